Context: an optimization exercise on an open-source flow, tuned for small area and a short achievable clock period. The choices shown serve that exercise and are no tape-out recipe.
At most, simulation tests tie the RTL to the original design; equivalence was not proved.
Runs are listed by start time; runs that overlapped did not see each other's results, and the first one shown may already differ from the original design.
Not every run is shown, and edits may drop behaviour that the tests do not exercise.
For runs 2 to 22, 25, 28, 31, 32, 43, 46, 48, 52, 53, 55 to 57, 59, 63, 69, 70, 72, 75, 79 and 80, only the layout was checked, not whether the RTL still works.
Power figures rest on the tool's default switching activity, not on a simulated workload.

==> design.v <==
module square_cell #(
	parameter WIDTH = 4,
	parameter STEP = 0
)(
	input clk,     
	input rst_n,   
	input valid_din,
	input [2 * WIDTH - 1:0]radicand,
	input [WIDTH - 1:0]last_dout,
	input [2 * WIDTH - 1:0]remainder_din,
	output reg valid_dout,
	output reg [2 * WIDTH - 1:0]radicand_dout,
	output reg [WIDTH - 1:0]this_dout,
	output reg [2 * WIDTH - 1:0]remainder_dout
);
wire [2 * WIDTH - 1:0]target_data = {remainder_din[2 * WIDTH - 3:0],radicand[2 * STEP +:2]};
wire [2 * WIDTH - 1:0]try_data = {{(WIDTH - 2){1'b0}},last_dout,2'b01};
always @(posedge clk or negedge rst_n) begin
	if(~rst_n) begin
		{valid_dout,radicand_dout,this_dout,remainder_dout} <= 'b0;
	end else begin
		valid_dout <= valid_din;
		radicand_dout <= radicand;
		if(target_data >= try_data) begin
			this_dout <= {last_dout[WIDTH - 2:0],1'b1};
			remainder_dout <= target_data - try_data;
		end else begin
			this_dout <= {last_dout[WIDTH - 2:0],1'b0};
			remainder_dout <= target_data;
		end
	end
end
endmodule
module square_extractor #(
	parameter WIDTH = 32
)(
	input clk,     
	input rst_n,   
	input din_valid,
	input [2 * WIDTH - 1:0]radicand,
	output dout_valid,
	output [WIDTH - 1:0]dout,
	output [2 * WIDTH - 1:0]remainder
);
genvar i;
generate
	for (i = WIDTH - 1; i >= 0; i = i - 1) begin:square
		wire [2 * WIDTH - 1:0]remainder_dout,remainder_din;
		wire [WIDTH - 1:0]this_dout,last_dout;
		wire [2 * WIDTH - 1:0]radicand_dout,radicand_din;
		wire valid_dout,valid_din;
		if(i == WIDTH - 1) begin
			assign remainder_din = 'b0;
			assign last_dout = 'b0;
			assign radicand_din = radicand;
			assign valid_din = din_valid;
		end else begin
			assign remainder_din = square[i + 1].remainder_dout;
			assign last_dout = square[i + 1].this_dout;
			assign radicand_din = square[i + 1].radicand_dout;
			assign valid_din = square[i + 1].valid_dout;
		end
		square_cell #(
			.WIDTH(WIDTH),
			.STEP(i)
		) u_square_cell (
			.clk(clk),     
			.rst_n(rst_n),   
			.valid_din(valid_din),
			.radicand(radicand_din),
			.last_dout(last_dout),
			.remainder_din(remainder_din),
			.valid_dout(valid_dout),
			.radicand_dout(radicand_dout),
			.this_dout(this_dout),
			.remainder_dout(remainder_dout)
		);
	end
endgenerate
assign dout_valid = square[0].valid_dout;
assign dout = square[0].this_dout;
assign remainder = square[0].remainder_dout;
endmodule
==> run.sh <==
#!/bin/bash
# synth_recipe.tcl (not shown) runs the flow's synth.tcl, then flattens the netlist and writes it again
# the make line also repeats each setting of config.mk as NAME=value (left out here)
make -C /OpenROAD-flow-scripts/flow DESIGN_CONFIG=/design/flow/config.mk WORK_HOME=/design/flow/orfs CLKGATE_MAP_FILE= SYNTH_SCRIPT=/design/flow/synth_recipe.tcl finish
==> config.mk <==
export PLATFORM = sky130hd
export DESIGN_NAME = square_extractor
export DESIGN_NICKNAME = square_extractor
export VERILOG_FILES = /design/flow/design.v
export SDC_FILE = /design/flow/constraint.sdc
export NUM_CORES = 8
export LEC_CHECK = 0
export CAP_MARGIN = 20
export CORE_MARGIN = 2
export CORE_UTILIZATION = 40
export SLEW_MARGIN = 20
==> constraint.sdc <==
create_clock -name core_clock -period 5.5 [get_ports {clk}]
set_input_delay 1.1000 -clock core_clock [delete_from_list [all_inputs] [get_ports {clk}]]
set_output_delay 1.1000 -clock core_clock [all_outputs]
set_load 0.01 [all_outputs]
==> impl_metrics.yaml, run 1 <==
status:
  status: "no timing/DRC/antenna violations"
worst_setup_path:
  cp_max_fo: 47
  crit_required_ps: 6290
  critPathKind: "flop to flop"
  cp-end-kind: "flop"
  worstPathArrival_ps: 5680
  startpoint_type: "flop"
logic_synthesis:
  syn_inst: 13085
  synth-edff-count: 0
  syn_area_mm2: 0.147
  synth-async-reset-ratio_pct: 100
  yosysWarnings: 32
  ys.flop_type: "dfrtp_1"
  ys_types: 93
  ys_seq_elements: 3431
  synth-seq-area-share_pct: 58.6
  avgSynthCellArea_um2: 11.2
placed_design:
  port_buffers: 163
  gp_congestion: 0.924
  dpl_cell_area_mm2: 0.154
  dp_hpwl_mm: 248
clock_tree:
  post-cts-setup-buffers: 0
  clk_latency_ps: 940
  cts_root_buffer: "clkbuf_16"
  post_cts_resized: 0
  h-tree-depth: 5
  cts_sinks: 3431
  cts_tree: "done"
  cts_max_path_buffers: 4
  clk_pin_slew_worst_paths_ps: 60
  cts_hold_buf: 0
  numCtsBuffers: 372
global_routing:
  track_usage_pct: 17.7
  grt.overflow.total: 0
  antenna_found_initial: 7
  grt_start_max_net_pins: 194
  grt_pass1_vias: 96840
  grt_pass1_wl_mm: 531
cells_and_area:
  drive_gt1_share_pct: 6.94
  area_growth_pct: 14.1
  final_cell_area_mm2: 0.167
  nets: 14068
  final_common_cell: "dfrtp_1"
  layout_common_cells: "dfrtp_1, nor2_1, xor2_1, nand2_1, inv_1"
floorplan:
  fp.dieH_um: 609
  initial_core_util_pct: 40.1
  die_w_um: 609
  core.rowCount: 222
  core_mm2: 0.365
  die-area_mm2: 0.371
  io_pins: 164
drt:
  avgViaCountPerCell: 5.12
  drt-pass1-iter-count: 9
  ant_nets: 0
  drc_errors: 0
  finalWirelength_mm: 330
  routedWlPerCell_um: 17.7
  vias: 95005
  first_iter_violations: 6127
timing:
  fmax_mhz: 205
  setup_tns_ps: 0
  post-route-period-util_pct: 88.8
  setup_viol: 0
  fin_worst_skew_ps: 64.7
  slew_violations: 0
  period_needed_ps: 4880
  rsz0062_at_grt: "no"
  max-slew-margin-rel_pct: 30.0
  worst_pin_slew_ps: 1050
  finalHoldViolations: 0
power_and_ir_drop:
  vdd_drop_max_uv: 301
  powerDensity_mw_per_mm2: 416
  p_leak_nw: 74.1
hold_path:
  hold_class: "input pin to asynchronous set/reset pin"
flow_run:
  maxCapViolations: 0
==> state kept, by name, summed over array words and instances, names as in the netlist <==
name,cells
square.u_square_cell.remainder_dout,1879
square.u_square_cell.this_dout,528
square.u_square_cell.valid_dout,32
square.u_square_cell.radicand_dout,992
==> worst max-delay path, stage by stage, from the launching register on <==
cell,delay (ps)
dfrtp_1,450
or3_1,500
nor4_1,790
nand4_1,320
or4_1,690
a211o_1,310
a31o_2,520
o211ai_1,480
or3_1,430
nor4_1,110
xor2_1,160
==> synthesized netlist by cell type, drive strengths merged, types with 13 or more instances <==
cell type | n | area [µm²]
and2 | 49 | 307
or2 | 89 | 557
a31oi | 56 | 350
xor2 | 940 | 8230
nor3b | 42 | 315
nand2b | 166 | 1040
a2111oi | 20 | 181
nand4 | 156 | 982
a21o | 237 | 1780
a211o | 18 | 158
o41ai | 24 | 210
xnor2 | 724 | 6340
nor4b | 35 | 307
nor3 | 537 | 2690
and3 | 54 | 338
a211oi | 53 | 398
o21ai | 513 | 2570
a21boi | 21 | 158
o21a | 92 | 691
nor4 | 311 | 1950
dfrtp | 3431 | 85900
o31ai | 68 | 510
o2111ai | 17 | 149
nand4b | 31 | 272
and4 | 13 | 114
nand3b | 50 | 375
nor2b | 93 | 582
mux2 | 72 | 811
inv | 747 | 2800
nand3 | 241 | 1210
or3 | 258 | 1620
or4b | 13 | 130
ha | 564 | 7060
nor2 | 966 | 3630
o21bai | 62 | 465
or4 | 213 | 1620
o211ai | 29 | 218
a21oi | 721 | 3610
clkbuf | 265 | 995
nand2 | 896 | 3360
buf | 32 | 173
==> logic make-up after synthesis <==
| family | Yosys count | synth area share, % |
|---|---|---|
| fa+ha+maj | 564 | 4.81 |
| compound gates | 2063 | 8.63 |
| buf+inv | 1048 | 2.72 |
| mux | 79 | 0.601 |
| flops | 3431 | 58.6 |
| simple gates | 4235 | 14.7 |
| xor+xnor | 1664 | 9.94 |
| other cells | 1 | 0.00256 |
==> final timing paths <==
check	slack [ps]	depth (start not counted)	to	start
max	620	10	square[9].u_square_cell.remainder_dout[60]$_DFF_PN0_	square[10].u_square_cell.remainder_dout[22]$_DFF_PN0_
min	180	1	square[2].u_square_cell.remainder_dout[0]$_DFF_PN0_	rst_n
max reg2reg	620	10	square[9].u_square_cell.remainder_dout[60]$_DFF_PN0_	square[10].u_square_cell.remainder_dout[22]$_DFF_PN0_
min reg2reg	320	0	square[27].u_square_cell.radicand_dout[44]$_DFF_PN0_	square[28].u_square_cell.radicand_dout[44]$_DFF_PN0_
max in group asynchronous	3760	3	square[31].u_square_cell.radicand_dout[29]$_DFF_PN0_	rst_n
min in group core_clock	320	0	square[27].u_square_cell.radicand_dout[44]$_DFF_PN0_	square[28].u_square_cell.radicand_dout[44]$_DFF_PN0_
==> routing by layer <==
layer	up-vias	wire length, µm	share of wire (%)	global-route usage, %
li1	45789	-	-	-
met1	46602	139000	42	22.2
met2	1923	161000	49	30.5
met3	691	13700	4.2	2.61
met4	0	15600	4.7	7.72
met5	-	0	0	0
==> through the flow <==
stage,setup WS (ps),utilization (%),hold slack (ps),power [mW],cells
6_report,617,45.8,183,69.6,18571
2_1_floorplan,1540,-,331,40.0,13085
3_3_place_gp,816,42.3,331,44.5,17878
3_5_place_dp,635,42.3,335,44.6,17879
4_1_cts,639,45.8,122,70.6,18555
5_1_grt,328,45.8,144,73.4,18564
==> cell type report <==
class	count	area [µm²]
timing repair buffer	275	2860
antenna	16	40.0
sequential	3431	85900
clock inverter	161	2140
multi-input combinational	8606	56900
inverter	751	2820
tap	4816	6030
clock buffer	515	10700
fill	33440	198000
==> power by group <==
group / total, mW / switching, mW / internal [mW]
Clock: 25.5 / 10.2 / 15.3
Sequential: 33.8 / 4.27 / 29.6
Combinational: 10.3 / 5.74 / 4.52
==> run 2: too many edits to list; what changed since run 1 <==
design.v: 83 -> 508 lines; modules unchanged: 0
  square_cell: edited, 33 -> 15 lines
  square_extractor: edited, 50 -> 493 lines, shown in part
==> module square_cell as of run 2 <==
module square_cell #(
	parameter J = 1
)(
	input  [J:0]   r,      
	input  [J-1:0] q,      
	input  [1:0]   b,      
	output [J+1:0] nr,
	output [J:0]   nq
);
	wire [J+1:0] s = {1'b0, r} + {1'b0, 1'b1, ~q} + {{(J+1){1'b0}}, |b};
	wire ge = s[J+1];
	assign nq = {q, ge};
	assign nr[1:0]   = ge ? {~(b[1] ^ b[0]), ~b[0]} : b;
	assign nr[J+1:2] = ge ? s[J-1:0] : r[J-1:0];
endmodule
==> module square_extractor, changes in run 2, first 15 of 522 lines <==
@@ -11,40 +11,483 @@
 );
-genvar i;
-generate
-	for (i = WIDTH - 1; i >= 0; i = i - 1) begin:square
-		wire [2 * WIDTH - 1:0]remainder_dout,remainder_din;
-		wire [WIDTH - 1:0]this_dout,last_dout;
-		wire [2 * WIDTH - 1:0]radicand_dout,radicand_din;
-		wire valid_dout,valid_din;
-		if(i == WIDTH - 1) begin
-			assign remainder_din = 'b0;
-			assign last_dout = 'b0;
-			assign radicand_din = radicand;
-			assign valid_din = din_valid;
-		end else begin
==> impl_metrics.yaml, run 2 <==
status:
  status: "no timing/DRC/antenna violations"
global_routing:
  track_usage_pct: 12.5
  use_met3_pct: 2.56
  busiest_layer: "met2"
  use_met2_pct: 20.7
  grtUsageMet1_pct: 15.5
  grt.overflow.total: 0
  grt_start_max_net_pins: 56
cells_and_area:
  nFillCells: 16214
  area_growth_pct: 15.8
  final_common_cell: "dfxtp_1"
  drive_gt1_share_pct: 9.85
  antennaDiodeCount: 0
  nets: 7418
  fin_util_pct: 46.7
  regArea_mm2: 0.0424
  multi_input_area_mm2: 0.0273
  largest_reg_flops: 62
  final_cell_area_mm2: 0.0844
placed_design:
  dp_hpwl_mm: 84.0
  port_buffers: 132
  place_inst: 8956
  gp_congestion: 0.873
  place_ws_ps: 1110
logic_synthesis:
  ys_seq_elements: 2112
  synth-seq-area-share_pct: 58.2
  synth-xor-area-share_pct: 4.49
  yosysWarnings: 1
  synth_mux_area_share_pct: 4.73
  synth_top_family_by_area: "compound AO/OA/AOI/OAI gates"
  synth-edff-count: 0
  avgSynthCellArea_um2: 11.2
  ys_types: 84
  synth-compound-area-share_pct: 10.8
  synth-async-reset-ratio_pct: 1.52
  synth_commonest_cells: "dfxtp_1, inv_1, ha_1"
  synth.most_common_cell: "dfxtp_1"
clock_tree:
  clk_latency_ps: 850
  h-tree-depth: 4
  post_cts_resized: 0
  numCtsBuffers: 208
  cts_hold_buf: 0
  post-cts-setup-buffers: 0
drt:
  wl_met3_mm: 4.40
  drc_errors: 0
  met2WireLength_mm: 52.4
  drt-pass1-iter-count: 5
  vias: 43006
flow_run:
  maxCapViolations: 0
floorplan:
  io_pins: 164
  die-area_mm2: 0.186
  core_mm2: 0.181
worst_setup_path:
  cpMostUsedCell: "inv_1"
  ff2ff_path_depth: 15
  worstPathCellList: "inv_1, ha_1, inv_1, fa_1, inv_1, fa_1, nor2b_1, o31a_1, o41ai_2, a31oi_1, a221oi_1, o31a_1, o21a_1, buf_4, mux2_2"
  crit_family: "compound AO/OA/AOI/OAI gates"
  path_buf_inv: 4
  critPathKind: "flop to flop"
  max_stage_delay_ps: 500
  cp_slowest_cell: "a221oi_1"
  crit_required_ps: 6230
  startpoint_type: "flop"
timing:
  max-slew-margin-rel_pct: 29.2
  period_needed_ps: 4400
  finalHoldViolations: 0
  hold_ws_ps: 280
  fin_ws_ps: 1100
  setup_viol: 0
  fin_worst_skew_ps: 56.4
hold_path:
  hold_class: "flop to flop"
  min_from: "x_s7[18]$_DFF_P_"
==> run 2: cell count changes in the layout (fill, tap and decap cells not counted), sizes merged, moves of 176 or more <==
cell | before | now
dfrtp | 3431 | 32
dfxtp | 0 | 2080
xor2 | 940 | 138
nor2 | 966 | 323
nand2 | 896 | 299
xnor2 | 724 | 236
nor3 | 537 | 100
a21oi | 721 | 360
nor4 | 311 | 8
or3 | 258 | 24
clkbuf | 515 | 288
or4 | 213 | 12
mux2 | 72 | 257
o21ai | 513 | 337
==> run 2: worst max path at each step <==
| stage | start | end | slack (ps) | cells after the start |
|---|---|---|---|---|
| after floorplan | x_s24[12]$_DFF_P_ | r_s25[19]$_DFF_P_ | 1690 | 15 |
| after global placement | x_s30[0]$_DFF_P_ | r_s31[2]$_DFF_P_ | 1150 | 15 |
| after detailed placement | x_s24[12]$_DFF_P_ | r_s25[6]$_DFF_P_ | 1110 | 15 |
| after CTS | x_s24[12]$_DFF_P_ | r_s25[21]$_DFF_P_ | 1070 | 15 |
| after global routing | x_s24[12]$_DFF_P_ | r_s25[21]$_DFF_P_ | 750 | 15 |
| final | x_s30[0]$_DFF_P_ | r_s31[2]$_DFF_P_ | 1100 | 15 |
==> run 2: final cells by class <==
class	count	area share, %
clock buffer	288	7.03
clock inverter	98	1.86
inverter	723	3.21
multi-input combinational	3596	32.3
sequential	2112	50.3
tap	2370	3.51
timing repair buffer	155	1.77
Power of run 2 is not shown: the default activity estimate is doubtful for this run.
==> inputs of run 3 (changes only) <==
--- a/config.mk
+++ b/config.mk
@@ -7,2 +7,3 @@
 export LEC_CHECK = 0
+export ABC_CLOCK_PERIOD_IN_PS = 1500
 export CAP_MARGIN = 20
==> impl_metrics.yaml, run 3 <==
clock_tree:
  cts_root_buffer: "clkbuf_16"
  post-cts-setup-buffers: 0
  h-tree-depth: 4
  clk_latency_ps: 850
  clk_pin_slew_worst_paths_ps: 60
  cts_sinks: 2112
  numCtsBuffers: 208
logic_synthesis:
  ys.flop_type: "dfxtp_1"
  synth_top_area_share_pct: 57.1
  synth.most_common_cell: "dfxtp_1"
  avgSynthCellArea_um2: 11.2
  synth-seq-area-share_pct: 58.2
  synth_top_cell_by_area: "dfxtp_1"
  synth-async-reset-ratio_pct: 1.52
  synth_commonest_cells: "dfxtp_1, inv_1, ha_1"
  synth-edff-count: 0
  ys_types: 84
floorplan:
  core.rowCount: 156
  io_pins: 164
  core_mm2: 0.181
  die_w_um: 431
worst_setup_path:
  ff2ff_path_depth: 15
  path_buf_inv: 4
  ff2ff_setup_slack_ps: 1100
  cp_slowest_cell: "a221oi_1"
  critPathKind: "flop to flop"
  max_stage_delay_ps: 500
  crit_required_ps: 6230
  crit_family: "compound AO/OA/AOI/OAI gates"
  reg2reg_from: "x_s30[0]$_DFF_P_"
  startpoint_type: "flop"
  cpMostUsedCell: "inv_1"
cells_and_area:
  area_growth_pct: 15.8
  largest-register: "x_s0"
  final_common_cell: "dfxtp_1"
  multi_input_area_mm2: 0.0273
  largest_reg_flops: 62
  regArea_mm2: 0.0424
  nets: 7418
  nFillCells: 16214
  final_cell_area_mm2: 0.0844
  instances_no_fill: 9342
  reg_top3: "x_s0 (62), x_s1 (60), x_s2 (58)"
  antennaDiodeCount: 0
drt:
  wirelength_met1_mm: 55.3
  avgViaCountPerCell: 4.60
  finalWirelength_mm: 116
  drt-pass1-iter-count: 5
  wl_met3_mm: 4.40
  vias: 43006
  routedWlPerCell_um: 12.4
placed_design:
  dp_hpwl_mm: 84.0
  place_ws_ps: 1110
  place_inst: 8956
timing:
  fin_ws_ps: 1100
  worst_pin_slew_ps: 1030
  slew_violations: 0
  setup_tns_ps: 0
  setup_viol: 0
  fin_worst_skew_ps: 56.4
  finalHoldViolations: 0
hold_path:
  hold_class: "flop to flop"
  min_from: "x_s7[18]$_DFF_P_"
  min_path_cells: 0
flow_run:
  maxCapViolations: 0
global_routing:
  grt_start_max_net_pins: 56
  grt_pass1_wl_mm: 197
  track_usage_pct: 12.5
  use_met2_pct: 20.7
  grtUsageMet1_pct: 15.5
status:
  status: "no timing/DRC/antenna violations"
-- run 3: layout make-up --
| type | instances | share of cell area, % |
|---|---|---|
| clock buffer | 288 | 7.03 |
| clock inverter | 98 | 1.86 |
| inverter | 723 | 3.21 |
| multi-input combinational | 3596 | 32.3 |
| sequential | 2112 | 50.3 |
| tap | 2370 | 3.51 |
| timing repair buffer | 155 | 1.77 |
-- run 3: worst max-delay path by stage --
stage                            startpoint           endpoint
final                      x_s30[0]$_DFF_P_   r_s31[2]$_DFF_P_
after global routing      x_s24[12]$_DFF_P_  r_s25[21]$_DFF_P_
after CTS                 x_s24[12]$_DFF_P_  r_s25[21]$_DFF_P_
after detailed placement  x_s24[12]$_DFF_P_   r_s25[6]$_DFF_P_
after global placement     x_s30[0]$_DFF_P_   r_s31[2]$_DFF_P_
after floorplan           x_s24[12]$_DFF_P_  r_s25[19]$_DFF_P_
-- run 3: cell families (layout without fill, tap and decap cells) --
logic type / count (synthesis) / count (layout) / share of synthesized area (%)
AOI/OAI and AO/OA: 1246 / 1246 / 10.8
xor gates and xnor gates: 374 / 374 / 4.49
and+or+nand+nor: 1087 / 1087 / 6.99
other: 1 / 31 / 0.00515
DFF: 2112 / 2112 / 58.2
adders and majority gates: 555 / 555 / 10.1
muxes: 303 / 303 / 4.73
buffers and inverters: 834 / 1264 / 4.55
Power of run 3 is not shown: the default activity estimate is doubtful for this run.
==> inputs of run 4 (changes only) <==
--- a/config.mk
+++ b/config.mk
@@ -11,2 +11,3 @@
 export CORE_UTILIZATION = 40
+export SETUP_SLACK_MARGIN = 3.0
 export SLEW_MARGIN = 20
==> impl_metrics.yaml, run 4 <==
status:
  status: "no timing/DRC/antenna violations"
clock_tree:
  clk_pin_slew_worst_paths_ps: 60
  clk_latency_ps: 850
  cts_hold_buf: 0
  cts_tree: "done"
  post_cts_resized: 966
  post-cts-setup-buffers: 232
  cts_max_path_buffers: 3
placed_design:
  gp_congestion: 0.892
  dpl_cell_area_mm2: 0.0784
  port_buffers: 132
timing:
  fmax_mhz: 266
  max-slew-margin-rel_pct: 48.2
  setup_viol: 0
  setup_tns_ps: 0
  hold_ws_ps: 298
  finalHoldViolations: 0
  fin_ws_ps: 1740
worst_setup_path:
  cp_slowest_cell: "o41a_1"
  path_buf_inv: 4
  cp-end-kind: "flop"
  max_stage_delay_ps: 400
  worstPathArrival_ps: 4460
  cpMostUsedCell: "inv_2"
  startpoint_type: "flop"
  crit_required_ps: 6200
  worstPathCellList: "inv_2, ha_4, inv_2, fa_2, inv_2, fa_2, nor2b_1, o31a_1, o41a_1, o221a_4, a21oi_4, o21ai_1, o41a_1, a211o_1, buf_12, mux2_4"
  cp_max_fo: 30
  critPathKind: "flop to flop"
global_routing:
  grt.overflow.total: 0
  grt_pass1_wl_mm: 224
  antenna_found_initial: 2
  track_usage_pct: 14.6
drt:
  first_iter_violations: 1646
  drc_errors: 0
  vias: 45849
  finalWirelength_mm: 139
  drt-pass1-iter-count: 5
  avgViaCountPerCell: 4.70
floorplan:
  die-area_mm2: 0.186
  core.rowCount: 156
  core_mm2: 0.181
  fp.dieH_um: 431
  io_pins: 164
  die_w_um: 431
  initial_core_util_pct: 40.3
logic_synthesis:
  synth-async-reset-ratio_pct: 1.52
  ys.flop_type: "dfxtp_1"
  ys_types: 84
  syn_inst: 6512
  avgSynthCellArea_um2: 11.2
  syn_area_mm2: 0.0729
  synth.most_common_cell: "dfxtp_1"
  synth_top_area_share_pct: 57.1
  synth-edff-count: 0
  synth_commonest_cells: "dfxtp_1, inv_1, ha_1"
  synthTopCellsByArea: "dfxtp_1, ha_1, inv_1, mux2_2, xnor2_1"
  ys_seq_elements: 2112
cells_and_area:
  top_area_cell_class: "sequential cells"
  drive_gt1_share_pct: 25.9
  multi_input_area_share_pct: 34.0
  buf_share_pct: 6.43
  signal_buffers: 537
  nFillCells: 15296
  final_common_cell: "dfxtp_1"
  largest_reg_flops: 62
  nonClockInverterCount: 726
  area_growth_pct: 29.3
  regArea_mm2: 0.0425
  final_cell_area_mm2: 0.0943
  largest-register: "x_s0"
[run 4: cell counts after synthesis]
Identical to the previous run, type by type.
[run 4: worst paths after layout]
check	from	end	depth (start not counted)
max in group asynchronous	rst_n	v_s22$_DFF_PN0_	2
min in group asynchronous	rst_n	v_s0$_DFF_PN0_	2
setup reg to reg	x_s26[9]$_DFF_P_	r_s27[19]$_DFF_P_	16
hold / removal	x_s26[7]$_DFF_P_	x_s27[7]$_DFF_P_	0
hold reg to reg	x_s26[7]$_DFF_P_	x_s27[7]$_DFF_P_	0
setup / recovery	x_s26[9]$_DFF_P_	r_s27[19]$_DFF_P_	16
[run 4: per-layer routing]
layer	wire length, µm	up-vias	track usage, %
met5	0	-	0
met1	52400	21463	14.5
li1	-	23267	-
met2	74600	724	28.0
met4	7600	0	8.51
met3	4630	395	2.70
[run 4: per-stage QoR]
step,utilization (%),cells
final,52.1,9756
after global routing,52.1,9755
after CTS,50.8,9646
after detailed placement,43.3,8958
after global placement,43.3,8958
after floorplan,-,6542
[run 4: kinds of logic after synthesis]
kind of cell,synth area share (%)
flip-flops,58.2
AO/OA/AOI/OAI,10.8
AND/OR/NAND/NOR,6.99
buffers and inverters,4.55
adder cells (fa/ha/maj),10.1
XOR/XNOR,4.49
multiplexers,4.73
other,0.00515
Power of run 4 is not shown: default switching activity piles up to over one toggle a cycle in this logic, so the estimate is an artifact.
==> inputs of run 5 (changes only) <==
--- a/config.mk
+++ b/config.mk
@@ -7,3 +7,3 @@
 export LEC_CHECK = 0
-export ABC_CLOCK_PERIOD_IN_PS = 1500
+export ABC_AREA = 1
 export CAP_MARGIN = 20
@@ -11,3 +11,2 @@
 export CORE_UTILIZATION = 40
-export SETUP_SLACK_MARGIN = 3.0
 export SLEW_MARGIN = 20
==> impl_metrics.yaml, run 5 <==
drt:
  vias: 59838
  routedWlPerCell_um: 15.5
  drt-pass1-iter-count: 6
  ant_nets: 0
  finalWirelength_mm: 201
  avgViaCountPerCell: 4.62
worst_setup_path:
  path_buf_inv: 5
  worstPathArrival_ps: 4150
  crit_path_start: "x_s26[8]$_DFF_P_"
  ff2ff_path_depth: 16
  critPathKind: "flop to flop"
  cp_slowest_cell: "nand2_2"
  reg2reg_from: "x_s26[8]$_DFF_P_"
  worstPathCellList: "inv_1, ha_1, inv_1, fa_1, inv_1, fa_1, inv_1, nand3_1, nand3_1, nand3_1, nand3_1, nand3b_1, nand2_2, inv_2, nand2_1, nand2_1"
  cp-end-kind: "flop"
  ff2ff_setup_slack_ps: 2040
  startpoint_type: "flop"
  max_stage_delay_ps: 580
  crit_family: "simple AND/OR/NAND/NOR gates"
floorplan:
  core.rowCount: 166
  io_pins: 164
  core_mm2: 0.204
  die_w_um: 456
  initial_core_util_pct: 40.1
  die-area_mm2: 0.208
global_routing:
  grt_pass1_wl_mm: 319
  grt_pass1_vias: 58536
  grt_start_max_net_pins: 46
  track_usage_pct: 19.2
status:
  status: "no timing/DRC/antenna violations"
logic_synthesis:
  syn_inst: 9854
  syn_area_mm2: 0.0818
  synth_top_area_share_pct: 50.9
  synth-async-reset-ratio_pct: 1.52
  ys.flop_type: "dfxtp_1"
  ys_types: 51
  yosysWarnings: 1
  synth.most_common_cell: "nand2_1"
  synth-seq-area-share_pct: 51.9
  synth-edff-count: 0
cells_and_area:
  largest-register: "x_s0"
  area_growth_pct: 13.8
  instances_no_fill: 12962
  final_cell_area_mm2: 0.0931
  layout_common_cells: "nand2_1, dfxtp_1, inv_1, nand3_1, nor2_1"
  largest_reg_flops: 62
  reg_top3: "x_s0 (62), x_s1 (60), x_s2 (58)"
  fin_util_pct: 45.7
clock_tree:
  clk_latency_ps: 870
  cts_max_path_buffers: 3
  h-tree-depth: 4
  post_cts_resized: 0
  cts_sinks: 2112
  post-cts-setup-buffers: 0
  cts_tree: "done"
timing:
  fin_ws_ps: 2040
  fin_worst_skew_ps: 45.7
  setup_tns_ps: 0
  fmax_mhz: 289
  hold_ws_ps: 303
  rsz0062_at_grt: "no"
  setup_viol: 0
  finalHoldViolations: 0
  slew_violations: 0
hold_path:
  min_to: "x_s18[18]$_DFF_P_"
  hold_class: "flop to flop"
placed_design:
  dp_hpwl_mm: 159
  dpl_cell_area_mm2: 0.0857
  gp_congestion: 0.893
  place_inst: 12580
  place_ws_ps: 2080
## run 5: worst max path at each step
stage,endpoint,cells past startpoint
6_report,r_s27[22]$_DFF_P_,16
3_5_place_dp,r_s27[19]$_DFF_P_,16
2_1_floorplan,r_s15[13]$_DFF_P_,15
5_1_grt,r_s27[21]$_DFF_P_,16
3_3_place_gp,r_s24[25]$_DFF_P_,12
4_1_cts,r_s27[22]$_DFF_P_,16
## run 5: kinds of logic (layout without fill, tap and decap cells)
group | count (synthesis) | count (layout) | share of synthesized area [%]
AO/OA/AOI/OAI | 816 | 816 | 5.50
XOR/XNOR | 259 | 259 | 2.77
flip-flops | 2112 | 2112 | 51.9
AND/OR/NAND/NOR | 4378 | 4378 | 22.3
buffers and inverters | 1733 | 2122 | 8.52
other | 1 | 32 | 0.00458
adder cells (fa/ha/maj) | 555 | 555 | 9.04
## run 5: final cells by class
type,instances,area [µm²]
antenna,1,2.50
clock buffer,297,6010
clock inverter,83,1390
fill,19995,111000
inverter,1605,6030
multi-input combinational,6039,32500
sequential,2112,42400
tap,2688,3360
timing repair buffer,137,1370
## run 5: metal layers
layer / wire, µm / up-vias / GRT usage [%]
met5: 0 / - / 0
met4: 4850 / 0 / 5.49
met3: 8590 / 276 / 2.69
met2: 94800 / 1145 / 32.7
met1: 93000 / 27281 / 25.2
li1: - / 31136 / -
Power of run 5 is not shown: the default activity estimate is doubtful for this run.
==> run 6: too many edits to list; what changed since run 5 <==
design.v: 508 -> 4801 lines; modules unchanged: 0
  square_row1: new, 20 lines, not shown
  square_row2: new, 24 lines, not shown
  square_row3: new, 30 lines, not shown
  square_row4: new, 36 lines, not shown
  square_row5: new, 42 lines, not shown
  square_row6: new, 48 lines, not shown
  square_row7: new, 56 lines, not shown
  square_row8: new, 64 lines, not shown
  square_row9: new, 72 lines, not shown
  square_row10: new, 80 lines, not shown
  square_row11: new, 88 lines, not shown
  square_row12: new, 96 lines, not shown
  square_row13: new, 104 lines, not shown
  square_row14: new, 112 lines, not shown
  square_row15: new, 122 lines, not shown
  square_row16: new, 132 lines, not shown
  square_row17: new, 142 lines, not shown
  square_row18: new, 152 lines, not shown
  square_row19: new, 162 lines, not shown
  square_row20: new, 172 lines, not shown
  and 12 more new or edited modules, 0 of them shown
  removed: square_cell
==> impl_metrics.yaml, run 6 <==
timing:
  max-slew-margin-rel_pct: 35.3
  post-route-period-util_pct: 62.4
  worst_pin_slew_ps: 970
  fin_ws_ps: 2070
  fmax_mhz: 292
  rsz0062_at_grt: "no"
  setup_viol: 0
  slew_violations: 0
  setup_tns_ps: 0
  period_needed_ps: 3430
cells_and_area:
  reg_top3: "x_s0 (62), x_s1 (60), x_s2 (58)"
  area_growth_pct: 13.7
  final_common_cell: "inv_1"
  nFillCells: 21989
  final_cell_area_mm2: 0.103
  largest_reg_flops: 62
  instances_no_fill: 14491
  nets: 12418
  layout_common_cells: "inv_1, nand2_1, dfxtp_1, ha_1, nor2_1"
worst_setup_path:
  cp_max_fo: 42
  crit_family: "simple AND/OR/NAND/NOR gates"
  cp-end-kind: "flop"
  startpoint_type: "flop"
  cp_slowest_cell: "nand3_2"
  endpoint: "r_s25[4]$_DFF_P_"
  reg2reg_from: "q_s24[9]$_DFF_P_"
  max_stage_delay_ps: 910
  critPathKind: "flop to flop"
  path_depth: 9
  ff2ff_path_depth: 9
  path_buf_inv: 2
clock_tree:
  cts_root_buffer: "clkbuf_16"
  numCtsBuffers: 218
  cts_tree: "done"
  clk_latency_ps: 880
  cts_hold_buf: 0
  post-cts-setup-buffers: 0
  h-tree-depth: 4
logic_synthesis:
  synth-async-reset-ratio_pct: 1.52
  yosysWarnings: 1
  synth-seq-area-share_pct: 46.7
  synth-edff-count: 0
  synth_mux_area_share_pct: 0
  synth_adder_area_share_pct: 14.7
  synthTopCellsByArea: "dfxtp_1, ha_1, inv_1, nand2_1, nor2_1"
  synth-xor-area-share_pct: 2.91
  synth_top_family_by_area: "simple AND/OR/NAND/NOR gates"
  synth-simple-area-share_pct: 18.2
  synth.most_common_cell: "inv_1"
  ys_types: 51
  ys.flop_type: "dfxtp_1"
  synth_top_cell_by_area: "dfxtp_1"
  ys_seq_elements: 2112
  synth_top_area_share_pct: 45.8
  syn_area_mm2: 0.0909
drt:
  routedWlPerCell_um: 15.1
  finalWirelength_mm: 218
  drc_errors: 0
  ant_nets: 0
  drt-pass1-iter-count: 8
global_routing:
  grt_pass1_wl_mm: 345
  track_usage_pct: 18.7
  grt.overflow.total: 0
  antenna_found_initial: 1
status:
  status: "no timing/DRC/antenna violations"
placed_design:
  port_buffers: 132
  dpl_cell_area_mm2: 0.0953
  gp_congestion: 0.945
floorplan:
  initial_core_util_pct: 40.3
  io_pins: 164
  core_mm2: 0.225
run 6: logic make-up after synthesis:
logic type,count (synthesis)
fa+ha+maj,1051
simple gates,3937
other cells,1
compound gates,1192
buf+inv,2443
flops,2112
xor+xnor,302
run 6: routing by layer:
layer / track usage, % / wire length (µm) / vias to the layer above
li1: - / - / 34325
met1: 24.3 / 100000 / 30454
met2: 32.0 / 102000 / 1386
met3: 2.70 / 10300 / 295
met4: 5.30 / 5500 / 0
met5: 0 / 0 / -
run 6: through the flow:
stage	util (%)	hold WS (ps)
6_report	45.9	305
5_1_grt	45.9	305
4_1_cts	45.8	285
3_5_place_dp	42.3	312
3_3_place_gp	42.3	310
2_1_floorplan	-	310
run 6: cell type report:
type / instances / area (µm²) / area share, %
sequential: 2112 / 42400 / 41.1
multi-input combinational: 6513 / 39100 / 37.8
inverter: 2314 / 8690 / 8.41
clock buffer: 286 / 6040 / 5.85
tap: 2992 / 3740 / 3.62
clock inverter: 127 / 1960 / 1.90
timing repair buffer: 141 / 1390 / 1.34
antenna: 6 / 15.0 / 0.0145
run 6: worst register-to-register path, stage by stage, from the launching register on:
cell,delay [ps]
dfxtp_1,370
inv_1,60
ha_1,210
inv_1,60
o21ai_0,180
a21oi_1,170
nand3_1,270
nand3_1,590
nand3_2,910
o21ai_0,500
Power of run 6 is not shown: the default activity estimate is doubtful for this run.
==> inputs of run 7 (changes only) <==
==> design.v: back to that of run 2 <==
--- a/config.mk
+++ b/config.mk
@@ -11,2 +11,3 @@
 export CORE_UTILIZATION = 40
+export SETUP_SLACK_MARGIN = 3.0
 export SLEW_MARGIN = 20
==> impl_metrics.yaml, run 7 <==
clock_tree:
  cts_max_path_buffers: 3
  h-tree-depth: 4
  numCtsBuffers: 209
  post_cts_resized: 475
  cts_root_buffer: "clkbuf_16"
  cts_tree: "done"
  post-cts-setup-buffers: 72
  clk_pin_slew_worst_paths_ps: 70
global_routing:
  grtUsageMet1_pct: 26.2
  busiest_layer: "met2"
  use_met3_pct: 2.67
  antenna_found_initial: 3
  track_usage_pct: 19.8
  use_met2_pct: 33.7
  grt_start_max_net_pins: 46
worst_setup_path:
  cp_slowest_cell: "fa_2"
  worstPathArrival_ps: 3280
  worstPathCellList: "inv_2, ha_4, inv_2, fa_2, fa_2, nand2_2, nand3_4, nand2_4, o21ai_4, nand2_2, nand3_4, buf_12, clkinv_8, nand2_1, o21ai_1"
  cp-end-kind: "flop"
  critPathKind: "flop to flop"
  max_stage_delay_ps: 410
  cp_max_fo: 6
  reg2reg_from: "x_s22[17]$_DFF_P_"
  crit_path_start: "x_s22[17]$_DFF_P_"
timing:
  fin_ws_ps: 3000
  post-route-period-util_pct: 45.4
  slew_violations: 0
  setup_viol: 0
  hold_ws_ps: 299
  fin_worst_skew_ps: 48.9
  finalHoldViolations: 0
  max-slew-margin-rel_pct: 43.7
  setup_tns_ps: 0
logic_synthesis:
  syn_area_mm2: 0.0818
  synth_top_cell_by_area: "dfxtp_1"
  synth-simple-area-share_pct: 22.3
  synth-xor-area-share_pct: 2.77
  synth.most_common_cell: "nand2_1"
  synth_top_area_share_pct: 50.9
  synth-seq-area-share_pct: 51.9
  syn_inst: 9854
  synth_mux_area_share_pct: 0
  synth-compound-area-share_pct: 5.50
  ys_types: 51
  synth_commonest_cells: "nand2_1, dfxtp_1, inv_1"
  yosysWarnings: 1
  ys.flop_type: "dfxtp_1"
  synth-edff-count: 0
  synth_top_family_by_area: "simple AND/OR/NAND/NOR gates"
  synth-async-reset-ratio_pct: 1.52
  ys_seq_elements: 2112
  synthTopCellsByArea: "dfxtp_1, nand2_1, ha_1, inv_1, nand3_1"
cells_and_area:
  layout_common_cells: "nand2_1, dfxtp_1, inv_1, nor2_1, nand3_1"
  nets: 10918
  drive_gt1_share_pct: 9.89
  final_common_cell: "nand2_1"
  largest_reg_flops: 62
  fin_util_pct: 47.4
  area_growth_pct: 18.1
floorplan:
  core_mm2: 0.204
  die-area_mm2: 0.208
  core.rowCount: 166
  io_pins: 164
  die_w_um: 456
placed_design:
  place_ws_ps: 2080
  place_inst: 12580
  dpl_cell_area_mm2: 0.0857
status:
  status: "no timing/DRC/antenna violations"
drt:
  first_iter_violations: 3963
flow_run:
  maxCapViolations: 0
hold_path:
  min_from: "x_s17[18]$_DFF_P_"
run 7: cell types whose count changed after synthesis, sizes merged, moves of 26 or more:
| cell | delta |
|---|---|
| nor2 | -218 |
| xnor2 | +52 |
| o21bai | -26 |
| nand3 | +43 |
| inv | -709 |
| ha | -526 |
| a21oi | +28 |
| nand2 | +657 |
| fa | +30 |
| xor2 | -95 |
| o21ai | -362 |
run 7: cell families (layout without fill, tap and decap cells):
kind of cell	after synthesis	count (layout)
flip-flops	2112	2112
AND/OR/NAND/NOR	4378	4411
other	1	32
XOR/XNOR	259	259
AO/OA/AOI/OAI	816	816
buffers and inverters	1733	2281
adder cells (fa/ha/maj)	555	555
run 7: metal layers:
layer	vias up	wire, µm	part of all wire (%)
met5	-	0	0
met4	0	5110	2.4
met3	296	9460	4.4
met2	1310	100000	47
met1	28206	98200	46
li1	31614	-	-
run 7: critical path, delay by kind of cell, from the launching register on:
family	cells	cell delay [ps]
compound gates	2	150
buf+inv	4	390
simple gates	6	610
fa+ha+maj	3	940
flops	1	330
run 7: area by class of cell:
class | count | area (µm²)
multi-input cells | 6072 | 34400
repair inverters | 15 | 189
repair buffers | 281 | 2570
fillers | 19749 | 107000
flip-flops and latches | 2112 | 42500
inverters | 1605 | 6180
diodes | 1 | 2.50
clock inverters | 83 | 1390
clock buffers | 297 | 6010
well taps | 2688 | 3360
Power of run 7 is not shown: the default activity estimate is doubtful for this run.
==> inputs of run 8 (changes only) <==
--- a/config.mk
+++ b/config.mk
@@ -11,3 +11,3 @@
 export CORE_UTILIZATION = 40
-export SETUP_SLACK_MARGIN = 3.0
+export SETUP_SLACK_MARGIN = 2.0
 export SLEW_MARGIN = 20
==> impl_metrics.yaml, run 8 <==
logic_synthesis:
  ys.flop_type: "dfxtp_1"
  synth_top_family_by_area: "simple AND/OR/NAND/NOR gates"
  syn_inst: 9854
  yosysWarnings: 1
  avgSynthCellArea_um2: 8.30
  synth-compound-area-share_pct: 5.50
  synth-simple-area-share_pct: 22.3
  synth_top_area_share_pct: 50.9
  synth-async-reset-ratio_pct: 1.52
  synth-xor-area-share_pct: 2.77
  synth_mux_area_share_pct: 0
  synth.most_common_cell: "nand2_1"
  ys_seq_elements: 2112
  ys_types: 51
  synth-seq-area-share_pct: 51.9
  syn_area_mm2: 0.0818
  synth_adder_area_share_pct: 9.04
hold_path:
  hold_class: "flop to flop"
drt:
  ant_nets: 0
  finalWirelength_mm: 201
  vias: 59862
  routedWlPerCell_um: 15.5
  drt-pass1-iter-count: 6
  drc_errors: 0
  avgViaCountPerCell: 4.62
timing:
  fin_worst_skew_ps: 49.8
  fmax_mhz: 315
  fin_ws_ps: 2330
  slew_violations: 0
  max-slew-margin-rel_pct: 32.3
  setup_viol: 0
  worst_pin_slew_ps: 1010
  period_needed_ps: 3170
  post-route-period-util_pct: 57.7
  finalHoldViolations: 0
  hold_ws_ps: 301
floorplan:
  initial_core_util_pct: 40.1
  fp.dieH_um: 456
  core.rowCount: 166
  die_w_um: 456
clock_tree:
  cts_tree: "done"
  numCtsBuffers: 209
  post-cts-setup-buffers: 0
  h-tree-depth: 4
  clk_pin_slew_worst_paths_ps: 70
  cts_max_path_buffers: 3
placed_design:
  dpl_cell_area_mm2: 0.0857
  place_inst: 12580
  dp_hpwl_mm: 159
  port_buffers: 132
  gp_congestion: 0.893
global_routing:
  track_usage_pct: 19.2
  antenna_found_initial: 3
  grt_pass1_wl_mm: 319
  grt_pass1_vias: 58536
worst_setup_path:
  crit_family: "adder cells"
  cpMostUsedCell: "nand2_1"
  worstPathCellList: "inv_1, ha_1, inv_1, fa_1, fa_1, nand2_1, nand3_1, nand2_1, o21ai_2, nand2_1, nand3_2, inv_4, o21ai_0"
  crit_required_ps: 6200
  cp_max_fo: 35
  critPathKind: "flop to flop"
  cp-end-kind: "flop"
  startpoint_type: "flop"
  worstPathArrival_ps: 3870
cells_and_area:
  drive_gt1_share_pct: 4.34
  largest_reg_flops: 62
  area_growth_pct: 13.9
  instances_no_fill: 12962
  layout_common_cells: "nand2_1, dfxtp_1, inv_1, nand3_1, nor2_1"
flow_run:
  maxCapViolations: 0
status:
  status: "no timing/DRC/antenna violations"
-- run 8: cell counts after synthesis --
Identical to the previous run, type by type.
-- run 8: per-layer routing --
metal	part of all wire (%)	vias to the layer above	wire length [µm]	GRT usage (%)
met5	0	-	0	0
met4	2.4	0	4860	5.49
met3	4.4	279	8780	2.69
met2	47	1187	94600	32.7
met1	46	27250	92900	25.2
li1	-	31146	-	-
-- run 8: final cells by class --
type	instances	area share, %
Clock buffer	297	6.45
Antenna cell	1	0.00269
Multi-Input combinational cell	6039	34.9
Tap cell	2688	3.61
Clock inverter	83	1.49
Sequential cell	2112	45.6
Inverter	1605	6.48
Timing Repair Buffer	137	1.47
-- run 8: repair_timing --
item,4_1_cts,5_1_grt
gates resized for setup,0,11
setup endpoints to repair,0,180
endpoints found under the hold margin,0,0
-- run 8: worst paths after layout --
path                                   start           endpoint  slack [ps]  cells past startpoint
min in group asynchronous              rst_n     v_s0$_DFF_PN0_         640                      2
hold / removal             x_s17[18]$_DFF_P_  x_s18[18]$_DFF_P_         300                      0
hold reg to reg            x_s17[18]$_DFF_P_  x_s18[18]$_DFF_P_         300                      0
setup / recovery           x_s22[16]$_DFF_P_  r_s23[12]$_DFF_P_        2330                     13
setup reg to reg           x_s22[16]$_DFF_P_  r_s23[12]$_DFF_P_        2330                     13
max in group asynchronous              rst_n     v_s9$_DFF_PN0_        4560                      2
Power of run 8 is not shown: the default activity estimate is doubtful for this run.
==> run 9: too many edits to list; what changed since run 8 <==
design.v: 508 -> 508 lines; modules unchanged: 0
  square_cell: edited, 15 -> 15 lines, not shown
  square_extractor: edited, 493 -> 493 lines, not shown
--- a/config.mk
+++ b/config.mk
@@ -11,3 +11,3 @@
 export CORE_UTILIZATION = 40
-export SETUP_SLACK_MARGIN = 2.0
+export SETUP_SLACK_MARGIN = 4.0
 export SLEW_MARGIN = 20
==> impl_metrics.yaml, run 9 <==
cells_and_area:
  nets: 10720
  largest-register: "x_s0"
  reg_top3: "x_s0 (62), x_s1 (60), x_s2 (58)"
  final_common_cell: "nand2_1"
  nFillCells: 17812
  instances_no_fill: 12926
  largest_reg_flops: 62
timing:
  post-route-period-util_pct: 44.2
  fmax_mhz: 411
  setup_tns_ps: 0
  max-slew-margin-rel_pct: 55.8
  hold_ws_ps: 286
  setup_viol: 0
logic_synthesis:
  ys_seq_elements: 2112
  synth-seq-area-share_pct: 53.5
  ys.flop_type: "dfxtp_1"
  synth_top_cell_by_area: "dfxtp_1"
  synthTopCellsByArea: "dfxtp_1, nand2_1, ha_1, inv_1, nand3_1"
  synth_top_area_share_pct: 52.5
  synth.most_common_cell: "nand2_1"
  synth-edff-count: 0
  syn_inst: 9359
  synth-async-reset-ratio_pct: 1.52
  avgSynthCellArea_um2: 8.47
  synth-simple-area-share_pct: 23.0
  synth_commonest_cells: "nand2_1, dfxtp_1, inv_1"
worst_setup_path:
  max_stage_delay_ps: 380
  critPathKind: "flop to flop"
  crit_path_start: "x_s20[20]$_DFF_P_"
  cp_slowest_cell: "fa_2"
  reg2reg_to: "r_s21[21]$_DFF_P_"
  path_buf_inv: 3
  ff2ff_path_depth: 13
  ff2ff_setup_slack_ps: 3070
  crit_required_ps: 6200
  startpoint_type: "flop"
clock_tree:
  clk_latency_ps: 860
  cts_root_buffer: "clkbuf_16"
  post-cts-setup-buffers: 270
  cts_max_path_buffers: 3
  cts_sinks: 2112
placed_design:
  dpl_cell_area_mm2: 0.0848
  dp_hpwl_mm: 149
  gp_congestion: 0.916
  place_inst: 12047
floorplan:
  initial_core_util_pct: 40.2
  die_w_um: 449
  io_pins: 164
  die-area_mm2: 0.202
global_routing:
  use_met2_pct: 35.2
  grt_pass1_vias: 60927
  grt.overflow.total: 0
  grt_pass1_wl_mm: 332
  use_met3_pct: 2.93
  antenna_found_initial: 5
  grt_start_max_net_pins: 33
  grtUsageMet1_pct: 26.5
  busiest_layer: "met2"
drt:
  top_layer_used: "met4"
  routedWlPerCell_um: 16.6
  finalWirelength_mm: 215
  ant_nets: 0
  vias: 61708
  drt-pass1-iter-count: 6
  first_iter_violations: 3800
  wirelength_met1_mm: 94.5
  avgViaCountPerCell: 4.77
status:
  status: "no timing/DRC/antenna violations"
hold_path:
  min_from: "x_s14[2]$_DFF_P_"
  min_path_cells: 0
  hold_class: "flop to flop"
[run 9: cell count changes after synthesis, moves of 11 or more]
| cell | change |
|---|---|
| o21ai_0 | +33 |
| nand3_1 | -23 |
| buf_6 | -12 |
| nor2_1 | -57 |
| xnor2_1 | +30 |
| xor2_1 | -24 |
| nand3b_1 | -20 |
| inv_1 | -498 |
| buf_2 | +11 |
| nand2_1 | +234 |
| nand4_1 | -45 |
| a21oi_1 | -91 |
[run 9: cell type report]
cell class / count / area, µm² / area share [%]
Tap cell: 2640 / 3300 / 3.13
Inverter: 1119 / 4630 / 4.39
Clock inverter: 120 / 1740 / 1.65
Timing Repair Buffer: 515 / 5570 / 5.28
Antenna cell: 1 / 2.50 / 0.00237
Sequential cell: 2112 / 42600 / 40.4
Timing Repair inverter: 83 / 1320 / 1.25
Multi-Input combinational cell: 6057 / 40500 / 38.3
Clock buffer: 279 / 5920 / 5.61
[run 9: worst max path at each step]
stage / cells after the start / endpoint
after global routing: 13 / r_s21[14]$_DFF_P_
after CTS: 2 / dout[24]
after global placement: 16 / r_s29[12]$_DFF_P_
after detailed placement: 16 / r_s29[27]$_DFF_P_
final: 13 / r_s21[21]$_DFF_P_
after floorplan: 13 / r_s21[13]$_DFF_P_
Power of run 9 is left out: the tool's default activity adds up to more than one toggle a clock period on the data nets, which glitch-free logic cannot reach.
==> inputs of run 10 (changes only) <==
--- a/config.mk
+++ b/config.mk
@@ -11,3 +11,3 @@
 export CORE_UTILIZATION = 40
-export SETUP_SLACK_MARGIN = 4.0
+export SETUP_SLACK_MARGIN = 5.0
 export SLEW_MARGIN = 20
==> impl_metrics.yaml, run 10 <==
cells_and_area:
  largest_reg_flops: 62
  reg_top3: "x_s0 (62), x_s1 (60), x_s2 (58)"
  instances_no_fill: 12934
  fin_util_pct: 53.5
  largest-register: "x_s0"
  layout_common_cells: "nand2_1, dfxtp_1, inv_1, nor2_1, nand2_2"
  final_cell_area_mm2: 0.106
  nets: 10731
  multi_input_area_mm2: 0.0403
logic_synthesis:
  synth-edff-count: 0
  avgSynthCellArea_um2: 8.47
  synthTopCellsByArea: "dfxtp_1, nand2_1, ha_1, inv_1, nand3_1"
  synth-compound-area-share_pct: 4.96
  synth_top_family_by_area: "simple AND/OR/NAND/NOR gates"
  synth-xor-area-share_pct: 2.93
  syn_inst: 9359
  synth_top_area_share_pct: 52.5
  yosysWarnings: 1
  synth_top_cell_by_area: "dfxtp_1"
  synth-seq-area-share_pct: 53.5
  ys_types: 51
  ys_seq_elements: 2112
  synth-async-reset-ratio_pct: 1.52
drt:
  first_iter_violations: 3524
  ant_nets: 0
  finalWirelength_mm: 216
  vias: 61746
  drc_errors: 0
  drt-pass1-iter-count: 6
global_routing:
  antenna_found_initial: 10
  grt_start_max_net_pins: 18
  grt_pass1_vias: 60652
timing:
  hold_ws_ps: 252
  setup_tns_ps: 0
  rsz0062_at_grt: "yes"
  worst_pin_slew_ps: 699
  fin_worst_skew_ps: 58.5
  max-slew-margin-rel_pct: 53.2
  fmax_mhz: 412
  period_needed_ps: 2430
  finalHoldViolations: 0
  fin_ws_ps: 3070
  post-route-period-util_pct: 44.1
floorplan:
  io_pins: 164
  die_w_um: 449
  core.rowCount: 163
  die-area_mm2: 0.202
  initial_core_util_pct: 40.2
  fp.dieH_um: 449
  core_mm2: 0.197
clock_tree:
  clk_pin_slew_worst_paths_ps: 70
  cts_max_path_buffers: 3
  cts_sinks: 2112
  cts_root_buffer: "clkbuf_16"
worst_setup_path:
  worstPathCellList: "buf_6"
  cp_slowest_cell: "dfxtp_2"
  cp-end-kind: "output pin"
  worstPathArrival_ps: 1330
  crit_required_ps: 4400
  max_stage_delay_ps: 360
  path_depth: 1
  path_buf_inv: 1
  cp_max_fo: 1
  reg2reg_from: "x_s22[17]$_DFF_P_"
placed_design:
  place_ws_ps: 2400
  port_buffers: 132
  dpl_cell_area_mm2: 0.0848
  dp_hpwl_mm: 150
status:
  status: "no timing/DRC/antenna violations"
hold_path:
  hold_class: "input pin to asynchronous set/reset pin"
flow_run:
  maxCapViolations: 0
## run 10: worst paths after layout
check	end	slack (ps)
worst max register to register	r_s23[3]$_DFF_P_	3080
max in group asynchronous	v_s26$_DFF_PN0_	5130
worst max-delay path	remainder[21]	3070
min in group core_clock	x_s29[2]$_DFF_P_	280
worst min-delay path	v_s16$_DFF_PN0_	250
worst min register to register	x_s29[2]$_DFF_P_	280
## run 10: metal layers
layer | track usage (%) | up-vias | wire length (µm)
li1 | - | 31060 | -
met1 | 26.6 | 28917 | 94300
met2 | 35.7 | 1408 | 105000
met3 | 3.17 | 359 | 10600
met4 | 6.67 | 2 | 6490
met5 | 0 | - | 9
## run 10: kinds of logic (layout without fill, tap and decap cells)
kind of cell               after synthesis  in the layout
muxes                                    1              1
xor gates and xnor gates               265            265
AOI/OAI and AO/OA                      735            735
and+or+nand+nor                       4453           4478
DFF                                   2112           2112
other                                    1             37
buffers and inverters                 1237           2111
adders and majority gates              555            555
## run 10: layout make-up
| class | count | area share (%) |
|---|---|---|
| Timing Repair Buffer | 518 | 5.36 |
| Antenna cell | 6 | 0.0142 |
| Sequential cell | 2112 | 40.6 |
| Multi-Input combinational cell | 6065 | 38.2 |
| Inverter | 1119 | 4.38 |
| Clock inverter | 109 | 1.43 |
| Timing Repair inverter | 84 | 1.26 |
| Tap cell | 2640 | 3.13 |
| Clock buffer | 281 | 5.65 |
Power of run 10 is left out for the same reason.
==> inputs of run 11 (changes only) <==
--- a/design.v
+++ b/design.v
@@ -9,7 +9,6 @@
 );
-	wire [J+1:0] s = {1'b0, r} + {1'b0, 1'b1, qn} + {{(J+1){1'b0}}, |b};
-	wire ge = s[J+1];
+	wire [J+2:0] d = {r, b} + {1'b1, qn, 2'b11};
+	wire ge = ~d[J+2];
 	assign nqn = {qn, ~ge};
-	assign nr[1:0]   = ge ? {~(b[1] ^ b[0]), ~b[0]} : b;
-	assign nr[J+1:2] = ge ? s[J-1:0] : r[J-1:0];
+	assign nr = ge ? d[J+1:0] : {r[J-1:0], b};
 endmodule
--- a/config.mk
+++ b/config.mk
@@ -11,3 +11,3 @@
 export CORE_UTILIZATION = 40
-export SETUP_SLACK_MARGIN = 5.0
+export SETUP_SLACK_MARGIN = 3
 export SLEW_MARGIN = 20
==> impl_metrics.yaml, run 11 <==
logic_synthesis:
  yosysWarnings: 1
  synth-seq-area-share_pct: 51.1
  ys_seq_elements: 2112
  syn_inst: 10201
  avgSynthCellArea_um2: 8.15
  synth_commonest_cells: "nand2_1, dfxtp_1, inv_1"
  synth_top_cell_by_area: "dfxtp_1"
  synth_top_area_share_pct: 50.1
  synth-async-reset-ratio_pct: 1.52
  synth-edff-count: 0
  ys_types: 49
  synth.most_common_cell: "nand2_1"
worst_setup_path:
  startpoint_type: "flop"
  endpoint: "dout_valid"
  ff2ff_path_depth: 10
  path_depth: 1
  path_buf_inv: 1
  crit_family: "flip-flops"
  reg2reg_from: "r_s29[17]$_DFF_P_"
  reg2reg_to: "r_s30[14]$_DFF_P_"
  max_stage_delay_ps: 380
  worstPathCellList: "buf_2"
  critPathKind: "flop to output pin"
  cp_slowest_cell: "dfrtp_1"
  crit_path_start: "v_s31$_DFF_PN0_"
  worstPathArrival_ps: 1360
floorplan:
  fp.dieH_um: 460
  core_mm2: 0.207
  io_pins: 164
  die_w_um: 460
  core.rowCount: 167
  die-area_mm2: 0.211
drt:
  top_layer_used: "met4"
  vias: 65228
  met2WireLength_mm: 111
  wl_met3_mm: 11.3
  drt-pass1-iter-count: 6
placed_design:
  gp_congestion: 0.961
  dp_hpwl_mm: 185
  port_buffers: 132
  place_inst: 12930
cells_and_area:
  layout_common_cells: "nand2_1, dfxtp_1, inv_1, nand3_1, nor2_1"
  area_growth_pct: 15.1
  instances_no_fill: 13361
  final_common_cell: "nand2_1"
  largest_reg_flops: 62
  nets: 11074
  drive_gt1_share_pct: 6.95
clock_tree:
  cts_sinks: 2112
  cts_hold_buf: 0
  clk_latency_ps: 830
  clk_pin_slew_worst_paths_ps: 60
  cts_tree: "done"
global_routing:
  use_met2_pct: 37.0
  track_usage_pct: 21.8
  busiest_layer: "met2"
  grt_pass1_vias: 63382
  antenna_found_initial: 4
  grt_pass1_wl_mm: 361
  grtUsageMet1_pct: 28.2
  use_met3_pct: 2.91
timing:
  finalHoldViolations: 0
  post-route-period-util_pct: 44.8
  rsz0062_at_grt: "yes"
  slew_violations: 0
  worst_pin_slew_ps: 763
  max-slew-margin-rel_pct: 49.1
  setup_viol: 0
  setup_tns_ps: 0
hold_path:
  min_path_cells: 0
status:
  status: "no timing/DRC/antenna violations"
## run 11: stage by stage
| stage | utilization, % | hold slack, ps | setup WS, ps | area (µm²) |
|---|---|---|---|---|
| floorplan | - | 310 | 3570 | 83200 |
| global placement | 42.0 | 310 | 2450 | 87000 |
| detailed placement | 42.0 | 312 | 2540 | 87000 |
| CTS | 45.8 | 280 | 2940 | 94700 |
| global route | 46.2 | 289 | 2960 | 95600 |
| finish | 46.2 | 280 | 3040 | 95600 |
## run 11: kinds of logic (layout without fill, tap and decap cells)
kind of cell / Yosys count / after routing / share of synthesized area, %
fa+ha+maj: 527 / 527 / 7.93
xor+xnor: 328 / 328 / 3.47
compound gates: 1038 / 1038 / 6.74
simple gates: 4966 / 4981 / 24.7
buf+inv: 1229 / 1640 / 6.11
flops: 2112 / 2112 / 51.1
other cells: 1 / 31 / 0.00451
## run 11: cell type report
cell class                      instances  area [µm²]  share of cell area [%]
Clock inverter                        104        1370                    1.43
Timing Repair Buffer                  161        1350                    1.41
Tap cell                             2704        3380                    3.54
Inverter                             1089        4090                    4.27
Sequential cell                      2112       42500                    44.4
Clock buffer                          286        6020                    6.29
Multi-Input combinational cell       6905       36900                    38.6
## run 11: repair_timing
| action | CTS | global route |
|---|---|---|
| gates resized for setup | 367 | 161 |
| cloned | 6 | 9 |
| buffers inserted | 9 | 17 |
| setup endpoints to repair | 469 | 445 |
| pin swaps | 8 | 19 |
Power of run 11 is left out for the same reason.
==> inputs of run 12 (changes only) <==
--- a/config.mk
+++ b/config.mk
@@ -11,3 +11,3 @@
 export CORE_UTILIZATION = 40
-export SETUP_SLACK_MARGIN = 3
+export SETUP_SLACK_MARGIN = 2.5
 export SLEW_MARGIN = 20
==> impl_metrics.yaml, run 12 <==
timing:
  setup_viol: 0
  fmax_mhz: 352
  post-route-period-util_pct: 51.6
  slew_violations: 0
  max-slew-margin-rel_pct: 38.5
  period_needed_ps: 2840
  fin_worst_skew_ps: 63.2
  worst_pin_slew_ps: 922
worst_setup_path:
  ff2ff_path_depth: 10
  worstPathArrival_ps: 1740
  startpoint_type: "flop"
  reg2reg_to: "r_s26[24]$_DFF_P_"
  cp-end-kind: "output pin"
  critPathKind: "flop to output pin"
  reg2reg_from: "qn_s25[11]$_DFF_P_"
  ff2ff_setup_slack_ps: 2660
cells_and_area:
  reg_top3: "x_s0 (62), x_s1 (60), x_s2 (58)"
  drive_gt1_share_pct: 4.60
  instances_no_fill: 13321
  final_common_cell: "nand2_1"
  fin_util_pct: 45.6
  nets: 11033
  largest-register: "x_s0"
  largest_reg_flops: 62
logic_synthesis:
  syn_area_mm2: 0.0831
  synth_top_family_by_area: "simple AND/OR/NAND/NOR gates"
  synth_top_area_share_pct: 50.1
  synth-edff-count: 0
  syn_inst: 10201
  synth-async-reset-ratio_pct: 1.52
  synth-simple-area-share_pct: 24.7
  synth_adder_area_share_pct: 7.93
  synth_mux_area_share_pct: 0
  ys.flop_type: "dfxtp_1"
  ys_types: 49
  synth_commonest_cells: "nand2_1, dfxtp_1, inv_1"
  synth-xor-area-share_pct: 3.47
  yosysWarnings: 1
  synth-compound-area-share_pct: 6.74
drt:
  first_iter_violations: 4581
  drc_errors: 0
  drt-pass1-iter-count: 6
  finalWirelength_mm: 232
  vias: 64672
  wirelength_met1_mm: 103
  top_layer_used: "met4"
  avgViaCountPerCell: 4.85
global_routing:
  grt_start_max_net_pins: 35
  track_usage_pct: 21.6
  use_met3_pct: 2.92
  use_met2_pct: 36.6
  grt_pass1_vias: 62907
  grt_pass1_wl_mm: 357
  grt.overflow.total: 0
clock_tree:
  clk_latency_ps: 830
  post-cts-setup-buffers: 0
  cts_sinks: 2112
  cts_tree: "done"
  h-tree-depth: 4
  cts_root_buffer: "clkbuf_16"
  cts_max_path_buffers: 3
hold_path:
  min_path_cells: 0
  hold_class: "flop to flop"
  min_to: "x_s5[26]$_DFF_P_"
floorplan:
  initial_core_util_pct: 40.2
  core.rowCount: 167
  core_mm2: 0.207
placed_design:
  place_inst: 12930
  port_buffers: 132
  dp_hpwl_mm: 185
status:
  status: "no timing/DRC/antenna violations"
==> run 12: cell counts after synthesis <==
Identical to the previous run, type by type.
==> run 12: layout make-up <==
class	count	area, µm²
fill	20393	112000
sequential	2112	42400
multi-input combinational	6890	35800
clock buffer	286	6020
inverter	1089	4090
tap	2704	3380
clock inverter	104	1370
timing repair buffer	135	1350
antenna	1	2.50
==> run 12: how the worst max path moves through the flow <==
stage,startpoint,endpoint,slack [ps],cells after the start
floorplan,qn_s24[12]$_DFF_P_,r_s25[13]$_DFF_P_,3570,12
global placement,r_s26[20]$_DFF_P_,r_s27[23]$_DFF_P_,2450,10
detailed placement,qn_s23[22]$_DFF_P_,r_s24[4]$_DFF_P_,2540,10
CTS,qn_s30[24]$_DFF_P_,r_s31[6]$_DFF_P_,2520,11
global route,qn_s29[0]$_DFF_P_,r_s30[25]$_DFF_P_,2510,13
finish,qn_s31[5]$_DFF_P_,dout[5],2660,2
==> run 12: what timing repair did <==
item | CTS | global route
gates resized for setup | 1 | 14
hold buffers | 0 | 0
cloned | 0 | 0
setup endpoints to repair | 1 | 83
==> run 12: through the flow <==
stage                     hold WS (ps)  worst slack (ps)
after floorplan                    310              3570
after CTS                          280              2520
final                              282              2660
after global routing               289              2510
after detailed placement           312              2540
after global placement             310              2450
==> run 12: critical path, cell delays in order, from the launching register on <==
cell and delay (ps):
dfxtp_1 330, inv_1 60, clkdlybuf4s50_1 520
Power of run 12 is left out for the same reason.
==> run 13: too many edits to list; what changed since run 12 <==
design.v: 507 -> 443 lines; modules unchanged: 1
  square_extractor: edited, 493 -> 429 lines, not shown
--- a/config.mk
+++ b/config.mk
@@ -11,3 +11,3 @@
 export CORE_UTILIZATION = 40
-export SETUP_SLACK_MARGIN = 2.5
+export SETUP_SLACK_MARGIN = 3
 export SLEW_MARGIN = 20
==> impl_metrics.yaml, run 13 <==
logic_synthesis:
  synth_top_cell_by_area: "dfxtp_1"
  ys_seq_elements: 1584
  syn_inst: 7374
  synth-async-reset-ratio_pct: 1.52
  yosysWarnings: 1
  synth_top_area_share_pct: 48.6
  synth-seq-area-share_pct: 49.5
  synth-edff-count: 0
  syn_area_mm2: 0.0643
  synth_commonest_cells: "nand2_1, dfxtp_1, o21ai_0"
  ys.flop_type: "dfxtp_1"
cells_and_area:
  signal_buffers: 475
  layout_common_cells: "nand2_1, dfxtp_1, inv_1, a21oi_1, o21ai_0"
  area_growth_pct: 30.2
  largest-register: "x_s0"
  nets: 8572
  reg_top3: "x_s0 (60), x_s1 (56), x_s2 (52)"
  buf_share_pct: 4.76
  nFillCells: 14456
  design.seq.count: 1584
  nClkBuffers: 225
  seq_share_pct: 38.4
  multi_input_area_mm2: 0.0361
  drive_gt1_share_pct: 22.7
  clock_area_share_pct: 7.20
  largest_reg_flops: 60
  antennaDiodeCount: 0
drt:
  drc_errors: 0
  ant_nets: 0
  vias: 51442
  routedWlPerCell_um: 17.5
  first_iter_violations: 3325
worst_setup_path:
  endpoint: "r_s6[8]$_DFF_P_"
  path_buf_inv: 13
  reg2reg_from: "qn_s5[0]$_DFF_P_"
  worstPathArrival_ps: 4210
  max_stage_delay_ps: 340
  cp_max_fo: 7
  reg2reg_to: "r_s6[8]$_DFF_P_"
  ff2ff_setup_slack_ps: 1990
  critPathKind: "flop to flop"
  path_depth: 25
  startpoint_type: "flop"
clock_tree:
  cts_hold_buf: 0
  post-cts-setup-buffers: 239
  clk_latency_ps: 810
  cts_tree: "done"
  cts_root_buffer: "clkbuf_16"
  cts_sinks: 1584
  post_cts_resized: 1208
global_routing:
  grt.overflow.total: 0
  grt_start_max_net_pins: 61
  track_usage_pct: 20.9
  grt_pass1_wl_mm: 272
  antenna_found_initial: 2
  grt_pass1_vias: 50156
floorplan:
  core.rowCount: 147
  initial_core_util_pct: 40.2
  core_mm2: 0.160
placed_design:
  dpl_cell_area_mm2: 0.0685
  gp_congestion: 0.917
  dp_hpwl_mm: 128
timing:
  fin_worst_skew_ps: 25.4
  period_needed_ps: 3510
  worst_pin_slew_ps: 752
  setup_tns_ps: 0
  fmax_mhz: 285
  max-slew-margin-rel_pct: 49.5
  setup_viol: 0
status:
  status: "no timing/DRC/antenna violations"
hold_path:
  hold_class: "input pin to asynchronous set/reset pin"
## run 13: changes by cell type after synthesis, sizes merged, moves of 18 or more
cell	before	now
nor2	579	355
a31oi	10	61
nand3	682	264
xnor2	78	224
dfxtp	2080	1560
nand4	155	51
nand2	3416	1738
inv	1089	599
o21ai	356	683
clkbuf	3	39
buf	137	82
nor4	5	29
and2	24	6
## run 13: per-stage QoR
step | instances | hold slack, ps | utilization, % | worst slack [ps]
floorplan | 7404 | 310 | - | 2310
global placement | 9506 | 310 | 42.8 | 1390
detailed placement | 9506 | 312 | 42.8 | 1360
CTS | 10094 | 307 | 49.8 | 2120
global route | 10200 | 266 | 52.3 | 1850
finish | 10200 | 266 | 52.3 | 1990
## run 13: cells by family after synthesis
group,after synthesis,synth area share [%]
xor+xnor,465,6.37
fa+ha+maj,529,10.3
flops,1584,49.5
simple gates,2556,16.2
compound gates,1519,13.0
other cells,1,0.00584
buf+inv,720,4.53
## run 13: layer usage
layer / vias to the layer above / track usage [%] / part of all wire, % / wire, µm
met5: - / 0 / 0 / 0
met4: 0 / 7.14 / 3.0 / 5320
met3: 313 / 3.22 / 4.6 / 8180
met2: 1196 / 34.7 / 46 / 83100
met1: 24031 / 27.7 / 46 / 82200
li1: 25902 / - / - / -
Power of run 13 is left out for the same reason.
--- run 14: outline of the changes from run 13 ---
design.v: 443 -> 475 lines; modules unchanged: 1
  square_extractor: edited, 429 -> 461 lines, not shown
==> impl_metrics.yaml, run 14 <==
status:
  status: "no timing/DRC/antenna violations"
placed_design:
  place_ws_ps: 2200
  gp_congestion: 0.921
  place_inst: 10526
  port_buffers: 132
cells_and_area:
  drive_gt1_share_pct: 11.2
  regArea_mm2: 0.0372
  buf_share_pct: 2.24
  nets: 9082
  instances_no_fill: 11004
  clock_area_share_pct: 7.91
  nonClockInverterCount: 593
  nClkBuffers: 250
  signal_buffers: 224
  multi_input_area_share_pct: 39.8
  multi_input_gates: 5629
  reg_top3: "x_s0 (60), x_s1 (56), x_s2 (52)"
  final_cell_area_mm2: 0.0851
  multi_input_area_mm2: 0.0339
  largest-register: "x_s0"
  fin_util_pct: 47.8
  design.seq.count: 1848
  largest_reg_flops: 60
drt:
  wl_met3_mm: 9.47
  vias: 54888
  finalWirelength_mm: 188
  first_iter_violations: 3526
  drc_errors: 0
  top_layer_used: "met4"
  ant_nets: 0
  routedWlPerCell_um: 17.1
  wirelength_met1_mm: 86.0
hold_path:
  hold_class: "flop to flop"
  min_path_cells: 0
  min_to: "x_s19[11]$_DFF_P_"
clock_tree:
  cts_root_buffer: "clkbuf_16"
  cts_max_path_buffers: 3
  cts_tree: "done"
  numCtsBuffers: 191
  clk_latency_ps: 840
floorplan:
  die_w_um: 427
  core_mm2: 0.178
  io_pins: 164
  die-area_mm2: 0.182
worst_setup_path:
  path_buf_inv: 0
  cp-end-kind: "flop"
  worstPathCellList: "ha_4, nand2_2, nand2_2, a21oi_4, nand2_2, nand2_4, nand2_8, o21ai_4, ha_4, a21oi_4, o21bai_1, a21oi_2, nand3_2, nand2_4, nand2_1, nand2_1"
  crit_family: "simple AND/OR/NAND/NOR gates"
  ff2ff_setup_slack_ps: 2660
  cpMostUsedCell: "nand2_2"
timing:
  rsz0062_at_grt: "yes"
  slew_violations: 0
  finalHoldViolations: 0
  setup_viol: 0
  post-route-period-util_pct: 51.6
  fin_ws_ps: 2660
  fmax_mhz: 352
global_routing:
  track_usage_pct: 19.7
  use_met3_pct: 2.99
logic_synthesis:
  synthTopCellsByArea: "dfxtp_1, nand2_1, ha_1, o21ai_0, a21oi_1"
  synth_adder_area_share_pct: 9.23
  synth_top_cell_by_area: "dfxtp_1"
  avgSynthCellArea_um2: 8.81
  syn_inst: 8129
  synth_top_area_share_pct: 50.9
  syn_area_mm2: 0.0716
  synth-xor-area-share_pct: 5.49
  yosysWarnings: 1
  synth-seq-area-share_pct: 51.9
  ys_seq_elements: 1848
flow_run:
  maxCapViolations: 0
-- run 14: cell types whose count changed in the layout (fill, tap and decap cells not counted), moves of 67 or more --
cell / delta
nand2_1: +419
dfxtp_1: +331
buf_4: -221
o21ai_0: +174
ha_1: +135
a21oi_1: +125
ha_4: -125
nand3_1: +103
nand2_2: -102
nor2_1: +96
o21ai_2: -67
-- run 14: how the worst max path moves through the flow --
| stage | slack [ps] | cells past startpoint | to | startpoint |
|---|---|---|---|---|
| 6_report | 2660 | 16 | r_s3[8]$_DFF_P_ | r_s2[3]$_DFF_P_ |
| 5_1_grt | 2540 | 17 | r_s3[8]$_DFF_P_ | r_s2[3]$_DFF_P_ |
| 4_1_cts | 2760 | 17 | r_s3[8]$_DFF_P_ | r_s2[4]$_DFF_P_ |
| 3_5_place_dp | 2200 | 12 | r_s26[3]$_DFF_P_ | x_s25[2]$_DFF_P_ |
| 3_3_place_gp | 2330 | 12 | r_s26[22]$_DFF_P_ | x_s25[2]$_DFF_P_ |
| 2_1_floorplan | 2890 | 21 | r_s2[5]$_DFF_P_ | qn_s1[2]$_DFF_P_ |
-- run 14: repair_timing --
item | 4_1_cts | 5_1_grt
setup buffers | 33 | 54
setup endpoints to repair | 523 | 484
gates resized for setup | 518 | 370
pin swaps | 41 | 83
cloned | 15 | 21
Power of run 14 is left out for the same reason.
==> inputs of run 15 (changes only) <==
==> design.v: back to that of run 11 <==
--- a/config.mk
+++ b/config.mk
@@ -11,2 +11,3 @@
 export CORE_UTILIZATION = 40
+export CTS_BUF_LIST = sky130_fd_sc_hd__clkbuf_8
 export SETUP_SLACK_MARGIN = 3
==> impl_metrics.yaml, run 15 <==
worst_setup_path:
  startpoint_type: "flop"
  reg2reg_to: "r_s29[17]$_DFF_P_"
  path_buf_inv: 1
  crit_required_ps: 4400
  endpoint: "dout_valid"
  worstPathArrival_ps: 1540
  cp-end-kind: "output pin"
  reg2reg_from: "qn_s28[24]$_DFF_P_"
  path_depth: 1
  crit_family: "flip-flops"
  cp_slowest_cell: "dfrtp_1"
logic_synthesis:
  ys_types: 49
  yosysWarnings: 1
  avgSynthCellArea_um2: 8.15
  synth-seq-area-share_pct: 51.1
  synth.most_common_cell: "nand2_1"
  synth_top_family_by_area: "simple AND/OR/NAND/NOR gates"
  synth-xor-area-share_pct: 3.47
  ys_seq_elements: 2112
  synth_top_cell_by_area: "dfxtp_1"
  synth-edff-count: 0
  synthTopCellsByArea: "dfxtp_1, nand2_1, ha_1, inv_1, nand3_1"
  ys.flop_type: "dfxtp_1"
global_routing:
  grt_start_max_net_pins: 35
  grt.overflow.total: 0
  track_usage_pct: 22.0
  grt_pass1_vias: 64566
hold_path:
  hold_class: "flop to flop"
  min_from: "x_s2[29]$_DFF_P_"
cells_and_area:
  layout_common_cells: "nand2_1, dfxtp_1, inv_1, nand3_1, nor2_1"
  nFillCells: 20447
  reg_top3: "x_s0 (62), x_s1 (60), x_s2 (58)"
  multi_input_area_mm2: 0.0369
  drive_gt1_share_pct: 8.45
  regArea_mm2: 0.0425
  largest-register: "x_s0"
  fin_util_pct: 46.3
  largest_reg_flops: 62
  area_growth_pct: 15.2
timing:
  finalHoldViolations: 0
  post-route-period-util_pct: 48.1
  period_needed_ps: 2640
  fin_ws_ps: 2860
  hold_ws_ps: 274
  slew_violations: 0
  setup_tns_ps: 0
floorplan:
  core.rowCount: 167
  io_pins: 164
  die_w_um: 460
  die-area_mm2: 0.211
  fp.dieH_um: 460
clock_tree:
  clk_pin_slew_worst_paths_ps: 60
  h-tree-depth: 5
  clk_latency_ps: 1030
  post_cts_resized: 408
  cts_max_path_buffers: 4
  numCtsBuffers: 355
  cts_tree: "done"
drt:
  first_iter_violations: 4491
  drt-pass1-iter-count: 5
  drc_errors: 0
  finalWirelength_mm: 239
  ant_nets: 0
  vias: 66117
placed_design:
  place_inst: 12930
  dp_hpwl_mm: 185
  place_ws_ps: 2540
  gp_congestion: 0.961
  dpl_cell_area_mm2: 0.0870
  port_buffers: 132
status:
  status: "no timing/DRC/antenna violations"
## run 15: cell count changes in the layout (fill, tap and decap cells not counted), moves of 54 or more
cell       delta
clkbuf_16   -196
nor2_1      +140
inv_1       +608
nand2_1    +1384
nand3_1     +345
clkbuf_8    +426
o21ai_0     -187
o21ai_1     -119
xnor2_1     -141
ha_1         +54
buf_4        -59
dfxtp_1     +270
nand4_1      +56
## run 15: logic make-up after synthesis
| kind of cell | Yosys count |
|---|---|
| XOR/XNOR | 328 |
| other | 1 |
| AO/OA/AOI/OAI | 1038 |
| flip-flops | 2112 |
| buffers and inverters | 1229 |
| AND/OR/NAND/NOR | 4966 |
| adder cells (fa/ha/maj) | 527 |
## run 15: layer usage
layer | vias up | wire (µm) | global-route usage, %
li1 | 33470 | - | -
met1 | 30288 | 105000 | 28.0
met2 | 1841 | 112000 | 37.0
met3 | 518 | 11900 | 3.13
met4 | 0 | 10100 | 9.52
met5 | - | 0 | 0
## run 15: cell type report
cell class,instances,share of cell area (%)
Timing Repair Buffer,153,1.59
Sequential cell,2112,44.4
Antenna cell,4,0.0105
Clock inverter,154,1.11
Inverter,1089,4.27
Multi-Input combinational cell,6905,38.6
Tap cell,2704,3.53
Clock buffer,455,6.54
Power of run 15 is left out for the same reason.
==> inputs of run 16 (changes only) <==
--- a/config.mk
+++ b/config.mk
@@ -11,3 +11,4 @@
 export CORE_UTILIZATION = 40
-export CTS_BUF_LIST = sky130_fd_sc_hd__clkbuf_8
+export CTS_CLUSTER_DIAMETER = 60
+export CTS_CLUSTER_SIZE = 30
 export SETUP_SLACK_MARGIN = 3
==> impl_metrics.yaml, run 16 <==
status:
  status: "no timing/DRC/antenna violations"
logic_synthesis:
  synth_top_cell_by_area: "dfxtp_1"
  synth-compound-area-share_pct: 6.74
  ys_seq_elements: 2112
  yosysWarnings: 1
  syn_area_mm2: 0.0831
  avgSynthCellArea_um2: 8.15
  synth_commonest_cells: "nand2_1, dfxtp_1, inv_1"
  synth-xor-area-share_pct: 3.47
  syn_inst: 10201
  ys.flop_type: "dfxtp_1"
  synth-seq-area-share_pct: 51.1
  synth_adder_area_share_pct: 7.93
  ys_types: 49
  synth-edff-count: 0
  synth-simple-area-share_pct: 24.7
  synth_top_area_share_pct: 50.1
  synthTopCellsByArea: "dfxtp_1, nand2_1, ha_1, inv_1, nand3_1"
  synth_mux_area_share_pct: 0
worst_setup_path:
  crit_required_ps: 6200
  cp-end-kind: "flop"
  cp_slowest_cell: "dfxtp_1"
  cp_max_fo: 6
  worstPathCellList: "ha_1, nand2_1, o21ai_0, nand2_1, nand2_1, a21oi_4, buf_4, nand3_4, buf_12, nand3_1, nand2_1"
  startpoint_type: "flop"
  critPathKind: "flop to flop"
clock_tree:
  cts_max_path_buffers: 3
  clk_pin_slew_worst_paths_ps: 100
  post_cts_resized: 368
  numCtsBuffers: 146
  cts_hold_buf: 0
  cts_root_buffer: "clkbuf_16"
  h-tree-depth: 4
cells_and_area:
  instances_no_fill: 13232
  largest_reg_flops: 62
  final_cell_area_mm2: 0.0937
  nFillCells: 20478
  largest-register: "x_s0"
  area_growth_pct: 12.8
  reg_top3: "x_s0 (62), x_s1 (60), x_s2 (58)"
  regArea_mm2: 0.0425
  final_common_cell: "nand2_1"
hold_path:
  min_path_cells: 0
  hold_class: "flop to flop"
timing:
  rsz0062_at_grt: "yes"
  fin_worst_skew_ps: 34.4
  worst_pin_slew_ps: 694
  setup_tns_ps: 0
  fin_ws_ps: 3010
  slew_violations: 0
drt:
  met2WireLength_mm: 110
  avgViaCountPerCell: 4.89
  drc_errors: 0
  vias: 64731
  top_layer_used: "met4"
  ant_nets: 0
placed_design:
  place_ws_ps: 2540
  place_inst: 12930
  dp_hpwl_mm: 185
  gp_congestion: 0.961
  port_buffers: 132
  dpl_cell_area_mm2: 0.0870
global_routing:
  grtUsageMet1_pct: 28.0
  busiest_layer: "met2"
  antenna_found_initial: 6
  use_met3_pct: 2.62
  track_usage_pct: 21.6
  grt_pass1_wl_mm: 357
floorplan:
  core.rowCount: 167
  io_pins: 164
  fp.dieH_um: 460
run 16: cell counts after synthesis:
No cell type changed its count.
run 16: cell families after synthesis:
family          count (synthesis)
compound gates               1038
xor+xnor                      328
simple gates                 4966
flops                        2112
buf+inv                      1229
other cells                     1
fa+ha+maj                     527
run 16: worst max-delay path by stage:
stage                             from                end  cells after the start
finish               r_s24[19]$_DFF_P_  r_s25[18]$_DFF_P_                     11
global route        qn_s15[11]$_DFF_P_  r_s16[10]$_DFF_P_                     10
CTS                 qn_s22[20]$_DFF_P_  r_s23[15]$_DFF_P_                     10
detailed placement  qn_s23[22]$_DFF_P_   r_s24[4]$_DFF_P_                     10
global placement     r_s26[20]$_DFF_P_  r_s27[23]$_DFF_P_                     10
floorplan           qn_s24[12]$_DFF_P_  r_s25[13]$_DFF_P_                     12
run 16: cell type report:
cell class | instances | share of cell area [%]
Sequential cell | 2112 | 45.3
Multi-Input combinational cell | 6905 | 39.4
Inverter | 1089 | 4.36
Clock buffer | 156 | 4.05
Tap cell | 2704 | 3.61
Clock inverter | 105 | 1.76
Timing Repair Buffer | 159 | 1.44
Antenna cell | 2 | 0.00534
run 16: critical path: cells and delay by family, from the launching register on:
kind	cells	cell delay [ps]
AND/OR/NAND/NOR	6	750
AO/OA/AOI/OAI	2	380
flip-flops	1	480
adder cells (fa/ha/maj)	1	370
buffers and inverters	2	390
Power of run 16 is left out for the same reason.
==> inputs of run 17 (changes only) <==
--- a/config.mk
+++ b/config.mk
@@ -10,3 +10,3 @@
 export CORE_MARGIN = 2
-export CORE_UTILIZATION = 40
+export CORE_UTILIZATION = 55
 export CTS_CLUSTER_DIAMETER = 60
==> impl_metrics.yaml, run 17 <==
drt:
  first_iter_violations: 6083
  wl_met3_mm: 17.2
  top_layer_used: "met4"
  finalWirelength_mm: 235
  vias: 66363
  met2WireLength_mm: 100
  wirelength_met1_mm: 109
global_routing:
  track_usage_pct: 29.3
  grt_pass1_vias: 61772
  antenna_found_initial: 5
  grtUsageMet1_pct: 42.2
  grt_start_max_net_pins: 34
  grt_pass1_wl_mm: 350
  grt.overflow.total: 0
  busiest_layer: "met2"
worst_setup_path:
  reg2reg_to: "r_s28[23]$_DFF_P_"
  max_stage_delay_ps: 480
  startpoint_type: "flop"
  crit_family: "simple AND/OR/NAND/NOR gates"
  path_buf_inv: 1
  cp-end-kind: "flop"
  critPathKind: "flop to flop"
  worstPathCellList: "ha_1, nand2_1, nor2_1, inv_1, o21ai_0, nand3_1, nand4_1, nand2_1, nand2_1, nand2_1"
  ff2ff_setup_slack_ps: 3010
  reg2reg_from: "qn_s27[12]$_DFF_P_"
  path_depth: 10
timing:
  setup_viol: 0
  rsz0062_at_grt: "yes"
  max-slew-margin-rel_pct: 37.6
  fmax_mhz: 401
  worst_pin_slew_ps: 935
  setup_tns_ps: 0
  post-route-period-util_pct: 45.3
logic_synthesis:
  synth_mux_area_share_pct: 0
  yosysWarnings: 1
  synth_adder_area_share_pct: 7.93
  synth-xor-area-share_pct: 3.47
  synth-edff-count: 0
  synth-simple-area-share_pct: 24.7
  ys_seq_elements: 2112
  synth-compound-area-share_pct: 6.74
  syn_area_mm2: 0.0831
  ys.flop_type: "dfxtp_1"
  synth-seq-area-share_pct: 51.1
  synth-async-reset-ratio_pct: 1.52
  ys_types: 49
  synth_top_area_share_pct: 50.1
cells_and_area:
  nets: 11007
  instances_no_fill: 12538
  area_growth_pct: 11.5
  largest-register: "x_s0"
  antennaDiodeCount: 0
  largest_reg_flops: 62
  layout_common_cells: "nand2_1, dfxtp_1, inv_1, nand3_1, nor2_1"
placed_design:
  dp_hpwl_mm: 182
  port_buffers: 132
floorplan:
  die_w_um: 393
  io_pins: 164
  initial_core_util_pct: 55.4
  core.rowCount: 142
  die-area_mm2: 0.154
hold_path:
  min_to: "x_s14[7]$_DFF_P_"
  min_from: "x_s13[7]$_DFF_P_"
  hold_class: "flop to flop"
clock_tree:
  clk_latency_ps: 780
  h-tree-depth: 4
  clk_pin_slew_worst_paths_ps: 100
  cts_hold_buf: 0
  cts_sinks: 2112
  cts_max_path_buffers: 3
status:
  status: "no timing/DRC/antenna violations"
[run 17: cell counts after synthesis]
No cell type changed its count.
[run 17: per-stage QoR]
step | util, % | hold slack (ps) | setup slack, ps | instance area, µm²
final | 61.8 | 310 | 3010 | 92700
after global routing | 61.8 | 310 | 2920 | 92700
after CTS | 61.1 | 315 | 3000 | 91600
after floorplan | - | 310 | 3570 | 83200
after global placement | 57.4 | 310 | 2520 | 86100
after detailed placement | 57.4 | 312 | 2520 | 86100
[run 17: worst reg2reg max path, stage by stage, from the launching register on]
cell	delay, ps
dfxtp_1	370
ha_1	390
nand2_1	130
nor2_1	320
inv_1	70
o21ai_0	480
nand3_1	260
nand4_1	140
nand2_1	80
nand2_1	70
nand2_1	70
[run 17: repair_timing]
| action | CTS | global route |
|---|---|---|
| resized for setup | 247 | 185 |
| endpoints found under the setup margin | 436 | 476 |
| gates cloned | 4 | 13 |
| endpoints found under the hold margin | 0 | 0 |
| pin swaps | 3 | 15 |
| setup buffers | 11 | 15 |
[run 17: layout make-up]
cell class / instances / area [µm²]
clock buffers: 158 / 3720
multi-input cells: 6906 / 36800
well taps: 2016 / 2520
flip-flops and latches: 2112 / 42500
clock inverters: 94 / 1460
fillers: 13381 / 57300
inverters: 1089 / 4090
repair buffers: 163 / 1560
Power of run 17 is left out for the same reason.
==> inputs of run 18 (changes only) <==
--- a/config.mk
+++ b/config.mk
@@ -10,3 +10,3 @@
 export CORE_MARGIN = 2
-export CORE_UTILIZATION = 55
+export CORE_UTILIZATION = 65
 export CTS_CLUSTER_DIAMETER = 60
==> impl_metrics.yaml, run 18 <==
cells_and_area:
  multi_input_area_mm2: 0.0370
  reg_top3: "x_s0 (62), x_s1 (60), x_s2 (58)"
  buf_share_pct: 1.50
  signal_buffers: 159
  largest-register: "x_s0"
  largest_reg_flops: 62
  layout_common_cells: "nand2_1, dfxtp_1, inv_1, nand3_1, nor2_1"
  area_growth_pct: 10.8
  instances_no_fill: 12176
  design.seq.count: 2112
  final_common_cell: "nand2_1"
  seq_share_pct: 46.2
  nonClockInverterCount: 1090
  nFillCells: 9437
  nets: 10999
  top_area_cell_class: "sequential cells"
  antennaDiodeCount: 6
  drive_gt1_share_pct: 6.06
logic_synthesis:
  synth_top_area_share_pct: 50.1
  synth_adder_area_share_pct: 7.93
  avgSynthCellArea_um2: 8.15
  ys_types: 49
  synth-async-reset-ratio_pct: 1.52
  ys.flop_type: "dfxtp_1"
  synth-edff-count: 0
  synth.most_common_cell: "nand2_1"
  synth_commonest_cells: "nand2_1, dfxtp_1, inv_1"
  synth-compound-area-share_pct: 6.74
  yosysWarnings: 1
  synth-seq-area-share_pct: 51.1
worst_setup_path:
  worstPathCellList: "ha_1, a21o_1, a31oi_1, nand3_2, xor2_4, buf_12, o21ai_0"
  cp-end-kind: "flop"
  ff2ff_path_depth: 7
  reg2reg_to: "r_s10[9]$_DFF_P_"
  startpoint_type: "flop"
  path_buf_inv: 1
  cp_slowest_cell: "ha_1"
  critPathKind: "flop to flop"
  crit_family: "compound AO/OA/AOI/OAI gates"
  ff2ff_setup_slack_ps: 2950
  crit_path_start: "qn_s9[7]$_DFF_P_"
global_routing:
  antenna_found_initial: 12
  grt_pass1_vias: 66334
  grt_pass1_wl_mm: 376
clock_tree:
  clk_latency_ps: 830
  cts_hold_buf: 0
  cts_max_path_buffers: 3
  numCtsBuffers: 133
  cts_root_buffer: "clkbuf_16"
  cts_sinks: 2112
  cts_tree: "done"
drt:
  avgViaCountPerCell: 5.77
  vias: 70308
  drt-pass1-iter-count: 8
  first_iter_violations: 8356
  routedWlPerCell_um: 20.9
floorplan:
  die-area_mm2: 0.131
  initial_core_util_pct: 65.3
  fp.dieH_um: 362
  io_pins: 164
timing:
  slew_violations: 0
  finalHoldViolations: 0
  setup_tns_ps: 0
  setup_viol: 0
  post-route-period-util_pct: 46.4
hold_path:
  min_to: "x_s2[30]$_DFF_P_"
  min_from: "x_s1[30]$_DFF_P_"
  hold_class: "flop to flop"
placed_design:
  port_buffers: 132
  dp_hpwl_mm: 185
status:
  status: "no timing/DRC/antenna violations"
==> run 18: stage by stage <==
step / util (%) / area [µm²] / hold slack [ps] / setup WS, ps
floorplan: - / 83200 / 310 / 3570
global placement: 67.3 / 85700 / 310 / 2440
detailed placement: 67.3 / 85700 / 312 / 2490
CTS: 71.4 / 90800 / 303 / 2980
global route: 72.4 / 92000 / 302 / 2920
finish: 72.4 / 92100 / 305 / 2950
==> run 18: worst register-to-register path, cell delays in order (launching register included) <==
cell     delay, ps
dfxtp_2        400
ha_1           410
a21o_1         230
a31oi_1        310
nand3_2        300
xor2_4         270
buf_12         170
o21ai_0        350
==> run 18: how the worst max path moves through the flow <==
stage | slack, ps | end
global placement | 2440 | r_s28[27]$_DFF_P_
detailed placement | 2490 | r_s24[20]$_DFF_P_
global route | 2920 | r_s29[9]$_DFF_P_
CTS | 2980 | r_s24[10]$_DFF_P_
floorplan | 3570 | r_s25[13]$_DFF_P_
finish | 2950 | r_s10[9]$_DFF_P_
==> run 18: timing repair <==
action | in CTS | in global routing
pin swaps | 3 | 22
cloned | 5 | 16
endpoints found under the setup margin | 446 | 486
setup buffers | 6 | 18
gates resized for setup | 328 | 221
==> run 18: layer usage <==
layer,vias up,part of all wire [%],track usage (%)
li1,32943,-,-
met1,32334,41,49.7
met2,4105,43,56.9
met3,920,10,7.37
met4,6,5.2,17.6
met5,-,0.015,0
Power of run 18 is left out for the same reason.
==> run 19: too many edits to list; what changed since run 18 <==
design.v: 507 -> 499 lines; modules unchanged: 1
  square_extractor: edited, 493 -> 485 lines, not shown
--- a/config.mk
+++ b/config.mk
@@ -10,3 +10,3 @@
 export CORE_MARGIN = 2
-export CORE_UTILIZATION = 65
+export CORE_UTILIZATION = 40
 export CTS_CLUSTER_DIAMETER = 60
==> impl_metrics.yaml, run 19 <==
clock_tree:
  cts_root_buffer: "clkbuf_16"
  h-tree-depth: 4
  numCtsBuffers: 152
  clk_latency_ps: 830
  cts_hold_buf: 0
  cts_tree: "done"
drt:
  met2WireLength_mm: 112
  drt-pass1-iter-count: 6
  finalWirelength_mm: 231
  routedWlPerCell_um: 17.6
  avgViaCountPerCell: 4.91
  wirelength_met1_mm: 102
  ant_nets: 0
  drc_errors: 0
  first_iter_violations: 4775
  top_layer_used: "met4"
global_routing:
  use_met3_pct: 2.60
  track_usage_pct: 21.4
  grtUsageMet1_pct: 27.2
  antenna_found_initial: 5
  busiest_layer: "met2"
worst_setup_path:
  path_depth: 2
  max_stage_delay_ps: 380
  reg2reg_to: "r_s30[24]$_DFF_P_"
  path_buf_inv: 2
  reg2reg_from: "r_s29[24]$_DFF_P_"
  crit_required_ps: 4400
  critPathKind: "flop to output pin"
  crit_path_start: "qn_s30[10]$_DFF_P_"
  cp_max_fo: 1
  crit_family: "flip-flops"
  cp_slowest_cell: "dfxtp_2"
  worstPathArrival_ps: 1360
  endpoint: "dout[10]"
  startpoint_type: "flop"
placed_design:
  gp_congestion: 0.917
  place_inst: 12831
  port_buffers: 132
  place_ws_ps: 2410
cells_and_area:
  nets: 10951
  final_cell_area_mm2: 0.0928
  largest-register: "x_s0"
  final_common_cell: "nand2_1"
  largest_reg_flops: 60
logic_synthesis:
  ys.flop_type: "dfxtp_1"
  synth_top_area_share_pct: 49.5
  ys_seq_elements: 2046
  synth_top_cell_by_area: "dfxtp_1"
  synthTopCellsByArea: "dfxtp_1, nand2_1, ha_1, inv_1, nand3_1"
  syn_inst: 10133
  synth_commonest_cells: "nand2_1, dfxtp_1, inv_1"
  yosysWarnings: 1
  synth-seq-area-share_pct: 50.4
  ys_types: 49
status:
  status: "no timing/DRC/antenna violations"
flow_run:
  maxCapViolations: 0
floorplan:
  fp.dieH_um: 455
  initial_core_util_pct: 40.3
  die-area_mm2: 0.207
  core_mm2: 0.202
  core.rowCount: 165
timing:
  post-route-period-util_pct: 44.7
  slew_violations: 0
  finalHoldViolations: 0
  period_needed_ps: 2460
  max-slew-margin-rel_pct: 42.4
  setup_tns_ps: 0
  rsz0062_at_grt: "yes"
  worst_pin_slew_ps: 863
  fin_worst_skew_ps: 49.2
hold_path:
  hold_class: "flop to flop"
-- run 19: cell families after synthesis --
logic type,synth area share (%)
xor gates and xnor gates,3.55
buffers and inverters,6.11
other,0.00460
DFF,50.4
adders and majority gates,8.09
and+or+nand+nor,25.1
AOI/OAI and AO/OA,6.68
-- run 19: cell type report --
type	instances	area [µm²]
Multi-Input combinational cell	6922	37100
Clock buffer	164	3940
Tap cell	2672	3340
Timing Repair Buffer	160	1420
Fill cell	20046	110000
Clock inverter	110	1740
Antenna cell	1	2.50
Sequential cell	2046	41200
Inverter	1075	4040
-- run 19: worst min-delay path by stage --
stage	from	end	slack, ps	cells past startpoint
floorplan	x_s9[0]$_DFF_P_	x_s10[0]$_DFF_P_	310	0
global placement	x_s1[17]$_DFF_P_	x_s2[17]$_DFF_P_	310	0
detailed placement	x_s3[42]$_DFF_P_	x_s4[42]$_DFF_P_	310	0
CTS	x_s13[21]$_DFF_P_	x_s14[21]$_DFF_P_	300	0
global route	x_s13[21]$_DFF_P_	x_s14[21]$_DFF_P_	300	0
finish	x_s13[21]$_DFF_P_	x_s14[21]$_DFF_P_	300	0
-- run 19: timing repair --
action                                  CTS  global route
endpoints found under the setup margin  492           458
buffers inserted                         10            14
pin swaps                                 5            27
gates cloned                              5            15
gates resized for setup                 383           214
Power of run 19 is left out for the same reason.
## Run 20: large edit since run 19, in outline
design.v: 499 -> 653 lines; modules unchanged: 1
  square_cell4: new, 19 lines, not shown
  square_extractor: edited, 485 -> 620 lines, not shown
==> impl_metrics.yaml, run 20 <==
timing:
  rsz0062_at_grt: "yes"
  setup_viol: 0
  fin_worst_skew_ps: 62.0
  hold_ws_ps: 311
  fmax_mhz: 404
  post-route-period-util_pct: 45.0
  slew_violations: 0
  max-slew-margin-rel_pct: 38.4
  fin_ws_ps: 3020
  worst_pin_slew_ps: 923
  finalHoldViolations: 0
global_routing:
  grt_pass1_vias: 61770
  antenna_found_initial: 6
  grt_start_max_net_pins: 34
  use_met3_pct: 3.50
  grt.overflow.total: 0
  grt_pass1_wl_mm: 367
  grtUsageMet1_pct: 32.7
  track_usage_pct: 23.2
hold_path:
  min_to: "x_s1[0]$_DFF_P_"
  min_from: "x_s0[0]$_DFF_P_"
  min_path_cells: 0
cells_and_area:
  final_cell_area_mm2: 0.0912
  reg_top3: "x_s0 (56), x_s1 (54), x_s2 (52)"
  final_common_cell: "nand2_1"
  fin_util_pct: 46.2
  largest_reg_flops: 56
  layout_common_cells: "nand2_1, dfxtp_1, inv_1, nand3_1, nor2_1"
logic_synthesis:
  synth_commonest_cells: "nand2_1, dfxtp_1, inv_1"
  ys.flop_type: "dfxtp_1"
  synth-compound-area-share_pct: 7.33
  synth_top_area_share_pct: 47.4
  synth-edff-count: 0
  synth_mux_area_share_pct: 0
  syn_area_mm2: 0.0796
  synth.most_common_cell: "nand2_1"
  ys_types: 53
  avgSynthCellArea_um2: 7.86
worst_setup_path:
  max_stage_delay_ps: 490
  crit_required_ps: 6240
  ff2ff_setup_slack_ps: 3020
  worstPathCellList: "ha_1, nand2_1, inv_1, nand2_1, nand2_1, nand2_1, nand2_1, a21oi_4, nand3_2, nand2_8, nand2_1, nand2_1"
  reg2reg_to: "r_s27[18]$_DFF_P_"
  critPathKind: "flop to flop"
  cp-end-kind: "flop"
  cp_max_fo: 16
  cp_slowest_cell: "dfxtp_1"
  ff2ff_path_depth: 12
  worstPathArrival_ps: 3210
  reg2reg_from: "qn_s26[17]$_DFF_P_"
floorplan:
  core_mm2: 0.198
  io_pins: 164
  core.rowCount: 163
  fp.dieH_um: 450
drt:
  first_iter_violations: 5396
  avgViaCountPerCell: 4.98
  drt-pass1-iter-count: 8
  wirelength_met1_mm: 116
  top_layer_used: "met4"
  finalWirelength_mm: 246
  met2WireLength_mm: 108
  wl_met3_mm: 15.4
placed_design:
  place_ws_ps: 1800
  gp_congestion: 0.946
  place_inst: 12790
clock_tree:
  cts_max_path_buffers: 3
  cts_sinks: 1914
  clk_latency_ps: 830
  clk_pin_slew_worst_paths_ps: 90
  cts_root_buffer: "clkbuf_16"
status:
  status: "no timing/DRC/antenna violations"
[run 20: cell types whose count changed after synthesis, sizes merged, moves of 9 or more]
cell / previous run / this run
o211ai: 1 / 10
dfxtp: 2015 / 1885
xor2: 253 / 241
o21bai: 60 / 69
inv: 1075 / 1103
nand2: 3433 / 3479
a21oi: 527 / 541
[run 20: worst max-delay path: cells and delay by family, from the launching register on]
family | cells | cell delay, ps
flops | 1 | 490
simple gates | 9 | 1240
compound gates | 1 | 230
buf+inv | 1 | 50
fa+ha+maj | 1 | 370
[run 20: logic make-up after synthesis]
kind of cell               after synthesis
and+or+nand+nor                       5051
DFF                                   1914
buffers and inverters                 1253
xor gates and xnor gates               318
adders and majority gates              524
other                                    1
AOI/OAI and AO/OA                     1068
[run 20: timing repair]
| item | CTS | global route |
|---|---|---|
| buffers inserted | 11 | 48 |
| hold buffers | 0 | 0 |
| gates cloned | 5 | 17 |
| gates resized for setup | 393 | 249 |
| endpoints found under the setup margin | 494 | 460 |
| pin swaps | 6 | 37 |
[run 20: layout make-up]
cell class | count | area, µm²
Sequential cell | 1914 | 38500
Tap cell | 2640 | 3300
Timing Repair Buffer | 197 | 1750
Clock inverter | 110 | 1810
Inverter | 1106 | 4160
Multi-Input combinational cell | 7014 | 37800
Antenna cell | 2 | 5.00
Clock buffer | 160 | 3880
Fill cell | 19567 | 106000
Power of run 20 is left out for the same reason.
==> inputs of run 21 (changes only) <==
==> design.v: back to that of run 19 <==
==> flow/run.sh (new file) <==
#!/bin/bash
# Own flow: the standard layout (standard.sh), except that synthesis maps
# the combinational logic with flow/abc.script (see flow/synth.tcl).  Each
# step's full output goes to a log file of its own in this folder.
set -euo pipefail
W=$(pwd)
export OWN_WORK=$W
export OWN_ABC_SCRIPT=$W/flow/abc.script
for step in synth floorplan place cts route finish; do
  bash standard.sh SYNTH_SCRIPT=$W/flow/synth.tcl $step > $W/$step.log 2>&1
done
==> flow/abc.script (new file) <==
strash
dch
map -a
topo
stime -c
buffer -c
upsize -c
dnsize -c
==> flow/synth.tcl (new file) <==
# The standard flow's synthesis script (synth_recipe.tcl in the work folder), with Yosys's
# abc pass run on flow/abc.script instead of ORFS's script.  Only the mapping
# of the combinational logic changes; the flip-flops and their names are the
# standard synthesis's.
proc abc {args} {
  set i [lsearch $args -script]
  lset args [expr {$i + 1}] $::env(OWN_ABC_SCRIPT)
  puts "own flow: abc $args"
  yosys abc {*}$args
}
source $::env(OWN_WORK)/synth_recipe.tcl
==> standard.sh (new file) <==
#!/bin/bash
# synth_recipe.tcl (not shown) runs the flow's synth.tcl, then flattens the netlist and writes it again
# the make line also repeats each setting of config.mk as NAME=value (left out here)
make -C /OpenROAD-flow-scripts/flow DESIGN_CONFIG=/design/flow/config.mk WORK_HOME=/design/flow/orfs CLKGATE_MAP_FILE= SYNTH_SCRIPT=/design/flow/synth_recipe.tcl "${@:-finish}"
removed: run.sh
==> impl_metrics.yaml, run 21 <==
placed_design:
  place_inst: 9743
  port_buffers: 132
  dpl_cell_area_mm2: 0.0759
  gp_congestion: 0.893
  dp_hpwl_mm: 123
cells_and_area:
  nClkBuffers: 161
  antennaDiodeCount: 1
  nonClockInverterCount: 685
  design.seq.count: 2046
  nets: 8453
  final_cell_area_mm2: 0.0908
  signal_buffers: 465
  buf_share_pct: 6.17
  largest_reg_flops: 60
  layout_common_cells: "dfxtp_1, nand2_1, inv_1, a21oi_1, o21ai_0"
  seq_share_pct: 45.5
  area_growth_pct: 25.9
  instances_no_fill: 10335
  drive_gt1_share_pct: 21.2
  nFillCells: 16023
flow_run:
  maxCapViolations: 0
timing:
  fin_ws_ps: 2910
  setup_viol: 0
  post-route-period-util_pct: 47.1
  rsz0062_at_grt: "yes"
  period_needed_ps: 2590
  worst_pin_slew_ps: 835
  fin_worst_skew_ps: 44.8
logic_synthesis:
  yosysWarnings: 1
  synth_mux_area_share_pct: 0
  ys.flop_type: "dfxtp_1"
  syn_inst: 7341
  synth_top_cell_by_area: "dfxtp_1"
  synth_top_family_by_area: "compound AO/OA/AOI/OAI gates"
  synth-simple-area-share_pct: 9.38
  synth_adder_area_share_pct: 9.14
  synthTopCellsByArea: "dfxtp_1, ha_1, o21ai_0, xor2_1, nand2_1"
  avgSynthCellArea_um2: 9.82
  synth-edff-count: 0
  synth-compound-area-share_pct: 13.0
worst_setup_path:
  worstPathCellList: "buf_6"
  path_buf_inv: 1
  cp_slowest_cell: "dfrtp_2"
  cp_max_fo: 1
  critPathKind: "flop to output pin"
  crit_family: "flip-flops"
  max_stage_delay_ps: 510
  cp-end-kind: "output pin"
floorplan:
  initial_core_util_pct: 40.3
  fp.dieH_um: 429
  io_pins: 164
  die_w_um: 429
  core.rowCount: 155
  nWellTaps: 2355
clock_tree:
  cts_root_buffer: "clkbuf_16"
  cts_hold_buf: 0
  h-tree-depth: 4
  cts_sinks: 2046
  post-cts-setup-buffers: 140
  cts_max_path_buffers: 3
  clk_latency_ps: 810
  clk_pin_slew_worst_paths_ps: 90
global_routing:
  grt_start_max_net_pins: 43
  track_usage_pct: 18.2
  grt.overflow.total: 0
hold_path:
  hold_class: "flop to flop"
drt:
  finalWirelength_mm: 179
  first_iter_violations: 2871
  drt-pass1-iter-count: 7
  drc_errors: 0
status:
  status: "no timing/DRC/antenna violations"
[run 21: cell count changes in the layout (fill, tap and decap cells not counted), moves of 84 or more]
cell	change
nand2_1	-2627
nand3_1	-554
inv_1	-452
nor2_1	-198
xor2_1	+180
o21ai_0	+173
o21ai_1	+167
nand4_1	-137
o21ai_2	+125
buf_4	+118
nand2_2	+91
ha_4	+84
[run 21: routing by layer]
metal | global-route usage (%) | up-vias | share of wire, %
met3 | 2.53 | 358 | 3.5
met1 | 23.4 | 23800 | 45
met5 | 0 | - | 0
met2 | 31.2 | 942 | 48
met4 | 6.11 | 0 | 3.4
li1 | - | 25516 | -
[run 21: final timing paths]
| check | startpoint | to | slack [ps] | depth (start not counted) |
|---|---|---|---|---|
| max in group asynchronous | rst_n | v_s30$_DFF_PN0_ | 4680 | 1 |
| min reg2reg | x_s0[21]$_DFF_P_ | x_s1[21]$_DFF_P_ | 310 | 0 |
| min | x_s0[21]$_DFF_P_ | x_s1[21]$_DFF_P_ | 310 | 0 |
| min in group asynchronous | rst_n | v_s21$_DFF_PN0_ | 320 | 1 |
| max reg2reg | r_s28[21]$_DFF_P_ | r_s29[29]$_DFF_P_ | 2930 | 12 |
| max | v_s30$_DFF_PN0_ | dout_valid | 2910 | 1 |
Power of run 21 is left out for the same reason.
==> run 22: too many edits to list; what changed since run 21 <==
design.v: 499 -> 437 lines; modules unchanged: 1
  square_cell4: new, 19 lines, not shown
  square_extractor: edited, 485 -> 404 lines, not shown
removed: flow/run.sh
removed: flow/abc.script
removed: flow/synth.tcl
removed: standard.sh
==> run.sh (new file) <==
#!/bin/bash
# synth_recipe.tcl (not shown) runs the flow's synth.tcl, then flattens the netlist and writes it again
# the make line also repeats each setting of config.mk as NAME=value (left out here)
make -C /OpenROAD-flow-scripts/flow DESIGN_CONFIG=/design/flow/config.mk WORK_HOME=/design/flow/orfs CLKGATE_MAP_FILE= SYNTH_SCRIPT=/design/flow/synth_recipe.tcl finish
==> impl_metrics.yaml, run 22 <==
clock_tree:
  cts_max_path_buffers: 3
  cts_tree: "done"
  h-tree-depth: 4
  cts_hold_buf: 0
  clk_latency_ps: 820
  cts_root_buffer: "clkbuf_16"
  cts_sinks: 1782
  numCtsBuffers: 145
logic_synthesis:
  synth-async-reset-ratio_pct: 1.52
  synthTopCellsByArea: "dfxtp_1, nand2_1, ha_1, inv_1, nand3_1"
  syn_inst: 10083
  synth_top_cell_by_area: "dfxtp_1"
  synth-edff-count: 0
  synth_top_area_share_pct: 45.2
  syn_area_mm2: 0.0777
  synth_commonest_cells: "nand2_1, dfxtp_1, inv_1"
  yosysWarnings: 1
  ys_types: 52
  synth-seq-area-share_pct: 46.1
  avgSynthCellArea_um2: 7.71
cells_and_area:
  final_common_cell: "nand2_1"
  fin_util_pct: 46.1
  nFillCells: 18966
  drive_gt1_share_pct: 6.72
  area_growth_pct: 14.2
  layout_common_cells: "nand2_1, dfxtp_1, inv_1, nand3_1, nor2_1"
  largest-register: "x_s0"
floorplan:
  initial_core_util_pct: 40.3
  fp.dieH_um: 445
  die_w_um: 445
  die-area_mm2: 0.198
  core.rowCount: 161
  io_pins: 164
  core_mm2: 0.193
worst_setup_path:
  endpoint: "r_s20[20]$_DFF_P_"
  critPathKind: "flop to flop"
  cp_max_fo: 5
  crit_required_ps: 6140
  cp-end-kind: "flop"
  reg2reg_from: "qn_s19[13]$_DFF_P_"
  ff2ff_setup_slack_ps: 2950
  reg2reg_to: "r_s20[20]$_DFF_P_"
  crit_path_start: "qn_s19[13]$_DFF_P_"
  startpoint_type: "flop"
  ff2ff_path_depth: 10
global_routing:
  antenna_found_initial: 11
  grt_pass1_wl_mm: 349
  track_usage_pct: 22.3
  grt.overflow.total: 0
  grt_start_max_net_pins: 35
placed_design:
  dp_hpwl_mm: 179
  place_ws_ps: 2460
  gp_congestion: 0.960
  dpl_cell_area_mm2: 0.0815
  port_buffers: 132
timing:
  rsz0062_at_grt: "yes"
  setup_viol: 0
  fin_ws_ps: 2950
  post-route-period-util_pct: 46.3
  hold_ws_ps: 247
  fin_worst_skew_ps: 37.9
  setup_tns_ps: 0
  finalHoldViolations: 0
  slew_violations: 0
drt:
  drc_errors: 0
  finalWirelength_mm: 230
  first_iter_violations: 4640
  ant_nets: 0
  routedWlPerCell_um: 17.8
flow_run:
  maxCapViolations: 0
status:
  status: "no timing/DRC/antenna violations"
## run 22: worst max-delay path, stage by stage (launching register included)
cell	delay (ps)
dfxtp_1	370
ha_1	420
nand2_1	130
nor2_1	190
inv_1	80
nor3_1	400
nand3_1	300
nand4_1	180
nand2_1	100
nand2_1	80
nand2_1	140
## run 22: what timing repair did
| item | CTS | global route |
|---|---|---|
| pin swaps | 11 | 32 |
| resized for setup | 399 | 230 |
| setup endpoints to repair | 453 | 466 |
| endpoints found under the hold margin | 0 | 0 |
| setup buffers | 7 | 33 |
| cloned | 4 | 17 |
## run 22: cell type report
type                       instances  area (µm²)  area share [%]
antenna                            2        5.00         0.00564
clock buffer                     163        3940            4.43
clock inverter                   105        1560            1.76
inverter                        1131        4250            4.79
multi-input combinational       7081       38500            43.3
sequential                      1782       35900            40.4
tap                             2526        3160            3.56
timing repair buffer             179        1500            1.69
## run 22: routing by layer
| layer | global-route usage (%) | routed length, µm |
|---|---|---|
| met1 | 30.5 | 108000 |
| met2 | 36.6 | 104000 |
| met3 | 2.69 | 10700 |
| met4 | 7.34 | 7640 |
| met5 | 0 | 0 |
## run 22: kinds of logic after synthesis
logic type	synth area share [%]
AND/OR/NAND/NOR	26.8
buffers and inverters	6.66
other	0.00482
AO/OA/AOI/OAI	7.36
flip-flops	46.1
adder cells (fa/ha/maj)	9.56
XOR/XNOR	3.53
Power of run 22 is left out for the same reason.
==> inputs of run 23 (changes only) <==
==> design.v (replaced) <==
module square_cell #(
	parameter J = 1
)(
	input  [J:0]   r,      
	input  [J-1:0] qn,     
	input  [1:0]   b,      
	output [J+1:0] nr,
	output [J:0]   nqn
);
	wire [J+2:0] d = {r, b} + {1'b1, qn, 2'b11};
	wire ge = ~d[J+2];
	assign nqn = {qn, ~ge};
	assign nr = ge ? d[J+1:0] : {r[J-1:0], b};
endmodule
module square_cell4 #(
	parameter J = 1
)(
	input  [J:0]   r,      
	input  [J-1:0] qn,     
	input  [3:0]   b,      
	output [J+2:0] nr,
	output [J+1:0] nqn
);
	wire [J+5:0] t = {1'b0, r, b};
	wire [J+5:0] d1 = t + {3'b111, qn, 3'b111};             
	wire [J+5:0] d2 = t + {2'b11, qn, 4'b1100};             
	wire [J+5:0] d3 = t + {3'b111, qn, 3'b000} + {2'b11, qn, 4'b1111};  
	wire ge1 = ~d1[J+5];
	wire ge2 = ~d2[J+5];
	wire ge3 = ~d3[J+5];
	assign nqn = {qn, ~ge2, ~((ge1 & ~ge2) | ge3)};
	assign nr = ge3 ? d3[J+2:0] : ge2 ? d2[J+2:0] : ge1 ? d1[J+2:0] : t[J+2:0];
endmodule
module square_extractor #(
	parameter WIDTH = 32
)(
	input clk,     
	input rst_n,   
	input din_valid,
	input [2 * WIDTH - 1:0]radicand,
	output dout_valid,
	output [WIDTH - 1:0]dout,
	output [2 * WIDTH - 1:0]remainder
);
	reg [2:0] qn3;
	reg [3:0] r3;
	always @(*)
		case (radicand[63:58])
			6'd0: begin qn3 = 3'd7; r3 = 4'd0; end
			6'd1: begin qn3 = 3'd6; r3 = 4'd0; end
			6'd2: begin qn3 = 3'd6; r3 = 4'd1; end
			6'd3: begin qn3 = 3'd6; r3 = 4'd2; end
			6'd4: begin qn3 = 3'd5; r3 = 4'd0; end
			6'd5: begin qn3 = 3'd5; r3 = 4'd1; end
			6'd6: begin qn3 = 3'd5; r3 = 4'd2; end
			6'd7: begin qn3 = 3'd5; r3 = 4'd3; end
			6'd8: begin qn3 = 3'd5; r3 = 4'd4; end
			6'd9: begin qn3 = 3'd4; r3 = 4'd0; end
			6'd10: begin qn3 = 3'd4; r3 = 4'd1; end
			6'd11: begin qn3 = 3'd4; r3 = 4'd2; end
			6'd12: begin qn3 = 3'd4; r3 = 4'd3; end
			6'd13: begin qn3 = 3'd4; r3 = 4'd4; end
			6'd14: begin qn3 = 3'd4; r3 = 4'd5; end
			6'd15: begin qn3 = 3'd4; r3 = 4'd6; end
			6'd16: begin qn3 = 3'd3; r3 = 4'd0; end
			6'd17: begin qn3 = 3'd3; r3 = 4'd1; end
			6'd18: begin qn3 = 3'd3; r3 = 4'd2; end
			6'd19: begin qn3 = 3'd3; r3 = 4'd3; end
			6'd20: begin qn3 = 3'd3; r3 = 4'd4; end
			6'd21: begin qn3 = 3'd3; r3 = 4'd5; end
			6'd22: begin qn3 = 3'd3; r3 = 4'd6; end
			6'd23: begin qn3 = 3'd3; r3 = 4'd7; end
			6'd24: begin qn3 = 3'd3; r3 = 4'd8; end
			6'd25: begin qn3 = 3'd2; r3 = 4'd0; end
			6'd26: begin qn3 = 3'd2; r3 = 4'd1; end
			6'd27: begin qn3 = 3'd2; r3 = 4'd2; end
			6'd28: begin qn3 = 3'd2; r3 = 4'd3; end
			6'd29: begin qn3 = 3'd2; r3 = 4'd4; end
			6'd30: begin qn3 = 3'd2; r3 = 4'd5; end
			6'd31: begin qn3 = 3'd2; r3 = 4'd6; end
			6'd32: begin qn3 = 3'd2; r3 = 4'd7; end
			6'd33: begin qn3 = 3'd2; r3 = 4'd8; end
			6'd34: begin qn3 = 3'd2; r3 = 4'd9; end
			6'd35: begin qn3 = 3'd2; r3 = 4'd10; end
			6'd36: begin qn3 = 3'd1; r3 = 4'd0; end
			6'd37: begin qn3 = 3'd1; r3 = 4'd1; end
			6'd38: begin qn3 = 3'd1; r3 = 4'd2; end
			6'd39: begin qn3 = 3'd1; r3 = 4'd3; end
			6'd40: begin qn3 = 3'd1; r3 = 4'd4; end
			6'd41: begin qn3 = 3'd1; r3 = 4'd5; end
			6'd42: begin qn3 = 3'd1; r3 = 4'd6; end
			6'd43: begin qn3 = 3'd1; r3 = 4'd7; end
			6'd44: begin qn3 = 3'd1; r3 = 4'd8; end
			6'd45: begin qn3 = 3'd1; r3 = 4'd9; end
			6'd46: begin qn3 = 3'd1; r3 = 4'd10; end
			6'd47: begin qn3 = 3'd1; r3 = 4'd11; end
			6'd48: begin qn3 = 3'd1; r3 = 4'd12; end
			6'd49: begin qn3 = 3'd0; r3 = 4'd0; end
			6'd50: begin qn3 = 3'd0; r3 = 4'd1; end
			6'd51: begin qn3 = 3'd0; r3 = 4'd2; end
			6'd52: begin qn3 = 3'd0; r3 = 4'd3; end
			6'd53: begin qn3 = 3'd0; r3 = 4'd4; end
			6'd54: begin qn3 = 3'd0; r3 = 4'd5; end
			6'd55: begin qn3 = 3'd0; r3 = 4'd6; end
			6'd56: begin qn3 = 3'd0; r3 = 4'd7; end
			6'd57: begin qn3 = 3'd0; r3 = 4'd8; end
			6'd58: begin qn3 = 3'd0; r3 = 4'd9; end
			6'd59: begin qn3 = 3'd0; r3 = 4'd10; end
			6'd60: begin qn3 = 3'd0; r3 = 4'd11; end
			6'd61: begin qn3 = 3'd0; r3 = 4'd12; end
			6'd62: begin qn3 = 3'd0; r3 = 4'd13; end
			6'd63: begin qn3 = 3'd0; r3 = 4'd14; end
			default: begin qn3 = 3'd0; r3 = 4'd0; end
		endcase
	wire [57:0] x3 = radicand[57:0];
	reg v_s0;
	reg [2:0] qn_s0;
	reg [3:0] r_s0;
	reg [57:0] x_s0;
	always @(posedge clk or negedge rst_n)
		if (!rst_n) v_s0 <= 1'b0;
		else v_s0 <= din_valid;
	always @(posedge clk) begin qn_s0 <= qn3; r_s0 <= r3; x_s0 <= x3; end
	wire [4:0] qn5;
	wire [5:0] r5;
	square_cell4 #(.J(3)) u_step3 (.r(r_s0), .qn(qn_s0), .b(x_s0[57:54]), .nr(r5), .nqn(qn5));
	wire [53:0] x5 = x_s0[53:0];
	reg v_s1;
	reg [4:0] qn_s1;
	reg [5:0] r_s1;
	reg [53:0] x_s1;
	always @(posedge clk or negedge rst_n)
		if (!rst_n) v_s1 <= 1'b0;
		else v_s1 <= v_s0;
	always @(posedge clk) begin qn_s1 <= qn5; r_s1 <= r5; x_s1 <= x5; end
	wire [6:0] qn7;
	wire [7:0] r7;
	square_cell4 #(.J(5)) u_step5 (.r(r_s1), .qn(qn_s1), .b(x_s1[53:50]), .nr(r7), .nqn(qn7));
	wire [49:0] x7 = x_s1[49:0];
	reg v_s2;
	reg [6:0] qn_s2;
	reg [7:0] r_s2;
	reg [49:0] x_s2;
	always @(posedge clk or negedge rst_n)
		if (!rst_n) v_s2 <= 1'b0;
		else v_s2 <= v_s1;
	always @(posedge clk) begin qn_s2 <= qn7; r_s2 <= r7; x_s2 <= x7; end
	wire [8:0] qn9;
	wire [9:0] r9;
	square_cell4 #(.J(7)) u_step7 (.r(r_s2), .qn(qn_s2), .b(x_s2[49:46]), .nr(r9), .nqn(qn9));
	wire [45:0] x9 = x_s2[45:0];
	reg v_s3;
	reg [8:0] qn_s3;
	reg [9:0] r_s3;
	reg [45:0] x_s3;
	always @(posedge clk or negedge rst_n)
		if (!rst_n) v_s3 <= 1'b0;
		else v_s3 <= v_s2;
	always @(posedge clk) begin qn_s3 <= qn9; r_s3 <= r9; x_s3 <= x9; end
	wire [10:0] qn11;
	wire [11:0] r11;
	square_cell4 #(.J(9)) u_step9 (.r(r_s3), .qn(qn_s3), .b(x_s3[45:42]), .nr(r11), .nqn(qn11));
	wire [41:0] x11 = x_s3[41:0];
	reg v_s4;
	reg [10:0] qn_s4;
	reg [11:0] r_s4;
	reg [41:0] x_s4;
	always @(posedge clk or negedge rst_n)
		if (!rst_n) v_s4 <= 1'b0;
		else v_s4 <= v_s3;
	always @(posedge clk) begin qn_s4 <= qn11; r_s4 <= r11; x_s4 <= x11; end
	wire [12:0] qn13;
	wire [13:0] r13;
	square_cell4 #(.J(11)) u_step11 (.r(r_s4), .qn(qn_s4), .b(x_s4[41:38]), .nr(r13), .nqn(qn13));
	wire [37:0] x13 = x_s4[37:0];
	reg v_s5;
	reg [12:0] qn_s5;
	reg [13:0] r_s5;
	reg [37:0] x_s5;
	always @(posedge clk or negedge rst_n)
		if (!rst_n) v_s5 <= 1'b0;
		else v_s5 <= v_s4;
	always @(posedge clk) begin qn_s5 <= qn13; r_s5 <= r13; x_s5 <= x13; end
	wire [13:0] qn14;
	wire [14:0] r14;
	square_cell #(.J(13)) u_step13 (.r(r_s5), .qn(qn_s5), .b(x_s5[37:36]), .nr(r14), .nqn(qn14));
	wire [35:0] x14 = x_s5[35:0];
	reg v_s6;
	reg [13:0] qn_s6;
	reg [14:0] r_s6;
	reg [35:0] x_s6;
	always @(posedge clk or negedge rst_n)
		if (!rst_n) v_s6 <= 1'b0;
		else v_s6 <= v_s5;
	always @(posedge clk) begin qn_s6 <= qn14; r_s6 <= r14; x_s6 <= x14; end
	wire [14:0] qn15;
	wire [15:0] r15;
	square_cell #(.J(14)) u_step14 (.r(r_s6), .qn(qn_s6), .b(x_s6[35:34]), .nr(r15), .nqn(qn15));
	wire [33:0] x15 = x_s6[33:0];
	reg v_s7;
	reg [14:0] qn_s7;
	reg [15:0] r_s7;
	reg [33:0] x_s7;
	always @(posedge clk or negedge rst_n)
		if (!rst_n) v_s7 <= 1'b0;
		else v_s7 <= v_s6;
	always @(posedge clk) begin qn_s7 <= qn15; r_s7 <= r15; x_s7 <= x15; end
	wire [15:0] qn16;
	wire [16:0] r16;
	square_cell #(.J(15)) u_step15 (.r(r_s7), .qn(qn_s7), .b(x_s7[33:32]), .nr(r16), .nqn(qn16));
	wire [31:0] x16 = x_s7[31:0];
	reg v_s8;
	reg [15:0] qn_s8;
	reg [16:0] r_s8;
	reg [31:0] x_s8;
	always @(posedge clk or negedge rst_n)
		if (!rst_n) v_s8 <= 1'b0;
		else v_s8 <= v_s7;
	always @(posedge clk) begin qn_s8 <= qn16; r_s8 <= r16; x_s8 <= x16; end
	wire [16:0] qn17;
	wire [17:0] r17;
	square_cell #(.J(16)) u_step16 (.r(r_s8), .qn(qn_s8), .b(x_s8[31:30]), .nr(r17), .nqn(qn17));
	wire [29:0] x17 = x_s8[29:0];
	reg v_s9;
	reg [16:0] qn_s9;
	reg [17:0] r_s9;
	reg [29:0] x_s9;
	always @(posedge clk or negedge rst_n)
		if (!rst_n) v_s9 <= 1'b0;
		else v_s9 <= v_s8;
	always @(posedge clk) begin qn_s9 <= qn17; r_s9 <= r17; x_s9 <= x17; end
	wire [17:0] qn18;
	wire [18:0] r18;
	square_cell #(.J(17)) u_step17 (.r(r_s9), .qn(qn_s9), .b(x_s9[29:28]), .nr(r18), .nqn(qn18));
	wire [27:0] x18 = x_s9[27:0];
	reg v_s10;
	reg [17:0] qn_s10;
	reg [18:0] r_s10;
	reg [27:0] x_s10;
	always @(posedge clk or negedge rst_n)
		if (!rst_n) v_s10 <= 1'b0;
		else v_s10 <= v_s9;
	always @(posedge clk) begin qn_s10 <= qn18; r_s10 <= r18; x_s10 <= x18; end
	wire [18:0] qn19;
	wire [19:0] r19;
	square_cell #(.J(18)) u_step18 (.r(r_s10), .qn(qn_s10), .b(x_s10[27:26]), .nr(r19), .nqn(qn19));
	wire [25:0] x19 = x_s10[25:0];
	reg v_s11;
	reg [18:0] qn_s11;
	reg [19:0] r_s11;
	reg [25:0] x_s11;
	always @(posedge clk or negedge rst_n)
		if (!rst_n) v_s11 <= 1'b0;
		else v_s11 <= v_s10;
	always @(posedge clk) begin qn_s11 <= qn19; r_s11 <= r19; x_s11 <= x19; end
	wire [19:0] qn20;
	wire [20:0] r20;
	square_cell #(.J(19)) u_step19 (.r(r_s11), .qn(qn_s11), .b(x_s11[25:24]), .nr(r20), .nqn(qn20));
	wire [23:0] x20 = x_s11[23:0];
	reg v_s12;
	reg [19:0] qn_s12;
	reg [20:0] r_s12;
	reg [23:0] x_s12;
	always @(posedge clk or negedge rst_n)
		if (!rst_n) v_s12 <= 1'b0;
		else v_s12 <= v_s11;
	always @(posedge clk) begin qn_s12 <= qn20; r_s12 <= r20; x_s12 <= x20; end
	wire [20:0] qn21;
	wire [21:0] r21;
	square_cell #(.J(20)) u_step20 (.r(r_s12), .qn(qn_s12), .b(x_s12[23:22]), .nr(r21), .nqn(qn21));
	wire [21:0] x21 = x_s12[21:0];
	reg v_s13;
	reg [20:0] qn_s13;
	reg [21:0] r_s13;
	reg [21:0] x_s13;
	always @(posedge clk or negedge rst_n)
		if (!rst_n) v_s13 <= 1'b0;
		else v_s13 <= v_s12;
	always @(posedge clk) begin qn_s13 <= qn21; r_s13 <= r21; x_s13 <= x21; end
	wire [21:0] qn22;
	wire [22:0] r22;
	square_cell #(.J(21)) u_step21 (.r(r_s13), .qn(qn_s13), .b(x_s13[21:20]), .nr(r22), .nqn(qn22));
	wire [19:0] x22 = x_s13[19:0];
	reg v_s14;
	reg [21:0] qn_s14;
	reg [22:0] r_s14;
	reg [19:0] x_s14;
	always @(posedge clk or negedge rst_n)
		if (!rst_n) v_s14 <= 1'b0;
		else v_s14 <= v_s13;
	always @(posedge clk) begin qn_s14 <= qn22; r_s14 <= r22; x_s14 <= x22; end
	wire [22:0] qn23;
	wire [23:0] r23;
	square_cell #(.J(22)) u_step22 (.r(r_s14), .qn(qn_s14), .b(x_s14[19:18]), .nr(r23), .nqn(qn23));
	wire [17:0] x23 = x_s14[17:0];
	reg v_s15;
	reg [22:0] qn_s15;
	reg [23:0] r_s15;
	reg [17:0] x_s15;
	always @(posedge clk or negedge rst_n)
		if (!rst_n) v_s15 <= 1'b0;
		else v_s15 <= v_s14;
	always @(posedge clk) begin qn_s15 <= qn23; r_s15 <= r23; x_s15 <= x23; end
	wire [23:0] qn24;
	wire [24:0] r24;
	square_cell #(.J(23)) u_step23 (.r(r_s15), .qn(qn_s15), .b(x_s15[17:16]), .nr(r24), .nqn(qn24));
	wire [15:0] x24 = x_s15[15:0];
	reg v_s16;
	reg [23:0] qn_s16;
	reg [24:0] r_s16;
	reg [15:0] x_s16;
	always @(posedge clk or negedge rst_n)
		if (!rst_n) v_s16 <= 1'b0;
		else v_s16 <= v_s15;
	always @(posedge clk) begin qn_s16 <= qn24; r_s16 <= r24; x_s16 <= x24; end
	wire [24:0] qn25;
	wire [25:0] r25;
	square_cell #(.J(24)) u_step24 (.r(r_s16), .qn(qn_s16), .b(x_s16[15:14]), .nr(r25), .nqn(qn25));
	wire [13:0] x25 = x_s16[13:0];
	reg v_s17;
	reg [24:0] qn_s17;
	reg [25:0] r_s17;
	reg [13:0] x_s17;
	always @(posedge clk or negedge rst_n)
		if (!rst_n) v_s17 <= 1'b0;
		else v_s17 <= v_s16;
	always @(posedge clk) begin qn_s17 <= qn25; r_s17 <= r25; x_s17 <= x25; end
	wire [25:0] qn26;
	wire [26:0] r26;
	square_cell #(.J(25)) u_step25 (.r(r_s17), .qn(qn_s17), .b(x_s17[13:12]), .nr(r26), .nqn(qn26));
	wire [11:0] x26 = x_s17[11:0];
	reg v_s18;
	reg [25:0] qn_s18;
	reg [26:0] r_s18;
	reg [11:0] x_s18;
	always @(posedge clk or negedge rst_n)
		if (!rst_n) v_s18 <= 1'b0;
		else v_s18 <= v_s17;
	always @(posedge clk) begin qn_s18 <= qn26; r_s18 <= r26; x_s18 <= x26; end
	wire [26:0] qn27;
	wire [27:0] r27;
	square_cell #(.J(26)) u_step26 (.r(r_s18), .qn(qn_s18), .b(x_s18[11:10]), .nr(r27), .nqn(qn27));
	wire [9:0] x27 = x_s18[9:0];
	reg v_s19;
	reg [26:0] qn_s19;
	reg [27:0] r_s19;
	reg [9:0] x_s19;
	always @(posedge clk or negedge rst_n)
		if (!rst_n) v_s19 <= 1'b0;
		else v_s19 <= v_s18;
	always @(posedge clk) begin qn_s19 <= qn27; r_s19 <= r27; x_s19 <= x27; end
	wire [27:0] qn28;
	wire [28:0] r28;
	square_cell #(.J(27)) u_step27 (.r(r_s19), .qn(qn_s19), .b(x_s19[9:8]), .nr(r28), .nqn(qn28));
	wire [7:0] x28 = x_s19[7:0];
	reg v_s20;
	reg [27:0] qn_s20;
	reg [28:0] r_s20;
	reg [7:0] x_s20;
	always @(posedge clk or negedge rst_n)
		if (!rst_n) v_s20 <= 1'b0;
		else v_s20 <= v_s19;
	always @(posedge clk) begin qn_s20 <= qn28; r_s20 <= r28; x_s20 <= x28; end
	wire [28:0] qn29;
	wire [29:0] r29;
	square_cell #(.J(28)) u_step28 (.r(r_s20), .qn(qn_s20), .b(x_s20[7:6]), .nr(r29), .nqn(qn29));
	wire [5:0] x29 = x_s20[5:0];
	reg v_s21;
	reg [28:0] qn_s21;
	reg [29:0] r_s21;
	reg [5:0] x_s21;
	always @(posedge clk or negedge rst_n)
		if (!rst_n) v_s21 <= 1'b0;
		else v_s21 <= v_s20;
	always @(posedge clk) begin qn_s21 <= qn29; r_s21 <= r29; x_s21 <= x29; end
	wire [29:0] qn30;
	wire [30:0] r30;
	square_cell #(.J(29)) u_step29 (.r(r_s21), .qn(qn_s21), .b(x_s21[5:4]), .nr(r30), .nqn(qn30));
	wire [3:0] x30 = x_s21[3:0];
	reg v_s22;
	reg [29:0] qn_s22;
	reg [30:0] r_s22;
	reg [3:0] x_s22;
	always @(posedge clk or negedge rst_n)
		if (!rst_n) v_s22 <= 1'b0;
		else v_s22 <= v_s21;
	always @(posedge clk) begin qn_s22 <= qn30; r_s22 <= r30; x_s22 <= x30; end
	wire [30:0] qn31;
	wire [31:0] r31;
	square_cell #(.J(30)) u_step30 (.r(r_s22), .qn(qn_s22), .b(x_s22[3:2]), .nr(r31), .nqn(qn31));
	wire [1:0] x31 = x_s22[1:0];
	reg v_s23;
	reg [30:0] qn_s23;
	reg [31:0] r_s23;
	reg [1:0] x_s23;
	always @(posedge clk or negedge rst_n)
		if (!rst_n) v_s23 <= 1'b0;
		else v_s23 <= v_s22;
	always @(posedge clk) begin qn_s23 <= qn31; r_s23 <= r31; x_s23 <= x31; end
	wire [31:0] qn32;
	wire [32:0] r32;
	square_cell #(.J(31)) u_step31 (.r(r_s23), .qn(qn_s23), .b(x_s23[1:0]), .nr(r32), .nqn(qn32));
	reg v_s24;
	reg [31:0] qn_s24;
	reg [32:0] r_s24;
	always @(posedge clk or negedge rst_n)
		if (!rst_n) v_s24 <= 1'b0;
		else v_s24 <= v_s23;
	always @(posedge clk) begin qn_s24 <= qn32; r_s24 <= r32; end
	assign dout_valid = v_s24;
	assign dout = ~qn_s24;
	assign remainder = {31'b0, r_s24};
endmodule
==> impl_metrics.yaml, run 23 <==
status:
  status: "no timing/DRC/antenna violations"
global_routing:
  use_met3_pct: 3.31
  track_usage_pct: 22.2
  grt_pass1_vias: 61393
  grt_pass1_wl_mm: 346
  grt_start_max_net_pins: 35
  grtUsageMet1_pct: 30.9
logic_synthesis:
  ys_types: 55
  synthTopCellsByArea: "dfxtp_1, nand2_1, ha_1, inv_1, nand3_1"
  synth-seq-area-share_pct: 42.9
  synth-async-reset-ratio_pct: 1.52
  avgSynthCellArea_um2: 7.51
  synth_top_cell_by_area: "dfxtp_1"
  ys_seq_elements: 1650
  synth_commonest_cells: "nand2_1, dfxtp_1, inv_1"
  ys.flop_type: "dfxtp_1"
  syn_area_mm2: 0.0773
  synth-edff-count: 0
  synth_top_area_share_pct: 42.1
drt:
  drt-pass1-iter-count: 8
  routedWlPerCell_um: 17.3
  ant_nets: 0
  drc_errors: 0
  finalWirelength_mm: 228
  avgViaCountPerCell: 4.97
timing:
  worst_pin_slew_ps: 793
  finalHoldViolations: 0
  fin_ws_ps: 2990
  setup_tns_ps: 0
  slew_violations: 0
  fin_worst_skew_ps: 56.5
  hold_ws_ps: 310
  max-slew-margin-rel_pct: 47.1
worst_setup_path:
  cpMostUsedCell: "nand2_1"
  reg2reg_to: "r_s23[6]$_DFF_P_"
  max_stage_delay_ps: 400
  startpoint_type: "flop"
  crit_path_start: "qn_s22[0]$_DFF_P_"
  endpoint: "r_s23[6]$_DFF_P_"
  reg2reg_from: "qn_s22[0]$_DFF_P_"
  path_depth: 12
  path_buf_inv: 0
  ff2ff_path_depth: 12
  cp_slowest_cell: "ha_2"
  crit_required_ps: 6150
  ff2ff_setup_slack_ps: 2990
  critPathKind: "flop to flop"
  cp_max_fo: 16
clock_tree:
  numCtsBuffers: 132
  clk_pin_slew_worst_paths_ps: 100
  cts_tree: "done"
  clk_latency_ps: 820
  cts_root_buffer: "clkbuf_16"
  cts_hold_buf: 0
hold_path:
  hold_class: "flop to flop"
  min_from: "x_s6[18]$_DFF_P_"
floorplan:
  die-area_mm2: 0.197
  io_pins: 164
  core_mm2: 0.192
  fp.dieH_um: 444
  core.rowCount: 161
  initial_core_util_pct: 40.2
cells_and_area:
  layout_common_cells: "nand2_1, dfxtp_1, inv_1, nand3_1, nor2_1"
  largest-register: "x_s0"
  reg_top3: "x_s0 (58), x_s1 (54), x_s2 (50)"
  drive_gt1_share_pct: 6.84
flow_run:
  maxCapViolations: 0
placed_design:
  dpl_cell_area_mm2: 0.0810
  place_ws_ps: 2440
  gp_congestion: 0.956
  place_inst: 12850
-- run 23: cell types whose count changed in the layout (fill, tap and decap cells not counted), moves of 9 or more --
cell,before,now
ha_1,540,580
dfxtp_2,61,86
clkbuf_16,153,135
dfxtp_1,1686,1528
inv_1,1127,1210
xnor2_1,72,62
o21ai_0,291,273
nor2_1,592,621
nand3_1,685,731
fa_1,18,39
nand4_1,164,173
inv_2,3,13
nand2_1,3357,3455
o21ai_1,31,20
-- run 23: kinds of logic after synthesis --
logic type / share of synthesized area, %
compound gates: 7.35
other cells: 0.00485
flops: 42.9
simple gates: 28.3
xor+xnor: 3.55
buf+inv: 7.21
fa+ha+maj: 10.7
-- run 23: routing by layer --
metal | wire, µm | share of wire [%]
met4 | 5710 | 2.5
met3 | 13600 | 6.0
met5 | 8 | 0.0035
met2 | 101000 | 44
met1 | 107000 | 47
-- run 23: repair_timing --
| action | 4_1_cts | 5_1_grt |
|---|---|---|
| setup endpoints to repair | 517 | 476 |
| resized for setup | 413 | 251 |
| setup buffers | 9 | 27 |
| gates cloned | 1 | 12 |
| pin swaps | 5 | 40 |
-- run 23: final cells by class --
type | instances | area [µm²]
fillers | 19268 | 105000
multi-input cells | 7320 | 40200
flip-flops and latches | 1650 | 33300
inverters | 1228 | 4620
clock buffers | 145 | 3470
well taps | 2526 | 3160
repair buffers | 175 | 1470
clock inverters | 97 | 1470
diodes | 3 | 7.51
Power of run 23 is left out for the same reason.
==> run 24: too many edits to list; what changed since run 23 <==
design.v: 413 -> 473 lines; modules unchanged: 2
  square_extractor: edited, 380 -> 440 lines, not shown
==> impl_metrics.yaml, run 24 <==
logic_synthesis:
  synth.most_common_cell: "nand2_1"
  synth_top_area_share_pct: 48.4
  ys_types: 52
  synth-simple-area-share_pct: 25.6
  ys.flop_type: "dfxtp_1"
  synth-async-reset-ratio_pct: 1.52
  yosysWarnings: 1
  synth-edff-count: 0
  avgSynthCellArea_um2: 7.98
  synth_commonest_cells: "nand2_1, dfxtp_1, inv_1"
  synth_top_cell_by_area: "dfxtp_1"
  syn_area_mm2: 0.0806
  synth_adder_area_share_pct: 8.21
  synth-xor-area-share_pct: 3.49
floorplan:
  fp.dieH_um: 453
  io_pins: 164
  core_mm2: 0.200
  core.rowCount: 164
drt:
  met2WireLength_mm: 110
  drt-pass1-iter-count: 7
  avgViaCountPerCell: 4.95
  top_layer_used: "met4"
  drc_errors: 0
  finalWirelength_mm: 234
  routedWlPerCell_um: 17.8
cells_and_area:
  area_growth_pct: 13.7
  nFillCells: 19847
  multi_input_area_mm2: 0.0373
  drive_gt1_share_pct: 6.58
  largest-register: "x_s0"
  instances_no_fill: 13089
  nets: 10911
clock_tree:
  cts_sinks: 1980
  clk_pin_slew_worst_paths_ps: 100
  post-cts-setup-buffers: 0
  cts_tree: "done"
  post_cts_resized: 395
  cts_max_path_buffers: 3
  h-tree-depth: 4
  cts_root_buffer: "clkbuf_16"
worst_setup_path:
  worstPathArrival_ps: 1360
  worstPathCellList: "inv_2, buf_6"
  cp_slowest_cell: "dfxtp_2"
  critPathKind: "flop to output pin"
  startpoint_type: "flop"
  cp-end-kind: "output pin"
  path_buf_inv: 2
  cp_max_fo: 1
timing:
  worst_pin_slew_ps: 769
  fmax_mhz: 406
  period_needed_ps: 2460
  slew_violations: 0
  post-route-period-util_pct: 44.8
  max-slew-margin-rel_pct: 48.7
  finalHoldViolations: 0
  fin_ws_ps: 3040
global_routing:
  grt_pass1_vias: 62236
  busiest_layer: "met2"
  use_met2_pct: 37.2
  grt.overflow.total: 0
  grt_pass1_wl_mm: 353
  antenna_found_initial: 6
  use_met3_pct: 2.85
  grt_start_max_net_pins: 35
placed_design:
  dpl_cell_area_mm2: 0.0844
  place_inst: 12779
  place_ws_ps: 2560
  port_buffers: 132
flow_run:
  maxCapViolations: 0
status:
  status: "no timing/DRC/antenna violations"
hold_path:
  hold_class: "flop to flop"
==> run 24: final cells by class <==
cell class / count / area share, %
Inverter: 1095 / 4.48
Sequential cell: 1980 / 43.5
Timing Repair Buffer: 161 / 1.55
Antenna cell: 2 / 0.00546
Clock inverter: 113 / 2.13
Clock buffer: 149 / 4.00
Multi-Input combinational cell: 6933 / 40.7
Tap cell: 2656 / 3.63
==> run 24: path summary, 6_finish.rpt <==
| path | from | to | slack, ps | cells past startpoint |
|---|---|---|---|---|
| max in group asynchronous | rst_n | v_s26$_DFF_PN0_ | 4540 | 2 |
| hold reg to reg | x_s16[16]$_DFF_P_ | x_s17[16]$_DFF_P_ | 310 | 0 |
| hold / removal | x_s16[16]$_DFF_P_ | x_s17[16]$_DFF_P_ | 310 | 0 |
| setup / recovery | qn_s29[5]$_DFF_P_ | dout[5] | 3040 | 2 |
| min in group asynchronous | rst_n | v_s0$_DFF_PN0_ | 630 | 2 |
| setup reg to reg | qn_s19[16]$_DFF_P_ | r_s20[19]$_DFF_P_ | 3050 | 11 |
==> run 24: cell families (layout without fill, tap and decap cells) <==
group / Yosys count / count (layout)
AO/OA/AOI/OAI: 1041 / 1041
XOR/XNOR: 320 / 320
adder cells (fa/ha/maj): 529 / 529
buffers and inverters: 1238 / 1518
flip-flops: 1980 / 1980
other: 1 / 33
AND/OR/NAND/NOR: 4993 / 5012
Power of run 24 is left out for the same reason.
==> inputs of run 25 (changes only) <==
==> design.v (replaced) <==
module square_cell #(
	parameter J = 1
)(
	input  [J:0]   r,      
	input  [J-1:0] qn,     
	input  [1:0]   b,      
	output [J+1:0] nr,
	output [J:0]   nqn
);
	wire [J+2:0] d = {r, b} + {1'b1, qn, 2'b11};
	wire ge = ~d[J+2];
	assign nqn = {qn, ~ge};
	assign nr = ge ? d[J+1:0] : {r[J-1:0], b};
endmodule
module square_cell4 #(
	parameter J = 1
)(
	input  [J:0]   r,      
	input  [J-1:0] qn,     
	input  [3:0]   b,      
	output [J+2:0] nr,
	output [J+1:0] nqn
);
	wire [J+5:0] t = {1'b0, r, b};
	wire [J+5:0] d1 = t + {3'b111, qn, 3'b111};             
	wire [J+5:0] d2 = t + {2'b11, qn, 4'b1100};             
	wire [J+5:0] d3 = t + {3'b111, qn, 3'b000} + {2'b11, qn, 4'b1111};  
	wire ge1 = ~d1[J+5];
	wire ge2 = ~d2[J+5];
	wire ge3 = ~d3[J+5];
	assign nqn = {qn, ~ge2, ~((ge1 & ~ge2) | ge3)};
	assign nr = ge3 ? d3[J+2:0] : ge2 ? d2[J+2:0] : ge1 ? d1[J+2:0] : t[J+2:0];
endmodule
module square_extractor #(
	parameter WIDTH = 32
)(
	input clk,     
	input rst_n,   
	input din_valid,
	input [2 * WIDTH - 1:0]radicand,
	output dout_valid,
	output [WIDTH - 1:0]dout,
	output [2 * WIDTH - 1:0]remainder
);
	reg [2:0] qn3;
	reg [3:0] r3;
	always @(*)
		case (radicand[63:58])
			6'd0: begin qn3 = 3'd7; r3 = 4'd0; end
			6'd1: begin qn3 = 3'd6; r3 = 4'd0; end
			6'd2: begin qn3 = 3'd6; r3 = 4'd1; end
			6'd3: begin qn3 = 3'd6; r3 = 4'd2; end
			6'd4: begin qn3 = 3'd5; r3 = 4'd0; end
			6'd5: begin qn3 = 3'd5; r3 = 4'd1; end
			6'd6: begin qn3 = 3'd5; r3 = 4'd2; end
			6'd7: begin qn3 = 3'd5; r3 = 4'd3; end
			6'd8: begin qn3 = 3'd5; r3 = 4'd4; end
			6'd9: begin qn3 = 3'd4; r3 = 4'd0; end
			6'd10: begin qn3 = 3'd4; r3 = 4'd1; end
			6'd11: begin qn3 = 3'd4; r3 = 4'd2; end
			6'd12: begin qn3 = 3'd4; r3 = 4'd3; end
			6'd13: begin qn3 = 3'd4; r3 = 4'd4; end
			6'd14: begin qn3 = 3'd4; r3 = 4'd5; end
			6'd15: begin qn3 = 3'd4; r3 = 4'd6; end
			6'd16: begin qn3 = 3'd3; r3 = 4'd0; end
			6'd17: begin qn3 = 3'd3; r3 = 4'd1; end
			6'd18: begin qn3 = 3'd3; r3 = 4'd2; end
			6'd19: begin qn3 = 3'd3; r3 = 4'd3; end
			6'd20: begin qn3 = 3'd3; r3 = 4'd4; end
			6'd21: begin qn3 = 3'd3; r3 = 4'd5; end
			6'd22: begin qn3 = 3'd3; r3 = 4'd6; end
			6'd23: begin qn3 = 3'd3; r3 = 4'd7; end
			6'd24: begin qn3 = 3'd3; r3 = 4'd8; end
			6'd25: begin qn3 = 3'd2; r3 = 4'd0; end
			6'd26: begin qn3 = 3'd2; r3 = 4'd1; end
			6'd27: begin qn3 = 3'd2; r3 = 4'd2; end
			6'd28: begin qn3 = 3'd2; r3 = 4'd3; end
			6'd29: begin qn3 = 3'd2; r3 = 4'd4; end
			6'd30: begin qn3 = 3'd2; r3 = 4'd5; end
			6'd31: begin qn3 = 3'd2; r3 = 4'd6; end
			6'd32: begin qn3 = 3'd2; r3 = 4'd7; end
			6'd33: begin qn3 = 3'd2; r3 = 4'd8; end
			6'd34: begin qn3 = 3'd2; r3 = 4'd9; end
			6'd35: begin qn3 = 3'd2; r3 = 4'd10; end
			6'd36: begin qn3 = 3'd1; r3 = 4'd0; end
			6'd37: begin qn3 = 3'd1; r3 = 4'd1; end
			6'd38: begin qn3 = 3'd1; r3 = 4'd2; end
			6'd39: begin qn3 = 3'd1; r3 = 4'd3; end
			6'd40: begin qn3 = 3'd1; r3 = 4'd4; end
			6'd41: begin qn3 = 3'd1; r3 = 4'd5; end
			6'd42: begin qn3 = 3'd1; r3 = 4'd6; end
			6'd43: begin qn3 = 3'd1; r3 = 4'd7; end
			6'd44: begin qn3 = 3'd1; r3 = 4'd8; end
			6'd45: begin qn3 = 3'd1; r3 = 4'd9; end
			6'd46: begin qn3 = 3'd1; r3 = 4'd10; end
			6'd47: begin qn3 = 3'd1; r3 = 4'd11; end
			6'd48: begin qn3 = 3'd1; r3 = 4'd12; end
			6'd49: begin qn3 = 3'd0; r3 = 4'd0; end
			6'd50: begin qn3 = 3'd0; r3 = 4'd1; end
			6'd51: begin qn3 = 3'd0; r3 = 4'd2; end
			6'd52: begin qn3 = 3'd0; r3 = 4'd3; end
			6'd53: begin qn3 = 3'd0; r3 = 4'd4; end
			6'd54: begin qn3 = 3'd0; r3 = 4'd5; end
			6'd55: begin qn3 = 3'd0; r3 = 4'd6; end
			6'd56: begin qn3 = 3'd0; r3 = 4'd7; end
			6'd57: begin qn3 = 3'd0; r3 = 4'd8; end
			6'd58: begin qn3 = 3'd0; r3 = 4'd9; end
			6'd59: begin qn3 = 3'd0; r3 = 4'd10; end
			6'd60: begin qn3 = 3'd0; r3 = 4'd11; end
			6'd61: begin qn3 = 3'd0; r3 = 4'd12; end
			6'd62: begin qn3 = 3'd0; r3 = 4'd13; end
			6'd63: begin qn3 = 3'd0; r3 = 4'd14; end
			default: begin qn3 = 3'd0; r3 = 4'd0; end
		endcase
	wire [57:0] x3 = radicand[57:0];
	reg v_s0;
	reg [2:0] qn_s0;
	reg [3:0] r_s0;
	reg [57:0] x_s0;
	always @(posedge clk or negedge rst_n)
		if (!rst_n) v_s0 <= 1'b0;
		else v_s0 <= din_valid;
	always @(posedge clk) begin qn_s0 <= qn3; r_s0 <= r3; x_s0 <= x3; end
	wire [4:0] qn5;
	wire [5:0] r5;
	square_cell4 #(.J(3)) u_step3 (.r(r_s0), .qn(qn_s0), .b(x_s0[57:54]), .nr(r5), .nqn(qn5));
	wire [53:0] x5 = x_s0[53:0];
	reg v_s1;
	reg [4:0] qn_s1;
	reg [5:0] r_s1;
	reg [53:0] x_s1;
	always @(posedge clk or negedge rst_n)
		if (!rst_n) v_s1 <= 1'b0;
		else v_s1 <= v_s0;
	always @(posedge clk) begin qn_s1 <= qn5; r_s1 <= r5; x_s1 <= x5; end
	wire [6:0] qn7;
	wire [7:0] r7;
	square_cell4 #(.J(5)) u_step5 (.r(r_s1), .qn(qn_s1), .b(x_s1[53:50]), .nr(r7), .nqn(qn7));
	wire [49:0] x7 = x_s1[49:0];
	reg v_s2;
	reg [6:0] qn_s2;
	reg [7:0] r_s2;
	reg [49:0] x_s2;
	always @(posedge clk or negedge rst_n)
		if (!rst_n) v_s2 <= 1'b0;
		else v_s2 <= v_s1;
	always @(posedge clk) begin qn_s2 <= qn7; r_s2 <= r7; x_s2 <= x7; end
	wire [8:0] qn9;
	wire [9:0] r9;
	square_cell4 #(.J(7)) u_step7 (.r(r_s2), .qn(qn_s2), .b(x_s2[49:46]), .nr(r9), .nqn(qn9));
	wire [45:0] x9 = x_s2[45:0];
	reg v_s3;
	reg [8:0] qn_s3;
	reg [9:0] r_s3;
	reg [45:0] x_s3;
	always @(posedge clk or negedge rst_n)
		if (!rst_n) v_s3 <= 1'b0;
		else v_s3 <= v_s2;
	always @(posedge clk) begin qn_s3 <= qn9; r_s3 <= r9; x_s3 <= x9; end
	wire [10:0] qn11;
	wire [11:0] r11;
	square_cell4 #(.J(9)) u_step9 (.r(r_s3), .qn(qn_s3), .b(x_s3[45:42]), .nr(r11), .nqn(qn11));
	wire [41:0] x11 = x_s3[41:0];
	reg v_s4;
	reg [10:0] qn_s4;
	reg [11:0] r_s4;
	reg [41:0] x_s4;
	always @(posedge clk or negedge rst_n)
		if (!rst_n) v_s4 <= 1'b0;
		else v_s4 <= v_s3;
	always @(posedge clk) begin qn_s4 <= qn11; r_s4 <= r11; x_s4 <= x11; end
	wire [12:0] qn13;
	wire [13:0] r13;
	square_cell4 #(.J(11)) u_step11 (.r(r_s4), .qn(qn_s4), .b(x_s4[41:38]), .nr(r13), .nqn(qn13));
	wire [37:0] x13 = x_s4[37:0];
	reg v_s5;
	reg [12:0] qn_s5;
	reg [13:0] r_s5;
	reg [37:0] x_s5;
	always @(posedge clk or negedge rst_n)
		if (!rst_n) v_s5 <= 1'b0;
		else v_s5 <= v_s4;
	always @(posedge clk) begin qn_s5 <= qn13; r_s5 <= r13; x_s5 <= x13; end
	wire [14:0] qn15;
	wire [15:0] r15;
	square_cell4 #(.J(13)) u_step13 (.r(r_s5), .qn(qn_s5), .b(x_s5[37:34]), .nr(r15), .nqn(qn15));
	wire [33:0] x15 = x_s5[33:0];
	reg v_s6;
	reg [14:0] qn_s6;
	reg [15:0] r_s6;
	reg [33:0] x_s6;
	always @(posedge clk or negedge rst_n)
		if (!rst_n) v_s6 <= 1'b0;
		else v_s6 <= v_s5;
	always @(posedge clk) begin qn_s6 <= qn15; r_s6 <= r15; x_s6 <= x15; end
	wire [16:0] qn17;
	wire [17:0] r17;
	square_cell4 #(.J(15)) u_step15 (.r(r_s6), .qn(qn_s6), .b(x_s6[33:30]), .nr(r17), .nqn(qn17));
	wire [29:0] x17 = x_s6[29:0];
	reg v_s7;
	reg [16:0] qn_s7;
	reg [17:0] r_s7;
	reg [29:0] x_s7;
	always @(posedge clk or negedge rst_n)
		if (!rst_n) v_s7 <= 1'b0;
		else v_s7 <= v_s6;
	always @(posedge clk) begin qn_s7 <= qn17; r_s7 <= r17; x_s7 <= x17; end
	wire [18:0] qn19;
	wire [19:0] r19;
	square_cell4 #(.J(17)) u_step17 (.r(r_s7), .qn(qn_s7), .b(x_s7[29:26]), .nr(r19), .nqn(qn19));
	wire [25:0] x19 = x_s7[25:0];
	reg v_s8;
	reg [18:0] qn_s8;
	reg [19:0] r_s8;
	reg [25:0] x_s8;
	always @(posedge clk or negedge rst_n)
		if (!rst_n) v_s8 <= 1'b0;
		else v_s8 <= v_s7;
	always @(posedge clk) begin qn_s8 <= qn19; r_s8 <= r19; x_s8 <= x19; end
	wire [19:0] qn20;
	wire [20:0] r20;
	square_cell #(.J(19)) u_step19 (.r(r_s8), .qn(qn_s8), .b(x_s8[25:24]), .nr(r20), .nqn(qn20));
	wire [23:0] x20 = x_s8[23:0];
	reg v_s9;
	reg [19:0] qn_s9;
	reg [20:0] r_s9;
	reg [23:0] x_s9;
	always @(posedge clk or negedge rst_n)
		if (!rst_n) v_s9 <= 1'b0;
		else v_s9 <= v_s8;
	always @(posedge clk) begin qn_s9 <= qn20; r_s9 <= r20; x_s9 <= x20; end
	wire [20:0] qn21;
	wire [21:0] r21;
	square_cell #(.J(20)) u_step20 (.r(r_s9), .qn(qn_s9), .b(x_s9[23:22]), .nr(r21), .nqn(qn21));
	wire [21:0] x21 = x_s9[21:0];
	reg v_s10;
	reg [20:0] qn_s10;
	reg [21:0] r_s10;
	reg [21:0] x_s10;
	always @(posedge clk or negedge rst_n)
		if (!rst_n) v_s10 <= 1'b0;
		else v_s10 <= v_s9;
	always @(posedge clk) begin qn_s10 <= qn21; r_s10 <= r21; x_s10 <= x21; end
	wire [21:0] qn22;
	wire [22:0] r22;
	square_cell #(.J(21)) u_step21 (.r(r_s10), .qn(qn_s10), .b(x_s10[21:20]), .nr(r22), .nqn(qn22));
	wire [19:0] x22 = x_s10[19:0];
	reg v_s11;
	reg [21:0] qn_s11;
	reg [22:0] r_s11;
	reg [19:0] x_s11;
	always @(posedge clk or negedge rst_n)
		if (!rst_n) v_s11 <= 1'b0;
		else v_s11 <= v_s10;
	always @(posedge clk) begin qn_s11 <= qn22; r_s11 <= r22; x_s11 <= x22; end
	wire [22:0] qn23;
	wire [23:0] r23;
	square_cell #(.J(22)) u_step22 (.r(r_s11), .qn(qn_s11), .b(x_s11[19:18]), .nr(r23), .nqn(qn23));
	wire [17:0] x23 = x_s11[17:0];
	reg v_s12;
	reg [22:0] qn_s12;
	reg [23:0] r_s12;
	reg [17:0] x_s12;
	always @(posedge clk or negedge rst_n)
		if (!rst_n) v_s12 <= 1'b0;
		else v_s12 <= v_s11;
	always @(posedge clk) begin qn_s12 <= qn23; r_s12 <= r23; x_s12 <= x23; end
	wire [23:0] qn24;
	wire [24:0] r24;
	square_cell #(.J(23)) u_step23 (.r(r_s12), .qn(qn_s12), .b(x_s12[17:16]), .nr(r24), .nqn(qn24));
	wire [15:0] x24 = x_s12[15:0];
	reg v_s13;
	reg [23:0] qn_s13;
	reg [24:0] r_s13;
	reg [15:0] x_s13;
	always @(posedge clk or negedge rst_n)
		if (!rst_n) v_s13 <= 1'b0;
		else v_s13 <= v_s12;
	always @(posedge clk) begin qn_s13 <= qn24; r_s13 <= r24; x_s13 <= x24; end
	wire [24:0] qn25;
	wire [25:0] r25;
	square_cell #(.J(24)) u_step24 (.r(r_s13), .qn(qn_s13), .b(x_s13[15:14]), .nr(r25), .nqn(qn25));
	wire [13:0] x25 = x_s13[13:0];
	reg v_s14;
	reg [24:0] qn_s14;
	reg [25:0] r_s14;
	reg [13:0] x_s14;
	always @(posedge clk or negedge rst_n)
		if (!rst_n) v_s14 <= 1'b0;
		else v_s14 <= v_s13;
	always @(posedge clk) begin qn_s14 <= qn25; r_s14 <= r25; x_s14 <= x25; end
	wire [25:0] qn26;
	wire [26:0] r26;
	square_cell #(.J(25)) u_step25 (.r(r_s14), .qn(qn_s14), .b(x_s14[13:12]), .nr(r26), .nqn(qn26));
	wire [11:0] x26 = x_s14[11:0];
	reg v_s15;
	reg [25:0] qn_s15;
	reg [26:0] r_s15;
	reg [11:0] x_s15;
	always @(posedge clk or negedge rst_n)
		if (!rst_n) v_s15 <= 1'b0;
		else v_s15 <= v_s14;
	always @(posedge clk) begin qn_s15 <= qn26; r_s15 <= r26; x_s15 <= x26; end
	wire [26:0] qn27;
	wire [27:0] r27;
	square_cell #(.J(26)) u_step26 (.r(r_s15), .qn(qn_s15), .b(x_s15[11:10]), .nr(r27), .nqn(qn27));
	wire [9:0] x27 = x_s15[9:0];
	reg v_s16;
	reg [26:0] qn_s16;
	reg [27:0] r_s16;
	reg [9:0] x_s16;
	always @(posedge clk or negedge rst_n)
		if (!rst_n) v_s16 <= 1'b0;
		else v_s16 <= v_s15;
	always @(posedge clk) begin qn_s16 <= qn27; r_s16 <= r27; x_s16 <= x27; end
	wire [27:0] qn28;
	wire [28:0] r28;
	square_cell #(.J(27)) u_step27 (.r(r_s16), .qn(qn_s16), .b(x_s16[9:8]), .nr(r28), .nqn(qn28));
	wire [7:0] x28 = x_s16[7:0];
	reg v_s17;
	reg [27:0] qn_s17;
	reg [28:0] r_s17;
	reg [7:0] x_s17;
	always @(posedge clk or negedge rst_n)
		if (!rst_n) v_s17 <= 1'b0;
		else v_s17 <= v_s16;
	always @(posedge clk) begin qn_s17 <= qn28; r_s17 <= r28; x_s17 <= x28; end
	wire [28:0] qn29;
	wire [29:0] r29;
	square_cell #(.J(28)) u_step28 (.r(r_s17), .qn(qn_s17), .b(x_s17[7:6]), .nr(r29), .nqn(qn29));
	wire [5:0] x29 = x_s17[5:0];
	reg v_s18;
	reg [28:0] qn_s18;
	reg [29:0] r_s18;
	reg [5:0] x_s18;
	always @(posedge clk or negedge rst_n)
		if (!rst_n) v_s18 <= 1'b0;
		else v_s18 <= v_s17;
	always @(posedge clk) begin qn_s18 <= qn29; r_s18 <= r29; x_s18 <= x29; end
	wire [29:0] qn30;
	wire [30:0] r30;
	square_cell #(.J(29)) u_step29 (.r(r_s18), .qn(qn_s18), .b(x_s18[5:4]), .nr(r30), .nqn(qn30));
	wire [3:0] x30 = x_s18[3:0];
	reg v_s19;
	reg [29:0] qn_s19;
	reg [30:0] r_s19;
	reg [3:0] x_s19;
	always @(posedge clk or negedge rst_n)
		if (!rst_n) v_s19 <= 1'b0;
		else v_s19 <= v_s18;
	always @(posedge clk) begin qn_s19 <= qn30; r_s19 <= r30; x_s19 <= x30; end
	wire [30:0] qn31;
	wire [31:0] r31;
	square_cell #(.J(30)) u_step30 (.r(r_s19), .qn(qn_s19), .b(x_s19[3:2]), .nr(r31), .nqn(qn31));
	wire [1:0] x31 = x_s19[1:0];
	reg v_s20;
	reg [30:0] qn_s20;
	reg [31:0] r_s20;
	reg [1:0] x_s20;
	always @(posedge clk or negedge rst_n)
		if (!rst_n) v_s20 <= 1'b0;
		else v_s20 <= v_s19;
	always @(posedge clk) begin qn_s20 <= qn31; r_s20 <= r31; x_s20 <= x31; end
	wire [31:0] qn32;
	wire [32:0] r32;
	square_cell #(.J(31)) u_step31 (.r(r_s20), .qn(qn_s20), .b(x_s20[1:0]), .nr(r32), .nqn(qn32));
	reg v_s21;
	reg [31:0] qn_s21;
	reg [32:0] r_s21;
	always @(posedge clk or negedge rst_n)
		if (!rst_n) v_s21 <= 1'b0;
		else v_s21 <= v_s20;
	always @(posedge clk) begin qn_s21 <= qn32; r_s21 <= r32; end
	assign dout_valid = v_s21;
	assign dout = ~qn_s21;
	assign remainder = {31'b0, r_s21};
endmodule
==> impl_metrics.yaml, run 25 <==
logic_synthesis:
  avgSynthCellArea_um2: 7.57
  ys.flop_type: "dfxtp_1"
  synth_top_cell_by_area: "dfxtp_1"
  synth_commonest_cells: "nand2_1, dfxtp_1, inv_1"
  synth-seq-area-share_pct: 39.0
  syn_inst: 9876
  synthTopCellsByArea: "dfxtp_1, nand2_1, ha_1, inv_1, a21oi_1"
  synth-async-reset-ratio_pct: 1.52
  yosysWarnings: 1
  ys_types: 66
  synth-edff-count: 0
  synth_top_area_share_pct: 38.3
  ys_seq_elements: 1452
drt:
  vias: 65420
  avgViaCountPerCell: 5.10
  drt-pass1-iter-count: 7
  routedWlPerCell_um: 17.8
  top_layer_used: "met4"
  wl_met3_mm: 14.2
  wirelength_met1_mm: 102
  finalWirelength_mm: 229
  met2WireLength_mm: 106
cells_and_area:
  nets: 11044
  antennaDiodeCount: 0
  largest-register: "x_s0"
  drive_gt1_share_pct: 11.7
  reg_top3: "x_s0 (58), x_s1 (54), x_s2 (50)"
  final_common_cell: "nand2_1"
  largest_reg_flops: 58
  fin_util_pct: 47.3
clock_tree:
  cts_sinks: 1452
  h-tree-depth: 4
  cts_max_path_buffers: 3
  cts_hold_buf: 0
  cts_root_buffer: "clkbuf_16"
  cts_tree: "done"
worst_setup_path:
  crit_path_start: "qn_s7[13]$_DFF_P_"
  worstPathArrival_ps: 3320
  reg2reg_to: "r_s8[10]$_DFF_P_"
  worstPathCellList: "inv_2, fa_1, inv_2, ha_4, inv_4, nor3_4, nand2_2, nor2_2, nand2_2, nand3_4, clkinvlp_4, buf_12, buf_16, nand3_2, nand2_1"
  ff2ff_setup_slack_ps: 2890
  cp-end-kind: "flop"
  cp_max_fo: 6
  critPathKind: "flop to flop"
  cp_slowest_cell: "fa_1"
  ff2ff_path_depth: 15
  reg2reg_from: "qn_s7[13]$_DFF_P_"
  path_buf_inv: 6
placed_design:
  place_inst: 12392
  gp_congestion: 0.995
  dp_hpwl_mm: 176
  port_buffers: 132
global_routing:
  grt_start_max_net_pins: 38
  use_met2_pct: 37.6
  grtUsageMet1_pct: 30.2
  grt_pass1_vias: 61832
  grt.overflow.total: 0
  busiest_layer: "met2"
  antenna_found_initial: 8
floorplan:
  initial_core_util_pct: 40.3
  fp.dieH_um: 436
  core.rowCount: 158
status:
  status: "no timing/DRC/antenna violations"
timing:
  post-route-period-util_pct: 47.5
  setup_viol: 0
  fmax_mhz: 383
  period_needed_ps: 2610
  max-slew-margin-rel_pct: 38.1
  slew_violations: 0
  hold_ws_ps: 311
hold_path:
  hold_class: "flop to flop"
[run 25: metrics by stage]
stage | area (µm²) | worst slack (ps)
6_report | 87800 | 2890
3_3_place_gp | 78200 | 2200
4_1_cts | 84700 | 2870
3_5_place_dp | 78200 | 2130
5_1_grt | 87800 | 2780
2_1_floorplan | 74900 | 3060
[run 25: timing repair]
action / in CTS / in global routing
resized for setup: 590 / 515
pin swaps: 47 / 127
gates cloned: 12 / 26
setup buffers: 53 / 85
endpoints found under the setup margin: 390 / 461
[run 25: final cells by class]
| cell class | count | area (µm²) |
|---|---|---|
| flip-flops and latches | 1452 | 29600 |
| inverters | 974 | 3710 |
| multi-input cells | 7384 | 43900 |
| clock buffers | 142 | 3410 |
| clock inverters | 108 | 1710 |
| repair inverters | 1 | 7.51 |
| repair buffers | 277 | 2410 |
| well taps | 2480 | 3100 |
| fillers | 18414 | 97800 |
[run 25: kinds of logic (layout without fill, tap and decap cells)]
family                     after synthesis  count (layout)  share of synthesized area, %
AOI/OAI and AO/OA                     1292            1292                          9.46
DFF                                   1452            1452                          39.0
other                                    1              31                       0.00502
adders and majority gates              753             753                          13.5
xor gates and xnor gates               361             361                          4.23
buffers and inverters                 1103            1502                          6.33
and+or+nand+nor                       4914            4947                          27.5
Power of run 25 is left out for the same reason.
==> inputs of run 26 (changes only) <==
==> design.v: back to that of run 23 <==
--- a/config.mk
+++ b/config.mk
@@ -13,3 +13,3 @@
 export CTS_CLUSTER_SIZE = 30
-export SETUP_SLACK_MARGIN = 3
+export SETUP_SLACK_MARGIN = 3.2
 export SLEW_MARGIN = 20
==> impl_metrics.yaml, run 26 <==
status:
  status: "no timing/DRC/antenna violations"
worst_setup_path:
  startpoint_type: "flop"
  crit_family: "flip-flops"
  reg2reg_to: "r_s5[11]$_DFF_P_"
  cp-end-kind: "output pin"
  max_stage_delay_ps: 370
  crit_required_ps: 4400
  cp_max_fo: 1
  reg2reg_from: "qn_s4[4]$_DFF_P_"
  cp_slowest_cell: "dfxtp_2"
  endpoint: "dout[5]"
  ff2ff_path_depth: 11
drt:
  first_iter_violations: 5305
  vias: 67618
  ant_nets: 0
  routedWlPerCell_um: 18.2
  drc_errors: 0
  drt-pass1-iter-count: 8
  avgViaCountPerCell: 5.07
  finalWirelength_mm: 243
logic_synthesis:
  synth_adder_area_share_pct: 10.7
  synth-async-reset-ratio_pct: 1.52
  avgSynthCellArea_um2: 7.51
  synth.most_common_cell: "nand2_1"
  synth-simple-area-share_pct: 28.3
  synth-xor-area-share_pct: 3.55
  synthTopCellsByArea: "dfxtp_1, nand2_1, ha_1, inv_1, nand3_1"
  syn_area_mm2: 0.0773
  syn_inst: 10295
  ys_seq_elements: 1650
  ys.flop_type: "dfxtp_1"
  ys_types: 55
  synth_top_area_share_pct: 42.1
  synth-compound-area-share_pct: 7.35
  synth-edff-count: 0
  synth_mux_area_share_pct: 0
clock_tree:
  numCtsBuffers: 135
  clk_latency_ps: 820
  post-cts-setup-buffers: 86
  cts_sinks: 1650
  cts_root_buffer: "clkbuf_16"
  clk_pin_slew_worst_paths_ps: 100
  h-tree-depth: 4
hold_path:
  hold_class: "input pin to asynchronous set/reset pin"
cells_and_area:
  area_growth_pct: 21.2
  final_cell_area_mm2: 0.0937
  drive_gt1_share_pct: 14.5
  largest-register: "x_s0"
  layout_common_cells: "nand2_1, dfxtp_1, inv_1, nand3_1, nor2_1"
  nets: 11396
  reg_top3: "x_s0 (58), x_s1 (54), x_s2 (50)"
placed_design:
  dpl_cell_area_mm2: 0.0810
  port_buffers: 132
timing:
  slew_violations: 0
  setup_tns_ps: 0
  fmax_mhz: 410
  rsz0062_at_grt: "yes"
  max-slew-margin-rel_pct: 48.1
  period_needed_ps: 2440
  finalHoldViolations: 0
  post-route-period-util_pct: 44.3
  fin_worst_skew_ps: 38.3
global_routing:
  grt.overflow.total: 0
  grt_pass1_wl_mm: 358
  grt_start_max_net_pins: 31
  antenna_found_initial: 9
flow_run:
  maxCapViolations: 0
floorplan:
  die-area_mm2: 0.197
  fp.dieH_um: 444
  core.rowCount: 161
  die_w_um: 444
## run 26: cell count changes after synthesis, moves of 55 or more
| cell | previous run | this run |
|---|---|---|
| a21oi_1 | 668 | 562 |
| dfxtp_1 | 1430 | 1625 |
| ha_1 | 665 | 599 |
| inv_1 | 962 | 1222 |
| nand2_1 | 3138 | 3502 |
| nand3_1 | 618 | 751 |
| nor2_1 | 679 | 624 |
| o21ai_0 | 368 | 282 |
## run 26: cells by family after synthesis
group / Yosys count
other cells: 1
fa+ha+maj: 639
xor+xnor: 312
compound gates: 1043
buf+inv: 1367
flops: 1650
simple gates: 5283
## run 26: cell type report
type                            instances  area (µm²)
Timing Repair Buffer                  309        3060
Antenna cell                            3        7.51
Sequential cell                      1650       33500
Multi-Input combinational cell       7366       44200
Fill cell                           18653       98700
Clock buffer                          152        3600
Tap cell                             2526        3160
Clock inverter                         95        1470
Inverter                             1228        4630
## run 26: per-layer routing
metal	GRT usage (%)	vias up	part of all wire, %
met1	32.3	31273	46
met5	0	-	0.089
li1	-	33807	-
met2	36.8	2137	44
met3	2.96	399	6.0
met4	7.11	2	3.0
## run 26: stage by stage
stage	utilization, %	setup WS, ps
after floorplan	-	3220
after global placement	42.1	2520
after detailed placement	42.1	2450
after CTS	46.4	2960
after global routing	48.7	3000
final	48.7	3060
Power of run 26 is left out for the same reason.
==> inputs of run 27 (changes only) <==
--- a/config.mk
+++ b/config.mk
@@ -7,3 +7,3 @@
 export LEC_CHECK = 0
-export ABC_AREA = 1
+export ABC_AREA = 0
 export CAP_MARGIN = 20
@@ -13,3 +13,3 @@
 export CTS_CLUSTER_SIZE = 30
-export SETUP_SLACK_MARGIN = 3.2
+export SETUP_SLACK_MARGIN = 3
 export SLEW_MARGIN = 20
==> impl_metrics.yaml, run 27 <==
worst_setup_path:
  crit_required_ps: 6130
  cp_slowest_cell: "dfxtp_2"
  ff2ff_path_depth: 13
  endpoint: "r_s18[3]$_DFF_P_"
  crit_path_start: "qn_s17[0]$_DFF_P_"
  cp-end-kind: "flop"
  worstPathCellList: "ha_4, o21a_1, o21a_1, o2111ai_2, nand4_1, a41oi_4, nor4b_4, o32a_1, a211oi_4, xnor2_4, buf_12, buf_16, mux2_2"
status:
  status: "no timing/DRC/antenna violations"
cells_and_area:
  design.seq.count: 1650
  nClkBuffers: 143
  clock_area_share_pct: 5.82
  largest_reg_flops: 58
  signal_buffers: 625
  layout_common_cells: "dfxtp_1, ha_1, mux2_4, a21oi_1, xnor2_1"
  multi_input_gates: 4132
  nonClockInverterCount: 328
  reg_top3: "x_s0 (58), x_s1 (54), x_s2 (50)"
  area_growth_pct: 30.3
  nets: 7577
  multi_input_area_mm2: 0.0378
  largest-register: "x_s0"
  instances_no_fill: 9186
  top_area_cell_class: "multi-input gates"
  buf_share_pct: 7.86
floorplan:
  die_w_um: 413
  io_pins: 164
  die-area_mm2: 0.171
  core_mm2: 0.167
  nWellTaps: 2204
  fp.dieH_um: 413
  initial_core_util_pct: 40.2
drt:
  drt-pass1-iter-count: 5
  ant_nets: 0
  drc_errors: 0
  first_iter_violations: 1902
  vias: 46078
logic_synthesis:
  synth_mux_area_share_pct: 7.22
  ys_seq_elements: 1650
  synth_top_cell_by_area: "dfxtp_1"
  yosysWarnings: 1
  syn_area_mm2: 0.0670
  synth_commonest_cells: "dfxtp_1, ha_1, a21oi_1"
  synth_top_area_share_pct: 48.6
  ys.flop_type: "dfxtp_1"
  synth.most_common_cell: "dfxtp_1"
  synth-xor-area-share_pct: 6.08
  synthTopCellsByArea: "dfxtp_1, ha_1, mux2_2, xnor2_1, a21oi_1"
  synth-async-reset-ratio_pct: 1.52
  avgSynthCellArea_um2: 10.8
  ys_types: 101
  synth-simple-area-share_pct: 8.51
  syn_inst: 6185
  synth-edff-count: 0
  synth-seq-area-share_pct: 49.5
placed_design:
  dp_hpwl_mm: 103
  gp_congestion: 0.868
timing:
  fin_worst_skew_ps: 47.2
  period_needed_ps: 3320
  rsz0062_at_grt: "yes"
  finalHoldViolations: 0
  worst_pin_slew_ps: 683
  fmax_mhz: 301
  fin_ws_ps: 2180
global_routing:
  antenna_found_initial: 1
  grt_pass1_wl_mm: 240
  track_usage_pct: 17.3
  grt_start_max_net_pins: 31
clock_tree:
  cts_sinks: 1650
  cts_hold_buf: 0
  numCtsBuffers: 134
  clk_pin_slew_worst_paths_ps: 100
run 27: kinds of logic (layout without fill, tap and decap cells):
kind of cell / Yosys count / count (layout)
xor gates and xnor gates: 459 / 460
buffers and inverters: 438 / 1200
DFF: 1650 / 1650
AOI/OAI and AO/OA: 1389 / 1390
muxes: 432 / 432
adders and majority gates: 640 / 640
other: 1 / 31
and+or+nand+nor: 1176 / 1179
run 27: what timing repair did:
action | in CTS | in global routing
setup endpoints to repair | 597 | 540
hold endpoints to repair | 0 | 0
setup buffers | 290 | 140
resized for setup | 1062 | 362
pin swaps | 272 | 207
gates cloned | 45 | 3
run 27: worst max-delay path, delay by kind of cell (launching register included):
family                     cells  cell delay (ps)
AOI/OAI and AO/OA              6             1450
xor gates and xnor gates       1              210
adders and majority gates      1              240
buffers and inverters          2              270
DFF                            1              340
muxes                          1              330
and+or+nand+nor                2              310
run 27: stage by stage:
step	hold WS, ps	util [%]	area [µm²]
floorplan	310	-	69400
global placement	310	43.7	72800
detailed placement	312	43.7	72800
CTS	300	50.7	84500
global route	263	52.4	87300
finish	286	52.4	87300
run 27: layer usage:
layer	GRT usage, %	wire length [µm]
met5	0	0
met1	18.7	60700
met3	2.64	4650
met4	8.23	7610
met2	32.8	79600
Power of run 27 is left out for the same reason.
## Run 28: large edit since run 27, in outline
design.v: 413 -> 593 lines; modules unchanged: 2
  square_extractor: edited, 380 -> 560 lines, shown in part
==> module square_extractor as of run 28, first 26 of 560 lines <==
module square_extractor #(
	parameter WIDTH = 32
)(
	input clk,     
	input rst_n,   
	input din_valid,
	input [2 * WIDTH - 1:0]radicand,
	output dout_valid,
	output [WIDTH - 1:0]dout,
	output [2 * WIDTH - 1:0]remainder
);
	reg [3:0] qn4;
	reg [4:0] r4;
	always @(*)
		case (radicand[63:56])
			8'd0: begin qn4 = 4'd15; r4 = 5'd0; end
			8'd1: begin qn4 = 4'd14; r4 = 5'd0; end
			8'd2: begin qn4 = 4'd14; r4 = 5'd1; end
			8'd3: begin qn4 = 4'd14; r4 = 5'd2; end
			8'd4: begin qn4 = 4'd13; r4 = 5'd0; end
			8'd5: begin qn4 = 4'd13; r4 = 5'd1; end
			8'd6: begin qn4 = 4'd13; r4 = 5'd2; end
			8'd7: begin qn4 = 4'd13; r4 = 5'd3; end
			8'd8: begin qn4 = 4'd13; r4 = 5'd4; end
			8'd9: begin qn4 = 4'd12; r4 = 5'd0; end
			8'd10: begin qn4 = 4'd12; r4 = 5'd1; end
--- a/config.mk
+++ b/config.mk
@@ -7,3 +7,3 @@
 export LEC_CHECK = 0
-export ABC_AREA = 0
+export ABC_AREA = 1
 export CAP_MARGIN = 20
==> impl_metrics.yaml, run 28 <==
status:
  status: "no timing/DRC/antenna violations"
worst_setup_path:
  ff2ff_path_depth: 9
  path_buf_inv: 1
  cp-end-kind: "flop"
  crit_required_ps: 6160
  path_depth: 9
  critPathKind: "flop to flop"
  crit_family: "compound AO/OA/AOI/OAI gates"
  cp_max_fo: 8
  worstPathArrival_ps: 3140
  worstPathCellList: "inv_2, fa_1, nand2_1, o21ai_0, nand3_1, nand3_1, nand2_1, a21oi_2, a21oi_1"
  startpoint_type: "flop"
clock_tree:
  cts_max_path_buffers: 3
  cts_hold_buf: 0
  cts_root_buffer: "clkbuf_16"
  cts_tree: "done"
  h-tree-depth: 4
  cts_sinks: 1584
  clk_pin_slew_worst_paths_ps: 90
timing:
  finalHoldViolations: 0
  max-slew-margin-rel_pct: 44.6
  post-route-period-util_pct: 45.0
  setup_viol: 0
  fin_ws_ps: 3030
  setup_tns_ps: 0
  slew_violations: 0
  period_needed_ps: 2470
  fmax_mhz: 404
global_routing:
  track_usage_pct: 22.3
  grt_start_max_net_pins: 35
  use_met2_pct: 36.3
  busiest_layer: "met2"
  grt.overflow.total: 0
  use_met3_pct: 2.87
  grtUsageMet1_pct: 30.9
  antenna_found_initial: 1
cells_and_area:
  area_growth_pct: 14.0
  fin_util_pct: 46.0
  final_common_cell: "nand2_1"
  final_cell_area_mm2: 0.0877
  reg_top3: "x_s0 (56), x_s1 (52), x_s2 (48)"
  instances_no_fill: 13269
floorplan:
  core_mm2: 0.191
  fp.dieH_um: 443
  core.rowCount: 160
  die_w_um: 443
  io_pins: 164
placed_design:
  place_inst: 12948
  dpl_cell_area_mm2: 0.0806
  gp_congestion: 0.959
drt:
  wl_met3_mm: 12.5
  routedWlPerCell_um: 17.2
  top_layer_used: "met4"
  finalWirelength_mm: 229
  wirelength_met1_mm: 108
  ant_nets: 0
  drc_errors: 0
logic_synthesis:
  synth_commonest_cells: "nand2_1, dfxtp_1, inv_1"
  synth-seq-area-share_pct: 41.4
  syn_area_mm2: 0.0769
  syn_inst: 10416
  ys.flop_type: "dfxtp_1"
  synth-edff-count: 0
  synth.most_common_cell: "nand2_1"
  avgSynthCellArea_um2: 7.39
  synthTopCellsByArea: "dfxtp_1, nand2_1, ha_1, inv_1, nand3_1"
  yosysWarnings: 1
  ys_seq_elements: 1584
  synth_top_area_share_pct: 40.6
hold_path:
  hold_class: "input pin to asynchronous set/reset pin"
flow_run:
  maxCapViolations: 0
run 28: layout make-up:
class                      count  area, µm²
multi-input combinational   7474      41200
clock buffer                 146       3520
sequential                  1584      32000
antenna                       15       37.5
fill                       19214     103000
inverter                    1261       4750
timing repair buffer         177       1560
tap                         2511       3140
clock inverter               100       1480
timing repair inverter         1       7.51
run 28: repair_timing:
action | 4_1_cts | 5_1_grt
cloned | 5 | 14
setup buffers | 17 | 24
resized for setup | 384 | 270
setup endpoints to repair | 514 | 479
pin swaps | 11 | 33
run 28: cell families after synthesis:
logic type               Yosys count  share of synthesized area (%)
XOR/XNOR                         306                           3.48
AO/OA/AOI/OAI                   1120                           7.97
flip-flops                      1584                           41.4
AND/OR/NAND/NOR                 5357                           28.9
adder cells (fa/ha/maj)          643                           10.9
buffers and inverters           1405                           7.43
other                              1                        0.00487
run 28: path summary, 6_finish.rpt:
check                      slack (ps)             start               end
min in group core_clock           320  x_s0[19]$_DFF_P_  x_s1[19]$_DFF_P_
hold / removal                    250             rst_n   v_s18$_DFF_PN0_
setup reg to reg                 3030  x_s4[38]$_DFF_P_  r_s5[12]$_DFF_P_
hold reg to reg                   320  x_s0[19]$_DFF_P_  x_s1[19]$_DFF_P_
setup / recovery                 3030  x_s4[38]$_DFF_P_  r_s5[12]$_DFF_P_
max in group asynchronous        4900             rst_n    v_s4$_DFF_PN0_
Power of run 28 is left out for the same reason.
==> inputs of run 29 (changes only) <==
==> design.v: back to that of run 23 <==
--- a/config.mk
+++ b/config.mk
@@ -13,3 +13,3 @@
 export CTS_CLUSTER_SIZE = 30
-export SETUP_SLACK_MARGIN = 3
+export SETUP_SLACK_MARGIN = 3.1
 export SLEW_MARGIN = 20
==> impl_metrics.yaml, run 29 <==
timing:
  worst_pin_slew_ps: 923
  setup_viol: 0
  setup_tns_ps: 0
  rsz0062_at_grt: "yes"
  hold_ws_ps: 310
  fin_ws_ps: 3070
  period_needed_ps: 2430
  slew_violations: 0
  max-slew-margin-rel_pct: 38.4
  finalHoldViolations: 0
cells_and_area:
  signal_buffers: 213
  final_cell_area_mm2: 0.0898
  design.seq.count: 1650
  multi_input_area_share_pct: 46.3
  top_area_cell_class: "multi-input gates"
  nets: 11269
  seq_share_pct: 37.2
  regArea_mm2: 0.0334
  fin_util_pct: 46.7
  buf_share_pct: 2.31
  antennaDiodeCount: 3
  instances_no_fill: 13200
  nFillCells: 19087
  area_growth_pct: 16.1
logic_synthesis:
  synth_commonest_cells: "nand2_1, dfxtp_1, inv_1"
  synth_mux_area_share_pct: 0
  synth-async-reset-ratio_pct: 1.52
  yosysWarnings: 1
  synth_top_area_share_pct: 42.1
  synth-simple-area-share_pct: 28.3
  synth-seq-area-share_pct: 42.9
  syn_area_mm2: 0.0773
  synthTopCellsByArea: "dfxtp_1, nand2_1, ha_1, inv_1, nand3_1"
  synth-xor-area-share_pct: 3.55
  ys_seq_elements: 1650
  synth_top_family_by_area: "simple AND/OR/NAND/NOR gates"
  synth-compound-area-share_pct: 7.35
  ys.flop_type: "dfxtp_1"
worst_setup_path:
  endpoint: "r_s5[0]$_DFF_P_"
  reg2reg_from: "r_s4[9]$_DFF_P_"
  cp_slowest_cell: "fa_1"
  cp_max_fo: 5
  crit_required_ps: 6180
  ff2ff_path_depth: 10
  critPathKind: "flop to flop"
  crit_path_start: "r_s4[9]$_DFF_P_"
  worstPathCellList: "fa_1, ha_4, nand2_1, a21oi_1, nor3b_2, nand2_1, a21oi_4, buf_8, o21ai_2, xor2_1"
  cpMostUsedCell: "nand2_1"
floorplan:
  io_pins: 164
  core.rowCount: 161
  die-area_mm2: 0.197
  core_mm2: 0.192
  nWellTaps: 2526
global_routing:
  grt_pass1_vias: 61835
placed_design:
  gp_congestion: 0.956
  port_buffers: 132
  dpl_cell_area_mm2: 0.0810
status:
  status: "no timing/DRC/antenna violations"
drt:
  first_iter_violations: 5198
  drc_errors: 0
  drt-pass1-iter-count: 6
  avgViaCountPerCell: 5.00
  ant_nets: 0
flow_run:
  maxCapViolations: 0
clock_tree:
  h-tree-depth: 4
  clk_latency_ps: 820
  post-cts-setup-buffers: 28
  cts_sinks: 1650
  cts_hold_buf: 0
  post_cts_resized: 578
hold_path:
  hold_class: "flop to flop"
==> run 29: cell types whose count changed after synthesis, moves of 15 or more <==
cell / before / now
dfxtp_1: 1560 / 1625
a21oi_1: 597 / 562
inv_1: 1248 / 1222
nand2_1: 3547 / 3502
xor2_1: 233 / 248
==> run 29: worst min path at each step <==
stage | start | end | depth (start not counted)
floorplan | x_s9[0]$_DFF_P_ | x_s10[0]$_DFF_P_ | 0
global placement | x_s12[14]$_DFF_P_ | x_s13[14]$_DFF_P_ | 0
detailed placement | x_s9[11]$_DFF_P_ | x_s10[11]$_DFF_P_ | 0
CTS | x_s6[18]$_DFF_P_ | x_s7[18]$_DFF_P_ | 0
global route | x_s3[1]$_DFF_P_ | x_s4[1]$_DFF_P_ | 0
finish | x_s6[18]$_DFF_P_ | x_s7[18]$_DFF_P_ | 0
==> run 29: metal layers <==
layer  GRT usage [%]  part of all wire, %  vias up
met4            6.10                  2.6        2
met1            31.3                   47    30383
met2            36.0                   44     1799
li1                -                    -    33476
met5               0               0.0035        -
met3            3.39                  6.0      319
==> run 29: worst max-delay path: cells and delay by family, from the launching register on <==
kind,cells,cell delay [ps]
compound gates,3,340
simple gates,3,430
fa+ha+maj,2,830
xor+xnor,1,180
buf+inv,1,180
flops,1,350
Power of run 29 is left out for the same reason.
==> inputs of run 30 (changes only) <==
--- a/config.mk
+++ b/config.mk
@@ -11,5 +11,5 @@
 export CORE_UTILIZATION = 40
-export CTS_CLUSTER_DIAMETER = 60
-export CTS_CLUSTER_SIZE = 30
-export SETUP_SLACK_MARGIN = 3.1
+export CTS_CLUSTER_DIAMETER = 40
+export CTS_CLUSTER_SIZE = 20
+export SETUP_SLACK_MARGIN = 3.05
 export SLEW_MARGIN = 20
==> impl_metrics.yaml, run 30 <==
timing:
  setup_viol: 0
  worst_pin_slew_ps: 792
  fmax_mhz: 406
  finalHoldViolations: 0
  period_needed_ps: 2470
  hold_ws_ps: 304
  post-route-period-util_pct: 44.8
  fin_worst_skew_ps: 53.3
logic_synthesis:
  synth-compound-area-share_pct: 7.35
  synth.most_common_cell: "nand2_1"
  synth-seq-area-share_pct: 42.9
  syn_area_mm2: 0.0773
  yosysWarnings: 1
  syn_inst: 10295
  ys_types: 55
  synth_mux_area_share_pct: 0
  synth-simple-area-share_pct: 28.3
  synth-edff-count: 0
  ys_seq_elements: 1650
  synth-async-reset-ratio_pct: 1.52
cells_and_area:
  antennaDiodeCount: 2
  nets: 11336
  final_common_cell: "nand2_1"
  multi_input_area_mm2: 0.0408
  multi_input_area_share_pct: 44.3
  largest-register: "x_s0"
  seq_share_pct: 36.2
  design.seq.count: 1650
  final_cell_area_mm2: 0.0922
  regArea_mm2: 0.0334
  layout_common_cells: "nand2_1, dfxtp_1, inv_1, nand3_1, nor2_1"
  buf_share_pct: 2.12
  drive_gt1_share_pct: 9.85
  top_area_cell_class: "multi-input gates"
  reg_top3: "x_s0 (58), x_s1 (54), x_s2 (50)"
  nClkBuffers: 246
  nonClockInverterCount: 1228
  largest_reg_flops: 58
drt:
  routedWlPerCell_um: 17.3
  drt-pass1-iter-count: 10
  avgViaCountPerCell: 4.97
  vias: 66419
  finalWirelength_mm: 231
global_routing:
  grt.overflow.total: 0
  grt_pass1_vias: 62644
  antenna_found_initial: 7
floorplan:
  die-area_mm2: 0.197
  fp.dieH_um: 444
  initial_core_util_pct: 40.2
  nWellTaps: 2526
  core.rowCount: 161
clock_tree:
  clk_pin_slew_worst_paths_ps: 70
  h-tree-depth: 4
  cts_root_buffer: "clkbuf_16"
  cts_tree: "done"
  cts_sinks: 1650
  cts_hold_buf: 0
placed_design:
  dpl_cell_area_mm2: 0.0810
  dp_hpwl_mm: 180
  port_buffers: 132
worst_setup_path:
  ff2ff_path_depth: 11
  reg2reg_to: "r_s5[8]$_DFF_P_"
  cp_slowest_cell: "dfrtp_1"
  worstPathArrival_ps: 1370
  path_depth: 1
  crit_required_ps: 4400
  max_stage_delay_ps: 380
  crit_path_start: "v_s24$_DFF_PN0_"
hold_path:
  hold_class: "flop to flop"
  min_from: "x_s8[17]$_DFF_P_"
status:
  status: "no timing/DRC/antenna violations"
run 30: how the worst min path moves through the flow:
stage | endpoint | slack, ps | cells past startpoint
after floorplan | x_s10[0]$_DFF_P_ | 310 | 0
after global placement | x_s13[14]$_DFF_P_ | 310 | 0
after detailed placement | x_s10[11]$_DFF_P_ | 310 | 0
after CTS | x_s6[23]$_DFF_P_ | 300 | 0
after global routing | x_s13[8]$_DFF_P_ | 310 | 0
final | x_s9[17]$_DFF_P_ | 300 | 0
run 30: what timing repair did:
action | in CTS | in global routing
endpoints found under the hold margin | 0 | 0
gates cloned | 6 | 15
endpoints found under the setup margin | 538 | 537
pin swaps | 16 | 57
setup buffers | 15 | 42
gates resized for setup | 510 | 369
run 30: layer usage:
metal  routed length (µm)  share of wire (%)  vias up  track usage, %
li1                     -                  -    33734               -
met1               108000                 47    30390            31.2
met2               103000                 45     1938            36.1
met3                14400                6.2      357            3.68
met4                 5830                2.5        0            6.26
met5                    0                  0        -               0
run 30: per-stage QoR:
step	std cells	util [%]	worst slack [ps]
6_report	13361	47.9	3030
5_1_grt	13359	47.9	2950
4_1_cts	13302	46.8	2940
3_5_place_dp	12850	42.1	2440
3_3_place_gp	12847	42.1	2510
2_1_floorplan	10325	-	3130
Power of run 30 is left out for the same reason.
==> run 31: too many edits to list; what changed since run 30 <==
design.v: 413 -> 4186 lines; modules unchanged: 1
  square_row13: new, 109 lines, not shown
  square_row14: new, 119 lines, not shown
  square_row15: new, 129 lines, not shown
  square_row16: new, 139 lines, not shown
  square_row17: new, 149 lines, not shown
  square_row18: new, 159 lines, not shown
  square_row19: new, 169 lines, not shown
  square_row20: new, 179 lines, not shown
  square_row21: new, 189 lines, not shown
  square_row22: new, 199 lines, not shown
  square_row23: new, 209 lines, not shown
  square_row24: new, 219 lines, not shown
  square_row25: new, 229 lines, not shown
  square_row26: new, 239 lines, not shown
  square_row27: new, 249 lines, not shown
  and 5 more new or edited modules, 0 of them shown
  removed: square_cell
--- a/config.mk
+++ b/config.mk
@@ -11,5 +11,5 @@
 export CORE_UTILIZATION = 40
-export CTS_CLUSTER_DIAMETER = 40
-export CTS_CLUSTER_SIZE = 20
-export SETUP_SLACK_MARGIN = 3.05
+export CTS_CLUSTER_DIAMETER = 60
+export CTS_CLUSTER_SIZE = 30
+export SETUP_SLACK_MARGIN = 3.1
 export SLEW_MARGIN = 20
==> impl_metrics.yaml, run 31 <==
global_routing:
  track_usage_pct: 21.9
  grt.overflow.total: 0
  grt_start_max_net_pins: 35
logic_synthesis:
  synthTopCellsByArea: "dfxtp_1, nand2_1, ha_1, inv_1, nand3_1"
  avgSynthCellArea_um2: 7.53
  synth.most_common_cell: "nand2_1"
  synth-simple-area-share_pct: 28.3
  ys_seq_elements: 1650
  ys.flop_type: "dfxtp_1"
  synth-seq-area-share_pct: 42.7
  synth_top_family_by_area: "simple AND/OR/NAND/NOR gates"
  synth_mux_area_share_pct: 0
  synth-async-reset-ratio_pct: 1.52
  synth_top_cell_by_area: "dfxtp_1"
  yosysWarnings: 1
  synth_commonest_cells: "nand2_1, dfxtp_1, inv_1"
  synth_top_area_share_pct: 41.9
  synth-xor-area-share_pct: 3.49
timing:
  fin_worst_skew_ps: 72.1
  finalHoldViolations: 0
  worst_pin_slew_ps: 939
  slew_violations: 0
  hold_ws_ps: 267
  post-route-period-util_pct: 44.6
  period_needed_ps: 2450
  setup_tns_ps: 0
  rsz0062_at_grt: "yes"
  fin_ws_ps: 3050
floorplan:
  fp.dieH_um: 445
  initial_core_util_pct: 40.3
  io_pins: 164
  die_w_um: 445
  core_mm2: 0.193
cells_and_area:
  drive_gt1_share_pct: 9.78
  area_growth_pct: 15.6
  fin_util_pct: 46.6
  layout_common_cells: "nand2_1, dfxtp_1, inv_1, nand3_1, nor2_1"
  nets: 11261
worst_setup_path:
  path_buf_inv: 3
  cp_slowest_cell: "fa_2"
  endpoint: "r_s3[0]$_DFF_P_"
  reg2reg_from: "qn_s2[1]$_DFF_P_"
  crit_path_start: "qn_s2[1]$_DFF_P_"
  startpoint_type: "flop"
  ff2ff_setup_slack_ps: 3050
  cp-end-kind: "flop"
  worstPathArrival_ps: 3150
  critPathKind: "flop to flop"
  crit_required_ps: 6200
clock_tree:
  numCtsBuffers: 120
  h-tree-depth: 3
  cts_max_path_buffers: 3
  clk_latency_ps: 810
  cts_tree: "done"
  clk_pin_slew_worst_paths_ps: 100
  cts_root_buffer: "clkbuf_16"
  cts_sinks: 1650
placed_design:
  place_ws_ps: 2510
  gp_congestion: 0.979
  place_inst: 12857
  dpl_cell_area_mm2: 0.0812
  port_buffers: 132
drt:
  drc_errors: 0
  avgViaCountPerCell: 5.01
  wirelength_met1_mm: 105
  top_layer_used: "met4"
  wl_met3_mm: 14.5
  routedWlPerCell_um: 17.2
  drt-pass1-iter-count: 6
  ant_nets: 0
status:
  status: "no timing/DRC/antenna violations"
-- run 31: changes by cell type after synthesis, moves of 5 or more --
cell      before   now
nand2_2       41    73
nor2_1       624   610
o21bai_1      61    66
inv_1       1222  1234
nand3_1      751   758
xor2_1       248   241
a21oi_2        6    15
nand2_1     3502  3463
o21ai_0      282   269
-- run 31: timing repair --
| action | 4_1_cts | 5_1_grt |
|---|---|---|
| gates resized for setup | 527 | 497 |
| setup buffers | 22 | 52 |
| cloned | 6 | 22 |
| pin swaps | 15 | 66 |
| endpoints found under the setup margin | 526 | 551 |
| hold endpoints to repair | 0 | 0 |
-- run 31: final cells by class --
cell class | instances | area (µm²)
clock inverters | 95 | 1600
well taps | 2526 | 3160
fillers | 18973 | 103000
repair buffers | 210 | 2120
multi-input cells | 7333 | 41600
inverters | 1240 | 4670
flip-flops and latches | 1650 | 33400
diodes | 3 | 7.51
clock buffers | 131 | 3150
-- run 31: logic make-up after synthesis --
logic type | after synthesis
flip-flops | 1650
buffers and inverters | 1380
AO/OA/AOI/OAI | 1053
AND/OR/NAND/NOR | 5275
other | 1
adder cells (fa/ha/maj) | 639
XOR/XNOR | 308
-- run 31: routing by layer --
| layer | global-route usage (%) | vias up |
|---|---|---|
| met1 | 30.3 | 30370 |
| met4 | 5.59 | 0 |
| li1 | - | 33457 |
| met5 | 0 | - |
| met2 | 35.6 | 1954 |
| met3 | 3.21 | 351 |
Power of run 31 is left out for the same reason.
==> inputs of run 32 (changes only) <==
==> design.v (replaced) <==
module square_cell #(
	parameter J = 1
)(
	input  [J:0]   r,      
	input  [J-1:0] qn,     
	input  [1:0]   b,      
	output [J+1:0] nr,
	output [J:0]   nqn
);
	wire [J+2:0] d = {r, b} + {1'b1, qn, 2'b11};
	wire ge = ~d[J+2];
	assign nqn = {qn, ~ge};
	assign nr = ge ? d[J+1:0] : {r[J-1:0], b};
endmodule
module square_cell4 #(
	parameter J = 1
)(
	input  [J:0]   r,      
	input  [J-1:0] qn,     
	input  [3:0]   b,      
	output [J+2:0] nr,
	output [J+1:0] nqn
);
	wire [J+5:0] t = {1'b0, r, b};
	wire [J+5:0] d1 = t + {3'b111, qn, 3'b111};             
	wire [J+5:0] d2 = t + {2'b11, qn, 4'b1100};             
	wire [J+5:0] d3 = t + {3'b111, qn, 3'b000} + {2'b11, qn, 4'b1111};  
	wire ge1 = ~d1[J+5];
	wire ge2 = ~d2[J+5];
	wire ge3 = ~d3[J+5];
	assign nqn = {qn, ~ge2, ~((ge1 & ~ge2) | ge3)};
	assign nr = ge3 ? d3[J+2:0] : ge2 ? d2[J+2:0] : ge1 ? d1[J+2:0] : t[J+2:0];
endmodule
module square_extractor #(
	parameter WIDTH = 32
)(
	input clk,     
	input rst_n,   
	input din_valid,
	input [2 * WIDTH - 1:0]radicand,
	output dout_valid,
	output [WIDTH - 1:0]dout,
	output [2 * WIDTH - 1:0]remainder
);
	wire [4:0] qn5;
	wire [5:0] r5;
	wire [4:0] q5_t;
	wire [9:0] sq5_t;
	assign q5_t = (radicand[63:54] >= 10'd961) ? 5'd31 : (radicand[63:54] >= 10'd900) ? 5'd30 : (radicand[63:54] >= 10'd841) ? 5'd29 : (radicand[63:54] >= 10'd784) ? 5'd28 : (radicand[63:54] >= 10'd729) ? 5'd27 : (radicand[63:54] >= 10'd676) ? 5'd26 : (radicand[63:54] >= 10'd625) ? 5'd25 : (radicand[63:54] >= 10'd576) ? 5'd24 : (radicand[63:54] >= 10'd529) ? 5'd23 : (radicand[63:54] >= 10'd484) ? 5'd22 : (radicand[63:54] >= 10'd441) ? 5'd21 : (radicand[63:54] >= 10'd400) ? 5'd20 : (radicand[63:54] >= 10'd361) ? 5'd19 : (radicand[63:54] >= 10'd324) ? 5'd18 : (radicand[63:54] >= 10'd289) ? 5'd17 : (radicand[63:54] >= 10'd256) ? 5'd16 : (radicand[63:54] >= 10'd225) ? 5'd15 : (radicand[63:54] >= 10'd196) ? 5'd14 : (radicand[63:54] >= 10'd169) ? 5'd13 : (radicand[63:54] >= 10'd144) ? 5'd12 : (radicand[63:54] >= 10'd121) ? 5'd11 : (radicand[63:54] >= 10'd100) ? 5'd10 : (radicand[63:54] >= 10'd81) ? 5'd9 : (radicand[63:54] >= 10'd64) ? 5'd8 : (radicand[63:54] >= 10'd49) ? 5'd7 : (radicand[63:54] >= 10'd36) ? 5'd6 : (radicand[63:54] >= 10'd25) ? 5'd5 : (radicand[63:54] >= 10'd16) ? 5'd4 : (radicand[63:54] >= 10'd9) ? 5'd3 : (radicand[63:54] >= 10'd4) ? 5'd2 : (radicand[63:54] >= 10'd1) ? 5'd1 : 5'd0;
	assign sq5_t = (radicand[63:54] >= 10'd961) ? 10'd961 : (radicand[63:54] >= 10'd900) ? 10'd900 : (radicand[63:54] >= 10'd841) ? 10'd841 : (radicand[63:54] >= 10'd784) ? 10'd784 : (radicand[63:54] >= 10'd729) ? 10'd729 : (radicand[63:54] >= 10'd676) ? 10'd676 : (radicand[63:54] >= 10'd625) ? 10'd625 : (radicand[63:54] >= 10'd576) ? 10'd576 : (radicand[63:54] >= 10'd529) ? 10'd529 : (radicand[63:54] >= 10'd484) ? 10'd484 : (radicand[63:54] >= 10'd441) ? 10'd441 : (radicand[63:54] >= 10'd400) ? 10'd400 : (radicand[63:54] >= 10'd361) ? 10'd361 : (radicand[63:54] >= 10'd324) ? 10'd324 : (radicand[63:54] >= 10'd289) ? 10'd289 : (radicand[63:54] >= 10'd256) ? 10'd256 : (radicand[63:54] >= 10'd225) ? 10'd225 : (radicand[63:54] >= 10'd196) ? 10'd196 : (radicand[63:54] >= 10'd169) ? 10'd169 : (radicand[63:54] >= 10'd144) ? 10'd144 : (radicand[63:54] >= 10'd121) ? 10'd121 : (radicand[63:54] >= 10'd100) ? 10'd100 : (radicand[63:54] >= 10'd81) ? 10'd81 : (radicand[63:54] >= 10'd64) ? 10'd64 : (radicand[63:54] >= 10'd49) ? 10'd49 : (radicand[63:54] >= 10'd36) ? 10'd36 : (radicand[63:54] >= 10'd25) ? 10'd25 : (radicand[63:54] >= 10'd16) ? 10'd16 : (radicand[63:54] >= 10'd9) ? 10'd9 : (radicand[63:54] >= 10'd4) ? 10'd4 : (radicand[63:54] >= 10'd1) ? 10'd1 : 10'd0;
	assign qn5 = ~q5_t;
	wire [9:0] r5_t = radicand[63:54] - sq5_t;
	assign r5 = r5_t[5:0];
	wire [53:0] x5 = radicand[53:0];
	reg v_s0;
	reg [4:0] qn_s0;
	reg [5:0] r_s0;
	reg [53:0] x_s0;
	always @(posedge clk or negedge rst_n)
		if (!rst_n) v_s0 <= 1'b0;
		else v_s0 <= din_valid;
	always @(posedge clk) begin qn_s0 <= qn5; r_s0 <= r5; x_s0 <= x5; end
	wire [6:0] qn7;
	wire [7:0] r7;
	square_cell4 #(.J(5)) u_step5 (.r(r_s0), .qn(qn_s0), .b(x_s0[53:50]), .nr(r7), .nqn(qn7));
	wire [49:0] x7 = x_s0[49:0];
	reg v_s1;
	reg [6:0] qn_s1;
	reg [7:0] r_s1;
	reg [49:0] x_s1;
	always @(posedge clk or negedge rst_n)
		if (!rst_n) v_s1 <= 1'b0;
		else v_s1 <= v_s0;
	always @(posedge clk) begin qn_s1 <= qn7; r_s1 <= r7; x_s1 <= x7; end
	wire [8:0] qn9;
	wire [9:0] r9;
	square_cell4 #(.J(7)) u_step7 (.r(r_s1), .qn(qn_s1), .b(x_s1[49:46]), .nr(r9), .nqn(qn9));
	wire [45:0] x9 = x_s1[45:0];
	reg v_s2;
	reg [8:0] qn_s2;
	reg [9:0] r_s2;
	reg [45:0] x_s2;
	always @(posedge clk or negedge rst_n)
		if (!rst_n) v_s2 <= 1'b0;
		else v_s2 <= v_s1;
	always @(posedge clk) begin qn_s2 <= qn9; r_s2 <= r9; x_s2 <= x9; end
	wire [10:0] qn11;
	wire [11:0] r11;
	square_cell4 #(.J(9)) u_step9 (.r(r_s2), .qn(qn_s2), .b(x_s2[45:42]), .nr(r11), .nqn(qn11));
	wire [41:0] x11 = x_s2[41:0];
	reg v_s3;
	reg [10:0] qn_s3;
	reg [11:0] r_s3;
	reg [41:0] x_s3;
	always @(posedge clk or negedge rst_n)
		if (!rst_n) v_s3 <= 1'b0;
		else v_s3 <= v_s2;
	always @(posedge clk) begin qn_s3 <= qn11; r_s3 <= r11; x_s3 <= x11; end
	wire [12:0] qn13;
	wire [13:0] r13;
	square_cell4 #(.J(11)) u_step11 (.r(r_s3), .qn(qn_s3), .b(x_s3[41:38]), .nr(r13), .nqn(qn13));
	wire [37:0] x13 = x_s3[37:0];
	reg v_s4;
	reg [12:0] qn_s4;
	reg [13:0] r_s4;
	reg [37:0] x_s4;
	always @(posedge clk or negedge rst_n)
		if (!rst_n) v_s4 <= 1'b0;
		else v_s4 <= v_s3;
	always @(posedge clk) begin qn_s4 <= qn13; r_s4 <= r13; x_s4 <= x13; end
	wire [13:0] qn14;
	wire [14:0] r14;
	square_cell #(.J(13)) u_step13 (.r(r_s4), .qn(qn_s4), .b(x_s4[37:36]), .nr(r14), .nqn(qn14));
	wire [35:0] x14 = x_s4[35:0];
	reg v_s5;
	reg [13:0] qn_s5;
	reg [14:0] r_s5;
	reg [35:0] x_s5;
	always @(posedge clk or negedge rst_n)
		if (!rst_n) v_s5 <= 1'b0;
		else v_s5 <= v_s4;
	always @(posedge clk) begin qn_s5 <= qn14; r_s5 <= r14; x_s5 <= x14; end
	wire [14:0] qn15;
	wire [15:0] r15;
	square_cell #(.J(14)) u_step14 (.r(r_s5), .qn(qn_s5), .b(x_s5[35:34]), .nr(r15), .nqn(qn15));
	wire [33:0] x15 = x_s5[33:0];
	reg v_s6;
	reg [14:0] qn_s6;
	reg [15:0] r_s6;
	reg [33:0] x_s6;
	always @(posedge clk or negedge rst_n)
		if (!rst_n) v_s6 <= 1'b0;
		else v_s6 <= v_s5;
	always @(posedge clk) begin qn_s6 <= qn15; r_s6 <= r15; x_s6 <= x15; end
	wire [15:0] qn16;
	wire [16:0] r16;
	square_cell #(.J(15)) u_step15 (.r(r_s6), .qn(qn_s6), .b(x_s6[33:32]), .nr(r16), .nqn(qn16));
	wire [31:0] x16 = x_s6[31:0];
	reg v_s7;
	reg [15:0] qn_s7;
	reg [16:0] r_s7;
	reg [31:0] x_s7;
	always @(posedge clk or negedge rst_n)
		if (!rst_n) v_s7 <= 1'b0;
		else v_s7 <= v_s6;
	always @(posedge clk) begin qn_s7 <= qn16; r_s7 <= r16; x_s7 <= x16; end
	wire [16:0] qn17;
	wire [17:0] r17;
	square_cell #(.J(16)) u_step16 (.r(r_s7), .qn(qn_s7), .b(x_s7[31:30]), .nr(r17), .nqn(qn17));
	wire [29:0] x17 = x_s7[29:0];
	reg v_s8;
	reg [16:0] qn_s8;
	reg [17:0] r_s8;
	reg [29:0] x_s8;
	always @(posedge clk or negedge rst_n)
		if (!rst_n) v_s8 <= 1'b0;
		else v_s8 <= v_s7;
	always @(posedge clk) begin qn_s8 <= qn17; r_s8 <= r17; x_s8 <= x17; end
	wire [17:0] qn18;
	wire [18:0] r18;
	square_cell #(.J(17)) u_step17 (.r(r_s8), .qn(qn_s8), .b(x_s8[29:28]), .nr(r18), .nqn(qn18));
	wire [27:0] x18 = x_s8[27:0];
	reg v_s9;
	reg [17:0] qn_s9;
	reg [18:0] r_s9;
	reg [27:0] x_s9;
	always @(posedge clk or negedge rst_n)
		if (!rst_n) v_s9 <= 1'b0;
		else v_s9 <= v_s8;
	always @(posedge clk) begin qn_s9 <= qn18; r_s9 <= r18; x_s9 <= x18; end
	wire [18:0] qn19;
	wire [19:0] r19;
	square_cell #(.J(18)) u_step18 (.r(r_s9), .qn(qn_s9), .b(x_s9[27:26]), .nr(r19), .nqn(qn19));
	wire [25:0] x19 = x_s9[25:0];
	reg v_s10;
	reg [18:0] qn_s10;
	reg [19:0] r_s10;
	reg [25:0] x_s10;
	always @(posedge clk or negedge rst_n)
		if (!rst_n) v_s10 <= 1'b0;
		else v_s10 <= v_s9;
	always @(posedge clk) begin qn_s10 <= qn19; r_s10 <= r19; x_s10 <= x19; end
	wire [19:0] qn20;
	wire [20:0] r20;
	square_cell #(.J(19)) u_step19 (.r(r_s10), .qn(qn_s10), .b(x_s10[25:24]), .nr(r20), .nqn(qn20));
	wire [23:0] x20 = x_s10[23:0];
	reg v_s11;
	reg [19:0] qn_s11;
	reg [20:0] r_s11;
	reg [23:0] x_s11;
	always @(posedge clk or negedge rst_n)
		if (!rst_n) v_s11 <= 1'b0;
		else v_s11 <= v_s10;
	always @(posedge clk) begin qn_s11 <= qn20; r_s11 <= r20; x_s11 <= x20; end
	wire [20:0] qn21;
	wire [21:0] r21;
	square_cell #(.J(20)) u_step20 (.r(r_s11), .qn(qn_s11), .b(x_s11[23:22]), .nr(r21), .nqn(qn21));
	wire [21:0] x21 = x_s11[21:0];
	reg v_s12;
	reg [20:0] qn_s12;
	reg [21:0] r_s12;
	reg [21:0] x_s12;
	always @(posedge clk or negedge rst_n)
		if (!rst_n) v_s12 <= 1'b0;
		else v_s12 <= v_s11;
	always @(posedge clk) begin qn_s12 <= qn21; r_s12 <= r21; x_s12 <= x21; end
	wire [21:0] qn22;
	wire [22:0] r22;
	square_cell #(.J(21)) u_step21 (.r(r_s12), .qn(qn_s12), .b(x_s12[21:20]), .nr(r22), .nqn(qn22));
	wire [19:0] x22 = x_s12[19:0];
	reg v_s13;
	reg [21:0] qn_s13;
	reg [22:0] r_s13;
	reg [19:0] x_s13;
	always @(posedge clk or negedge rst_n)
		if (!rst_n) v_s13 <= 1'b0;
		else v_s13 <= v_s12;
	always @(posedge clk) begin qn_s13 <= qn22; r_s13 <= r22; x_s13 <= x22; end
	wire [22:0] qn23;
	wire [23:0] r23;
	square_cell #(.J(22)) u_step22 (.r(r_s13), .qn(qn_s13), .b(x_s13[19:18]), .nr(r23), .nqn(qn23));
	wire [17:0] x23 = x_s13[17:0];
	reg v_s14;
	reg [22:0] qn_s14;
	reg [23:0] r_s14;
	reg [17:0] x_s14;
	always @(posedge clk or negedge rst_n)
		if (!rst_n) v_s14 <= 1'b0;
		else v_s14 <= v_s13;
	always @(posedge clk) begin qn_s14 <= qn23; r_s14 <= r23; x_s14 <= x23; end
	wire [23:0] qn24;
	wire [24:0] r24;
	square_cell #(.J(23)) u_step23 (.r(r_s14), .qn(qn_s14), .b(x_s14[17:16]), .nr(r24), .nqn(qn24));
	wire [15:0] x24 = x_s14[15:0];
	reg v_s15;
	reg [23:0] qn_s15;
	reg [24:0] r_s15;
	reg [15:0] x_s15;
	always @(posedge clk or negedge rst_n)
		if (!rst_n) v_s15 <= 1'b0;
		else v_s15 <= v_s14;
	always @(posedge clk) begin qn_s15 <= qn24; r_s15 <= r24; x_s15 <= x24; end
	wire [24:0] qn25;
	wire [25:0] r25;
	square_cell #(.J(24)) u_step24 (.r(r_s15), .qn(qn_s15), .b(x_s15[15:14]), .nr(r25), .nqn(qn25));
	wire [13:0] x25 = x_s15[13:0];
	reg v_s16;
	reg [24:0] qn_s16;
	reg [25:0] r_s16;
	reg [13:0] x_s16;
	always @(posedge clk or negedge rst_n)
		if (!rst_n) v_s16 <= 1'b0;
		else v_s16 <= v_s15;
	always @(posedge clk) begin qn_s16 <= qn25; r_s16 <= r25; x_s16 <= x25; end
	wire [25:0] qn26;
	wire [26:0] r26;
	square_cell #(.J(25)) u_step25 (.r(r_s16), .qn(qn_s16), .b(x_s16[13:12]), .nr(r26), .nqn(qn26));
	wire [11:0] x26 = x_s16[11:0];
	reg v_s17;
	reg [25:0] qn_s17;
	reg [26:0] r_s17;
	reg [11:0] x_s17;
	always @(posedge clk or negedge rst_n)
		if (!rst_n) v_s17 <= 1'b0;
		else v_s17 <= v_s16;
	always @(posedge clk) begin qn_s17 <= qn26; r_s17 <= r26; x_s17 <= x26; end
	wire [26:0] qn27;
	wire [27:0] r27;
	square_cell #(.J(26)) u_step26 (.r(r_s17), .qn(qn_s17), .b(x_s17[11:10]), .nr(r27), .nqn(qn27));
	wire [9:0] x27 = x_s17[9:0];
	reg v_s18;
	reg [26:0] qn_s18;
	reg [27:0] r_s18;
	reg [9:0] x_s18;
	always @(posedge clk or negedge rst_n)
		if (!rst_n) v_s18 <= 1'b0;
		else v_s18 <= v_s17;
	always @(posedge clk) begin qn_s18 <= qn27; r_s18 <= r27; x_s18 <= x27; end
	wire [27:0] qn28;
	wire [28:0] r28;
	square_cell #(.J(27)) u_step27 (.r(r_s18), .qn(qn_s18), .b(x_s18[9:8]), .nr(r28), .nqn(qn28));
	wire [7:0] x28 = x_s18[7:0];
	reg v_s19;
	reg [27:0] qn_s19;
	reg [28:0] r_s19;
	reg [7:0] x_s19;
	always @(posedge clk or negedge rst_n)
		if (!rst_n) v_s19 <= 1'b0;
		else v_s19 <= v_s18;
	always @(posedge clk) begin qn_s19 <= qn28; r_s19 <= r28; x_s19 <= x28; end
	wire [28:0] qn29;
	wire [29:0] r29;
	square_cell #(.J(28)) u_step28 (.r(r_s19), .qn(qn_s19), .b(x_s19[7:6]), .nr(r29), .nqn(qn29));
	wire [5:0] x29 = x_s19[5:0];
	reg v_s20;
	reg [28:0] qn_s20;
	reg [29:0] r_s20;
	reg [5:0] x_s20;
	always @(posedge clk or negedge rst_n)
		if (!rst_n) v_s20 <= 1'b0;
		else v_s20 <= v_s19;
	always @(posedge clk) begin qn_s20 <= qn29; r_s20 <= r29; x_s20 <= x29; end
	wire [29:0] qn30;
	wire [30:0] r30;
	square_cell #(.J(29)) u_step29 (.r(r_s20), .qn(qn_s20), .b(x_s20[5:4]), .nr(r30), .nqn(qn30));
	wire [3:0] x30 = x_s20[3:0];
	reg v_s21;
	reg [29:0] qn_s21;
	reg [30:0] r_s21;
	reg [3:0] x_s21;
	always @(posedge clk or negedge rst_n)
		if (!rst_n) v_s21 <= 1'b0;
		else v_s21 <= v_s20;
	always @(posedge clk) begin qn_s21 <= qn30; r_s21 <= r30; x_s21 <= x30; end
	wire [30:0] qn31;
	wire [31:0] r31;
	square_cell #(.J(30)) u_step30 (.r(r_s21), .qn(qn_s21), .b(x_s21[3:2]), .nr(r31), .nqn(qn31));
	wire [1:0] x31 = x_s21[1:0];
	reg v_s22;
	reg [30:0] qn_s22;
	reg [31:0] r_s22;
	reg [1:0] x_s22;
	always @(posedge clk or negedge rst_n)
		if (!rst_n) v_s22 <= 1'b0;
		else v_s22 <= v_s21;
	always @(posedge clk) begin qn_s22 <= qn31; r_s22 <= r31; x_s22 <= x31; end
	wire [31:0] qn32;
	wire [32:0] r32;
	square_cell #(.J(31)) u_step31 (.r(r_s22), .qn(qn_s22), .b(x_s22[1:0]), .nr(r32), .nqn(qn32));
	reg v_s23;
	reg [31:0] qn_s23;
	reg [32:0] r_s23;
	always @(posedge clk or negedge rst_n)
		if (!rst_n) v_s23 <= 1'b0;
		else v_s23 <= v_s22;
	always @(posedge clk) begin qn_s23 <= qn32; r_s23 <= r32; end
	assign dout_valid = v_s23;
	assign dout = ~qn_s23;
	assign remainder = {31'b0, r_s23};
endmodule
==> impl_metrics.yaml, run 32 <==
status:
  status: "no timing/DRC/antenna violations"
global_routing:
  grt_start_max_net_pins: 47
  grt_pass1_vias: 49554
  track_usage_pct: 19.6
placed_design:
  gp_congestion: 0.887
  place_inst: 9129
  dp_hpwl_mm: 108
  port_buffers: 132
  place_ws_ps: 697
timing:
  hold_ws_ps: 292
  fmax_mhz: 312
  max-slew-margin-rel_pct: 54.2
  slew_violations: 0
  finalHoldViolations: 0
  setup_viol: 0
  rsz0062_at_grt: "yes"
  worst_pin_slew_ps: 685
floorplan:
  nWellTaps: 2160
  die-area_mm2: 0.165
drt:
  met2WireLength_mm: 86.7
  routedWlPerCell_um: 17.3
  avgViaCountPerCell: 5.01
  finalWirelength_mm: 173
  top_layer_used: "met5"
  wirelength_met1_mm: 71.4
  drc_errors: 0
  wl_met3_mm: 6.51
worst_setup_path:
  startpoint_type: "input pin"
  cp-end-kind: "flop"
  ff2ff_path_depth: 16
  crit_family: "simple AND/OR/NAND/NOR gates"
  reg2reg_from: "qn_s3[1]$_DFF_P_"
  critPathKind: "input pin to flop"
  crit_required_ps: 6140
  worstPathCellList: "buf_8, nor2_4, nand2_2, nand2_4, nand3_4, nor2_1, nor2_1, nor3_1, o21ai_1, nand2_1, nand3_1, nand2_1, a21boi_1, o21ai_1, nand2_1, nand2_1, nand2_2, ha_4, a21o_1, a21oi_2, nor2_1, nor2_1, xor2_1, xnor2_1"
cells_and_area:
  regArea_mm2: 0.0323
  largest-register: "x_s0"
  design.seq.count: 1584
  layout_common_cells: "dfxtp_1, nand2_1, inv_1, a21oi_1, buf_4"
  clock_area_share_pct: 5.39
  nonClockInverterCount: 617
  signal_buffers: 676
  multi_input_gates: 4695
  multi_input_area_mm2: 0.0382
  top_area_cell_class: "multi-input gates"
  reg_top3: "x_s0 (54), x_s1 (50), x_s2 (46)"
  area_growth_pct: 36.2
  nFillCells: 13499
  buf_share_pct: 7.59
  largest_reg_flops: 54
  instances_no_fill: 9976
clock_tree:
  cts_max_path_buffers: 3
  clk_pin_slew_worst_paths_ps: 80
  post-cts-setup-buffers: 323
  cts_sinks: 1584
  h-tree-depth: 4
  clk_latency_ps: 790
  cts_root_buffer: "clkbuf_16"
logic_synthesis:
  syn_inst: 6922
  synth_adder_area_share_pct: 12.3
  synth_top_cell_by_area: "dfxtp_1"
  synth-simple-area-share_pct: 11.7
  synth_top_area_share_pct: 48.4
  synth_mux_area_share_pct: 0
  synth-seq-area-share_pct: 49.3
  syn_area_mm2: 0.0646
  ys_seq_elements: 1584
  yosysWarnings: 1
  synth_commonest_cells: "dfxtp_1, nand2_1, a21oi_1"
  synth-async-reset-ratio_pct: 1.52
  synth-xor-area-share_pct: 7.10
==> run 32: cell count changes in the layout (fill, tap and decap cells not counted), moves of 169 or more <==
cell and change:
nor2_1 -370, nand2_4 +169, buf_4 +317, nand3_1 -641
nand2_1 -2543, dfxtp_1 -172, o21ai_2 +281, inv_1 -727
==> run 32: worst min path at each step <==
stage | startpoint | endpoint | slack (ps) | depth (start not counted)
floorplan | x_s1[44]$_DFF_P_ | x_s2[44]$_DFF_P_ | 310 | 0
global placement | x_s14[4]$_DFF_P_ | x_s15[4]$_DFF_P_ | 310 | 0
detailed placement | x_s12[8]$_DFF_P_ | x_s13[8]$_DFF_P_ | 310 | 0
CTS | x_s13[5]$_DFF_P_ | x_s14[5]$_DFF_P_ | 300 | 0
global route | x_s10[5]$_DFF_P_ | x_s11[5]$_DFF_P_ | 300 | 0
finish | x_s13[5]$_DFF_P_ | x_s14[5]$_DFF_P_ | 290 | 0
==> run 32: metal layers <==
| layer | vias to the layer above | global-route usage [%] |
|---|---|---|
| met5 | - | 0 |
| li1 | 24858 | - |
| met1 | 23573 | 23.2 |
| met3 | 461 | 2.87 |
| met4 | 2 | 8.41 |
| met2 | 1073 | 35.0 |
Power of run 32 is left out for the same reason.
==> inputs of run 33 (changes only) <==
==> design.v: back to that of run 23 <==
--- a/config.mk
+++ b/config.mk
@@ -12,4 +12,4 @@
 export CTS_CLUSTER_DIAMETER = 60
-export CTS_CLUSTER_SIZE = 30
-export SETUP_SLACK_MARGIN = 3.1
+export CTS_CLUSTER_SIZE = 40
+export SETUP_SLACK_MARGIN = 3.05
 export SLEW_MARGIN = 20
==> impl_metrics.yaml, run 33 <==
logic_synthesis:
  syn_inst: 10295
  synth-xor-area-share_pct: 3.55
  syn_area_mm2: 0.0773
  synth_mux_area_share_pct: 0
  synth-compound-area-share_pct: 7.35
  synth-seq-area-share_pct: 42.9
  synth_adder_area_share_pct: 10.7
  ys.flop_type: "dfxtp_1"
  yosysWarnings: 1
  ys_seq_elements: 1650
  ys_types: 55
  synth_top_area_share_pct: 42.1
  synth_top_cell_by_area: "dfxtp_1"
cells_and_area:
  multi_input_area_share_pct: 46.1
  buf_share_pct: 1.92
  nFillCells: 19192
  seq_share_pct: 37.6
  fin_util_pct: 46.1
  regArea_mm2: 0.0334
  largest_reg_flops: 58
  multi_input_gates: 7329
  nonClockInverterCount: 1228
  nClkBuffers: 143
  final_common_cell: "nand2_1"
drt:
  finalWirelength_mm: 229
  vias: 65725
  routedWlPerCell_um: 17.4
  drt-pass1-iter-count: 9
  met2WireLength_mm: 102
global_routing:
  grt_pass1_vias: 61547
  grtUsageMet1_pct: 31.3
  use_met3_pct: 3.59
  antenna_found_initial: 7
  grt_start_max_net_pins: 38
  grt.overflow.total: 0
  track_usage_pct: 22.4
  grt_pass1_wl_mm: 348
  use_met2_pct: 35.9
timing:
  hold_ws_ps: 306
  finalHoldViolations: 0
  slew_violations: 0
  setup_tns_ps: 0
  fin_worst_skew_ps: 44.5
  setup_viol: 0
  max-slew-margin-rel_pct: 24.9
worst_setup_path:
  cp-end-kind: "output pin"
  cp_max_fo: 1
  crit_family: "flip-flops"
  ff2ff_setup_slack_ps: 3060
  ff2ff_path_depth: 13
  path_buf_inv: 2
  cp_slowest_cell: "dfxtp_2"
  startpoint_type: "flop"
status:
  status: "no timing/DRC/antenna violations"
floorplan:
  core.rowCount: 161
  die_w_um: 444
  core_mm2: 0.192
  nWellTaps: 2526
  initial_core_util_pct: 40.2
placed_design:
  port_buffers: 132
  gp_congestion: 0.956
  dpl_cell_area_mm2: 0.0810
  dp_hpwl_mm: 180
clock_tree:
  post-cts-setup-buffers: 13
  cts_max_path_buffers: 3
  cts_hold_buf: 0
  h-tree-depth: 4
  clk_latency_ps: 820
  clk_pin_slew_worst_paths_ps: 110
  cts_tree: "done"
hold_path:
  hold_class: "flop to flop"
## run 33: cell count changes in the layout (fill, tap and decap cells not counted), sizes merged, moves of 21 or more
cell,delta
buf,-484
o21ai,-452
nand3,+650
dfxtp,+65
xor2,-37
a31oi,-27
inv,+626
nor3,+39
nor2,+383
nand4,+130
ha,+21
a21oi,-51
nand2,+2245
xnor2,-171
## run 33: worst max-delay path by stage
| stage | startpoint | endpoint | slack, ps | depth (start not counted) |
|---|---|---|---|---|
| after floorplan | qn_s2[0]$_DFF_P_ | r_s3[4]$_DFF_P_ | 3130 | 14 |
| after detailed placement | qn_s4[2]$_DFF_P_ | r_s5[1]$_DFF_P_ | 2440 | 10 |
| after CTS | qn_s24[5]$_DFF_P_ | dout[5] | 2960 | 2 |
| after global routing | r_s4[8]$_DFF_P_ | r_s5[12]$_DFF_P_ | 2920 | 13 |
| final | qn_s24[3]$_DFF_P_ | dout[3] | 3050 | 2 |
| after global placement | qn_s4[2]$_DFF_P_ | r_s5[1]$_DFF_P_ | 2510 | 10 |
## run 33: per-stage QoR
stage / setup WS [ps] / instances
5_1_grt: 2920 / 13168
4_1_cts: 2960 / 13112
2_1_floorplan: 3130 / 10325
6_report: 3050 / 13171
3_3_place_gp: 2510 / 12847
3_5_place_dp: 2440 / 12850
Power of run 33 is left out for the same reason.
==> inputs of run 34 (changes only) <==
--- a/config.mk
+++ b/config.mk
@@ -11,4 +11,4 @@
 export CORE_UTILIZATION = 40
-export CTS_CLUSTER_DIAMETER = 60
-export CTS_CLUSTER_SIZE = 40
+export CTS_CLUSTER_DIAMETER = 100
+export CTS_CLUSTER_SIZE = 30
 export SETUP_SLACK_MARGIN = 3.05
==> impl_metrics.yaml, run 34 <==
timing:
  max-slew-margin-rel_pct: 39.6
  rsz0062_at_grt: "yes"
  slew_violations: 0
  finalHoldViolations: 0
  fin_ws_ps: 3040
  period_needed_ps: 2460
  worst_pin_slew_ps: 904
  hold_ws_ps: 297
  post-route-period-util_pct: 44.7
logic_synthesis:
  syn_area_mm2: 0.0773
  synth_commonest_cells: "nand2_1, dfxtp_1, inv_1"
  synth.most_common_cell: "nand2_1"
  ys.flop_type: "dfxtp_1"
  synthTopCellsByArea: "dfxtp_1, nand2_1, ha_1, inv_1, nand3_1"
  synth-edff-count: 0
  synth_top_family_by_area: "simple AND/OR/NAND/NOR gates"
  synth_top_area_share_pct: 42.1
  syn_inst: 10295
  synth_mux_area_share_pct: 0
  synth_adder_area_share_pct: 10.7
  synth-compound-area-share_pct: 7.35
  synth-async-reset-ratio_pct: 1.52
  yosysWarnings: 1
drt:
  top_layer_used: "met4"
  ant_nets: 0
  drt-pass1-iter-count: 8
  finalWirelength_mm: 229
  met2WireLength_mm: 103
  avgViaCountPerCell: 5.01
placed_design:
  dpl_cell_area_mm2: 0.0810
  place_inst: 12850
  dp_hpwl_mm: 180
  port_buffers: 132
  place_ws_ps: 2440
worst_setup_path:
  crit_family: "adder cells"
  ff2ff_setup_slack_ps: 3040
  path_buf_inv: 4
  cp-end-kind: "flop"
  max_stage_delay_ps: 530
  critPathKind: "flop to flop"
  cp_slowest_cell: "fa_1"
  worstPathCellList: "fa_1, ha_4, inv_4, o21bai_1, nand3_1, nand3_4, a21oi_2, buf_6, buf_6, nand2_2, inv_2, nand2_1, nand2_1"
  crit_required_ps: 6160
global_routing:
  track_usage_pct: 22.2
  grt_pass1_wl_mm: 346
  use_met3_pct: 2.76
  use_met2_pct: 36.0
  busiest_layer: "met2"
  grt.overflow.total: 0
  grt_pass1_vias: 60935
  grtUsageMet1_pct: 31.2
  grt_start_max_net_pins: 35
clock_tree:
  cts_hold_buf: 0
  clk_pin_slew_worst_paths_ps: 120
  cts_sinks: 1650
  clk_latency_ps: 760
floorplan:
  core_mm2: 0.192
  initial_core_util_pct: 40.2
  fp.dieH_um: 444
  core.rowCount: 161
  die_w_um: 444
cells_and_area:
  final_cell_area_mm2: 0.0863
  instances_no_fill: 13056
  area_growth_pct: 11.6
  fin_util_pct: 44.8
  layout_common_cells: "nand2_1, dfxtp_1, inv_1, nand3_1, nor2_1"
  drive_gt1_share_pct: 7.36
  largest_reg_flops: 58
  largest-register: "x_s0"
status:
  status: "no timing/DRC/antenna violations"
flow_run:
  maxCapViolations: 0
==> run 34: layout make-up <==
class	instances	area, µm²
clock inverter	36	542
timing repair buffer	202	1680
multi-input combinational	7331	41000
antenna	1	2.50
clock buffer	82	1890
tap	2526	3160
inverter	1228	4620
fill	19439	106000
sequential	1650	33400
==> run 34: logic make-up after synthesis <==
| kind of cell | after synthesis |
|---|---|
| AOI/OAI and AO/OA | 1043 |
| xor gates and xnor gates | 312 |
| adders and majority gates | 639 |
| buffers and inverters | 1367 |
| DFF | 1650 |
| other | 1 |
| and+or+nand+nor | 5283 |
==> run 34: what timing repair did <==
item,4_1_cts,5_1_grt
gates resized for setup,469,387
cloned,5,18
pin swaps,11,73
endpoints found under the setup margin,542,502
buffers inserted,17,47
==> run 34: worst paths after layout <==
kind / from / depth (start not counted) / end
worst max-delay path: qn_s4[2]$_DFF_P_ / 13 / r_s5[11]$_DFF_P_
worst min-delay path: x_s9[18]$_DFF_P_ / 0 / x_s10[18]$_DFF_P_
worst max register to register: qn_s4[2]$_DFF_P_ / 13 / r_s5[11]$_DFF_P_
worst min register to register: x_s9[18]$_DFF_P_ / 0 / x_s10[18]$_DFF_P_
max in group asynchronous: rst_n / 2 / v_s1$_DFF_PN0_
min in group asynchronous: rst_n / 2 / v_s22$_DFF_PN0_
Power of run 34 is left out for the same reason.
==> inputs of run 35 (changes only) <==
--- a/config.mk
+++ b/config.mk
@@ -12,3 +12,3 @@
 export CTS_CLUSTER_DIAMETER = 100
-export CTS_CLUSTER_SIZE = 30
+export CTS_CLUSTER_SIZE = 25
 export SETUP_SLACK_MARGIN = 3.05
==> impl_metrics.yaml, run 35 <==
status:
  status: "no timing/DRC/antenna violations"
logic_synthesis:
  synth-seq-area-share_pct: 42.9
  syn_inst: 10295
  synth-edff-count: 0
  synth_top_area_share_pct: 42.1
  synth.most_common_cell: "nand2_1"
  synth_commonest_cells: "nand2_1, dfxtp_1, inv_1"
  yosysWarnings: 1
floorplan:
  core.rowCount: 161
  fp.dieH_um: 444
  die-area_mm2: 0.197
  io_pins: 164
  die_w_um: 444
  core_mm2: 0.192
  initial_core_util_pct: 40.2
clock_tree:
  cts_root_buffer: "clkbuf_16"
  cts_hold_buf: 0
  post-cts-setup-buffers: 15
  cts_sinks: 1650
placed_design:
  dpl_cell_area_mm2: 0.0810
  place_ws_ps: 2440
  place_inst: 12850
  dp_hpwl_mm: 180
  gp_congestion: 0.956
  port_buffers: 132
timing:
  max-slew-margin-rel_pct: 47.9
  hold_ws_ps: 300
  rsz0062_at_grt: "yes"
  period_needed_ps: 2460
  finalHoldViolations: 0
  post-route-period-util_pct: 44.7
  worst_pin_slew_ps: 780
  setup_viol: 0
  fin_worst_skew_ps: 35.1
  fmax_mhz: 406
worst_setup_path:
  critPathKind: "flop to flop"
  cp_slowest_cell: "fa_1"
  reg2reg_from: "qn_s4[7]$_DFF_P_"
  path_depth: 13
  path_buf_inv: 6
  startpoint_type: "flop"
  endpoint: "r_s5[11]$_DFF_P_"
  worstPathCellList: "inv_2, fa_1, inv_2, ha_4, inv_4, nor4_4, a21oi_2, buf_6, buf_6, nand2_2, inv_2, nand2_1, nand2_1"
  max_stage_delay_ps: 550
  cp_max_fo: 7
  ff2ff_path_depth: 13
  cp-end-kind: "flop"
  cpMostUsedCell: "inv_2"
  crit_family: "adder cells"
  reg2reg_to: "r_s5[11]$_DFF_P_"
  crit_required_ps: 6140
cells_and_area:
  fin_util_pct: 44.6
  final_common_cell: "nand2_1"
  regArea_mm2: 0.0334
  largest-register: "x_s0"
  multi_input_area_mm2: 0.0406
  final_cell_area_mm2: 0.0859
  nets: 11182
  reg_top3: "x_s0 (58), x_s1 (54), x_s2 (50)"
  area_growth_pct: 11.1
drt:
  avgViaCountPerCell: 4.99
  vias: 65154
  drc_errors: 0
  first_iter_violations: 5167
  drt-pass1-iter-count: 6
  ant_nets: 0
hold_path:
  min_from: "x_s3[29]$_DFF_P_"
global_routing:
  grt_pass1_vias: 61054
  antenna_found_initial: 6
  grt.overflow.total: 0
flow_run:
  maxCapViolations: 0
## run 35: worst min path at each step
stage / to / slack [ps] / depth (start not counted)
2_1_floorplan: x_s10[0]$_DFF_P_ / 310 / 0
3_3_place_gp: x_s13[14]$_DFF_P_ / 310 / 0
3_5_place_dp: x_s10[11]$_DFF_P_ / 310 / 0
4_1_cts: x_s4[28]$_DFF_P_ / 300 / 0
5_1_grt: x_s2[26]$_DFF_P_ / 310 / 0
6_report: x_s4[29]$_DFF_P_ / 300 / 0
## run 35: cell families (layout without fill, tap and decap cells)
logic type      Yosys count  count (layout)  share of synthesized area [%]
compound gates         1043            1043                           7.35
simple gates           5283            5302                           28.3
fa+ha+maj               639             639                           10.7
xor+xnor                312             312                           3.55
flops                  1650            1650                           42.9
buf+inv                1367            1540                           7.21
other cells               1              34                        0.00485
## run 35: layer usage
layer	track usage, %	wire, µm
met5	0	0
met4	5.61	5150
met3	2.77	12500
met2	36.0	103000
met1	31.2	108000
## run 35: area by class of cell
| type | count | area share, % |
|---|---|---|
| sequential | 1650 | 38.9 |
| clock buffer | 100 | 2.61 |
| clock inverter | 27 | 0.372 |
| antenna | 3 | 0.00874 |
| timing repair buffer | 185 | 1.76 |
| inverter | 1228 | 5.38 |
| tap | 2526 | 3.68 |
| multi-input combinational | 7327 | 47.3 |
Power of run 35 is left out for the same reason.
==> inputs of run 36 (changes only) <==
--- a/config.mk
+++ b/config.mk
@@ -11,4 +11,4 @@
 export CORE_UTILIZATION = 40
-export CTS_CLUSTER_DIAMETER = 100
-export CTS_CLUSTER_SIZE = 25
+export CTS_CLUSTER_DIAMETER = 150
+export CTS_CLUSTER_SIZE = 30
 export SETUP_SLACK_MARGIN = 3.05
==> impl_metrics.yaml, run 36 <==
logic_synthesis:
  avgSynthCellArea_um2: 7.51
  synth-async-reset-ratio_pct: 1.52
  syn_inst: 10295
  yosysWarnings: 1
  synth_top_area_share_pct: 42.1
  ys_types: 55
  synth_commonest_cells: "nand2_1, dfxtp_1, inv_1"
  synthTopCellsByArea: "dfxtp_1, nand2_1, ha_1, inv_1, nand3_1"
  synth-edff-count: 0
  ys.flop_type: "dfxtp_1"
timing:
  slew_violations: 0
  fin_ws_ps: 3080
  hold_ws_ps: 315
  max-slew-margin-rel_pct: 50.5
  period_needed_ps: 2420
  finalHoldViolations: 0
  setup_tns_ps: 0
  post-route-period-util_pct: 44.0
placed_design:
  place_ws_ps: 2440
  dpl_cell_area_mm2: 0.0810
  dp_hpwl_mm: 180
  place_inst: 12850
  port_buffers: 132
floorplan:
  initial_core_util_pct: 40.2
  fp.dieH_um: 444
  core.rowCount: 161
  die-area_mm2: 0.197
global_routing:
  grt_pass1_vias: 60803
  busiest_layer: "met2"
  grt_start_max_net_pins: 35
  grt.overflow.total: 0
  grtUsageMet1_pct: 31.0
  antenna_found_initial: 7
  track_usage_pct: 22.0
drt:
  ant_nets: 0
  wirelength_met1_mm: 109
  drt-pass1-iter-count: 6
  drc_errors: 0
  routedWlPerCell_um: 17.6
  vias: 65034
  first_iter_violations: 5145
  wl_met3_mm: 12.7
  finalWirelength_mm: 228
  avgViaCountPerCell: 5.00
flow_run:
  maxCapViolations: 0
hold_path:
  hold_class: "flop to flop"
  min_from: "x_s5[22]$_DFF_P_"
  min_path_cells: 0
worst_setup_path:
  endpoint: "r_s5[11]$_DFF_P_"
  startpoint_type: "flop"
  critPathKind: "flop to flop"
  worstPathArrival_ps: 3100
  cp-end-kind: "flop"
  reg2reg_to: "r_s5[11]$_DFF_P_"
clock_tree:
  cts_sinks: 1650
  post_cts_resized: 489
  clk_latency_ps: 780
  cts_hold_buf: 0
  numCtsBuffers: 61
  cts_max_path_buffers: 3
  post-cts-setup-buffers: 18
  cts_root_buffer: "clkbuf_16"
cells_and_area:
  fin_util_pct: 44.4
  final_cell_area_mm2: 0.0854
  nets: 11177
  reg_top3: "x_s0 (58), x_s1 (54), x_s2 (50)"
  nFillCells: 19544
  instances_no_fill: 13010
  multi_input_area_mm2: 0.0408
  area_growth_pct: 10.4
status:
  status: "no timing/DRC/antenna violations"
==> run 36: cell types whose count changed in the layout (fill, tap and decap cells not counted), sizes merged <==
| cell | delta |
|---|---|
| inv | -17 |
| buf | +16 |
| clkbuf | -31 |
| nand2 | +1 |
| diode | -2 |
| nand3 | +1 |
| clkinv | -4 |
==> run 36: worst max-delay path, cell delays in order (launching register included) <==
cell and delay, ps:
dfxtp_4 400, fa_1 550, ha_4 320, inv_2 50
o21bai_1 170, nand3_1 150, nand3_4 160, a21oi_2 80
buf_6 160, buf_6 120, nand2_2 60, inv_2 30
nand2_1 50, nand2_1 50
==> run 36: cells by family after synthesis <==
| logic type | count (synthesis) | share of synthesized area [%] |
|---|---|---|
| simple gates | 5283 | 28.3 |
| flops | 1650 | 42.9 |
| buf+inv | 1367 | 7.21 |
| compound gates | 1043 | 7.35 |
| fa+ha+maj | 639 | 10.7 |
| xor+xnor | 312 | 3.55 |
| other cells | 1 | 0.00485 |
==> run 36: cell type report <==
type                            instances  share of cell area [%]
Antenna cell                            1                 0.00293
Inverter                             1228                    5.41
Tap cell                             2526                    3.70
Timing Repair Buffer                  201                    2.08
Sequential cell                      1650                    39.1
Clock buffer                           69                    1.82
Clock inverter                          6                  0.0689
Multi-Input combinational cell       7329                    47.8
Power of run 36 is left out for the same reason.
==> inputs of run 37 (changes only) <==
--- a/config.mk
+++ b/config.mk
@@ -11,4 +11,4 @@
 export CORE_UTILIZATION = 40
-export CTS_CLUSTER_DIAMETER = 150
-export CTS_CLUSTER_SIZE = 30
+export CTS_CLUSTER_DIAMETER = 100
+export CTS_CLUSTER_SIZE = 20
 export SETUP_SLACK_MARGIN = 3.05
==> impl_metrics.yaml, run 37 <==
timing:
  post-route-period-util_pct: 44.8
  hold_ws_ps: 309
  slew_violations: 0
  setup_tns_ps: 0
  setup_viol: 0
  fmax_mhz: 406
  fin_worst_skew_ps: 45.2
  finalHoldViolations: 0
worst_setup_path:
  startpoint_type: "flop"
  path_buf_inv: 5
  crit_family: "adder cells"
  cpMostUsedCell: "inv_2"
  cp_max_fo: 6
  cp-end-kind: "flop"
  crit_required_ps: 6160
  max_stage_delay_ps: 540
  crit_path_start: "qn_s4[9]$_DFF_P_"
  cp_slowest_cell: "fa_1"
  worstPathCellList: "inv_2, fa_1, inv_2, ha_4, nand4_1, nor4_4, a21oi_2, buf_6, buf_6, nand2_2, inv_2, nand2_1, nand2_1"
  critPathKind: "flop to flop"
cells_and_area:
  reg_top3: "x_s0 (58), x_s1 (54), x_s2 (50)"
  nets: 11205
  largest-register: "x_s0"
  instances_no_fill: 13058
  final_common_cell: "nand2_1"
  largest_reg_flops: 58
floorplan:
  core.rowCount: 161
  die_w_um: 444
  core_mm2: 0.192
  fp.dieH_um: 444
  die-area_mm2: 0.197
  io_pins: 164
  initial_core_util_pct: 40.2
logic_synthesis:
  synth.most_common_cell: "nand2_1"
  synth_commonest_cells: "nand2_1, dfxtp_1, inv_1"
  yosysWarnings: 1
  syn_inst: 10295
  synth_top_cell_by_area: "dfxtp_1"
  ys.flop_type: "dfxtp_1"
  syn_area_mm2: 0.0773
  synth-seq-area-share_pct: 42.9
  avgSynthCellArea_um2: 7.51
  synth-async-reset-ratio_pct: 1.52
  ys_seq_elements: 1650
  synth_top_area_share_pct: 42.1
drt:
  drt-pass1-iter-count: 7
  finalWirelength_mm: 228
  ant_nets: 0
  drc_errors: 0
  avgViaCountPerCell: 5.00
  routedWlPerCell_um: 17.5
  vias: 65301
  first_iter_violations: 5126
clock_tree:
  post-cts-setup-buffers: 19
  numCtsBuffers: 95
  post_cts_resized: 488
  cts_hold_buf: 0
  cts_max_path_buffers: 3
  h-tree-depth: 3
  clk_pin_slew_worst_paths_ps: 90
placed_design:
  place_ws_ps: 2440
  port_buffers: 132
  dpl_cell_area_mm2: 0.0810
  dp_hpwl_mm: 180
  place_inst: 12850
  gp_congestion: 0.956
hold_path:
  hold_class: "flop to flop"
global_routing:
  grt_start_max_net_pins: 35
  grt_pass1_wl_mm: 347
  grt.overflow.total: 0
status:
  status: "no timing/DRC/antenna violations"
run 37: per-layer routing:
metal	up-vias	routed length (µm)	global-route usage [%]
li1	33207	-	-
met2	1768	102000	36.0
met5	-	0	0
met3	276	13500	2.97
met4	0	5530	5.74
met1	30050	107000	31.2
run 37: kinds of logic after synthesis:
logic type      synth area share (%)
simple gates                    28.3
fa+ha+maj                       10.7
compound gates                  7.35
buf+inv                         7.21
flops                           42.9
xor+xnor                        3.55
other cells                  0.00485
run 37: area by class of cell:
type / instances / area, µm²
fill: 19440 / 106000
inverter: 1228 / 4620
antenna: 4 / 10.0
tap: 2526 / 3160
clock buffer: 106 / 2420
multi-input combinational: 7325 / 40600
timing repair buffer: 199 / 1720
clock inverter: 20 / 280
sequential: 1650 / 33400
run 37: path summary, 6_finish.rpt:
kind / end / slack, ps / cells after the start
min in group asynchronous: v_s22$_DFF_PN0_ / 690 / 2
max in group asynchronous: v_s23$_DFF_PN0_ / 4550 / 2
worst min register to register: x_s2[48]$_DFF_P_ / 310 / 0
worst max-delay path: r_s5[11]$_DFF_P_ / 3040 / 13
worst max register to register: r_s5[11]$_DFF_P_ / 3040 / 13
worst min-delay path: x_s2[48]$_DFF_P_ / 310 / 0
Power of run 37 is left out for the same reason.
==> inputs of run 38 (changes only) <==
--- a/config.mk
+++ b/config.mk
@@ -11,3 +11,3 @@
 export CORE_UTILIZATION = 40
-export CTS_CLUSTER_DIAMETER = 100
+export CTS_CLUSTER_DIAMETER = 200
 export CTS_CLUSTER_SIZE = 20
==> impl_metrics.yaml, run 38 <==
status:
  status: "no timing/DRC/antenna violations"
timing:
  rsz0062_at_grt: "yes"
  fmax_mhz: 411
  finalHoldViolations: 0
  max-slew-margin-rel_pct: 48.6
  worst_pin_slew_ps: 770
  slew_violations: 0
  fin_worst_skew_ps: 49.1
worst_setup_path:
  crit_family: "adder cells"
  endpoint: "r_s5[11]$_DFF_P_"
  cp_slowest_cell: "fa_1"
  startpoint_type: "flop"
  path_buf_inv: 4
  crit_required_ps: 6150
  cp_max_fo: 5
  worstPathArrival_ps: 3090
  reg2reg_to: "r_s5[11]$_DFF_P_"
  cp-end-kind: "flop"
  ff2ff_path_depth: 13
  crit_path_start: "qn_s4[2]$_DFF_P_"
placed_design:
  gp_congestion: 0.956
  dpl_cell_area_mm2: 0.0810
  place_ws_ps: 2440
  dp_hpwl_mm: 180
  port_buffers: 132
clock_tree:
  cts_sinks: 1650
  h-tree-depth: 3
  cts_tree: "done"
  post-cts-setup-buffers: 18
  clk_pin_slew_worst_paths_ps: 100
  numCtsBuffers: 92
  cts_hold_buf: 0
cells_and_area:
  regArea_mm2: 0.0334
  nFillCells: 19438
  largest_reg_flops: 58
  area_growth_pct: 11.4
  largest-register: "x_s0"
  final_cell_area_mm2: 0.0862
  drive_gt1_share_pct: 6.89
  layout_common_cells: "nand2_1, dfxtp_1, inv_1, nand3_1, nor2_1"
  nets: 11211
  multi_input_area_mm2: 0.0409
global_routing:
  grtUsageMet1_pct: 31.2
  grt_start_max_net_pins: 35
  track_usage_pct: 22.3
  use_met3_pct: 2.96
logic_synthesis:
  yosysWarnings: 1
  synth_top_family_by_area: "simple AND/OR/NAND/NOR gates"
  synthTopCellsByArea: "dfxtp_1, nand2_1, ha_1, inv_1, nand3_1"
  synth_commonest_cells: "nand2_1, dfxtp_1, inv_1"
  synth-compound-area-share_pct: 7.35
  synth-simple-area-share_pct: 28.3
  avgSynthCellArea_um2: 7.51
  synth_top_area_share_pct: 42.1
  synth-xor-area-share_pct: 3.55
  ys_seq_elements: 1650
  syn_inst: 10295
  synth-seq-area-share_pct: 42.9
  synth-async-reset-ratio_pct: 1.52
floorplan:
  core.rowCount: 161
  die-area_mm2: 0.197
  io_pins: 164
  die_w_um: 444
drt:
  finalWirelength_mm: 229
  wl_met3_mm: 13.4
  drc_errors: 0
  ant_nets: 0
  avgViaCountPerCell: 5.00
  vias: 65255
  met2WireLength_mm: 102
hold_path:
  min_path_cells: 0
## run 38: cell counts after synthesis
No cell type changed its count.
## run 38: worst min path at each step
stage | from | to
2_1_floorplan | x_s9[0]$_DFF_P_ | x_s10[0]$_DFF_P_
6_report | x_s7[18]$_DFF_P_ | x_s8[18]$_DFF_P_
3_3_place_gp | x_s12[14]$_DFF_P_ | x_s13[14]$_DFF_P_
3_5_place_dp | x_s9[11]$_DFF_P_ | x_s10[11]$_DFF_P_
4_1_cts | x_s3[28]$_DFF_P_ | x_s4[28]$_DFF_P_
5_1_grt | x_s11[0]$_DFF_P_ | x_s12[0]$_DFF_P_
## run 38: cells by family (layout without fill, tap and decap cells)
family | count (synthesis) | in the layout
compound gates | 1043 | 1043
fa+ha+maj | 639 | 639
other cells | 1 | 35
xor+xnor | 312 | 312
simple gates | 5283 | 5304
flops | 1650 | 1650
buf+inv | 1367 | 1536
## run 38: final cells by class
| class | instances | share of cell area [%] |
|---|---|---|
| Multi-Input combinational cell | 7329 | 47.4 |
| Sequential cell | 1650 | 38.7 |
| Inverter | 1228 | 5.36 |
| Tap cell | 2526 | 3.67 |
| Clock buffer | 102 | 2.79 |
| Timing Repair Buffer | 204 | 1.99 |
| Clock inverter | 2 | 0.0232 |
| Antenna cell | 4 | 0.0116 |
Power of run 38 is left out for the same reason.
==> inputs of run 39 (changes only) <==
--- a/config.mk
+++ b/config.mk
@@ -11,4 +11,4 @@
 export CORE_UTILIZATION = 40
-export CTS_CLUSTER_DIAMETER = 200
-export CTS_CLUSTER_SIZE = 20
+export CTS_CLUSTER_DIAMETER = 250
+export CTS_CLUSTER_SIZE = 25
 export SETUP_SLACK_MARGIN = 3.05
==> impl_metrics.yaml, run 39 <==
cells_and_area:
  area_growth_pct: 10.9
  largest-register: "x_s0"
  final_common_cell: "nand2_1"
  final_cell_area_mm2: 0.0858
  fin_util_pct: 44.6
  drive_gt1_share_pct: 6.87
  reg_top3: "x_s0 (58), x_s1 (54), x_s2 (50)"
  largest_reg_flops: 58
  layout_common_cells: "nand2_1, dfxtp_1, inv_1, nand3_1, nor2_1"
worst_setup_path:
  crit_path_start: "r_s2[5]$_DFF_P_"
  reg2reg_from: "r_s2[5]$_DFF_P_"
  cp_max_fo: 5
  cp-end-kind: "flop"
  worstPathArrival_ps: 3080
  path_buf_inv: 1
  cp_slowest_cell: "fa_1"
  crit_required_ps: 6160
  max_stage_delay_ps: 590
  startpoint_type: "flop"
logic_synthesis:
  synth.most_common_cell: "nand2_1"
  synth_top_cell_by_area: "dfxtp_1"
  synth-async-reset-ratio_pct: 1.52
  syn_area_mm2: 0.0773
  ys.flop_type: "dfxtp_1"
  synth-simple-area-share_pct: 28.3
  synthTopCellsByArea: "dfxtp_1, nand2_1, ha_1, inv_1, nand3_1"
  ys_seq_elements: 1650
  syn_inst: 10295
  yosysWarnings: 1
  synth-compound-area-share_pct: 7.35
  synth-xor-area-share_pct: 3.55
  avgSynthCellArea_um2: 7.51
  synth-edff-count: 0
drt:
  routedWlPerCell_um: 17.5
  wirelength_met1_mm: 108
  wl_met3_mm: 12.4
  drt-pass1-iter-count: 6
  avgViaCountPerCell: 5.00
  vias: 65183
placed_design:
  gp_congestion: 0.956
  place_inst: 12850
  dpl_cell_area_mm2: 0.0810
  dp_hpwl_mm: 180
  place_ws_ps: 2440
clock_tree:
  cts_sinks: 1650
  clk_latency_ps: 750
  clk_pin_slew_worst_paths_ps: 110
  h-tree-depth: 3
  cts_tree: "done"
floorplan:
  fp.dieH_um: 444
  core.rowCount: 161
  core_mm2: 0.192
  die-area_mm2: 0.197
timing:
  period_needed_ps: 2420
  max-slew-margin-rel_pct: 52.3
  setup_tns_ps: 0
  hold_ws_ps: 315
  fin_worst_skew_ps: 39.3
  finalHoldViolations: 0
  setup_viol: 0
  slew_violations: 0
  fin_ws_ps: 3080
global_routing:
  grt_start_max_net_pins: 35
  grtUsageMet1_pct: 31.2
  grt_pass1_wl_mm: 346
  antenna_found_initial: 7
  busiest_layer: "met2"
  grt.overflow.total: 0
flow_run:
  maxCapViolations: 0
hold_path:
  hold_class: "flop to flop"
status:
  status: "no timing/DRC/antenna violations"
run 39: kinds of logic (layout without fill, tap and decap cells):
logic type / Yosys count / in the layout
AO/OA/AOI/OAI: 1043 / 1043
XOR/XNOR: 312 / 312
adder cells (fa/ha/maj): 639 / 639
buffers and inverters: 1367 / 1525
flip-flops: 1650 / 1650
other: 1 / 33
AND/OR/NAND/NOR: 5283 / 5301
run 39: layout make-up:
type	count	area [µm²]	share of cell area, %
Antenna cell	2	5.00	0.00584
Clock buffer	84	1930	2.25
Clock inverter	6	111	0.130
Inverter	1228	4620	5.38
Multi-Input combinational cell	7326	40800	47.6
Sequential cell	1650	33400	38.9
Tap cell	2526	3160	3.69
Timing Repair Buffer	207	1720	2.00
run 39: what timing repair did:
item	CTS	global route
cloned	5	13
hold buffers	0	0
buffers inserted	20	49
pin swaps	15	64
endpoints found under the setup margin	541	492
resized for setup	479	346
run 39: final timing paths:
| kind | slack [ps] | depth (start not counted) | endpoint |
|---|---|---|---|
| hold reg to reg | 310 | 0 | x_s4[41]$_DFF_P_ |
| setup / recovery | 3080 | 9 | r_s3[0]$_DFF_P_ |
| setup reg to reg | 3080 | 9 | r_s3[0]$_DFF_P_ |
| hold / removal | 310 | 0 | x_s4[41]$_DFF_P_ |
| min in group asynchronous | 720 | 2 | v_s24$_DFF_PN0_ |
| max in group asynchronous | 4530 | 2 | v_s2$_DFF_PN0_ |
Power of run 39 is left out for the same reason.
==> inputs of run 40 (changes only) <==
--- a/config.mk
+++ b/config.mk
@@ -11,4 +11,4 @@
 export CORE_UTILIZATION = 40
-export CTS_CLUSTER_DIAMETER = 250
-export CTS_CLUSTER_SIZE = 25
+export CTS_CLUSTER_DIAMETER = 300
+export CTS_CLUSTER_SIZE = 16
 export SETUP_SLACK_MARGIN = 3.05
==> impl_metrics.yaml, run 40 <==
worst_setup_path:
  endpoint: "r_s5[11]$_DFF_P_"
  worstPathArrival_ps: 3160
  startpoint_type: "flop"
  ff2ff_setup_slack_ps: 3040
  crit_required_ps: 6200
  crit_path_start: "r_s4[6]$_DFF_P_"
  reg2reg_to: "r_s5[11]$_DFF_P_"
global_routing:
  grt_pass1_wl_mm: 348
  antenna_found_initial: 7
  grt_start_max_net_pins: 35
  grt_pass1_vias: 61378
  track_usage_pct: 22.3
cells_and_area:
  nets: 11209
  fin_util_pct: 44.9
  largest-register: "x_s0"
  reg_top3: "x_s0 (58), x_s1 (54), x_s2 (50)"
  instances_no_fill: 13047
  final_cell_area_mm2: 0.0864
  drive_gt1_share_pct: 6.74
  largest_reg_flops: 58
  final_common_cell: "nand2_1"
clock_tree:
  numCtsBuffers: 113
  clk_latency_ps: 810
  cts_sinks: 1650
  cts_tree: "done"
  clk_pin_slew_worst_paths_ps: 80
  cts_max_path_buffers: 3
  cts_root_buffer: "clkbuf_16"
  h-tree-depth: 3
timing:
  worst_pin_slew_ps: 753
  fmax_mhz: 407
  max-slew-margin-rel_pct: 49.3
  fin_ws_ps: 3040
  finalHoldViolations: 0
  post-route-period-util_pct: 44.7
  hold_ws_ps: 282
  setup_viol: 0
  fin_worst_skew_ps: 64.2
  rsz0062_at_grt: "yes"
  setup_tns_ps: 0
  period_needed_ps: 2460
logic_synthesis:
  synth-edff-count: 0
  yosysWarnings: 1
  synthTopCellsByArea: "dfxtp_1, nand2_1, ha_1, inv_1, nand3_1"
  synth_top_area_share_pct: 42.1
  synth-async-reset-ratio_pct: 1.52
  ys_types: 55
  ys.flop_type: "dfxtp_1"
  synth.most_common_cell: "nand2_1"
  synth-seq-area-share_pct: 42.9
  synth_top_cell_by_area: "dfxtp_1"
  synth_commonest_cells: "nand2_1, dfxtp_1, inv_1"
  syn_inst: 10295
  syn_area_mm2: 0.0773
hold_path:
  min_path_cells: 0
  hold_class: "flop to flop"
floorplan:
  die_w_um: 444
  core.rowCount: 161
  initial_core_util_pct: 40.2
  die-area_mm2: 0.197
  core_mm2: 0.192
drt:
  vias: 65381
  drc_errors: 0
  drt-pass1-iter-count: 10
  avgViaCountPerCell: 5.01
  first_iter_violations: 5076
placed_design:
  place_ws_ps: 2440
  gp_congestion: 0.956
  place_inst: 12850
flow_run:
  maxCapViolations: 0
status:
  status: "no timing/DRC/antenna violations"
-- run 40: cell counts after synthesis --
Identical to the previous run, type by type.
-- run 40: cell type report --
type                    instances  area, µm²
fillers                     19416     106000
multi-input cells            7327      40700
flip-flops and latches       1650      33300
inverters                    1228       4620
well taps                    2526       3160
clock buffers                 123       2870
repair buffers                183       1540
clock inverters                 8        203
diodes                          2       5.00
-- run 40: worst max-delay path, cell delays in order (launching register included) --
cell	delay [ps]
dfxtp_2	370
fa_1	490
ha_2	410
inv_1	110
nor4_4	390
a21oi_2	120
buf_6	160
buf_6	120
nand2_2	60
inv_2	30
nand2_1	50
nand2_1	50
-- run 40: cells by family after synthesis --
kind of cell / after synthesis / synth area share, %
DFF: 1650 / 42.9
buffers and inverters: 1367 / 7.21
and+or+nand+nor: 5283 / 28.3
xor gates and xnor gates: 312 / 3.55
AOI/OAI and AO/OA: 1043 / 7.35
adders and majority gates: 639 / 10.7
other: 1 / 0.00485
-- run 40: what timing repair did --
action	in CTS	in global routing
pin swaps	15	56
setup buffers	13	32
endpoints found under the setup margin	525	497
gates resized for setup	474	320
hold buffers	0	0
cloned	6	13
-- run 40: metal layers --
layer  vias up  track usage [%]  wire [µm]
met4         2             5.83       5950
li1      33206                -          -
met1     30123             31.2     108000
met3       312             3.12      13300
met2      1738             36.0     102000
met5         -                0          7
Power of run 40 is left out for the same reason.
==> inputs of run 41 (changes only) <==
--- a/config.mk
+++ b/config.mk
@@ -11,5 +11,5 @@
 export CORE_UTILIZATION = 40
-export CTS_CLUSTER_DIAMETER = 300
-export CTS_CLUSTER_SIZE = 16
-export SETUP_SLACK_MARGIN = 3.05
+export CTS_CLUSTER_DIAMETER = 250
+export CTS_CLUSTER_SIZE = 25
+export SETUP_SLACK_MARGIN = 3.1
 export SLEW_MARGIN = 20
==> impl_metrics.yaml, run 41 <==
worst_setup_path:
  worstPathCellList: "fa_1, ha_1, inv_1, nor3_1, nand2_1, nand3_4, a21oi_2, buf_6, buf_6, nand2_2, inv_2, nand2_1, nand2_1"
  path_depth: 13
  cp_slowest_cell: "dfxtp_1"
  ff2ff_setup_slack_ps: 3050
  ff2ff_path_depth: 13
  endpoint: "r_s5[11]$_DFF_P_"
  cp-end-kind: "flop"
  worstPathArrival_ps: 3100
  cpMostUsedCell: "nand2_1"
  critPathKind: "flop to flop"
  reg2reg_from: "r_s4[0]$_DFF_P_"
  max_stage_delay_ps: 460
  crit_path_start: "r_s4[0]$_DFF_P_"
  crit_required_ps: 6150
  reg2reg_to: "r_s5[11]$_DFF_P_"
placed_design:
  port_buffers: 132
  place_inst: 12850
  dpl_cell_area_mm2: 0.0810
  gp_congestion: 0.956
  dp_hpwl_mm: 180
  place_ws_ps: 2440
timing:
  worst_pin_slew_ps: 856
  max-slew-margin-rel_pct: 42.9
  post-route-period-util_pct: 44.5
  period_needed_ps: 2450
  finalHoldViolations: 0
  rsz0062_at_grt: "yes"
  slew_violations: 0
status:
  status: "no timing/DRC/antenna violations"
logic_synthesis:
  synth_top_cell_by_area: "dfxtp_1"
  syn_area_mm2: 0.0773
  synth-async-reset-ratio_pct: 1.52
  ys.flop_type: "dfxtp_1"
  syn_inst: 10295
  yosysWarnings: 1
  synth-seq-area-share_pct: 42.9
  synth_top_area_share_pct: 42.1
  ys_types: 55
  ys_seq_elements: 1650
hold_path:
  min_path_cells: 0
  min_to: "x_s2[48]$_DFF_P_"
  hold_class: "flop to flop"
  min_from: "x_s1[48]$_DFF_P_"
cells_and_area:
  final_common_cell: "nand2_1"
  fin_util_pct: 45.3
  drive_gt1_share_pct: 8.96
  layout_common_cells: "nand2_1, dfxtp_1, inv_1, nand3_1, nor2_1"
  reg_top3: "x_s0 (58), x_s1 (54), x_s2 (50)"
drt:
  avgViaCountPerCell: 5.02
  routedWlPerCell_um: 17.7
  drc_errors: 0
  drt-pass1-iter-count: 9
  vias: 65618
floorplan:
  io_pins: 164
  core_mm2: 0.192
  fp.dieH_um: 444
  die-area_mm2: 0.197
  die_w_um: 444
clock_tree:
  h-tree-depth: 3
  cts_tree: "done"
  clk_pin_slew_worst_paths_ps: 110
  cts_hold_buf: 0
  cts_max_path_buffers: 3
  cts_sinks: 1650
  numCtsBuffers: 75
  cts_root_buffer: "clkbuf_16"
global_routing:
  grt_pass1_vias: 61235
  antenna_found_initial: 8
  grt_start_max_net_pins: 35
  track_usage_pct: 22.3
  grt.overflow.total: 0
## run 41: cell counts after synthesis
Identical to the previous run, type by type.
## run 41: kinds of logic (layout without fill, tap and decap cells)
group,count (synthesis),after routing,share of synthesized area [%]
and+or+nand+nor,5283,5313,28.3
xor gates and xnor gates,312,312,3.55
AOI/OAI and AO/OA,1043,1043,7.35
adders and majority gates,639,639,10.7
other,1,36,0.00485
buffers and inverters,1367,1558,7.21
DFF,1650,1650,42.9
## run 41: layout make-up
| class | count | area, µm² |
|---|---|---|
| Antenna cell | 5 | 12.5 |
| Clock buffer | 84 | 1930 |
| Clock inverter | 6 | 111 |
| Fill cell | 19371 | 105000 |
| Inverter | 1228 | 4620 |
| Multi-Input combinational cell | 7338 | 41700 |
| Sequential cell | 1650 | 33400 |
| Tap cell | 2526 | 3160 |
| Timing Repair Buffer | 240 | 2210 |
## run 41: repair_timing
action                                  CTS  global route
pin swaps                                31           115
endpoints found under the hold margin     0             0
gates resized for setup                 567           494
endpoints found under the setup margin  554           522
cloned                                   10            20
setup buffers                            32            70
## run 41: routing by layer
layer / GRT usage [%] / wire length, µm / share of wire (%) / vias to the layer above
met4: 5.46 / 5470 / 2.4 / 0
met2: 36.3 / 104000 / 45 / 1792
met1: 31.5 / 108000 / 47 / 30305
met5: 0 / 0 / 0 / -
li1: - / - / - / 33250
met3: 2.69 / 13300 / 5.8 / 271
Power of run 41 is left out for the same reason.
==> inputs of run 42 (changes only) <==
--- a/config.mk
+++ b/config.mk
@@ -13,3 +13,3 @@
 export CTS_CLUSTER_SIZE = 25
-export SETUP_SLACK_MARGIN = 3.1
+export SETUP_SLACK_MARGIN = 3.15
 export SLEW_MARGIN = 20
==> impl_metrics.yaml, run 42 <==
global_routing:
  track_usage_pct: 22.7
  grt.overflow.total: 0
  grt_pass1_wl_mm: 353
  antenna_found_initial: 5
  grt_pass1_vias: 62363
logic_synthesis:
  ys.flop_type: "dfxtp_1"
  syn_area_mm2: 0.0773
  ys_types: 55
  synth_top_area_share_pct: 42.1
  synthTopCellsByArea: "dfxtp_1, nand2_1, ha_1, inv_1, nand3_1"
  ys_seq_elements: 1650
  synth_commonest_cells: "nand2_1, dfxtp_1, inv_1"
  syn_inst: 10295
  synth-edff-count: 0
  synth-async-reset-ratio_pct: 1.52
clock_tree:
  cts_max_path_buffers: 3
  clk_pin_slew_worst_paths_ps: 100
  cts_root_buffer: "clkbuf_16"
  cts_tree: "done"
  cts_sinks: 1650
timing:
  setup_tns_ps: 0
  post-route-period-util_pct: 43.6
  finalHoldViolations: 0
  max-slew-margin-rel_pct: 42.3
  fin_worst_skew_ps: 47.6
  worst_pin_slew_ps: 865
  rsz0062_at_grt: "yes"
  period_needed_ps: 2400
  setup_viol: 0
worst_setup_path:
  reg2reg_to: "r_s5[10]$_DFF_P_"
  ff2ff_setup_slack_ps: 3100
  worstPathCellList: "inv_2, fa_1, inv_2, ha_4, nand4_1, nor4_4, buf_4, a21oi_4, buf_6, a21oi_2, a21oi_1"
  reg2reg_from: "r_s4[8]$_DFF_P_"
  path_depth: 11
  max_stage_delay_ps: 540
  startpoint_type: "flop"
  cp_slowest_cell: "fa_1"
  critPathKind: "flop to flop"
  crit_family: "adder cells"
  path_buf_inv: 4
  cp_max_fo: 7
  crit_required_ps: 6140
floorplan:
  die_w_um: 444
  core_mm2: 0.192
  fp.dieH_um: 444
  io_pins: 164
cells_and_area:
  nets: 11298
  largest-register: "x_s0"
  reg_top3: "x_s0 (58), x_s1 (54), x_s2 (50)"
  instances_no_fill: 13131
  layout_common_cells: "nand2_1, dfxtp_1, inv_1, nand3_1, nor2_1"
  area_growth_pct: 15.1
  largest_reg_flops: 58
  drive_gt1_share_pct: 11.2
  final_common_cell: "nand2_1"
drt:
  finalWirelength_mm: 238
  drt-pass1-iter-count: 8
  ant_nets: 0
  routedWlPerCell_um: 18.1
  drc_errors: 0
  top_layer_used: "met4"
  met2WireLength_mm: 108
  wl_met3_mm: 12.5
  wirelength_met1_mm: 111
placed_design:
  port_buffers: 132
  gp_congestion: 0.965
  dp_hpwl_mm: 182
status:
  status: "no timing/DRC/antenna violations"
hold_path:
  hold_class: "flop to flop"
  min_to: "x_s10[19]$_DFF_P_"
flow_run:
  maxCapViolations: 0
run 42: final cells by class:
type                       instances  area [µm²]
fill                           19116      103000
multi-input combinational       7355       42900
sequential                      1650       33500
inverter                        1228        4630
tap                             2526        3160
timing repair buffer             282        2760
clock buffer                      85        1980
clock inverter                     4        53.8
antenna                            1        2.50
run 42: metrics by stage:
step | hold slack (ps) | util [%] | setup slack [ps] | cell area (µm²)
after floorplan | 310 | - | 3190 | 77400
after CTS | 320 | 44.3 | 3060 | 85100
final | 314 | 46.3 | 3100 | 89000
after global placement | 310 | 42.1 | 2300 | 81000
after detailed placement | 312 | 42.1 | 2310 | 81000
after global routing | 324 | 46.3 | 3030 | 89000
run 42: logic make-up (layout without fill, tap and decap cells):
family,after synthesis,after routing,synth area share (%)
compound gates,1043,1043,7.35
xor+xnor,312,312,3.55
fa+ha+maj,639,639,10.7
buf+inv,1367,1599,7.21
flops,1650,1650,42.9
other cells,1,32,0.00485
simple gates,5283,5330,28.3
run 42: what timing repair did:
action | in CTS | in global routing
endpoints found under the hold margin | 0 | 0
setup buffers | 58 | 87
setup endpoints to repair | 573 | 558
resized for setup | 691 | 668
pin swaps | 50 | 125
hold buffers | 0 | 0
cloned | 17 | 33
run 42: metal layers:
metal  up-vias  global-route usage, %
met5         -                      0
met4         0                   6.39
met3       306                   2.28
met2      1855                   37.4
met1     30608                   31.4
li1      33431                      -
Power of run 42 is left out for the same reason.
==> inputs of run 43 (changes only) <==
==> design.v: back to that of run 28 <==
--- a/config.mk
+++ b/config.mk
@@ -13,3 +13,3 @@
 export CTS_CLUSTER_SIZE = 25
-export SETUP_SLACK_MARGIN = 3.15
+export SETUP_SLACK_MARGIN = 3.05
 export SLEW_MARGIN = 20
==> impl_metrics.yaml, run 43 <==
logic_synthesis:
  synth_top_area_share_pct: 40.6
  synth-compound-area-share_pct: 7.97
  synth-xor-area-share_pct: 3.48
  ys.flop_type: "dfxtp_1"
  synth-seq-area-share_pct: 41.4
  synthTopCellsByArea: "dfxtp_1, nand2_1, ha_1, inv_1, nand3_1"
  synth_top_cell_by_area: "dfxtp_1"
  synth_mux_area_share_pct: 0
  syn_inst: 10416
  syn_area_mm2: 0.0769
  synth.most_common_cell: "nand2_1"
  synth-edff-count: 0
cells_and_area:
  seq_share_pct: 37.5
  final_common_cell: "nand2_1"
  largest-register: "x_s0"
  layout_common_cells: "nand2_1, dfxtp_1, inv_1, nand3_1, nor2_1"
  final_cell_area_mm2: 0.0854
  reg_top3: "x_s0 (56), x_s1 (52), x_s2 (48)"
  multi_input_area_share_pct: 48.9
  antennaDiodeCount: 12
  design.seq.count: 1584
  nClkBuffers: 83
  top_area_cell_class: "multi-input gates"
  nets: 11315
  multi_input_area_mm2: 0.0418
  nFillCells: 19396
  signal_buffers: 198
  multi_input_gates: 7485
drt:
  ant_nets: 0
  wirelength_met1_mm: 108
  finalWirelength_mm: 230
  first_iter_violations: 5448
  routedWlPerCell_um: 17.5
  wl_met3_mm: 12.6
  met2WireLength_mm: 103
  drc_errors: 0
  drt-pass1-iter-count: 7
timing:
  fin_worst_skew_ps: 52.5
  fmax_mhz: 410
  rsz0062_at_grt: "yes"
  period_needed_ps: 2440
  max-slew-margin-rel_pct: 34.7
  setup_tns_ps: 0
floorplan:
  core_mm2: 0.191
  die_w_um: 443
  die-area_mm2: 0.196
  nWellTaps: 2511
  fp.dieH_um: 443
  initial_core_util_pct: 40.4
clock_tree:
  cts_tree: "done"
  clk_latency_ps: 750
  cts_root_buffer: "clkbuf_16"
worst_setup_path:
  crit_required_ps: 6140
  crit_family: "compound AO/OA/AOI/OAI gates"
  path_buf_inv: 1
  worstPathCellList: "clkinvlp_4, fa_2, nand2_1, o21ai_0, nand3_1, nand3_1, nand2_1, a21oi_2, a21oi_1"
  cp_max_fo: 7
  worstPathArrival_ps: 3080
  startpoint_type: "flop"
  cp_slowest_cell: "fa_2"
global_routing:
  busiest_layer: "met2"
  grt_pass1_wl_mm: 350
  grt_pass1_vias: 62371
  grtUsageMet1_pct: 31.0
  grt_start_max_net_pins: 35
  antenna_found_initial: 1
  use_met3_pct: 2.30
  grt.overflow.total: 0
flow_run:
  maxCapViolations: 0
status:
  status: "no timing/DRC/antenna violations"
placed_design:
  dpl_cell_area_mm2: 0.0806
[run 43: cell types whose count changed after synthesis, moves of 6 or more]
cell,delta
dfxtp_1,-65
nand2_1,+45
a21oi_1,+35
inv_1,+26
xor2_1,-15
nor2_1,+13
o21ai_0,+13
nand2_2,+12
xnor2_1,+11
o21bai_1,+9
a31oi_1,+8
clkbuf_1,+8
a21o_1,+6
inv_2,+6
[run 43: path summary, 6_finish.rpt]
check / start / end / slack [ps] / cells after the start
min in group asynchronous: rst_n / v_s16$_DFF_PN0_ / 340 / 1
max: x_s4[38]$_DFF_P_ / r_s5[12]$_DFF_P_ / 3060 / 9
min reg2reg: x_s0[19]$_DFF_P_ / x_s1[19]$_DFF_P_ / 310 / 0
max in group asynchronous: rst_n / v_s0$_DFF_PN0_ / 4820 / 1
max reg2reg: x_s4[38]$_DFF_P_ / r_s5[12]$_DFF_P_ / 3060 / 9
min: x_s0[19]$_DFF_P_ / x_s1[19]$_DFF_P_ / 310 / 0
[run 43: repair_timing]
item	4_1_cts	5_1_grt
endpoints found under the setup margin	538	489
setup buffers	18	44
gates cloned	12	19
hold buffers	0	0
pin swaps	20	65
gates resized for setup	493	337
Power of run 43 is left out for the same reason.
==> inputs of run 44 (changes only) <==
==> design.v: back to that of run 23 <==
==> flow/run.sh (new file) <==
#!/bin/bash
# Own flow: the standard layout (standard.sh), except that synthesis maps
# the combinational logic with flow/abc.script (see flow/synth.tcl).  Each
# step's full output goes to a log file of its own in this folder.
set -euo pipefail
W=$(pwd)
export OWN_WORK=$W
export OWN_ABC_SCRIPT=$W/flow/abc.script
for step in synth floorplan place cts route finish; do
  bash standard.sh SYNTH_SCRIPT=$W/flow/synth.tcl $step > $W/$step.log 2>&1
done
==> flow/abc.script (new file) <==
strash
dch
map -D 900
topo
stime -c
buffer -c
upsize -c
dnsize -c
==> flow/synth.tcl (new file) <==
# The standard flow's synthesis script (synth_recipe.tcl in the work folder), with Yosys's
# abc pass run on flow/abc.script instead of ORFS's script.  Only the mapping
# of the combinational logic changes; the flip-flops and their names are the
# standard synthesis's.
proc abc {args} {
  set i [lsearch $args -script]
  lset args [expr {$i + 1}] $::env(OWN_ABC_SCRIPT)
  puts "own flow: abc $args"
  yosys abc {*}$args
}
source $::env(OWN_WORK)/synth_recipe.tcl
==> standard.sh (new file) <==
#!/bin/bash
# synth_recipe.tcl (not shown) runs the flow's synth.tcl, then flattens the netlist and writes it again
# the make line also repeats each setting of config.mk as NAME=value (left out here)
make -C /OpenROAD-flow-scripts/flow DESIGN_CONFIG=/design/flow/config.mk WORK_HOME=/design/flow/orfs CLKGATE_MAP_FILE= SYNTH_SCRIPT=/design/flow/synth_recipe.tcl "${@:-finish}"
removed: run.sh
==> impl_metrics.yaml, run 44 <==
worst_setup_path:
  reg2reg_to: "r_s15[0]$_DFF_P_"
  path_depth: 9
  startpoint_type: "flop"
  crit_required_ps: 6100
  worstPathCellList: "ha_1, nand2_1, nor2_4, inv_1, nor3_4, nand3b_4, o211ai_4, buf_4, xnor3_1"
  cp-end-kind: "flop"
  worstPathArrival_ps: 3060
  reg2reg_from: "r_s14[13]$_DFF_P_"
  critPathKind: "flop to flop"
  max_stage_delay_ps: 400
  cp_slowest_cell: "ha_1"
  ff2ff_path_depth: 9
  crit_path_start: "r_s14[13]$_DFF_P_"
placed_design:
  gp_congestion: 0.977
  place_ws_ps: 2250
  dp_hpwl_mm: 181
  place_inst: 11233
floorplan:
  core_mm2: 0.186
  initial_core_util_pct: 40.3
  die_w_um: 437
  io_pins: 164
drt:
  drc_errors: 0
  ant_nets: 0
  finalWirelength_mm: 238
  first_iter_violations: 5261
  drt-pass1-iter-count: 6
  avgViaCountPerCell: 5.50
  vias: 63474
timing:
  fin_worst_skew_ps: 34.6
  slew_violations: 0
  rsz0062_at_grt: "yes"
  finalHoldViolations: 0
  period_needed_ps: 2460
  max-slew-margin-rel_pct: 46.9
  fin_ws_ps: 3040
  hold_ws_ps: 303
  worst_pin_slew_ps: 786
  setup_viol: 0
global_routing:
  antenna_found_initial: 3
  track_usage_pct: 23.6
  grt.overflow.total: 0
logic_synthesis:
  ys_types: 94
  synth_commonest_cells: "dfxtp_1, nand2_1, inv_1"
  ys_seq_elements: 1650
  avgSynthCellArea_um2: 8.53
  synth-edff-count: 0
  synth_top_area_share_pct: 43.5
  syn_area_mm2: 0.0748
  ys.flop_type: "dfxtp_1"
  synth-xor-area-share_pct: 3.33
cells_and_area:
  layout_common_cells: "dfxtp_1, nand2_1, inv_1, nand3_1, a21oi_1"
  largest_reg_flops: 58
  reg_top3: "x_s0 (58), x_s1 (54), x_s2 (50)"
  largest-register: "x_s0"
  drive_gt1_share_pct: 13.3
  fin_util_pct: 46.2
  area_growth_pct: 14.6
  instances_no_fill: 11538
hold_path:
  min_path_cells: 0
  min_to: "x_s10[23]$_DFF_P_"
  hold_class: "flop to flop"
  min_from: "x_s9[23]$_DFF_P_"
clock_tree:
  h-tree-depth: 3
  clk_latency_ps: 760
  cts_root_buffer: "clkbuf_16"
  numCtsBuffers: 75
  clk_pin_slew_worst_paths_ps: 110
  cts_max_path_buffers: 3
  cts_tree: "done"
status:
  status: "no timing/DRC/antenna violations"
flow_run:
  maxCapViolations: 0
[run 44: changes by cell type after synthesis, moves of 65 or more]
cell / before / now
nor2_1: 637 / 495
o21ai_2: 3 / 76
nand2_1: 3547 / 1459
dfxtp_1: 1560 / 1625
o211ai_1: 13 / 78
inv_1: 1248 / 749
nand4_1: 178 / 262
o21ai_1: 19 / 115
a21oi_1: 597 / 712
o21ai_0: 295 / 589
nand3b_1: 15 / 88
nand3_1: 750 / 672
[run 44: routing by layer]
layer / wire length (µm) / vias to the layer above / GRT usage [%]
li1: - / 30834 / -
met1: 107000 / 30098 / 32.1
met2: 109000 / 2095 / 38.9
met3: 13000 / 447 / 2.73
met4: 8970 / 0 / 8.02
met5: 0 / - / 0
[run 44: timing repair]
action | in CTS | in global routing
resized for setup | 714 | 505
cloned | 27 | 16
buffers inserted | 79 | 96
pin swaps | 65 | 104
setup endpoints to repair | 549 | 508
hold endpoints to repair | 0 | 0
[run 44: final cells by class]
cell class / instances / area, µm²
Fill cell: 17995 / 99900
Multi-Input combinational cell: 6234 / 41400
Sequential cell: 1650 / 33400
Tap cell: 2480 / 3100
Timing Repair Buffer: 326 / 2900
Inverter: 760 / 2880
Clock buffer: 80 / 1920
Clock inverter: 6 / 115
Timing Repair inverter: 1 / 5.00
Antenna cell: 1 / 2.50
Power of run 44 is left out for the same reason.
==> inputs of run 45 (changes only) <==
==> flow/abc.script (replaced) <==
strash
dch
map -B 0.9
topo
stime -c
buffer -c
upsize -c
dnsize -c
==> flow/synth.tcl (replaced) <==
# The standard flow's synthesis script (synth_recipe.tcl in the work folder), without
# Yosys's extract_fa step (ORFS's mapping of full and half adders onto the
# library's fa/ha cells) and with Yosys's abc pass run on flow/abc.script.
# Only the mapping of the combinational logic changes; the flip-flops and
# their names are the standard synthesis's.
proc extract_fa {args} { puts "own flow: extract_fa skipped" }
proc abc {args} {
  set i [lsearch $args -script]
  lset args [expr {$i + 1}] $::env(OWN_ABC_SCRIPT)
  puts "own flow: abc $args"
  yosys abc {*}$args
}
source $::env(OWN_WORK)/synth_recipe.tcl
==> impl_metrics.yaml, run 45 <==
logic_synthesis:
  synth-edff-count: 0
  yosysWarnings: 1
  ys_types: 51
  ys.flop_type: "dfxtp_1"
  synthTopCellsByArea: "dfxtp_1, nand2_1, nor2_1, inv_1, nand3_1"
  synth-seq-area-share_pct: 43.0
  syn_area_mm2: 0.0771
  synth_top_cell_by_area: "dfxtp_1"
  avgSynthCellArea_um2: 6.58
  synth_top_area_share_pct: 42.2
  synth.most_common_cell: "nand2_1"
  syn_inst: 11713
  synth_commonest_cells: "nand2_1, dfxtp_1, nor2_1"
timing:
  fmax_mhz: 417
  max-slew-margin-rel_pct: 54.7
  fin_worst_skew_ps: 38.4
  setup_viol: 0
  post-route-period-util_pct: 43.6
  rsz0062_at_grt: "yes"
  worst_pin_slew_ps: 672
  slew_violations: 0
  finalHoldViolations: 0
drt:
  avgViaCountPerCell: 4.93
  drc_errors: 0
  finalWirelength_mm: 234
  met2WireLength_mm: 107
  routedWlPerCell_um: 16.2
  vias: 71043
  top_layer_used: "met4"
  drt-pass1-iter-count: 6
status:
  status: "no timing/DRC/antenna violations"
floorplan:
  fp.dieH_um: 443
  die-area_mm2: 0.196
  core.rowCount: 161
  die_w_um: 443
  io_pins: 164
  initial_core_util_pct: 40.2
worst_setup_path:
  worstPathArrival_ps: 1300
  crit_family: "flip-flops"
  worstPathCellList: "inv_2, buf_6"
  cp_slowest_cell: "dfxtp_2"
  reg2reg_from: "r_s21[21]$_DFF_P_"
  startpoint_type: "flop"
  cp_max_fo: 1
  crit_path_start: "qn_s24[11]$_DFF_P_"
  path_buf_inv: 2
  crit_required_ps: 4400
cells_and_area:
  layout_common_cells: "nand2_1, dfxtp_1, inv_1, nor2_1, nand3_1"
  drive_gt1_share_pct: 5.04
  final_common_cell: "nand2_1"
  largest-register: "x_s0"
  area_growth_pct: 9.21
  largest_reg_flops: 58
clock_tree:
  clk_latency_ps: 760
  cts_max_path_buffers: 3
  cts_hold_buf: 0
  post-cts-setup-buffers: 4
  clk_pin_slew_worst_paths_ps: 110
  cts_tree: "done"
  cts_root_buffer: "clkbuf_16"
  h-tree-depth: 3
placed_design:
  gp_congestion: 0.971
  dp_hpwl_mm: 183
  place_ws_ps: 2630
  port_buffers: 132
global_routing:
  grt_pass1_wl_mm: 354
  grt_start_max_net_pins: 46
  grt.overflow.total: 0
  antenna_found_initial: 3
  track_usage_pct: 22.5
flow_run:
  maxCapViolations: 0
==> run 45: worst paths after layout <==
check / to / slack, ps / depth (start not counted)
min in group core_clock: x_s11[1]$_DFF_P_ / 310 / 0
worst max register to register: r_s22[27]$_DFF_P_ / 3150 / 12
worst max-delay path: dout[11] / 3100 / 2
worst min register to register: x_s11[1]$_DFF_P_ / 310 / 0
max in group asynchronous: v_s2$_DFF_PN0_ / 4860 / 1
worst min-delay path: v_s17$_DFF_PN0_ / 290 / 1
==> run 45: metrics by stage <==
stage               instances  cell area [µm²]  util, %  hold WS (ps)
floorplan               11743            77200        -           310
global placement        14259            80600     42.0           310
detailed placement      14259            80600     42.0           312
CTS                     14353            82700     43.1           313
global route            14399            84200     43.9           313
finish                  14401            84200     43.9           294
==> run 45: layout make-up <==
class	instances	area, µm²
timing repair buffer	153	1240
clock inverter	5	55.1
clock buffer	81	1940
antenna	4	10.0
fill	20080	108000
multi-input combinational	8502	39000
tap	2526	3160
inverter	1480	5560
sequential	1650	33300
==> run 45: cells by family after synthesis <==
family / Yosys count / synth area share (%)
other cells: 1 / 0.00486
xor+xnor: 342 / 3.88
simple gates: 6921 / 36.1
buf+inv: 1624 / 8.60
compound gates: 1175 / 8.37
flops: 1650 / 43.0
==> run 45: per-layer routing <==
layer  track usage [%]  vias up
met5                 0        -
met4              7.18        0
met3              2.16      329
met2              38.1     1859
met1              30.1    32254
li1                  -    36601
Power of run 45 is not shown: the default activity estimate is doubtful for this run.
==> inputs of run 46 (changes only) <==
==> design.v (replaced) <==
module square_cell #(
	parameter J = 1
)(
	input  [J:0]   r,      
	input  [J-1:0] qn,     
	input  [1:0]   b,      
	output [J+1:0] nr,
	output [J:0]   nqn
);
	wire [J+2:0] d = {r, b} + {1'b1, qn, 2'b11};
	wire ge = ~d[J+2];
	assign nqn = {qn, ~ge};
	assign nr = ge ? d[J+1:0] : {r[J-1:0], b};
endmodule
module square_cell4 #(
	parameter J = 1
)(
	input  [J:0]   r,      
	input  [J-1:0] qn,     
	input  [3:0]   b,      
	output [J+2:0] nr,
	output [J+1:0] nqn
);
	wire [J+5:0] t = {1'b0, r, b};
	wire [J+5:0] d1 = t + {3'b111, qn, 3'b111};             
	wire [J+5:0] d2 = t + {2'b11, qn, 4'b1100};             
	wire [J+5:0] d3 = t + {3'b111, qn, 3'b000} + {2'b11, qn, 4'b1111};  
	wire ge1 = ~d1[J+5];
	wire ge2 = ~d2[J+5];
	wire ge3 = ~d3[J+5];
	assign nqn = {qn, ~ge2, ~((ge1 & ~ge2) | ge3)};
	assign nr = ge3 ? d3[J+2:0] : ge2 ? d2[J+2:0] : ge1 ? d1[J+2:0] : t[J+2:0];
endmodule
module square_extractor #(
	parameter WIDTH = 32
)(
	input clk,     
	input rst_n,   
	input din_valid,
	input [2 * WIDTH - 1:0]radicand,
	output dout_valid,
	output [WIDTH - 1:0]dout,
	output [2 * WIDTH - 1:0]remainder
);
	wire [2:0] qn3;
	wire [3:0] r3;
	wire [2:0] q3_t;
	wire [5:0] sq3_t;
	assign q3_t = (radicand[63:58] >= 6'd49) ? 3'd7 : (radicand[63:58] >= 6'd36) ? 3'd6 : (radicand[63:58] >= 6'd25) ? 3'd5 : (radicand[63:58] >= 6'd16) ? 3'd4 : (radicand[63:58] >= 6'd9) ? 3'd3 : (radicand[63:58] >= 6'd4) ? 3'd2 : (radicand[63:58] >= 6'd1) ? 3'd1 : 3'd0;
	assign sq3_t = (radicand[63:58] >= 6'd49) ? 6'd49 : (radicand[63:58] >= 6'd36) ? 6'd36 : (radicand[63:58] >= 6'd25) ? 6'd25 : (radicand[63:58] >= 6'd16) ? 6'd16 : (radicand[63:58] >= 6'd9) ? 6'd9 : (radicand[63:58] >= 6'd4) ? 6'd4 : (radicand[63:58] >= 6'd1) ? 6'd1 : 6'd0;
	assign qn3 = ~q3_t;
	wire [5:0] r3_t = radicand[63:58] - sq3_t;
	assign r3 = r3_t[3:0];
	wire [57:0] x3 = radicand[57:0];
	reg v_s0;
	reg [2:0] qn_s0;
	reg [3:0] r_s0;
	reg [57:0] x_s0;
	always @(posedge clk or negedge rst_n)
		if (!rst_n) v_s0 <= 1'b0;
		else v_s0 <= din_valid;
	always @(posedge clk) begin qn_s0 <= qn3; r_s0 <= r3; x_s0 <= x3; end
	wire [4:0] qn5;
	wire [5:0] r5;
	square_cell4 #(.J(3)) u_step3 (.r(r_s0), .qn(qn_s0), .b(x_s0[57:54]), .nr(r5), .nqn(qn5));
	wire [53:0] x5 = x_s0[53:0];
	reg v_s1;
	reg [4:0] qn_s1;
	reg [5:0] r_s1;
	reg [53:0] x_s1;
	always @(posedge clk or negedge rst_n)
		if (!rst_n) v_s1 <= 1'b0;
		else v_s1 <= v_s0;
	always @(posedge clk) begin qn_s1 <= qn5; r_s1 <= r5; x_s1 <= x5; end
	wire [6:0] qn7;
	wire [7:0] r7;
	square_cell4 #(.J(5)) u_step5 (.r(r_s1), .qn(qn_s1), .b(x_s1[53:50]), .nr(r7), .nqn(qn7));
	wire [49:0] x7 = x_s1[49:0];
	reg v_s2;
	reg [6:0] qn_s2;
	reg [7:0] r_s2;
	reg [49:0] x_s2;
	always @(posedge clk or negedge rst_n)
		if (!rst_n) v_s2 <= 1'b0;
		else v_s2 <= v_s1;
	always @(posedge clk) begin qn_s2 <= qn7; r_s2 <= r7; x_s2 <= x7; end
	wire [8:0] qn9;
	wire [9:0] r9;
	square_cell4 #(.J(7)) u_step7 (.r(r_s2), .qn(qn_s2), .b(x_s2[49:46]), .nr(r9), .nqn(qn9));
	wire [45:0] x9 = x_s2[45:0];
	reg v_s3;
	reg [8:0] qn_s3;
	reg [9:0] r_s3;
	reg [45:0] x_s3;
	always @(posedge clk or negedge rst_n)
		if (!rst_n) v_s3 <= 1'b0;
		else v_s3 <= v_s2;
	always @(posedge clk) begin qn_s3 <= qn9; r_s3 <= r9; x_s3 <= x9; end
	wire [10:0] qn11;
	wire [11:0] r11;
	square_cell4 #(.J(9)) u_step9 (.r(r_s3), .qn(qn_s3), .b(x_s3[45:42]), .nr(r11), .nqn(qn11));
	wire [41:0] x11 = x_s3[41:0];
	reg v_s4;
	reg [10:0] qn_s4;
	reg [11:0] r_s4;
	reg [41:0] x_s4;
	always @(posedge clk or negedge rst_n)
		if (!rst_n) v_s4 <= 1'b0;
		else v_s4 <= v_s3;
	always @(posedge clk) begin qn_s4 <= qn11; r_s4 <= r11; x_s4 <= x11; end
	wire [12:0] qn13;
	wire [13:0] r13;
	square_cell4 #(.J(11)) u_step11 (.r(r_s4), .qn(qn_s4), .b(x_s4[41:38]), .nr(r13), .nqn(qn13));
	wire [37:0] x13 = x_s4[37:0];
	reg v_s5;
	reg [12:0] qn_s5;
	reg [13:0] r_s5;
	reg [37:0] x_s5;
	always @(posedge clk or negedge rst_n)
		if (!rst_n) v_s5 <= 1'b0;
		else v_s5 <= v_s4;
	always @(posedge clk) begin qn_s5 <= qn13; r_s5 <= r13; x_s5 <= x13; end
	wire [14:0] qn15;
	wire [15:0] r15;
	square_cell4 #(.J(13)) u_step13 (.r(r_s5), .qn(qn_s5), .b(x_s5[37:34]), .nr(r15), .nqn(qn15));
	wire [33:0] x15 = x_s5[33:0];
	reg v_s6;
	reg [14:0] qn_s6;
	reg [15:0] r_s6;
	reg [33:0] x_s6;
	always @(posedge clk or negedge rst_n)
		if (!rst_n) v_s6 <= 1'b0;
		else v_s6 <= v_s5;
	always @(posedge clk) begin qn_s6 <= qn15; r_s6 <= r15; x_s6 <= x15; end
	wire [15:0] qn16;
	wire [16:0] r16;
	square_cell #(.J(15)) u_step15 (.r(r_s6), .qn(qn_s6), .b(x_s6[33:32]), .nr(r16), .nqn(qn16));
	wire [31:0] x16 = x_s6[31:0];
	reg v_s7;
	reg [15:0] qn_s7;
	reg [16:0] r_s7;
	reg [31:0] x_s7;
	always @(posedge clk or negedge rst_n)
		if (!rst_n) v_s7 <= 1'b0;
		else v_s7 <= v_s6;
	always @(posedge clk) begin qn_s7 <= qn16; r_s7 <= r16; x_s7 <= x16; end
	wire [16:0] qn17;
	wire [17:0] r17;
	square_cell #(.J(16)) u_step16 (.r(r_s7), .qn(qn_s7), .b(x_s7[31:30]), .nr(r17), .nqn(qn17));
	wire [29:0] x17 = x_s7[29:0];
	reg v_s8;
	reg [16:0] qn_s8;
	reg [17:0] r_s8;
	reg [29:0] x_s8;
	always @(posedge clk or negedge rst_n)
		if (!rst_n) v_s8 <= 1'b0;
		else v_s8 <= v_s7;
	always @(posedge clk) begin qn_s8 <= qn17; r_s8 <= r17; x_s8 <= x17; end
	wire [17:0] qn18;
	wire [18:0] r18;
	square_cell #(.J(17)) u_step17 (.r(r_s8), .qn(qn_s8), .b(x_s8[29:28]), .nr(r18), .nqn(qn18));
	wire [27:0] x18 = x_s8[27:0];
	reg v_s9;
	reg [17:0] qn_s9;
	reg [18:0] r_s9;
	reg [27:0] x_s9;
	always @(posedge clk or negedge rst_n)
		if (!rst_n) v_s9 <= 1'b0;
		else v_s9 <= v_s8;
	always @(posedge clk) begin qn_s9 <= qn18; r_s9 <= r18; x_s9 <= x18; end
	wire [18:0] qn19;
	wire [19:0] r19;
	square_cell #(.J(18)) u_step18 (.r(r_s9), .qn(qn_s9), .b(x_s9[27:26]), .nr(r19), .nqn(qn19));
	wire [25:0] x19 = x_s9[25:0];
	reg v_s10;
	reg [18:0] qn_s10;
	reg [19:0] r_s10;
	reg [25:0] x_s10;
	always @(posedge clk or negedge rst_n)
		if (!rst_n) v_s10 <= 1'b0;
		else v_s10 <= v_s9;
	always @(posedge clk) begin qn_s10 <= qn19; r_s10 <= r19; x_s10 <= x19; end
	wire [19:0] qn20;
	wire [20:0] r20;
	square_cell #(.J(19)) u_step19 (.r(r_s10), .qn(qn_s10), .b(x_s10[25:24]), .nr(r20), .nqn(qn20));
	wire [23:0] x20 = x_s10[23:0];
	reg v_s11;
	reg [19:0] qn_s11;
	reg [20:0] r_s11;
	reg [23:0] x_s11;
	always @(posedge clk or negedge rst_n)
		if (!rst_n) v_s11 <= 1'b0;
		else v_s11 <= v_s10;
	always @(posedge clk) begin qn_s11 <= qn20; r_s11 <= r20; x_s11 <= x20; end
	wire [20:0] qn21;
	wire [21:0] r21;
	square_cell #(.J(20)) u_step20 (.r(r_s11), .qn(qn_s11), .b(x_s11[23:22]), .nr(r21), .nqn(qn21));
	wire [21:0] x21 = x_s11[21:0];
	reg v_s12;
	reg [20:0] qn_s12;
	reg [21:0] r_s12;
	reg [21:0] x_s12;
	always @(posedge clk or negedge rst_n)
		if (!rst_n) v_s12 <= 1'b0;
		else v_s12 <= v_s11;
	always @(posedge clk) begin qn_s12 <= qn21; r_s12 <= r21; x_s12 <= x21; end
	wire [21:0] qn22;
	wire [22:0] r22;
	square_cell #(.J(21)) u_step21 (.r(r_s12), .qn(qn_s12), .b(x_s12[21:20]), .nr(r22), .nqn(qn22));
	wire [19:0] x22 = x_s12[19:0];
	reg v_s13;
	reg [21:0] qn_s13;
	reg [22:0] r_s13;
	reg [19:0] x_s13;
	always @(posedge clk or negedge rst_n)
		if (!rst_n) v_s13 <= 1'b0;
		else v_s13 <= v_s12;
	always @(posedge clk) begin qn_s13 <= qn22; r_s13 <= r22; x_s13 <= x22; end
	wire [22:0] qn23;
	wire [23:0] r23;
	square_cell #(.J(22)) u_step22 (.r(r_s13), .qn(qn_s13), .b(x_s13[19:18]), .nr(r23), .nqn(qn23));
	wire [17:0] x23 = x_s13[17:0];
	reg v_s14;
	reg [22:0] qn_s14;
	reg [23:0] r_s14;
	reg [17:0] x_s14;
	always @(posedge clk or negedge rst_n)
		if (!rst_n) v_s14 <= 1'b0;
		else v_s14 <= v_s13;
	always @(posedge clk) begin qn_s14 <= qn23; r_s14 <= r23; x_s14 <= x23; end
	wire [23:0] qn24;
	wire [24:0] r24;
	square_cell #(.J(23)) u_step23 (.r(r_s14), .qn(qn_s14), .b(x_s14[17:16]), .nr(r24), .nqn(qn24));
	wire [15:0] x24 = x_s14[15:0];
	reg v_s15;
	reg [23:0] qn_s15;
	reg [24:0] r_s15;
	reg [15:0] x_s15;
	always @(posedge clk or negedge rst_n)
		if (!rst_n) v_s15 <= 1'b0;
		else v_s15 <= v_s14;
	always @(posedge clk) begin qn_s15 <= qn24; r_s15 <= r24; x_s15 <= x24; end
	wire [24:0] qn25;
	wire [25:0] r25;
	square_cell #(.J(24)) u_step24 (.r(r_s15), .qn(qn_s15), .b(x_s15[15:14]), .nr(r25), .nqn(qn25));
	wire [13:0] x25 = x_s15[13:0];
	reg v_s16;
	reg [24:0] qn_s16;
	reg [25:0] r_s16;
	reg [13:0] x_s16;
	always @(posedge clk or negedge rst_n)
		if (!rst_n) v_s16 <= 1'b0;
		else v_s16 <= v_s15;
	always @(posedge clk) begin qn_s16 <= qn25; r_s16 <= r25; x_s16 <= x25; end
	wire [25:0] qn26;
	wire [26:0] r26;
	square_cell #(.J(25)) u_step25 (.r(r_s16), .qn(qn_s16), .b(x_s16[13:12]), .nr(r26), .nqn(qn26));
	wire [11:0] x26 = x_s16[11:0];
	reg v_s17;
	reg [25:0] qn_s17;
	reg [26:0] r_s17;
	reg [11:0] x_s17;
	always @(posedge clk or negedge rst_n)
		if (!rst_n) v_s17 <= 1'b0;
		else v_s17 <= v_s16;
	always @(posedge clk) begin qn_s17 <= qn26; r_s17 <= r26; x_s17 <= x26; end
	wire [26:0] qn27;
	wire [27:0] r27;
	square_cell #(.J(26)) u_step26 (.r(r_s17), .qn(qn_s17), .b(x_s17[11:10]), .nr(r27), .nqn(qn27));
	wire [9:0] x27 = x_s17[9:0];
	reg v_s18;
	reg [26:0] qn_s18;
	reg [27:0] r_s18;
	reg [9:0] x_s18;
	always @(posedge clk or negedge rst_n)
		if (!rst_n) v_s18 <= 1'b0;
		else v_s18 <= v_s17;
	always @(posedge clk) begin qn_s18 <= qn27; r_s18 <= r27; x_s18 <= x27; end
	wire [27:0] qn28;
	wire [28:0] r28;
	square_cell #(.J(27)) u_step27 (.r(r_s18), .qn(qn_s18), .b(x_s18[9:8]), .nr(r28), .nqn(qn28));
	wire [7:0] x28 = x_s18[7:0];
	reg v_s19;
	reg [27:0] qn_s19;
	reg [28:0] r_s19;
	reg [7:0] x_s19;
	always @(posedge clk or negedge rst_n)
		if (!rst_n) v_s19 <= 1'b0;
		else v_s19 <= v_s18;
	always @(posedge clk) begin qn_s19 <= qn28; r_s19 <= r28; x_s19 <= x28; end
	wire [28:0] qn29;
	wire [29:0] r29;
	square_cell #(.J(28)) u_step28 (.r(r_s19), .qn(qn_s19), .b(x_s19[7:6]), .nr(r29), .nqn(qn29));
	wire [5:0] x29 = x_s19[5:0];
	reg v_s20;
	reg [28:0] qn_s20;
	reg [29:0] r_s20;
	reg [5:0] x_s20;
	always @(posedge clk or negedge rst_n)
		if (!rst_n) v_s20 <= 1'b0;
		else v_s20 <= v_s19;
	always @(posedge clk) begin qn_s20 <= qn29; r_s20 <= r29; x_s20 <= x29; end
	wire [29:0] qn30;
	wire [30:0] r30;
	square_cell #(.J(29)) u_step29 (.r(r_s20), .qn(qn_s20), .b(x_s20[5:4]), .nr(r30), .nqn(qn30));
	wire [3:0] x30 = x_s20[3:0];
	reg v_s21;
	reg [29:0] qn_s21;
	reg [30:0] r_s21;
	reg [3:0] x_s21;
	always @(posedge clk or negedge rst_n)
		if (!rst_n) v_s21 <= 1'b0;
		else v_s21 <= v_s20;
	always @(posedge clk) begin qn_s21 <= qn30; r_s21 <= r30; x_s21 <= x30; end
	wire [30:0] qn31;
	wire [31:0] r31;
	square_cell #(.J(30)) u_step30 (.r(r_s21), .qn(qn_s21), .b(x_s21[3:2]), .nr(r31), .nqn(qn31));
	wire [1:0] x31 = x_s21[1:0];
	reg v_s22;
	reg [30:0] qn_s22;
	reg [31:0] r_s22;
	reg [1:0] x_s22;
	always @(posedge clk or negedge rst_n)
		if (!rst_n) v_s22 <= 1'b0;
		else v_s22 <= v_s21;
	always @(posedge clk) begin qn_s22 <= qn31; r_s22 <= r31; x_s22 <= x31; end
	wire [31:0] qn32;
	wire [32:0] r32;
	square_cell #(.J(31)) u_step31 (.r(r_s22), .qn(qn_s22), .b(x_s22[1:0]), .nr(r32), .nqn(qn32));
	reg v_s23;
	reg [31:0] qn_s23;
	reg [32:0] r_s23;
	always @(posedge clk or negedge rst_n)
		if (!rst_n) v_s23 <= 1'b0;
		else v_s23 <= v_s22;
	always @(posedge clk) begin qn_s23 <= qn32; r_s23 <= r32; end
	assign dout_valid = v_s23;
	assign dout = ~qn_s23;
	assign remainder = {31'b0, r_s23};
endmodule
==> impl_metrics.yaml, run 46 <==
worst_setup_path:
  worstPathCellList: "nor2_1, inv_1, nand2_1, nor2_2, inv_2, nor2_2, inv_2, nor3_2, nand3_1, nand3b_1, buf_4, nand2_4, o21ai_1"
  startpoint_type: "flop"
  ff2ff_setup_slack_ps: 3090
  reg2reg_from: "qn_s17[11]$_DFF_P_"
  cp_max_fo: 11
  reg2reg_to: "r_s18[13]$_DFF_P_"
  endpoint: "r_s18[13]$_DFF_P_"
  path_buf_inv: 4
  crit_family: "simple AND/OR/NAND/NOR gates"
  ff2ff_path_depth: 13
  crit_path_start: "qn_s17[11]$_DFF_P_"
cells_and_area:
  reg_top3: "x_s0 (58), x_s1 (54), x_s2 (50)"
  antennaDiodeCount: 2
  buf_share_pct: 1.61
  top_area_cell_class: "multi-input gates"
  final_common_cell: "nand2_1"
  largest_reg_flops: 58
  fin_util_pct: 44.1
  nFillCells: 19859
  drive_gt1_share_pct: 6.54
  clock_area_share_pct: 2.38
  nets: 11676
  regArea_mm2: 0.0319
  seq_share_pct: 38.4
drt:
  avgViaCountPerCell: 4.95
  routedWlPerCell_um: 16.3
  drc_errors: 0
  ant_nets: 0
  vias: 69928
logic_synthesis:
  synth-xor-area-share_pct: 4.57
  avgSynthCellArea_um2: 6.62
  synth.most_common_cell: "nand2_1"
  synth-async-reset-ratio_pct: 1.52
  yosysWarnings: 1
  synth_mux_area_share_pct: 0
  synth-simple-area-share_pct: 35.9
  ys.flop_type: "dfxtp_1"
  synth_top_family_by_area: "simple AND/OR/NAND/NOR gates"
  synth_top_area_share_pct: 41.2
  synth_adder_area_share_pct: 0.0132
  syn_inst: 11458
  ys_types: 61
  synth-compound-area-share_pct: 8.95
  synth-edff-count: 0
  syn_area_mm2: 0.0759
global_routing:
  use_met2_pct: 37.4
  busiest_layer: "met2"
  grt_pass1_wl_mm: 349
  use_met3_pct: 2.17
  grt.overflow.total: 0
timing:
  worst_pin_slew_ps: 735
  finalHoldViolations: 0
  setup_tns_ps: 0
  fin_worst_skew_ps: 55.5
  rsz0062_at_grt: "yes"
  fmax_mhz: 415
floorplan:
  die_w_um: 440
  core_mm2: 0.188
  fp.dieH_um: 440
  die-area_mm2: 0.193
  io_pins: 164
  core.rowCount: 159
clock_tree:
  cts_root_buffer: "clkbuf_16"
  cts_tree: "done"
  numCtsBuffers: 73
  post-cts-setup-buffers: 7
  cts_max_path_buffers: 3
  clk_latency_ps: 760
  clk_pin_slew_worst_paths_ps: 120
placed_design:
  gp_congestion: 0.944
status:
  status: "no timing/DRC/antenna violations"
==> run 46: worst min-delay path by stage <==
| stage | startpoint | depth (start not counted) | to | slack, ps |
|---|---|---|---|---|
| floorplan | x_s9[0]$_DFF_P_ | 0 | x_s10[0]$_DFF_P_ | 310 |
| global placement | x_s10[6]$_DFF_P_ | 0 | x_s11[6]$_DFF_P_ | 310 |
| detailed placement | x_s9[12]$_DFF_P_ | 0 | x_s10[12]$_DFF_P_ | 310 |
| CTS | x_s6[31]$_DFF_P_ | 0 | x_s7[31]$_DFF_P_ | 310 |
| global route | rst_n | 1 | v_s4$_DFF_PN0_ | 320 |
| finish | x_s6[31]$_DFF_P_ | 0 | x_s7[31]$_DFF_P_ | 300 |
==> run 46: cell families (layout without fill, tap and decap cells) <==
kind of cell | Yosys count | after routing
DFF | 1584 | 1584
buffers and inverters | 1557 | 1651
AOI/OAI and AO/OA | 1231 | 1232
and+or+nand+nor | 6690 | 6725
xor gates and xnor gates | 394 | 394
other | 1 | 33
adders and majority gates | 1 | 1
==> run 46: metal layers <==
| layer | routed length, µm | vias to the layer above |
|---|---|---|
| met5 | 0 | - |
| met3 | 12000 | 281 |
| met2 | 104000 | 1869 |
| met4 | 6500 | 0 |
| li1 | - | 35883 |
| met1 | 108000 | 31895 |
Power of run 46 is not shown: the default activity estimate is doubtful for this run.
==> inputs of run 47 (changes only) <==
==> design.v: back to that of run 23 <==
--- a/config.mk
+++ b/config.mk
@@ -11,4 +11,4 @@
 export CORE_UTILIZATION = 40
-export CTS_CLUSTER_DIAMETER = 250
-export CTS_CLUSTER_SIZE = 25
+export CTS_CLUSTER_DIAMETER = 200
+export CTS_CLUSTER_SIZE = 20
 export SETUP_SLACK_MARGIN = 3.05
==> impl_metrics.yaml, run 47 <==
timing:
  post-route-period-util_pct: 43.7
  fin_worst_skew_ps: 42.4
  finalHoldViolations: 0
  setup_tns_ps: 0
  setup_viol: 0
  worst_pin_slew_ps: 636
  period_needed_ps: 2400
  slew_violations: 0
  max-slew-margin-rel_pct: 57.2
flow_run:
  maxCapViolations: 0
drt:
  routedWlPerCell_um: 16.2
  finalWirelength_mm: 233
  drt-pass1-iter-count: 6
  ant_nets: 0
  first_iter_violations: 5651
  drc_errors: 0
clock_tree:
  clk_latency_ps: 780
  cts_sinks: 1650
  cts_root_buffer: "clkbuf_16"
  numCtsBuffers: 92
  cts_tree: "done"
  clk_pin_slew_worst_paths_ps: 90
  cts_max_path_buffers: 3
worst_setup_path:
  startpoint_type: "flop"
  ff2ff_path_depth: 13
  reg2reg_to: "r_s16[18]$_DFF_P_"
  critPathKind: "flop to output pin"
  worstPathArrival_ps: 1300
  cp_max_fo: 1
  endpoint: "dout[11]"
  cp-end-kind: "output pin"
  ff2ff_setup_slack_ps: 3150
logic_synthesis:
  synth_top_cell_by_area: "dfxtp_1"
  synth_top_family_by_area: "simple AND/OR/NAND/NOR gates"
  synth_commonest_cells: "nand2_1, dfxtp_1, nor2_1"
  synth-edff-count: 0
  synth-seq-area-share_pct: 43.0
  synth-async-reset-ratio_pct: 1.52
  synth-xor-area-share_pct: 3.88
  synthTopCellsByArea: "dfxtp_1, nand2_1, nor2_1, inv_1, nand3_1"
  yosysWarnings: 1
  syn_area_mm2: 0.0771
  synth_top_area_share_pct: 42.2
  synth-compound-area-share_pct: 8.37
  avgSynthCellArea_um2: 6.58
  synth-simple-area-share_pct: 36.1
  syn_inst: 11713
  ys_seq_elements: 1650
  synth_mux_area_share_pct: 0
  ys.flop_type: "dfxtp_1"
global_routing:
  grt.overflow.total: 0
  grt_start_max_net_pins: 46
  grt_pass1_vias: 65497
  antenna_found_initial: 3
floorplan:
  die_w_um: 443
  core_mm2: 0.192
  io_pins: 164
  fp.dieH_um: 443
  die-area_mm2: 0.196
cells_and_area:
  nets: 11936
  drive_gt1_share_pct: 5.12
  multi_input_area_mm2: 0.0389
  regArea_mm2: 0.0333
  area_growth_pct: 9.62
  largest_reg_flops: 58
  layout_common_cells: "nand2_1, dfxtp_1, inv_1, nor2_1, nand3_1"
  reg_top3: "x_s0 (58), x_s1 (54), x_s2 (50)"
hold_path:
  hold_class: "input pin to asynchronous set/reset pin"
status:
  status: "no timing/DRC/antenna violations"
placed_design:
  port_buffers: 132
  gp_congestion: 0.971
==> run 47: area by class of cell <==
class,count,share of cell area (%)
multi-input cells,8497,46.0
flip-flops and latches,1650,39.3
inverters,1480,6.58
well taps,2526,3.74
clock buffers,99,2.83
repair buffers,148,1.40
clock inverters,5,0.0681
diodes,3,0.00888
==> run 47: timing repair <==
item	4_1_cts	5_1_grt
setup buffers	4	10
setup endpoints to repair	426	466
gates cloned	4	24
gates resized for setup	346	282
pin swaps	4	31
==> run 47: per-layer routing <==
metal / global-route usage (%) / vias up / part of all wire (%)
met3: 2.32 / 347 / 5.2
met2: 38.3 / 1838 / 46
met1: 30.1 / 32296 / 46
li1: - / 36581 / -
met5: 0 / - / 0
met4: 7.01 / 0 / 3.2
==> run 47: stage by stage <==
stage | hold slack [ps] | instance area, µm² | setup slack [ps] | instances | util [%]
5_1_grt | 297 | 84500 | 3000 | 14407 | 44.0
2_1_floorplan | 310 | 77200 | 3580 | 11743 | -
3_3_place_gp | 310 | 80600 | 2640 | 14259 | 42.0
6_report | 295 | 84500 | 3100 | 14408 | 44.0
4_1_cts | 302 | 83200 | 2820 | 14371 | 43.3
3_5_place_dp | 312 | 80600 | 2630 | 14259 | 42.0
==> run 47: worst max-delay path, stage by stage (launching register included) <==
cell and delay [ps]:
dfxtp_2 370, inv_2 50, buf_6 110
Power of run 47 is not shown: the default activity estimate is doubtful for this run.
==> inputs of run 48 (changes only) <==
==> design.v: back to that of run 46 <==
==> impl_metrics.yaml, run 48 <==
placed_design:
  place_ws_ps: 2400
  dp_hpwl_mm: 179
  dpl_cell_area_mm2: 0.0792
  gp_congestion: 0.944
  port_buffers: 132
worst_setup_path:
  crit_family: "simple AND/OR/NAND/NOR gates"
  ff2ff_path_depth: 13
  max_stage_delay_ps: 370
  path_buf_inv: 3
  reg2reg_from: "qn_s13[2]$_DFF_P_"
  cp_max_fo: 6
  path_depth: 13
  crit_path_start: "qn_s13[2]$_DFF_P_"
  cp-end-kind: "flop"
  startpoint_type: "flop"
  cp_slowest_cell: "dfxtp_2"
  worstPathCellList: "nand2_1, inv_1, nor2_2, nand2_1, inv_1, nand2_1, o21bai_4, nand3_2, nand4_1, buf_4, nand2_4, nand2_1, nand2_1"
  cpMostUsedCell: "nand2_1"
  crit_required_ps: 6130
  ff2ff_setup_slack_ps: 3100
logic_synthesis:
  synth-xor-area-share_pct: 4.57
  syn_inst: 11458
  synth_top_cell_by_area: "dfxtp_1"
  synth-simple-area-share_pct: 35.9
  synth_adder_area_share_pct: 0.0132
  synth-edff-count: 0
  synth-seq-area-share_pct: 42.0
  synth_top_area_share_pct: 41.2
  ys.flop_type: "dfxtp_1"
  synth_mux_area_share_pct: 0
  synth_top_family_by_area: "simple AND/OR/NAND/NOR gates"
  synth_commonest_cells: "nand2_1, dfxtp_1, nor2_1"
  ys_seq_elements: 1584
  synthTopCellsByArea: "dfxtp_1, nand2_1, nor2_1, inv_1, nand3_1"
  synth-compound-area-share_pct: 8.95
  avgSynthCellArea_um2: 6.62
drt:
  ant_nets: 0
  top_layer_used: "met4"
  avgViaCountPerCell: 4.96
  routedWlPerCell_um: 16.3
  drt-pass1-iter-count: 6
  finalWirelength_mm: 231
  first_iter_violations: 5735
cells_and_area:
  drive_gt1_share_pct: 6.80
  reg_top3: "x_s0 (58), x_s1 (54), x_s2 (50)"
  layout_common_cells: "nand2_1, dfxtp_1, nor2_1, inv_1, nand3_1"
  nets: 11696
  fin_util_pct: 44.4
  largest-register: "x_s0"
timing:
  post-route-period-util_pct: 43.6
  fin_worst_skew_ps: 45.4
  max-slew-margin-rel_pct: 50.0
  fin_ws_ps: 3100
  fmax_mhz: 417
clock_tree:
  numCtsBuffers: 89
  cts_hold_buf: 0
  cts_sinks: 1584
  h-tree-depth: 3
  clk_pin_slew_worst_paths_ps: 90
  cts_max_path_buffers: 3
global_routing:
  grt.overflow.total: 0
  antenna_found_initial: 4
  grt_pass1_wl_mm: 350
  track_usage_pct: 22.6
  grt_pass1_vias: 63937
floorplan:
  core_mm2: 0.188
  core.rowCount: 159
  io_pins: 164
status:
  status: "no timing/DRC/antenna violations"
hold_path:
  hold_class: "input pin to asynchronous set/reset pin"
flow_run:
  maxCapViolations: 0
[run 48: changes by cell type after synthesis, sizes merged, moves of 6 or more]
cell / change
nand2: -235
inv: -74
nor2: +68
dfxtp: -65
o21ai: +55
xor2: +55
nand4: -49
a31oi: +29
a21oi: -16
nor3: -14
o21a: -10
nand3b: -6
[run 48: area by class of cell]
type | instances | area (µm²) | share of cell area [%]
Clock buffer | 95 | 2270 | 2.72
Antenna cell | 2 | 5.00 | 0.00600
Multi-Input combinational cell | 8380 | 39400 | 47.2
Clock inverter | 7 | 141 | 0.169
Sequential cell | 1584 | 31900 | 38.2
Tap cell | 2495 | 3120 | 3.74
Inverter | 1408 | 5310 | 6.36
Timing Repair Buffer | 166 | 1330 | 1.59
[run 48: repair_timing]
action / CTS / global route
endpoints found under the setup margin: 374 / 451
resized for setup: 330 / 342
pin swaps: 7 / 41
setup buffers: 6 / 28
gates cloned: 7 / 26
[run 48: metal layers]
| layer | up-vias | GRT usage (%) |
|---|---|---|
| met2 | 1908 | 37.4 |
| li1 | 35935 | - |
| met4 | 0 | 7.03 |
| met5 | - | 0 |
| met1 | 31995 | 30.9 |
| met3 | 299 | 2.36 |
Power of run 48 is not shown: the default activity estimate is doubtful for this run.
==> inputs of run 49 (changes only) <==
==> design.v (replaced) <==
module square_cell #(
	parameter J = 1
)(
	input  [J:0]   r,      
	input  [J-1:0] qn,     
	input  [1:0]   b,      
	output [J+1:0] nr,
	output [J:0]   nqn
);
	wire [J+2:0] d = {r, b} + {1'b1, qn, 2'b11};
	wire ge = ~d[J+2];
	assign nqn = {qn, ~ge};
	assign nr = ge ? d[J+1:0] : {r[J-1:0], b};
endmodule
module square_cell4 #(
	parameter J = 1
)(
	input  [J:0]   r,      
	input  [J-1:0] qn,     
	input  [3:0]   b,      
	output [J+2:0] nr,
	output [J+1:0] nqn
);
	wire [J+5:0] t = {1'b0, r, b};
	wire [J+5:0] d1 = t + {3'b111, qn, 3'b111};             
	wire [J+5:0] d2 = t + {2'b11, qn, 4'b1100};             
	wire [J+5:0] d3 = t + {3'b111, qn, 3'b000} + {2'b11, qn, 4'b1111};  
	wire ge1 = ~d1[J+5];
	wire ge2 = ~d2[J+5];
	wire ge3 = ~d3[J+5];
	assign nqn = {qn, ~ge2, ~((ge1 & ~ge2) | ge3)};
	assign nr = ge3 ? d3[J+2:0] : ge2 ? d2[J+2:0] : ge1 ? d1[J+2:0] : t[J+2:0];
endmodule
module square_extractor #(
	parameter WIDTH = 32
)(
	input clk,     
	input rst_n,   
	input din_valid,
	input [2 * WIDTH - 1:0]radicand,
	output dout_valid,
	output [WIDTH - 1:0]dout,
	output [2 * WIDTH - 1:0]remainder
);
	wire [2:0] qn3;
	wire [3:0] r3;
	wire [2:0] q3_t;
	wire [5:0] sq3_t;
	assign q3_t = (radicand[63:58] >= 6'd49) ? 3'd7 : (radicand[63:58] >= 6'd36) ? 3'd6 : (radicand[63:58] >= 6'd25) ? 3'd5 : (radicand[63:58] >= 6'd16) ? 3'd4 : (radicand[63:58] >= 6'd9) ? 3'd3 : (radicand[63:58] >= 6'd4) ? 3'd2 : (radicand[63:58] >= 6'd1) ? 3'd1 : 3'd0;
	assign sq3_t = (radicand[63:58] >= 6'd49) ? 6'd49 : (radicand[63:58] >= 6'd36) ? 6'd36 : (radicand[63:58] >= 6'd25) ? 6'd25 : (radicand[63:58] >= 6'd16) ? 6'd16 : (radicand[63:58] >= 6'd9) ? 6'd9 : (radicand[63:58] >= 6'd4) ? 6'd4 : (radicand[63:58] >= 6'd1) ? 6'd1 : 6'd0;
	assign qn3 = ~q3_t;
	wire [5:0] r3_t = radicand[63:58] - sq3_t;
	assign r3 = r3_t[3:0];
	wire [57:0] x3 = radicand[57:0];
	reg v_s0;
	reg [2:0] qn_s0;
	reg [3:0] r_s0;
	reg [57:0] x_s0;
	always @(posedge clk or negedge rst_n)
		if (!rst_n) v_s0 <= 1'b0;
		else v_s0 <= din_valid;
	always @(posedge clk) begin qn_s0 <= qn3; r_s0 <= r3; x_s0 <= x3; end
	wire [4:0] qn5;
	wire [5:0] r5;
	square_cell4 #(.J(3)) u_step3 (.r(r_s0), .qn(qn_s0), .b(x_s0[57:54]), .nr(r5), .nqn(qn5));
	wire [53:0] x5 = x_s0[53:0];
	reg v_s1;
	reg [4:0] qn_s1;
	reg [5:0] r_s1;
	reg [53:0] x_s1;
	always @(posedge clk or negedge rst_n)
		if (!rst_n) v_s1 <= 1'b0;
		else v_s1 <= v_s0;
	always @(posedge clk) begin qn_s1 <= qn5; r_s1 <= r5; x_s1 <= x5; end
	wire [6:0] qn7;
	wire [7:0] r7;
	square_cell4 #(.J(5)) u_step5 (.r(r_s1), .qn(qn_s1), .b(x_s1[53:50]), .nr(r7), .nqn(qn7));
	wire [49:0] x7 = x_s1[49:0];
	reg v_s2;
	reg [6:0] qn_s2;
	reg [7:0] r_s2;
	reg [49:0] x_s2;
	always @(posedge clk or negedge rst_n)
		if (!rst_n) v_s2 <= 1'b0;
		else v_s2 <= v_s1;
	always @(posedge clk) begin qn_s2 <= qn7; r_s2 <= r7; x_s2 <= x7; end
	wire [8:0] qn9;
	wire [9:0] r9;
	square_cell4 #(.J(7)) u_step7 (.r(r_s2), .qn(qn_s2), .b(x_s2[49:46]), .nr(r9), .nqn(qn9));
	wire [45:0] x9 = x_s2[45:0];
	reg v_s3;
	reg [8:0] qn_s3;
	reg [9:0] r_s3;
	reg [45:0] x_s3;
	always @(posedge clk or negedge rst_n)
		if (!rst_n) v_s3 <= 1'b0;
		else v_s3 <= v_s2;
	always @(posedge clk) begin qn_s3 <= qn9; r_s3 <= r9; x_s3 <= x9; end
	wire [10:0] qn11;
	wire [11:0] r11;
	square_cell4 #(.J(9)) u_step9 (.r(r_s3), .qn(qn_s3), .b(x_s3[45:42]), .nr(r11), .nqn(qn11));
	wire [41:0] x11 = x_s3[41:0];
	reg v_s4;
	reg [10:0] qn_s4;
	reg [11:0] r_s4;
	reg [41:0] x_s4;
	always @(posedge clk or negedge rst_n)
		if (!rst_n) v_s4 <= 1'b0;
		else v_s4 <= v_s3;
	always @(posedge clk) begin qn_s4 <= qn11; r_s4 <= r11; x_s4 <= x11; end
	wire [12:0] qn13;
	wire [13:0] r13;
	square_cell4 #(.J(11)) u_step11 (.r(r_s4), .qn(qn_s4), .b(x_s4[41:38]), .nr(r13), .nqn(qn13));
	wire [37:0] x13 = x_s4[37:0];
	reg v_s5;
	reg [12:0] qn_s5;
	reg [13:0] r_s5;
	reg [37:0] x_s5;
	always @(posedge clk or negedge rst_n)
		if (!rst_n) v_s5 <= 1'b0;
		else v_s5 <= v_s4;
	always @(posedge clk) begin qn_s5 <= qn13; r_s5 <= r13; x_s5 <= x13; end
	wire [14:0] qn15;
	wire [15:0] r15;
	square_cell4 #(.J(13)) u_step13 (.r(r_s5), .qn(qn_s5), .b(x_s5[37:34]), .nr(r15), .nqn(qn15));
	wire [33:0] x15 = x_s5[33:0];
	reg v_s6;
	reg [14:0] qn_s6;
	reg [15:0] r_s6;
	reg [33:0] x_s6;
	always @(posedge clk or negedge rst_n)
		if (!rst_n) v_s6 <= 1'b0;
		else v_s6 <= v_s5;
	always @(posedge clk) begin qn_s6 <= qn15; r_s6 <= r15; x_s6 <= x15; end
	wire [16:0] qn17;
	wire [17:0] r17;
	square_cell4 #(.J(15)) u_step15 (.r(r_s6), .qn(qn_s6), .b(x_s6[33:30]), .nr(r17), .nqn(qn17));
	wire [29:0] x17 = x_s6[29:0];
	reg v_s7;
	reg [16:0] qn_s7;
	reg [17:0] r_s7;
	reg [29:0] x_s7;
	always @(posedge clk or negedge rst_n)
		if (!rst_n) v_s7 <= 1'b0;
		else v_s7 <= v_s6;
	always @(posedge clk) begin qn_s7 <= qn17; r_s7 <= r17; x_s7 <= x17; end
	wire [18:0] qn19;
	wire [19:0] r19;
	square_cell4 #(.J(17)) u_step17 (.r(r_s7), .qn(qn_s7), .b(x_s7[29:26]), .nr(r19), .nqn(qn19));
	wire [25:0] x19 = x_s7[25:0];
	reg v_s8;
	reg [18:0] qn_s8;
	reg [19:0] r_s8;
	reg [25:0] x_s8;
	always @(posedge clk or negedge rst_n)
		if (!rst_n) v_s8 <= 1'b0;
		else v_s8 <= v_s7;
	always @(posedge clk) begin qn_s8 <= qn19; r_s8 <= r19; x_s8 <= x19; end
	wire [19:0] qn20;
	wire [20:0] r20;
	square_cell #(.J(19)) u_step19 (.r(r_s8), .qn(qn_s8), .b(x_s8[25:24]), .nr(r20), .nqn(qn20));
	wire [23:0] x20 = x_s8[23:0];
	reg v_s9;
	reg [19:0] qn_s9;
	reg [20:0] r_s9;
	reg [23:0] x_s9;
	always @(posedge clk or negedge rst_n)
		if (!rst_n) v_s9 <= 1'b0;
		else v_s9 <= v_s8;
	always @(posedge clk) begin qn_s9 <= qn20; r_s9 <= r20; x_s9 <= x20; end
	wire [20:0] qn21;
	wire [21:0] r21;
	square_cell #(.J(20)) u_step20 (.r(r_s9), .qn(qn_s9), .b(x_s9[23:22]), .nr(r21), .nqn(qn21));
	wire [21:0] x21 = x_s9[21:0];
	reg v_s10;
	reg [20:0] qn_s10;
	reg [21:0] r_s10;
	reg [21:0] x_s10;
	always @(posedge clk or negedge rst_n)
		if (!rst_n) v_s10 <= 1'b0;
		else v_s10 <= v_s9;
	always @(posedge clk) begin qn_s10 <= qn21; r_s10 <= r21; x_s10 <= x21; end
	wire [21:0] qn22;
	wire [22:0] r22;
	square_cell #(.J(21)) u_step21 (.r(r_s10), .qn(qn_s10), .b(x_s10[21:20]), .nr(r22), .nqn(qn22));
	wire [19:0] x22 = x_s10[19:0];
	reg v_s11;
	reg [21:0] qn_s11;
	reg [22:0] r_s11;
	reg [19:0] x_s11;
	always @(posedge clk or negedge rst_n)
		if (!rst_n) v_s11 <= 1'b0;
		else v_s11 <= v_s10;
	always @(posedge clk) begin qn_s11 <= qn22; r_s11 <= r22; x_s11 <= x22; end
	wire [22:0] qn23;
	wire [23:0] r23;
	square_cell #(.J(22)) u_step22 (.r(r_s11), .qn(qn_s11), .b(x_s11[19:18]), .nr(r23), .nqn(qn23));
	wire [17:0] x23 = x_s11[17:0];
	reg v_s12;
	reg [22:0] qn_s12;
	reg [23:0] r_s12;
	reg [17:0] x_s12;
	always @(posedge clk or negedge rst_n)
		if (!rst_n) v_s12 <= 1'b0;
		else v_s12 <= v_s11;
	always @(posedge clk) begin qn_s12 <= qn23; r_s12 <= r23; x_s12 <= x23; end
	wire [23:0] qn24;
	wire [24:0] r24;
	square_cell #(.J(23)) u_step23 (.r(r_s12), .qn(qn_s12), .b(x_s12[17:16]), .nr(r24), .nqn(qn24));
	wire [15:0] x24 = x_s12[15:0];
	reg v_s13;
	reg [23:0] qn_s13;
	reg [24:0] r_s13;
	reg [15:0] x_s13;
	always @(posedge clk or negedge rst_n)
		if (!rst_n) v_s13 <= 1'b0;
		else v_s13 <= v_s12;
	always @(posedge clk) begin qn_s13 <= qn24; r_s13 <= r24; x_s13 <= x24; end
	wire [24:0] qn25;
	wire [25:0] r25;
	square_cell #(.J(24)) u_step24 (.r(r_s13), .qn(qn_s13), .b(x_s13[15:14]), .nr(r25), .nqn(qn25));
	wire [13:0] x25 = x_s13[13:0];
	reg v_s14;
	reg [24:0] qn_s14;
	reg [25:0] r_s14;
	reg [13:0] x_s14;
	always @(posedge clk or negedge rst_n)
		if (!rst_n) v_s14 <= 1'b0;
		else v_s14 <= v_s13;
	always @(posedge clk) begin qn_s14 <= qn25; r_s14 <= r25; x_s14 <= x25; end
	wire [25:0] qn26;
	wire [26:0] r26;
	square_cell #(.J(25)) u_step25 (.r(r_s14), .qn(qn_s14), .b(x_s14[13:12]), .nr(r26), .nqn(qn26));
	wire [11:0] x26 = x_s14[11:0];
	reg v_s15;
	reg [25:0] qn_s15;
	reg [26:0] r_s15;
	reg [11:0] x_s15;
	always @(posedge clk or negedge rst_n)
		if (!rst_n) v_s15 <= 1'b0;
		else v_s15 <= v_s14;
	always @(posedge clk) begin qn_s15 <= qn26; r_s15 <= r26; x_s15 <= x26; end
	wire [26:0] qn27;
	wire [27:0] r27;
	square_cell #(.J(26)) u_step26 (.r(r_s15), .qn(qn_s15), .b(x_s15[11:10]), .nr(r27), .nqn(qn27));
	wire [9:0] x27 = x_s15[9:0];
	reg v_s16;
	reg [26:0] qn_s16;
	reg [27:0] r_s16;
	reg [9:0] x_s16;
	always @(posedge clk or negedge rst_n)
		if (!rst_n) v_s16 <= 1'b0;
		else v_s16 <= v_s15;
	always @(posedge clk) begin qn_s16 <= qn27; r_s16 <= r27; x_s16 <= x27; end
	wire [27:0] qn28;
	wire [28:0] r28;
	square_cell #(.J(27)) u_step27 (.r(r_s16), .qn(qn_s16), .b(x_s16[9:8]), .nr(r28), .nqn(qn28));
	wire [7:0] x28 = x_s16[7:0];
	reg v_s17;
	reg [27:0] qn_s17;
	reg [28:0] r_s17;
	reg [7:0] x_s17;
	always @(posedge clk or negedge rst_n)
		if (!rst_n) v_s17 <= 1'b0;
		else v_s17 <= v_s16;
	always @(posedge clk) begin qn_s17 <= qn28; r_s17 <= r28; x_s17 <= x28; end
	wire [28:0] qn29;
	wire [29:0] r29;
	square_cell #(.J(28)) u_step28 (.r(r_s17), .qn(qn_s17), .b(x_s17[7:6]), .nr(r29), .nqn(qn29));
	wire [5:0] x29 = x_s17[5:0];
	reg v_s18;
	reg [28:0] qn_s18;
	reg [29:0] r_s18;
	reg [5:0] x_s18;
	always @(posedge clk or negedge rst_n)
		if (!rst_n) v_s18 <= 1'b0;
		else v_s18 <= v_s17;
	always @(posedge clk) begin qn_s18 <= qn29; r_s18 <= r29; x_s18 <= x29; end
	wire [29:0] qn30;
	wire [30:0] r30;
	square_cell #(.J(29)) u_step29 (.r(r_s18), .qn(qn_s18), .b(x_s18[5:4]), .nr(r30), .nqn(qn30));
	wire [3:0] x30 = x_s18[3:0];
	reg v_s19;
	reg [29:0] qn_s19;
	reg [30:0] r_s19;
	reg [3:0] x_s19;
	always @(posedge clk or negedge rst_n)
		if (!rst_n) v_s19 <= 1'b0;
		else v_s19 <= v_s18;
	always @(posedge clk) begin qn_s19 <= qn30; r_s19 <= r30; x_s19 <= x30; end
	wire [30:0] qn31;
	wire [31:0] r31;
	square_cell #(.J(30)) u_step30 (.r(r_s19), .qn(qn_s19), .b(x_s19[3:2]), .nr(r31), .nqn(qn31));
	wire [1:0] x31 = x_s19[1:0];
	reg v_s20;
	reg [30:0] qn_s20;
	reg [31:0] r_s20;
	reg [1:0] x_s20;
	always @(posedge clk or negedge rst_n)
		if (!rst_n) v_s20 <= 1'b0;
		else v_s20 <= v_s19;
	always @(posedge clk) begin qn_s20 <= qn31; r_s20 <= r31; x_s20 <= x31; end
	wire [31:0] qn32;
	wire [32:0] r32;
	square_cell #(.J(31)) u_step31 (.r(r_s20), .qn(qn_s20), .b(x_s20[1:0]), .nr(r32), .nqn(qn32));
	reg v_s21;
	reg [31:0] qn_s21;
	reg [32:0] r_s21;
	always @(posedge clk or negedge rst_n)
		if (!rst_n) v_s21 <= 1'b0;
		else v_s21 <= v_s20;
	always @(posedge clk) begin qn_s21 <= qn32; r_s21 <= r32; end
	assign dout_valid = v_s21;
	assign dout = ~qn_s21;
	assign remainder = {31'b0, r_s21};
endmodule
==> impl_metrics.yaml, run 49 <==
status:
  status: "no timing/DRC/antenna violations"
cells_and_area:
  nets: 11780
  drive_gt1_share_pct: 9.00
  reg_top3: "x_s0 (58), x_s1 (54), x_s2 (50)"
  largest-register: "x_s0"
  area_growth_pct: 12.2
  fin_util_pct: 45.1
  layout_common_cells: "nand2_1, nor2_1, inv_1, dfxtp_1, nand3_1"
  final_common_cell: "nand2_1"
  instances_no_fill: 14203
drt:
  vias: 71490
  drt-pass1-iter-count: 6
  avgViaCountPerCell: 5.03
  drc_errors: 0
  routedWlPerCell_um: 16.5
  first_iter_violations: 5793
worst_setup_path:
  critPathKind: "flop to output pin"
  worstPathCellList: "clkdlybuf4s15_1"
  cp_slowest_cell: "dfxtp_1"
  crit_required_ps: 4400
  path_buf_inv: 1
  worstPathArrival_ps: 1280
  max_stage_delay_ps: 320
  startpoint_type: "flop"
clock_tree:
  clk_latency_ps: 750
  h-tree-depth: 3
  numCtsBuffers: 82
  cts_max_path_buffers: 3
  clk_pin_slew_worst_paths_ps: 80
  cts_root_buffer: "clkbuf_16"
  cts_tree: "done"
logic_synthesis:
  syn_inst: 11518
  avgSynthCellArea_um2: 6.46
  synthTopCellsByArea: "dfxtp_1, nand2_1, nor2_1, inv_1, nand3_1"
  ys_types: 67
  ys_seq_elements: 1452
  synth.most_common_cell: "nand2_1"
  synth-xor-area-share_pct: 5.06
  synth_top_area_share_pct: 38.5
  synth-edff-count: 0
  yosysWarnings: 1
  synth-compound-area-share_pct: 10.8
  syn_area_mm2: 0.0744
  synth_adder_area_share_pct: 0
  synth-async-reset-ratio_pct: 1.52
  ys.flop_type: "dfxtp_1"
  synth-simple-area-share_pct: 36.2
  synth_top_cell_by_area: "dfxtp_1"
  synth_mux_area_share_pct: 0
  synth-seq-area-share_pct: 39.2
timing:
  slew_violations: 0
  fin_worst_skew_ps: 38.7
  fin_ws_ps: 3120
  max-slew-margin-rel_pct: 39.4
  period_needed_ps: 2380
floorplan:
  die_w_um: 435
  fp.dieH_um: 435
  initial_core_util_pct: 40.2
  core.rowCount: 158
  io_pins: 164
placed_design:
  place_ws_ps: 2370
  port_buffers: 132
  place_inst: 13993
  dp_hpwl_mm: 180
  dpl_cell_area_mm2: 0.0778
  gp_congestion: 0.952
hold_path:
  hold_class: "flop to flop"
global_routing:
  grt.overflow.total: 0
  antenna_found_initial: 5
  grt_pass1_vias: 65740
flow_run:
  maxCapViolations: 0
[run 49: final cells by class]
type                            count  area (µm²)
Antenna cell                        1        2.50
Clock buffer                       87        2090
Clock inverter                      6        82.6
Fill cell                       19427      102000
Inverter                         1401        5320
Multi-Input combinational cell   8566       41600
Sequential cell                  1452       29400
Tap cell                         2480        3100
Timing Repair Buffer              209        1880
Timing Repair inverter              1        8.76
[run 49: layer usage]
metal | GRT usage, % | up-vias | routed length (µm)
li1 | - | 36514 | -
met1 | 30.7 | 32749 | 105000
met2 | 40.0 | 1900 | 109000
met3 | 2.21 | 327 | 12400
met4 | 6.85 | 0 | 6560
met5 | 0 | - | 0
[run 49: worst paths after layout]
kind,from,to,slack (ps),cells past startpoint
worst max-delay path,r_s21[16]$_DFF_P_,remainder[16],3120,1
worst min-delay path,x_s10[4]$_DFF_P_,x_s11[4]$_DFF_P_,310,0
worst max register to register,qn_s8[13]$_DFF_P_,r_s9[18]$_DFF_P_,3130,12
worst min register to register,x_s10[4]$_DFF_P_,x_s11[4]$_DFF_P_,310,0
max in group asynchronous,rst_n,v_s20$_DFF_PN0_,4060,1
min in group asynchronous,rst_n,v_s0$_DFF_PN0_,870,1
[run 49: what timing repair did]
action,in CTS,in global routing
pin swaps,19,68
gates cloned,13,29
buffers inserted,17,57
setup endpoints to repair,508,466
resized for setup,442,611
Power of run 49 is not shown: default switching activity piles up to over one toggle a cycle in this logic, so the estimate is an artifact.
==> inputs of run 50 (changes only) <==
--- a/flow/run.sh
+++ b/flow/run.sh
@@ -9,3 +9,3 @@
 for step in synth floorplan place cts route finish; do
-  bash standard.sh SYNTH_SCRIPT=$W/flow/synth.tcl $step > $W/$step.log 2>&1
+  bash standard.sh SYNTH_SCRIPT=$W/flow/synth.tcl RECOVER_POWER=100 $step > $W/$step.log 2>&1
 done
==> impl_metrics.yaml, run 50 <==
status:
  status: "no timing/DRC/antenna violations"
worst_setup_path:
  cpMostUsedCell: "nand2_1"
  cp-end-kind: "flop"
  crit_required_ps: 6170
  max_stage_delay_ps: 680
  critPathKind: "flop to flop"
  path_buf_inv: 2
  startpoint_type: "flop"
  crit_family: "simple AND/OR/NAND/NOR gates"
  worstPathCellList: "inv_1, nand2_1, nand3_1, nand2_1, nand3_1, nand2_1, o21ai_0, nand2_1, nand2_1, a21oi_1, nand2_2, nor2_4, clkbuf_1, nand2_1, nand2_1"
  cp_max_fo: 16
drt:
  vias: 71596
  routedWlPerCell_um: 16.5
  drc_errors: 0
  ant_nets: 0
  drt-pass1-iter-count: 6
  met2WireLength_mm: 109
  wirelength_met1_mm: 105
  top_layer_used: "met4"
  avgViaCountPerCell: 5.04
  first_iter_violations: 5770
floorplan:
  fp.dieH_um: 435
  die_w_um: 435
  initial_core_util_pct: 40.2
  core.rowCount: 158
placed_design:
  port_buffers: 132
  place_ws_ps: 2370
  dpl_cell_area_mm2: 0.0778
  gp_congestion: 0.952
flow_run:
  maxCapViolations: 0
cells_and_area:
  nets: 11780
  drive_gt1_share_pct: 6.34
  final_cell_area_mm2: 0.0821
  largest-register: "x_s0"
  largest_reg_flops: 58
  layout_common_cells: "nand2_1, nor2_1, dfxtp_1, inv_1, nand3_1"
  reg_top3: "x_s0 (58), x_s1 (54), x_s2 (50)"
  area_growth_pct: 10.3
  final_common_cell: "nand2_1"
timing:
  fin_worst_skew_ps: 42.2
  period_needed_ps: 3660
  setup_viol: 0
  max-slew-margin-rel_pct: 36.9
  slew_violations: 0
  setup_tns_ps: 0
  fin_ws_ps: 1840
global_routing:
  grt.overflow.total: 0
  use_met3_pct: 2.21
  grtUsageMet1_pct: 30.7
  use_met2_pct: 40.0
  busiest_layer: "met2"
  grt_start_max_net_pins: 40
  antenna_found_initial: 6
logic_synthesis:
  ys_seq_elements: 1452
  synth_adder_area_share_pct: 0
  synth-edff-count: 0
  ys.flop_type: "dfxtp_1"
  syn_inst: 11518
  yosysWarnings: 1
  synth-seq-area-share_pct: 39.2
  synth_top_cell_by_area: "dfxtp_1"
  ys_types: 67
  synth-xor-area-share_pct: 5.06
  synth_commonest_cells: "nand2_1, nor2_1, dfxtp_1"
  syn_area_mm2: 0.0744
  synthTopCellsByArea: "dfxtp_1, nand2_1, nor2_1, inv_1, nand3_1"
clock_tree:
  cts_root_buffer: "clkbuf_16"
  clk_pin_slew_worst_paths_ps: 90
  numCtsBuffers: 82
  cts_hold_buf: 0
  cts_tree: "done"
-- run 50: area by class of cell --
| type | count | area share, % |
|---|---|---|
| timing repair inverter | 1 | 0.00610 |
| timing repair buffer | 209 | 2.05 |
| multi-input combinational | 8566 | 49.4 |
| clock buffer | 87 | 2.55 |
| sequential | 1452 | 35.6 |
| clock inverter | 6 | 0.101 |
| antenna | 1 | 0.00305 |
| inverter | 1401 | 6.45 |
| tap | 2480 | 3.78 |
-- run 50: final timing paths --
check | from | to | slack, ps | cells after the start
max in group asynchronous | rst_n | v_s20$_DFF_PN0_ | 3980 | 1
min reg2reg | x_s10[4]$_DFF_P_ | x_s11[4]$_DFF_P_ | 310 | 0
min in group asynchronous | rst_n | v_s0$_DFF_PN0_ | 940 | 1
min | x_s10[4]$_DFF_P_ | x_s11[4]$_DFF_P_ | 310 | 0
max | qn_s5[6]$_DFF_P_ | r_s6[6]$_DFF_P_ | 1840 | 15
max reg2reg | qn_s5[6]$_DFF_P_ | r_s6[6]$_DFF_P_ | 1840 | 15
-- run 50: kinds of logic after synthesis --
kind of cell	count (synthesis)
flops	1452
other cells	1
buf+inv	1571
xor+xnor	430
compound gates	1432
simple gates	6632
-- run 50: repair_timing --
item | 4_1_cts | 5_1_grt
setup buffers | 17 | 57
pin swaps | 19 | 68
setup endpoints to repair | 508 | 466
cloned | 13 | 29
gates resized for setup | 442 | 611
Power of run 50 is left out for the same reason.
==> inputs of run 51 (changes only) <==
--- a/flow/run.sh
+++ b/flow/run.sh
@@ -9,3 +9,3 @@
 for step in synth floorplan place cts route finish; do
-  bash standard.sh SYNTH_SCRIPT=$W/flow/synth.tcl RECOVER_POWER=100 $step > $W/$step.log 2>&1
+  bash standard.sh SYNTH_SCRIPT=$W/flow/synth.tcl $step > $W/$step.log 2>&1
 done
==> flow/abc.script (replaced) <==
strash
dch
map -B 0.5
topo
stime -c
buffer -c
upsize -c
dnsize -c
==> impl_metrics.yaml, run 51 <==
placed_design:
  gp_congestion: 0.953
  dp_hpwl_mm: 178
  port_buffers: 132
global_routing:
  grt_pass1_wl_mm: 353
  grt_pass1_vias: 64362
  grt.overflow.total: 0
worst_setup_path:
  max_stage_delay_ps: 420
  worstPathCellList: "nand2_1, inv_1, nor2_2, a21oi_1, o21ai_0, a21o_1, a21oi_1, nand2_2, nand2_8, nand2_8, nand2_8, nand3_1, nand2_1"
  worstPathArrival_ps: 3130
  endpoint: "r_s21[19]$_DFF_P_"
  cp_max_fo: 17
  cp-end-kind: "flop"
  ff2ff_setup_slack_ps: 3060
  ff2ff_path_depth: 13
  reg2reg_from: "r_s20[14]$_DFF_P_"
  crit_required_ps: 6190
  critPathKind: "flop to flop"
  crit_path_start: "r_s20[14]$_DFF_P_"
  cpMostUsedCell: "nand2_8"
logic_synthesis:
  synth-edff-count: 0
  ys.flop_type: "dfxtp_1"
  synth.most_common_cell: "nand2_1"
  synth_top_cell_by_area: "dfxtp_1"
  synth-xor-area-share_pct: 5.40
  synthTopCellsByArea: "dfxtp_1, nand2_1, nor2_1, inv_1, a21oi_1"
  ys_types: 72
  synth-compound-area-share_pct: 13.5
  synth-simple-area-share_pct: 32.9
  avgSynthCellArea_um2: 6.70
  synth_commonest_cells: "nand2_1, nor2_1, dfxtp_1"
  synth_mux_area_share_pct: 0
  syn_inst: 10835
  synth-seq-area-share_pct: 40.2
  synth-async-reset-ratio_pct: 1.52
  synth_adder_area_share_pct: 0
  ys_seq_elements: 1452
  synth_top_family_by_area: "simple AND/OR/NAND/NOR gates"
floorplan:
  fp.dieH_um: 430
  core.rowCount: 156
  io_pins: 164
  initial_core_util_pct: 40.2
drt:
  avgViaCountPerCell: 5.21
  routedWlPerCell_um: 17.4
  first_iter_violations: 5524
  drc_errors: 0
  vias: 70325
  ant_nets: 0
flow_run:
  maxCapViolations: 0
hold_path:
  hold_class: "flop to flop"
  min_path_cells: 0
  min_to: "x_s4[36]$_DFF_P_"
  min_from: "x_s3[36]$_DFF_P_"
timing:
  worst_pin_slew_ps: 913
  rsz0062_at_grt: "yes"
  slew_violations: 0
  period_needed_ps: 2440
  setup_tns_ps: 0
  finalHoldViolations: 0
clock_tree:
  clk_pin_slew_worst_paths_ps: 100
  cts_root_buffer: "clkbuf_16"
  cts_tree: "done"
  numCtsBuffers: 82
  clk_latency_ps: 770
  cts_hold_buf: 0
  h-tree-depth: 3
cells_and_area:
  nets: 11176
  drive_gt1_share_pct: 10.6
  largest_reg_flops: 58
  reg_top3: "x_s0 (58), x_s1 (54), x_s2 (50)"
  largest-register: "x_s0"
status:
  status: "no timing/DRC/antenna violations"
## run 51: metal layers
metal / global-route usage, % / up-vias / wire length (µm)
met5: 0 / - / 0
met1: 31.4 / 32564 / 105000
met4: 7.91 / 0 / 7650
met3: 2.46 / 382 / 12700
met2: 40.6 / 2017 / 109000
li1: - / 35362 / -
## run 51: what timing repair did
item                                    4_1_cts  5_1_grt
endpoints found under the setup margin      514      464
setup buffers                                43       91
pin swaps                                    28      103
resized for setup                           623      705
gates cloned                                 20       32
## run 51: area by class of cell
type / instances / area, µm²
multi-input combinational: 8042 / 40900
fill: 18461 / 97700
antenna: 1 / 2.50
clock inverter: 7 / 175
timing repair buffer: 275 / 2430
inverter: 1256 / 4770
clock buffer: 87 / 2090
sequential: 1452 / 29600
tap: 2370 / 2970
## run 51: cells by family after synthesis
family	after synthesis
flops	1452
buf+inv	1420
simple gates	5762
xor+xnor	446
compound gates	1754
other cells	1
## run 51: per-stage QoR
step	hold slack, ps	cell area (µm²)	setup slack [ps]	cells
3_3_place_gp	310	75900	2120	13209
2_1_floorplan	310	72700	3120	10865
5_1_grt	325	82900	2930	13489
3_5_place_dp	312	75900	2150	13209
6_report	310	82900	3060	13490
4_1_cts	310	79500	2960	13366
## run 51: critical path: cells and delay by family (launching register included)
family | cells | cell delay (ps)
flops | 1 | 420
compound gates | 4 | 750
simple gates | 8 | 1060
buf+inv | 1 | 110
Power of run 51 is left out for the same reason.
--- run 52: outline of the changes from run 51 ---
design.v: 316 -> 2191 lines; modules unchanged: 1
  square_row19: new, 111 lines, not shown
  square_row20: new, 113 lines, not shown
  square_row21: new, 123 lines, not shown
  square_row22: new, 125 lines, not shown
  square_row23: new, 135 lines, not shown
  square_row24: new, 137 lines, not shown
  square_row25: new, 147 lines, not shown
  square_row26: new, 149 lines, not shown
  square_row27: new, 159 lines, not shown
  square_row28: new, 161 lines, not shown
  square_row29: new, 171 lines, not shown
  square_row30: new, 173 lines, not shown
  square_row31: new, 185 lines, not shown
  square_extractor: edited, 283 -> 283 lines, not shown
  removed: square_cell
==> flow/abc.script (replaced) <==
strash
dch
map -B 0.9
topo
stime -c
buffer -c
upsize -c
dnsize -c
==> impl_metrics.yaml, run 52 <==
clock_tree:
  cts_sinks: 1452
  clk_pin_slew_worst_paths_ps: 100
  cts_max_path_buffers: 3
  h-tree-depth: 3
  post_cts_resized: 494
  cts_root_buffer: "clkbuf_16"
  cts_hold_buf: 0
  cts_tree: "done"
  post-cts-setup-buffers: 27
  clk_latency_ps: 790
timing:
  fmax_mhz: 418
  period_needed_ps: 2390
  fin_worst_skew_ps: 57.3
  fin_ws_ps: 3110
  finalHoldViolations: 0
  hold_ws_ps: 273
  setup_tns_ps: 0
drt:
  avgViaCountPerCell: 4.89
  ant_nets: 0
  drt-pass1-iter-count: 6
  wirelength_met1_mm: 91.4
  wl_met3_mm: 9.65
  vias: 64616
  finalWirelength_mm: 204
  met2WireLength_mm: 97.2
  top_layer_used: "met5"
  routedWlPerCell_um: 15.5
cells_and_area:
  multi_input_area_mm2: 0.0371
  fin_util_pct: 45.2
  nets: 10948
  area_growth_pct: 12.1
  final_common_cell: "nand2_1"
  drive_gt1_share_pct: 8.59
  largest_reg_flops: 58
  reg_top3: "x_s0 (58), x_s1 (54), x_s2 (50)"
  nFillCells: 17922
logic_synthesis:
  ys_seq_elements: 1452
  synth-seq-area-share_pct: 41.5
  synth-simple-area-share_pct: 36.2
  avgSynthCellArea_um2: 6.59
  synth-xor-area-share_pct: 5.47
  ys.flop_type: "dfxtp_1"
  syn_area_mm2: 0.0703
  synth-async-reset-ratio_pct: 1.52
  synth_mux_area_share_pct: 0
  synth_commonest_cells: "nand2_1, dfxtp_1, inv_1"
  ys_types: 55
  synth_top_family_by_area: "simple AND/OR/NAND/NOR gates"
  synth-edff-count: 0
  synthTopCellsByArea: "dfxtp_1, nand2_1, inv_1, nor2_1, nand3_1"
  synth-compound-area-share_pct: 8.05
global_routing:
  antenna_found_initial: 4
  use_met3_pct: 2.24
  grtUsageMet1_pct: 27.7
  grt_start_max_net_pins: 45
worst_setup_path:
  worstPathArrival_ps: 1290
  crit_family: "flip-flops"
  cp-end-kind: "output pin"
  max_stage_delay_ps: 360
  cp_slowest_cell: "dfxtp_2"
  worstPathCellList: "inv_1, buf_2"
  critPathKind: "flop to output pin"
placed_design:
  port_buffers: 132
  dp_hpwl_mm: 155
  gp_congestion: 0.906
  place_ws_ps: 2280
flow_run:
  maxCapViolations: 0
floorplan:
  initial_core_util_pct: 40.3
  die_w_um: 423
  fp.dieH_um: 423
status:
  status: "no timing/DRC/antenna violations"
-- run 52: worst paths after layout --
check,from,end,slack (ps),cells past startpoint
max,qn_s21[18]$_DFF_P_,dout[18],3110,2
min,x_s6[28]$_DFF_P_,x_s7[28]$_DFF_P_,270,0
max reg2reg,x_s14[12]$_DFF_P_,r_s15[24]$_DFF_P_,3130,15
min reg2reg,x_s6[28]$_DFF_P_,x_s7[28]$_DFF_P_,270,0
max in group asynchronous,rst_n,v_s7$_DFF_PN0_,4870,1
min in group asynchronous,rst_n,v_s18$_DFF_PN0_,290,1
-- run 52: kinds of logic after synthesis --
| logic type | Yosys count |
|---|---|
| other | 1 |
| AO/OA/AOI/OAI | 1009 |
| XOR/XNOR | 439 |
| buffers and inverters | 1469 |
| flip-flops | 1452 |
| AND/OR/NAND/NOR | 6286 |
-- run 52: cell type report --
cell class,count,area share [%]
inverters,1306,6.45
repair buffers,232,2.42
multi-input cells,7800,47.1
flip-flops and latches,1452,37.5
clock inverters,8,0.208
repair inverters,7,0.0683
well taps,2325,3.69
clock buffers,87,2.63
diodes,1,0.00318
-- run 52: through the flow --
step | std cells | instance area, µm²
6_report | 13218 | 78700
5_1_grt | 13217 | 78700
4_1_cts | 13123 | 76400
3_5_place_dp | 12985 | 73500
3_3_place_gp | 12984 | 73400
2_1_floorplan | 10686 | 70400
Power of run 52 is left out for the same reason.
## Run 53: large edit since run 52, in outline
design.v: 2191 -> 1685 lines; modules unchanged: 2
  square_row19: edited, 111 -> 83 lines, not shown
  square_row20: edited, 113 -> 85 lines, not shown
  square_row21: edited, 123 -> 93 lines, not shown
  square_row22: edited, 125 -> 95 lines, not shown
  square_row23: edited, 135 -> 99 lines, not shown
  square_row24: edited, 137 -> 101 lines, not shown
  square_row25: edited, 147 -> 107 lines, not shown
  square_row26: edited, 149 -> 109 lines, not shown
  square_row27: edited, 159 -> 113 lines, not shown
  square_row28: edited, 161 -> 115 lines, not shown
  square_row29: edited, 171 -> 125 lines, not shown
  square_row30: edited, 173 -> 127 lines, not shown
  square_row31: edited, 185 -> 131 lines, not shown
==> impl_metrics.yaml, run 53 <==
cells_and_area:
  area_growth_pct: 17.6
  multi_input_area_share_pct: 46.3
  largest_reg_flops: 58
  drive_gt1_share_pct: 15.2
  nClkBuffers: 86
  antennaDiodeCount: 1
  final_common_cell: "nand2_1"
  fin_util_pct: 47.2
  design.seq.count: 1452
  layout_common_cells: "nand2_1, dfxtp_1, inv_1, nor2_1, xor2_1"
  regArea_mm2: 0.0296
  signal_buffers: 335
  multi_input_gates: 6693
  nets: 9663
  nonClockInverterCount: 1032
  instances_no_fill: 11795
  multi_input_area_mm2: 0.0359
worst_setup_path:
  cpMostUsedCell: "nand2_4"
  critPathKind: "flop to flop"
  cp_slowest_cell: "dfxtp_2"
  reg2reg_from: "qn_s18[11]$_DFF_P_"
  cp_max_fo: 8
  path_buf_inv: 2
  cp-end-kind: "flop"
  crit_required_ps: 6130
  worstPathCellList: "nor2_1, nor2_4, nand2_2, nor2_4, a21oi_2, nand2_2, nand2_2, nand2_4, nand2_4, nand2_4, nand2_4, nand2_4, nand2_8, buf_12, buf_12, nand3_4, nand3_4, nand2_2"
  ff2ff_path_depth: 18
  endpoint: "r_s19[11]$_DFF_P_"
global_routing:
  grt_start_max_net_pins: 50
  use_met3_pct: 1.98
  grt_pass1_vias: 51729
  busiest_layer: "met2"
  use_met2_pct: 31.6
  antenna_found_initial: 2
drt:
  drt-pass1-iter-count: 6
  ant_nets: 0
  finalWirelength_mm: 173
logic_synthesis:
  synth-xor-area-share_pct: 7.69
  ys_seq_elements: 1452
  synth-async-reset-ratio_pct: 1.52
  synth_top_cell_by_area: "dfxtp_1"
  synth_adder_area_share_pct: 0
  syn_inst: 9253
  synth.most_common_cell: "nand2_1"
  synth_commonest_cells: "nand2_1, dfxtp_1, nor2_1"
  yosysWarnings: 1
  ys_types: 69
  synthTopCellsByArea: "dfxtp_1, nand2_1, nor2_1, inv_1, xor2_1"
  synth_mux_area_share_pct: 0
  syn_area_mm2: 0.0660
  synth-compound-area-share_pct: 9.42
  ys.flop_type: "dfxtp_1"
timing:
  fin_ws_ps: 3020
  setup_tns_ps: 0
  worst_pin_slew_ps: 1090
  setup_viol: 0
  period_needed_ps: 2480
  max-slew-margin-rel_pct: 27.0
placed_design:
  dpl_cell_area_mm2: 0.0689
  dp_hpwl_mm: 117
  port_buffers: 132
clock_tree:
  cts_tree: "done"
  cts_sinks: 1452
  h-tree-depth: 3
  cts_max_path_buffers: 3
  numCtsBuffers: 82
floorplan:
  core_mm2: 0.164
  nWellTaps: 2189
  core.rowCount: 149
  io_pins: 164
status:
  status: "no timing/DRC/antenna violations"
## run 53: cell count changes after synthesis, moves of 39 or more
| cell | previous run | this run |
|---|---|---|
| nand3_1 | 609 | 464 |
| nor2_1 | 1245 | 1050 |
| inv_1 | 1280 | 993 |
| nand4_1 | 84 | 36 |
| nand2_2 | 48 | 120 |
| xor2_1 | 285 | 383 |
| o21ai_0 | 345 | 391 |
| o21bai_1 | 72 | 11 |
| xnor2_1 | 154 | 193 |
| nand2_1 | 4032 | 2949 |
## run 53: worst min path at each step
stage                       from                 to  cells after the start
6_report       x_s12[12]$_DFF_P_  x_s13[12]$_DFF_P_                      0
5_1_grt         x_s3[13]$_DFF_P_   x_s4[13]$_DFF_P_                      0
4_1_cts        x_s11[16]$_DFF_P_  x_s12[16]$_DFF_P_                      0
3_5_place_dp   x_s10[10]$_DFF_P_  x_s11[10]$_DFF_P_                      0
3_3_place_gp    x_s1[41]$_DFF_P_   x_s2[41]$_DFF_P_                      0
2_1_floorplan    x_s9[0]$_DFF_P_   x_s10[0]$_DFF_P_                      0
## run 53: timing repair
action | CTS | global route
endpoints found under the setup margin | 468 | 473
resized for setup | 505 | 878
cloned | 25 | 52
buffers inserted | 46 | 149
pin swaps | 29 | 186
## run 53: routing by layer
metal	up-vias	routed length (µm)
met3	360	7340
met5	-	0
met4	0	6940
met1	25954	73700
met2	1256	84600
li1	29616	-
Power of run 53 is left out for the same reason.
--- run 54: outline of the changes from run 53 ---
design.v: 1685 -> 3781 lines; modules unchanged: 1
  square_cell: new, 14 lines, not shown
  square_row19: edited, 83 -> 101 lines, not shown
  square_row20: edited, 85 -> 111 lines, not shown
  square_row21: edited, 93 -> 113 lines, not shown
  square_row22: edited, 95 -> 123 lines, not shown
  square_row23: edited, 99 -> 125 lines, not shown
  square_row24: edited, 101 -> 135 lines, not shown
  square_row25: edited, 107 -> 137 lines, not shown
  square_row26: edited, 109 -> 147 lines, not shown
  square_row27: edited, 113 -> 149 lines, not shown
  square_row28: edited, 115 -> 159 lines, not shown
  square_row29: edited, 125 -> 161 lines, not shown
  square_row30: edited, 127 -> 171 lines, not shown
  square_row31: edited, 131 -> 173 lines, not shown
  square_row4_3: new, 98 lines, not shown
  square_row4_5: new, 128 lines, not shown
  square_row4_7: new, 158 lines, not shown
  square_row4_9: new, 188 lines, not shown
  square_row4_11: new, 218 lines, not shown
  square_row4_13: new, 254 lines, not shown
  and 3 more new or edited modules, 0 of them shown
==> impl_metrics.yaml, run 54 <==
worst_setup_path:
  path_buf_inv: 2
  reg2reg_to: "r_s8[11]$_DFF_P_"
  critPathKind: "flop to flop"
  ff2ff_setup_slack_ps: 3080
  cp_slowest_cell: "dfxtp_1"
  cpMostUsedCell: "nand2_1"
  reg2reg_from: "r_s7[7]$_DFF_P_"
  cp_max_fo: 24
  path_depth: 14
  worstPathArrival_ps: 3060
  endpoint: "r_s8[11]$_DFF_P_"
  worstPathCellList: "inv_1, nand2_1, nand2_1, nor3_2, nand3_1, nor2_1, nand2_1, nand2_2, a21oi_2, buf_12, o211ai_1, o21ai_0, nand2_1, nand2_1"
  cp-end-kind: "flop"
placed_design:
  place_inst: 11619
  gp_congestion: 0.909
  port_buffers: 132
  place_ws_ps: 2260
  dp_hpwl_mm: 128
drt:
  avgViaCountPerCell: 4.86
  vias: 57607
  drc_errors: 0
  finalWirelength_mm: 173
  drt-pass1-iter-count: 6
  first_iter_violations: 4084
  ant_nets: 0
logic_synthesis:
  synth_top_cell_by_area: "dfxtp_1"
  synth_top_area_share_pct: 43.7
  synth-edff-count: 0
  synth-seq-area-share_pct: 44.6
  synth-async-reset-ratio_pct: 1.52
  ys.flop_type: "dfxtp_1"
  syn_area_mm2: 0.0655
  yosysWarnings: 1
  synth_commonest_cells: "nand2_1, dfxtp_1, nor2_1"
  synthTopCellsByArea: "dfxtp_1, nand2_1, nor2_1, inv_1, nand3_1"
timing:
  rsz0062_at_grt: "yes"
  worst_pin_slew_ps: 657
  fin_ws_ps: 3080
  fin_worst_skew_ps: 40.8
  slew_violations: 0
  setup_viol: 0
  fmax_mhz: 414
  setup_tns_ps: 0
  hold_ws_ps: 311
cells_and_area:
  largest_reg_flops: 58
  final_common_cell: "nand2_1"
  drive_gt1_share_pct: 10.5
  nets: 9734
  largest-register: "x_s0"
  multi_input_area_mm2: 0.0341
  antennaDiodeCount: 0
  layout_common_cells: "nand2_1, dfxtp_1, inv_1, nor2_1, nand3_1"
  instances_no_fill: 11851
  area_growth_pct: 14.2
clock_tree:
  cts_root_buffer: "clkbuf_16"
  clk_latency_ps: 740
  h-tree-depth: 3
  cts_max_path_buffers: 3
  cts_hold_buf: 0
  numCtsBuffers: 82
  post-cts-setup-buffers: 21
floorplan:
  io_pins: 164
  core_mm2: 0.163
  die_w_um: 409
global_routing:
  grt.overflow.total: 0
  grt_start_max_net_pins: 44
  track_usage_pct: 19.3
hold_path:
  min_from: "x_s4[14]$_DFF_P_"
  min_to: "x_s5[14]$_DFF_P_"
  min_path_cells: 0
status:
  status: "no timing/DRC/antenna violations"
==> run 54: cell count changes after synthesis, sizes merged, moves of 23 or more <==
| cell | previous run | this run |
|---|---|---|
| a21boi | 51 | 19 |
| a31oi | 35 | 12 |
| nand2 | 3085 | 3420 |
| nand3 | 482 | 564 |
| nand3b | 16 | 51 |
| o21bai | 11 | 38 |
| xor2 | 383 | 267 |
==> run 54: worst register-to-register path, cell delays in order, from the launching register on <==
cell	delay (ps)
dfxtp_1	420
inv_1	100
nand2_1	130
nand2_1	130
nor3_2	240
nand3_1	220
nor2_1	130
nand2_1	80
nand2_2	170
a21oi_2	110
buf_12	190
o211ai_1	130
o21ai_0	170
nand2_1	90
nand2_1	40
==> run 54: cells by family after synthesis <==
group	share of synthesized area [%]
AOI/OAI and AO/OA	8.48
xor gates and xnor gates	6.15
buffers and inverters	7.31
DFF	44.6
other	0.00573
and+or+nand+nor	33.5
==> run 54: layer usage <==
metal	vias to the layer above	wire, µm	track usage, %
met4	0	4580	5.41
li1	29802	-	-
met3	265	7400	1.95
met1	26329	76200	24.2
met2	1211	85000	34.8
met5	-	0	0
==> run 54: area by class of cell <==
cell class / instances / area share (%)
multi-input combinational: 6878 / 45.6
sequential: 1452 / 39.4
inverter: 1011 / 5.25
tap: 2175 / 3.64
timing repair buffer: 239 / 3.08
clock buffer: 85 / 2.76
clock inverter: 8 / 0.236
timing repair inverter: 3 / 0.0285
Power of run 54 is left out for the same reason.
==> run 55: too many edits to list; what changed since run 54 <==
design.v: 3781 -> 2051 lines; modules unchanged: 2
  square_row19: edited, 101 -> 95 lines, not shown
  square_row20: edited, 111 -> 101 lines, not shown
  square_row21: edited, 113 -> 107 lines, not shown
  square_row22: edited, 123 -> 115 lines, not shown
  square_row23: edited, 125 -> 119 lines, not shown
  square_row24: edited, 135 -> 125 lines, not shown
  square_row25: edited, 137 -> 131 lines, not shown
  square_row26: edited, 147 -> 139 lines, not shown
  square_row27: edited, 149 -> 145 lines, not shown
  square_row28: edited, 159 -> 153 lines, not shown
  square_row29: edited, 161 -> 161 lines, not shown
  square_row30: edited, 171 -> 171 lines, not shown
  square_row31: edited, 173 -> 173 lines, not shown
  square_extractor: edited, 283 -> 283 lines, not shown
  removed: square_row4_3, square_row4_5, square_row4_7, square_row4_9, square_row4_11, square_row4_13, square_row4_15, square_row4_17
==> impl_metrics.yaml, run 55 <==
timing:
  setup_viol: 0
  slew_violations: 0
  fmax_mhz: 407
  hold_ws_ps: 308
  worst_pin_slew_ps: 1120
  rsz0062_at_grt: "yes"
  setup_tns_ps: 0
  post-route-period-util_pct: 44.6
  fin_worst_skew_ps: 44.1
  period_needed_ps: 2450
logic_synthesis:
  synth-async-reset-ratio_pct: 1.52
  avgSynthCellArea_um2: 6.68
  synth.most_common_cell: "nand2_1"
  synth-edff-count: 0
  synth_commonest_cells: "nand2_1, dfxtp_1, nor2_1"
  syn_area_mm2: 0.0706
  syn_inst: 10579
  ys.flop_type: "dfxtp_1"
  ys_types: 65
  synth-seq-area-share_pct: 41.3
  synth_top_cell_by_area: "dfxtp_1"
  yosysWarnings: 1
  ys_seq_elements: 1452
cells_and_area:
  drive_gt1_share_pct: 10.9
  final_cell_area_mm2: 0.0803
  layout_common_cells: "nand2_1, dfxtp_1, inv_1, nor2_1, nand3_1"
  instances_no_fill: 13197
  area_growth_pct: 13.7
  final_common_cell: "nand2_1"
worst_setup_path:
  ff2ff_setup_slack_ps: 3050
  reg2reg_to: "r_s21[2]$_DFF_P_"
  critPathKind: "flop to flop"
  crit_required_ps: 6110
  startpoint_type: "flop"
  endpoint: "r_s21[2]$_DFF_P_"
  reg2reg_from: "r_s20[13]$_DFF_P_"
  crit_path_start: "r_s20[13]$_DFF_P_"
  worstPathCellList: "nand2_2, inv_1, or2_1, nor2_2, nand2_2, nor2_4, nand2_8, nand2_8, nand2_4, nand2_4, nand2_8, buf_12, nand2_8, nand2_8, nand3_2, nand2_1"
  worstPathArrival_ps: 3060
  cp_slowest_cell: "dfxtp_2"
placed_design:
  gp_congestion: 0.904
  place_inst: 12896
  dpl_cell_area_mm2: 0.0736
  place_ws_ps: 2220
  dp_hpwl_mm: 134
  port_buffers: 132
hold_path:
  min_to: "x_s7[27]$_DFF_P_"
  min_from: "x_s6[27]$_DFF_P_"
  min_path_cells: 0
drt:
  drt-pass1-iter-count: 8
  avgViaCountPerCell: 4.89
  finalWirelength_mm: 192
  drc_errors: 0
  routedWlPerCell_um: 14.5
flow_run:
  maxCapViolations: 0
clock_tree:
  h-tree-depth: 3
  cts_max_path_buffers: 3
  cts_sinks: 1452
  clk_pin_slew_worst_paths_ps: 100
  cts_tree: "done"
  clk_latency_ps: 750
  cts_root_buffer: "clkbuf_16"
floorplan:
  fp.dieH_um: 424
  core_mm2: 0.176
  core.rowCount: 154
  initial_core_util_pct: 40.2
  die_w_um: 424
global_routing:
  grt_pass1_vias: 58763
  grt_pass1_wl_mm: 283
  grt.overflow.total: 0
status:
  status: "no timing/DRC/antenna violations"
-- run 55: cell type report --
type | count | area (µm²)
Multi-Input combinational cell | 7820 | 38700
Timing Repair Buffer | 273 | 2370
Timing Repair inverter | 2 | 15.0
Clock buffer | 88 | 2120
Tap cell | 2340 | 2930
Sequential cell | 1452 | 29500
Clock inverter | 6 | 125
Fill cell | 17780 | 95400
Inverter | 1216 | 4600
-- run 55: routing by layer --
layer / share of wire, % / GRT usage (%) / vias up
li1: - / - / 33557
met2: 51 / 34.7 / 1351
met1: 41 / 22.4 / 29297
met3: 4.0 / 2.09 / 367
met4: 3.6 / 6.13 / 0
met5: 0 / 0 / -
-- run 55: cell families (layout without fill, tap and decap cells) --
family | count (synthesis) | count (layout) | share of synthesized area [%]
other | 1 | 31 | 0.00531
AOI/OAI and AO/OA | 1004 | 1005 | 8.12
buffers and inverters | 1404 | 1585 | 8.48
DFF | 1452 | 1452 | 41.3
adders and majority gates | 1 | 1 | 0.0142
and+or+nand+nor | 6318 | 6384 | 37.1
xor gates and xnor gates | 399 | 399 | 4.95
-- run 55: what timing repair did --
action	in CTS	in global routing
hold buffers	0	0
pin swaps	15	106
buffers inserted	23	113
cloned	12	59
gates resized for setup	402	554
endpoints found under the setup margin	491	468
-- run 55: critical path, delay by kind of cell, from the launching register on --
family                 cells  cell delay (ps)
and+or+nand+nor           14             1760
buffers and inverters      2              190
DFF                        1              350
Power of run 55 is not shown: the default activity estimate is doubtful for this run.
## Run 56: large edit since run 55, in outline
design.v: 2051 -> 1983 lines; modules unchanged: 3
  square_row19: edited, 95 -> 79 lines, not shown
  square_row20: edited, 101 -> 83 lines, not shown
  square_row21: edited, 107 -> 85 lines, not shown
  square_row22: edited, 115 -> 93 lines, not shown
  square_row23: edited, 119 -> 95 lines, not shown
  square_row24: edited, 125 -> 135 lines, not shown
  square_row25: edited, 131 -> 137 lines, not shown
  square_row26: edited, 139 -> 147 lines, not shown
  square_row27: edited, 145 -> 149 lines, not shown
  square_row28: edited, 153 -> 159 lines, not shown
  square_row29: edited, 161 -> 161 lines, not shown
  square_row30: edited, 171 -> 171 lines, not shown
  square_row31: edited, 173 -> 173 lines, not shown
==> impl_metrics.yaml, run 56 <==
placed_design:
  port_buffers: 132
global_routing:
  grt.overflow.total: 0
  grtUsageMet1_pct: 26.1
  grt_pass1_wl_mm: 293
  grt_start_max_net_pins: 44
  use_met3_pct: 2.17
  track_usage_pct: 20.7
  use_met2_pct: 36.8
  grt_pass1_vias: 56094
timing:
  fmax_mhz: 417
  max-slew-margin-rel_pct: 36.5
  post-route-period-util_pct: 43.6
  setup_tns_ps: 0
  finalHoldViolations: 0
  worst_pin_slew_ps: 951
  setup_viol: 0
drt:
  avgViaCountPerCell: 4.92
  finalWirelength_mm: 193
  drc_errors: 0
  top_layer_used: "met4"
  ant_nets: 0
  met2WireLength_mm: 93.1
worst_setup_path:
  crit_path_start: "x_s5[37]$_DFF_P_"
  critPathKind: "flop to flop"
  ff2ff_path_depth: 14
  worstPathCellList: "nor2_1, inv_2, nand2_1, inv_1, nand4_1, nor3_4, nand3_4, nand3_4, buf_4, nand2_1, o211ai_1, nand2_1, nand2_1, nand2_1"
  ff2ff_setup_slack_ps: 3100
  cp-end-kind: "flop"
  crit_required_ps: 6120
  cp_slowest_cell: "dfxtp_1"
  worstPathArrival_ps: 3020
  max_stage_delay_ps: 430
  crit_family: "simple AND/OR/NAND/NOR gates"
  cpMostUsedCell: "nand2_1"
  startpoint_type: "flop"
  reg2reg_to: "r_s6[3]$_DFF_P_"
  path_buf_inv: 3
clock_tree:
  clk_pin_slew_worst_paths_ps: 90
  post_cts_resized: 500
  cts_tree: "done"
  post-cts-setup-buffers: 45
  cts_sinks: 1452
  h-tree-depth: 3
  cts_root_buffer: "clkbuf_16"
  numCtsBuffers: 82
  cts_hold_buf: 0
flow_run:
  maxCapViolations: 0
logic_synthesis:
  synth-edff-count: 0
  ys_seq_elements: 1452
  synth.most_common_cell: "nand2_1"
  syn_area_mm2: 0.0684
  avgSynthCellArea_um2: 6.86
  ys.flop_type: "dfxtp_1"
  synth_commonest_cells: "nand2_1, dfxtp_1, nor2_1"
  synth-async-reset-ratio_pct: 1.52
floorplan:
  io_pins: 164
  fp.dieH_um: 418
  core_mm2: 0.170
  core.rowCount: 151
  die_w_um: 418
cells_and_area:
  largest_reg_flops: 58
  area_growth_pct: 14.3
  final_common_cell: "nand2_1"
  nets: 10322
  reg_top3: "x_s0 (58), x_s1 (54), x_s2 (50)"
  antennaDiodeCount: 0
  layout_common_cells: "nand2_1, dfxtp_1, inv_1, nor2_1, nand3_1"
  drive_gt1_share_pct: 11.2
hold_path:
  min_path_cells: 0
  min_from: "x_s14[5]$_DFF_P_"
status:
  status: "no timing/DRC/antenna violations"
## run 56: changes by cell type in the layout (fill, tap and decap cells not counted), moves of 29 or more
cell | before | now
o21bai_1 | 26 | 55
nand3_1 | 690 | 520
nand4_1 | 92 | 61
xnor2_1 | 134 | 252
inv_1 | 1148 | 1097
o21ai_0 | 217 | 333
nand2_1 | 3824 | 3283
## run 56: stage by stage
step,setup slack (ps),cell area (µm²),hold WS [ps],std cells,util [%]
2_1_floorplan,3070,68500,310,10003,-
6_report,3100,78200,295,12482,46.1
3_5_place_dp,2380,71300,312,12181,42.1
4_1_cts,3020,75300,286,12349,44.4
5_1_grt,2950,78200,308,12482,46.1
3_3_place_gp,2270,71300,310,12181,42.1
## run 56: cell type report
cell class | count | area, µm²
tap | 2218 | 2780
timing repair inverter | 3 | 25.0
timing repair buffer | 279 | 2580
sequential | 1452 | 29500
clock buffer | 86 | 2090
fill | 17140 | 91500
clock inverter | 7 | 175
inverter | 1145 | 4370
multi-input combinational | 7292 | 36700
## run 56: cell families after synthesis
kind of cell,after synthesis,share of synthesized area [%]
flip-flops,1452,42.7
buffers and inverters,1322,8.19
XOR/XNOR,502,6.48
other,1,0.00548
AND/OR/NAND/NOR,5534,33.0
AO/OA/AOI/OAI,1162,9.66
Power of run 56 is not shown: default switching activity piles up to over one toggle a cycle in this logic, so the estimate is an artifact.
--- run 57: outline of the changes from run 56 ---
design.v: 1983 -> 4069 lines; modules unchanged: 10
  square_row23: edited, 95 -> 125 lines, not shown
  square_row4_3: new, 98 lines, not shown
  square_row4_5: new, 128 lines, not shown
  square_row4_7: new, 158 lines, not shown
  square_row4_9: new, 188 lines, not shown
  square_row4_11: new, 218 lines, not shown
  square_row4_13: new, 254 lines, not shown
  square_row4_15: new, 290 lines, not shown
  square_row4_17: new, 326 lines, not shown
  square_row4_19: new, 362 lines, not shown
  square_row4_21: new, 398 lines, not shown
  square_extractor: edited, 283 -> 259 lines, not shown
  removed: square_row19, square_row20, square_row21, square_row22
==> impl_metrics.yaml, run 57 <==
global_routing:
  grt_pass1_vias: 56227
  grt_start_max_net_pins: 51
  antenna_found_initial: 2
  use_met2_pct: 36.7
  use_met3_pct: 2.20
cells_and_area:
  drive_gt1_share_pct: 14.5
  instances_no_fill: 12622
  largest-register: "x_s0"
  seq_share_pct: 34.7
  nets: 10489
  buf_share_pct: 4.50
  nonClockInverterCount: 1161
  nFillCells: 16620
  layout_common_cells: "nand2_1, dfxtp_1, inv_1, nor2_1, nand3_1"
  reg_top3: "x_s0 (58), x_s1 (54), x_s2 (50)"
  regArea_mm2: 0.0270
  clock_area_share_pct: 2.65
  multi_input_area_share_pct: 48.7
  nClkBuffers: 79
  multi_input_gates: 7492
  multi_input_area_mm2: 0.0378
  top_area_cell_class: "multi-input gates"
  largest_reg_flops: 58
drt:
  wl_met3_mm: 10.3
  ant_nets: 0
  wirelength_met1_mm: 88.2
  drc_errors: 0
  top_layer_used: "met4"
  vias: 63042
  met2WireLength_mm: 91.7
  finalWirelength_mm: 196
  drt-pass1-iter-count: 7
clock_tree:
  cts_tree: "done"
  cts_sinks: 1320
  post-cts-setup-buffers: 74
  cts_root_buffer: "clkbuf_16"
  numCtsBuffers: 75
  clk_pin_slew_worst_paths_ps: 100
  h-tree-depth: 3
  cts_max_path_buffers: 3
  cts_hold_buf: 0
logic_synthesis:
  syn_area_mm2: 0.0662
  synth-compound-area-share_pct: 9.78
  synth-xor-area-share_pct: 5.86
  synth_mux_area_share_pct: 0
  syn_inst: 10047
  yosysWarnings: 1
  synth_top_area_share_pct: 39.3
  synth_top_cell_by_area: "dfxtp_1"
  synth-simple-area-share_pct: 36.0
  ys.flop_type: "dfxtp_1"
  synth.most_common_cell: "nand2_1"
  ys_types: 64
  synth_commonest_cells: "nand2_1, dfxtp_1, inv_1"
worst_setup_path:
  crit_required_ps: 6140
  reg2reg_to: "r_s10[7]$_DFF_P_"
  ff2ff_path_depth: 15
  cp_max_fo: 7
  critPathKind: "flop to flop"
  startpoint_type: "flop"
  ff2ff_setup_slack_ps: 3060
timing:
  setup_viol: 0
  worst_pin_slew_ps: 876
  finalHoldViolations: 0
  slew_violations: 0
  period_needed_ps: 2440
flow_run:
  maxCapViolations: 0
floorplan:
  core.rowCount: 149
  die_w_um: 411
status:
  status: "no timing/DRC/antenna violations"
placed_design:
  dp_hpwl_mm: 143
## run 57: worst min-delay path by stage
stage	startpoint	endpoint	slack [ps]	depth (start not counted)
finish	x_s5[22]$_DFF_P_	x_s6[22]$_DFF_P_	310	0
CTS	x_s5[22]$_DFF_P_	x_s6[22]$_DFF_P_	300	0
floorplan	x_s9[0]$_DFF_P_	x_s10[0]$_DFF_P_	310	0
global route	x_s2[8]$_DFF_P_	x_s3[8]$_DFF_P_	310	0
detailed placement	x_s11[3]$_DFF_P_	x_s12[3]$_DFF_P_	310	0
global placement	x_s6[27]$_DFF_P_	x_s7[27]$_DFF_P_	310	0
## run 57: through the flow
stage | utilization (%) | worst slack [ps] | area (µm²) | hold slack, ps
3_5_place_dp | 42.1 | 1770 | 69300 | 312
5_1_grt | 47.1 | 2950 | 77600 | 313
3_3_place_gp | 42.1 | 1730 | 69300 | 310
2_1_floorplan | - | 3160 | 66300 | 310
4_1_cts | 44.7 | 3000 | 73500 | 302
6_report | 47.1 | 3060 | 77600 | 308
## run 57: critical path, stage by stage, from the launching register on
cell and delay, ps:
dfxtp_4 440, clkinvlp_4 170, a21oi_4 210, nand3_4 130
a21oi_4 200, nand2_1 80, nand2_2 100, nor3_2 60
nand2_2 110, nand3_2 80, nand2_2 100, buf_12 140
clkinvlp_4 160, clkbuf_16 220, nand2_2 60, nand2_1 50
Power of run 57 is left out for the same reason.
==> inputs of run 58 (changes only) <==
==> design.v: back to that of run 54 <==
--- a/config.mk
+++ b/config.mk
@@ -13,3 +13,3 @@
 export CTS_CLUSTER_SIZE = 20
-export SETUP_SLACK_MARGIN = 3.05
+export SETUP_SLACK_MARGIN = 3.1
 export SLEW_MARGIN = 20
==> impl_metrics.yaml, run 58 <==
logic_synthesis:
  synth-xor-area-share_pct: 6.15
  synth_adder_area_share_pct: 0
  syn_inst: 9416
  synth_top_family_by_area: "simple AND/OR/NAND/NOR gates"
  synth_mux_area_share_pct: 0
  syn_area_mm2: 0.0655
  synth-seq-area-share_pct: 44.6
  synth_commonest_cells: "nand2_1, dfxtp_1, nor2_1"
  synth.most_common_cell: "nand2_1"
  synthTopCellsByArea: "dfxtp_1, nand2_1, nor2_1, inv_1, nand3_1"
  synth_top_cell_by_area: "dfxtp_1"
  ys.flop_type: "dfxtp_1"
  synth-async-reset-ratio_pct: 1.52
  ys_seq_elements: 1452
  synth-edff-count: 0
floorplan:
  io_pins: 164
  nWellTaps: 2175
  core.rowCount: 148
  core_mm2: 0.163
  die_w_um: 409
  die-area_mm2: 0.167
  initial_core_util_pct: 40.3
worst_setup_path:
  worstPathCellList: "inv_2, buf_6"
  startpoint_type: "flop"
  critPathKind: "flop to output pin"
  crit_required_ps: 4400
  max_stage_delay_ps: 340
  cp_max_fo: 1
timing:
  finalHoldViolations: 0
  max-slew-margin-rel_pct: 55.6
  slew_violations: 0
  rsz0062_at_grt: "yes"
  post-route-period-util_pct: 42.5
cells_and_area:
  largest_reg_flops: 58
  multi_input_area_share_pct: 45.9
  drive_gt1_share_pct: 13.0
  design.seq.count: 1452
  final_common_cell: "nand2_1"
  signal_buffers: 291
  reg_top3: "x_s0 (58), x_s1 (54), x_s2 (50)"
  layout_common_cells: "nand2_1, dfxtp_1, inv_1, nor2_1, nand3_1"
  multi_input_gates: 6885
  seq_share_pct: 38.9
  nFillCells: 16344
  nets: 9796
  largest-register: "x_s0"
  fin_util_pct: 46.7
  nonClockInverterCount: 1017
  nClkBuffers: 85
  top_area_cell_class: "multi-input gates"
  final_cell_area_mm2: 0.0760
  clock_area_share_pct: 2.95
global_routing:
  grt.overflow.total: 0
  track_usage_pct: 19.5
  grt_start_max_net_pins: 44
  grt_pass1_wl_mm: 266
  grt_pass1_vias: 52458
clock_tree:
  h-tree-depth: 3
  cts_tree: "done"
  clk_latency_ps: 740
  numCtsBuffers: 82
  cts_sinks: 1452
flow_run:
  maxCapViolations: 0
status:
  status: "no timing/DRC/antenna violations"
drt:
  first_iter_violations: 3846
  avgViaCountPerCell: 4.88
  routedWlPerCell_um: 14.8
  drt-pass1-iter-count: 8
placed_design:
  port_buffers: 132
  dp_hpwl_mm: 128
hold_path:
  hold_class: "flop to flop"
-- run 58: worst paths after layout --
kind	to	from	slack (ps)	cells after the start
hold reg to reg	x_s5[14]$_DFF_P_	x_s4[14]$_DFF_P_	310	0
setup reg to reg	r_s18[14]$_DFF_P_	qn_s17[12]$_DFF_P_	3170	13
setup / recovery	dout[13]	qn_s21[13]$_DFF_P_	3160	2
hold / removal	x_s5[14]$_DFF_P_	x_s4[14]$_DFF_P_	310	0
min in group asynchronous	v_s13$_DFF_PN0_	rst_n	330	1
max in group asynchronous	v_s0$_DFF_PN0_	rst_n	4840	1
-- run 58: per-stage QoR --
| step | setup slack (ps) | instances |
|---|---|---|
| after floorplan | 3190 | 9446 |
| after global placement | 2300 | 11619 |
| after global routing | 3050 | 11913 |
| after CTS | 3080 | 11766 |
| after detailed placement | 2260 | 11619 |
| final | 3160 | 11913 |
-- run 58: layer usage --
layer	track usage (%)	wire length, µm
met1	24.5	77100
met2	35.1	87100
met3	1.97	7600
met4	5.44	4520
met5	0	0
-- run 58: what timing repair did --
item	CTS	global route
pin swaps	31	102
buffers inserted	36	109
endpoints found under the setup margin	510	461
resized for setup	551	759
gates cloned	18	37
-- run 58: critical path, delay by kind of cell, from the launching register on --
family,cells,cell delay (ps)
flops,1,340
buf+inv,2,160
Power of run 58 is left out for the same reason.
==> run 59: too many edits to list; what changed since run 58 <==
design.v: 3781 -> 3919 lines; modules unchanged: 21
  square_row4_19: new, 362 lines, not shown
  square_extractor: edited, 283 -> 271 lines, not shown
  removed: square_row19, square_row20
--- a/config.mk
+++ b/config.mk
@@ -13,3 +13,3 @@
 export CTS_CLUSTER_SIZE = 20
-export SETUP_SLACK_MARGIN = 3.1
+export SETUP_SLACK_MARGIN = 3.05
 export SLEW_MARGIN = 20
==> impl_metrics.yaml, run 59 <==
status:
  status: "no timing/DRC/antenna violations"
timing:
  fin_worst_skew_ps: 26.8
  rsz0062_at_grt: "yes"
  slew_violations: 0
  setup_viol: 0
  max-slew-margin-rel_pct: 40.6
  period_needed_ps: 2390
  fin_ws_ps: 3110
worst_setup_path:
  crit_family: "flip-flops"
  endpoint: "remainder[4]"
  path_depth: 1
  worstPathCellList: "dlygate4sd2_1"
  worstPathArrival_ps: 1290
  crit_path_start: "r_s20[4]$_DFF_P_"
  path_buf_inv: 1
  ff2ff_path_depth: 17
  max_stage_delay_ps: 300
  crit_required_ps: 4400
  reg2reg_from: "qn_s6[1]$_DFF_P_"
  cp_max_fo: 1
  startpoint_type: "flop"
clock_tree:
  cts_tree: "done"
  clk_latency_ps: 730
  cts_max_path_buffers: 3
  clk_pin_slew_worst_paths_ps: 90
  h-tree-depth: 3
  cts_sinks: 1386
logic_synthesis:
  synth_top_area_share_pct: 41.8
  syn_area_mm2: 0.0654
  synth.most_common_cell: "nand2_1"
  synth-seq-area-share_pct: 42.6
  syn_inst: 9598
  synth-edff-count: 0
  synth_top_cell_by_area: "dfxtp_1"
  synth-async-reset-ratio_pct: 1.52
  ys.flop_type: "dfxtp_1"
  synth_commonest_cells: "nand2_1, dfxtp_1, nor2_1"
placed_design:
  gp_congestion: 0.950
  dpl_cell_area_mm2: 0.0685
  place_ws_ps: 1890
  port_buffers: 132
cells_and_area:
  largest_reg_flops: 58
  regArea_mm2: 0.0282
  drive_gt1_share_pct: 13.3
  area_growth_pct: 16.3
  fin_util_pct: 46.8
  nFillCells: 16526
  buf_share_pct: 3.83
  multi_input_gates: 7097
  reg_top3: "x_s0 (58), x_s1 (54), x_s2 (50)"
  final_cell_area_mm2: 0.0761
  design.seq.count: 1386
  signal_buffers: 310
  multi_input_area_mm2: 0.0359
  final_common_cell: "nand2_1"
  nonClockInverterCount: 1041
  seq_share_pct: 37.1
  nClkBuffers: 81
floorplan:
  core_mm2: 0.163
  io_pins: 164
  nWellTaps: 2175
  initial_core_util_pct: 40.2
drt:
  routedWlPerCell_um: 15.0
  avgViaCountPerCell: 4.90
  drc_errors: 0
hold_path:
  hold_class: "flop to flop"
  min_from: "x_s7[13]$_DFF_P_"
global_routing:
  grt_pass1_vias: 54031
  track_usage_pct: 20.4
  antenna_found_initial: 4
  grt_pass1_wl_mm: 279
run 59: cell types whose count changed in the layout (fill, tap and decap cells not counted), moves of 31 or more:
cell	delta
dfxtp_1	-79
o21ai_1	+66
buf_2	-49
o21ai_0	+42
nand3_1	+40
nand2_2	+34
nand2_1	-31
run 59: logic make-up (layout without fill, tap and decap cells):
kind of cell	Yosys count	after routing	synth area share [%]
AND/OR/NAND/NOR	5438	5479	34.2
flip-flops	1386	1386	42.6
buffers and inverters	1186	1440	7.68
AO/OA/AOI/OAI	1157	1157	9.72
XOR/XNOR	430	430	5.77
other	1	36	0.00573
run 59: per-stage QoR:
| step | cells | hold slack [ps] |
|---|---|---|
| global placement | 11796 | 310 |
| detailed placement | 11796 | 312 |
| finish | 12103 | 314 |
| floorplan | 9628 | 310 |
| CTS | 11955 | 319 |
| global route | 12101 | 322 |
run 59: repair_timing:
item / CTS / global route
endpoints found under the setup margin: 495 / 450
endpoints found under the hold margin: 0 / 0
buffers inserted: 48 / 116
gates cloned: 22 / 27
gates resized for setup: 467 / 777
pin swaps: 34 / 111
run 59: routing by layer:
| metal | part of all wire [%] | track usage, % |
|---|---|---|
| met2 | 47 | 35.3 |
| met4 | 3.3 | 6.78 |
| met1 | 44 | 26.1 |
| met5 | 0.0060 | 0 |
| met3 | 5.2 | 2.81 |
Power of run 59 is left out for the same reason.
==> inputs of run 60 (changes only) <==
==> design.v: back to that of run 54 <==
==> flow/run.sh (replaced) <==
#!/bin/bash
# Own flow: the standard layout (standard.sh, all steps unchanged), except
# that synthesis skips Yosys's extract_fa step and maps the combinational
# logic with flow/abc.script (ORFS's abc_area.script); see flow/synth.tcl.
# Each step's full output goes to a log file of its own in this folder.
set -euo pipefail
W=$(pwd)
export OWN_WORK=$W
export OWN_ABC_SCRIPT=$W/flow/abc.script
for step in synth floorplan place cts route finish; do
  bash standard.sh SYNTH_SCRIPT=$W/flow/synth.tcl $step > $W/$step.log 2>&1
done
--- a/config.mk
+++ b/config.mk
@@ -13,3 +13,3 @@
 export CTS_CLUSTER_SIZE = 20
-export SETUP_SLACK_MARGIN = 3.05
+export SETUP_SLACK_MARGIN = 3.1
 export SLEW_MARGIN = 20
==> impl_metrics.yaml, run 60 <==
status:
  status: "no timing/DRC/antenna violations"
placed_design:
  port_buffers: 132
  place_ws_ps: 2260
  dp_hpwl_mm: 128
  dpl_cell_area_mm2: 0.0687
drt:
  wirelength_met1_mm: 77.1
  wl_met3_mm: 7.60
  met2WireLength_mm: 87.1
  finalWirelength_mm: 176
  ant_nets: 0
  routedWlPerCell_um: 14.8
cells_and_area:
  largest-register: "x_s0"
  antennaDiodeCount: 0
  final_common_cell: "nand2_1"
  layout_common_cells: "nand2_1, dfxtp_1, inv_1, nor2_1, nand3_1"
  drive_gt1_share_pct: 13.0
  fin_util_pct: 46.7
  instances_no_fill: 11913
  area_growth_pct: 16.0
  regArea_mm2: 0.0295
  reg_top3: "x_s0 (58), x_s1 (54), x_s2 (50)"
  nets: 9796
timing:
  fin_worst_skew_ps: 41.8
  fin_ws_ps: 3160
  finalHoldViolations: 0
  setup_viol: 0
  rsz0062_at_grt: "yes"
  post-route-period-util_pct: 42.5
  worst_pin_slew_ps: 663
  max-slew-margin-rel_pct: 55.6
  hold_ws_ps: 311
  slew_violations: 0
  fmax_mhz: 428
worst_setup_path:
  worstPathArrival_ps: 1240
  cp-end-kind: "output pin"
  critPathKind: "flop to output pin"
  cp_slowest_cell: "dfxtp_2"
  max_stage_delay_ps: 340
  worstPathCellList: "inv_2, buf_6"
  crit_family: "flip-flops"
logic_synthesis:
  synth-seq-area-share_pct: 44.6
  synth-async-reset-ratio_pct: 1.52
  synth.most_common_cell: "nand2_1"
  ys_types: 69
  synth-compound-area-share_pct: 8.48
  ys_seq_elements: 1452
  ys.flop_type: "dfxtp_1"
  synth_commonest_cells: "nand2_1, dfxtp_1, nor2_1"
  synth-xor-area-share_pct: 6.15
  synthTopCellsByArea: "dfxtp_1, nand2_1, nor2_1, inv_1, nand3_1"
  syn_area_mm2: 0.0655
clock_tree:
  cts_tree: "done"
  clk_pin_slew_worst_paths_ps: 90
  h-tree-depth: 3
  post-cts-setup-buffers: 36
  clk_latency_ps: 740
  cts_root_buffer: "clkbuf_16"
global_routing:
  busiest_layer: "met2"
  grt_pass1_wl_mm: 266
  use_met2_pct: 35.1
  grt_pass1_vias: 52458
  antenna_found_initial: 2
floorplan:
  core_mm2: 0.163
  fp.dieH_um: 409
  initial_core_util_pct: 40.3
  die_w_um: 409
  core.rowCount: 148
  io_pins: 164
hold_path:
  min_path_cells: 0
  min_from: "x_s4[14]$_DFF_P_"
  hold_class: "flop to flop"
run 60: how the worst max path moves through the flow:
stage | end | slack (ps) | start | cells past startpoint
2_1_floorplan | r_s0[3]$_DFF_P_ | 3190 | radicand[61] | 14
5_1_grt | r_s16[1]$_DFF_P_ | 3050 | r_s15[8]$_DFF_P_ | 15
6_report | dout[13] | 3160 | qn_s21[13]$_DFF_P_ | 2
3_5_place_dp | r_s6[12]$_DFF_P_ | 2260 | qn_s5[3]$_DFF_P_ | 12
4_1_cts | r_s21[7]$_DFF_P_ | 3080 | qn_s20[11]$_DFF_P_ | 15
3_3_place_gp | r_s6[12]$_DFF_P_ | 2300 | qn_s5[0]$_DFF_P_ | 12
run 60: cell families (layout without fill, tap and decap cells):
logic type | count (synthesis) | in the layout
AND/OR/NAND/NOR | 5351 | 5394
flip-flops | 1452 | 1452
buffers and inverters | 1152 | 1401
AO/OA/AOI/OAI | 1003 | 1003
XOR/XNOR | 457 | 457
other | 1 | 31
run 60: final cells by class:
class / count / area share (%)
timing repair inverter: 6 / 0.0774
clock inverter: 8 / 0.232
sequential: 1452 / 38.9
multi-input combinational: 6885 / 45.9
inverter: 1011 / 5.20
tap: 2175 / 3.58
clock buffer: 85 / 2.72
timing repair buffer: 291 / 3.42
Power of run 60 is left out for the same reason.
==> inputs of run 61 (changes only) <==
--- a/config.mk
+++ b/config.mk
@@ -13,3 +13,3 @@
 export CTS_CLUSTER_SIZE = 20
-export SETUP_SLACK_MARGIN = 3.1
+export SETUP_SLACK_MARGIN = 3.15
 export SLEW_MARGIN = 20
==> impl_metrics.yaml, run 61 <==
logic_synthesis:
  yosysWarnings: 1
  ys.flop_type: "dfxtp_1"
  synth.most_common_cell: "nand2_1"
  synth-xor-area-share_pct: 6.15
  synth-simple-area-share_pct: 33.5
  syn_area_mm2: 0.0655
  synth_top_family_by_area: "simple AND/OR/NAND/NOR gates"
  synth_adder_area_share_pct: 0
  synth-async-reset-ratio_pct: 1.52
  ys_types: 69
  synth-compound-area-share_pct: 8.48
  synth_commonest_cells: "nand2_1, dfxtp_1, nor2_1"
  synth_mux_area_share_pct: 0
  synth-edff-count: 0
  ys_seq_elements: 1452
worst_setup_path:
  reg2reg_to: "r_s7[4]$_DFF_P_"
  crit_required_ps: 4400
  cp_slowest_cell: "dfxtp_2"
  worstPathArrival_ps: 1240
  path_depth: 2
  crit_family: "flip-flops"
  ff2ff_path_depth: 19
  reg2reg_from: "qn_s6[5]$_DFF_P_"
  path_buf_inv: 2
  crit_path_start: "qn_s21[13]$_DFF_P_"
  startpoint_type: "flop"
  endpoint: "dout[13]"
  ff2ff_setup_slack_ps: 3180
  critPathKind: "flop to output pin"
  max_stage_delay_ps: 340
placed_design:
  port_buffers: 132
  dp_hpwl_mm: 128
drt:
  ant_nets: 0
  first_iter_violations: 4023
  drt-pass1-iter-count: 6
  finalWirelength_mm: 179
  vias: 58546
  avgViaCountPerCell: 4.89
  drc_errors: 0
floorplan:
  core_mm2: 0.163
  die-area_mm2: 0.167
  io_pins: 164
  initial_core_util_pct: 40.3
  fp.dieH_um: 409
  core.rowCount: 148
global_routing:
  grt_pass1_vias: 52779
  track_usage_pct: 19.7
  grt_start_max_net_pins: 44
status:
  status: "no timing/DRC/antenna violations"
cells_and_area:
  drive_gt1_share_pct: 16.2
  largest_reg_flops: 58
  reg_top3: "x_s0 (58), x_s1 (54), x_s2 (50)"
  nets: 9848
  nFillCells: 16222
clock_tree:
  cts_hold_buf: 0
  clk_latency_ps: 740
  h-tree-depth: 3
  clk_pin_slew_worst_paths_ps: 100
  numCtsBuffers: 82
  cts_sinks: 1452
timing:
  setup_tns_ps: 0
  max-slew-margin-rel_pct: 53.7
  hold_ws_ps: 311
  fmax_mhz: 428
  period_needed_ps: 2340
  slew_violations: 0
  fin_worst_skew_ps: 40.2
  rsz0062_at_grt: "yes"
  post-route-period-util_pct: 42.5
hold_path:
  min_path_cells: 0
  hold_class: "flop to flop"
[run 61: cell types whose count changed in the layout (fill, tap and decap cells not counted), sizes merged]
| cell | change |
|---|---|
| buf | +42 |
| clkinv | +3 |
| clkinvlp | +1 |
| nand2 | +5 |
| nand3 | +1 |
[run 61: routing by layer]
layer | track usage (%) | vias up | wire, µm
li1 | - | 30062 | -
met1 | 24.7 | 27072 | 78200
met2 | 35.6 | 1169 | 89200
met3 | 1.98 | 243 | 7750
met4 | 5.45 | 0 | 4260
met5 | 0 | - | 0
[run 61: timing repair]
action	4_1_cts	5_1_grt
gates cloned	25	40
endpoints found under the setup margin	522	497
pin swaps	45	170
hold endpoints to repair	0	0
setup buffers	53	134
gates resized for setup	655	1047
[run 61: area by class of cell]
cell class,instances,share of cell area (%)
timing repair inverter,10,0.135
clock inverter,8,0.227
clock buffer,85,2.66
tap,2175,3.51
sequential,1452,38.2
timing repair buffer,333,4.03
inverter,1011,5.12
multi-input combinational,6891,46.2
[run 61: per-stage QoR]
| step | utilization [%] | std cells | area (µm²) | worst slack, ps |
|---|---|---|---|---|
| floorplan | - | 9446 | 65600 | 3190 |
| global placement | 42.2 | 11619 | 68700 | 2300 |
| detailed placement | 42.2 | 11619 | 68700 | 2260 |
| CTS | 44.7 | 11790 | 72700 | 3100 |
| global route | 47.7 | 11965 | 77600 | 3070 |
| finish | 47.7 | 11965 | 77600 | 3160 |
Power of run 61 is left out for the same reason.
==> inputs of run 62 (changes only) <==
--- a/config.mk
+++ b/config.mk
@@ -13,3 +13,3 @@
 export CTS_CLUSTER_SIZE = 20
-export SETUP_SLACK_MARGIN = 3.15
+export SETUP_SLACK_MARGIN = 3.2
 export SLEW_MARGIN = 20
==> impl_metrics.yaml, run 62 <==
worst_setup_path:
  max_stage_delay_ps: 370
  path_buf_inv: 2
  startpoint_type: "flop"
  crit_required_ps: 6210
  worstPathCellList: "nand2_1, nand2_4, nor2_4, nand3_4, nor2_4, nand4_1, nand3_4, clkinvlp_4, buf_12, o211ai_1, nand3_1, nand2_1"
  reg2reg_from: "r_s7[11]$_DFF_P_"
  path_depth: 12
  endpoint: "r_s8[7]$_DFF_P_"
  cp_slowest_cell: "dfxtp_4"
  ff2ff_setup_slack_ps: 3160
  crit_path_start: "r_s7[11]$_DFF_P_"
floorplan:
  core_mm2: 0.163
  initial_core_util_pct: 40.3
  core.rowCount: 148
  io_pins: 164
timing:
  setup_viol: 0
  setup_tns_ps: 0
  post-route-period-util_pct: 42.6
  max-slew-margin-rel_pct: 34.5
  slew_violations: 0
  fin_ws_ps: 3160
  rsz0062_at_grt: "yes"
  period_needed_ps: 2340
  hold_ws_ps: 312
cells_and_area:
  largest-register: "x_s0"
  final_common_cell: "nand2_1"
  largest_reg_flops: 58
  fin_util_pct: 49.2
  layout_common_cells: "nand2_1, dfxtp_1, inv_1, nor2_1, nand3_1"
  final_cell_area_mm2: 0.0800
  area_growth_pct: 22.2
placed_design:
  port_buffers: 132
  dp_hpwl_mm: 129
  place_ws_ps: 2090
logic_synthesis:
  yosysWarnings: 1
  ys.flop_type: "dfxtp_1"
  synth_top_family_by_area: "simple AND/OR/NAND/NOR gates"
  synth-simple-area-share_pct: 33.5
  synth-async-reset-ratio_pct: 1.52
  ys_types: 69
  ys_seq_elements: 1452
  synthTopCellsByArea: "dfxtp_1, nand2_1, nor2_1, inv_1, nand3_1"
  synth.most_common_cell: "nand2_1"
  synth-seq-area-share_pct: 44.6
  synth-xor-area-share_pct: 6.15
flow_run:
  maxCapViolations: 0
clock_tree:
  post_cts_resized: 818
  cts_tree: "done"
  post-cts-setup-buffers: 86
  cts_sinks: 1452
  numCtsBuffers: 82
  cts_root_buffer: "clkbuf_16"
  clk_latency_ps: 760
global_routing:
  grt_pass1_wl_mm: 277
  grt.overflow.total: 0
  grtUsageMet1_pct: 25.3
  grt_pass1_vias: 53713
  busiest_layer: "met2"
  grt_start_max_net_pins: 41
drt:
  wirelength_met1_mm: 80.0
  avgViaCountPerCell: 4.91
  routedWlPerCell_um: 15.3
  met2WireLength_mm: 92.1
  finalWirelength_mm: 185
  wl_met3_mm: 7.94
  drc_errors: 0
  drt-pass1-iter-count: 6
  top_layer_used: "met4"
  ant_nets: 0
hold_path:
  hold_class: "flop to flop"
status:
  status: "no timing/DRC/antenna violations"
-- run 62: cell type report --
cell class                      instances  area, µm²
Fill cell                           15985      82600
Multi-Input combinational cell       6892      37000
Sequential cell                      1452      29800
Timing Repair Buffer                  420       4060
Inverter                             1011       3990
Tap cell                             2175       2720
Clock buffer                           87       2110
Timing Repair inverter                 18        196
Clock inverter                          6        125
Antenna cell                            2       5.00
-- run 62: logic make-up (layout without fill, tap and decap cells) --
kind of cell | after synthesis | after routing
buf+inv | 1152 | 1542
simple gates | 5351 | 5400
flops | 1452 | 1452
other cells | 1 | 33
xor+xnor | 457 | 457
compound gates | 1003 | 1004
-- run 62: how the worst min path moves through the flow --
| stage | cells past startpoint | end | slack (ps) | start |
|---|---|---|---|---|
| finish | 0 | x_s3[36]$_DFF_P_ | 310 | x_s2[36]$_DFF_P_ |
| global route | 0 | x_s13[10]$_DFF_P_ | 320 | x_s12[10]$_DFF_P_ |
| CTS | 0 | x_s13[10]$_DFF_P_ | 310 | x_s12[10]$_DFF_P_ |
| detailed placement | 0 | x_s10[5]$_DFF_P_ | 310 | x_s9[5]$_DFF_P_ |
| global placement | 0 | x_s2[46]$_DFF_P_ | 310 | x_s1[46]$_DFF_P_ |
| floorplan | 0 | x_s10[0]$_DFF_P_ | 310 | x_s9[0]$_DFF_P_ |
Power of run 62 is left out for the same reason.
==> run 63: too many edits to list; what changed since run 62 <==
design.v: 3781 -> 3773 lines; modules unchanged: 23
  square_extractor: edited, 283 -> 275 lines, not shown
--- a/config.mk
+++ b/config.mk
@@ -13,3 +13,3 @@
 export CTS_CLUSTER_SIZE = 20
-export SETUP_SLACK_MARGIN = 3.2
+export SETUP_SLACK_MARGIN = 3.1
 export SLEW_MARGIN = 20
==> impl_metrics.yaml, run 63 <==
timing:
  slew_violations: 0
  fin_worst_skew_ps: 64.6
  finalHoldViolations: 0
  setup_tns_ps: 0
  fmax_mhz: 424
  setup_viol: 0
  period_needed_ps: 2360
  rsz0062_at_grt: "yes"
  post-route-period-util_pct: 42.9
  worst_pin_slew_ps: 893
status:
  status: "no timing/DRC/antenna violations"
placed_design:
  place_ws_ps: 1940
  port_buffers: 132
  dp_hpwl_mm: 134
  gp_congestion: 0.918
cells_and_area:
  multi_input_area_share_pct: 46.7
  signal_buffers: 323
  drive_gt1_share_pct: 15.5
  nClkBuffers: 83
  multi_input_area_mm2: 0.0352
  nonClockInverterCount: 1048
  regArea_mm2: 0.0283
  seq_share_pct: 37.5
  top_area_cell_class: "multi-input gates"
  buf_share_pct: 3.73
  largest-register: "x_s0"
  design.seq.count: 1386
  nFillCells: 16143
  multi_input_gates: 6837
global_routing:
  track_usage_pct: 20.6
  grt.overflow.total: 0
  grt_pass1_wl_mm: 275
clock_tree:
  post-cts-setup-buffers: 47
  cts_hold_buf: 0
  numCtsBuffers: 79
  post_cts_resized: 557
  clk_latency_ps: 740
  h-tree-depth: 3
  cts_tree: "done"
  clk_pin_slew_worst_paths_ps: 90
  cts_root_buffer: "clkbuf_16"
  cts_sinks: 1386
worst_setup_path:
  ff2ff_setup_slack_ps: 3150
  crit_family: "flip-flops"
  worstPathCellList: "inv_2, buf_6"
  cp_max_fo: 1
  max_stage_delay_ps: 370
  worstPathArrival_ps: 1260
logic_synthesis:
  synth-xor-area-share_pct: 6.09
  synth_commonest_cells: "nand2_1, dfxtp_1, nor2_1"
  yosysWarnings: 1
  ys_seq_elements: 1386
  ys.flop_type: "dfxtp_1"
  synth.most_common_cell: "nand2_1"
  avgSynthCellArea_um2: 6.93
  synth_top_area_share_pct: 42.2
  synth_top_cell_by_area: "dfxtp_1"
  synth-compound-area-share_pct: 10.1
  synth-async-reset-ratio_pct: 1.52
drt:
  vias: 57915
  finalWirelength_mm: 182
  drc_errors: 0
  first_iter_violations: 3646
  ant_nets: 0
  drt-pass1-iter-count: 8
floorplan:
  fp.dieH_um: 406
  nWellTaps: 2160
  die-area_mm2: 0.165
  core.rowCount: 147
flow_run:
  maxCapViolations: 0
hold_path:
  hold_class: "flop to flop"
run 63: cell types whose count changed after synthesis, sizes merged, moves of 9 or more:
cell / previous run / this run
nand2: 3420 / 3141
o21ai: 477 / 594
a21oi: 362 / 431
dfxtp: 1430 / 1365
nor2: 1095 / 1152
inv: 1011 / 1035
o211ai: 54 / 31
a31oi: 12 / 30
or2: 82 / 96
a21o: 10 / 22
nand3b: 51 / 40
xnor2: 190 / 180
nor3: 55 / 46
run 63: worst paths after layout:
kind,start,to,cells past startpoint
setup / recovery,qn_s20[25]$_DFF_P_,dout[25],2
hold / removal,x_s5[14]$_DFF_P_,x_s6[14]$_DFF_P_,0
setup reg to reg,qn_s5[9]$_DFF_P_,r_s6[4]$_DFF_P_,12
hold reg to reg,x_s5[14]$_DFF_P_,x_s6[14]$_DFF_P_,0
max in group asynchronous,rst_n,v_s16$_DFF_PN0_,1
min in group asynchronous,rst_n,v_s2$_DFF_PN0_,1
run 63: layer usage:
metal	up-vias	track usage, %	wire length [µm]
met2	1183	35.9	86600
met1	26563	26.9	82700
met3	269	1.97	7800
met4	0	6.34	5320
li1	29900	-	-
met5	-	0	0
run 63: stage by stage:
stage	instance area, µm²	utilization, %
finish	75300	46.9
global route	75300	46.9
CTS	71200	44.4
detailed placement	67900	42.3
global placement	67900	42.3
floorplan	64900	-
Power of run 63 is left out for the same reason.
==> inputs of run 64 (changes only) <==
==> design.v: back to that of run 54 <==
--- a/config.mk
+++ b/config.mk
@@ -13,2 +13,3 @@
 export CTS_CLUSTER_SIZE = 20
+export PLACE_DENSITY = 0.75
 export SETUP_SLACK_MARGIN = 3.1
==> impl_metrics.yaml, run 64 <==
status:
  status: "no timing/DRC/antenna violations"
cells_and_area:
  final_cell_area_mm2: 0.0756
  antennaDiodeCount: 1
  area_growth_pct: 15.4
  multi_input_gates: 6883
  nets: 9785
  drive_gt1_share_pct: 13.0
  seq_share_pct: 39.0
  regArea_mm2: 0.0295
  nonClockInverterCount: 1014
  nFillCells: 15913
  clock_area_share_pct: 2.98
  largest_reg_flops: 58
  layout_common_cells: "nand2_1, dfxtp_1, inv_1, nor2_1, nand3_1"
  signal_buffers: 285
worst_setup_path:
  cp-end-kind: "flop"
  worstPathCellList: "nand2_1, inv_1, nor2_1, nand2_1, o21ai_0, a21oi_1, nand2_4, nand2_4, nand3_4, nor2_2, nor2_4, xor2_1"
  endpoint: "r_s8[0]$_DFF_P_"
  reg2reg_from: "qn_s7[12]$_DFF_P_"
  worstPathArrival_ps: 2950
  crit_required_ps: 6100
  ff2ff_setup_slack_ps: 3150
  crit_family: "simple AND/OR/NAND/NOR gates"
  reg2reg_to: "r_s8[0]$_DFF_P_"
  path_depth: 12
  critPathKind: "flop to flop"
logic_synthesis:
  synth_top_family_by_area: "simple AND/OR/NAND/NOR gates"
  yosysWarnings: 1
  synth-xor-area-share_pct: 6.15
  synth_top_cell_by_area: "dfxtp_1"
  syn_inst: 9416
  synth_commonest_cells: "nand2_1, dfxtp_1, nor2_1"
  syn_area_mm2: 0.0655
  synth-edff-count: 0
  synth_adder_area_share_pct: 0
  synth-simple-area-share_pct: 33.5
  synth-seq-area-share_pct: 44.6
  synth_mux_area_share_pct: 0
  avgSynthCellArea_um2: 6.95
drt:
  avgViaCountPerCell: 4.94
  ant_nets: 0
  routedWlPerCell_um: 14.2
  met2WireLength_mm: 84.0
  wirelength_met1_mm: 68.1
  wl_met3_mm: 8.48
global_routing:
  grt_pass1_vias: 53962
  antenna_found_initial: 2
  grt_start_max_net_pins: 49
placed_design:
  dpl_cell_area_mm2: 0.0687
  gp_congestion: 0.952
  dp_hpwl_mm: 121
hold_path:
  min_from: "x_s2[44]$_DFF_P_"
  min_to: "x_s3[44]$_DFF_P_"
  hold_class: "flop to flop"
clock_tree:
  cts_max_path_buffers: 3
  cts_root_buffer: "clkbuf_16"
  clk_pin_slew_worst_paths_ps: 90
  cts_sinks: 1452
  cts_hold_buf: 0
  cts_tree: "done"
  numCtsBuffers: 82
floorplan:
  die_w_um: 409
  nWellTaps: 2175
  core_mm2: 0.163
  die-area_mm2: 0.167
timing:
  rsz0062_at_grt: "yes"
  finalHoldViolations: 0
  setup_viol: 0
  hold_ws_ps: 291
  post-route-period-util_pct: 42.8
  worst_pin_slew_ps: 984
[run 64: changes by cell type after synthesis, sizes merged, moves of 10 or more]
cell    before   now
a21o        22    10
nand2     3141  3420
inv       1035  1011
a21oi      431   362
o21ai      594   477
a31oi       30    12
dfxtp     1365  1430
nand3b      40    51
o211ai      31    54
nor2      1152  1095
xnor2      180   190
or2         96    82
[run 64: per-stage QoR]
stage	worst slack [ps]	utilization [%]
after floorplan	3190	-
after global placement	2150	42.2
after detailed placement	2330	42.2
after CTS	2990	44.3
after global routing	3020	46.5
final	3150	46.5
[run 64: metal layers]
| layer | global-route usage [%] | up-vias |
|---|---|---|
| li1 | - | 29938 |
| met1 | 21.4 | 26597 |
| met2 | 34.0 | 1730 |
| met3 | 2.26 | 475 |
| met4 | 8.84 | 0 |
| met5 | 0 | - |
[run 64: kinds of logic (layout without fill, tap and decap cells)]
logic type | after synthesis | after routing
AND/OR/NAND/NOR | 5351 | 5391
AO/OA/AOI/OAI | 1003 | 1004
buffers and inverters | 1152 | 1391
other | 1 | 32
XOR/XNOR | 457 | 457
flip-flops | 1452 | 1452
[run 64: repair_timing]
item                                    CTS  global route
pin swaps                                26           113
resized for setup                       531           733
hold endpoints to repair                  0             0
setup buffers                            42           107
endpoints found under the setup margin  521           453
cloned                                   17            28
Power of run 64 is left out for the same reason.
==> inputs of run 65 (changes only) <==
--- a/config.mk
+++ b/config.mk
@@ -13,3 +13,3 @@
 export CTS_CLUSTER_SIZE = 20
-export PLACE_DENSITY = 0.75
+export PLACE_DENSITY = 0.45
 export SETUP_SLACK_MARGIN = 3.1
==> impl_metrics.yaml, run 65 <==
placed_design:
  place_ws_ps: 2350
  place_inst: 11624
  dp_hpwl_mm: 138
  port_buffers: 132
clock_tree:
  h-tree-depth: 3
  cts_tree: "done"
  cts_sinks: 1452
  cts_hold_buf: 0
  numCtsBuffers: 82
  cts_max_path_buffers: 3
cells_and_area:
  nets: 9809
  clock_area_share_pct: 2.92
  buf_share_pct: 3.54
  antennaDiodeCount: 2
  area_growth_pct: 16.1
  top_area_cell_class: "multi-input gates"
  reg_top3: "x_s0 (58), x_s1 (54), x_s2 (50)"
  seq_share_pct: 38.9
  nClkBuffers: 86
  largest-register: "x_s0"
  regArea_mm2: 0.0296
  nonClockInverterCount: 1018
  final_common_cell: "nand2_1"
  design.seq.count: 1452
  instances_no_fill: 11927
  layout_common_cells: "nand2_1, dfxtp_1, inv_1, nor2_1, nand3_1"
  multi_input_area_mm2: 0.0348
  nFillCells: 16636
floorplan:
  initial_core_util_pct: 40.3
  die_w_um: 409
  die-area_mm2: 0.167
  io_pins: 164
  fp.dieH_um: 409
  nWellTaps: 2175
timing:
  setup_tns_ps: 0
  worst_pin_slew_ps: 1020
  slew_violations: 0
  hold_ws_ps: 288
  fin_ws_ps: 3160
  finalHoldViolations: 0
  fin_worst_skew_ps: 46.1
  rsz0062_at_grt: "yes"
drt:
  first_iter_violations: 3315
  drt-pass1-iter-count: 6
  avgViaCountPerCell: 4.80
  routedWlPerCell_um: 15.7
  finalWirelength_mm: 187
  ant_nets: 0
  drc_errors: 0
logic_synthesis:
  synth-async-reset-ratio_pct: 1.52
  synth-seq-area-share_pct: 44.6
  ys.flop_type: "dfxtp_1"
  yosysWarnings: 1
  synthTopCellsByArea: "dfxtp_1, nand2_1, nor2_1, inv_1, nand3_1"
  synth_commonest_cells: "nand2_1, dfxtp_1, nor2_1"
  ys_seq_elements: 1452
  avgSynthCellArea_um2: 6.95
  synth_top_area_share_pct: 43.7
global_routing:
  antenna_found_initial: 2
  grt_start_max_net_pins: 44
  track_usage_pct: 21.2
  grt_pass1_vias: 53134
  grt_pass1_wl_mm: 284
hold_path:
  min_path_cells: 0
worst_setup_path:
  cp-end-kind: "output pin"
  crit_required_ps: 4400
  worstPathArrival_ps: 1240
  startpoint_type: "flop"
  ff2ff_setup_slack_ps: 3180
flow_run:
  maxCapViolations: 0
status:
  status: "no timing/DRC/antenna violations"
==> run 65: worst max-delay path by stage <==
stage	end	cells past startpoint
final	dout[15]	2
after global routing	r_s11[17]$_DFF_P_	13
after CTS	r_s19[30]$_DFF_P_	17
after detailed placement	r_s6[12]$_DFF_P_	11
after global placement	r_s6[12]$_DFF_P_	11
after floorplan	r_s0[3]$_DFF_P_	14
==> run 65: cell families (layout without fill, tap and decap cells) <==
group                     Yosys count  after routing  synth area share [%]
AOI/OAI and AO/OA                1003           1003                  8.48
xor gates and xnor gates          457            457                  6.15
buffers and inverters            1152           1421                  7.31
DFF                              1452           1452                  44.6
other                               1             33               0.00573
and+or+nand+nor                  5351           5386                  33.5
==> run 65: timing repair <==
item,CTS,global route
endpoints found under the setup margin,517,454
buffers inserted,52,109
cloned,23,25
pin swaps,36,90
gates resized for setup,606,797
==> run 65: through the flow <==
stage / cell area [µm²] / util (%)
floorplan: 65600 / -
detailed placement: 68700 / 42.3
global route: 76000 / 46.8
global placement: 68700 / 42.3
CTS: 72400 / 44.6
finish: 76000 / 46.8
==> run 65: layer usage <==
metal	part of all wire (%)	vias to the layer above	global-route usage (%)
met1	44	26255	25.8
met4	2.5	0	5.84
met5	0	-	0
li1	-	29939	-
met2	50	877	39.3
met3	3.2	225	2.16
==> run 65: critical path, stage by stage, from the launching register on <==
cell,delay [ps]
dfxtp_2,340
inv_1,30
buf_2,130
Power of run 65 is left out for the same reason.
==> inputs of run 66 (changes only) <==
--- a/config.mk
+++ b/config.mk
@@ -13,4 +13,4 @@
 export CTS_CLUSTER_SIZE = 20
-export PLACE_DENSITY = 0.45
 export SETUP_SLACK_MARGIN = 3.1
 export SLEW_MARGIN = 20
+export TNS_END_PERCENT = 30.0
==> impl_metrics.yaml, run 66 <==
status:
  status: "no timing/DRC/antenna violations"
cells_and_area:
  design.seq.count: 1452
  multi_input_gates: 6874
  reg_top3: "x_s0 (58), x_s1 (54), x_s2 (50)"
  nets: 9712
  area_growth_pct: 13.0
  top_area_cell_class: "multi-input gates"
  multi_input_area_mm2: 0.0336
  layout_common_cells: "nand2_1, dfxtp_1, nor2_1, inv_1, nand3_1"
  drive_gt1_share_pct: 8.74
  final_common_cell: "nand2_1"
global_routing:
  use_met3_pct: 1.95
  grtUsageMet1_pct: 24.0
  grt_pass1_vias: 52090
  grt_start_max_net_pins: 44
  busiest_layer: "met2"
  track_usage_pct: 19.1
  antenna_found_initial: 1
  grt_pass1_wl_mm: 262
  grt.overflow.total: 0
logic_synthesis:
  synth_adder_area_share_pct: 0
  synth-simple-area-share_pct: 33.5
  synth_top_cell_by_area: "dfxtp_1"
  ys_types: 69
  synth.most_common_cell: "nand2_1"
  syn_area_mm2: 0.0655
  synthTopCellsByArea: "dfxtp_1, nand2_1, nor2_1, inv_1, nand3_1"
  synth-xor-area-share_pct: 6.15
  syn_inst: 9416
  synth_mux_area_share_pct: 0
  synth_commonest_cells: "nand2_1, dfxtp_1, nor2_1"
  synth_top_area_share_pct: 43.7
  yosysWarnings: 1
  avgSynthCellArea_um2: 6.95
clock_tree:
  cts_max_path_buffers: 3
  clk_pin_slew_worst_paths_ps: 100
  cts_tree: "done"
  post-cts-setup-buffers: 26
  h-tree-depth: 3
  numCtsBuffers: 82
  post_cts_resized: 229
drt:
  routedWlPerCell_um: 14.5
  finalWirelength_mm: 171
  avgViaCountPerCell: 4.85
  drt-pass1-iter-count: 8
  wirelength_met1_mm: 75.5
  wl_met3_mm: 7.57
  drc_errors: 0
  top_layer_used: "met4"
  first_iter_violations: 4006
timing:
  period_needed_ps: 2700
  max-slew-margin-rel_pct: 52.1
  worst_pin_slew_ps: 716
  rsz0062_at_grt: "yes"
  fin_worst_skew_ps: 39.5
  slew_violations: 0
  post-route-period-util_pct: 49.0
  setup_viol: 0
  fmax_mhz: 371
worst_setup_path:
  cp_max_fo: 1
  crit_family: "buffers and inverters"
  startpoint_type: "flop"
  path_buf_inv: 1
  crit_path_start: "r_s21[22]$_DFF_P_"
  worstPathCellList: "clkdlybuf4s50_1"
floorplan:
  core.rowCount: 148
  core_mm2: 0.163
  die_w_um: 409
placed_design:
  port_buffers: 132
flow_run:
  maxCapViolations: 0
hold_path:
  min_from: "x_s7[11]$_DFF_P_"
## run 66: cell count changes in the layout (fill, tap and decap cells not counted), sizes merged, moves of 2 or more
cell           change
clkinvlp           -3
dlymetal6s2s       +9
inv                +3
nand2              -4
dlygate4sd2       +15
buf              -149
clkbuf             +7
clkdlybuf4s50     +28
diode              -2
clkinv             -3
## run 66: worst paths after layout
kind,endpoint,slack [ps],cells after the start
min reg2reg,x_s8[11]$_DFF_P_,310,0
min,x_s8[11]$_DFF_P_,310,0
max reg2reg,r_s16[22]$_DFF_P_,3050,14
min in group asynchronous,v_s13$_DFF_PN0_,330,1
max in group asynchronous,v_s0$_DFF_PN0_,4840,1
max,remainder[22],2800,1
## run 66: per-stage QoR
step | util [%] | hold slack [ps] | std cells
floorplan | - | 310 | 9446
global placement | 42.2 | 310 | 11619
detailed placement | 42.2 | 312 | 11619
CTS | 44.2 | 298 | 11746
global route | 45.5 | 306 | 11829
finish | 45.5 | 311 | 11829
## run 66: worst reg2reg max path, stage by stage (launching register included)
cell     delay (ps)
dfxtp_1         360
nand2_1          80
inv_1            70
nor2_1           70
and2_1          210
a21oi_1         240
nor2_1           70
nor2_1          140
nor2_1           60
nor2_1          110
nand2_2          90
xor2_4          170
inv_4           330
nand2_1         110
o21ai_1         230
Power of run 66 is left out for the same reason.
==> inputs of run 67 (changes only) <==
--- a/config.mk
+++ b/config.mk
@@ -15,2 +15,2 @@
 export SLEW_MARGIN = 20
-export TNS_END_PERCENT = 30.0
+export TNS_END_PERCENT = 60.0
==> impl_metrics.yaml, run 67 <==
logic_synthesis:
  ys_types: 69
  synth-seq-area-share_pct: 44.6
  synth.most_common_cell: "nand2_1"
  ys_seq_elements: 1452
  syn_area_mm2: 0.0655
  synth_commonest_cells: "nand2_1, dfxtp_1, nor2_1"
  synth-async-reset-ratio_pct: 1.52
  avgSynthCellArea_um2: 6.95
  synth_top_area_share_pct: 43.7
  ys.flop_type: "dfxtp_1"
  yosysWarnings: 1
  synthTopCellsByArea: "dfxtp_1, nand2_1, nor2_1, inv_1, nand3_1"
cells_and_area:
  design.seq.count: 1452
  nFillCells: 16340
  final_cell_area_mm2: 0.0759
  drive_gt1_share_pct: 12.6
  reg_top3: "x_s0 (58), x_s1 (54), x_s2 (50)"
  multi_input_gates: 6884
  largest_reg_flops: 58
  clock_area_share_pct: 2.95
  nets: 9786
  signal_buffers: 283
  layout_common_cells: "nand2_1, dfxtp_1, inv_1, nor2_1, nand3_1"
  multi_input_area_share_pct: 45.9
  buf_share_pct: 3.42
floorplan:
  fp.dieH_um: 409
  die-area_mm2: 0.167
  core.rowCount: 148
  nWellTaps: 2175
  initial_core_util_pct: 40.3
  core_mm2: 0.163
timing:
  fin_worst_skew_ps: 39.3
  slew_violations: 0
  setup_viol: 0
  setup_tns_ps: 0
  worst_pin_slew_ps: 642
  period_needed_ps: 2430
  max-slew-margin-rel_pct: 56.9
  fmax_mhz: 412
  finalHoldViolations: 0
drt:
  ant_nets: 0
  first_iter_violations: 3918
  routedWlPerCell_um: 14.7
  drc_errors: 0
  avgViaCountPerCell: 4.87
  vias: 57942
  met2WireLength_mm: 86.6
  drt-pass1-iter-count: 7
clock_tree:
  clk_latency_ps: 740
  clk_pin_slew_worst_paths_ps: 100
  numCtsBuffers: 82
  cts_root_buffer: "clkbuf_16"
  cts_sinks: 1452
  cts_tree: "done"
  cts_max_path_buffers: 3
  post-cts-setup-buffers: 33
worst_setup_path:
  cp-end-kind: "flop"
  ff2ff_setup_slack_ps: 3070
  crit_family: "simple AND/OR/NAND/NOR gates"
  cp_max_fo: 4
  startpoint_type: "flop"
  cp_slowest_cell: "dfxtp_1"
  worstPathArrival_ps: 3030
placed_design:
  dpl_cell_area_mm2: 0.0687
  port_buffers: 132
global_routing:
  grt.overflow.total: 0
  antenna_found_initial: 1
  track_usage_pct: 19.4
hold_path:
  min_from: "x_s7[11]$_DFF_P_"
  min_path_cells: 0
status:
  status: "no timing/DRC/antenna violations"
## run 67: how the worst max path moves through the flow
stage                              to  slack, ps  depth (start not counted)
floorplan             r_s0[3]$_DFF_P_       3190                         14
global placement     r_s6[12]$_DFF_P_       2300                         12
detailed placement   r_s6[12]$_DFF_P_       2260                         12
CTS                     remainder[10]       2750                          1
global route        r_s20[31]$_DFF_P_       2960                         15
finish              r_s16[25]$_DFF_P_       3070                         13
## run 67: stage by stage
| stage | setup slack, ps | util (%) | hold slack (ps) | cells |
|---|---|---|---|---|
| after floorplan | 3190 | - | 310 | 9446 |
| after global placement | 2300 | 42.2 | 310 | 11619 |
| after detailed placement | 2260 | 42.2 | 312 | 11619 |
| after CTS | 2750 | 44.3 | 298 | 11762 |
| after global routing | 2960 | 46.7 | 306 | 11903 |
| final | 3070 | 46.7 | 311 | 11903 |
## run 67: per-layer routing
| metal | vias up | track usage (%) |
|---|---|---|
| met2 | 1175 | 35.0 |
| met1 | 26594 | 24.5 |
| met3 | 239 | 2.02 |
| li1 | 29934 | - |
| met5 | - | 0 |
| met4 | 0 | 5.39 |
## run 67: cell families (layout without fill, tap and decap cells)
logic type	after synthesis	count (layout)	synth area share, %
simple gates	5351	5393	33.5
xor+xnor	457	457	6.15
compound gates	1003	1003	8.48
flops	1452	1452	44.6
buf+inv	1152	1392	7.31
other cells	1	31	0.00573
Power of run 67 is left out for the same reason.
==> inputs of run 68 (changes only) <==
--- a/config.mk
+++ b/config.mk
@@ -10,7 +10,7 @@
 export CORE_MARGIN = 2
-export CORE_UTILIZATION = 40
+export CORE_UTILIZATION = 55
 export CTS_CLUSTER_DIAMETER = 200
 export CTS_CLUSTER_SIZE = 20
+export PLACE_DENSITY = 0.75
 export SETUP_SLACK_MARGIN = 3.1
 export SLEW_MARGIN = 20
-export TNS_END_PERCENT = 60.0
==> impl_metrics.yaml, run 68 <==
timing:
  fin_ws_ps: 3150
  fin_worst_skew_ps: 50.2
  hold_ws_ps: 287
  setup_tns_ps: 0
  setup_viol: 0
  max-slew-margin-rel_pct: 28.5
  finalHoldViolations: 0
  period_needed_ps: 2350
  slew_violations: 0
  rsz0062_at_grt: "yes"
hold_path:
  hold_class: "flop to flop"
  min_from: "x_s11[15]$_DFF_P_"
global_routing:
  grt.overflow.total: 0
  track_usage_pct: 26.4
  grt_start_max_net_pins: 49
  antenna_found_initial: 2
  grt_pass1_wl_mm: 263
logic_synthesis:
  ys.flop_type: "dfxtp_1"
  synth-seq-area-share_pct: 44.6
  synthTopCellsByArea: "dfxtp_1, nand2_1, nor2_1, inv_1, nand3_1"
  synth_commonest_cells: "nand2_1, dfxtp_1, nor2_1"
  synth-edff-count: 0
  ys_types: 69
  synth_top_cell_by_area: "dfxtp_1"
  avgSynthCellArea_um2: 6.95
  syn_inst: 9416
  syn_area_mm2: 0.0655
  ys_seq_elements: 1452
clock_tree:
  clk_pin_slew_worst_paths_ps: 90
  numCtsBuffers: 82
  cts_sinks: 1452
  post_cts_resized: 465
  post-cts-setup-buffers: 24
  cts_max_path_buffers: 3
  cts_hold_buf: 0
  clk_latency_ps: 740
  cts_root_buffer: "clkbuf_16"
worst_setup_path:
  cp-end-kind: "output pin"
  worstPathArrival_ps: 1250
  startpoint_type: "flop"
  reg2reg_to: "r_s19[5]$_DFF_P_"
  max_stage_delay_ps: 320
  crit_path_start: "r_s21[10]$_DFF_P_"
  ff2ff_setup_slack_ps: 3150
  worstPathCellList: "clkdlybuf4s15_1"
  path_buf_inv: 1
  crit_family: "flip-flops"
  endpoint: "remainder[10]"
  cp_slowest_cell: "dfxtp_1"
drt:
  drc_errors: 0
  first_iter_violations: 4460
  ant_nets: 0
  finalWirelength_mm: 174
  routedWlPerCell_um: 15.5
cells_and_area:
  drive_gt1_share_pct: 12.8
  final_common_cell: "nand2_1"
  largest-register: "x_s0"
  instances_no_fill: 11246
  layout_common_cells: "nand2_1, dfxtp_1, inv_1, nor2_1, nand3_1"
  fin_util_pct: 63.2
  nets: 9764
  area_growth_pct: 14.0
  reg_top3: "x_s0 (58), x_s1 (54), x_s2 (50)"
  largest_reg_flops: 58
  final_cell_area_mm2: 0.0747
floorplan:
  fp.dieH_um: 349
  initial_core_util_pct: 55.4
  die-area_mm2: 0.122
status:
  status: "no timing/DRC/antenna violations"
placed_design:
  dp_hpwl_mm: 124
  place_inst: 10979
==> run 68: cell type report <==
type,count,area (µm²)
antenna,3,7.51
clock buffer,86,2070
clock inverter,8,168
fill,10498,43400
inverter,1011,3940
multi-input combinational,6884,34600
sequential,1452,29500
tap,1536,1920
timing repair buffer,260,2370
timing repair inverter,6,51.3
==> run 68: logic make-up (layout without fill, tap and decap cells) <==
logic type | Yosys count | in the layout | synth area share, %
AO/OA/AOI/OAI | 1003 | 1003 | 8.48
XOR/XNOR | 457 | 457 | 6.15
AND/OR/NAND/NOR | 5351 | 5393 | 33.5
other | 1 | 34 | 0.00573
flip-flops | 1452 | 1452 | 44.6
buffers and inverters | 1152 | 1371 | 7.31
==> run 68: metal layers <==
layer / wire [µm] / part of all wire, % / up-vias / track usage, %
met5: 0 / 0 / - / 0
met3: 11100 / 6.4 / 387 / 2.92
met1: 73500 / 42 / 26688 / 33.0
met4: 6900 / 4.0 / 0 / 10.5
met2: 82500 / 47 / 1832 / 46.4
li1: - / - / 29900 / -
==> run 68: worst reg2reg max path, stage by stage (launching register included) <==
cell     delay [ps]
dfxtp_1         360
nand2_1         120
inv_1            80
nor2_2          150
nand2_2          80
nand3_2          90
o21ai_4         100
o21ai_4         190
nand2_1          80
nand2_2         110
nand2_1          80
nand2_2         120
nand2_4         110
nand3_4         220
nand2_8         120
nand2_1          80
nand2_1         130
Power of run 68 is left out for the same reason.
## Run 69: large edit since run 68, in outline
design.v: 3781 -> 3571 lines; modules unchanged: 17
  square_row19: edited, 101 -> 79 lines, not shown
  square_row20: edited, 111 -> 83 lines, not shown
  square_row21: edited, 113 -> 85 lines, not shown
  square_row22: edited, 123 -> 93 lines, not shown
  square_row23: edited, 125 -> 95 lines, not shown
  square_row24: edited, 135 -> 99 lines, not shown
  square_row25: edited, 137 -> 101 lines, not shown
--- a/config.mk
+++ b/config.mk
@@ -10,6 +10,5 @@
 export CORE_MARGIN = 2
-export CORE_UTILIZATION = 55
+export CORE_UTILIZATION = 40
 export CTS_CLUSTER_DIAMETER = 200
 export CTS_CLUSTER_SIZE = 20
-export PLACE_DENSITY = 0.75
 export SETUP_SLACK_MARGIN = 3.1
==> impl_metrics.yaml, run 69 <==
global_routing:
  antenna_found_initial: 1
  grt_pass1_vias: 50551
  use_met2_pct: 31.7
  grtUsageMet1_pct: 23.7
  track_usage_pct: 18.3
  busiest_layer: "met2"
  grt_pass1_wl_mm: 253
logic_synthesis:
  synth-async-reset-ratio_pct: 1.52
  synth-edff-count: 0
  synth_top_area_share_pct: 43.8
  avgSynthCellArea_um2: 7.01
  synth_top_cell_by_area: "dfxtp_1"
  yosysWarnings: 1
  ys_seq_elements: 1452
  syn_area_mm2: 0.0654
  synth_commonest_cells: "nand2_1, dfxtp_1, nor2_1"
  synth-simple-area-share_pct: 33.9
  synth-compound-area-share_pct: 7.92
  synth-xor-area-share_pct: 6.17
  synth.most_common_cell: "nand2_1"
  syn_inst: 9325
  ys_types: 66
  synth-seq-area-share_pct: 44.6
cells_and_area:
  drive_gt1_share_pct: 15.5
  top_area_cell_class: "multi-input gates"
  nonClockInverterCount: 983
  final_common_cell: "nand2_1"
  multi_input_area_share_pct: 46.6
  seq_share_pct: 38.6
  clock_area_share_pct: 2.90
  antennaDiodeCount: 0
  final_cell_area_mm2: 0.0767
  nets: 9733
  layout_common_cells: "nand2_1, dfxtp_1, inv_1, nor2_1, nand3_1"
  reg_top3: "x_s0 (58), x_s1 (54), x_s2 (50)"
  multi_input_area_mm2: 0.0357
  fin_util_pct: 47.2
  largest_reg_flops: 58
worst_setup_path:
  worstPathArrival_ps: 1240
  crit_required_ps: 4400
  cp-end-kind: "output pin"
  cp_max_fo: 1
  startpoint_type: "flop"
floorplan:
  die_w_um: 408
  die-area_mm2: 0.167
  nWellTaps: 2175
drt:
  first_iter_violations: 3386
  drc_errors: 0
  avgViaCountPerCell: 4.81
  vias: 57010
  drt-pass1-iter-count: 6
  finalWirelength_mm: 174
hold_path:
  hold_class: "flop to flop"
timing:
  slew_violations: 0
  setup_viol: 0
  post-route-period-util_pct: 42.5
  max-slew-margin-rel_pct: 42.8
  finalHoldViolations: 0
  worst_pin_slew_ps: 857
  fin_ws_ps: 3160
  setup_tns_ps: 0
  fmax_mhz: 428
flow_run:
  maxCapViolations: 0
placed_design:
  place_inst: 11529
  dp_hpwl_mm: 120
  place_ws_ps: 2260
  dpl_cell_area_mm2: 0.0685
clock_tree:
  cts_tree: "done"
  clk_latency_ps: 750
  cts_root_buffer: "clkbuf_16"
status:
  status: "no timing/DRC/antenna violations"
-- run 69: cell types whose count changed in the layout (fill, tap and decap cells not counted), moves of 34 or more --
| cell | previous run | this run |
|---|---|---|
| nand2_1 | 3206 | 3137 |
| nor2_1 | 923 | 855 |
| inv_1 | 967 | 917 |
| nand2_2 | 156 | 209 |
| xor2_1 | 250 | 292 |
| o21ai_0 | 338 | 250 |
| buf_4 | 100 | 142 |
| xnor2_1 | 189 | 155 |
-- run 69: final timing paths --
check | startpoint | endpoint | slack (ps) | depth (start not counted)
worst max-delay path | qn_s21[19]$_DFF_P_ | dout[19] | 3160 | 2
worst min-delay path | x_s15[1]$_DFF_P_ | x_s16[1]$_DFF_P_ | 290 | 0
worst max register to register | qn_s7[6]$_DFF_P_ | r_s8[0]$_DFF_P_ | 3180 | 16
worst min register to register | x_s15[1]$_DFF_P_ | x_s16[1]$_DFF_P_ | 290 | 0
max in group asynchronous | rst_n | v_s4$_DFF_PN0_ | 4830 | 1
min in group asynchronous | rst_n | v_s21$_DFF_PN0_ | 340 | 1
-- run 69: metal layers --
layer / share of wire (%) / up-vias / wire, µm
li1: - / 29700 / -
met3: 4.4 / 334 / 7620
met2: 49 / 1212 / 84600
met4: 4.0 / 0 / 6970
met5: 0 / - / 0
met1: 43 / 25764 / 75000
-- run 69: critical path: stages, from the launching register on --
cell and delay, ps:
dfxtp_1 320, inv_1 40, buf_2 130
Power of run 69 is left out for the same reason.
## Run 70: large edit since run 69, in outline
design.v: 3571 -> 3247 lines; modules unchanged: 16
  square_row4_3: edited, 98 -> 92 lines, not shown
  square_row4_5: edited, 128 -> 110 lines, not shown
  square_row4_7: edited, 158 -> 134 lines, not shown
  square_row4_9: edited, 188 -> 152 lines, not shown
  square_row4_11: edited, 218 -> 182 lines, not shown
  square_row4_13: edited, 254 -> 200 lines, not shown
  square_row4_15: edited, 290 -> 224 lines, not shown
  square_row4_17: edited, 326 -> 242 lines, not shown
==> impl_metrics.yaml, run 70 <==
logic_synthesis:
  synth_commonest_cells: "nand2_1, dfxtp_1, inv_1"
  syn_area_mm2: 0.0631
  synth_top_area_share_pct: 45.4
  synth_adder_area_share_pct: 0.0317
  ys_seq_elements: 1452
  avgSynthCellArea_um2: 7.14
  synth-async-reset-ratio_pct: 1.52
  synth-seq-area-share_pct: 46.2
  synth.most_common_cell: "nand2_1"
  synth_top_family_by_area: "simple AND/OR/NAND/NOR gates"
  synth-simple-area-share_pct: 30.4
  synthTopCellsByArea: "dfxtp_1, nand2_1, inv_1, nor2_1, xor2_1"
  synth-compound-area-share_pct: 9.16
  synth-xor-area-share_pct: 6.93
  yosysWarnings: 1
  ys.flop_type: "dfxtp_1"
global_routing:
  grt_pass1_vias: 49505
  use_met2_pct: 34.6
  grt_pass1_wl_mm: 247
  grtUsageMet1_pct: 21.7
  antenna_found_initial: 0
  use_met3_pct: 2.08
  grt_start_max_net_pins: 52
drt:
  met2WireLength_mm: 82.2
  drt-pass1-iter-count: 6
  ant_nets: 0
  finalWirelength_mm: 162
  drc_errors: 0
  wirelength_met1_mm: 67.9
hold_path:
  hold_class: "flop to flop"
  min_path_cells: 0
  min_to: "x_s13[12]$_DFF_P_"
  min_from: "x_s12[12]$_DFF_P_"
floorplan:
  core_mm2: 0.156
  core.rowCount: 145
  die-area_mm2: 0.161
  initial_core_util_pct: 40.3
  die_w_um: 401
  fp.dieH_um: 401
worst_setup_path:
  ff2ff_setup_slack_ps: 3130
  critPathKind: "flop to flop"
  ff2ff_path_depth: 18
  max_stage_delay_ps: 400
  path_buf_inv: 1
  crit_family: "simple AND/OR/NAND/NOR gates"
  startpoint_type: "flop"
  reg2reg_to: "r_s15[1]$_DFF_P_"
  worstPathCellList: "nand2_4, inv_2, nor2_4, nand3_2, nor2_2, nand2_2, nand2_4, nand2_2, nand2_4, nand2_1, nand2_2, nand2_2, nand2_4, nand2_8, nand3_4, nand2_8, nand2_2, nand2_1"
placed_design:
  place_inst: 10921
  place_ws_ps: 2040
  gp_congestion: 0.900
  dpl_cell_area_mm2: 0.0662
timing:
  setup_viol: 0
  slew_violations: 0
  finalHoldViolations: 0
  fin_ws_ps: 3130
  fmax_mhz: 422
  hold_ws_ps: 285
  setup_tns_ps: 0
  fin_worst_skew_ps: 61.3
cells_and_area:
  nets: 9308
  drive_gt1_share_pct: 16.8
  final_cell_area_mm2: 0.0751
  area_growth_pct: 19.0
  largest_reg_flops: 58
clock_tree:
  clk_pin_slew_worst_paths_ps: 80
  h-tree-depth: 3
  cts_hold_buf: 0
  cts_sinks: 1452
  cts_tree: "done"
status:
  status: "no timing/DRC/antenna violations"
run 70: changes by cell type after synthesis, sizes merged, moves of 7 or more:
cell    before   now
xnor2      157   209
inv        976   953
nand2     3445  3082
o211ai      34    41
nand3      590   474
o21bai      43    36
nor2      1088   935
a21o        20    29
a21boi      22    29
xor2       301   289
nand3b      39    29
or2         89   104
o21ai      382   479
run 70: how the worst max path moves through the flow:
stage                           start                end  cells after the start
floorplan                radicand[60]    r_s0[3]$_DFF_P_                     12
global placement     r_s20[0]$_DFF_P_  r_s21[32]$_DFF_P_                     16
detailed placement   r_s20[0]$_DFF_P_  r_s21[32]$_DFF_P_                     16
CTS                 r_s21[25]$_DFF_P_      remainder[25]                      1
global route         r_s5[10]$_DFF_P_    r_s6[2]$_DFF_P_                     14
finish              qn_s14[2]$_DFF_P_   r_s15[1]$_DFF_P_                     18
run 70: area by class of cell:
class,count,area [µm²]
Multi-Input combinational cell,6362,33400
Clock inverter,5,80.1
Timing Repair Buffer,374,3330
Fill cell,15273,81300
Timing Repair inverter,14,144
Clock buffer,88,2120
Inverter,955,3750
Sequential cell,1452,29700
Tap cell,2058,2570
Power of run 70 is left out for the same reason.
--- run 71: outline of the changes from run 70 ---
design.v: 3247 -> 3457 lines; modules unchanged: 17
  square_row19: edited, 79 -> 101 lines, not shown
  square_row20: edited, 83 -> 111 lines, not shown
  square_row21: edited, 85 -> 113 lines, not shown
  square_row22: edited, 93 -> 123 lines, not shown
  square_row23: edited, 95 -> 125 lines, not shown
  square_row24: edited, 99 -> 135 lines, not shown
  square_row25: edited, 101 -> 137 lines, not shown
--- a/config.mk
+++ b/config.mk
@@ -13,2 +13,3 @@
 export CTS_CLUSTER_SIZE = 20
+export PLACE_DENSITY = 0.75
 export SETUP_SLACK_MARGIN = 3.1
==> impl_metrics.yaml, run 71 <==
status:
  status: "no timing/DRC/antenna violations"
cells_and_area:
  largest_reg_flops: 58
  buf_share_pct: 3.78
  top_area_cell_class: "multi-input gates"
  nonClockInverterCount: 958
  multi_input_area_share_pct: 45.2
  fin_util_pct: 46.9
  antennaDiodeCount: 4
  regArea_mm2: 0.0296
  multi_input_gates: 6487
  design.seq.count: 1452
  nets: 9366
  multi_input_area_mm2: 0.0339
  nFillCells: 15294
  largest-register: "x_s0"
  signal_buffers: 318
  seq_share_pct: 39.4
global_routing:
  grt_start_max_net_pins: 53
  antenna_found_initial: 5
  track_usage_pct: 19.1
timing:
  finalHoldViolations: 0
  setup_viol: 0
  slew_violations: 0
  rsz0062_at_grt: "yes"
  hold_ws_ps: 276
  fin_worst_skew_ps: 68.9
  fin_ws_ps: 3100
  fmax_mhz: 417
worst_setup_path:
  crit_required_ps: 6150
  worstPathArrival_ps: 3050
  ff2ff_setup_slack_ps: 3100
  worstPathCellList: "nand2_1, inv_1, nor2_2, nand2_1, nor2_2, inv_1, nor3_2, nand2_2, nand2_4, nand3_2, nand2_2, nand2_4, nand2_4, nand2_8, nand2_8, nand2_1, o21ai_1"
  reg2reg_from: "r_s18[9]$_DFF_P_"
  cp_slowest_cell: "dfxtp_2"
  cp_max_fo: 8
  critPathKind: "flop to flop"
  ff2ff_path_depth: 17
  cp-end-kind: "flop"
drt:
  finalWirelength_mm: 171
  vias: 57429
  first_iter_violations: 4374
  drc_errors: 0
  avgViaCountPerCell: 5.04
hold_path:
  min_from: "x_s14[9]$_DFF_P_"
  min_to: "x_s15[9]$_DFF_P_"
  min_path_cells: 0
  hold_class: "flop to flop"
logic_synthesis:
  syn_inst: 8951
  synth-seq-area-share_pct: 45.5
  ys_seq_elements: 1452
  synth_top_area_share_pct: 44.6
  synth.most_common_cell: "nand2_1"
  yosysWarnings: 1
  synth-async-reset-ratio_pct: 1.52
  syn_area_mm2: 0.0642
  synthTopCellsByArea: "dfxtp_1, nand2_1, nor2_1, inv_1, nand3_1"
  ys_types: 66
floorplan:
  die_w_um: 405
  die-area_mm2: 0.164
  io_pins: 164
  initial_core_util_pct: 40.1
  nWellTaps: 2086
  core_mm2: 0.160
flow_run:
  maxCapViolations: 0
clock_tree:
  cts_sinks: 1452
  cts_root_buffer: "clkbuf_16"
  cts_tree: "done"
  cts_hold_buf: 0
placed_design:
  port_buffers: 132
  place_ws_ps: 2280
  gp_congestion: 0.925
## run 71: worst max path at each step
stage,to,cells past startpoint
2_1_floorplan,r_s0[3]$_DFF_P_,12
3_3_place_gp,r_s7[5]$_DFF_P_,15
3_5_place_dp,r_s6[6]$_DFF_P_,14
4_1_cts,r_s7[5]$_DFF_P_,16
5_1_grt,r_s19[12]$_DFF_P_,17
6_report,r_s19[8]$_DFF_P_,17
## run 71: critical path, delay by kind of cell (launching register included)
| kind | cells | cell delay [ps] |
|---|---|---|
| AND/OR/NAND/NOR | 14 | 1640 |
| flip-flops | 1 | 360 |
| buffers and inverters | 2 | 160 |
| AO/OA/AOI/OAI | 1 | 120 |
## run 71: cell families after synthesis
logic type	count (synthesis)	share of synthesized area (%)
other	1	0.00584
AOI/OAI and AO/OA	1188	10.3
buffers and inverters	1089	7.18
xor gates and xnor gates	473	6.47
DFF	1452	45.5
and+or+nand+nor	4748	30.6
## run 71: metrics by stage
step / instance area, µm² / instances
floorplan: 64300 / 8981
finish: 75000 / 11400
global placement: 67200 / 11066
detailed placement: 67300 / 11067
CTS: 70800 / 11220
global route: 75000 / 11396
## run 71: routing by layer
| metal | share of wire [%] | global-route usage [%] |
|---|---|---|
| met5 | 0 | 0 |
| met3 | 6.2 | 2.61 |
| met2 | 49 | 34.3 |
| met1 | 41 | 22.4 |
| met4 | 4.5 | 8.64 |
Power of run 71 is left out for the same reason.
## Run 72: large edit since run 71, in outline
design.v: 3457 -> 3505 lines; modules unchanged: 21
  square_row4_19: new, 272 lines, not shown
  square_extractor: edited, 283 -> 271 lines, not shown
  removed: square_row19, square_row20
--- a/config.mk
+++ b/config.mk
@@ -13,3 +13,2 @@
 export CTS_CLUSTER_SIZE = 20
-export PLACE_DENSITY = 0.75
 export SETUP_SLACK_MARGIN = 3.1
==> impl_metrics.yaml, run 72 <==
logic_synthesis:
  syn_area_mm2: 0.0638
  synth-simple-area-share_pct: 32.7
  synthTopCellsByArea: "dfxtp_1, nand2_1, nor2_1, inv_1, nand3_1"
  synth.most_common_cell: "nand2_1"
  ys_seq_elements: 1386
  avgSynthCellArea_um2: 6.89
  synth-seq-area-share_pct: 43.6
  synth_mux_area_share_pct: 0
  ys_types: 62
  synth-edff-count: 0
  synth-xor-area-share_pct: 6.31
  synth-async-reset-ratio_pct: 1.52
  synth_top_family_by_area: "simple AND/OR/NAND/NOR gates"
  synth-compound-area-share_pct: 9.74
cells_and_area:
  drive_gt1_share_pct: 16.8
  instances_no_fill: 11759
  fin_util_pct: 48.1
  area_growth_pct: 19.4
  nets: 9746
  signal_buffers: 384
  seq_share_pct: 37.2
  nFillCells: 15452
  layout_common_cells: "nand2_1, dfxtp_1, inv_1, nor2_1, nand3_1"
  multi_input_area_mm2: 0.0355
  regArea_mm2: 0.0283
  multi_input_area_share_pct: 46.6
  design.seq.count: 1386
  reg_top3: "x_s0 (58), x_s1 (54), x_s2 (50)"
clock_tree:
  cts_sinks: 1386
  h-tree-depth: 3
  clk_pin_slew_worst_paths_ps: 90
  cts_hold_buf: 0
  cts_tree: "done"
  numCtsBuffers: 79
  clk_latency_ps: 720
placed_design:
  place_inst: 11362
  dp_hpwl_mm: 120
timing:
  setup_viol: 0
  setup_tns_ps: 0
  max-slew-margin-rel_pct: 42.2
  fmax_mhz: 424
  slew_violations: 0
  finalHoldViolations: 0
  period_needed_ps: 2360
worst_setup_path:
  crit_family: "simple AND/OR/NAND/NOR gates"
  crit_required_ps: 6130
  cp_max_fo: 11
  path_buf_inv: 2
  critPathKind: "flop to flop"
  worstPathCellList: "xnor2_1, nor2_4, nand2_1, nor2_2, nand3_1, nand3_2, a21o_1, nand2_4, nand2_8, buf_12, inv_8, nand2_1, nand2_1"
  ff2ff_setup_slack_ps: 3140
  reg2reg_to: "r_s13[2]$_DFF_P_"
  max_stage_delay_ps: 420
status:
  status: "no timing/DRC/antenna violations"
drt:
  drc_errors: 0
  first_iter_violations: 3580
  drt-pass1-iter-count: 6
  wirelength_met1_mm: 74.6
  top_layer_used: "met5"
global_routing:
  antenna_found_initial: 1
  grt_pass1_wl_mm: 261
  track_usage_pct: 19.7
  use_met3_pct: 2.07
hold_path:
  min_path_cells: 0
  min_to: "x_s3[42]$_DFF_P_"
  hold_class: "flop to flop"
floorplan:
  initial_core_util_pct: 40.3
  die-area_mm2: 0.163
  io_pins: 164
  die_w_um: 403
flow_run:
  maxCapViolations: 0
-- run 72: changes by cell type after synthesis, sizes merged, moves of 8 or more --
cell	previous run	this run
nand2	2965	3166
nor2	1045	1071
o21ai	594	544
clkbuf	7	15
or2	105	119
nand3	486	597
a31oi	26	12
a21oi	405	418
xor2	239	250
nand3b	33	44
xnor2	234	210
dfxtp	1430	1365
inv	948	1025
-- run 72: worst max-delay path by stage --
stage | startpoint | endpoint | slack, ps
4_1_cts | r_s5[1]$_DFF_P_ | r_s6[3]$_DFF_P_ | 3100
3_3_place_gp | x_s5[34]$_DFF_P_ | r_s6[9]$_DFF_P_ | 2070
5_1_grt | qn_s12[14]$_DFF_P_ | r_s13[1]$_DFF_P_ | 2990
2_1_floorplan | radicand[61] | r_s0[3]$_DFF_P_ | 3260
3_5_place_dp | qn_s4[3]$_DFF_P_ | r_s5[4]$_DFF_P_ | 2090
6_report | qn_s12[9]$_DFF_P_ | r_s13[2]$_DFF_P_ | 3140
-- run 72: through the flow --
stage	area, µm²	worst slack (ps)
final	76200	3140
after global routing	76200	2990
after CTS	71300	3100
after detailed placement	66900	2090
after global placement	66900	2070
after floorplan	63900	3260
-- run 72: timing repair --
action	in CTS	in global routing
resized for setup	682	1029
setup endpoints to repair	511	453
cloned	35	34
endpoints found under the hold margin	0	0
setup buffers	72	167
pin swaps	46	180
Power of run 72 is left out for the same reason.
==> inputs of run 73 (changes only) <==
==> design.v: back to that of run 71 <==
==> impl_metrics.yaml, run 73 <==
status:
  status: "no timing/DRC/antenna violations"
placed_design:
  dp_hpwl_mm: 120
  port_buffers: 132
  gp_congestion: 0.900
floorplan:
  die-area_mm2: 0.164
  die_w_um: 405
  core_mm2: 0.160
  fp.dieH_um: 405
  core.rowCount: 147
  io_pins: 164
logic_synthesis:
  synth-simple-area-share_pct: 30.6
  synth_commonest_cells: "nand2_1, dfxtp_1, nor2_1"
  syn_area_mm2: 0.0642
  synth.most_common_cell: "nand2_1"
  ys_types: 66
  syn_inst: 8951
  synth_adder_area_share_pct: 0
  synth-edff-count: 0
  synth_top_cell_by_area: "dfxtp_1"
  synth-async-reset-ratio_pct: 1.52
  synthTopCellsByArea: "dfxtp_1, nand2_1, nor2_1, inv_1, nand3_1"
  ys_seq_elements: 1452
worst_setup_path:
  cp-end-kind: "flop"
  critPathKind: "flop to flop"
  ff2ff_path_depth: 15
  cp_max_fo: 12
  ff2ff_setup_slack_ps: 3150
  crit_path_start: "r_s16[4]$_DFF_P_"
cells_and_area:
  nFillCells: 15858
  regArea_mm2: 0.0295
  layout_common_cells: "nand2_1, dfxtp_1, inv_1, nor2_1, nand3_1"
  multi_input_area_mm2: 0.0335
  nonClockInverterCount: 956
  area_growth_pct: 15.9
  buf_share_pct: 3.60
  multi_input_area_share_pct: 45.0
  final_common_cell: "nand2_1"
  multi_input_gates: 6479
  largest-register: "x_s0"
  nets: 9342
  largest_reg_flops: 58
  seq_share_pct: 39.7
global_routing:
  use_met2_pct: 35.4
  antenna_found_initial: 1
  grt.overflow.total: 0
  grt_pass1_vias: 51287
  busiest_layer: "met2"
drt:
  vias: 55755
  ant_nets: 0
  top_layer_used: "met4"
  wirelength_met1_mm: 73.1
  drt-pass1-iter-count: 6
  first_iter_violations: 3267
  routedWlPerCell_um: 14.9
  avgViaCountPerCell: 4.90
  wl_met3_mm: 6.50
hold_path:
  min_path_cells: 0
  min_to: "x_s13[13]$_DFF_P_"
clock_tree:
  clk_pin_slew_worst_paths_ps: 80
  numCtsBuffers: 82
  cts_hold_buf: 0
  h-tree-depth: 3
  clk_latency_ps: 750
  cts_root_buffer: "clkbuf_16"
  cts_tree: "done"
timing:
  setup_viol: 0
  fmax_mhz: 426
  post-route-period-util_pct: 42.7
  worst_pin_slew_ps: 859
  rsz0062_at_grt: "yes"
  slew_violations: 0
## run 73: cell count changes after synthesis, sizes merged, moves of 8 or more
| cell | delta |
|---|---|
| nand3 | -111 |
| nand3b | -11 |
| dfxtp | +65 |
| a31oi | +14 |
| or2 | -14 |
| xnor2 | +24 |
| o21ai | +50 |
| clkbuf | -8 |
| nor2 | -26 |
| xor2 | -11 |
| nand2 | -201 |
| a21oi | -13 |
| inv | -77 |
## run 73: worst max-delay path, stage by stage, from the launching register on
cell      delay (ps)
dfxtp_1          390
nor2_1            90
nor2_4           140
nand2_2          110
nor2_1           140
nand2_1          110
o211ai_4         260
inv_2             90
o21ai_4          150
nand2_2           90
nand2_2           80
nand2_1           90
nand2_4          180
buf_12           170
nand2_1           50
o21ai_1          110
## run 73: what timing repair did
action                                  CTS  global route
endpoints found under the setup margin  523           470
pin swaps                                31           122
gates resized for setup                 574           736
gates cloned                             30            23
hold endpoints to repair                  0             0
setup buffers                            44           113
## run 73: metrics by stage
stage | hold WS (ps) | std cells | util [%] | instance area [µm²] | setup WS, ps
after global routing | 302 | 11370 | 46.5 | 74400 | 2990
after detailed placement | 312 | 11067 | 42.0 | 67200 | 2150
final | 274 | 11371 | 46.5 | 74400 | 3150
after global placement | 310 | 11067 | 42.0 | 67200 | 2180
after floorplan | 310 | 8981 | - | 64300 | 3260
after CTS | 284 | 11234 | 44.4 | 71000 | 3060
Power of run 73 is left out for the same reason.
==> inputs of run 74 (changes only) <==
--- a/config.mk
+++ b/config.mk
@@ -8,3 +8,3 @@
 export ABC_AREA = 1
-export CAP_MARGIN = 20
+export CAP_MARGIN = 10
 export CORE_MARGIN = 2
@@ -14,2 +14,2 @@
 export SETUP_SLACK_MARGIN = 3.1
-export SLEW_MARGIN = 20
+export SLEW_MARGIN = 10
==> impl_metrics.yaml, run 74 <==
drt:
  met2WireLength_mm: 84.0
  wl_met3_mm: 6.49
  wirelength_met1_mm: 73.1
  vias: 55719
  avgViaCountPerCell: 4.90
  first_iter_violations: 3408
  finalWirelength_mm: 169
  top_layer_used: "met4"
  ant_nets: 0
  drc_errors: 0
  routedWlPerCell_um: 14.9
cells_and_area:
  nets: 9344
  fin_util_pct: 46.5
  drive_gt1_share_pct: 14.9
  layout_common_cells: "nand2_1, dfxtp_1, inv_1, nor2_1, nand3_1"
  reg_top3: "x_s0 (58), x_s1 (54), x_s2 (50)"
  multi_input_area_mm2: 0.0335
  area_growth_pct: 15.9
  regArea_mm2: 0.0295
  largest_reg_flops: 58
clock_tree:
  cts_max_path_buffers: 3
  cts_tree: "done"
  cts_root_buffer: "clkbuf_16"
  h-tree-depth: 3
  clk_pin_slew_worst_paths_ps: 80
  numCtsBuffers: 82
worst_setup_path:
  crit_family: "simple AND/OR/NAND/NOR gates"
  worstPathCellList: "nand2_1, inv_2, nor2_4, nand3_2, nor2_4, nand2_1, o211ai_4, inv_2, o21ai_4, nand2_2, nand2_2, nand2_1, nand2_4, buf_12, nand2_1, o21ai_1"
  cp_slowest_cell: "dfxtp_2"
  crit_required_ps: 6170
  critPathKind: "flop to flop"
  cpMostUsedCell: "nand2_1"
logic_synthesis:
  synth_commonest_cells: "nand2_1, dfxtp_1, nor2_1"
  synth_top_area_share_pct: 44.6
  syn_inst: 8951
  synth_top_cell_by_area: "dfxtp_1"
  synth_top_family_by_area: "simple AND/OR/NAND/NOR gates"
  synth_adder_area_share_pct: 0
  ys.flop_type: "dfxtp_1"
  synth-compound-area-share_pct: 10.3
  syn_area_mm2: 0.0642
  synth-async-reset-ratio_pct: 1.52
  synth-simple-area-share_pct: 30.6
  yosysWarnings: 1
  synthTopCellsByArea: "dfxtp_1, nand2_1, nor2_1, inv_1, nand3_1"
  ys_types: 66
placed_design:
  gp_congestion: 0.900
  port_buffers: 132
floorplan:
  die-area_mm2: 0.164
  core_mm2: 0.160
  die_w_um: 405
  fp.dieH_um: 405
  initial_core_util_pct: 40.1
timing:
  hold_ws_ps: 275
  period_needed_ps: 2340
  rsz0062_at_grt: "yes"
  setup_tns_ps: 0
  finalHoldViolations: 0
  fin_worst_skew_ps: 69.4
  setup_viol: 0
  worst_pin_slew_ps: 1310
  slew_violations: 0
global_routing:
  antenna_found_initial: 1
  use_met3_pct: 2.13
  track_usage_pct: 19.5
  grt.overflow.total: 0
  grt_pass1_wl_mm: 260
  grt_start_max_net_pins: 44
  busiest_layer: "met2"
status:
  status: "no timing/DRC/antenna violations"
hold_path:
  hold_class: "flop to flop"
run 74: cell counts after synthesis:
Identical to the previous run, type by type.
run 74: cell type report:
type                            count  area share (%)
Clock inverter                      8           0.267
Timing Repair Buffer              306            3.65
Antenna cell                        1         0.00336
Clock buffer                       85            2.77
Tap cell                         2086            3.51
Sequential cell                  1452            39.7
Timing Repair inverter              6           0.104
Multi-Input combinational cell   6479            45.0
Inverter                          950            5.00
run 74: stage by stage:
step	cell area, µm²	cells
3_5_place_dp	67200	11067
3_3_place_gp	67200	11067
2_1_floorplan	64300	8981
4_1_cts	71000	11234
6_report	74400	11373
5_1_grt	74400	11372
run 74: repair_timing:
item | CTS | global route
endpoints found under the hold margin | 0 | 0
buffers inserted | 44 | 114
pin swaps | 31 | 122
setup endpoints to repair | 523 | 470
resized for setup | 574 | 741
gates cloned | 30 | 24
run 74: final timing paths:
check	from	depth (start not counted)	slack, ps	to
worst max register to register	r_s16[8]$_DFF_P_	16	3160	r_s17[26]$_DFF_P_
worst min register to register	x_s12[13]$_DFF_P_	0	270	x_s13[13]$_DFF_P_
worst min-delay path	x_s12[13]$_DFF_P_	0	270	x_s13[13]$_DFF_P_
max in group asynchronous	rst_n	1	4010	v_s10$_DFF_PN0_
worst max-delay path	r_s16[8]$_DFF_P_	16	3160	r_s17[26]$_DFF_P_
min in group asynchronous	rst_n	1	920	v_s5$_DFF_PN0_
Power of run 74 is left out for the same reason.
## Run 75: large edit since run 74, in outline
design.v: 3457 -> 3449 lines; modules unchanged: 23
  square_extractor: edited, 283 -> 275 lines, not shown
--- a/config.mk
+++ b/config.mk
@@ -8,3 +8,3 @@
 export ABC_AREA = 1
-export CAP_MARGIN = 10
+export CAP_MARGIN = 20
 export CORE_MARGIN = 2
@@ -14,2 +14,2 @@
 export SETUP_SLACK_MARGIN = 3.1
-export SLEW_MARGIN = 10
+export SLEW_MARGIN = 20
==> impl_metrics.yaml, run 75 <==
status:
  status: "no timing/DRC/antenna violations"
timing:
  finalHoldViolations: 0
  post-route-period-util_pct: 43.0
  hold_ws_ps: 293
  worst_pin_slew_ps: 997
  slew_violations: 0
  setup_tns_ps: 0
  fmax_mhz: 422
  setup_viol: 0
  fin_worst_skew_ps: 46.3
  period_needed_ps: 2370
logic_synthesis:
  syn_inst: 8859
  avgSynthCellArea_um2: 7.07
  ys_types: 68
  synth-async-reset-ratio_pct: 1.52
  yosysWarnings: 1
  synth_commonest_cells: "nand2_1, dfxtp_1, nor2_1"
  synth-edff-count: 0
cells_and_area:
  area_growth_pct: 19.7
  multi_input_gates: 6415
  layout_common_cells: "nand2_1, dfxtp_1, inv_1, nor2_1, a21oi_1"
  top_area_cell_class: "multi-input gates"
  regArea_mm2: 0.0282
  design.seq.count: 1386
  buf_share_pct: 4.14
  seq_share_pct: 37.7
  nonClockInverterCount: 1013
  largest_reg_flops: 54
  nets: 9334
  nFillCells: 15236
global_routing:
  grt.overflow.total: 0
  grt_pass1_wl_mm: 243
  grtUsageMet1_pct: 23.5
  use_met2_pct: 31.7
  grt_pass1_vias: 49452
hold_path:
  min_path_cells: 0
  min_to: "x_s5[31]$_DFF_P_"
clock_tree:
  cts_root_buffer: "clkbuf_16"
  cts_hold_buf: 0
  cts_tree: "done"
  cts_max_path_buffers: 3
  clk_latency_ps: 720
  clk_pin_slew_worst_paths_ps: 90
  cts_sinks: 1386
worst_setup_path:
  reg2reg_to: "r_s19[22]$_DFF_P_"
  cp_slowest_cell: "dfxtp_2"
  worstPathArrival_ps: 2960
  worstPathCellList: "nand2_2, inv_1, nor2_4, nand2_4, nor2_4, inv_1, nor3_4, nand2_1, nand3_2, inv_4, o21ai_4, nand2_2, nand2_2, nand2_4, nand2_8, clkinv_16, nand2_2, o21ai_2"
  cp-end-kind: "flop"
  startpoint_type: "flop"
  cpMostUsedCell: "nand2_2"
  ff2ff_path_depth: 18
  crit_required_ps: 6100
  path_buf_inv: 4
  critPathKind: "flop to flop"
drt:
  routedWlPerCell_um: 14.4
  top_layer_used: "met4"
  first_iter_violations: 2997
  avgViaCountPerCell: 4.85
  wl_met3_mm: 6.30
  vias: 54994
  drc_errors: 0
  ant_nets: 0
  met2WireLength_mm: 78.1
placed_design:
  gp_congestion: 0.915
  dp_hpwl_mm: 112
floorplan:
  fp.dieH_um: 400
  core_mm2: 0.156
  die-area_mm2: 0.160
  initial_core_util_pct: 40.2
flow_run:
  maxCapViolations: 0
[run 75: changes by cell type in the layout (fill, tap and decap cells not counted), moves of 30 or more]
cell and delta:
nand2_4 +42, nand2_2 +75, nor2_4 +55, nor2_1 -107
inv_1 +38, nand2_1 -79, xor2_1 +61, dfxtp_1 -65
xnor2_1 -53, nand3_1 -59, o21ai_1 -30, buf_4 +73
[run 75: cell families (layout without fill, tap and decap cells)]
group           after synthesis  count (layout)  synth area share (%)
other cells                   1              31               0.00599
flops                      1386            1386                  44.5
compound gates             1152            1155                  10.1
simple gates               4707            4749                  31.0
xor+xnor                    480             480                  6.73
buf+inv                    1133            1476                  7.61
[run 75: how the worst max path moves through the flow]
stage | start | endpoint | cells past startpoint
floorplan | radicand[58] | r_s0[5]$_DFF_P_ | 18
global placement | radicand[58] | r_s0[2]$_DFF_P_ | 20
detailed placement | radicand[58] | r_s0[2]$_DFF_P_ | 20
CTS | r_s3[6]$_DFF_P_ | r_s4[0]$_DFF_P_ | 13
global route | qn_s5[1]$_DFF_P_ | r_s6[1]$_DFF_P_ | 18
finish | r_s18[7]$_DFF_P_ | r_s19[22]$_DFF_P_ | 18
[run 75: what timing repair did]
item                                   4_1_cts  5_1_grt
setup buffers                               67      167
pin swaps                                   49      214
setup endpoints to repair                  532      470
cloned                                      25       40
endpoints found under the hold margin        0        0
resized for setup                          622     1173
Power of run 75 is left out for the same reason.
## Run 76: large edit since run 75, in outline
design.v: 3449 -> 3415 lines; modules unchanged: 22
  square_row17: new, 89 lines, not shown
  square_row18: new, 99 lines, not shown
  square_extractor: edited, 275 -> 295 lines, not shown
  removed: square_row4_17
--- a/config.mk
+++ b/config.mk
@@ -13,2 +13,3 @@
 export CTS_CLUSTER_SIZE = 20
+export GPL_ROUTABILITY_DRIVEN = 0
 export SETUP_SLACK_MARGIN = 3.1
==> impl_metrics.yaml, run 76 <==
worst_setup_path:
  cp_slowest_cell: "dfxtp_2"
  crit_required_ps: 6080
  crit_family: "simple AND/OR/NAND/NOR gates"
  ff2ff_setup_slack_ps: 3110
  cp_max_fo: 12
  crit_path_start: "qn_s14[3]$_DFF_P_"
  worstPathCellList: "nor2_1, nor2_4, a21oi_2, o21ai_1, nand3_1, nand3_4, nand4_1, nand2_2, xnor2_4, bufbuf_16, nand2_1, o21ai_0"
  path_buf_inv: 1
  worstPathArrival_ps: 2970
  reg2reg_to: "r_s15[7]$_DFF_P_"
logic_synthesis:
  synth-xor-area-share_pct: 6.55
  synth_top_cell_by_area: "dfxtp_1"
  synth.most_common_cell: "nand2_1"
  ys_types: 69
  synth_commonest_cells: "nand2_1, dfxtp_1, nor2_1"
  syn_area_mm2: 0.0644
  synth-async-reset-ratio_pct: 1.52
  synth-seq-area-share_pct: 47.4
  synth_adder_area_share_pct: 0
  synth_top_area_share_pct: 46.5
  yosysWarnings: 1
  synth-simple-area-share_pct: 29.6
  synth-compound-area-share_pct: 9.54
global_routing:
  track_usage_pct: 18.2
  grt_pass1_wl_mm: 246
  grt_pass1_vias: 50433
  antenna_found_initial: 2
drt:
  finalWirelength_mm: 163
  drc_errors: 0
  vias: 55080
  avgViaCountPerCell: 4.87
  first_iter_violations: 3520
  drt-pass1-iter-count: 6
  routedWlPerCell_um: 14.4
clock_tree:
  cts_root_buffer: "clkbuf_16"
  post_cts_resized: 478
  post-cts-setup-buffers: 22
  clk_pin_slew_worst_paths_ps: 90
  cts_hold_buf: 0
  clk_latency_ps: 740
  cts_tree: "done"
timing:
  period_needed_ps: 2390
  post-route-period-util_pct: 43.5
  worst_pin_slew_ps: 964
  setup_viol: 0
  setup_tns_ps: 0
  rsz0062_at_grt: "yes"
  max-slew-margin-rel_pct: 35.8
  slew_violations: 0
placed_design:
  dpl_cell_area_mm2: 0.0676
  port_buffers: 132
  dp_hpwl_mm: 114
  place_inst: 11025
cells_and_area:
  final_common_cell: "nand2_1"
  instances_no_fill: 11320
  final_cell_area_mm2: 0.0745
  regArea_mm2: 0.0307
  antennaDiodeCount: 0
  largest-register: "x_s0"
  largest_reg_flops: 58
  nets: 9219
  drive_gt1_share_pct: 12.8
  nFillCells: 15667
flow_run:
  maxCapViolations: 0
floorplan:
  core_mm2: 0.160
  core.rowCount: 147
  io_pins: 164
  fp.dieH_um: 405
status:
  status: "no timing/DRC/antenna violations"
hold_path:
  min_from: "x_s5[6]$_DFF_P_"
  min_path_cells: 0
run 76: changes by cell type in the layout (fill, tap and decap cells not counted), sizes merged, moves of 42 or more:
cell	previous run	this run
nand2	3037	2981
a21oi	443	394
buf	307	215
inv	1001	918
dfxtp	1365	1495
nor2	1001	1043
run 76: routing by layer:
| layer | GRT usage (%) | vias to the layer above | share of wire (%) |
|---|---|---|---|
| li1 | - | 28231 | - |
| met1 | 22.4 | 25317 | 43 |
| met2 | 32.8 | 1246 | 49 |
| met4 | 6.17 | 0 | 2.9 |
| met3 | 2.17 | 286 | 4.9 |
| met5 | 0 | - | 0 |
run 76: cell type report:
cell class | instances | share of cell area (%)
inverters | 923 | 4.83
repair inverters | 6 | 0.0856
multi-input cells | 6330 | 43.7
clock inverters | 6 | 0.173
well taps | 2160 | 3.63
repair buffers | 288 | 3.43
clock buffers | 89 | 2.92
flip-flops and latches | 1518 | 41.2
run 76: logic make-up (layout without fill, tap and decap cells):
group | count (synthesis) | in the layout
multiplexers | 1 | 1
flip-flops | 1518 | 1518
buffers and inverters | 1059 | 1312
other | 1 | 31
AO/OA/AOI/OAI | 1101 | 1101
AND/OR/NAND/NOR | 4675 | 4719
XOR/XNOR | 478 | 478
run 76: through the flow:
stage	hold WS (ps)	setup slack, ps
global route	327	3030
finish	315	3110
floorplan	310	3230
CTS	320	3030
detailed placement	312	2390
global placement	310	2460
Power of run 76 is left out for the same reason.
==> inputs of run 77 (changes only) <==
==> design.v: back to that of run 71 <==
==> impl_metrics.yaml, run 77 <==
floorplan:
  initial_core_util_pct: 40.1
  die-area_mm2: 0.164
  core_mm2: 0.160
  die_w_um: 405
  io_pins: 164
timing:
  worst_pin_slew_ps: 927
  finalHoldViolations: 0
  period_needed_ps: 2340
  rsz0062_at_grt: "yes"
  fmax_mhz: 427
  setup_tns_ps: 0
  max-slew-margin-rel_pct: 38.0
  setup_viol: 0
  slew_violations: 0
  post-route-period-util_pct: 42.6
clock_tree:
  cts_max_path_buffers: 3
  post-cts-setup-buffers: 39
  cts_sinks: 1452
  clk_pin_slew_worst_paths_ps: 80
  numCtsBuffers: 82
  post_cts_resized: 542
  cts_root_buffer: "clkbuf_16"
  h-tree-depth: 3
global_routing:
  busiest_layer: "met2"
  grt_pass1_wl_mm: 258
  grt.overflow.total: 0
  track_usage_pct: 19.2
  grt_pass1_vias: 51867
  use_met2_pct: 35.2
logic_synthesis:
  synth.most_common_cell: "nand2_1"
  synth_mux_area_share_pct: 0
  synthTopCellsByArea: "dfxtp_1, nand2_1, nor2_1, inv_1, nand3_1"
  syn_area_mm2: 0.0642
  ys_seq_elements: 1452
  synth-edff-count: 0
  avgSynthCellArea_um2: 7.17
  ys.flop_type: "dfxtp_1"
  synth-xor-area-share_pct: 6.47
  ys_types: 66
  synth-simple-area-share_pct: 30.6
  synth_commonest_cells: "nand2_1, dfxtp_1, nor2_1"
  synth_top_cell_by_area: "dfxtp_1"
worst_setup_path:
  reg2reg_from: "r_s18[10]$_DFF_P_"
  endpoint: "r_s19[24]$_DFF_P_"
  startpoint_type: "flop"
  crit_required_ps: 6130
  critPathKind: "flop to flop"
  cp_max_fo: 7
  reg2reg_to: "r_s19[24]$_DFF_P_"
  worstPathArrival_ps: 2980
  crit_path_start: "r_s18[10]$_DFF_P_"
flow_run:
  maxCapViolations: 0
drt:
  wl_met3_mm: 7.12
  vias: 55740
  first_iter_violations: 3695
  met2WireLength_mm: 83.2
  drc_errors: 0
  wirelength_met1_mm: 71.8
hold_path:
  min_path_cells: 0
  hold_class: "flop to flop"
  min_to: "x_s14[8]$_DFF_P_"
status:
  status: "no timing/DRC/antenna violations"
placed_design:
  port_buffers: 132
  dp_hpwl_mm: 118
cells_and_area:
  final_common_cell: "nand2_1"
  area_growth_pct: 15.8
  largest-register: "x_s0"
  antennaDiodeCount: 0
  nets: 9353
  reg_top3: "x_s0 (58), x_s1 (54), x_s2 (50)"
  drive_gt1_share_pct: 14.5
[run 77: cell count changes in the layout (fill, tap and decap cells not counted), moves of 30 or more]
cell     previous run  this run
dfxtp_1          1361      1270
nand2_1          2776      2710
nand2_2           110       201
nand3_1           381       425
o21ai_1           107       166
xor2_1            254       224
[run 77: worst max-delay path: stages, from the launching register on]
cell,delay [ps]
dfxtp_4,370
nand2_4,80
inv_1,50
nor2_2,140
nand3_2,150
nor2_4,160
inv_2,50
nor3_2,160
nand2_2,80
nand2_4,100
nand3_2,70
nand2_2,90
nand2_4,80
nand2_4,120
nand2_8,150
nand2_8,140
buf_12,150
o21ai_2,60
[run 77: layout make-up]
class                   instances  area (µm²)  area share [%]
repair buffers                302        2610            3.51
clock inverters                 8         209           0.281
inverters                     950        3720            5.00
well taps                    2086        2610            3.51
clock buffers                  85        2060            2.78
multi-input cells            6491       33500            45.1
flip-flops and latches       1452       29500            39.7
repair inverters                7        76.3           0.103
[run 77: metrics by stage]
stage	setup slack, ps	utilization (%)	instances	area, µm²	hold WS (ps)
CTS	3060	44.3	11234	70900	317
finish	3160	46.4	11381	74300	306
detailed placement	2210	42.0	11066	67200	312
global placement	2270	42.0	11066	67200	310
floorplan	3260	-	8981	64300	310
global route	3040	46.4	11381	74300	322
Power of run 77 is left out for the same reason.
==> inputs of run 78 (changes only) <==
==> design.v: back to that of run 76 <==
--- a/config.mk
+++ b/config.mk
@@ -13,4 +13,3 @@
 export CTS_CLUSTER_SIZE = 20
-export GPL_ROUTABILITY_DRIVEN = 0
-export SETUP_SLACK_MARGIN = 3.1
+export SETUP_SLACK_MARGIN = 3.12
 export SLEW_MARGIN = 20
==> impl_metrics.yaml, run 78 <==
logic_synthesis:
  ys.flop_type: "dfxtp_1"
  synth_top_cell_by_area: "dfxtp_1"
  synth_top_family_by_area: "simple AND/OR/NAND/NOR gates"
  synth-edff-count: 0
  synth-simple-area-share_pct: 29.6
  synth_top_area_share_pct: 46.5
  ys_seq_elements: 1518
  synth_mux_area_share_pct: 0.0175
  avgSynthCellArea_um2: 7.29
  synth.most_common_cell: "nand2_1"
  synth_adder_area_share_pct: 0
  synth_commonest_cells: "nand2_1, dfxtp_1, nor2_1"
  synth-compound-area-share_pct: 9.54
placed_design:
  dp_hpwl_mm: 117
  place_ws_ps: 2400
  place_inst: 11025
  gp_congestion: 0.877
  port_buffers: 132
  dpl_cell_area_mm2: 0.0676
timing:
  setup_tns_ps: 0
  rsz0062_at_grt: "yes"
  finalHoldViolations: 0
  post-route-period-util_pct: 42.6
  fin_ws_ps: 3160
  fmax_mhz: 427
  setup_viol: 0
drt:
  wl_met3_mm: 7.20
  avgViaCountPerCell: 4.85
  wirelength_met1_mm: 74.6
  met2WireLength_mm: 81.1
  routedWlPerCell_um: 14.7
  ant_nets: 0
  top_layer_used: "met4"
  drc_errors: 0
global_routing:
  grtUsageMet1_pct: 23.7
  grt_pass1_wl_mm: 249
  track_usage_pct: 18.7
  use_met2_pct: 33.3
  grt.overflow.total: 0
  antenna_found_initial: 1
clock_tree:
  cts_hold_buf: 0
  post-cts-setup-buffers: 30
  clk_latency_ps: 740
  cts_tree: "done"
  post_cts_resized: 545
  h-tree-depth: 3
worst_setup_path:
  max_stage_delay_ps: 320
  cp_slowest_cell: "dfxtp_2"
  worstPathCellList: "inv_1, buf_2"
  startpoint_type: "flop"
  reg2reg_from: "qn_s19[10]$_DFF_P_"
  crit_required_ps: 4400
  cp-end-kind: "output pin"
  ff2ff_setup_slack_ps: 3190
  ff2ff_path_depth: 16
hold_path:
  min_path_cells: 0
  min_from: "x_s14[0]$_DFF_P_"
cells_and_area:
  multi_input_area_mm2: 0.0332
  drive_gt1_share_pct: 15.1
  final_cell_area_mm2: 0.0754
  largest-register: "x_s0"
  reg_top3: "x_s0 (58), x_s1 (54), x_s2 (50)"
  largest_reg_flops: 58
  nets: 9245
floorplan:
  core_mm2: 0.160
  die_w_um: 405
  core.rowCount: 147
  io_pins: 164
  initial_core_util_pct: 40.2
flow_run:
  maxCapViolations: 0
status:
  status: "no timing/DRC/antenna violations"
[run 78: cell count changes after synthesis, moves of 26 or more]
| cell | delta |
|---|---|
| dfxtp_1 | +65 |
| nand3_1 | -56 |
| nand2_2 | -46 |
| o21ai_1 | -44 |
| inv_2 | -30 |
| xor2_1 | +29 |
| xnor2_1 | -26 |
[run 78: how the worst max path moves through the flow]
stage	slack, ps	cells past startpoint	end	start
6_report	3160	2	dout[22]	qn_s22[22]$_DFF_P_
5_1_grt	3040	16	r_s20[30]$_DFF_P_	qn_s19[10]$_DFF_P_
4_1_cts	3010	15	r_s15[25]$_DFF_P_	qn_s14[5]$_DFF_P_
3_5_place_dp	2400	15	r_s6[0]$_DFF_P_	qn_s5[2]$_DFF_P_
3_3_place_gp	2420	13	r_s6[12]$_DFF_P_	qn_s5[2]$_DFF_P_
2_1_floorplan	3230	12	r_s0[3]$_DFF_P_	radicand[61]
[run 78: area by class of cell]
class | instances | share of cell area [%]
inverter | 923 | 4.79
timing repair buffer | 303 | 3.51
antenna | 2 | 0.00664
clock buffer | 89 | 2.88
clock inverter | 6 | 0.179
tap | 2160 | 3.59
multi-input combinational | 6340 | 44.0
timing repair inverter | 7 | 0.0863
sequential | 1518 | 40.9
[run 78: critical path, delay by kind of cell, from the launching register on]
kind                   cells  cell delay, ps
buffers and inverters      2             190
flip-flops                 1             320
Power of run 78 is left out for the same reason.
==> inputs of run 79 (changes only) <==
--- a/design.v
+++ b/design.v
@@ -3405,3 +3405,3 @@
 	reg v_s22;
-	reg [31:0] qn_s22;
+	reg [31:0] q_s22;
 	reg [32:0] r_s22;
@@ -3410,5 +3410,5 @@
 		else v_s22 <= v_s21;
-	always @(posedge clk) begin qn_s22 <= qn32; r_s22 <= r32; end
+	always @(posedge clk) begin q_s22 <= ~qn32; r_s22 <= r32; end
 	assign dout_valid = v_s22;
-	assign dout = ~qn_s22;
+	assign dout = q_s22;
 	assign remainder = {31'b0, r_s22};
--- a/config.mk
+++ b/config.mk
@@ -13,3 +13,3 @@
 export CTS_CLUSTER_SIZE = 20
-export SETUP_SLACK_MARGIN = 3.12
+export SETUP_SLACK_MARGIN = 3.1
 export SLEW_MARGIN = 20
==> impl_metrics.yaml, run 79 <==
cells_and_area:
  largest-register: "x_s0"
  antennaDiodeCount: 0
  largest_reg_flops: 58
  nFillCells: 16159
  final_common_cell: "nand2_1"
  nets: 9294
  reg_top3: "x_s0 (58), x_s1 (54), x_s2 (50)"
  regArea_mm2: 0.0307
  fin_util_pct: 46.2
  multi_input_area_mm2: 0.0326
  drive_gt1_share_pct: 13.4
placed_design:
  dp_hpwl_mm: 119
  place_ws_ps: 2320
  port_buffers: 132
  place_inst: 11117
  dpl_cell_area_mm2: 0.0681
worst_setup_path:
  worstPathArrival_ps: 1240
  max_stage_delay_ps: 370
  ff2ff_setup_slack_ps: 3160
  cp-end-kind: "output pin"
  path_buf_inv: 1
  crit_required_ps: 4400
  path_depth: 1
  crit_path_start: "r_s22[24]$_DFF_P_"
  reg2reg_to: "r_s16[1]$_DFF_P_"
  cp_slowest_cell: "dfxtp_2"
  critPathKind: "flop to output pin"
  cp_max_fo: 1
status:
  status: "no timing/DRC/antenna violations"
global_routing:
  use_met3_pct: 2.38
  use_met2_pct: 33.3
  grt_pass1_wl_mm: 253
  grtUsageMet1_pct: 22.2
  antenna_found_initial: 2
  grt_start_max_net_pins: 47
  busiest_layer: "met2"
  grt.overflow.total: 0
drt:
  avgViaCountPerCell: 4.81
  met2WireLength_mm: 81.9
  vias: 54841
  finalWirelength_mm: 166
  first_iter_violations: 3287
  drt-pass1-iter-count: 5
  top_layer_used: "met4"
timing:
  rsz0062_at_grt: "yes"
  worst_pin_slew_ps: 704
  fin_worst_skew_ps: 51.3
  setup_tns_ps: 0
  period_needed_ps: 2340
  hold_ws_ps: 300
  max-slew-margin-rel_pct: 53.0
  slew_violations: 0
logic_synthesis:
  synth-simple-area-share_pct: 30.5
  synthTopCellsByArea: "dfxtp_1, nand2_1, nor2_1, inv_1, xor2_1"
  syn_area_mm2: 0.0650
  avgSynthCellArea_um2: 7.29
  syn_inst: 8926
  ys_seq_elements: 1518
  synth-seq-area-share_pct: 46.9
  synth-xor-area-share_pct: 6.34
  yosysWarnings: 1
clock_tree:
  cts_root_buffer: "clkbuf_16"
  cts_hold_buf: 0
  clk_latency_ps: 730
  cts_tree: "done"
floorplan:
  initial_core_util_pct: 40.4
  die_w_um: 407
  die-area_mm2: 0.166
  io_pins: 164
flow_run:
  maxCapViolations: 0
hold_path:
  min_path_cells: 0
## run 79: cell types whose count changed in the layout (fill, tap and decap cells not counted), sizes merged, moves of 8 or more
cell | before | now
nand2 | 2990 | 3055
nor2 | 1043 | 1089
o21ai | 547 | 522
buf | 231 | 209
a21oi | 394 | 408
nor3 | 66 | 52
nand3 | 426 | 435
or2 | 102 | 94
## run 79: worst min-delay path by stage
stage,startpoint,to,slack [ps]
after floorplan,x_s9[0]$_DFF_P_,x_s10[0]$_DFF_P_,310
after global placement,x_s1[40]$_DFF_P_,x_s2[40]$_DFF_P_,310
after detailed placement,x_s9[13]$_DFF_P_,x_s10[13]$_DFF_P_,310
after CTS,x_s3[0]$_DFF_P_,x_s4[0]$_DFF_P_,290
after global routing,x_s7[25]$_DFF_P_,x_s8[25]$_DFF_P_,300
final,x_s7[24]$_DFF_P_,x_s8[24]$_DFF_P_,300
## run 79: layout make-up
class	count	share of cell area, %
multi-input cells	6415	43.8
flip-flops and latches	1518	41.3
inverters	922	4.85
well taps	2160	3.63
repair buffers	281	3.23
clock buffers	89	2.89
clock inverters	7	0.203
repair inverters	4	0.0572
## run 79: timing repair
action / 4_1_cts / 5_1_grt
pin swaps: 19 / 93
endpoints found under the setup margin: 542 / 483
gates cloned: 12 / 34
setup buffers: 27 / 110
gates resized for setup: 451 / 628
Power of run 79 is left out for the same reason.
## Run 80: large edit since run 79, in outline
design.v: 3415 -> 3457 lines; modules unchanged: 22
  square_row4_17: new, 242 lines, not shown
  square_extractor: edited, 295 -> 283 lines, not shown
  removed: square_row17, square_row18
==> impl_metrics.yaml, run 80 <==
floorplan:
  core.rowCount: 146
  die-area_mm2: 0.163
  core_mm2: 0.158
  fp.dieH_um: 403
  initial_core_util_pct: 40.2
logic_synthesis:
  ys_types: 59
  syn_area_mm2: 0.0637
  synth_top_family_by_area: "simple AND/OR/NAND/NOR gates"
  synth-compound-area-share_pct: 9.97
  synth.most_common_cell: "nand2_1"
  synth-edff-count: 0
  syn_inst: 8982
  synth_top_cell_by_area: "dfxtp_1"
  synth_commonest_cells: "nand2_1, dfxtp_1, nor2_1"
  synth-async-reset-ratio_pct: 1.52
  synth-seq-area-share_pct: 45.8
  avgSynthCellArea_um2: 7.09
  yosysWarnings: 1
cells_and_area:
  antennaDiodeCount: 0
  reg_top3: "x_s0 (58), x_s1 (54), x_s2 (50)"
  nets: 9466
  final_common_cell: "nand2_1"
  area_growth_pct: 19.6
  nFillCells: 15420
  final_cell_area_mm2: 0.0762
  layout_common_cells: "nand2_1, dfxtp_1, inv_1, nor2_1, nand3_1"
  largest-register: "x_s0"
  largest_reg_flops: 58
clock_tree:
  numCtsBuffers: 82
  clk_latency_ps: 740
  cts_root_buffer: "clkbuf_16"
  clk_pin_slew_worst_paths_ps: 100
  cts_sinks: 1452
drt:
  finalWirelength_mm: 174
  wl_met3_mm: 7.07
  avgViaCountPerCell: 4.90
  vias: 56298
  routedWlPerCell_um: 15.2
  wirelength_met1_mm: 75.5
  drt-pass1-iter-count: 6
hold_path:
  min_path_cells: 0
  hold_class: "flop to flop"
  min_to: "x_s9[9]$_DFF_P_"
global_routing:
  grt.overflow.total: 0
  track_usage_pct: 19.6
  grt_pass1_vias: 51573
  grt_start_max_net_pins: 51
  antenna_found_initial: 3
worst_setup_path:
  ff2ff_setup_slack_ps: 3110
  crit_path_start: "qn_s6[10]$_DFF_P_"
  path_depth: 13
  cp_slowest_cell: "dfxtp_4"
  path_buf_inv: 2
  reg2reg_to: "r_s7[7]$_DFF_P_"
  startpoint_type: "flop"
  crit_required_ps: 6080
  critPathKind: "flop to flop"
  worstPathArrival_ps: 2970
  endpoint: "r_s7[7]$_DFF_P_"
timing:
  fmax_mhz: 419
  fin_ws_ps: 3110
  slew_violations: 0
  rsz0062_at_grt: "yes"
  max-slew-margin-rel_pct: 38.9
  worst_pin_slew_ps: 914
  fin_worst_skew_ps: 56.4
placed_design:
  place_ws_ps: 2040
  port_buffers: 132
  gp_congestion: 0.877
  dp_hpwl_mm: 121
status:
  status: "no timing/DRC/antenna violations"
[run 80: layout make-up]
cell class | instances | area, µm² | share of cell area, %
inverters | 977 | 3850 | 5.05
repair buffers | 402 | 3770 | 4.95
clock inverters | 8 | 195 | 0.256
clock buffers | 85 | 2060 | 2.71
well taps | 2072 | 2590 | 3.40
flip-flops and latches | 1452 | 29600 | 38.8
repair inverters | 10 | 96.3 | 0.126
multi-input cells | 6474 | 34100 | 44.7
[run 80: through the flow]
step | instances | hold slack [ps] | util [%]
5_1_grt | 11480 | 299 | 48.1
3_3_place_gp | 11087 | 309 | 42.2
3_5_place_dp | 11087 | 312 | 42.2
4_1_cts | 11283 | 299 | 44.8
6_report | 11480 | 287 | 48.1
2_1_floorplan | 9012 | 310 | -
[run 80: timing repair]
| action | 4_1_cts | 5_1_grt |
|---|---|---|
| pin swaps | 45 | 204 |
| setup buffers | 79 | 158 |
| endpoints found under the setup margin | 523 | 458 |
| resized for setup | 636 | 1080 |
| gates cloned | 24 | 39 |
[run 80: metal layers]
| layer | vias to the layer above | GRT usage, % |
|---|---|---|
| met2 | 1077 | 35.8 |
| li1 | 28920 | - |
| met1 | 26024 | 24.1 |
| met3 | 275 | 2.17 |
| met5 | - | 0 |
| met4 | 2 | 5.92 |
Power of run 80 is left out for the same reason.
==> inputs of run 81 (changes only) <==
==> design.v: back to that of run 76 <==
==> impl_metrics.yaml, run 81 <==
logic_synthesis:
  synth-xor-area-share_pct: 6.55
  synth_top_area_share_pct: 46.5
  synth_commonest_cells: "nand2_1, dfxtp_1, nor2_1"
  synth-edff-count: 0
  synth-async-reset-ratio_pct: 1.52
  ys.flop_type: "dfxtp_1"
  ys_types: 69
  syn_inst: 8833
  synth.most_common_cell: "nand2_1"
  synth_adder_area_share_pct: 0
  ys_seq_elements: 1518
  synth_top_cell_by_area: "dfxtp_1"
  synth_mux_area_share_pct: 0.0175
  synth-simple-area-share_pct: 29.6
clock_tree:
  cts_max_path_buffers: 3
  h-tree-depth: 3
  cts_sinks: 1518
  numCtsBuffers: 85
  cts_tree: "done"
  clk_latency_ps: 730
  cts_hold_buf: 0
global_routing:
  antenna_found_initial: 1
  busiest_layer: "met2"
  grt_pass1_vias: 49440
  grt_start_max_net_pins: 52
  grt_pass1_wl_mm: 249
  track_usage_pct: 18.6
  use_met3_pct: 2.08
drt:
  finalWirelength_mm: 164
  drc_errors: 0
  first_iter_violations: 3405
  top_layer_used: "met4"
  avgViaCountPerCell: 4.83
  wl_met3_mm: 7.40
  wirelength_met1_mm: 73.2
  routedWlPerCell_um: 14.5
  met2WireLength_mm: 79.9
cells_and_area:
  nFillCells: 15893
  layout_common_cells: "nand2_1, dfxtp_1, nor2_1, inv_1, nand3_1"
  instances_no_fill: 11319
  final_cell_area_mm2: 0.0748
  largest-register: "x_s0"
  largest_reg_flops: 58
  antennaDiodeCount: 0
  final_common_cell: "nand2_1"
floorplan:
  core.rowCount: 147
  fp.dieH_um: 405
  die-area_mm2: 0.164
  io_pins: 164
  initial_core_util_pct: 40.2
  die_w_um: 405
worst_setup_path:
  crit_required_ps: 4400
  cp_max_fo: 1
  startpoint_type: "flop"
  cp_slowest_cell: "dfxtp_2"
  crit_family: "flip-flops"
  critPathKind: "flop to output pin"
  worstPathCellList: "inv_2, buf_6"
timing:
  fmax_mhz: 427
  finalHoldViolations: 0
  hold_ws_ps: 320
  setup_tns_ps: 0
  post-route-period-util_pct: 42.5
  period_needed_ps: 2340
  worst_pin_slew_ps: 955
  rsz0062_at_grt: "yes"
  fin_ws_ps: 3160
status:
  status: "no timing/DRC/antenna violations"
placed_design:
  place_ws_ps: 2400
  gp_congestion: 0.877
  place_inst: 11025
[run 81: final timing paths]
check / cells past startpoint / slack (ps) / start / end
max reg2reg: 13 / 3180 / qn_s19[16]$_DFF_P_ / r_s20[4]$_DFF_P_
min in group asynchronous: 1 / 340 / rst_n / v_s0$_DFF_PN0_
max: 2 / 3160 / qn_s22[18]$_DFF_P_ / dout[18]
min reg2reg: 0 / 320 / x_s14[0]$_DFF_P_ / x_s15[0]$_DFF_P_
max in group asynchronous: 1 / 4830 / rst_n / v_s17$_DFF_PN0_
min: 0 / 320 / x_s14[0]$_DFF_P_ / x_s15[0]$_DFF_P_
[run 81: area by class of cell]
type	count	area (µm²)	share of cell area, %
multi-input combinational	6333	32900	43.9
sequential	1518	30800	41.2
inverter	923	3600	4.81
tap	2160	2700	3.61
timing repair buffer	284	2460	3.29
clock buffer	89	2170	2.91
clock inverter	6	135	0.181
timing repair inverter	6	53.8	0.0719
[run 81: worst reg2reg max path, cell delays in order, from the launching register on]
cell and delay [ps]:
dfxtp_1 400, xor2_1 320, nand2_1 150, nor2_1 110
inv_1 70, o21a_1 210, o21a_1 180, nand2_2 130
nand2_4 110, nand3_4 130, buf_12 170, nand2_8 110
nand2_1 80, nand2_1 60
[run 81: repair_timing]
item	CTS	global route
resized for setup	540	729
setup buffers	23	117
pin swaps	22	120
cloned	27	32
endpoints found under the setup margin	537	490
Power of run 81 is left out for the same reason.

re-timing with driven ports:
The flow's constraints put no driver on any port. The routed layouts listed below were extracted and timed again, unchanged, in two steps. Step 1: set_driving_cell puts a clkbuf_16 on clk and a buf_2 on each other input, an assumption about the parent block. Step 2, shift: input delay + t, output delay - t, t = (earliest + latest rising clock arrival at the registers) / 2. This alone moves slack from input paths to output paths. a / b / c = no drivers / after step 1 / after step 2; a / b = the first two.
| run | shift t [ns] | slack for setup (ns) | hold slack, ns |
|---|---|---|---|
| run 1 | 1.020 | 0.617 / 0.617 / 0.617 | 0.183 / 0.166 / 0.318 |
| run 2 | 0.897 | 1.099 / 1.099 / 1.099 | 0.280 / 0.280 / 0.280 |
| run 3 | 0.897 | 1.099 / 1.099 / 1.099 | 0.280 / 0.280 / 0.280 |
| run 4 | 0.900 | 1.736 / 1.736 / 1.736 | 0.298 / 0.298 / 0.298 |
| run 5 | 0.923 | 2.045 / 2.045 / 2.045 | 0.303 / 0.303 / 0.303 |
| run 6 | 0.944 | 2.070 / 2.070 / 2.070 | 0.305 / 0.305 / 0.305 |
| run 7 | 0.927 | 3.002 / 2.971 / 3.002 | 0.299 / 0.299 / 0.299 |
| run 8 | 0.924 | 2.327 / 2.327 / 2.327 | 0.301 / 0.301 / 0.301 |
| run 9 | 0.913 | 3.069 / 2.987 / 3.069 | 0.286 / 0.286 / 0.286 |
| run 10 | 0.910 | 3.074 / 2.991 / 3.078 | 0.252 / 0.193 / 0.276 |
| run 11 | 0.909 | 3.038 / 2.944 / 3.040 | 0.280 / 0.280 / 0.280 |
| run 12 | 0.913 | 2.659 / 2.561 / 2.663 | 0.282 / 0.282 / 0.282 |
| run 13 | 0.875 | 1.994 / 1.994 / 1.994 | 0.266 / 0.208 / 0.311 |
| run 14 | 0.905 | 2.662 / 2.662 / 2.586 | 0.303 / 0.303 / 0.303 |
| run 15 | 1.094 | 2.856 / 2.763 / 3.065 | 0.274 / 0.274 / 0.274 |
| run 16 | 0.906 | 3.009 / 2.942 / 3.009 | 0.306 / 0.306 / 0.306 |
| run 17 | 0.857 | 3.008 / 2.970 / 3.008 | 0.310 / 0.310 / 0.310 |
| run 18 | 0.899 | 2.950 / 2.950 / 2.950 | 0.305 / 0.305 / 0.305 |
| run 19 | 0.891 | 3.043 / 2.960 / 2.718 | 0.298 / 0.298 / 0.298 |
| run 20 | 0.893 | 3.023 / 2.947 / 2.300 | 0.311 / 0.311 / 0.311 |
| run 21 | 0.869 | 2.910 / 2.828 / 2.607 | 0.310 / 0.278 / 0.310 |
| run 22 | 0.891 | 2.951 / 2.931 / 2.610 | 0.247 / 0.183 / 0.310 |
| run 23 | 0.874 | 2.994 / 2.984 / 2.639 | 0.310 / 0.310 / 0.310 |
| run 24 | 0.903 | 3.038 / 2.951 / 2.626 | 0.305 / 0.305 / 0.305 |
| run 25 | 0.903 | 2.888 / 2.888 / 2.582 | 0.311 / 0.311 / 0.311 |
| run 26 | 0.890 | 3.064 / 2.980 / 2.613 | 0.254 / 0.196 / 0.310 |
| run 27 | 0.843 | 2.177 / 2.177 / 2.177 | 0.286 / 0.245 / 0.301 |
| run 28 | 0.877 | 3.027 / 2.981 / 2.333 | 0.249 / 0.182 / 0.317 |
| run 29 | 0.875 | 3.072 / 2.992 / 2.638 | 0.310 / 0.310 / 0.310 |
| run 30 | 0.919 | 3.034 / 2.948 / 2.631 | 0.304 / 0.304 / 0.304 |
| run 31 | 0.859 | 3.046 / 3.003 / 2.625 | 0.267 / 0.202 / 0.302 |
| run 32 | 0.837 | 2.297 / 2.334 / 1.497 | 0.292 / 0.292 / 0.292 |
| run 33 | 0.881 | 3.052 / 2.969 / 2.640 | 0.306 / 0.306 / 0.306 |
| run 34 | 0.817 | 3.043 / 3.043 / 2.634 | 0.297 / 0.297 / 0.297 |
| run 35 | 0.818 | 3.039 / 3.039 / 2.644 | 0.300 / 0.300 / 0.300 |
| run 36 | 0.839 | 3.081 / 3.034 / 2.644 | 0.315 / 0.315 / 0.315 |
| run 37 | 0.841 | 3.036 / 3.027 / 2.649 | 0.309 / 0.309 / 0.309 |
| run 38 | 0.830 | 3.066 / 3.042 / 2.629 | 0.303 / 0.303 / 0.303 |
| run 39 | 0.816 | 3.077 / 3.054 / 2.644 | 0.315 / 0.315 / 0.315 |
| run 40 | 0.863 | 3.044 / 3.030 / 2.651 | 0.282 / 0.282 / 0.282 |
| run 41 | 0.816 | 3.054 / 3.054 / 2.643 | 0.314 / 0.314 / 0.314 |
| run 42 | 0.821 | 3.100 / 3.058 / 2.578 | 0.314 / 0.275 / 0.314 |
| run 43 | 0.817 | 3.062 / 3.034 / 2.395 | 0.309 / 0.277 / 0.309 |
| run 44 | 0.826 | 3.043 / 3.019 / 2.460 | 0.303 / 0.252 / 0.303 |
| run 45 | 0.831 | 3.100 / 3.014 / 2.952 | 0.294 / 0.228 / 0.307 |
| run 46 | 0.814 | 3.090 / 3.043 / 2.477 | 0.300 / 0.244 / 0.300 |
| run 47 | 0.838 | 3.098 / 3.012 / 2.953 | 0.295 / 0.230 / 0.305 |
| run 48 | 0.827 | 3.102 / 3.043 / 2.473 | 0.299 / 0.237 / 0.300 |
| run 49 | 0.821 | 3.116 / 3.029 / 2.459 | 0.311 / 0.311 / 0.311 |
| run 50 | 0.821 | 1.838 / 1.838 / 1.838 | 0.310 / 0.310 / 0.310 |
| run 51 | 0.827 | 3.058 / 3.034 / 2.412 | 0.310 / 0.310 / 0.310 |
| run 52 | 0.835 | 3.108 / 3.026 / 2.439 | 0.273 / 0.232 / 0.273 |
| run 53 | 0.796 | 3.018 / 3.018 / 2.601 | 0.311 / 0.271 / 0.311 |
| run 54 | 0.803 | 3.082 / 3.028 / 2.498 | 0.311 / 0.267 / 0.311 |
| run 55 | 0.815 | 3.046 / 3.032 / 2.469 | 0.308 / 0.308 / 0.308 |
| run 56 | 0.818 | 3.100 / 3.021 / 2.591 | 0.295 / 0.270 / 0.295 |
| run 57 | 0.808 | 3.055 / 3.020 / 2.529 | 0.308 / 0.308 / 0.308 |
| run 58 | 0.805 | 3.161 / 3.075 / 2.521 | 0.311 / 0.265 / 0.311 |
| run 59 | 0.798 | 3.112 / 3.028 / 2.559 | 0.314 / 0.314 / 0.314 |
| run 60 | 0.805 | 3.161 / 3.075 / 2.521 | 0.311 / 0.265 / 0.311 |
| run 61 | 0.804 | 3.164 / 3.079 / 2.556 | 0.311 / 0.265 / 0.311 |
| run 62 | 0.815 | 3.155 / 3.074 / 2.604 | 0.312 / 0.281 / 0.312 |
| run 63 | 0.790 | 3.141 / 3.060 / 2.525 | 0.270 / 0.270 / 0.270 |
| run 64 | 0.774 | 3.146 / 3.093 / 2.560 | 0.291 / 0.291 / 0.291 |
| run 65 | 0.800 | 3.157 / 3.077 / 2.599 | 0.288 / 0.288 / 0.288 |
| run 66 | 0.799 | 2.804 / 2.720 / 2.452 | 0.311 / 0.270 / 0.311 |
| run 67 | 0.803 | 3.071 / 3.071 / 2.447 | 0.311 / 0.267 / 0.311 |
| run 68 | 0.782 | 3.146 / 3.072 / 2.689 | 0.287 / 0.287 / 0.287 |
| run 69 | 0.800 | 3.164 / 3.084 / 2.600 | 0.291 / 0.281 / 0.291 |
| run 70 | 0.774 | 3.130 / 3.082 / 2.610 | 0.285 / 0.285 / 0.285 |
| run 71 | 0.780 | 3.103 / 3.072 / 2.552 | 0.276 / 0.276 / 0.276 |
| run 72 | 0.772 | 3.142 / 3.092 / 2.556 | 0.312 / 0.312 / 0.312 |
| run 73 | 0.797 | 3.153 / 3.080 / 2.645 | 0.274 / 0.274 / 0.274 |
| run 74 | 0.798 | 3.159 / 3.079 / 2.643 | 0.275 / 0.275 / 0.275 |
| run 75 | 0.771 | 3.133 / 3.101 / 2.426 | 0.293 / 0.293 / 0.293 |
| run 76 | 0.789 | 3.106 / 3.085 / 2.596 | 0.315 / 0.297 / 0.315 |
| run 77 | 0.780 | 3.156 / 3.090 / 2.550 | 0.306 / 0.306 / 0.306 |
| run 78 | 0.795 | 3.158 / 3.079 / 2.656 | 0.320 / 0.286 / 0.320 |
| run 79 | 0.786 | 3.157 / 3.077 / 2.600 | 0.300 / 0.260 / 0.300 |
| run 80 | 0.790 | 3.115 / 3.102 / 2.597 | 0.287 / 0.287 / 0.287 |
| run 81 | 0.793 | 3.160 / 3.082 / 2.627 | 0.320 / 0.286 / 0.320 |
After both steps setup and hold are still met in every run listed. For run 32, which loses most, drivers alone change the setup slack by +0.037 ns; drivers and shift together by -0.800 ns.
